This is an optimization exercise on Yosys and OpenROAD, whose aim is small area, not a production implementation.
Only simulation tests tie the RTL to the original design; equivalence was not proved.
Runs are listed by start time; runs that overlapped did not see each other's results, and the first one shown may already differ from the original design.
The series may have gaps, and a smaller design here may also do less where the tests do not look.

$ cat design.v
module odd_even_sort_stage (
    input [7:0] a,
    input [7:0] b,
    output [7:0] hi,
    output [7:0] lo
);
    wire [7:0] g0 = a & ~b;
    wire [7:0] l0 = ~a & b;
    wire [3:0] g1, l1;
    wire [1:0] g2, l2;
    genvar i;
    generate
        for (i = 0; i < 4; i = i + 1) begin : t1
            assign g1[i] = g0[2 * i + 1] | (~l0[2 * i + 1] & g0[2 * i]);
            assign l1[i] = l0[2 * i + 1] | (~g0[2 * i + 1] & l0[2 * i]);
        end
        for (i = 0; i < 2; i = i + 1) begin : t2
            assign g2[i] = g1[2 * i + 1] | (~l1[2 * i + 1] & g1[2 * i]);
            assign l2[i] = l1[2 * i + 1] | (~g1[2 * i + 1] & l1[2 * i]);
        end
    endgenerate
    wire sel = ~(l2[1] | (~g2[1] & l2[0]));
    assign hi = sel ? a : b;
    assign lo = sel ? b : a;
endmodule
module odd_even_sort #(
    parameter n = 32,
    parameter k = 8
)
(
    input [n * k - 1:0] in,
    input clk, reset,
    output [n * k - 1:0] out
);
    reg [32:0] valid;
    always @(posedge clk, posedge reset)
    begin
        if (reset)
            valid <= 33'd0;
        else
            valid <= {valid[31:0], 1'b1};
    end
    reg [255:0] r0;
    always @(posedge clk) r0 <= in;
    wire [255:0] s0;
    odd_even_sort_stage ce0 (.a(r0[0 +: 8]), .b(r0[8 +: 8]), .hi(s0[0 +: 8]), .lo(s0[8 +: 8]));
    odd_even_sort_stage ce1 (.a(r0[16 +: 8]), .b(r0[24 +: 8]), .hi(s0[16 +: 8]), .lo(s0[24 +: 8]));
    odd_even_sort_stage ce2 (.a(r0[32 +: 8]), .b(r0[40 +: 8]), .hi(s0[32 +: 8]), .lo(s0[40 +: 8]));
    odd_even_sort_stage ce3 (.a(r0[48 +: 8]), .b(r0[56 +: 8]), .hi(s0[48 +: 8]), .lo(s0[56 +: 8]));
    odd_even_sort_stage ce4 (.a(r0[64 +: 8]), .b(r0[72 +: 8]), .hi(s0[64 +: 8]), .lo(s0[72 +: 8]));
    odd_even_sort_stage ce5 (.a(r0[80 +: 8]), .b(r0[88 +: 8]), .hi(s0[80 +: 8]), .lo(s0[88 +: 8]));
    odd_even_sort_stage ce6 (.a(r0[96 +: 8]), .b(r0[104 +: 8]), .hi(s0[96 +: 8]), .lo(s0[104 +: 8]));
    odd_even_sort_stage ce7 (.a(r0[112 +: 8]), .b(r0[120 +: 8]), .hi(s0[112 +: 8]), .lo(s0[120 +: 8]));
    odd_even_sort_stage ce8 (.a(r0[128 +: 8]), .b(r0[136 +: 8]), .hi(s0[128 +: 8]), .lo(s0[136 +: 8]));
    odd_even_sort_stage ce9 (.a(r0[144 +: 8]), .b(r0[152 +: 8]), .hi(s0[144 +: 8]), .lo(s0[152 +: 8]));
    odd_even_sort_stage ce10 (.a(r0[160 +: 8]), .b(r0[168 +: 8]), .hi(s0[160 +: 8]), .lo(s0[168 +: 8]));
    odd_even_sort_stage ce11 (.a(r0[176 +: 8]), .b(r0[184 +: 8]), .hi(s0[176 +: 8]), .lo(s0[184 +: 8]));
    odd_even_sort_stage ce12 (.a(r0[192 +: 8]), .b(r0[200 +: 8]), .hi(s0[192 +: 8]), .lo(s0[200 +: 8]));
    odd_even_sort_stage ce13 (.a(r0[208 +: 8]), .b(r0[216 +: 8]), .hi(s0[208 +: 8]), .lo(s0[216 +: 8]));
    odd_even_sort_stage ce14 (.a(r0[224 +: 8]), .b(r0[232 +: 8]), .hi(s0[224 +: 8]), .lo(s0[232 +: 8]));
    odd_even_sort_stage ce15 (.a(r0[240 +: 8]), .b(r0[248 +: 8]), .hi(s0[240 +: 8]), .lo(s0[248 +: 8]));
    wire [255:0] s1;
    odd_even_sort_stage ce16 (.a(s0[0 +: 8]), .b(s0[16 +: 8]), .hi(s1[0 +: 8]), .lo(s1[16 +: 8]));
    odd_even_sort_stage ce17 (.a(s0[8 +: 8]), .b(s0[24 +: 8]), .hi(s1[8 +: 8]), .lo(s1[24 +: 8]));
    odd_even_sort_stage ce18 (.a(s0[32 +: 8]), .b(s0[48 +: 8]), .hi(s1[32 +: 8]), .lo(s1[48 +: 8]));
    odd_even_sort_stage ce19 (.a(s0[40 +: 8]), .b(s0[56 +: 8]), .hi(s1[40 +: 8]), .lo(s1[56 +: 8]));
    odd_even_sort_stage ce20 (.a(s0[64 +: 8]), .b(s0[80 +: 8]), .hi(s1[64 +: 8]), .lo(s1[80 +: 8]));
    odd_even_sort_stage ce21 (.a(s0[72 +: 8]), .b(s0[88 +: 8]), .hi(s1[72 +: 8]), .lo(s1[88 +: 8]));
    odd_even_sort_stage ce22 (.a(s0[96 +: 8]), .b(s0[112 +: 8]), .hi(s1[96 +: 8]), .lo(s1[112 +: 8]));
    odd_even_sort_stage ce23 (.a(s0[104 +: 8]), .b(s0[120 +: 8]), .hi(s1[104 +: 8]), .lo(s1[120 +: 8]));
    odd_even_sort_stage ce24 (.a(s0[128 +: 8]), .b(s0[144 +: 8]), .hi(s1[128 +: 8]), .lo(s1[144 +: 8]));
    odd_even_sort_stage ce25 (.a(s0[136 +: 8]), .b(s0[152 +: 8]), .hi(s1[136 +: 8]), .lo(s1[152 +: 8]));
    odd_even_sort_stage ce26 (.a(s0[160 +: 8]), .b(s0[176 +: 8]), .hi(s1[160 +: 8]), .lo(s1[176 +: 8]));
    odd_even_sort_stage ce27 (.a(s0[168 +: 8]), .b(s0[184 +: 8]), .hi(s1[168 +: 8]), .lo(s1[184 +: 8]));
    odd_even_sort_stage ce28 (.a(s0[192 +: 8]), .b(s0[208 +: 8]), .hi(s1[192 +: 8]), .lo(s1[208 +: 8]));
    odd_even_sort_stage ce29 (.a(s0[200 +: 8]), .b(s0[216 +: 8]), .hi(s1[200 +: 8]), .lo(s1[216 +: 8]));
    odd_even_sort_stage ce30 (.a(s0[224 +: 8]), .b(s0[240 +: 8]), .hi(s1[224 +: 8]), .lo(s1[240 +: 8]));
    odd_even_sort_stage ce31 (.a(s0[232 +: 8]), .b(s0[248 +: 8]), .hi(s1[232 +: 8]), .lo(s1[248 +: 8]));
    reg [255:0] r1;
    always @(posedge clk) r1 <= s1;
    wire [255:0] s2;
    odd_even_sort_stage ce32 (.a(r1[8 +: 8]), .b(r1[16 +: 8]), .hi(s2[8 +: 8]), .lo(s2[16 +: 8]));
    odd_even_sort_stage ce33 (.a(r1[40 +: 8]), .b(r1[48 +: 8]), .hi(s2[40 +: 8]), .lo(s2[48 +: 8]));
    odd_even_sort_stage ce34 (.a(r1[72 +: 8]), .b(r1[80 +: 8]), .hi(s2[72 +: 8]), .lo(s2[80 +: 8]));
    odd_even_sort_stage ce35 (.a(r1[104 +: 8]), .b(r1[112 +: 8]), .hi(s2[104 +: 8]), .lo(s2[112 +: 8]));
    odd_even_sort_stage ce36 (.a(r1[136 +: 8]), .b(r1[144 +: 8]), .hi(s2[136 +: 8]), .lo(s2[144 +: 8]));
    odd_even_sort_stage ce37 (.a(r1[168 +: 8]), .b(r1[176 +: 8]), .hi(s2[168 +: 8]), .lo(s2[176 +: 8]));
    odd_even_sort_stage ce38 (.a(r1[200 +: 8]), .b(r1[208 +: 8]), .hi(s2[200 +: 8]), .lo(s2[208 +: 8]));
    odd_even_sort_stage ce39 (.a(r1[232 +: 8]), .b(r1[240 +: 8]), .hi(s2[232 +: 8]), .lo(s2[240 +: 8]));
    odd_even_sort_stage ce40 (.a(r1[0 +: 8]), .b(r1[32 +: 8]), .hi(s2[0 +: 8]), .lo(s2[32 +: 8]));
    odd_even_sort_stage ce41 (.a(r1[24 +: 8]), .b(r1[56 +: 8]), .hi(s2[24 +: 8]), .lo(s2[56 +: 8]));
    odd_even_sort_stage ce42 (.a(r1[64 +: 8]), .b(r1[96 +: 8]), .hi(s2[64 +: 8]), .lo(s2[96 +: 8]));
    odd_even_sort_stage ce43 (.a(r1[88 +: 8]), .b(r1[120 +: 8]), .hi(s2[88 +: 8]), .lo(s2[120 +: 8]));
    odd_even_sort_stage ce44 (.a(r1[128 +: 8]), .b(r1[160 +: 8]), .hi(s2[128 +: 8]), .lo(s2[160 +: 8]));
    odd_even_sort_stage ce45 (.a(r1[152 +: 8]), .b(r1[184 +: 8]), .hi(s2[152 +: 8]), .lo(s2[184 +: 8]));
    odd_even_sort_stage ce46 (.a(r1[192 +: 8]), .b(r1[224 +: 8]), .hi(s2[192 +: 8]), .lo(s2[224 +: 8]));
    odd_even_sort_stage ce47 (.a(r1[216 +: 8]), .b(r1[248 +: 8]), .hi(s2[216 +: 8]), .lo(s2[248 +: 8]));
    wire [255:0] s3;
    odd_even_sort_stage ce48 (.a(s2[8 +: 8]), .b(s2[40 +: 8]), .hi(s3[8 +: 8]), .lo(s3[40 +: 8]));
    odd_even_sort_stage ce49 (.a(s2[16 +: 8]), .b(s2[48 +: 8]), .hi(s3[16 +: 8]), .lo(s3[48 +: 8]));
    odd_even_sort_stage ce50 (.a(s2[72 +: 8]), .b(s2[104 +: 8]), .hi(s3[72 +: 8]), .lo(s3[104 +: 8]));
    odd_even_sort_stage ce51 (.a(s2[80 +: 8]), .b(s2[112 +: 8]), .hi(s3[80 +: 8]), .lo(s3[112 +: 8]));
    odd_even_sort_stage ce52 (.a(s2[136 +: 8]), .b(s2[168 +: 8]), .hi(s3[136 +: 8]), .lo(s3[168 +: 8]));
    odd_even_sort_stage ce53 (.a(s2[144 +: 8]), .b(s2[176 +: 8]), .hi(s3[144 +: 8]), .lo(s3[176 +: 8]));
    odd_even_sort_stage ce54 (.a(s2[200 +: 8]), .b(s2[232 +: 8]), .hi(s3[200 +: 8]), .lo(s3[232 +: 8]));
    odd_even_sort_stage ce55 (.a(s2[208 +: 8]), .b(s2[240 +: 8]), .hi(s3[208 +: 8]), .lo(s3[240 +: 8]));
    odd_even_sort_stage ce56 (.a(s2[0 +: 8]), .b(s2[64 +: 8]), .hi(s3[0 +: 8]), .lo(s3[64 +: 8]));
    odd_even_sort_stage ce57 (.a(s2[56 +: 8]), .b(s2[120 +: 8]), .hi(s3[56 +: 8]), .lo(s3[120 +: 8]));
    odd_even_sort_stage ce58 (.a(s2[128 +: 8]), .b(s2[192 +: 8]), .hi(s3[128 +: 8]), .lo(s3[192 +: 8]));
    odd_even_sort_stage ce59 (.a(s2[184 +: 8]), .b(s2[248 +: 8]), .hi(s3[184 +: 8]), .lo(s3[248 +: 8]));
    assign s3[24 +: 8] = s2[24 +: 8];
    assign s3[32 +: 8] = s2[32 +: 8];
    assign s3[88 +: 8] = s2[88 +: 8];
    assign s3[96 +: 8] = s2[96 +: 8];
    assign s3[152 +: 8] = s2[152 +: 8];
    assign s3[160 +: 8] = s2[160 +: 8];
    assign s3[216 +: 8] = s2[216 +: 8];
    assign s3[224 +: 8] = s2[224 +: 8];
    reg [255:0] r2;
    always @(posedge clk) r2 <= s3;
    wire [255:0] s4;
    odd_even_sort_stage ce60 (.a(r2[16 +: 8]), .b(r2[32 +: 8]), .hi(s4[16 +: 8]), .lo(s4[32 +: 8]));
    odd_even_sort_stage ce61 (.a(r2[24 +: 8]), .b(r2[40 +: 8]), .hi(s4[24 +: 8]), .lo(s4[40 +: 8]));
    odd_even_sort_stage ce62 (.a(r2[80 +: 8]), .b(r2[96 +: 8]), .hi(s4[80 +: 8]), .lo(s4[96 +: 8]));
    odd_even_sort_stage ce63 (.a(r2[88 +: 8]), .b(r2[104 +: 8]), .hi(s4[88 +: 8]), .lo(s4[104 +: 8]));
    odd_even_sort_stage ce64 (.a(r2[144 +: 8]), .b(r2[160 +: 8]), .hi(s4[144 +: 8]), .lo(s4[160 +: 8]));
    odd_even_sort_stage ce65 (.a(r2[152 +: 8]), .b(r2[168 +: 8]), .hi(s4[152 +: 8]), .lo(s4[168 +: 8]));
    odd_even_sort_stage ce66 (.a(r2[208 +: 8]), .b(r2[224 +: 8]), .hi(s4[208 +: 8]), .lo(s4[224 +: 8]));
    odd_even_sort_stage ce67 (.a(r2[216 +: 8]), .b(r2[232 +: 8]), .hi(s4[216 +: 8]), .lo(s4[232 +: 8]));
    odd_even_sort_stage ce68 (.a(r2[0 +: 8]), .b(r2[128 +: 8]), .hi(s4[0 +: 8]), .lo(s4[128 +: 8]));
    odd_even_sort_stage ce69 (.a(r2[120 +: 8]), .b(r2[248 +: 8]), .hi(s4[120 +: 8]), .lo(s4[248 +: 8]));
    assign s4[8 +: 8] = r2[8 +: 8];
    assign s4[48 +: 8] = r2[48 +: 8];
    assign s4[56 +: 8] = r2[56 +: 8];
    assign s4[64 +: 8] = r2[64 +: 8];
    assign s4[72 +: 8] = r2[72 +: 8];
    assign s4[112 +: 8] = r2[112 +: 8];
    assign s4[136 +: 8] = r2[136 +: 8];
    assign s4[176 +: 8] = r2[176 +: 8];
    assign s4[184 +: 8] = r2[184 +: 8];
    assign s4[192 +: 8] = r2[192 +: 8];
    assign s4[200 +: 8] = r2[200 +: 8];
    assign s4[240 +: 8] = r2[240 +: 8];
    wire [255:0] s5;
    odd_even_sort_stage ce70 (.a(s4[8 +: 8]), .b(s4[16 +: 8]), .hi(s5[8 +: 8]), .lo(s5[16 +: 8]));
    odd_even_sort_stage ce71 (.a(s4[24 +: 8]), .b(s4[32 +: 8]), .hi(s5[24 +: 8]), .lo(s5[32 +: 8]));
    odd_even_sort_stage ce72 (.a(s4[40 +: 8]), .b(s4[48 +: 8]), .hi(s5[40 +: 8]), .lo(s5[48 +: 8]));
    odd_even_sort_stage ce73 (.a(s4[72 +: 8]), .b(s4[80 +: 8]), .hi(s5[72 +: 8]), .lo(s5[80 +: 8]));
    odd_even_sort_stage ce74 (.a(s4[88 +: 8]), .b(s4[96 +: 8]), .hi(s5[88 +: 8]), .lo(s5[96 +: 8]));
    odd_even_sort_stage ce75 (.a(s4[104 +: 8]), .b(s4[112 +: 8]), .hi(s5[104 +: 8]), .lo(s5[112 +: 8]));
    odd_even_sort_stage ce76 (.a(s4[136 +: 8]), .b(s4[144 +: 8]), .hi(s5[136 +: 8]), .lo(s5[144 +: 8]));
    odd_even_sort_stage ce77 (.a(s4[152 +: 8]), .b(s4[160 +: 8]), .hi(s5[152 +: 8]), .lo(s5[160 +: 8]));
    odd_even_sort_stage ce78 (.a(s4[168 +: 8]), .b(s4[176 +: 8]), .hi(s5[168 +: 8]), .lo(s5[176 +: 8]));
    odd_even_sort_stage ce79 (.a(s4[200 +: 8]), .b(s4[208 +: 8]), .hi(s5[200 +: 8]), .lo(s5[208 +: 8]));
    odd_even_sort_stage ce80 (.a(s4[216 +: 8]), .b(s4[224 +: 8]), .hi(s5[216 +: 8]), .lo(s5[224 +: 8]));
    odd_even_sort_stage ce81 (.a(s4[232 +: 8]), .b(s4[240 +: 8]), .hi(s5[232 +: 8]), .lo(s5[240 +: 8]));
    assign s5[0 +: 8] = s4[0 +: 8];
    assign s5[56 +: 8] = s4[56 +: 8];
    assign s5[64 +: 8] = s4[64 +: 8];
    assign s5[120 +: 8] = s4[120 +: 8];
    assign s5[128 +: 8] = s4[128 +: 8];
    assign s5[184 +: 8] = s4[184 +: 8];
    assign s5[192 +: 8] = s4[192 +: 8];
    assign s5[248 +: 8] = s4[248 +: 8];
    reg [255:0] r3;
    always @(posedge clk) r3 <= s5;
    wire [255:0] s6;
    odd_even_sort_stage ce82 (.a(r3[8 +: 8]), .b(r3[72 +: 8]), .hi(s6[8 +: 8]), .lo(s6[72 +: 8]));
    odd_even_sort_stage ce83 (.a(r3[16 +: 8]), .b(r3[80 +: 8]), .hi(s6[16 +: 8]), .lo(s6[80 +: 8]));
    odd_even_sort_stage ce84 (.a(r3[24 +: 8]), .b(r3[88 +: 8]), .hi(s6[24 +: 8]), .lo(s6[88 +: 8]));
    odd_even_sort_stage ce85 (.a(r3[32 +: 8]), .b(r3[96 +: 8]), .hi(s6[32 +: 8]), .lo(s6[96 +: 8]));
    odd_even_sort_stage ce86 (.a(r3[40 +: 8]), .b(r3[104 +: 8]), .hi(s6[40 +: 8]), .lo(s6[104 +: 8]));
    odd_even_sort_stage ce87 (.a(r3[48 +: 8]), .b(r3[112 +: 8]), .hi(s6[48 +: 8]), .lo(s6[112 +: 8]));
    odd_even_sort_stage ce88 (.a(r3[136 +: 8]), .b(r3[200 +: 8]), .hi(s6[136 +: 8]), .lo(s6[200 +: 8]));
    odd_even_sort_stage ce89 (.a(r3[144 +: 8]), .b(r3[208 +: 8]), .hi(s6[144 +: 8]), .lo(s6[208 +: 8]));
    odd_even_sort_stage ce90 (.a(r3[152 +: 8]), .b(r3[216 +: 8]), .hi(s6[152 +: 8]), .lo(s6[216 +: 8]));
    odd_even_sort_stage ce91 (.a(r3[160 +: 8]), .b(r3[224 +: 8]), .hi(s6[160 +: 8]), .lo(s6[224 +: 8]));
    odd_even_sort_stage ce92 (.a(r3[168 +: 8]), .b(r3[232 +: 8]), .hi(s6[168 +: 8]), .lo(s6[232 +: 8]));
    odd_even_sort_stage ce93 (.a(r3[176 +: 8]), .b(r3[240 +: 8]), .hi(s6[176 +: 8]), .lo(s6[240 +: 8]));
    assign s6[0 +: 8] = r3[0 +: 8];
    assign s6[56 +: 8] = r3[56 +: 8];
    assign s6[64 +: 8] = r3[64 +: 8];
    assign s6[120 +: 8] = r3[120 +: 8];
    assign s6[128 +: 8] = r3[128 +: 8];
    assign s6[184 +: 8] = r3[184 +: 8];
    assign s6[192 +: 8] = r3[192 +: 8];
    assign s6[248 +: 8] = r3[248 +: 8];
    wire [255:0] s7;
    odd_even_sort_stage ce94 (.a(s6[32 +: 8]), .b(s6[64 +: 8]), .hi(s7[32 +: 8]), .lo(s7[64 +: 8]));
    odd_even_sort_stage ce95 (.a(s6[40 +: 8]), .b(s6[72 +: 8]), .hi(s7[40 +: 8]), .lo(s7[72 +: 8]));
    odd_even_sort_stage ce96 (.a(s6[48 +: 8]), .b(s6[80 +: 8]), .hi(s7[48 +: 8]), .lo(s7[80 +: 8]));
    odd_even_sort_stage ce97 (.a(s6[56 +: 8]), .b(s6[88 +: 8]), .hi(s7[56 +: 8]), .lo(s7[88 +: 8]));
    odd_even_sort_stage ce98 (.a(s6[160 +: 8]), .b(s6[192 +: 8]), .hi(s7[160 +: 8]), .lo(s7[192 +: 8]));
    odd_even_sort_stage ce99 (.a(s6[168 +: 8]), .b(s6[200 +: 8]), .hi(s7[168 +: 8]), .lo(s7[200 +: 8]));
    odd_even_sort_stage ce100 (.a(s6[176 +: 8]), .b(s6[208 +: 8]), .hi(s7[176 +: 8]), .lo(s7[208 +: 8]));
    odd_even_sort_stage ce101 (.a(s6[184 +: 8]), .b(s6[216 +: 8]), .hi(s7[184 +: 8]), .lo(s7[216 +: 8]));
    assign s7[0 +: 8] = s6[0 +: 8];
    assign s7[8 +: 8] = s6[8 +: 8];
    assign s7[16 +: 8] = s6[16 +: 8];
    assign s7[24 +: 8] = s6[24 +: 8];
    assign s7[96 +: 8] = s6[96 +: 8];
    assign s7[104 +: 8] = s6[104 +: 8];
    assign s7[112 +: 8] = s6[112 +: 8];
    assign s7[120 +: 8] = s6[120 +: 8];
    assign s7[128 +: 8] = s6[128 +: 8];
    assign s7[136 +: 8] = s6[136 +: 8];
    assign s7[144 +: 8] = s6[144 +: 8];
    assign s7[152 +: 8] = s6[152 +: 8];
    assign s7[224 +: 8] = s6[224 +: 8];
    assign s7[232 +: 8] = s6[232 +: 8];
    assign s7[240 +: 8] = s6[240 +: 8];
    assign s7[248 +: 8] = s6[248 +: 8];
    reg [255:0] r4;
    always @(posedge clk) r4 <= s7;
    wire [255:0] s8;
    odd_even_sort_stage ce102 (.a(r4[16 +: 8]), .b(r4[32 +: 8]), .hi(s8[16 +: 8]), .lo(s8[32 +: 8]));
    odd_even_sort_stage ce103 (.a(r4[24 +: 8]), .b(r4[40 +: 8]), .hi(s8[24 +: 8]), .lo(s8[40 +: 8]));
    odd_even_sort_stage ce104 (.a(r4[48 +: 8]), .b(r4[64 +: 8]), .hi(s8[48 +: 8]), .lo(s8[64 +: 8]));
    odd_even_sort_stage ce105 (.a(r4[56 +: 8]), .b(r4[72 +: 8]), .hi(s8[56 +: 8]), .lo(s8[72 +: 8]));
    odd_even_sort_stage ce106 (.a(r4[80 +: 8]), .b(r4[96 +: 8]), .hi(s8[80 +: 8]), .lo(s8[96 +: 8]));
    odd_even_sort_stage ce107 (.a(r4[88 +: 8]), .b(r4[104 +: 8]), .hi(s8[88 +: 8]), .lo(s8[104 +: 8]));
    odd_even_sort_stage ce108 (.a(r4[144 +: 8]), .b(r4[160 +: 8]), .hi(s8[144 +: 8]), .lo(s8[160 +: 8]));
    odd_even_sort_stage ce109 (.a(r4[152 +: 8]), .b(r4[168 +: 8]), .hi(s8[152 +: 8]), .lo(s8[168 +: 8]));
    odd_even_sort_stage ce110 (.a(r4[176 +: 8]), .b(r4[192 +: 8]), .hi(s8[176 +: 8]), .lo(s8[192 +: 8]));
    odd_even_sort_stage ce111 (.a(r4[184 +: 8]), .b(r4[200 +: 8]), .hi(s8[184 +: 8]), .lo(s8[200 +: 8]));
    odd_even_sort_stage ce112 (.a(r4[208 +: 8]), .b(r4[224 +: 8]), .hi(s8[208 +: 8]), .lo(s8[224 +: 8]));
    odd_even_sort_stage ce113 (.a(r4[216 +: 8]), .b(r4[232 +: 8]), .hi(s8[216 +: 8]), .lo(s8[232 +: 8]));
    assign s8[0 +: 8] = r4[0 +: 8];
    assign s8[8 +: 8] = r4[8 +: 8];
    assign s8[112 +: 8] = r4[112 +: 8];
    assign s8[120 +: 8] = r4[120 +: 8];
    assign s8[128 +: 8] = r4[128 +: 8];
    assign s8[136 +: 8] = r4[136 +: 8];
    assign s8[240 +: 8] = r4[240 +: 8];
    assign s8[248 +: 8] = r4[248 +: 8];
    wire [255:0] s9;
    odd_even_sort_stage ce114 (.a(s8[8 +: 8]), .b(s8[16 +: 8]), .hi(s9[8 +: 8]), .lo(s9[16 +: 8]));
    odd_even_sort_stage ce115 (.a(s8[24 +: 8]), .b(s8[32 +: 8]), .hi(s9[24 +: 8]), .lo(s9[32 +: 8]));
    odd_even_sort_stage ce116 (.a(s8[40 +: 8]), .b(s8[48 +: 8]), .hi(s9[40 +: 8]), .lo(s9[48 +: 8]));
    odd_even_sort_stage ce117 (.a(s8[56 +: 8]), .b(s8[64 +: 8]), .hi(s9[56 +: 8]), .lo(s9[64 +: 8]));
    odd_even_sort_stage ce118 (.a(s8[72 +: 8]), .b(s8[80 +: 8]), .hi(s9[72 +: 8]), .lo(s9[80 +: 8]));
    odd_even_sort_stage ce119 (.a(s8[88 +: 8]), .b(s8[96 +: 8]), .hi(s9[88 +: 8]), .lo(s9[96 +: 8]));
    odd_even_sort_stage ce120 (.a(s8[104 +: 8]), .b(s8[112 +: 8]), .hi(s9[104 +: 8]), .lo(s9[112 +: 8]));
    odd_even_sort_stage ce121 (.a(s8[136 +: 8]), .b(s8[144 +: 8]), .hi(s9[136 +: 8]), .lo(s9[144 +: 8]));
    odd_even_sort_stage ce122 (.a(s8[152 +: 8]), .b(s8[160 +: 8]), .hi(s9[152 +: 8]), .lo(s9[160 +: 8]));
    odd_even_sort_stage ce123 (.a(s8[168 +: 8]), .b(s8[176 +: 8]), .hi(s9[168 +: 8]), .lo(s9[176 +: 8]));
    odd_even_sort_stage ce124 (.a(s8[184 +: 8]), .b(s8[192 +: 8]), .hi(s9[184 +: 8]), .lo(s9[192 +: 8]));
    odd_even_sort_stage ce125 (.a(s8[200 +: 8]), .b(s8[208 +: 8]), .hi(s9[200 +: 8]), .lo(s9[208 +: 8]));
    odd_even_sort_stage ce126 (.a(s8[216 +: 8]), .b(s8[224 +: 8]), .hi(s9[216 +: 8]), .lo(s9[224 +: 8]));
    odd_even_sort_stage ce127 (.a(s8[232 +: 8]), .b(s8[240 +: 8]), .hi(s9[232 +: 8]), .lo(s9[240 +: 8]));
    assign s9[0 +: 8] = s8[0 +: 8];
    assign s9[120 +: 8] = s8[120 +: 8];
    assign s9[128 +: 8] = s8[128 +: 8];
    assign s9[248 +: 8] = s8[248 +: 8];
    reg [255:0] r5;
    always @(posedge clk) r5 <= s9;
    wire [255:0] s10;
    odd_even_sort_stage ce128 (.a(r5[8 +: 8]), .b(r5[136 +: 8]), .hi(s10[8 +: 8]), .lo(s10[136 +: 8]));
    odd_even_sort_stage ce129 (.a(r5[16 +: 8]), .b(r5[144 +: 8]), .hi(s10[16 +: 8]), .lo(s10[144 +: 8]));
    odd_even_sort_stage ce130 (.a(r5[24 +: 8]), .b(r5[152 +: 8]), .hi(s10[24 +: 8]), .lo(s10[152 +: 8]));
    odd_even_sort_stage ce131 (.a(r5[32 +: 8]), .b(r5[160 +: 8]), .hi(s10[32 +: 8]), .lo(s10[160 +: 8]));
    odd_even_sort_stage ce132 (.a(r5[40 +: 8]), .b(r5[168 +: 8]), .hi(s10[40 +: 8]), .lo(s10[168 +: 8]));
    odd_even_sort_stage ce133 (.a(r5[48 +: 8]), .b(r5[176 +: 8]), .hi(s10[48 +: 8]), .lo(s10[176 +: 8]));
    odd_even_sort_stage ce134 (.a(r5[56 +: 8]), .b(r5[184 +: 8]), .hi(s10[56 +: 8]), .lo(s10[184 +: 8]));
    odd_even_sort_stage ce135 (.a(r5[64 +: 8]), .b(r5[192 +: 8]), .hi(s10[64 +: 8]), .lo(s10[192 +: 8]));
    odd_even_sort_stage ce136 (.a(r5[72 +: 8]), .b(r5[200 +: 8]), .hi(s10[72 +: 8]), .lo(s10[200 +: 8]));
    odd_even_sort_stage ce137 (.a(r5[80 +: 8]), .b(r5[208 +: 8]), .hi(s10[80 +: 8]), .lo(s10[208 +: 8]));
    odd_even_sort_stage ce138 (.a(r5[88 +: 8]), .b(r5[216 +: 8]), .hi(s10[88 +: 8]), .lo(s10[216 +: 8]));
    odd_even_sort_stage ce139 (.a(r5[96 +: 8]), .b(r5[224 +: 8]), .hi(s10[96 +: 8]), .lo(s10[224 +: 8]));
    odd_even_sort_stage ce140 (.a(r5[104 +: 8]), .b(r5[232 +: 8]), .hi(s10[104 +: 8]), .lo(s10[232 +: 8]));
    odd_even_sort_stage ce141 (.a(r5[112 +: 8]), .b(r5[240 +: 8]), .hi(s10[112 +: 8]), .lo(s10[240 +: 8]));
    assign s10[0 +: 8] = r5[0 +: 8];
    assign s10[120 +: 8] = r5[120 +: 8];
    assign s10[128 +: 8] = r5[128 +: 8];
    assign s10[248 +: 8] = r5[248 +: 8];
    wire [255:0] s11;
    odd_even_sort_stage ce142 (.a(s10[64 +: 8]), .b(s10[128 +: 8]), .hi(s11[64 +: 8]), .lo(s11[128 +: 8]));
    odd_even_sort_stage ce143 (.a(s10[72 +: 8]), .b(s10[136 +: 8]), .hi(s11[72 +: 8]), .lo(s11[136 +: 8]));
    odd_even_sort_stage ce144 (.a(s10[80 +: 8]), .b(s10[144 +: 8]), .hi(s11[80 +: 8]), .lo(s11[144 +: 8]));
    odd_even_sort_stage ce145 (.a(s10[88 +: 8]), .b(s10[152 +: 8]), .hi(s11[88 +: 8]), .lo(s11[152 +: 8]));
    odd_even_sort_stage ce146 (.a(s10[96 +: 8]), .b(s10[160 +: 8]), .hi(s11[96 +: 8]), .lo(s11[160 +: 8]));
    odd_even_sort_stage ce147 (.a(s10[104 +: 8]), .b(s10[168 +: 8]), .hi(s11[104 +: 8]), .lo(s11[168 +: 8]));
    odd_even_sort_stage ce148 (.a(s10[112 +: 8]), .b(s10[176 +: 8]), .hi(s11[112 +: 8]), .lo(s11[176 +: 8]));
    odd_even_sort_stage ce149 (.a(s10[120 +: 8]), .b(s10[184 +: 8]), .hi(s11[120 +: 8]), .lo(s11[184 +: 8]));
    assign s11[0 +: 8] = s10[0 +: 8];
    assign s11[8 +: 8] = s10[8 +: 8];
    assign s11[16 +: 8] = s10[16 +: 8];
    assign s11[24 +: 8] = s10[24 +: 8];
    assign s11[32 +: 8] = s10[32 +: 8];
    assign s11[40 +: 8] = s10[40 +: 8];
    assign s11[48 +: 8] = s10[48 +: 8];
    assign s11[56 +: 8] = s10[56 +: 8];
    assign s11[192 +: 8] = s10[192 +: 8];
    assign s11[200 +: 8] = s10[200 +: 8];
    assign s11[208 +: 8] = s10[208 +: 8];
    assign s11[216 +: 8] = s10[216 +: 8];
    assign s11[224 +: 8] = s10[224 +: 8];
    assign s11[232 +: 8] = s10[232 +: 8];
    assign s11[240 +: 8] = s10[240 +: 8];
    assign s11[248 +: 8] = s10[248 +: 8];
    reg [255:0] r6;
    always @(posedge clk) r6 <= s11;
    wire [255:0] s12;
    odd_even_sort_stage ce150 (.a(r6[32 +: 8]), .b(r6[64 +: 8]), .hi(s12[32 +: 8]), .lo(s12[64 +: 8]));
    odd_even_sort_stage ce151 (.a(r6[40 +: 8]), .b(r6[72 +: 8]), .hi(s12[40 +: 8]), .lo(s12[72 +: 8]));
    odd_even_sort_stage ce152 (.a(r6[48 +: 8]), .b(r6[80 +: 8]), .hi(s12[48 +: 8]), .lo(s12[80 +: 8]));
    odd_even_sort_stage ce153 (.a(r6[56 +: 8]), .b(r6[88 +: 8]), .hi(s12[56 +: 8]), .lo(s12[88 +: 8]));
    odd_even_sort_stage ce154 (.a(r6[96 +: 8]), .b(r6[128 +: 8]), .hi(s12[96 +: 8]), .lo(s12[128 +: 8]));
    odd_even_sort_stage ce155 (.a(r6[104 +: 8]), .b(r6[136 +: 8]), .hi(s12[104 +: 8]), .lo(s12[136 +: 8]));
    odd_even_sort_stage ce156 (.a(r6[112 +: 8]), .b(r6[144 +: 8]), .hi(s12[112 +: 8]), .lo(s12[144 +: 8]));
    odd_even_sort_stage ce157 (.a(r6[120 +: 8]), .b(r6[152 +: 8]), .hi(s12[120 +: 8]), .lo(s12[152 +: 8]));
    odd_even_sort_stage ce158 (.a(r6[160 +: 8]), .b(r6[192 +: 8]), .hi(s12[160 +: 8]), .lo(s12[192 +: 8]));
    odd_even_sort_stage ce159 (.a(r6[168 +: 8]), .b(r6[200 +: 8]), .hi(s12[168 +: 8]), .lo(s12[200 +: 8]));
    odd_even_sort_stage ce160 (.a(r6[176 +: 8]), .b(r6[208 +: 8]), .hi(s12[176 +: 8]), .lo(s12[208 +: 8]));
    odd_even_sort_stage ce161 (.a(r6[184 +: 8]), .b(r6[216 +: 8]), .hi(s12[184 +: 8]), .lo(s12[216 +: 8]));
    assign s12[0 +: 8] = r6[0 +: 8];
    assign s12[8 +: 8] = r6[8 +: 8];
    assign s12[16 +: 8] = r6[16 +: 8];
    assign s12[24 +: 8] = r6[24 +: 8];
    assign s12[224 +: 8] = r6[224 +: 8];
    assign s12[232 +: 8] = r6[232 +: 8];
    assign s12[240 +: 8] = r6[240 +: 8];
    assign s12[248 +: 8] = r6[248 +: 8];
    wire [255:0] s13;
    odd_even_sort_stage ce162 (.a(s12[16 +: 8]), .b(s12[32 +: 8]), .hi(s13[16 +: 8]), .lo(s13[32 +: 8]));
    odd_even_sort_stage ce163 (.a(s12[24 +: 8]), .b(s12[40 +: 8]), .hi(s13[24 +: 8]), .lo(s13[40 +: 8]));
    odd_even_sort_stage ce164 (.a(s12[48 +: 8]), .b(s12[64 +: 8]), .hi(s13[48 +: 8]), .lo(s13[64 +: 8]));
    odd_even_sort_stage ce165 (.a(s12[56 +: 8]), .b(s12[72 +: 8]), .hi(s13[56 +: 8]), .lo(s13[72 +: 8]));
    odd_even_sort_stage ce166 (.a(s12[80 +: 8]), .b(s12[96 +: 8]), .hi(s13[80 +: 8]), .lo(s13[96 +: 8]));
    odd_even_sort_stage ce167 (.a(s12[88 +: 8]), .b(s12[104 +: 8]), .hi(s13[88 +: 8]), .lo(s13[104 +: 8]));
    odd_even_sort_stage ce168 (.a(s12[112 +: 8]), .b(s12[128 +: 8]), .hi(s13[112 +: 8]), .lo(s13[128 +: 8]));
    odd_even_sort_stage ce169 (.a(s12[120 +: 8]), .b(s12[136 +: 8]), .hi(s13[120 +: 8]), .lo(s13[136 +: 8]));
    odd_even_sort_stage ce170 (.a(s12[144 +: 8]), .b(s12[160 +: 8]), .hi(s13[144 +: 8]), .lo(s13[160 +: 8]));
    odd_even_sort_stage ce171 (.a(s12[152 +: 8]), .b(s12[168 +: 8]), .hi(s13[152 +: 8]), .lo(s13[168 +: 8]));
    odd_even_sort_stage ce172 (.a(s12[176 +: 8]), .b(s12[192 +: 8]), .hi(s13[176 +: 8]), .lo(s13[192 +: 8]));
    odd_even_sort_stage ce173 (.a(s12[184 +: 8]), .b(s12[200 +: 8]), .hi(s13[184 +: 8]), .lo(s13[200 +: 8]));
    odd_even_sort_stage ce174 (.a(s12[208 +: 8]), .b(s12[224 +: 8]), .hi(s13[208 +: 8]), .lo(s13[224 +: 8]));
    odd_even_sort_stage ce175 (.a(s12[216 +: 8]), .b(s12[232 +: 8]), .hi(s13[216 +: 8]), .lo(s13[232 +: 8]));
    assign s13[0 +: 8] = s12[0 +: 8];
    assign s13[8 +: 8] = s12[8 +: 8];
    assign s13[240 +: 8] = s12[240 +: 8];
    assign s13[248 +: 8] = s12[248 +: 8];
    reg [255:0] r7;
    always @(posedge clk) r7 <= s13;
    wire [255:0] s14;
    odd_even_sort_stage ce176 (.a(r7[8 +: 8]), .b(r7[16 +: 8]), .hi(s14[8 +: 8]), .lo(s14[16 +: 8]));
    odd_even_sort_stage ce177 (.a(r7[24 +: 8]), .b(r7[32 +: 8]), .hi(s14[24 +: 8]), .lo(s14[32 +: 8]));
    odd_even_sort_stage ce178 (.a(r7[40 +: 8]), .b(r7[48 +: 8]), .hi(s14[40 +: 8]), .lo(s14[48 +: 8]));
    odd_even_sort_stage ce179 (.a(r7[56 +: 8]), .b(r7[64 +: 8]), .hi(s14[56 +: 8]), .lo(s14[64 +: 8]));
    odd_even_sort_stage ce180 (.a(r7[72 +: 8]), .b(r7[80 +: 8]), .hi(s14[72 +: 8]), .lo(s14[80 +: 8]));
    odd_even_sort_stage ce181 (.a(r7[88 +: 8]), .b(r7[96 +: 8]), .hi(s14[88 +: 8]), .lo(s14[96 +: 8]));
    odd_even_sort_stage ce182 (.a(r7[104 +: 8]), .b(r7[112 +: 8]), .hi(s14[104 +: 8]), .lo(s14[112 +: 8]));
    odd_even_sort_stage ce183 (.a(r7[120 +: 8]), .b(r7[128 +: 8]), .hi(s14[120 +: 8]), .lo(s14[128 +: 8]));
    odd_even_sort_stage ce184 (.a(r7[136 +: 8]), .b(r7[144 +: 8]), .hi(s14[136 +: 8]), .lo(s14[144 +: 8]));
    odd_even_sort_stage ce185 (.a(r7[152 +: 8]), .b(r7[160 +: 8]), .hi(s14[152 +: 8]), .lo(s14[160 +: 8]));
    odd_even_sort_stage ce186 (.a(r7[168 +: 8]), .b(r7[176 +: 8]), .hi(s14[168 +: 8]), .lo(s14[176 +: 8]));
    odd_even_sort_stage ce187 (.a(r7[184 +: 8]), .b(r7[192 +: 8]), .hi(s14[184 +: 8]), .lo(s14[192 +: 8]));
    odd_even_sort_stage ce188 (.a(r7[200 +: 8]), .b(r7[208 +: 8]), .hi(s14[200 +: 8]), .lo(s14[208 +: 8]));
    odd_even_sort_stage ce189 (.a(r7[216 +: 8]), .b(r7[224 +: 8]), .hi(s14[216 +: 8]), .lo(s14[224 +: 8]));
    odd_even_sort_stage ce190 (.a(r7[232 +: 8]), .b(r7[240 +: 8]), .hi(s14[232 +: 8]), .lo(s14[240 +: 8]));
    assign s14[0 +: 8] = r7[0 +: 8];
    assign s14[248 +: 8] = r7[248 +: 8];
    wire [197:0] enc;
    assign enc[0 +: 5] = s14[0 +: 5];
    assign enc[5 +: 5] = s14[8 +: 5];
    assign enc[10 +: 5] = s14[16 +: 5];
    assign enc[15 +: 5] = s14[24 +: 5];
    assign enc[20 +: 5] = s14[32 +: 5];
    assign enc[25 +: 5] = s14[40 +: 5];
    assign enc[30 +: 5] = s14[48 +: 5];
    assign enc[35 +: 5] = s14[56 +: 5];
    assign enc[40 +: 5] = s14[64 +: 5];
    assign enc[45 +: 5] = s14[72 +: 5];
    assign enc[50 +: 5] = s14[80 +: 5];
    assign enc[55 +: 5] = s14[88 +: 5];
    assign enc[60 +: 5] = s14[96 +: 5];
    assign enc[65 +: 5] = s14[104 +: 5];
    assign enc[70 +: 5] = s14[112 +: 5];
    assign enc[75 +: 5] = s14[120 +: 5];
    assign enc[80 +: 5] = s14[128 +: 5];
    assign enc[85 +: 5] = s14[136 +: 5];
    assign enc[90 +: 5] = s14[144 +: 5];
    assign enc[95 +: 5] = s14[152 +: 5];
    assign enc[100 +: 5] = s14[160 +: 5];
    assign enc[105 +: 5] = s14[168 +: 5];
    assign enc[110 +: 5] = s14[176 +: 5];
    assign enc[115 +: 5] = s14[184 +: 5];
    assign enc[120 +: 5] = s14[192 +: 5];
    assign enc[125 +: 5] = s14[200 +: 5];
    assign enc[130 +: 5] = s14[208 +: 5];
    assign enc[135 +: 5] = s14[216 +: 5];
    assign enc[140 +: 5] = s14[224 +: 5];
    assign enc[145 +: 5] = s14[232 +: 5];
    assign enc[150 +: 5] = s14[240 +: 5];
    assign enc[155 +: 5] = s14[248 +: 5];
    wire [31:0] t1;
    assign t1[0] = s14[5 +: 3] >= 3'd1;
    assign t1[1] = s14[13 +: 3] >= 3'd1;
    assign t1[2] = s14[21 +: 3] >= 3'd1;
    assign t1[3] = s14[29 +: 3] >= 3'd1;
    assign t1[4] = s14[37 +: 3] >= 3'd1;
    assign t1[5] = s14[45 +: 3] >= 3'd1;
    assign t1[6] = s14[53 +: 3] >= 3'd1;
    assign t1[7] = s14[61 +: 3] >= 3'd1;
    assign t1[8] = s14[69 +: 3] >= 3'd1;
    assign t1[9] = s14[77 +: 3] >= 3'd1;
    assign t1[10] = s14[85 +: 3] >= 3'd1;
    assign t1[11] = s14[93 +: 3] >= 3'd1;
    assign t1[12] = s14[101 +: 3] >= 3'd1;
    assign t1[13] = s14[109 +: 3] >= 3'd1;
    assign t1[14] = s14[117 +: 3] >= 3'd1;
    assign t1[15] = s14[125 +: 3] >= 3'd1;
    assign t1[16] = s14[133 +: 3] >= 3'd1;
    assign t1[17] = s14[141 +: 3] >= 3'd1;
    assign t1[18] = s14[149 +: 3] >= 3'd1;
    assign t1[19] = s14[157 +: 3] >= 3'd1;
    assign t1[20] = s14[165 +: 3] >= 3'd1;
    assign t1[21] = s14[173 +: 3] >= 3'd1;
    assign t1[22] = s14[181 +: 3] >= 3'd1;
    assign t1[23] = s14[189 +: 3] >= 3'd1;
    assign t1[24] = s14[197 +: 3] >= 3'd1;
    assign t1[25] = s14[205 +: 3] >= 3'd1;
    assign t1[26] = s14[213 +: 3] >= 3'd1;
    assign t1[27] = s14[221 +: 3] >= 3'd1;
    assign t1[28] = s14[229 +: 3] >= 3'd1;
    assign t1[29] = s14[237 +: 3] >= 3'd1;
    assign t1[30] = s14[245 +: 3] >= 3'd1;
    assign t1[31] = 1'b0;
    wire [4:0] c1;
    assign c1[4] = t1[15];
    assign c1[3] = t1[{c1[4], 4'b0111}];
    assign c1[2] = t1[{c1[4:3], 3'b011}];
    assign c1[1] = t1[{c1[4:2], 2'b01}];
    assign c1[0] = t1[{c1[4:1], 1'b0}];
    assign enc[160 +: 5] = c1;
    wire [31:0] t2;
    assign t2[0] = s14[5 +: 3] >= 3'd2;
    assign t2[1] = s14[13 +: 3] >= 3'd2;
    assign t2[2] = s14[21 +: 3] >= 3'd2;
    assign t2[3] = s14[29 +: 3] >= 3'd2;
    assign t2[4] = s14[37 +: 3] >= 3'd2;
    assign t2[5] = s14[45 +: 3] >= 3'd2;
    assign t2[6] = s14[53 +: 3] >= 3'd2;
    assign t2[7] = s14[61 +: 3] >= 3'd2;
    assign t2[8] = s14[69 +: 3] >= 3'd2;
    assign t2[9] = s14[77 +: 3] >= 3'd2;
    assign t2[10] = s14[85 +: 3] >= 3'd2;
    assign t2[11] = s14[93 +: 3] >= 3'd2;
    assign t2[12] = s14[101 +: 3] >= 3'd2;
    assign t2[13] = s14[109 +: 3] >= 3'd2;
    assign t2[14] = s14[117 +: 3] >= 3'd2;
    assign t2[15] = s14[125 +: 3] >= 3'd2;
    assign t2[16] = s14[133 +: 3] >= 3'd2;
    assign t2[17] = s14[141 +: 3] >= 3'd2;
    assign t2[18] = s14[149 +: 3] >= 3'd2;
    assign t2[19] = s14[157 +: 3] >= 3'd2;
    assign t2[20] = s14[165 +: 3] >= 3'd2;
    assign t2[21] = s14[173 +: 3] >= 3'd2;
    assign t2[22] = s14[181 +: 3] >= 3'd2;
    assign t2[23] = s14[189 +: 3] >= 3'd2;
    assign t2[24] = s14[197 +: 3] >= 3'd2;
    assign t2[25] = s14[205 +: 3] >= 3'd2;
    assign t2[26] = s14[213 +: 3] >= 3'd2;
    assign t2[27] = s14[221 +: 3] >= 3'd2;
    assign t2[28] = s14[229 +: 3] >= 3'd2;
    assign t2[29] = s14[237 +: 3] >= 3'd2;
    assign t2[30] = s14[245 +: 3] >= 3'd2;
    assign t2[31] = 1'b0;
    wire [4:0] c2;
    assign c2[4] = t2[15];
    assign c2[3] = t2[{c2[4], 4'b0111}];
    assign c2[2] = t2[{c2[4:3], 3'b011}];
    assign c2[1] = t2[{c2[4:2], 2'b01}];
    assign c2[0] = t2[{c2[4:1], 1'b0}];
    assign enc[165 +: 5] = c2;
    wire [31:0] t3;
    assign t3[0] = s14[5 +: 3] >= 3'd3;
    assign t3[1] = s14[13 +: 3] >= 3'd3;
    assign t3[2] = s14[21 +: 3] >= 3'd3;
    assign t3[3] = s14[29 +: 3] >= 3'd3;
    assign t3[4] = s14[37 +: 3] >= 3'd3;
    assign t3[5] = s14[45 +: 3] >= 3'd3;
    assign t3[6] = s14[53 +: 3] >= 3'd3;
    assign t3[7] = s14[61 +: 3] >= 3'd3;
    assign t3[8] = s14[69 +: 3] >= 3'd3;
    assign t3[9] = s14[77 +: 3] >= 3'd3;
    assign t3[10] = s14[85 +: 3] >= 3'd3;
    assign t3[11] = s14[93 +: 3] >= 3'd3;
    assign t3[12] = s14[101 +: 3] >= 3'd3;
    assign t3[13] = s14[109 +: 3] >= 3'd3;
    assign t3[14] = s14[117 +: 3] >= 3'd3;
    assign t3[15] = s14[125 +: 3] >= 3'd3;
    assign t3[16] = s14[133 +: 3] >= 3'd3;
    assign t3[17] = s14[141 +: 3] >= 3'd3;
    assign t3[18] = s14[149 +: 3] >= 3'd3;
    assign t3[19] = s14[157 +: 3] >= 3'd3;
    assign t3[20] = s14[165 +: 3] >= 3'd3;
    assign t3[21] = s14[173 +: 3] >= 3'd3;
    assign t3[22] = s14[181 +: 3] >= 3'd3;
    assign t3[23] = s14[189 +: 3] >= 3'd3;
    assign t3[24] = s14[197 +: 3] >= 3'd3;
    assign t3[25] = s14[205 +: 3] >= 3'd3;
    assign t3[26] = s14[213 +: 3] >= 3'd3;
    assign t3[27] = s14[221 +: 3] >= 3'd3;
    assign t3[28] = s14[229 +: 3] >= 3'd3;
    assign t3[29] = s14[237 +: 3] >= 3'd3;
    assign t3[30] = s14[245 +: 3] >= 3'd3;
    assign t3[31] = 1'b0;
    wire [4:0] c3;
    assign c3[4] = t3[15];
    assign c3[3] = t3[{c3[4], 4'b0111}];
    assign c3[2] = t3[{c3[4:3], 3'b011}];
    assign c3[1] = t3[{c3[4:2], 2'b01}];
    assign c3[0] = t3[{c3[4:1], 1'b0}];
    assign enc[170 +: 5] = c3;
    wire [31:0] t4;
    assign t4[0] = s14[5 +: 3] >= 3'd4;
    assign t4[1] = s14[13 +: 3] >= 3'd4;
    assign t4[2] = s14[21 +: 3] >= 3'd4;
    assign t4[3] = s14[29 +: 3] >= 3'd4;
    assign t4[4] = s14[37 +: 3] >= 3'd4;
    assign t4[5] = s14[45 +: 3] >= 3'd4;
    assign t4[6] = s14[53 +: 3] >= 3'd4;
    assign t4[7] = s14[61 +: 3] >= 3'd4;
    assign t4[8] = s14[69 +: 3] >= 3'd4;
    assign t4[9] = s14[77 +: 3] >= 3'd4;
    assign t4[10] = s14[85 +: 3] >= 3'd4;
    assign t4[11] = s14[93 +: 3] >= 3'd4;
    assign t4[12] = s14[101 +: 3] >= 3'd4;
    assign t4[13] = s14[109 +: 3] >= 3'd4;
    assign t4[14] = s14[117 +: 3] >= 3'd4;
    assign t4[15] = s14[125 +: 3] >= 3'd4;
    assign t4[16] = s14[133 +: 3] >= 3'd4;
    assign t4[17] = s14[141 +: 3] >= 3'd4;
    assign t4[18] = s14[149 +: 3] >= 3'd4;
    assign t4[19] = s14[157 +: 3] >= 3'd4;
    assign t4[20] = s14[165 +: 3] >= 3'd4;
    assign t4[21] = s14[173 +: 3] >= 3'd4;
    assign t4[22] = s14[181 +: 3] >= 3'd4;
    assign t4[23] = s14[189 +: 3] >= 3'd4;
    assign t4[24] = s14[197 +: 3] >= 3'd4;
    assign t4[25] = s14[205 +: 3] >= 3'd4;
    assign t4[26] = s14[213 +: 3] >= 3'd4;
    assign t4[27] = s14[221 +: 3] >= 3'd4;
    assign t4[28] = s14[229 +: 3] >= 3'd4;
    assign t4[29] = s14[237 +: 3] >= 3'd4;
    assign t4[30] = s14[245 +: 3] >= 3'd4;
    assign t4[31] = 1'b0;
    wire [4:0] c4;
    assign c4[4] = t4[15];
    assign c4[3] = t4[{c4[4], 4'b0111}];
    assign c4[2] = t4[{c4[4:3], 3'b011}];
    assign c4[1] = t4[{c4[4:2], 2'b01}];
    assign c4[0] = t4[{c4[4:1], 1'b0}];
    assign enc[175 +: 5] = c4;
    wire [31:0] t5;
    assign t5[0] = s14[5 +: 3] >= 3'd5;
    assign t5[1] = s14[13 +: 3] >= 3'd5;
    assign t5[2] = s14[21 +: 3] >= 3'd5;
    assign t5[3] = s14[29 +: 3] >= 3'd5;
    assign t5[4] = s14[37 +: 3] >= 3'd5;
    assign t5[5] = s14[45 +: 3] >= 3'd5;
    assign t5[6] = s14[53 +: 3] >= 3'd5;
    assign t5[7] = s14[61 +: 3] >= 3'd5;
    assign t5[8] = s14[69 +: 3] >= 3'd5;
    assign t5[9] = s14[77 +: 3] >= 3'd5;
    assign t5[10] = s14[85 +: 3] >= 3'd5;
    assign t5[11] = s14[93 +: 3] >= 3'd5;
    assign t5[12] = s14[101 +: 3] >= 3'd5;
    assign t5[13] = s14[109 +: 3] >= 3'd5;
    assign t5[14] = s14[117 +: 3] >= 3'd5;
    assign t5[15] = s14[125 +: 3] >= 3'd5;
    assign t5[16] = s14[133 +: 3] >= 3'd5;
    assign t5[17] = s14[141 +: 3] >= 3'd5;
    assign t5[18] = s14[149 +: 3] >= 3'd5;
    assign t5[19] = s14[157 +: 3] >= 3'd5;
    assign t5[20] = s14[165 +: 3] >= 3'd5;
    assign t5[21] = s14[173 +: 3] >= 3'd5;
    assign t5[22] = s14[181 +: 3] >= 3'd5;
    assign t5[23] = s14[189 +: 3] >= 3'd5;
    assign t5[24] = s14[197 +: 3] >= 3'd5;
    assign t5[25] = s14[205 +: 3] >= 3'd5;
    assign t5[26] = s14[213 +: 3] >= 3'd5;
    assign t5[27] = s14[221 +: 3] >= 3'd5;
    assign t5[28] = s14[229 +: 3] >= 3'd5;
    assign t5[29] = s14[237 +: 3] >= 3'd5;
    assign t5[30] = s14[245 +: 3] >= 3'd5;
    assign t5[31] = 1'b0;
    wire [4:0] c5;
    assign c5[4] = t5[15];
    assign c5[3] = t5[{c5[4], 4'b0111}];
    assign c5[2] = t5[{c5[4:3], 3'b011}];
    assign c5[1] = t5[{c5[4:2], 2'b01}];
    assign c5[0] = t5[{c5[4:1], 1'b0}];
    assign enc[180 +: 5] = c5;
    wire [31:0] t6;
    assign t6[0] = s14[5 +: 3] >= 3'd6;
    assign t6[1] = s14[13 +: 3] >= 3'd6;
    assign t6[2] = s14[21 +: 3] >= 3'd6;
    assign t6[3] = s14[29 +: 3] >= 3'd6;
    assign t6[4] = s14[37 +: 3] >= 3'd6;
    assign t6[5] = s14[45 +: 3] >= 3'd6;
    assign t6[6] = s14[53 +: 3] >= 3'd6;
    assign t6[7] = s14[61 +: 3] >= 3'd6;
    assign t6[8] = s14[69 +: 3] >= 3'd6;
    assign t6[9] = s14[77 +: 3] >= 3'd6;
    assign t6[10] = s14[85 +: 3] >= 3'd6;
    assign t6[11] = s14[93 +: 3] >= 3'd6;
    assign t6[12] = s14[101 +: 3] >= 3'd6;
    assign t6[13] = s14[109 +: 3] >= 3'd6;
    assign t6[14] = s14[117 +: 3] >= 3'd6;
    assign t6[15] = s14[125 +: 3] >= 3'd6;
    assign t6[16] = s14[133 +: 3] >= 3'd6;
    assign t6[17] = s14[141 +: 3] >= 3'd6;
    assign t6[18] = s14[149 +: 3] >= 3'd6;
    assign t6[19] = s14[157 +: 3] >= 3'd6;
    assign t6[20] = s14[165 +: 3] >= 3'd6;
    assign t6[21] = s14[173 +: 3] >= 3'd6;
    assign t6[22] = s14[181 +: 3] >= 3'd6;
    assign t6[23] = s14[189 +: 3] >= 3'd6;
    assign t6[24] = s14[197 +: 3] >= 3'd6;
    assign t6[25] = s14[205 +: 3] >= 3'd6;
    assign t6[26] = s14[213 +: 3] >= 3'd6;
    assign t6[27] = s14[221 +: 3] >= 3'd6;
    assign t6[28] = s14[229 +: 3] >= 3'd6;
    assign t6[29] = s14[237 +: 3] >= 3'd6;
    assign t6[30] = s14[245 +: 3] >= 3'd6;
    assign t6[31] = 1'b0;
    wire [4:0] c6;
    assign c6[4] = t6[15];
    assign c6[3] = t6[{c6[4], 4'b0111}];
    assign c6[2] = t6[{c6[4:3], 3'b011}];
    assign c6[1] = t6[{c6[4:2], 2'b01}];
    assign c6[0] = t6[{c6[4:1], 1'b0}];
    assign enc[185 +: 5] = c6;
    wire [31:0] t7;
    assign t7[0] = s14[5 +: 3] >= 3'd7;
    assign t7[1] = s14[13 +: 3] >= 3'd7;
    assign t7[2] = s14[21 +: 3] >= 3'd7;
    assign t7[3] = s14[29 +: 3] >= 3'd7;
    assign t7[4] = s14[37 +: 3] >= 3'd7;
    assign t7[5] = s14[45 +: 3] >= 3'd7;
    assign t7[6] = s14[53 +: 3] >= 3'd7;
    assign t7[7] = s14[61 +: 3] >= 3'd7;
    assign t7[8] = s14[69 +: 3] >= 3'd7;
    assign t7[9] = s14[77 +: 3] >= 3'd7;
    assign t7[10] = s14[85 +: 3] >= 3'd7;
    assign t7[11] = s14[93 +: 3] >= 3'd7;
    assign t7[12] = s14[101 +: 3] >= 3'd7;
    assign t7[13] = s14[109 +: 3] >= 3'd7;
    assign t7[14] = s14[117 +: 3] >= 3'd7;
    assign t7[15] = s14[125 +: 3] >= 3'd7;
    assign t7[16] = s14[133 +: 3] >= 3'd7;
    assign t7[17] = s14[141 +: 3] >= 3'd7;
    assign t7[18] = s14[149 +: 3] >= 3'd7;
    assign t7[19] = s14[157 +: 3] >= 3'd7;
    assign t7[20] = s14[165 +: 3] >= 3'd7;
    assign t7[21] = s14[173 +: 3] >= 3'd7;
    assign t7[22] = s14[181 +: 3] >= 3'd7;
    assign t7[23] = s14[189 +: 3] >= 3'd7;
    assign t7[24] = s14[197 +: 3] >= 3'd7;
    assign t7[25] = s14[205 +: 3] >= 3'd7;
    assign t7[26] = s14[213 +: 3] >= 3'd7;
    assign t7[27] = s14[221 +: 3] >= 3'd7;
    assign t7[28] = s14[229 +: 3] >= 3'd7;
    assign t7[29] = s14[237 +: 3] >= 3'd7;
    assign t7[30] = s14[245 +: 3] >= 3'd7;
    assign t7[31] = 1'b0;
    wire [4:0] c7;
    assign c7[4] = t7[15];
    assign c7[3] = t7[{c7[4], 4'b0111}];
    assign c7[2] = t7[{c7[4:3], 3'b011}];
    assign c7[1] = t7[{c7[4:2], 2'b01}];
    assign c7[0] = t7[{c7[4:1], 1'b0}];
    assign enc[190 +: 5] = c7;
    assign enc[195 +: 3] = s14[253 +: 3];
    reg [197:0] r8;
    always @(posedge clk) r8 <= enc;
    reg [197:0] r9;
    always @(posedge clk) r9 <= r8;
    reg [197:0] r10;
    always @(posedge clk) r10 <= r9;
    reg [197:0] r11;
    always @(posedge clk) r11 <= r10;
    reg [197:0] r12;
    always @(posedge clk) r12 <= r11;
    reg [197:0] r13;
    always @(posedge clk) r13 <= r12;
    reg [197:0] r14;
    always @(posedge clk) r14 <= r13;
    reg [197:0] r15;
    always @(posedge clk) r15 <= r14;
    reg [197:0] r16;
    always @(posedge clk) r16 <= r15;
    reg [197:0] r17;
    always @(posedge clk) r17 <= r16;
    reg [197:0] r18;
    always @(posedge clk) r18 <= r17;
    reg [197:0] r19;
    always @(posedge clk) r19 <= r18;
    reg [197:0] r20;
    always @(posedge clk) r20 <= r19;
    reg [197:0] r21;
    always @(posedge clk) r21 <= r20;
    reg [197:0] r22;
    always @(posedge clk) r22 <= r21;
    reg [197:0] r23;
    always @(posedge clk) r23 <= r22;
    reg [197:0] r24;
    always @(posedge clk) r24 <= r23;
    reg [197:0] r25;
    always @(posedge clk) r25 <= r24;
    reg [197:0] r26;
    always @(posedge clk) r26 <= r25;
    reg [197:0] r27;
    always @(posedge clk) r27 <= r26;
    reg [197:0] r28;
    always @(posedge clk) r28 <= r27;
    reg [197:0] r29;
    always @(posedge clk) r29 <= r28;
    reg [197:0] r30;
    always @(posedge clk) r30 <= r29;
    reg [197:0] r31;
    always @(posedge clk) r31 <= r30;
    reg [197:0] r32;
    always @(posedge clk) r32 <= r31;
    wire [197:0] g = r32 & {198{valid[32]}};
    wire [4:0] d1 = g[160 +: 5];
    wire [4:0] d2 = g[165 +: 5];
    wire [4:0] d3 = g[170 +: 5];
    wire [4:0] d4 = g[175 +: 5];
    wire [4:0] d5 = g[180 +: 5];
    wire [4:0] d6 = g[185 +: 5];
    wire [4:0] d7 = g[190 +: 5];
    assign out[0 +: 5] = g[0 +: 5];
    wire [6:0] u0 = {(d7 > 5'd0), (d6 > 5'd0), (d5 > 5'd0), (d4 > 5'd0), (d3 > 5'd0), (d2 > 5'd0), (d1 > 5'd0)};
    assign out[7] = u0[3];
    assign out[6] = u0[3] ? u0[5] : u0[1];
    assign out[5] = u0[3] ? (u0[5] ? u0[6] : u0[4]) : (u0[1] ? u0[2] : u0[0]);
    assign out[8 +: 5] = g[5 +: 5];
    wire [6:0] u1 = {(d7 > 5'd1), (d6 > 5'd1), (d5 > 5'd1), (d4 > 5'd1), (d3 > 5'd1), (d2 > 5'd1), (d1 > 5'd1)};
    assign out[15] = u1[3];
    assign out[14] = u1[3] ? u1[5] : u1[1];
    assign out[13] = u1[3] ? (u1[5] ? u1[6] : u1[4]) : (u1[1] ? u1[2] : u1[0]);
    assign out[16 +: 5] = g[10 +: 5];
    wire [6:0] u2 = {(d7 > 5'd2), (d6 > 5'd2), (d5 > 5'd2), (d4 > 5'd2), (d3 > 5'd2), (d2 > 5'd2), (d1 > 5'd2)};
    assign out[23] = u2[3];
    assign out[22] = u2[3] ? u2[5] : u2[1];
    assign out[21] = u2[3] ? (u2[5] ? u2[6] : u2[4]) : (u2[1] ? u2[2] : u2[0]);
    assign out[24 +: 5] = g[15 +: 5];
    wire [6:0] u3 = {(d7 > 5'd3), (d6 > 5'd3), (d5 > 5'd3), (d4 > 5'd3), (d3 > 5'd3), (d2 > 5'd3), (d1 > 5'd3)};
    assign out[31] = u3[3];
    assign out[30] = u3[3] ? u3[5] : u3[1];
    assign out[29] = u3[3] ? (u3[5] ? u3[6] : u3[4]) : (u3[1] ? u3[2] : u3[0]);
    assign out[32 +: 5] = g[20 +: 5];
    wire [6:0] u4 = {(d7 > 5'd4), (d6 > 5'd4), (d5 > 5'd4), (d4 > 5'd4), (d3 > 5'd4), (d2 > 5'd4), (d1 > 5'd4)};
    assign out[39] = u4[3];
    assign out[38] = u4[3] ? u4[5] : u4[1];
    assign out[37] = u4[3] ? (u4[5] ? u4[6] : u4[4]) : (u4[1] ? u4[2] : u4[0]);
    assign out[40 +: 5] = g[25 +: 5];
    wire [6:0] u5 = {(d7 > 5'd5), (d6 > 5'd5), (d5 > 5'd5), (d4 > 5'd5), (d3 > 5'd5), (d2 > 5'd5), (d1 > 5'd5)};
    assign out[47] = u5[3];
    assign out[46] = u5[3] ? u5[5] : u5[1];
    assign out[45] = u5[3] ? (u5[5] ? u5[6] : u5[4]) : (u5[1] ? u5[2] : u5[0]);
    assign out[48 +: 5] = g[30 +: 5];
    wire [6:0] u6 = {(d7 > 5'd6), (d6 > 5'd6), (d5 > 5'd6), (d4 > 5'd6), (d3 > 5'd6), (d2 > 5'd6), (d1 > 5'd6)};
    assign out[55] = u6[3];
    assign out[54] = u6[3] ? u6[5] : u6[1];
    assign out[53] = u6[3] ? (u6[5] ? u6[6] : u6[4]) : (u6[1] ? u6[2] : u6[0]);
    assign out[56 +: 5] = g[35 +: 5];
    wire [6:0] u7 = {(d7 > 5'd7), (d6 > 5'd7), (d5 > 5'd7), (d4 > 5'd7), (d3 > 5'd7), (d2 > 5'd7), (d1 > 5'd7)};
    assign out[63] = u7[3];
    assign out[62] = u7[3] ? u7[5] : u7[1];
    assign out[61] = u7[3] ? (u7[5] ? u7[6] : u7[4]) : (u7[1] ? u7[2] : u7[0]);
    assign out[64 +: 5] = g[40 +: 5];
    wire [6:0] u8 = {(d7 > 5'd8), (d6 > 5'd8), (d5 > 5'd8), (d4 > 5'd8), (d3 > 5'd8), (d2 > 5'd8), (d1 > 5'd8)};
    assign out[71] = u8[3];
    assign out[70] = u8[3] ? u8[5] : u8[1];
    assign out[69] = u8[3] ? (u8[5] ? u8[6] : u8[4]) : (u8[1] ? u8[2] : u8[0]);
    assign out[72 +: 5] = g[45 +: 5];
    wire [6:0] u9 = {(d7 > 5'd9), (d6 > 5'd9), (d5 > 5'd9), (d4 > 5'd9), (d3 > 5'd9), (d2 > 5'd9), (d1 > 5'd9)};
    assign out[79] = u9[3];
    assign out[78] = u9[3] ? u9[5] : u9[1];
    assign out[77] = u9[3] ? (u9[5] ? u9[6] : u9[4]) : (u9[1] ? u9[2] : u9[0]);
    assign out[80 +: 5] = g[50 +: 5];
    wire [6:0] u10 = {(d7 > 5'd10), (d6 > 5'd10), (d5 > 5'd10), (d4 > 5'd10), (d3 > 5'd10), (d2 > 5'd10), (d1 > 5'd10)};
    assign out[87] = u10[3];
    assign out[86] = u10[3] ? u10[5] : u10[1];
    assign out[85] = u10[3] ? (u10[5] ? u10[6] : u10[4]) : (u10[1] ? u10[2] : u10[0]);
    assign out[88 +: 5] = g[55 +: 5];
    wire [6:0] u11 = {(d7 > 5'd11), (d6 > 5'd11), (d5 > 5'd11), (d4 > 5'd11), (d3 > 5'd11), (d2 > 5'd11), (d1 > 5'd11)};
    assign out[95] = u11[3];
    assign out[94] = u11[3] ? u11[5] : u11[1];
    assign out[93] = u11[3] ? (u11[5] ? u11[6] : u11[4]) : (u11[1] ? u11[2] : u11[0]);
    assign out[96 +: 5] = g[60 +: 5];
    wire [6:0] u12 = {(d7 > 5'd12), (d6 > 5'd12), (d5 > 5'd12), (d4 > 5'd12), (d3 > 5'd12), (d2 > 5'd12), (d1 > 5'd12)};
    assign out[103] = u12[3];
    assign out[102] = u12[3] ? u12[5] : u12[1];
    assign out[101] = u12[3] ? (u12[5] ? u12[6] : u12[4]) : (u12[1] ? u12[2] : u12[0]);
    assign out[104 +: 5] = g[65 +: 5];
    wire [6:0] u13 = {(d7 > 5'd13), (d6 > 5'd13), (d5 > 5'd13), (d4 > 5'd13), (d3 > 5'd13), (d2 > 5'd13), (d1 > 5'd13)};
    assign out[111] = u13[3];
    assign out[110] = u13[3] ? u13[5] : u13[1];
    assign out[109] = u13[3] ? (u13[5] ? u13[6] : u13[4]) : (u13[1] ? u13[2] : u13[0]);
    assign out[112 +: 5] = g[70 +: 5];
    wire [6:0] u14 = {(d7 > 5'd14), (d6 > 5'd14), (d5 > 5'd14), (d4 > 5'd14), (d3 > 5'd14), (d2 > 5'd14), (d1 > 5'd14)};
    assign out[119] = u14[3];
    assign out[118] = u14[3] ? u14[5] : u14[1];
    assign out[117] = u14[3] ? (u14[5] ? u14[6] : u14[4]) : (u14[1] ? u14[2] : u14[0]);
    assign out[120 +: 5] = g[75 +: 5];
    wire [6:0] u15 = {(d7 > 5'd15), (d6 > 5'd15), (d5 > 5'd15), (d4 > 5'd15), (d3 > 5'd15), (d2 > 5'd15), (d1 > 5'd15)};
    assign out[127] = u15[3];
    assign out[126] = u15[3] ? u15[5] : u15[1];
    assign out[125] = u15[3] ? (u15[5] ? u15[6] : u15[4]) : (u15[1] ? u15[2] : u15[0]);
    assign out[128 +: 5] = g[80 +: 5];
    wire [6:0] u16 = {(d7 > 5'd16), (d6 > 5'd16), (d5 > 5'd16), (d4 > 5'd16), (d3 > 5'd16), (d2 > 5'd16), (d1 > 5'd16)};
    assign out[135] = u16[3];
    assign out[134] = u16[3] ? u16[5] : u16[1];
    assign out[133] = u16[3] ? (u16[5] ? u16[6] : u16[4]) : (u16[1] ? u16[2] : u16[0]);
    assign out[136 +: 5] = g[85 +: 5];
    wire [6:0] u17 = {(d7 > 5'd17), (d6 > 5'd17), (d5 > 5'd17), (d4 > 5'd17), (d3 > 5'd17), (d2 > 5'd17), (d1 > 5'd17)};
    assign out[143] = u17[3];
    assign out[142] = u17[3] ? u17[5] : u17[1];
    assign out[141] = u17[3] ? (u17[5] ? u17[6] : u17[4]) : (u17[1] ? u17[2] : u17[0]);
    assign out[144 +: 5] = g[90 +: 5];
    wire [6:0] u18 = {(d7 > 5'd18), (d6 > 5'd18), (d5 > 5'd18), (d4 > 5'd18), (d3 > 5'd18), (d2 > 5'd18), (d1 > 5'd18)};
    assign out[151] = u18[3];
    assign out[150] = u18[3] ? u18[5] : u18[1];
    assign out[149] = u18[3] ? (u18[5] ? u18[6] : u18[4]) : (u18[1] ? u18[2] : u18[0]);
    assign out[152 +: 5] = g[95 +: 5];
    wire [6:0] u19 = {(d7 > 5'd19), (d6 > 5'd19), (d5 > 5'd19), (d4 > 5'd19), (d3 > 5'd19), (d2 > 5'd19), (d1 > 5'd19)};
    assign out[159] = u19[3];
    assign out[158] = u19[3] ? u19[5] : u19[1];
    assign out[157] = u19[3] ? (u19[5] ? u19[6] : u19[4]) : (u19[1] ? u19[2] : u19[0]);
    assign out[160 +: 5] = g[100 +: 5];
    wire [6:0] u20 = {(d7 > 5'd20), (d6 > 5'd20), (d5 > 5'd20), (d4 > 5'd20), (d3 > 5'd20), (d2 > 5'd20), (d1 > 5'd20)};
    assign out[167] = u20[3];
    assign out[166] = u20[3] ? u20[5] : u20[1];
    assign out[165] = u20[3] ? (u20[5] ? u20[6] : u20[4]) : (u20[1] ? u20[2] : u20[0]);
    assign out[168 +: 5] = g[105 +: 5];
    wire [6:0] u21 = {(d7 > 5'd21), (d6 > 5'd21), (d5 > 5'd21), (d4 > 5'd21), (d3 > 5'd21), (d2 > 5'd21), (d1 > 5'd21)};
    assign out[175] = u21[3];
    assign out[174] = u21[3] ? u21[5] : u21[1];
    assign out[173] = u21[3] ? (u21[5] ? u21[6] : u21[4]) : (u21[1] ? u21[2] : u21[0]);
    assign out[176 +: 5] = g[110 +: 5];
    wire [6:0] u22 = {(d7 > 5'd22), (d6 > 5'd22), (d5 > 5'd22), (d4 > 5'd22), (d3 > 5'd22), (d2 > 5'd22), (d1 > 5'd22)};
    assign out[183] = u22[3];
    assign out[182] = u22[3] ? u22[5] : u22[1];
    assign out[181] = u22[3] ? (u22[5] ? u22[6] : u22[4]) : (u22[1] ? u22[2] : u22[0]);
    assign out[184 +: 5] = g[115 +: 5];
    wire [6:0] u23 = {(d7 > 5'd23), (d6 > 5'd23), (d5 > 5'd23), (d4 > 5'd23), (d3 > 5'd23), (d2 > 5'd23), (d1 > 5'd23)};
    assign out[191] = u23[3];
    assign out[190] = u23[3] ? u23[5] : u23[1];
    assign out[189] = u23[3] ? (u23[5] ? u23[6] : u23[4]) : (u23[1] ? u23[2] : u23[0]);
    assign out[192 +: 5] = g[120 +: 5];
    wire [6:0] u24 = {(d7 > 5'd24), (d6 > 5'd24), (d5 > 5'd24), (d4 > 5'd24), (d3 > 5'd24), (d2 > 5'd24), (d1 > 5'd24)};
    assign out[199] = u24[3];
    assign out[198] = u24[3] ? u24[5] : u24[1];
    assign out[197] = u24[3] ? (u24[5] ? u24[6] : u24[4]) : (u24[1] ? u24[2] : u24[0]);
    assign out[200 +: 5] = g[125 +: 5];
    wire [6:0] u25 = {(d7 > 5'd25), (d6 > 5'd25), (d5 > 5'd25), (d4 > 5'd25), (d3 > 5'd25), (d2 > 5'd25), (d1 > 5'd25)};
    assign out[207] = u25[3];
    assign out[206] = u25[3] ? u25[5] : u25[1];
    assign out[205] = u25[3] ? (u25[5] ? u25[6] : u25[4]) : (u25[1] ? u25[2] : u25[0]);
    assign out[208 +: 5] = g[130 +: 5];
    wire [6:0] u26 = {(d7 > 5'd26), (d6 > 5'd26), (d5 > 5'd26), (d4 > 5'd26), (d3 > 5'd26), (d2 > 5'd26), (d1 > 5'd26)};
    assign out[215] = u26[3];
    assign out[214] = u26[3] ? u26[5] : u26[1];
    assign out[213] = u26[3] ? (u26[5] ? u26[6] : u26[4]) : (u26[1] ? u26[2] : u26[0]);
    assign out[216 +: 5] = g[135 +: 5];
    wire [6:0] u27 = {(d7 > 5'd27), (d6 > 5'd27), (d5 > 5'd27), (d4 > 5'd27), (d3 > 5'd27), (d2 > 5'd27), (d1 > 5'd27)};
    assign out[223] = u27[3];
    assign out[222] = u27[3] ? u27[5] : u27[1];
    assign out[221] = u27[3] ? (u27[5] ? u27[6] : u27[4]) : (u27[1] ? u27[2] : u27[0]);
    assign out[224 +: 5] = g[140 +: 5];
    wire [6:0] u28 = {(d7 > 5'd28), (d6 > 5'd28), (d5 > 5'd28), (d4 > 5'd28), (d3 > 5'd28), (d2 > 5'd28), (d1 > 5'd28)};
    assign out[231] = u28[3];
    assign out[230] = u28[3] ? u28[5] : u28[1];
    assign out[229] = u28[3] ? (u28[5] ? u28[6] : u28[4]) : (u28[1] ? u28[2] : u28[0]);
    assign out[232 +: 5] = g[145 +: 5];
    wire [6:0] u29 = {(d7 > 5'd29), (d6 > 5'd29), (d5 > 5'd29), (d4 > 5'd29), (d3 > 5'd29), (d2 > 5'd29), (d1 > 5'd29)};
    assign out[239] = u29[3];
    assign out[238] = u29[3] ? u29[5] : u29[1];
    assign out[237] = u29[3] ? (u29[5] ? u29[6] : u29[4]) : (u29[1] ? u29[2] : u29[0]);
    assign out[240 +: 5] = g[150 +: 5];
    wire [6:0] u30 = {(d7 > 5'd30), (d6 > 5'd30), (d5 > 5'd30), (d4 > 5'd30), (d3 > 5'd30), (d2 > 5'd30), (d1 > 5'd30)};
    assign out[247] = u30[3];
    assign out[246] = u30[3] ? u30[5] : u30[1];
    assign out[245] = u30[3] ? (u30[5] ? u30[6] : u30[4]) : (u30[1] ? u30[2] : u30[0]);
    assign out[248 +: 5] = g[155 +: 5];
    assign out[253 +: 3] = g[195 +: 3];
endmodule
$ cat run.sh
#!/bin/bash
# synth_recipe.tcl (not shown) runs the flow's synth.tcl, then flattens the netlist and writes it again
# the make line also repeats each setting of config.mk as NAME=value (left out here)
make -C /OpenROAD-flow-scripts/flow DESIGN_CONFIG=/design/flow/config.mk WORK_HOME=/design/flow/orfs CLKGATE_MAP_FILE= SYNTH_SCRIPT=/design/flow/synth_recipe.tcl finish
$ cat config.mk
export PLATFORM = sky130hd
export DESIGN_NAME = odd_even_sort
export DESIGN_NICKNAME = odd_even_sort
export VERILOG_FILES = /design/flow/design.v
export SDC_FILE = /design/flow/constraint.sdc
export NUM_CORES = 4
export LEC_CHECK = 0
export CAP_MARGIN = 20
export CORE_MARGIN = 2
export CORE_UTILIZATION = 45
export PLACE_DENSITY = 0.6
export SLEW_MARGIN = 20
$ cat constraint.sdc
create_clock -name core_clock -period 5.0 [get_ports {clk}]
set_input_delay 1.0000 -clock core_clock [delete_from_list [all_inputs] [get_ports {clk}]]
set_output_delay 1.0000 -clock core_clock [all_outputs]
set_load 0.01 [all_outputs]
==> results of run 1 <==
-- area by class of cell --
cell class              count  area [sq um]  share of cell area
flip-flops and latches   7031        141000               0.569
multi-input cells        9346         63900               0.258
clock buffers             946         19000              0.0768
repair buffers            933          8390              0.0339
well taps                6174          7720              0.0312
clock inverters           265          3840              0.0155
inverters                 965          3620              0.0146
diodes                     45           113            0.000455
-- metrics by stage --
stage,setup WS (ns),instances,util,instance area (sq um)
after global routing,0.00121,25700,0.533,248000
after detailed placement,-0.0516,24400,0.483,224000
after global placement,-0.0577,24400,0.483,224000
after floorplan,0.320,17800,-,210000
after CTS,0.000424,25700,0.533,247000
final,0.169,25700,0.533,248000
-- repair_timing --
action	CTS	global route
endpoints found under the setup margin	17	71
pin swaps	1	0
endpoints found under the hold margin	0	0
buffers inserted	4	0
gates resized for setup	6	27
-- critical path, delay by kind of cell (launching register included) --
family	cells	cell delay (ns)
AO/OA/AOI/OAI	3	0.74
buffers and inverters	1	0.58
flip-flops	1	0.88
AND/OR/NAND/NOR	3	0.57
-- flip-flops by register name (all words and copies together), names as in the netlist, 256 cells and up --
signal and flops:
r7 256, r4 256, r1 256, r0 256
r5 256, r6 256, r3 256, r2 256
-- synth_stat cells, types with 44 or more instances --
library cell | number | share of area
mux2_2 | 460 | 0.025
buf_2 | 52 | 0.0012
o21ai_1 | 111 | 0.0026
nor2_1 | 1030 | 0.018
a21oi_1 | 872 | 0.021
or2_2 | 51 | 0.0015
maj3_1 | 541 | 0.026
inv_1 | 952 | 0.017
nand3_1 | 138 | 0.0033
a22oi_1 | 70 | 0.0025
dfxtp_1 | 6998 | 0.67
and3_1 | 60 | 0.0018
mux2_1 | 123 | 0.0066
o221ai_1 | 83 | 0.0035
and2_1 | 260 | 0.0077
a21boi_0 | 44 | 0.0016
o22ai_1 | 153 | 0.0046
a221oi_1 | 101 | 0.0042
clkbuf_1 | 354 | 0.0063
nor2b_1 | 338 | 0.010
nand2_1 | 1029 | 0.018
nor4_1 | 45 | 0.0013
nand2b_1 | 338 | 0.010
a31oi_1 | 148 | 0.0044
nor3_1 | 220 | 0.0052
a211oi_1 | 134 | 0.0048
a21o_1 | 115 | 0.0041
o211ai_1 | 83 | 0.0030
o31ai_1 | 55 | 0.0020
o21a_1 | 90 | 0.0032
mux2i_1 | 1322 | 0.063
o21ai_0 | 668 | 0.016
buf_1 | 56 | 0.0010
-- logic make-up after synthesis --
kind of cell	after synthesis	synth area share
DFF	7031	0.671
and+or+nand+nor	3672	0.0834
AOI/OAI and AO/OA	3207	0.0981
muxes	1914	0.0952
buffers and inverters	1436	0.0262
adders and majority gates	550	0.0263
xor gates and xnor gates	2	0.0000834
other	1	0.0000179
-- worst paths after layout --
path / start / end / slack [ns] / cells after the start
worst min register to register: r24[191]$_DFF_P_ / r25[191]$_DFF_P_ / 0.26 / 0
worst min-delay path: r24[191]$_DFF_P_ / r25[191]$_DFF_P_ / 0.26 / 0
min in group asynchronous: reset / valid[32]$_DFF_PP0_ / 0.30 / 2
worst max register to register: r5[88]$_DFF_P_ / r6[88]$_DFF_P_ / 0.21 / 15
worst max-delay path: r32[188]$_DFF_P_ / out[13] / 0.17 / 7
max in group asynchronous: reset / valid[1]$_DFF_PP0_ / 4.18 / 3
-- layer usage --
layer,global-route usage,part of all wire
met5,0,0.00027
met4,0.128,0.069
met3,0.0307,0.045
met1,0.250,0.42
met2,0.345,0.47
==> notes.md, run 1 <==
status = complete, no violations
Via Count = 127k
Hold Crit Class = reg -> reg
Final nets = 19.2k
Hold Violations, Final = 0
ratio of cells with drive above 1 in the final layout = 0.109
FILL cells = 39.9k
Critical Path Max Stage Delay = 0.88 ns
critical-path cell list = nor2_1 -> nand2_1 -> o21ai_0 -> nand3b_1 -> o311ai_0 -> a21oi_1 -> clkdlybuf4s50_1
H-tree Lvls = 6
routed vias/inst = 4.95
Worst Path Required = 4.00 ns
initial core utilization = 0.453
post-synthesis cell count = 17.8k
sequential element share of the synthesized area = 0.671
core area = 464000 sq um
Net Count, Synth = 18.1k
Setup Skew = 0.0701 ns
critical path's slowest cell = dfxtp_1
Final GP Congestion = 0.981
WHS = 0.263 ns
first-pass GRT wire length = 746 mm
critical path launch point type = flip-flop
total track usage = 0.206
root buf cell = clkbuf_16
final period utilization = 0.966
area grow syn2layout = 17.8%
# DRC = 0
synth warn = 1
Die Wd = 687 um
Slew HR = 0.260
Synth Flop Type = dfxtp_1
Async S/R FF share, synth = 0.00469
syn avg cell area = 11.8 sq um
arrival time worst endpoint = 3.83 ns
final setup fails = 0
Clock Latency Late Sink = 1.09 ns
commonest non-fill, non-tap cell in the layout = dfxtp_1
Final ANT Viol Nets = 0
worst slew pin tran = 1.10 ns
Cell variety after synth = 102
# clock sinks = 7031
EDFF count, synth = 0
synthesized area = 210000 sq um
final-report max-slew violation count = 0
max cap viols = 0
Port Buffers = 513
clk slew on worst S/H paths = 0.06 ns
largest net degree at the start of global routing = 107
clk buf depth = 4
most frequent cells in the layout = dfxtp_1 (6996), mux2i_1 (1315), nand2_1 (1029)
die footprint = 472000 sq um
Pre-antenna DRT Iters = 6
vias in the first global route = 121k
TritonCTS buffer count = 661
RSZ-0062 raised after global routing = no
CP Max Fanout = 18
Tmin final = 4.83 ns
setup TNS = 0 ns
Synth Register Bits = 7031
Core Rows = 250
post-cts hold buffer count = 0
total congestion overflow = 0
routed len/inst = 19.6 um
initial drt markers = 8263
crit path kind = reg -> out
antenna violations before repair = 31
achievable frequency = 207 MHz
DIE HEIGHT = 687 um
drt total wl = 504 mm
crit end category = output port
Ports = 514
CTS tree = yes
post-DP HPWL = 388 mm
Power of run 1 is not shown: the default activity estimate is doubtful for this run.
==> inputs of run 2 (changes only) <==
--- a/config.mk
+++ b/config.mk
@@ -8,5 +8,5 @@
 export CAP_MARGIN = 20
 export CORE_MARGIN = 2
-export CORE_UTILIZATION = 45
-export PLACE_DENSITY = 0.6
+export CORE_UTILIZATION = 60
+export PLACE_DENSITY = 0.72
 export SLEW_MARGIN = 20
==> notes.md, run 2 <==
status = complete, no violations
drt total wl = 542 mm
Port Buffers = 513
ratio of cells with drive above 1 in the final layout = 0.105
initial drt markers = 10.3k
cell area after layout = 244000 sq um
end-of-flow core utilization = 0.700
# clock sinks = 7031
die footprint = 355000 sq um
most frequent cells in the layout = dfxtp_1 (6997), mux2i_1 (1318), nand2_1 (1029)
Async S/R FF share, synth = 0.00469
FILL cells = 23.9k
WHS = 0.269 ns
post-DP HPWL = 381 mm
Worst Path Required = 4.00 ns
final setup fails = 0
met2 WL = 267 mm
area grow syn2layout = 16.2%
achievable frequency = 203 MHz
setup TNS = 0 ns
Clock Latency Late Sink = 1.07 ns
root buf cell = clkbuf_16
Post-synth top cells = dfxtp_1 (6998), mux2i_1 (1322), nor2_1 (1030)
Synth Flop Type = dfxtp_1
DR top layer = met5
# DRC = 0
arrival time worst endpoint = 3.94 ns
Tmin final = 4.94 ns
CP Max Fanout = 6
total track usage = 0.296
count leader, synth = dfxtp_1
Net Count, Synth = 18.1k
critical path's slowest cell = clkdlybuf4s50_1
Synth top area share = 0.667
final period utilization = 0.987
Hold Violations, Final = 0
vias in the first global route = 130k
Core Rows = 217
largest net degree at the start of global routing = 102
Post-DP Area = 222000 sq um
Cell variety after synth = 102
crit path kind = reg -> out
syn avg cell area = 11.8 sq um
post-CTS setup buffer count = 0
detailed-routed wire length on met3 = 26.7 mm
first-pass GRT wire length = 799 mm
final-report max-slew violation count = 0
DIE HEIGHT = 596 um
routed vias/inst = 5.45
antenna violations before repair = 39
RSZ-0062 raised after global routing = no
Critical Path Max Stage Delay = 0.55 ns
met1 wire length = 210 mm
sequential element share of the synthesized area = 0.671
max cap viols = 0
Synth Register Bits = 7031
EDFF count, synth = 0
CTS tree = yes
initial core utilization = 0.602
TritonCTS buffer count = 631
Final nets = 19.2k
Via Count = 131k
top cells by area, synth = dfxtp_1 (67%), mux2i_1 (6.3%), maj3_1 (2.6%)
Pre-antenna DRT Iters = 7
Setup Skew = 0.0788 ns
Final ANT Viol Nets = 0
clk slew on worst S/H paths = 0.07 ns
critical path launch point type = flip-flop
worst slew pin tran = 1.24 ns
critical-path cell list = inv_1 -> nor2_1 -> o21ai_0 -> mux2_2 -> a21oi_1 -> clkdlybuf4s50_1
total congestion overflow = 0
Slew HR = 0.166
commonest non-fill, non-tap cell in the layout = dfxtp_1
Yosys top cell by area = dfxtp_1
Die Wd = 596 um
routed len/inst = 22.6 um
Final GP Congestion = 1.02
synth warn = 1
synthesized area = 210000 sq um
post-synthesis cell count = 17.8k
crit end category = output port
core area = 349000 sq um
Ports = 514
H-tree Lvls = 6
clk buf depth = 4
Hold Crit Class = reg -> reg
-- run 2: changes by cell type in the layout (fill, tap and decap cells not counted), sizes merged, moves of 4 or more --
cell / delta
clkbuf: -31
inv: +9
clkinvlp: -4
bufinv: -10
diode: -14
clkinv: -36
-- run 2: worst max-delay path: cells and delay by family, from the launching register on --
kind | cells | cell delay (ns)
AOI/OAI and AO/OA | 2 | 0.68
DFF | 1 | 0.46
muxes | 1 | 0.47
buffers and inverters | 2 | 0.74
and+or+nand+nor | 1 | 0.52
-- run 2: timing repair --
item | in CTS | in global routing
setup endpoints to repair | 5 | 48
gates resized for setup | 5 | 17
hold buffers | 0 | 0
-- run 2: layout make-up --
cell class                      instances  area, sq um  share of cell area
Antenna cell                           31         77.6            0.000318
Clock buffer                          916        18300              0.0749
Clock inverter                        224         3230              0.0132
Inverter                              965         3620              0.0148
Multi-Input combinational cell       9346        63900               0.262
Sequential cell                      7031       141000               0.577
Tap cell                             4599         5750              0.0236
Timing Repair Buffer                  930         8350              0.0342
-- run 2: final timing paths --
| path | endpoint | slack [ns] | startpoint | cells after the start |
|---|---|---|---|---|
| min in group asynchronous | valid[31]$_DFF_PP0_ | 0.28 | reset | 2 |
| max in group asynchronous | valid[10]$_DFF_PP0_ | 4.22 | reset | 3 |
| setup reg to reg | r6[88]$_DFF_P_ | 0.14 | r5[88]$_DFF_P_ | 15 |
| hold reg to reg | r17[144]$_DFF_P_ | 0.27 | r16[144]$_DFF_P_ | 0 |
| setup / recovery | out[165] | 0.06 | valid[32]$_DFF_PP0_ | 6 |
| hold / removal | r17[144]$_DFF_P_ | 0.27 | r16[144]$_DFF_P_ | 0 |
-- run 2: routing by layer --
metal  up-vias  global-route usage
met4        20               0.195
met5         -                   0
met1     62000               0.337
met2      4266               0.520
li1      63400                   -
met3      1344              0.0415
-- run 2: kinds of logic (layout without fill, tap and decap cells) --
logic type / after synthesis / in the layout / synth area share
XOR/XNOR: 2 / 2 / 0.0000834
flip-flops: 7031 / 7031 / 0.671
AO/OA/AOI/OAI: 3207 / 3207 / 0.0981
adder cells (fa/ha/maj): 550 / 550 / 0.0263
AND/OR/NAND/NOR: 3672 / 3672 / 0.0834
buffers and inverters: 1436 / 3035 / 0.0262
other: 1 / 32 / 0.0000179
multiplexers: 1914 / 1914 / 0.0952
-- run 2: stage by stage --
step,worst slack (ns),std cells
2_1_floorplan,0.320,17800
3_3_place_gp,0.0547,22900
3_5_place_dp,0.00702,22900
4_1_cts,0.0178,24000
5_1_grt,0.00177,24000
6_report,0.0648,24000
Power of run 2 is not shown: the default activity estimate is doubtful for this run.
==> inputs of run 3 (changes only) <==
==> design.v (replaced) <==
module odd_even_sort_stage (
    input [7:0] a,
    input [7:0] b,
    output [7:0] hi,
    output [7:0] lo
);
    wire [7:0] g0 = a & ~b;
    wire [7:0] l0 = ~a & b;
    wire [3:0] g1, l1;
    wire [1:0] g2, l2;
    genvar i;
    generate
        for (i = 0; i < 4; i = i + 1) begin : t1
            assign g1[i] = g0[2 * i + 1] | (~l0[2 * i + 1] & g0[2 * i]);
            assign l1[i] = l0[2 * i + 1] | (~g0[2 * i + 1] & l0[2 * i]);
        end
        for (i = 0; i < 2; i = i + 1) begin : t2
            assign g2[i] = g1[2 * i + 1] | (~l1[2 * i + 1] & g1[2 * i]);
            assign l2[i] = l1[2 * i + 1] | (~g1[2 * i + 1] & l1[2 * i]);
        end
    endgenerate
    wire sel = ~(l2[1] | (~g2[1] & l2[0]));
    assign hi = sel ? a : b;
    assign lo = sel ? b : a;
endmodule
module odd_even_sort #(
    parameter n = 32,
    parameter k = 8
)
(
    input [n * k - 1:0] in,
    input clk, reset,
    output [n * k - 1:0] out
);
    reg [32:0] valid;
    always @(posedge clk, posedge reset)
    begin
        if (reset)
            valid <= 33'd0;
        else
            valid <= {valid[31:0], 1'b1};
    end
    wire [255:0] s0;
    odd_even_sort_stage ce0 (.a(in[0 +: 8]), .b(in[104 +: 8]), .hi(s0[0 +: 8]), .lo(s0[104 +: 8]));
    odd_even_sort_stage ce1 (.a(in[8 +: 8]), .b(in[96 +: 8]), .hi(s0[8 +: 8]), .lo(s0[96 +: 8]));
    odd_even_sort_stage ce2 (.a(in[16 +: 8]), .b(in[120 +: 8]), .hi(s0[16 +: 8]), .lo(s0[120 +: 8]));
    odd_even_sort_stage ce3 (.a(in[24 +: 8]), .b(in[112 +: 8]), .hi(s0[24 +: 8]), .lo(s0[112 +: 8]));
    odd_even_sort_stage ce4 (.a(in[32 +: 8]), .b(in[64 +: 8]), .hi(s0[32 +: 8]), .lo(s0[64 +: 8]));
    odd_even_sort_stage ce5 (.a(in[40 +: 8]), .b(in[48 +: 8]), .hi(s0[40 +: 8]), .lo(s0[48 +: 8]));
    odd_even_sort_stage ce6 (.a(in[56 +: 8]), .b(in[88 +: 8]), .hi(s0[56 +: 8]), .lo(s0[88 +: 8]));
    odd_even_sort_stage ce7 (.a(in[72 +: 8]), .b(in[80 +: 8]), .hi(s0[72 +: 8]), .lo(s0[80 +: 8]));
    odd_even_sort_stage ce8 (.a(in[128 +: 8]), .b(in[232 +: 8]), .hi(s0[128 +: 8]), .lo(s0[232 +: 8]));
    odd_even_sort_stage ce9 (.a(in[136 +: 8]), .b(in[224 +: 8]), .hi(s0[136 +: 8]), .lo(s0[224 +: 8]));
    odd_even_sort_stage ce10 (.a(in[144 +: 8]), .b(in[248 +: 8]), .hi(s0[144 +: 8]), .lo(s0[248 +: 8]));
    odd_even_sort_stage ce11 (.a(in[152 +: 8]), .b(in[240 +: 8]), .hi(s0[152 +: 8]), .lo(s0[240 +: 8]));
    odd_even_sort_stage ce12 (.a(in[160 +: 8]), .b(in[192 +: 8]), .hi(s0[160 +: 8]), .lo(s0[192 +: 8]));
    odd_even_sort_stage ce13 (.a(in[168 +: 8]), .b(in[176 +: 8]), .hi(s0[168 +: 8]), .lo(s0[176 +: 8]));
    odd_even_sort_stage ce14 (.a(in[184 +: 8]), .b(in[216 +: 8]), .hi(s0[184 +: 8]), .lo(s0[216 +: 8]));
    odd_even_sort_stage ce15 (.a(in[200 +: 8]), .b(in[208 +: 8]), .hi(s0[200 +: 8]), .lo(s0[208 +: 8]));
    wire [255:0] s1;
    odd_even_sort_stage ce16 (.a(s0[0 +: 8]), .b(s0[40 +: 8]), .hi(s1[0 +: 8]), .lo(s1[40 +: 8]));
    odd_even_sort_stage ce17 (.a(s0[8 +: 8]), .b(s0[56 +: 8]), .hi(s1[8 +: 8]), .lo(s1[56 +: 8]));
    odd_even_sort_stage ce18 (.a(s0[16 +: 8]), .b(s0[72 +: 8]), .hi(s1[16 +: 8]), .lo(s1[72 +: 8]));
    odd_even_sort_stage ce19 (.a(s0[24 +: 8]), .b(s0[32 +: 8]), .hi(s1[24 +: 8]), .lo(s1[32 +: 8]));
    odd_even_sort_stage ce20 (.a(s0[48 +: 8]), .b(s0[104 +: 8]), .hi(s1[48 +: 8]), .lo(s1[104 +: 8]));
    odd_even_sort_stage ce21 (.a(s0[64 +: 8]), .b(s0[112 +: 8]), .hi(s1[64 +: 8]), .lo(s1[112 +: 8]));
    odd_even_sort_stage ce22 (.a(s0[80 +: 8]), .b(s0[120 +: 8]), .hi(s1[80 +: 8]), .lo(s1[120 +: 8]));
    odd_even_sort_stage ce23 (.a(s0[88 +: 8]), .b(s0[96 +: 8]), .hi(s1[88 +: 8]), .lo(s1[96 +: 8]));
    odd_even_sort_stage ce24 (.a(s0[128 +: 8]), .b(s0[168 +: 8]), .hi(s1[128 +: 8]), .lo(s1[168 +: 8]));
    odd_even_sort_stage ce25 (.a(s0[136 +: 8]), .b(s0[184 +: 8]), .hi(s1[136 +: 8]), .lo(s1[184 +: 8]));
    odd_even_sort_stage ce26 (.a(s0[144 +: 8]), .b(s0[200 +: 8]), .hi(s1[144 +: 8]), .lo(s1[200 +: 8]));
    odd_even_sort_stage ce27 (.a(s0[152 +: 8]), .b(s0[160 +: 8]), .hi(s1[152 +: 8]), .lo(s1[160 +: 8]));
    odd_even_sort_stage ce28 (.a(s0[176 +: 8]), .b(s0[232 +: 8]), .hi(s1[176 +: 8]), .lo(s1[232 +: 8]));
    odd_even_sort_stage ce29 (.a(s0[192 +: 8]), .b(s0[240 +: 8]), .hi(s1[192 +: 8]), .lo(s1[240 +: 8]));
    odd_even_sort_stage ce30 (.a(s0[208 +: 8]), .b(s0[248 +: 8]), .hi(s1[208 +: 8]), .lo(s1[248 +: 8]));
    odd_even_sort_stage ce31 (.a(s0[216 +: 8]), .b(s0[224 +: 8]), .hi(s1[216 +: 8]), .lo(s1[224 +: 8]));
    wire [255:0] s2;
    odd_even_sort_stage ce32 (.a(s1[0 +: 8]), .b(s1[8 +: 8]), .hi(s2[0 +: 8]), .lo(s2[8 +: 8]));
    odd_even_sort_stage ce33 (.a(s1[16 +: 8]), .b(s1[24 +: 8]), .hi(s2[16 +: 8]), .lo(s2[24 +: 8]));
    odd_even_sort_stage ce34 (.a(s1[32 +: 8]), .b(s1[40 +: 8]), .hi(s2[32 +: 8]), .lo(s2[40 +: 8]));
    odd_even_sort_stage ce35 (.a(s1[48 +: 8]), .b(s1[64 +: 8]), .hi(s2[48 +: 8]), .lo(s2[64 +: 8]));
    odd_even_sort_stage ce36 (.a(s1[56 +: 8]), .b(s1[72 +: 8]), .hi(s2[56 +: 8]), .lo(s2[72 +: 8]));
    odd_even_sort_stage ce37 (.a(s1[80 +: 8]), .b(s1[88 +: 8]), .hi(s2[80 +: 8]), .lo(s2[88 +: 8]));
    odd_even_sort_stage ce38 (.a(s1[96 +: 8]), .b(s1[104 +: 8]), .hi(s2[96 +: 8]), .lo(s2[104 +: 8]));
    odd_even_sort_stage ce39 (.a(s1[112 +: 8]), .b(s1[120 +: 8]), .hi(s2[112 +: 8]), .lo(s2[120 +: 8]));
    odd_even_sort_stage ce40 (.a(s1[128 +: 8]), .b(s1[136 +: 8]), .hi(s2[128 +: 8]), .lo(s2[136 +: 8]));
    odd_even_sort_stage ce41 (.a(s1[144 +: 8]), .b(s1[152 +: 8]), .hi(s2[144 +: 8]), .lo(s2[152 +: 8]));
    odd_even_sort_stage ce42 (.a(s1[160 +: 8]), .b(s1[168 +: 8]), .hi(s2[160 +: 8]), .lo(s2[168 +: 8]));
    odd_even_sort_stage ce43 (.a(s1[176 +: 8]), .b(s1[192 +: 8]), .hi(s2[176 +: 8]), .lo(s2[192 +: 8]));
    odd_even_sort_stage ce44 (.a(s1[184 +: 8]), .b(s1[200 +: 8]), .hi(s2[184 +: 8]), .lo(s2[200 +: 8]));
    odd_even_sort_stage ce45 (.a(s1[208 +: 8]), .b(s1[216 +: 8]), .hi(s2[208 +: 8]), .lo(s2[216 +: 8]));
    odd_even_sort_stage ce46 (.a(s1[224 +: 8]), .b(s1[232 +: 8]), .hi(s2[224 +: 8]), .lo(s2[232 +: 8]));
    odd_even_sort_stage ce47 (.a(s1[240 +: 8]), .b(s1[248 +: 8]), .hi(s2[240 +: 8]), .lo(s2[248 +: 8]));
    reg [255:0] r0;
    always @(posedge clk) r0 <= s2;
    wire [255:0] s3;
    odd_even_sort_stage ce48 (.a(r0[0 +: 8]), .b(r0[16 +: 8]), .hi(s3[0 +: 8]), .lo(s3[16 +: 8]));
    odd_even_sort_stage ce49 (.a(r0[8 +: 8]), .b(r0[24 +: 8]), .hi(s3[8 +: 8]), .lo(s3[24 +: 8]));
    odd_even_sort_stage ce50 (.a(r0[32 +: 8]), .b(r0[80 +: 8]), .hi(s3[32 +: 8]), .lo(s3[80 +: 8]));
    odd_even_sort_stage ce51 (.a(r0[40 +: 8]), .b(r0[88 +: 8]), .hi(s3[40 +: 8]), .lo(s3[88 +: 8]));
    odd_even_sort_stage ce52 (.a(r0[48 +: 8]), .b(r0[56 +: 8]), .hi(s3[48 +: 8]), .lo(s3[56 +: 8]));
    odd_even_sort_stage ce53 (.a(r0[64 +: 8]), .b(r0[72 +: 8]), .hi(s3[64 +: 8]), .lo(s3[72 +: 8]));
    odd_even_sort_stage ce54 (.a(r0[96 +: 8]), .b(r0[112 +: 8]), .hi(s3[96 +: 8]), .lo(s3[112 +: 8]));
    odd_even_sort_stage ce55 (.a(r0[104 +: 8]), .b(r0[120 +: 8]), .hi(s3[104 +: 8]), .lo(s3[120 +: 8]));
    odd_even_sort_stage ce56 (.a(r0[128 +: 8]), .b(r0[144 +: 8]), .hi(s3[128 +: 8]), .lo(s3[144 +: 8]));
    odd_even_sort_stage ce57 (.a(r0[136 +: 8]), .b(r0[152 +: 8]), .hi(s3[136 +: 8]), .lo(s3[152 +: 8]));
    odd_even_sort_stage ce58 (.a(r0[160 +: 8]), .b(r0[208 +: 8]), .hi(s3[160 +: 8]), .lo(s3[208 +: 8]));
    odd_even_sort_stage ce59 (.a(r0[168 +: 8]), .b(r0[216 +: 8]), .hi(s3[168 +: 8]), .lo(s3[216 +: 8]));
    odd_even_sort_stage ce60 (.a(r0[176 +: 8]), .b(r0[184 +: 8]), .hi(s3[176 +: 8]), .lo(s3[184 +: 8]));
    odd_even_sort_stage ce61 (.a(r0[192 +: 8]), .b(r0[200 +: 8]), .hi(s3[192 +: 8]), .lo(s3[200 +: 8]));
    odd_even_sort_stage ce62 (.a(r0[224 +: 8]), .b(r0[240 +: 8]), .hi(s3[224 +: 8]), .lo(s3[240 +: 8]));
    odd_even_sort_stage ce63 (.a(r0[232 +: 8]), .b(r0[248 +: 8]), .hi(s3[232 +: 8]), .lo(s3[248 +: 8]));
    wire [255:0] s4;
    odd_even_sort_stage ce64 (.a(s3[8 +: 8]), .b(s3[16 +: 8]), .hi(s4[8 +: 8]), .lo(s4[16 +: 8]));
    odd_even_sort_stage ce65 (.a(s3[24 +: 8]), .b(s3[96 +: 8]), .hi(s4[24 +: 8]), .lo(s4[96 +: 8]));
    odd_even_sort_stage ce66 (.a(s3[32 +: 8]), .b(s3[48 +: 8]), .hi(s4[32 +: 8]), .lo(s4[48 +: 8]));
    odd_even_sort_stage ce67 (.a(s3[40 +: 8]), .b(s3[56 +: 8]), .hi(s4[40 +: 8]), .lo(s4[56 +: 8]));
    odd_even_sort_stage ce68 (.a(s3[64 +: 8]), .b(s3[80 +: 8]), .hi(s4[64 +: 8]), .lo(s4[80 +: 8]));
    odd_even_sort_stage ce69 (.a(s3[72 +: 8]), .b(s3[88 +: 8]), .hi(s4[72 +: 8]), .lo(s4[88 +: 8]));
    odd_even_sort_stage ce70 (.a(s3[104 +: 8]), .b(s3[112 +: 8]), .hi(s4[104 +: 8]), .lo(s4[112 +: 8]));
    odd_even_sort_stage ce71 (.a(s3[136 +: 8]), .b(s3[144 +: 8]), .hi(s4[136 +: 8]), .lo(s4[144 +: 8]));
    odd_even_sort_stage ce72 (.a(s3[152 +: 8]), .b(s3[224 +: 8]), .hi(s4[152 +: 8]), .lo(s4[224 +: 8]));
    odd_even_sort_stage ce73 (.a(s3[160 +: 8]), .b(s3[176 +: 8]), .hi(s4[160 +: 8]), .lo(s4[176 +: 8]));
    odd_even_sort_stage ce74 (.a(s3[168 +: 8]), .b(s3[184 +: 8]), .hi(s4[168 +: 8]), .lo(s4[184 +: 8]));
    odd_even_sort_stage ce75 (.a(s3[192 +: 8]), .b(s3[208 +: 8]), .hi(s4[192 +: 8]), .lo(s4[208 +: 8]));
    odd_even_sort_stage ce76 (.a(s3[200 +: 8]), .b(s3[216 +: 8]), .hi(s4[200 +: 8]), .lo(s4[216 +: 8]));
    odd_even_sort_stage ce77 (.a(s3[232 +: 8]), .b(s3[240 +: 8]), .hi(s4[232 +: 8]), .lo(s4[240 +: 8]));
    odd_even_sort_stage ce78 (.a(s3[0 +: 8]), .b(s3[128 +: 8]), .hi(s4[0 +: 8]), .lo(s4[128 +: 8]));
    odd_even_sort_stage ce79 (.a(s3[120 +: 8]), .b(s3[248 +: 8]), .hi(s4[120 +: 8]), .lo(s4[248 +: 8]));
    reg [255:0] r1;
    always @(posedge clk) r1 <= s4;
    wire [255:0] s5;
    odd_even_sort_stage ce80 (.a(r1[8 +: 8]), .b(r1[32 +: 8]), .hi(s5[8 +: 8]), .lo(s5[32 +: 8]));
    odd_even_sort_stage ce81 (.a(r1[16 +: 8]), .b(r1[48 +: 8]), .hi(s5[16 +: 8]), .lo(s5[48 +: 8]));
    odd_even_sort_stage ce82 (.a(r1[40 +: 8]), .b(r1[64 +: 8]), .hi(s5[40 +: 8]), .lo(s5[64 +: 8]));
    odd_even_sort_stage ce83 (.a(r1[56 +: 8]), .b(r1[80 +: 8]), .hi(s5[56 +: 8]), .lo(s5[80 +: 8]));
    odd_even_sort_stage ce84 (.a(r1[72 +: 8]), .b(r1[104 +: 8]), .hi(s5[72 +: 8]), .lo(s5[104 +: 8]));
    odd_even_sort_stage ce85 (.a(r1[88 +: 8]), .b(r1[112 +: 8]), .hi(s5[88 +: 8]), .lo(s5[112 +: 8]));
    odd_even_sort_stage ce86 (.a(r1[136 +: 8]), .b(r1[160 +: 8]), .hi(s5[136 +: 8]), .lo(s5[160 +: 8]));
    odd_even_sort_stage ce87 (.a(r1[144 +: 8]), .b(r1[176 +: 8]), .hi(s5[144 +: 8]), .lo(s5[176 +: 8]));
    odd_even_sort_stage ce88 (.a(r1[168 +: 8]), .b(r1[192 +: 8]), .hi(s5[168 +: 8]), .lo(s5[192 +: 8]));
    odd_even_sort_stage ce89 (.a(r1[184 +: 8]), .b(r1[208 +: 8]), .hi(s5[184 +: 8]), .lo(s5[208 +: 8]));
    odd_even_sort_stage ce90 (.a(r1[200 +: 8]), .b(r1[232 +: 8]), .hi(s5[200 +: 8]), .lo(s5[232 +: 8]));
    odd_even_sort_stage ce91 (.a(r1[216 +: 8]), .b(r1[240 +: 8]), .hi(s5[216 +: 8]), .lo(s5[240 +: 8]));
    assign s5[0 +: 8] = r1[0 +: 8];
    assign s5[24 +: 8] = r1[24 +: 8];
    assign s5[96 +: 8] = r1[96 +: 8];
    assign s5[120 +: 8] = r1[120 +: 8];
    assign s5[128 +: 8] = r1[128 +: 8];
    assign s5[152 +: 8] = r1[152 +: 8];
    assign s5[224 +: 8] = r1[224 +: 8];
    assign s5[248 +: 8] = r1[248 +: 8];
    wire [255:0] s6;
    odd_even_sort_stage ce92 (.a(s5[16 +: 8]), .b(s5[32 +: 8]), .hi(s6[16 +: 8]), .lo(s6[32 +: 8]));
    odd_even_sort_stage ce93 (.a(s5[24 +: 8]), .b(s5[48 +: 8]), .hi(s6[24 +: 8]), .lo(s6[48 +: 8]));
    odd_even_sort_stage ce94 (.a(s5[72 +: 8]), .b(s5[96 +: 8]), .hi(s6[72 +: 8]), .lo(s6[96 +: 8]));
    odd_even_sort_stage ce95 (.a(s5[88 +: 8]), .b(s5[104 +: 8]), .hi(s6[88 +: 8]), .lo(s6[104 +: 8]));
    odd_even_sort_stage ce96 (.a(s5[144 +: 8]), .b(s5[160 +: 8]), .hi(s6[144 +: 8]), .lo(s6[160 +: 8]));
    odd_even_sort_stage ce97 (.a(s5[152 +: 8]), .b(s5[176 +: 8]), .hi(s6[152 +: 8]), .lo(s6[176 +: 8]));
    odd_even_sort_stage ce98 (.a(s5[200 +: 8]), .b(s5[224 +: 8]), .hi(s6[200 +: 8]), .lo(s6[224 +: 8]));
    odd_even_sort_stage ce99 (.a(s5[216 +: 8]), .b(s5[232 +: 8]), .hi(s6[216 +: 8]), .lo(s6[232 +: 8]));
    odd_even_sort_stage ce100 (.a(s5[8 +: 8]), .b(s5[136 +: 8]), .hi(s6[8 +: 8]), .lo(s6[136 +: 8]));
    odd_even_sort_stage ce101 (.a(s5[112 +: 8]), .b(s5[240 +: 8]), .hi(s6[112 +: 8]), .lo(s6[240 +: 8]));
    assign s6[0 +: 8] = s5[0 +: 8];
    assign s6[40 +: 8] = s5[40 +: 8];
    assign s6[56 +: 8] = s5[56 +: 8];
    assign s6[64 +: 8] = s5[64 +: 8];
    assign s6[80 +: 8] = s5[80 +: 8];
    assign s6[120 +: 8] = s5[120 +: 8];
    assign s6[128 +: 8] = s5[128 +: 8];
    assign s6[168 +: 8] = s5[168 +: 8];
    assign s6[184 +: 8] = s5[184 +: 8];
    assign s6[192 +: 8] = s5[192 +: 8];
    assign s6[208 +: 8] = s5[208 +: 8];
    assign s6[248 +: 8] = s5[248 +: 8];
    reg [255:0] r2;
    always @(posedge clk) r2 <= s6;
    wire [255:0] s7;
    odd_even_sort_stage ce102 (.a(r2[24 +: 8]), .b(r2[40 +: 8]), .hi(s7[24 +: 8]), .lo(s7[40 +: 8]));
    odd_even_sort_stage ce103 (.a(r2[48 +: 8]), .b(r2[64 +: 8]), .hi(s7[48 +: 8]), .lo(s7[64 +: 8]));
    odd_even_sort_stage ce104 (.a(r2[56 +: 8]), .b(r2[72 +: 8]), .hi(s7[56 +: 8]), .lo(s7[72 +: 8]));
    odd_even_sort_stage ce105 (.a(r2[80 +: 8]), .b(r2[96 +: 8]), .hi(s7[80 +: 8]), .lo(s7[96 +: 8]));
    odd_even_sort_stage ce106 (.a(r2[152 +: 8]), .b(r2[168 +: 8]), .hi(s7[152 +: 8]), .lo(s7[168 +: 8]));
    odd_even_sort_stage ce107 (.a(r2[176 +: 8]), .b(r2[192 +: 8]), .hi(s7[176 +: 8]), .lo(s7[192 +: 8]));
    odd_even_sort_stage ce108 (.a(r2[184 +: 8]), .b(r2[200 +: 8]), .hi(s7[184 +: 8]), .lo(s7[200 +: 8]));
    odd_even_sort_stage ce109 (.a(r2[208 +: 8]), .b(r2[224 +: 8]), .hi(s7[208 +: 8]), .lo(s7[224 +: 8]));
    odd_even_sort_stage ce110 (.a(r2[16 +: 8]), .b(r2[144 +: 8]), .hi(s7[16 +: 8]), .lo(s7[144 +: 8]));
    odd_even_sort_stage ce111 (.a(r2[104 +: 8]), .b(r2[232 +: 8]), .hi(s7[104 +: 8]), .lo(s7[232 +: 8]));
    assign s7[0 +: 8] = r2[0 +: 8];
    assign s7[8 +: 8] = r2[8 +: 8];
    assign s7[32 +: 8] = r2[32 +: 8];
    assign s7[88 +: 8] = r2[88 +: 8];
    assign s7[112 +: 8] = r2[112 +: 8];
    assign s7[120 +: 8] = r2[120 +: 8];
    assign s7[128 +: 8] = r2[128 +: 8];
    assign s7[136 +: 8] = r2[136 +: 8];
    assign s7[160 +: 8] = r2[160 +: 8];
    assign s7[216 +: 8] = r2[216 +: 8];
    assign s7[240 +: 8] = r2[240 +: 8];
    assign s7[248 +: 8] = r2[248 +: 8];
    wire [255:0] s8;
    odd_even_sort_stage ce112 (.a(s7[24 +: 8]), .b(s7[32 +: 8]), .hi(s8[24 +: 8]), .lo(s8[32 +: 8]));
    odd_even_sort_stage ce113 (.a(s7[40 +: 8]), .b(s7[48 +: 8]), .hi(s8[40 +: 8]), .lo(s8[48 +: 8]));
    odd_even_sort_stage ce114 (.a(s7[56 +: 8]), .b(s7[64 +: 8]), .hi(s8[56 +: 8]), .lo(s8[64 +: 8]));
    odd_even_sort_stage ce115 (.a(s7[72 +: 8]), .b(s7[80 +: 8]), .hi(s8[72 +: 8]), .lo(s8[80 +: 8]));
    odd_even_sort_stage ce116 (.a(s7[88 +: 8]), .b(s7[96 +: 8]), .hi(s8[88 +: 8]), .lo(s8[96 +: 8]));
    odd_even_sort_stage ce117 (.a(s7[152 +: 8]), .b(s7[160 +: 8]), .hi(s8[152 +: 8]), .lo(s8[160 +: 8]));
    odd_even_sort_stage ce118 (.a(s7[168 +: 8]), .b(s7[176 +: 8]), .hi(s8[168 +: 8]), .lo(s8[176 +: 8]));
    odd_even_sort_stage ce119 (.a(s7[184 +: 8]), .b(s7[192 +: 8]), .hi(s8[184 +: 8]), .lo(s8[192 +: 8]));
    odd_even_sort_stage ce120 (.a(s7[200 +: 8]), .b(s7[208 +: 8]), .hi(s8[200 +: 8]), .lo(s8[208 +: 8]));
    odd_even_sort_stage ce121 (.a(s7[216 +: 8]), .b(s7[224 +: 8]), .hi(s8[216 +: 8]), .lo(s8[224 +: 8]));
    assign s8[0 +: 8] = s7[0 +: 8];
    assign s8[8 +: 8] = s7[8 +: 8];
    assign s8[16 +: 8] = s7[16 +: 8];
    assign s8[104 +: 8] = s7[104 +: 8];
    assign s8[112 +: 8] = s7[112 +: 8];
    assign s8[120 +: 8] = s7[120 +: 8];
    assign s8[128 +: 8] = s7[128 +: 8];
    assign s8[136 +: 8] = s7[136 +: 8];
    assign s8[144 +: 8] = s7[144 +: 8];
    assign s8[232 +: 8] = s7[232 +: 8];
    assign s8[240 +: 8] = s7[240 +: 8];
    assign s8[248 +: 8] = s7[248 +: 8];
    reg [255:0] r3;
    always @(posedge clk) r3 <= s8;
    wire [255:0] s9;
    odd_even_sort_stage ce122 (.a(r3[48 +: 8]), .b(r3[56 +: 8]), .hi(s9[48 +: 8]), .lo(s9[56 +: 8]));
    odd_even_sort_stage ce123 (.a(r3[64 +: 8]), .b(r3[72 +: 8]), .hi(s9[64 +: 8]), .lo(s9[72 +: 8]));
    odd_even_sort_stage ce124 (.a(r3[176 +: 8]), .b(r3[184 +: 8]), .hi(s9[176 +: 8]), .lo(s9[184 +: 8]));
    odd_even_sort_stage ce125 (.a(r3[192 +: 8]), .b(r3[200 +: 8]), .hi(s9[192 +: 8]), .lo(s9[200 +: 8]));
    odd_even_sort_stage ce126 (.a(r3[24 +: 8]), .b(r3[152 +: 8]), .hi(s9[24 +: 8]), .lo(s9[152 +: 8]));
    odd_even_sort_stage ce127 (.a(r3[32 +: 8]), .b(r3[160 +: 8]), .hi(s9[32 +: 8]), .lo(s9[160 +: 8]));
    odd_even_sort_stage ce128 (.a(r3[40 +: 8]), .b(r3[168 +: 8]), .hi(s9[40 +: 8]), .lo(s9[168 +: 8]));
    odd_even_sort_stage ce129 (.a(r3[80 +: 8]), .b(r3[208 +: 8]), .hi(s9[80 +: 8]), .lo(s9[208 +: 8]));
    odd_even_sort_stage ce130 (.a(r3[88 +: 8]), .b(r3[216 +: 8]), .hi(s9[88 +: 8]), .lo(s9[216 +: 8]));
    odd_even_sort_stage ce131 (.a(r3[96 +: 8]), .b(r3[224 +: 8]), .hi(s9[96 +: 8]), .lo(s9[224 +: 8]));
    assign s9[0 +: 8] = r3[0 +: 8];
    assign s9[8 +: 8] = r3[8 +: 8];
    assign s9[16 +: 8] = r3[16 +: 8];
    assign s9[104 +: 8] = r3[104 +: 8];
    assign s9[112 +: 8] = r3[112 +: 8];
    assign s9[120 +: 8] = r3[120 +: 8];
    assign s9[128 +: 8] = r3[128 +: 8];
    assign s9[136 +: 8] = r3[136 +: 8];
    assign s9[144 +: 8] = r3[144 +: 8];
    assign s9[232 +: 8] = r3[232 +: 8];
    assign s9[240 +: 8] = r3[240 +: 8];
    assign s9[248 +: 8] = r3[248 +: 8];
    wire [255:0] s10;
    odd_even_sort_stage ce132 (.a(s9[48 +: 8]), .b(s9[176 +: 8]), .hi(s10[48 +: 8]), .lo(s10[176 +: 8]));
    odd_even_sort_stage ce133 (.a(s9[56 +: 8]), .b(s9[184 +: 8]), .hi(s10[56 +: 8]), .lo(s10[184 +: 8]));
    odd_even_sort_stage ce134 (.a(s9[64 +: 8]), .b(s9[192 +: 8]), .hi(s10[64 +: 8]), .lo(s10[192 +: 8]));
    odd_even_sort_stage ce135 (.a(s9[72 +: 8]), .b(s9[200 +: 8]), .hi(s10[72 +: 8]), .lo(s10[200 +: 8]));
    odd_even_sort_stage ce136 (.a(s9[80 +: 8]), .b(s9[144 +: 8]), .hi(s10[80 +: 8]), .lo(s10[144 +: 8]));
    odd_even_sort_stage ce137 (.a(s9[88 +: 8]), .b(s9[152 +: 8]), .hi(s10[88 +: 8]), .lo(s10[152 +: 8]));
    odd_even_sort_stage ce138 (.a(s9[96 +: 8]), .b(s9[160 +: 8]), .hi(s10[96 +: 8]), .lo(s10[160 +: 8]));
    odd_even_sort_stage ce139 (.a(s9[104 +: 8]), .b(s9[168 +: 8]), .hi(s10[104 +: 8]), .lo(s10[168 +: 8]));
    assign s10[0 +: 8] = s9[0 +: 8];
    assign s10[8 +: 8] = s9[8 +: 8];
    assign s10[16 +: 8] = s9[16 +: 8];
    assign s10[24 +: 8] = s9[24 +: 8];
    assign s10[32 +: 8] = s9[32 +: 8];
    assign s10[40 +: 8] = s9[40 +: 8];
    assign s10[112 +: 8] = s9[112 +: 8];
    assign s10[120 +: 8] = s9[120 +: 8];
    assign s10[128 +: 8] = s9[128 +: 8];
    assign s10[136 +: 8] = s9[136 +: 8];
    assign s10[208 +: 8] = s9[208 +: 8];
    assign s10[216 +: 8] = s9[216 +: 8];
    assign s10[224 +: 8] = s9[224 +: 8];
    assign s10[232 +: 8] = s9[232 +: 8];
    assign s10[240 +: 8] = s9[240 +: 8];
    assign s10[248 +: 8] = s9[248 +: 8];
    reg [255:0] r4;
    always @(posedge clk) r4 <= s10;
    wire [255:0] s11;
    odd_even_sort_stage ce140 (.a(r4[64 +: 8]), .b(r4[128 +: 8]), .hi(s11[64 +: 8]), .lo(s11[128 +: 8]));
    odd_even_sort_stage ce141 (.a(r4[72 +: 8]), .b(r4[136 +: 8]), .hi(s11[72 +: 8]), .lo(s11[136 +: 8]));
    odd_even_sort_stage ce142 (.a(r4[112 +: 8]), .b(r4[176 +: 8]), .hi(s11[112 +: 8]), .lo(s11[176 +: 8]));
    odd_even_sort_stage ce143 (.a(r4[120 +: 8]), .b(r4[184 +: 8]), .hi(s11[120 +: 8]), .lo(s11[184 +: 8]));
    odd_even_sort_stage ce144 (.a(r4[48 +: 8]), .b(r4[80 +: 8]), .hi(s11[48 +: 8]), .lo(s11[80 +: 8]));
    odd_even_sort_stage ce145 (.a(r4[56 +: 8]), .b(r4[88 +: 8]), .hi(s11[56 +: 8]), .lo(s11[88 +: 8]));
    odd_even_sort_stage ce146 (.a(r4[160 +: 8]), .b(r4[192 +: 8]), .hi(s11[160 +: 8]), .lo(s11[192 +: 8]));
    odd_even_sort_stage ce147 (.a(r4[168 +: 8]), .b(r4[200 +: 8]), .hi(s11[168 +: 8]), .lo(s11[200 +: 8]));
    assign s11[0 +: 8] = r4[0 +: 8];
    assign s11[8 +: 8] = r4[8 +: 8];
    assign s11[16 +: 8] = r4[16 +: 8];
    assign s11[24 +: 8] = r4[24 +: 8];
    assign s11[32 +: 8] = r4[32 +: 8];
    assign s11[40 +: 8] = r4[40 +: 8];
    assign s11[96 +: 8] = r4[96 +: 8];
    assign s11[104 +: 8] = r4[104 +: 8];
    assign s11[144 +: 8] = r4[144 +: 8];
    assign s11[152 +: 8] = r4[152 +: 8];
    assign s11[208 +: 8] = r4[208 +: 8];
    assign s11[216 +: 8] = r4[216 +: 8];
    assign s11[224 +: 8] = r4[224 +: 8];
    assign s11[232 +: 8] = r4[232 +: 8];
    assign s11[240 +: 8] = r4[240 +: 8];
    assign s11[248 +: 8] = r4[248 +: 8];
    wire [255:0] s12;
    odd_even_sort_stage ce148 (.a(s11[32 +: 8]), .b(s11[64 +: 8]), .hi(s12[32 +: 8]), .lo(s12[64 +: 8]));
    odd_even_sort_stage ce149 (.a(s11[40 +: 8]), .b(s11[72 +: 8]), .hi(s12[40 +: 8]), .lo(s12[72 +: 8]));
    odd_even_sort_stage ce150 (.a(s11[96 +: 8]), .b(s11[128 +: 8]), .hi(s12[96 +: 8]), .lo(s12[128 +: 8]));
    odd_even_sort_stage ce151 (.a(s11[104 +: 8]), .b(s11[136 +: 8]), .hi(s12[104 +: 8]), .lo(s12[136 +: 8]));
    odd_even_sort_stage ce152 (.a(s11[112 +: 8]), .b(s11[144 +: 8]), .hi(s12[112 +: 8]), .lo(s12[144 +: 8]));
    odd_even_sort_stage ce153 (.a(s11[120 +: 8]), .b(s11[152 +: 8]), .hi(s12[120 +: 8]), .lo(s12[152 +: 8]));
    odd_even_sort_stage ce154 (.a(s11[176 +: 8]), .b(s11[208 +: 8]), .hi(s12[176 +: 8]), .lo(s12[208 +: 8]));
    odd_even_sort_stage ce155 (.a(s11[184 +: 8]), .b(s11[216 +: 8]), .hi(s12[184 +: 8]), .lo(s12[216 +: 8]));
    assign s12[0 +: 8] = s11[0 +: 8];
    assign s12[8 +: 8] = s11[8 +: 8];
    assign s12[16 +: 8] = s11[16 +: 8];
    assign s12[24 +: 8] = s11[24 +: 8];
    assign s12[48 +: 8] = s11[48 +: 8];
    assign s12[56 +: 8] = s11[56 +: 8];
    assign s12[80 +: 8] = s11[80 +: 8];
    assign s12[88 +: 8] = s11[88 +: 8];
    assign s12[160 +: 8] = s11[160 +: 8];
    assign s12[168 +: 8] = s11[168 +: 8];
    assign s12[192 +: 8] = s11[192 +: 8];
    assign s12[200 +: 8] = s11[200 +: 8];
    assign s12[224 +: 8] = s11[224 +: 8];
    assign s12[232 +: 8] = s11[232 +: 8];
    assign s12[240 +: 8] = s11[240 +: 8];
    assign s12[248 +: 8] = s11[248 +: 8];
    reg [255:0] r5;
    always @(posedge clk) r5 <= s12;
    wire [255:0] s13;
    odd_even_sort_stage ce156 (.a(r5[16 +: 8]), .b(r5[32 +: 8]), .hi(s13[16 +: 8]), .lo(s13[32 +: 8]));
    odd_even_sort_stage ce157 (.a(r5[24 +: 8]), .b(r5[40 +: 8]), .hi(s13[24 +: 8]), .lo(s13[40 +: 8]));
    odd_even_sort_stage ce158 (.a(r5[48 +: 8]), .b(r5[64 +: 8]), .hi(s13[48 +: 8]), .lo(s13[64 +: 8]));
    odd_even_sort_stage ce159 (.a(r5[56 +: 8]), .b(r5[72 +: 8]), .hi(s13[56 +: 8]), .lo(s13[72 +: 8]));
    odd_even_sort_stage ce160 (.a(r5[80 +: 8]), .b(r5[96 +: 8]), .hi(s13[80 +: 8]), .lo(s13[96 +: 8]));
    odd_even_sort_stage ce161 (.a(r5[88 +: 8]), .b(r5[104 +: 8]), .hi(s13[88 +: 8]), .lo(s13[104 +: 8]));
    odd_even_sort_stage ce162 (.a(r5[112 +: 8]), .b(r5[128 +: 8]), .hi(s13[112 +: 8]), .lo(s13[128 +: 8]));
    odd_even_sort_stage ce163 (.a(r5[120 +: 8]), .b(r5[136 +: 8]), .hi(s13[120 +: 8]), .lo(s13[136 +: 8]));
    odd_even_sort_stage ce164 (.a(r5[144 +: 8]), .b(r5[160 +: 8]), .hi(s13[144 +: 8]), .lo(s13[160 +: 8]));
    odd_even_sort_stage ce165 (.a(r5[152 +: 8]), .b(r5[168 +: 8]), .hi(s13[152 +: 8]), .lo(s13[168 +: 8]));
    odd_even_sort_stage ce166 (.a(r5[176 +: 8]), .b(r5[192 +: 8]), .hi(s13[176 +: 8]), .lo(s13[192 +: 8]));
    odd_even_sort_stage ce167 (.a(r5[184 +: 8]), .b(r5[200 +: 8]), .hi(s13[184 +: 8]), .lo(s13[200 +: 8]));
    odd_even_sort_stage ce168 (.a(r5[208 +: 8]), .b(r5[224 +: 8]), .hi(s13[208 +: 8]), .lo(s13[224 +: 8]));
    odd_even_sort_stage ce169 (.a(r5[216 +: 8]), .b(r5[232 +: 8]), .hi(s13[216 +: 8]), .lo(s13[232 +: 8]));
    assign s13[0 +: 8] = r5[0 +: 8];
    assign s13[8 +: 8] = r5[8 +: 8];
    assign s13[240 +: 8] = r5[240 +: 8];
    assign s13[248 +: 8] = r5[248 +: 8];
    wire [255:0] s14;
    odd_even_sort_stage ce170 (.a(s13[8 +: 8]), .b(s13[16 +: 8]), .hi(s14[8 +: 8]), .lo(s14[16 +: 8]));
    odd_even_sort_stage ce171 (.a(s13[24 +: 8]), .b(s13[32 +: 8]), .hi(s14[24 +: 8]), .lo(s14[32 +: 8]));
    odd_even_sort_stage ce172 (.a(s13[40 +: 8]), .b(s13[48 +: 8]), .hi(s14[40 +: 8]), .lo(s14[48 +: 8]));
    odd_even_sort_stage ce173 (.a(s13[56 +: 8]), .b(s13[64 +: 8]), .hi(s14[56 +: 8]), .lo(s14[64 +: 8]));
    odd_even_sort_stage ce174 (.a(s13[72 +: 8]), .b(s13[80 +: 8]), .hi(s14[72 +: 8]), .lo(s14[80 +: 8]));
    odd_even_sort_stage ce175 (.a(s13[88 +: 8]), .b(s13[96 +: 8]), .hi(s14[88 +: 8]), .lo(s14[96 +: 8]));
    odd_even_sort_stage ce176 (.a(s13[104 +: 8]), .b(s13[112 +: 8]), .hi(s14[104 +: 8]), .lo(s14[112 +: 8]));
    odd_even_sort_stage ce177 (.a(s13[120 +: 8]), .b(s13[128 +: 8]), .hi(s14[120 +: 8]), .lo(s14[128 +: 8]));
    odd_even_sort_stage ce178 (.a(s13[136 +: 8]), .b(s13[144 +: 8]), .hi(s14[136 +: 8]), .lo(s14[144 +: 8]));
    odd_even_sort_stage ce179 (.a(s13[152 +: 8]), .b(s13[160 +: 8]), .hi(s14[152 +: 8]), .lo(s14[160 +: 8]));
    odd_even_sort_stage ce180 (.a(s13[168 +: 8]), .b(s13[176 +: 8]), .hi(s14[168 +: 8]), .lo(s14[176 +: 8]));
    odd_even_sort_stage ce181 (.a(s13[184 +: 8]), .b(s13[192 +: 8]), .hi(s14[184 +: 8]), .lo(s14[192 +: 8]));
    odd_even_sort_stage ce182 (.a(s13[200 +: 8]), .b(s13[208 +: 8]), .hi(s14[200 +: 8]), .lo(s14[208 +: 8]));
    odd_even_sort_stage ce183 (.a(s13[216 +: 8]), .b(s13[224 +: 8]), .hi(s14[216 +: 8]), .lo(s14[224 +: 8]));
    odd_even_sort_stage ce184 (.a(s13[232 +: 8]), .b(s13[240 +: 8]), .hi(s14[232 +: 8]), .lo(s14[240 +: 8]));
    assign s14[0 +: 8] = s13[0 +: 8];
    assign s14[248 +: 8] = s13[248 +: 8];
    wire [197:0] enc;
    assign enc[0 +: 5] = s14[0 +: 5];
    assign enc[5 +: 5] = s14[8 +: 5];
    assign enc[10 +: 5] = s14[16 +: 5];
    assign enc[15 +: 5] = s14[24 +: 5];
    assign enc[20 +: 5] = s14[32 +: 5];
    assign enc[25 +: 5] = s14[40 +: 5];
    assign enc[30 +: 5] = s14[48 +: 5];
    assign enc[35 +: 5] = s14[56 +: 5];
    assign enc[40 +: 5] = s14[64 +: 5];
    assign enc[45 +: 5] = s14[72 +: 5];
    assign enc[50 +: 5] = s14[80 +: 5];
    assign enc[55 +: 5] = s14[88 +: 5];
    assign enc[60 +: 5] = s14[96 +: 5];
    assign enc[65 +: 5] = s14[104 +: 5];
    assign enc[70 +: 5] = s14[112 +: 5];
    assign enc[75 +: 5] = s14[120 +: 5];
    assign enc[80 +: 5] = s14[128 +: 5];
    assign enc[85 +: 5] = s14[136 +: 5];
    assign enc[90 +: 5] = s14[144 +: 5];
    assign enc[95 +: 5] = s14[152 +: 5];
    assign enc[100 +: 5] = s14[160 +: 5];
    assign enc[105 +: 5] = s14[168 +: 5];
    assign enc[110 +: 5] = s14[176 +: 5];
    assign enc[115 +: 5] = s14[184 +: 5];
    assign enc[120 +: 5] = s14[192 +: 5];
    assign enc[125 +: 5] = s14[200 +: 5];
    assign enc[130 +: 5] = s14[208 +: 5];
    assign enc[135 +: 5] = s14[216 +: 5];
    assign enc[140 +: 5] = s14[224 +: 5];
    assign enc[145 +: 5] = s14[232 +: 5];
    assign enc[150 +: 5] = s14[240 +: 5];
    assign enc[155 +: 5] = s14[248 +: 5];
    wire [31:0] t1;
    assign t1[0] = s14[5 +: 3] >= 3'd1;
    assign t1[1] = s14[13 +: 3] >= 3'd1;
    assign t1[2] = s14[21 +: 3] >= 3'd1;
    assign t1[3] = s14[29 +: 3] >= 3'd1;
    assign t1[4] = s14[37 +: 3] >= 3'd1;
    assign t1[5] = s14[45 +: 3] >= 3'd1;
    assign t1[6] = s14[53 +: 3] >= 3'd1;
    assign t1[7] = s14[61 +: 3] >= 3'd1;
    assign t1[8] = s14[69 +: 3] >= 3'd1;
    assign t1[9] = s14[77 +: 3] >= 3'd1;
    assign t1[10] = s14[85 +: 3] >= 3'd1;
    assign t1[11] = s14[93 +: 3] >= 3'd1;
    assign t1[12] = s14[101 +: 3] >= 3'd1;
    assign t1[13] = s14[109 +: 3] >= 3'd1;
    assign t1[14] = s14[117 +: 3] >= 3'd1;
    assign t1[15] = s14[125 +: 3] >= 3'd1;
    assign t1[16] = s14[133 +: 3] >= 3'd1;
    assign t1[17] = s14[141 +: 3] >= 3'd1;
    assign t1[18] = s14[149 +: 3] >= 3'd1;
    assign t1[19] = s14[157 +: 3] >= 3'd1;
    assign t1[20] = s14[165 +: 3] >= 3'd1;
    assign t1[21] = s14[173 +: 3] >= 3'd1;
    assign t1[22] = s14[181 +: 3] >= 3'd1;
    assign t1[23] = s14[189 +: 3] >= 3'd1;
    assign t1[24] = s14[197 +: 3] >= 3'd1;
    assign t1[25] = s14[205 +: 3] >= 3'd1;
    assign t1[26] = s14[213 +: 3] >= 3'd1;
    assign t1[27] = s14[221 +: 3] >= 3'd1;
    assign t1[28] = s14[229 +: 3] >= 3'd1;
    assign t1[29] = s14[237 +: 3] >= 3'd1;
    assign t1[30] = s14[245 +: 3] >= 3'd1;
    assign t1[31] = 1'b0;
    wire [4:0] c1;
    assign c1[4] = t1[15];
    assign c1[3] = t1[{c1[4], 4'b0111}];
    assign c1[2] = t1[{c1[4:3], 3'b011}];
    assign c1[1] = t1[{c1[4:2], 2'b01}];
    assign c1[0] = t1[{c1[4:1], 1'b0}];
    assign enc[160 +: 5] = c1;
    wire [31:0] t2;
    assign t2[0] = s14[5 +: 3] >= 3'd2;
    assign t2[1] = s14[13 +: 3] >= 3'd2;
    assign t2[2] = s14[21 +: 3] >= 3'd2;
    assign t2[3] = s14[29 +: 3] >= 3'd2;
    assign t2[4] = s14[37 +: 3] >= 3'd2;
    assign t2[5] = s14[45 +: 3] >= 3'd2;
    assign t2[6] = s14[53 +: 3] >= 3'd2;
    assign t2[7] = s14[61 +: 3] >= 3'd2;
    assign t2[8] = s14[69 +: 3] >= 3'd2;
    assign t2[9] = s14[77 +: 3] >= 3'd2;
    assign t2[10] = s14[85 +: 3] >= 3'd2;
    assign t2[11] = s14[93 +: 3] >= 3'd2;
    assign t2[12] = s14[101 +: 3] >= 3'd2;
    assign t2[13] = s14[109 +: 3] >= 3'd2;
    assign t2[14] = s14[117 +: 3] >= 3'd2;
    assign t2[15] = s14[125 +: 3] >= 3'd2;
    assign t2[16] = s14[133 +: 3] >= 3'd2;
    assign t2[17] = s14[141 +: 3] >= 3'd2;
    assign t2[18] = s14[149 +: 3] >= 3'd2;
    assign t2[19] = s14[157 +: 3] >= 3'd2;
    assign t2[20] = s14[165 +: 3] >= 3'd2;
    assign t2[21] = s14[173 +: 3] >= 3'd2;
    assign t2[22] = s14[181 +: 3] >= 3'd2;
    assign t2[23] = s14[189 +: 3] >= 3'd2;
    assign t2[24] = s14[197 +: 3] >= 3'd2;
    assign t2[25] = s14[205 +: 3] >= 3'd2;
    assign t2[26] = s14[213 +: 3] >= 3'd2;
    assign t2[27] = s14[221 +: 3] >= 3'd2;
    assign t2[28] = s14[229 +: 3] >= 3'd2;
    assign t2[29] = s14[237 +: 3] >= 3'd2;
    assign t2[30] = s14[245 +: 3] >= 3'd2;
    assign t2[31] = 1'b0;
    wire [4:0] c2;
    assign c2[4] = t2[15];
    assign c2[3] = t2[{c2[4], 4'b0111}];
    assign c2[2] = t2[{c2[4:3], 3'b011}];
    assign c2[1] = t2[{c2[4:2], 2'b01}];
    assign c2[0] = t2[{c2[4:1], 1'b0}];
    assign enc[165 +: 5] = c2;
    wire [31:0] t3;
    assign t3[0] = s14[5 +: 3] >= 3'd3;
    assign t3[1] = s14[13 +: 3] >= 3'd3;
    assign t3[2] = s14[21 +: 3] >= 3'd3;
    assign t3[3] = s14[29 +: 3] >= 3'd3;
    assign t3[4] = s14[37 +: 3] >= 3'd3;
    assign t3[5] = s14[45 +: 3] >= 3'd3;
    assign t3[6] = s14[53 +: 3] >= 3'd3;
    assign t3[7] = s14[61 +: 3] >= 3'd3;
    assign t3[8] = s14[69 +: 3] >= 3'd3;
    assign t3[9] = s14[77 +: 3] >= 3'd3;
    assign t3[10] = s14[85 +: 3] >= 3'd3;
    assign t3[11] = s14[93 +: 3] >= 3'd3;
    assign t3[12] = s14[101 +: 3] >= 3'd3;
    assign t3[13] = s14[109 +: 3] >= 3'd3;
    assign t3[14] = s14[117 +: 3] >= 3'd3;
    assign t3[15] = s14[125 +: 3] >= 3'd3;
    assign t3[16] = s14[133 +: 3] >= 3'd3;
    assign t3[17] = s14[141 +: 3] >= 3'd3;
    assign t3[18] = s14[149 +: 3] >= 3'd3;
    assign t3[19] = s14[157 +: 3] >= 3'd3;
    assign t3[20] = s14[165 +: 3] >= 3'd3;
    assign t3[21] = s14[173 +: 3] >= 3'd3;
    assign t3[22] = s14[181 +: 3] >= 3'd3;
    assign t3[23] = s14[189 +: 3] >= 3'd3;
    assign t3[24] = s14[197 +: 3] >= 3'd3;
    assign t3[25] = s14[205 +: 3] >= 3'd3;
    assign t3[26] = s14[213 +: 3] >= 3'd3;
    assign t3[27] = s14[221 +: 3] >= 3'd3;
    assign t3[28] = s14[229 +: 3] >= 3'd3;
    assign t3[29] = s14[237 +: 3] >= 3'd3;
    assign t3[30] = s14[245 +: 3] >= 3'd3;
    assign t3[31] = 1'b0;
    wire [4:0] c3;
    assign c3[4] = t3[15];
    assign c3[3] = t3[{c3[4], 4'b0111}];
    assign c3[2] = t3[{c3[4:3], 3'b011}];
    assign c3[1] = t3[{c3[4:2], 2'b01}];
    assign c3[0] = t3[{c3[4:1], 1'b0}];
    assign enc[170 +: 5] = c3;
    wire [31:0] t4;
    assign t4[0] = s14[5 +: 3] >= 3'd4;
    assign t4[1] = s14[13 +: 3] >= 3'd4;
    assign t4[2] = s14[21 +: 3] >= 3'd4;
    assign t4[3] = s14[29 +: 3] >= 3'd4;
    assign t4[4] = s14[37 +: 3] >= 3'd4;
    assign t4[5] = s14[45 +: 3] >= 3'd4;
    assign t4[6] = s14[53 +: 3] >= 3'd4;
    assign t4[7] = s14[61 +: 3] >= 3'd4;
    assign t4[8] = s14[69 +: 3] >= 3'd4;
    assign t4[9] = s14[77 +: 3] >= 3'd4;
    assign t4[10] = s14[85 +: 3] >= 3'd4;
    assign t4[11] = s14[93 +: 3] >= 3'd4;
    assign t4[12] = s14[101 +: 3] >= 3'd4;
    assign t4[13] = s14[109 +: 3] >= 3'd4;
    assign t4[14] = s14[117 +: 3] >= 3'd4;
    assign t4[15] = s14[125 +: 3] >= 3'd4;
    assign t4[16] = s14[133 +: 3] >= 3'd4;
    assign t4[17] = s14[141 +: 3] >= 3'd4;
    assign t4[18] = s14[149 +: 3] >= 3'd4;
    assign t4[19] = s14[157 +: 3] >= 3'd4;
    assign t4[20] = s14[165 +: 3] >= 3'd4;
    assign t4[21] = s14[173 +: 3] >= 3'd4;
    assign t4[22] = s14[181 +: 3] >= 3'd4;
    assign t4[23] = s14[189 +: 3] >= 3'd4;
    assign t4[24] = s14[197 +: 3] >= 3'd4;
    assign t4[25] = s14[205 +: 3] >= 3'd4;
    assign t4[26] = s14[213 +: 3] >= 3'd4;
    assign t4[27] = s14[221 +: 3] >= 3'd4;
    assign t4[28] = s14[229 +: 3] >= 3'd4;
    assign t4[29] = s14[237 +: 3] >= 3'd4;
    assign t4[30] = s14[245 +: 3] >= 3'd4;
    assign t4[31] = 1'b0;
    wire [4:0] c4;
    assign c4[4] = t4[15];
    assign c4[3] = t4[{c4[4], 4'b0111}];
    assign c4[2] = t4[{c4[4:3], 3'b011}];
    assign c4[1] = t4[{c4[4:2], 2'b01}];
    assign c4[0] = t4[{c4[4:1], 1'b0}];
    assign enc[175 +: 5] = c4;
    wire [31:0] t5;
    assign t5[0] = s14[5 +: 3] >= 3'd5;
    assign t5[1] = s14[13 +: 3] >= 3'd5;
    assign t5[2] = s14[21 +: 3] >= 3'd5;
    assign t5[3] = s14[29 +: 3] >= 3'd5;
    assign t5[4] = s14[37 +: 3] >= 3'd5;
    assign t5[5] = s14[45 +: 3] >= 3'd5;
    assign t5[6] = s14[53 +: 3] >= 3'd5;
    assign t5[7] = s14[61 +: 3] >= 3'd5;
    assign t5[8] = s14[69 +: 3] >= 3'd5;
    assign t5[9] = s14[77 +: 3] >= 3'd5;
    assign t5[10] = s14[85 +: 3] >= 3'd5;
    assign t5[11] = s14[93 +: 3] >= 3'd5;
    assign t5[12] = s14[101 +: 3] >= 3'd5;
    assign t5[13] = s14[109 +: 3] >= 3'd5;
    assign t5[14] = s14[117 +: 3] >= 3'd5;
    assign t5[15] = s14[125 +: 3] >= 3'd5;
    assign t5[16] = s14[133 +: 3] >= 3'd5;
    assign t5[17] = s14[141 +: 3] >= 3'd5;
    assign t5[18] = s14[149 +: 3] >= 3'd5;
    assign t5[19] = s14[157 +: 3] >= 3'd5;
    assign t5[20] = s14[165 +: 3] >= 3'd5;
    assign t5[21] = s14[173 +: 3] >= 3'd5;
    assign t5[22] = s14[181 +: 3] >= 3'd5;
    assign t5[23] = s14[189 +: 3] >= 3'd5;
    assign t5[24] = s14[197 +: 3] >= 3'd5;
    assign t5[25] = s14[205 +: 3] >= 3'd5;
    assign t5[26] = s14[213 +: 3] >= 3'd5;
    assign t5[27] = s14[221 +: 3] >= 3'd5;
    assign t5[28] = s14[229 +: 3] >= 3'd5;
    assign t5[29] = s14[237 +: 3] >= 3'd5;
    assign t5[30] = s14[245 +: 3] >= 3'd5;
    assign t5[31] = 1'b0;
    wire [4:0] c5;
    assign c5[4] = t5[15];
    assign c5[3] = t5[{c5[4], 4'b0111}];
    assign c5[2] = t5[{c5[4:3], 3'b011}];
    assign c5[1] = t5[{c5[4:2], 2'b01}];
    assign c5[0] = t5[{c5[4:1], 1'b0}];
    assign enc[180 +: 5] = c5;
    wire [31:0] t6;
    assign t6[0] = s14[5 +: 3] >= 3'd6;
    assign t6[1] = s14[13 +: 3] >= 3'd6;
    assign t6[2] = s14[21 +: 3] >= 3'd6;
    assign t6[3] = s14[29 +: 3] >= 3'd6;
    assign t6[4] = s14[37 +: 3] >= 3'd6;
    assign t6[5] = s14[45 +: 3] >= 3'd6;
    assign t6[6] = s14[53 +: 3] >= 3'd6;
    assign t6[7] = s14[61 +: 3] >= 3'd6;
    assign t6[8] = s14[69 +: 3] >= 3'd6;
    assign t6[9] = s14[77 +: 3] >= 3'd6;
    assign t6[10] = s14[85 +: 3] >= 3'd6;
    assign t6[11] = s14[93 +: 3] >= 3'd6;
    assign t6[12] = s14[101 +: 3] >= 3'd6;
    assign t6[13] = s14[109 +: 3] >= 3'd6;
    assign t6[14] = s14[117 +: 3] >= 3'd6;
    assign t6[15] = s14[125 +: 3] >= 3'd6;
    assign t6[16] = s14[133 +: 3] >= 3'd6;
    assign t6[17] = s14[141 +: 3] >= 3'd6;
    assign t6[18] = s14[149 +: 3] >= 3'd6;
    assign t6[19] = s14[157 +: 3] >= 3'd6;
    assign t6[20] = s14[165 +: 3] >= 3'd6;
    assign t6[21] = s14[173 +: 3] >= 3'd6;
    assign t6[22] = s14[181 +: 3] >= 3'd6;
    assign t6[23] = s14[189 +: 3] >= 3'd6;
    assign t6[24] = s14[197 +: 3] >= 3'd6;
    assign t6[25] = s14[205 +: 3] >= 3'd6;
    assign t6[26] = s14[213 +: 3] >= 3'd6;
    assign t6[27] = s14[221 +: 3] >= 3'd6;
    assign t6[28] = s14[229 +: 3] >= 3'd6;
    assign t6[29] = s14[237 +: 3] >= 3'd6;
    assign t6[30] = s14[245 +: 3] >= 3'd6;
    assign t6[31] = 1'b0;
    wire [4:0] c6;
    assign c6[4] = t6[15];
    assign c6[3] = t6[{c6[4], 4'b0111}];
    assign c6[2] = t6[{c6[4:3], 3'b011}];
    assign c6[1] = t6[{c6[4:2], 2'b01}];
    assign c6[0] = t6[{c6[4:1], 1'b0}];
    assign enc[185 +: 5] = c6;
    wire [31:0] t7;
    assign t7[0] = s14[5 +: 3] >= 3'd7;
    assign t7[1] = s14[13 +: 3] >= 3'd7;
    assign t7[2] = s14[21 +: 3] >= 3'd7;
    assign t7[3] = s14[29 +: 3] >= 3'd7;
    assign t7[4] = s14[37 +: 3] >= 3'd7;
    assign t7[5] = s14[45 +: 3] >= 3'd7;
    assign t7[6] = s14[53 +: 3] >= 3'd7;
    assign t7[7] = s14[61 +: 3] >= 3'd7;
    assign t7[8] = s14[69 +: 3] >= 3'd7;
    assign t7[9] = s14[77 +: 3] >= 3'd7;
    assign t7[10] = s14[85 +: 3] >= 3'd7;
    assign t7[11] = s14[93 +: 3] >= 3'd7;
    assign t7[12] = s14[101 +: 3] >= 3'd7;
    assign t7[13] = s14[109 +: 3] >= 3'd7;
    assign t7[14] = s14[117 +: 3] >= 3'd7;
    assign t7[15] = s14[125 +: 3] >= 3'd7;
    assign t7[16] = s14[133 +: 3] >= 3'd7;
    assign t7[17] = s14[141 +: 3] >= 3'd7;
    assign t7[18] = s14[149 +: 3] >= 3'd7;
    assign t7[19] = s14[157 +: 3] >= 3'd7;
    assign t7[20] = s14[165 +: 3] >= 3'd7;
    assign t7[21] = s14[173 +: 3] >= 3'd7;
    assign t7[22] = s14[181 +: 3] >= 3'd7;
    assign t7[23] = s14[189 +: 3] >= 3'd7;
    assign t7[24] = s14[197 +: 3] >= 3'd7;
    assign t7[25] = s14[205 +: 3] >= 3'd7;
    assign t7[26] = s14[213 +: 3] >= 3'd7;
    assign t7[27] = s14[221 +: 3] >= 3'd7;
    assign t7[28] = s14[229 +: 3] >= 3'd7;
    assign t7[29] = s14[237 +: 3] >= 3'd7;
    assign t7[30] = s14[245 +: 3] >= 3'd7;
    assign t7[31] = 1'b0;
    wire [4:0] c7;
    assign c7[4] = t7[15];
    assign c7[3] = t7[{c7[4], 4'b0111}];
    assign c7[2] = t7[{c7[4:3], 3'b011}];
    assign c7[1] = t7[{c7[4:2], 2'b01}];
    assign c7[0] = t7[{c7[4:1], 1'b0}];
    assign enc[190 +: 5] = c7;
    assign enc[195 +: 3] = s14[253 +: 3];
    reg [197:0] r6;
    always @(posedge clk) r6 <= enc;
    reg [197:0] r7;
    always @(posedge clk) r7 <= r6;
    reg [197:0] r8;
    always @(posedge clk) r8 <= r7;
    reg [197:0] r9;
    always @(posedge clk) r9 <= r8;
    reg [197:0] r10;
    always @(posedge clk) r10 <= r9;
    reg [197:0] r11;
    always @(posedge clk) r11 <= r10;
    reg [197:0] r12;
    always @(posedge clk) r12 <= r11;
    reg [197:0] r13;
    always @(posedge clk) r13 <= r12;
    reg [197:0] r14;
    always @(posedge clk) r14 <= r13;
    reg [197:0] r15;
    always @(posedge clk) r15 <= r14;
    reg [197:0] r16;
    always @(posedge clk) r16 <= r15;
    reg [197:0] r17;
    always @(posedge clk) r17 <= r16;
    reg [197:0] r18;
    always @(posedge clk) r18 <= r17;
    reg [197:0] r19;
    always @(posedge clk) r19 <= r18;
    reg [197:0] r20;
    always @(posedge clk) r20 <= r19;
    reg [197:0] r21;
    always @(posedge clk) r21 <= r20;
    reg [197:0] r22;
    always @(posedge clk) r22 <= r21;
    reg [197:0] r23;
    always @(posedge clk) r23 <= r22;
    reg [197:0] r24;
    always @(posedge clk) r24 <= r23;
    reg [197:0] r25;
    always @(posedge clk) r25 <= r24;
    reg [197:0] r26;
    always @(posedge clk) r26 <= r25;
    reg [197:0] r27;
    always @(posedge clk) r27 <= r26;
    reg [197:0] r28;
    always @(posedge clk) r28 <= r27;
    reg [197:0] r29;
    always @(posedge clk) r29 <= r28;
    reg [197:0] r30;
    always @(posedge clk) r30 <= r29;
    reg [197:0] r31;
    always @(posedge clk) r31 <= r30;
    reg [197:0] r32;
    always @(posedge clk) r32 <= r31;
    wire [197:0] g = r32;
    wire [255:0] dec;
    wire [4:0] d1 = g[160 +: 5];
    wire [4:0] d2 = g[165 +: 5];
    wire [4:0] d3 = g[170 +: 5];
    wire [4:0] d4 = g[175 +: 5];
    wire [4:0] d5 = g[180 +: 5];
    wire [4:0] d6 = g[185 +: 5];
    wire [4:0] d7 = g[190 +: 5];
    assign dec[0 +: 5] = g[0 +: 5];
    wire [6:0] u0 = {(d7 > 5'd0), (d6 > 5'd0), (d5 > 5'd0), (d4 > 5'd0), (d3 > 5'd0), (d2 > 5'd0), (d1 > 5'd0)};
    assign dec[7] = u0[3];
    assign dec[6] = u0[3] ? u0[5] : u0[1];
    assign dec[5] = u0[3] ? (u0[5] ? u0[6] : u0[4]) : (u0[1] ? u0[2] : u0[0]);
    assign dec[8 +: 5] = g[5 +: 5];
    wire [6:0] u1 = {(d7 > 5'd1), (d6 > 5'd1), (d5 > 5'd1), (d4 > 5'd1), (d3 > 5'd1), (d2 > 5'd1), (d1 > 5'd1)};
    assign dec[15] = u1[3];
    assign dec[14] = u1[3] ? u1[5] : u1[1];
    assign dec[13] = u1[3] ? (u1[5] ? u1[6] : u1[4]) : (u1[1] ? u1[2] : u1[0]);
    assign dec[16 +: 5] = g[10 +: 5];
    wire [6:0] u2 = {(d7 > 5'd2), (d6 > 5'd2), (d5 > 5'd2), (d4 > 5'd2), (d3 > 5'd2), (d2 > 5'd2), (d1 > 5'd2)};
    assign dec[23] = u2[3];
    assign dec[22] = u2[3] ? u2[5] : u2[1];
    assign dec[21] = u2[3] ? (u2[5] ? u2[6] : u2[4]) : (u2[1] ? u2[2] : u2[0]);
    assign dec[24 +: 5] = g[15 +: 5];
    wire [6:0] u3 = {(d7 > 5'd3), (d6 > 5'd3), (d5 > 5'd3), (d4 > 5'd3), (d3 > 5'd3), (d2 > 5'd3), (d1 > 5'd3)};
    assign dec[31] = u3[3];
    assign dec[30] = u3[3] ? u3[5] : u3[1];
    assign dec[29] = u3[3] ? (u3[5] ? u3[6] : u3[4]) : (u3[1] ? u3[2] : u3[0]);
    assign dec[32 +: 5] = g[20 +: 5];
    wire [6:0] u4 = {(d7 > 5'd4), (d6 > 5'd4), (d5 > 5'd4), (d4 > 5'd4), (d3 > 5'd4), (d2 > 5'd4), (d1 > 5'd4)};
    assign dec[39] = u4[3];
    assign dec[38] = u4[3] ? u4[5] : u4[1];
    assign dec[37] = u4[3] ? (u4[5] ? u4[6] : u4[4]) : (u4[1] ? u4[2] : u4[0]);
    assign dec[40 +: 5] = g[25 +: 5];
    wire [6:0] u5 = {(d7 > 5'd5), (d6 > 5'd5), (d5 > 5'd5), (d4 > 5'd5), (d3 > 5'd5), (d2 > 5'd5), (d1 > 5'd5)};
    assign dec[47] = u5[3];
    assign dec[46] = u5[3] ? u5[5] : u5[1];
    assign dec[45] = u5[3] ? (u5[5] ? u5[6] : u5[4]) : (u5[1] ? u5[2] : u5[0]);
    assign dec[48 +: 5] = g[30 +: 5];
    wire [6:0] u6 = {(d7 > 5'd6), (d6 > 5'd6), (d5 > 5'd6), (d4 > 5'd6), (d3 > 5'd6), (d2 > 5'd6), (d1 > 5'd6)};
    assign dec[55] = u6[3];
    assign dec[54] = u6[3] ? u6[5] : u6[1];
    assign dec[53] = u6[3] ? (u6[5] ? u6[6] : u6[4]) : (u6[1] ? u6[2] : u6[0]);
    assign dec[56 +: 5] = g[35 +: 5];
    wire [6:0] u7 = {(d7 > 5'd7), (d6 > 5'd7), (d5 > 5'd7), (d4 > 5'd7), (d3 > 5'd7), (d2 > 5'd7), (d1 > 5'd7)};
    assign dec[63] = u7[3];
    assign dec[62] = u7[3] ? u7[5] : u7[1];
    assign dec[61] = u7[3] ? (u7[5] ? u7[6] : u7[4]) : (u7[1] ? u7[2] : u7[0]);
    assign dec[64 +: 5] = g[40 +: 5];
    wire [6:0] u8 = {(d7 > 5'd8), (d6 > 5'd8), (d5 > 5'd8), (d4 > 5'd8), (d3 > 5'd8), (d2 > 5'd8), (d1 > 5'd8)};
    assign dec[71] = u8[3];
    assign dec[70] = u8[3] ? u8[5] : u8[1];
    assign dec[69] = u8[3] ? (u8[5] ? u8[6] : u8[4]) : (u8[1] ? u8[2] : u8[0]);
    assign dec[72 +: 5] = g[45 +: 5];
    wire [6:0] u9 = {(d7 > 5'd9), (d6 > 5'd9), (d5 > 5'd9), (d4 > 5'd9), (d3 > 5'd9), (d2 > 5'd9), (d1 > 5'd9)};
    assign dec[79] = u9[3];
    assign dec[78] = u9[3] ? u9[5] : u9[1];
    assign dec[77] = u9[3] ? (u9[5] ? u9[6] : u9[4]) : (u9[1] ? u9[2] : u9[0]);
    assign dec[80 +: 5] = g[50 +: 5];
    wire [6:0] u10 = {(d7 > 5'd10), (d6 > 5'd10), (d5 > 5'd10), (d4 > 5'd10), (d3 > 5'd10), (d2 > 5'd10), (d1 > 5'd10)};
    assign dec[87] = u10[3];
    assign dec[86] = u10[3] ? u10[5] : u10[1];
    assign dec[85] = u10[3] ? (u10[5] ? u10[6] : u10[4]) : (u10[1] ? u10[2] : u10[0]);
    assign dec[88 +: 5] = g[55 +: 5];
    wire [6:0] u11 = {(d7 > 5'd11), (d6 > 5'd11), (d5 > 5'd11), (d4 > 5'd11), (d3 > 5'd11), (d2 > 5'd11), (d1 > 5'd11)};
    assign dec[95] = u11[3];
    assign dec[94] = u11[3] ? u11[5] : u11[1];
    assign dec[93] = u11[3] ? (u11[5] ? u11[6] : u11[4]) : (u11[1] ? u11[2] : u11[0]);
    assign dec[96 +: 5] = g[60 +: 5];
    wire [6:0] u12 = {(d7 > 5'd12), (d6 > 5'd12), (d5 > 5'd12), (d4 > 5'd12), (d3 > 5'd12), (d2 > 5'd12), (d1 > 5'd12)};
    assign dec[103] = u12[3];
    assign dec[102] = u12[3] ? u12[5] : u12[1];
    assign dec[101] = u12[3] ? (u12[5] ? u12[6] : u12[4]) : (u12[1] ? u12[2] : u12[0]);
    assign dec[104 +: 5] = g[65 +: 5];
    wire [6:0] u13 = {(d7 > 5'd13), (d6 > 5'd13), (d5 > 5'd13), (d4 > 5'd13), (d3 > 5'd13), (d2 > 5'd13), (d1 > 5'd13)};
    assign dec[111] = u13[3];
    assign dec[110] = u13[3] ? u13[5] : u13[1];
    assign dec[109] = u13[3] ? (u13[5] ? u13[6] : u13[4]) : (u13[1] ? u13[2] : u13[0]);
    assign dec[112 +: 5] = g[70 +: 5];
    wire [6:0] u14 = {(d7 > 5'd14), (d6 > 5'd14), (d5 > 5'd14), (d4 > 5'd14), (d3 > 5'd14), (d2 > 5'd14), (d1 > 5'd14)};
    assign dec[119] = u14[3];
    assign dec[118] = u14[3] ? u14[5] : u14[1];
    assign dec[117] = u14[3] ? (u14[5] ? u14[6] : u14[4]) : (u14[1] ? u14[2] : u14[0]);
    assign dec[120 +: 5] = g[75 +: 5];
    wire [6:0] u15 = {(d7 > 5'd15), (d6 > 5'd15), (d5 > 5'd15), (d4 > 5'd15), (d3 > 5'd15), (d2 > 5'd15), (d1 > 5'd15)};
    assign dec[127] = u15[3];
    assign dec[126] = u15[3] ? u15[5] : u15[1];
    assign dec[125] = u15[3] ? (u15[5] ? u15[6] : u15[4]) : (u15[1] ? u15[2] : u15[0]);
    assign dec[128 +: 5] = g[80 +: 5];
    wire [6:0] u16 = {(d7 > 5'd16), (d6 > 5'd16), (d5 > 5'd16), (d4 > 5'd16), (d3 > 5'd16), (d2 > 5'd16), (d1 > 5'd16)};
    assign dec[135] = u16[3];
    assign dec[134] = u16[3] ? u16[5] : u16[1];
    assign dec[133] = u16[3] ? (u16[5] ? u16[6] : u16[4]) : (u16[1] ? u16[2] : u16[0]);
    assign dec[136 +: 5] = g[85 +: 5];
    wire [6:0] u17 = {(d7 > 5'd17), (d6 > 5'd17), (d5 > 5'd17), (d4 > 5'd17), (d3 > 5'd17), (d2 > 5'd17), (d1 > 5'd17)};
    assign dec[143] = u17[3];
    assign dec[142] = u17[3] ? u17[5] : u17[1];
    assign dec[141] = u17[3] ? (u17[5] ? u17[6] : u17[4]) : (u17[1] ? u17[2] : u17[0]);
    assign dec[144 +: 5] = g[90 +: 5];
    wire [6:0] u18 = {(d7 > 5'd18), (d6 > 5'd18), (d5 > 5'd18), (d4 > 5'd18), (d3 > 5'd18), (d2 > 5'd18), (d1 > 5'd18)};
    assign dec[151] = u18[3];
    assign dec[150] = u18[3] ? u18[5] : u18[1];
    assign dec[149] = u18[3] ? (u18[5] ? u18[6] : u18[4]) : (u18[1] ? u18[2] : u18[0]);
    assign dec[152 +: 5] = g[95 +: 5];
    wire [6:0] u19 = {(d7 > 5'd19), (d6 > 5'd19), (d5 > 5'd19), (d4 > 5'd19), (d3 > 5'd19), (d2 > 5'd19), (d1 > 5'd19)};
    assign dec[159] = u19[3];
    assign dec[158] = u19[3] ? u19[5] : u19[1];
    assign dec[157] = u19[3] ? (u19[5] ? u19[6] : u19[4]) : (u19[1] ? u19[2] : u19[0]);
    assign dec[160 +: 5] = g[100 +: 5];
    wire [6:0] u20 = {(d7 > 5'd20), (d6 > 5'd20), (d5 > 5'd20), (d4 > 5'd20), (d3 > 5'd20), (d2 > 5'd20), (d1 > 5'd20)};
    assign dec[167] = u20[3];
    assign dec[166] = u20[3] ? u20[5] : u20[1];
    assign dec[165] = u20[3] ? (u20[5] ? u20[6] : u20[4]) : (u20[1] ? u20[2] : u20[0]);
    assign dec[168 +: 5] = g[105 +: 5];
    wire [6:0] u21 = {(d7 > 5'd21), (d6 > 5'd21), (d5 > 5'd21), (d4 > 5'd21), (d3 > 5'd21), (d2 > 5'd21), (d1 > 5'd21)};
    assign dec[175] = u21[3];
    assign dec[174] = u21[3] ? u21[5] : u21[1];
    assign dec[173] = u21[3] ? (u21[5] ? u21[6] : u21[4]) : (u21[1] ? u21[2] : u21[0]);
    assign dec[176 +: 5] = g[110 +: 5];
    wire [6:0] u22 = {(d7 > 5'd22), (d6 > 5'd22), (d5 > 5'd22), (d4 > 5'd22), (d3 > 5'd22), (d2 > 5'd22), (d1 > 5'd22)};
    assign dec[183] = u22[3];
    assign dec[182] = u22[3] ? u22[5] : u22[1];
    assign dec[181] = u22[3] ? (u22[5] ? u22[6] : u22[4]) : (u22[1] ? u22[2] : u22[0]);
    assign dec[184 +: 5] = g[115 +: 5];
    wire [6:0] u23 = {(d7 > 5'd23), (d6 > 5'd23), (d5 > 5'd23), (d4 > 5'd23), (d3 > 5'd23), (d2 > 5'd23), (d1 > 5'd23)};
    assign dec[191] = u23[3];
    assign dec[190] = u23[3] ? u23[5] : u23[1];
    assign dec[189] = u23[3] ? (u23[5] ? u23[6] : u23[4]) : (u23[1] ? u23[2] : u23[0]);
    assign dec[192 +: 5] = g[120 +: 5];
    wire [6:0] u24 = {(d7 > 5'd24), (d6 > 5'd24), (d5 > 5'd24), (d4 > 5'd24), (d3 > 5'd24), (d2 > 5'd24), (d1 > 5'd24)};
    assign dec[199] = u24[3];
    assign dec[198] = u24[3] ? u24[5] : u24[1];
    assign dec[197] = u24[3] ? (u24[5] ? u24[6] : u24[4]) : (u24[1] ? u24[2] : u24[0]);
    assign dec[200 +: 5] = g[125 +: 5];
    wire [6:0] u25 = {(d7 > 5'd25), (d6 > 5'd25), (d5 > 5'd25), (d4 > 5'd25), (d3 > 5'd25), (d2 > 5'd25), (d1 > 5'd25)};
    assign dec[207] = u25[3];
    assign dec[206] = u25[3] ? u25[5] : u25[1];
    assign dec[205] = u25[3] ? (u25[5] ? u25[6] : u25[4]) : (u25[1] ? u25[2] : u25[0]);
    assign dec[208 +: 5] = g[130 +: 5];
    wire [6:0] u26 = {(d7 > 5'd26), (d6 > 5'd26), (d5 > 5'd26), (d4 > 5'd26), (d3 > 5'd26), (d2 > 5'd26), (d1 > 5'd26)};
    assign dec[215] = u26[3];
    assign dec[214] = u26[3] ? u26[5] : u26[1];
    assign dec[213] = u26[3] ? (u26[5] ? u26[6] : u26[4]) : (u26[1] ? u26[2] : u26[0]);
    assign dec[216 +: 5] = g[135 +: 5];
    wire [6:0] u27 = {(d7 > 5'd27), (d6 > 5'd27), (d5 > 5'd27), (d4 > 5'd27), (d3 > 5'd27), (d2 > 5'd27), (d1 > 5'd27)};
    assign dec[223] = u27[3];
    assign dec[222] = u27[3] ? u27[5] : u27[1];
    assign dec[221] = u27[3] ? (u27[5] ? u27[6] : u27[4]) : (u27[1] ? u27[2] : u27[0]);
    assign dec[224 +: 5] = g[140 +: 5];
    wire [6:0] u28 = {(d7 > 5'd28), (d6 > 5'd28), (d5 > 5'd28), (d4 > 5'd28), (d3 > 5'd28), (d2 > 5'd28), (d1 > 5'd28)};
    assign dec[231] = u28[3];
    assign dec[230] = u28[3] ? u28[5] : u28[1];
    assign dec[229] = u28[3] ? (u28[5] ? u28[6] : u28[4]) : (u28[1] ? u28[2] : u28[0]);
    assign dec[232 +: 5] = g[145 +: 5];
    wire [6:0] u29 = {(d7 > 5'd29), (d6 > 5'd29), (d5 > 5'd29), (d4 > 5'd29), (d3 > 5'd29), (d2 > 5'd29), (d1 > 5'd29)};
    assign dec[239] = u29[3];
    assign dec[238] = u29[3] ? u29[5] : u29[1];
    assign dec[237] = u29[3] ? (u29[5] ? u29[6] : u29[4]) : (u29[1] ? u29[2] : u29[0]);
    assign dec[240 +: 5] = g[150 +: 5];
    wire [6:0] u30 = {(d7 > 5'd30), (d6 > 5'd30), (d5 > 5'd30), (d4 > 5'd30), (d3 > 5'd30), (d2 > 5'd30), (d1 > 5'd30)};
    assign dec[247] = u30[3];
    assign dec[246] = u30[3] ? u30[5] : u30[1];
    assign dec[245] = u30[3] ? (u30[5] ? u30[6] : u30[4]) : (u30[1] ? u30[2] : u30[0]);
    assign dec[248 +: 5] = g[155 +: 5];
    assign dec[253 +: 3] = g[195 +: 3];
    assign out = dec & {256{valid[32]}};
endmodule
--- a/config.mk
+++ b/config.mk
@@ -6,7 +6,11 @@
 export NUM_CORES = 4
 export LEC_CHECK = 0
+export ABC_AREA = 1
 export CAP_MARGIN = 20
 export CORE_MARGIN = 2
 export CORE_UTILIZATION = 60
+export CTS_BUF_LIST = sky130_fd_sc_hd__clkbuf_16
+export CTS_CLUSTER_DIAMETER = 80
+export CTS_CLUSTER_SIZE = 24
 export PLACE_DENSITY = 0.72
 export SLEW_MARGIN = 20
==> notes.md, run 3 <==
Pre-antenna DRT Iters = 7
Setup Skew = 0.0860 ns
top cells by area, synth = dfxtp_1 (68%), nand2_1 (9.2%), o21ai_0 (5.5%)
post-synthesis cell count = 21.6k
status = complete, no violations
Async S/R FF share, synth = 0.00477
Cell variety after synth = 79
Hold Crit Class = reg -> reg
r2r startpoint = r5[125]$_DFF_P_
post-cts hold buffer count = 0
Critical Path Max Stage Delay = 0.63 ns
Post-synth top cells = dfxtp_1 (6882), nand2_1 (4995), inv_1 (2618)
most frequent cells in the layout = dfxtp_1 (6879), nand2_1 (4995), inv_1 (2629)
routed vias/inst = 5.11
critical path's slowest cell = clkdlybuf4s50_1
Hold Crit Depth = 0
critical path launch point type = flip-flop
Synth Area in Adders = 0.000639
simple-gate area share of the yosys netlist = 0.153
Ports = 514
final period utilization = 0.985
vias in the first global route = 132k
CP startpoint = r32[168]$_DFF_P_
# DRC = 0
ratio of cells with drive above 1 in the final layout = 0.0628
Yosys top cell by area = dfxtp_1
Sequential cell area = 139000 sq um
first-pass GRT wire length = 776 mm
Slew HR = 0.196
EDFF count, synth = 0
CTS tree = yes
post-DP HPWL = 386 mm
root buf cell = clkbuf_16
critical-path cell list = nand2_1 -> nor2_1 -> nand2_1 -> nor4_1 -> a31oi_1 -> a221oi_1 -> clkdlybuf4s50_1
final-report max-slew violation count = 0
worst slew pin tran = 1.19 ns
antenna violations before repair = 36
TritonCTS buffer count = 342
die footprint = 344000 sq um
Final GP Congestion = 0.999
Port Buffers = 513
Worst Path Required = 4.00 ns
achievable frequency = 203 MHz
Final nets = 22.9k
max cap viols = 0
initial drt markers = 12.0k
initial core utilization = 0.604
FF-to-FF setup slack = 0.20 ns
total congestion overflow = 0
CP Max Fanout = 8
Synth Flop Type = dfxtp_1
Synth Register Bits = 6915
main combinational cell family by area after synthesis = simple AND/OR/NAND/NOR gates
syn avg cell area = 9.44 sq um
Compound-Gate Fraction of Synth Area = 0.105
Core Rows = 213
clk slew on worst S/H paths = 0.09 ns
clk buf depth = 4
count leader, synth = dfxtp_1
Worst Setup EP = out[229]
Worst Reg-to-Reg Cells = 30
crit path kind = reg -> out
# clock sinks = 6915
Net Count, Synth = 21.8k
xor/xnor share of the synthesized area = 0
routed len/inst = 19.1 um
area grow syn2layout = 11.8%
Hold Violations, Final = 0
Tmin final = 4.92 ns
crit end category = output port
Die Wd = 587 um
DIE HEIGHT = 587 um
commonest non-fill, non-tap cell in the layout = dfxtp_1
synth warn = 1
multiplexer area fraction after synthesis = 0
most numerous cell on the critical path = nand2_1
Clock Latency Late Sink = 0.98 ns
Via Count = 140k
largest net degree at the start of global routing = 93
WHS = 0.282 ns
final setup fails = 0
FILL cells = 25.4k
RSZ-0062 raised after global routing = yes
drt total wl = 523 mm
area occupied by multi-input gates = 52900 sq um
synthesized area = 204000 sq um
Reg2Reg Capture Point = r6[170]$_DFF_P_
sequential element share of the synthesized area = 0.681
core area = 337000 sq um
Synth top area share = 0.677
total track usage = 0.293
Final ANT Viol Nets = 0
H-tree Lvls = 5
arrival time worst endpoint = 3.92 ns
-- run 3: cell types whose count changed in the layout (fill, tap and decap cells not counted), sizes merged, moves of 311 or more --
cell and change:
buf +311, clkbuf -571, inv +1692, maj3 -537, mux2 -583, mux2i -1323
nand2 +4074, nand2b -338, nand3 +808, nor2 +426, nor2b -339, o21ai +1624
-- run 3: layout make-up --
| type | instances | share of cell area |
|---|---|---|
| clock inverters | 69 | 0.00413 |
| flip-flops and latches | 6915 | 0.609 |
| clock buffers | 345 | 0.0379 |
| multi-input cells | 11500 | 0.232 |
| inverters | 2666 | 0.0440 |
| well taps | 4515 | 0.0248 |
| repair buffers | 1241 | 0.0479 |
| diodes | 29 | 0.000319 |
-- run 3: per-layer routing --
layer / wire, um / track usage / vias to the layer above
li1: - / - / 70100
met1: 206000 / 0.344 / 63900
met2: 257000 / 0.523 / 4442
met3: 26400 / 0.0334 / 1111
met4: 32900 / 0.162 / 10
met5: 65 / 0 / -
-- run 3: cells by family (layout without fill, tap and decap cells) --
logic type,after synthesis,in the layout
buf+inv,3129,4321
fa+ha+maj,13,13
compound gates,3839,3839
other cells,1,30
simple gates,7664,7664
flops,6915,6915
-- run 3: timing repair --
item / 4_1_cts / 5_1_grt
setup buffers: 0 / 1
pin swaps: 0 / 1
gates resized for setup: 2 / 24
setup endpoints to repair: 3 / 10
gates cloned: 0 / 0
-- run 3: critical path: cells and delay by family (launching register included) --
family | cells | cell delay [ns]
AOI/OAI and AO/OA | 2 | 0.60
and+or+nand+nor | 4 | 1.16
DFF | 1 | 0.58
buffers and inverters | 1 | 0.63
-- run 3: worst min-delay path by stage --
stage                startpoint               end  slack, ns
4_1_cts        r28[154]$_DFF_P_  r29[154]$_DFF_P_       0.29
2_1_floorplan     r9[0]$_DFF_P_    r10[0]$_DFF_P_       0.31
5_1_grt        r21[160]$_DFF_P_  r22[160]$_DFF_P_       0.29
6_report         r25[5]$_DFF_P_    r26[5]$_DFF_P_       0.28
3_5_place_dp    r9[107]$_DFF_P_  r10[107]$_DFF_P_       0.31
3_3_place_gp   r29[175]$_DFF_P_  r30[175]$_DFF_P_       0.31
-- run 3: per-stage QoR --
step / util / cell area, sq um / worst slack [ns] / cells / setup TNS, ns
after floorplan: - / 204000 / 1.01 / 21600 / 0
after global placement: 0.647 / 218000 / -0.199 / 26900 / -5.33
after detailed placement: 0.647 / 218000 / -0.227 / 26900 / -7.99
after CTS: 0.675 / 228000 / 0.00656 / 27300 / 0
after global routing: 0.675 / 228000 / -0.0184 / 27300 / -0.0235
final: 0.676 / 228000 / 0.0774 / 27300 / 0
Power of run 3 is not shown: default switching activity piles up to over one toggle a cycle in this logic, so the estimate is an artifact.
==> inputs of run 4 (changes only) <==
--- a/design.v
+++ b/design.v
@@ -58,21 +58,23 @@
     odd_even_sort_stage ce14 (.a(in[184 +: 8]), .b(in[216 +: 8]), .hi(s0[184 +: 8]), .lo(s0[216 +: 8]));
     odd_even_sort_stage ce15 (.a(in[200 +: 8]), .b(in[208 +: 8]), .hi(s0[200 +: 8]), .lo(s0[208 +: 8]));
+    reg [255:0] r0;
+    always @(posedge clk) r0 <= s0;
     wire [255:0] s1;
-    odd_even_sort_stage ce16 (.a(s0[0 +: 8]), .b(s0[40 +: 8]), .hi(s1[0 +: 8]), .lo(s1[40 +: 8]));
-    odd_even_sort_stage ce17 (.a(s0[8 +: 8]), .b(s0[56 +: 8]), .hi(s1[8 +: 8]), .lo(s1[56 +: 8]));
-    odd_even_sort_stage ce18 (.a(s0[16 +: 8]), .b(s0[72 +: 8]), .hi(s1[16 +: 8]), .lo(s1[72 +: 8]));
-    odd_even_sort_stage ce19 (.a(s0[24 +: 8]), .b(s0[32 +: 8]), .hi(s1[24 +: 8]), .lo(s1[32 +: 8]));
-    odd_even_sort_stage ce20 (.a(s0[48 +: 8]), .b(s0[104 +: 8]), .hi(s1[48 +: 8]), .lo(s1[104 +: 8]));
-    odd_even_sort_stage ce21 (.a(s0[64 +: 8]), .b(s0[112 +: 8]), .hi(s1[64 +: 8]), .lo(s1[112 +: 8]));
-    odd_even_sort_stage ce22 (.a(s0[80 +: 8]), .b(s0[120 +: 8]), .hi(s1[80 +: 8]), .lo(s1[120 +: 8]));
-    odd_even_sort_stage ce23 (.a(s0[88 +: 8]), .b(s0[96 +: 8]), .hi(s1[88 +: 8]), .lo(s1[96 +: 8]));
-    odd_even_sort_stage ce24 (.a(s0[128 +: 8]), .b(s0[168 +: 8]), .hi(s1[128 +: 8]), .lo(s1[168 +: 8]));
-    odd_even_sort_stage ce25 (.a(s0[136 +: 8]), .b(s0[184 +: 8]), .hi(s1[136 +: 8]), .lo(s1[184 +: 8]));
-    odd_even_sort_stage ce26 (.a(s0[144 +: 8]), .b(s0[200 +: 8]), .hi(s1[144 +: 8]), .lo(s1[200 +: 8]));
-    odd_even_sort_stage ce27 (.a(s0[152 +: 8]), .b(s0[160 +: 8]), .hi(s1[152 +: 8]), .lo(s1[160 +: 8]));
-    odd_even_sort_stage ce28 (.a(s0[176 +: 8]), .b(s0[232 +: 8]), .hi(s1[176 +: 8]), .lo(s1[232 +: 8]));
-    odd_even_sort_stage ce29 (.a(s0[192 +: 8]), .b(s0[240 +: 8]), .hi(s1[192 +: 8]), .lo(s1[240 +: 8]));
-    odd_even_sort_stage ce30 (.a(s0[208 +: 8]), .b(s0[248 +: 8]), .hi(s1[208 +: 8]), .lo(s1[248 +: 8]));
-    odd_even_sort_stage ce31 (.a(s0[216 +: 8]), .b(s0[224 +: 8]), .hi(s1[216 +: 8]), .lo(s1[224 +: 8]));
+    odd_even_sort_stage ce16 (.a(r0[0 +: 8]), .b(r0[40 +: 8]), .hi(s1[0 +: 8]), .lo(s1[40 +: 8]));
+    odd_even_sort_stage ce17 (.a(r0[8 +: 8]), .b(r0[56 +: 8]), .hi(s1[8 +: 8]), .lo(s1[56 +: 8]));
+    odd_even_sort_stage ce18 (.a(r0[16 +: 8]), .b(r0[72 +: 8]), .hi(s1[16 +: 8]), .lo(s1[72 +: 8]));
+    odd_even_sort_stage ce19 (.a(r0[24 +: 8]), .b(r0[32 +: 8]), .hi(s1[24 +: 8]), .lo(s1[32 +: 8]));
+    odd_even_sort_stage ce20 (.a(r0[48 +: 8]), .b(r0[104 +: 8]), .hi(s1[48 +: 8]), .lo(s1[104 +: 8]));
+    odd_even_sort_stage ce21 (.a(r0[64 +: 8]), .b(r0[112 +: 8]), .hi(s1[64 +: 8]), .lo(s1[112 +: 8]));
+    odd_even_sort_stage ce22 (.a(r0[80 +: 8]), .b(r0[120 +: 8]), .hi(s1[80 +: 8]), .lo(s1[120 +: 8]));
+    odd_even_sort_stage ce23 (.a(r0[88 +: 8]), .b(r0[96 +: 8]), .hi(s1[88 +: 8]), .lo(s1[96 +: 8]));
+    odd_even_sort_stage ce24 (.a(r0[128 +: 8]), .b(r0[168 +: 8]), .hi(s1[128 +: 8]), .lo(s1[168 +: 8]));
+    odd_even_sort_stage ce25 (.a(r0[136 +: 8]), .b(r0[184 +: 8]), .hi(s1[136 +: 8]), .lo(s1[184 +: 8]));
+    odd_even_sort_stage ce26 (.a(r0[144 +: 8]), .b(r0[200 +: 8]), .hi(s1[144 +: 8]), .lo(s1[200 +: 8]));
+    odd_even_sort_stage ce27 (.a(r0[152 +: 8]), .b(r0[160 +: 8]), .hi(s1[152 +: 8]), .lo(s1[160 +: 8]));
+    odd_even_sort_stage ce28 (.a(r0[176 +: 8]), .b(r0[232 +: 8]), .hi(s1[176 +: 8]), .lo(s1[232 +: 8]));
+    odd_even_sort_stage ce29 (.a(r0[192 +: 8]), .b(r0[240 +: 8]), .hi(s1[192 +: 8]), .lo(s1[240 +: 8]));
+    odd_even_sort_stage ce30 (.a(r0[208 +: 8]), .b(r0[248 +: 8]), .hi(s1[208 +: 8]), .lo(s1[248 +: 8]));
+    odd_even_sort_stage ce31 (.a(r0[216 +: 8]), .b(r0[224 +: 8]), .hi(s1[216 +: 8]), .lo(s1[224 +: 8]));
     wire [255:0] s2;
     odd_even_sort_stage ce32 (.a(s1[0 +: 8]), .b(s1[8 +: 8]), .hi(s2[0 +: 8]), .lo(s2[8 +: 8]));
@@ -92,23 +94,23 @@
     odd_even_sort_stage ce46 (.a(s1[224 +: 8]), .b(s1[232 +: 8]), .hi(s2[224 +: 8]), .lo(s2[232 +: 8]));
     odd_even_sort_stage ce47 (.a(s1[240 +: 8]), .b(s1[248 +: 8]), .hi(s2[240 +: 8]), .lo(s2[248 +: 8]));
-    reg [255:0] r0;
-    always @(posedge clk) r0 <= s2;
+    reg [255:0] r1;
+    always @(posedge clk) r1 <= s2;
     wire [255:0] s3;
-    odd_even_sort_stage ce48 (.a(r0[0 +: 8]), .b(r0[16 +: 8]), .hi(s3[0 +: 8]), .lo(s3[16 +: 8]));
-    odd_even_sort_stage ce49 (.a(r0[8 +: 8]), .b(r0[24 +: 8]), .hi(s3[8 +: 8]), .lo(s3[24 +: 8]));
-    odd_even_sort_stage ce50 (.a(r0[32 +: 8]), .b(r0[80 +: 8]), .hi(s3[32 +: 8]), .lo(s3[80 +: 8]));
-    odd_even_sort_stage ce51 (.a(r0[40 +: 8]), .b(r0[88 +: 8]), .hi(s3[40 +: 8]), .lo(s3[88 +: 8]));
-    odd_even_sort_stage ce52 (.a(r0[48 +: 8]), .b(r0[56 +: 8]), .hi(s3[48 +: 8]), .lo(s3[56 +: 8]));
-    odd_even_sort_stage ce53 (.a(r0[64 +: 8]), .b(r0[72 +: 8]), .hi(s3[64 +: 8]), .lo(s3[72 +: 8]));
-    odd_even_sort_stage ce54 (.a(r0[96 +: 8]), .b(r0[112 +: 8]), .hi(s3[96 +: 8]), .lo(s3[112 +: 8]));
-    odd_even_sort_stage ce55 (.a(r0[104 +: 8]), .b(r0[120 +: 8]), .hi(s3[104 +: 8]), .lo(s3[120 +: 8]));
-    odd_even_sort_stage ce56 (.a(r0[128 +: 8]), .b(r0[144 +: 8]), .hi(s3[128 +: 8]), .lo(s3[144 +: 8]));
-    odd_even_sort_stage ce57 (.a(r0[136 +: 8]), .b(r0[152 +: 8]), .hi(s3[136 +: 8]), .lo(s3[152 +: 8]));
-    odd_even_sort_stage ce58 (.a(r0[160 +: 8]), .b(r0[208 +: 8]), .hi(s3[160 +: 8]), .lo(s3[208 +: 8]));
-    odd_even_sort_stage ce59 (.a(r0[168 +: 8]), .b(r0[216 +: 8]), .hi(s3[168 +: 8]), .lo(s3[216 +: 8]));
-    odd_even_sort_stage ce60 (.a(r0[176 +: 8]), .b(r0[184 +: 8]), .hi(s3[176 +: 8]), .lo(s3[184 +: 8]));
-    odd_even_sort_stage ce61 (.a(r0[192 +: 8]), .b(r0[200 +: 8]), .hi(s3[192 +: 8]), .lo(s3[200 +: 8]));
-    odd_even_sort_stage ce62 (.a(r0[224 +: 8]), .b(r0[240 +: 8]), .hi(s3[224 +: 8]), .lo(s3[240 +: 8]));
-    odd_even_sort_stage ce63 (.a(r0[232 +: 8]), .b(r0[248 +: 8]), .hi(s3[232 +: 8]), .lo(s3[248 +: 8]));
+    odd_even_sort_stage ce48 (.a(r1[0 +: 8]), .b(r1[16 +: 8]), .hi(s3[0 +: 8]), .lo(s3[16 +: 8]));
+    odd_even_sort_stage ce49 (.a(r1[8 +: 8]), .b(r1[24 +: 8]), .hi(s3[8 +: 8]), .lo(s3[24 +: 8]));
+    odd_even_sort_stage ce50 (.a(r1[32 +: 8]), .b(r1[80 +: 8]), .hi(s3[32 +: 8]), .lo(s3[80 +: 8]));
+    odd_even_sort_stage ce51 (.a(r1[40 +: 8]), .b(r1[88 +: 8]), .hi(s3[40 +: 8]), .lo(s3[88 +: 8]));
+    odd_even_sort_stage ce52 (.a(r1[48 +: 8]), .b(r1[56 +: 8]), .hi(s3[48 +: 8]), .lo(s3[56 +: 8]));
+    odd_even_sort_stage ce53 (.a(r1[64 +: 8]), .b(r1[72 +: 8]), .hi(s3[64 +: 8]), .lo(s3[72 +: 8]));
+    odd_even_sort_stage ce54 (.a(r1[96 +: 8]), .b(r1[112 +: 8]), .hi(s3[96 +: 8]), .lo(s3[112 +: 8]));
+    odd_even_sort_stage ce55 (.a(r1[104 +: 8]), .b(r1[120 +: 8]), .hi(s3[104 +: 8]), .lo(s3[120 +: 8]));
+    odd_even_sort_stage ce56 (.a(r1[128 +: 8]), .b(r1[144 +: 8]), .hi(s3[128 +: 8]), .lo(s3[144 +: 8]));
+    odd_even_sort_stage ce57 (.a(r1[136 +: 8]), .b(r1[152 +: 8]), .hi(s3[136 +: 8]), .lo(s3[152 +: 8]));
+    odd_even_sort_stage ce58 (.a(r1[160 +: 8]), .b(r1[208 +: 8]), .hi(s3[160 +: 8]), .lo(s3[208 +: 8]));
+    odd_even_sort_stage ce59 (.a(r1[168 +: 8]), .b(r1[216 +: 8]), .hi(s3[168 +: 8]), .lo(s3[216 +: 8]));
+    odd_even_sort_stage ce60 (.a(r1[176 +: 8]), .b(r1[184 +: 8]), .hi(s3[176 +: 8]), .lo(s3[184 +: 8]));
+    odd_even_sort_stage ce61 (.a(r1[192 +: 8]), .b(r1[200 +: 8]), .hi(s3[192 +: 8]), .lo(s3[200 +: 8]));
+    odd_even_sort_stage ce62 (.a(r1[224 +: 8]), .b(r1[240 +: 8]), .hi(s3[224 +: 8]), .lo(s3[240 +: 8]));
+    odd_even_sort_stage ce63 (.a(r1[232 +: 8]), .b(r1[248 +: 8]), .hi(s3[232 +: 8]), .lo(s3[248 +: 8]));
     wire [255:0] s4;
     odd_even_sort_stage ce64 (.a(s3[8 +: 8]), .b(s3[16 +: 8]), .hi(s4[8 +: 8]), .lo(s4[16 +: 8]));
@@ -128,27 +130,27 @@
     odd_even_sort_stage ce78 (.a(s3[0 +: 8]), .b(s3[128 +: 8]), .hi(s4[0 +: 8]), .lo(s4[128 +: 8]));
     odd_even_sort_stage ce79 (.a(s3[120 +: 8]), .b(s3[248 +: 8]), .hi(s4[120 +: 8]), .lo(s4[248 +: 8]));
-    reg [255:0] r1;
-    always @(posedge clk) r1 <= s4;
+    reg [255:0] r2;
+    always @(posedge clk) r2 <= s4;
     wire [255:0] s5;
-    odd_even_sort_stage ce80 (.a(r1[8 +: 8]), .b(r1[32 +: 8]), .hi(s5[8 +: 8]), .lo(s5[32 +: 8]));
-    odd_even_sort_stage ce81 (.a(r1[16 +: 8]), .b(r1[48 +: 8]), .hi(s5[16 +: 8]), .lo(s5[48 +: 8]));
-    odd_even_sort_stage ce82 (.a(r1[40 +: 8]), .b(r1[64 +: 8]), .hi(s5[40 +: 8]), .lo(s5[64 +: 8]));
-    odd_even_sort_stage ce83 (.a(r1[56 +: 8]), .b(r1[80 +: 8]), .hi(s5[56 +: 8]), .lo(s5[80 +: 8]));
-    odd_even_sort_stage ce84 (.a(r1[72 +: 8]), .b(r1[104 +: 8]), .hi(s5[72 +: 8]), .lo(s5[104 +: 8]));
-    odd_even_sort_stage ce85 (.a(r1[88 +: 8]), .b(r1[112 +: 8]), .hi(s5[88 +: 8]), .lo(s5[112 +: 8]));
-    odd_even_sort_stage ce86 (.a(r1[136 +: 8]), .b(r1[160 +: 8]), .hi(s5[136 +: 8]), .lo(s5[160 +: 8]));
-    odd_even_sort_stage ce87 (.a(r1[144 +: 8]), .b(r1[176 +: 8]), .hi(s5[144 +: 8]), .lo(s5[176 +: 8]));
-    odd_even_sort_stage ce88 (.a(r1[168 +: 8]), .b(r1[192 +: 8]), .hi(s5[168 +: 8]), .lo(s5[192 +: 8]));
-    odd_even_sort_stage ce89 (.a(r1[184 +: 8]), .b(r1[208 +: 8]), .hi(s5[184 +: 8]), .lo(s5[208 +: 8]));
-    odd_even_sort_stage ce90 (.a(r1[200 +: 8]), .b(r1[232 +: 8]), .hi(s5[200 +: 8]), .lo(s5[232 +: 8]));
-    odd_even_sort_stage ce91 (.a(r1[216 +: 8]), .b(r1[240 +: 8]), .hi(s5[216 +: 8]), .lo(s5[240 +: 8]));
-    assign s5[0 +: 8] = r1[0 +: 8];
-    assign s5[24 +: 8] = r1[24 +: 8];
-    assign s5[96 +: 8] = r1[96 +: 8];
-    assign s5[120 +: 8] = r1[120 +: 8];
-    assign s5[128 +: 8] = r1[128 +: 8];
-    assign s5[152 +: 8] = r1[152 +: 8];
-    assign s5[224 +: 8] = r1[224 +: 8];
-    assign s5[248 +: 8] = r1[248 +: 8];
+    odd_even_sort_stage ce80 (.a(r2[8 +: 8]), .b(r2[32 +: 8]), .hi(s5[8 +: 8]), .lo(s5[32 +: 8]));
+    odd_even_sort_stage ce81 (.a(r2[16 +: 8]), .b(r2[48 +: 8]), .hi(s5[16 +: 8]), .lo(s5[48 +: 8]));
+    odd_even_sort_stage ce82 (.a(r2[40 +: 8]), .b(r2[64 +: 8]), .hi(s5[40 +: 8]), .lo(s5[64 +: 8]));
+    odd_even_sort_stage ce83 (.a(r2[56 +: 8]), .b(r2[80 +: 8]), .hi(s5[56 +: 8]), .lo(s5[80 +: 8]));
+    odd_even_sort_stage ce84 (.a(r2[72 +: 8]), .b(r2[104 +: 8]), .hi(s5[72 +: 8]), .lo(s5[104 +: 8]));
+    odd_even_sort_stage ce85 (.a(r2[88 +: 8]), .b(r2[112 +: 8]), .hi(s5[88 +: 8]), .lo(s5[112 +: 8]));
+    odd_even_sort_stage ce86 (.a(r2[136 +: 8]), .b(r2[160 +: 8]), .hi(s5[136 +: 8]), .lo(s5[160 +: 8]));
+    odd_even_sort_stage ce87 (.a(r2[144 +: 8]), .b(r2[176 +: 8]), .hi(s5[144 +: 8]), .lo(s5[176 +: 8]));
+    odd_even_sort_stage ce88 (.a(r2[168 +: 8]), .b(r2[192 +: 8]), .hi(s5[168 +: 8]), .lo(s5[192 +: 8]));
+    odd_even_sort_stage ce89 (.a(r2[184 +: 8]), .b(r2[208 +: 8]), .hi(s5[184 +: 8]), .lo(s5[208 +: 8]));
+    odd_even_sort_stage ce90 (.a(r2[200 +: 8]), .b(r2[232 +: 8]), .hi(s5[200 +: 8]), .lo(s5[232 +: 8]));
+    odd_even_sort_stage ce91 (.a(r2[216 +: 8]), .b(r2[240 +: 8]), .hi(s5[216 +: 8]), .lo(s5[240 +: 8]));
+    assign s5[0 +: 8] = r2[0 +: 8];
+    assign s5[24 +: 8] = r2[24 +: 8];
+    assign s5[96 +: 8] = r2[96 +: 8];
+    assign s5[120 +: 8] = r2[120 +: 8];
+    assign s5[128 +: 8] = r2[128 +: 8];
+    assign s5[152 +: 8] = r2[152 +: 8];
+    assign s5[224 +: 8] = r2[224 +: 8];
+    assign s5[248 +: 8] = r2[248 +: 8];
     wire [255:0] s6;
     odd_even_sort_stage ce92 (.a(s5[16 +: 8]), .b(s5[32 +: 8]), .hi(s6[16 +: 8]), .lo(s6[32 +: 8]));
@@ -174,29 +176,29 @@
     assign s6[208 +: 8] = s5[208 +: 8];
     assign s6[248 +: 8] = s5[248 +: 8];
-    reg [255:0] r2;
-    always @(posedge clk) r2 <= s6;
+    reg [255:0] r3;
+    always @(posedge clk) r3 <= s6;
     wire [255:0] s7;
-    odd_even_sort_stage ce102 (.a(r2[24 +: 8]), .b(r2[40 +: 8]), .hi(s7[24 +: 8]), .lo(s7[40 +: 8]));
-    odd_even_sort_stage ce103 (.a(r2[48 +: 8]), .b(r2[64 +: 8]), .hi(s7[48 +: 8]), .lo(s7[64 +: 8]));
-    odd_even_sort_stage ce104 (.a(r2[56 +: 8]), .b(r2[72 +: 8]), .hi(s7[56 +: 8]), .lo(s7[72 +: 8]));
-    odd_even_sort_stage ce105 (.a(r2[80 +: 8]), .b(r2[96 +: 8]), .hi(s7[80 +: 8]), .lo(s7[96 +: 8]));
-    odd_even_sort_stage ce106 (.a(r2[152 +: 8]), .b(r2[168 +: 8]), .hi(s7[152 +: 8]), .lo(s7[168 +: 8]));
-    odd_even_sort_stage ce107 (.a(r2[176 +: 8]), .b(r2[192 +: 8]), .hi(s7[176 +: 8]), .lo(s7[192 +: 8]));
-    odd_even_sort_stage ce108 (.a(r2[184 +: 8]), .b(r2[200 +: 8]), .hi(s7[184 +: 8]), .lo(s7[200 +: 8]));
-    odd_even_sort_stage ce109 (.a(r2[208 +: 8]), .b(r2[224 +: 8]), .hi(s7[208 +: 8]), .lo(s7[224 +: 8]));
-    odd_even_sort_stage ce110 (.a(r2[16 +: 8]), .b(r2[144 +: 8]), .hi(s7[16 +: 8]), .lo(s7[144 +: 8]));
-    odd_even_sort_stage ce111 (.a(r2[104 +: 8]), .b(r2[232 +: 8]), .hi(s7[104 +: 8]), .lo(s7[232 +: 8]));
-    assign s7[0 +: 8] = r2[0 +: 8];
-    assign s7[8 +: 8] = r2[8 +: 8];
-    assign s7[32 +: 8] = r2[32 +: 8];
-    assign s7[88 +: 8] = r2[88 +: 8];
-    assign s7[112 +: 8] = r2[112 +: 8];
-    assign s7[120 +: 8] = r2[120 +: 8];
-    assign s7[128 +: 8] = r2[128 +: 8];
-    assign s7[136 +: 8] = r2[136 +: 8];
-    assign s7[160 +: 8] = r2[160 +: 8];
-    assign s7[216 +: 8] = r2[216 +: 8];
-    assign s7[240 +: 8] = r2[240 +: 8];
-    assign s7[248 +: 8] = r2[248 +: 8];
+    odd_even_sort_stage ce102 (.a(r3[24 +: 8]), .b(r3[40 +: 8]), .hi(s7[24 +: 8]), .lo(s7[40 +: 8]));
+    odd_even_sort_stage ce103 (.a(r3[48 +: 8]), .b(r3[64 +: 8]), .hi(s7[48 +: 8]), .lo(s7[64 +: 8]));
+    odd_even_sort_stage ce104 (.a(r3[56 +: 8]), .b(r3[72 +: 8]), .hi(s7[56 +: 8]), .lo(s7[72 +: 8]));
+    odd_even_sort_stage ce105 (.a(r3[80 +: 8]), .b(r3[96 +: 8]), .hi(s7[80 +: 8]), .lo(s7[96 +: 8]));
+    odd_even_sort_stage ce106 (.a(r3[152 +: 8]), .b(r3[168 +: 8]), .hi(s7[152 +: 8]), .lo(s7[168 +: 8]));
+    odd_even_sort_stage ce107 (.a(r3[176 +: 8]), .b(r3[192 +: 8]), .hi(s7[176 +: 8]), .lo(s7[192 +: 8]));
+    odd_even_sort_stage ce108 (.a(r3[184 +: 8]), .b(r3[200 +: 8]), .hi(s7[184 +: 8]), .lo(s7[200 +: 8]));
+    odd_even_sort_stage ce109 (.a(r3[208 +: 8]), .b(r3[224 +: 8]), .hi(s7[208 +: 8]), .lo(s7[224 +: 8]));
+    odd_even_sort_stage ce110 (.a(r3[16 +: 8]), .b(r3[144 +: 8]), .hi(s7[16 +: 8]), .lo(s7[144 +: 8]));
+    odd_even_sort_stage ce111 (.a(r3[104 +: 8]), .b(r3[232 +: 8]), .hi(s7[104 +: 8]), .lo(s7[232 +: 8]));
+    assign s7[0 +: 8] = r3[0 +: 8];
+    assign s7[8 +: 8] = r3[8 +: 8];
+    assign s7[32 +: 8] = r3[32 +: 8];
+    assign s7[88 +: 8] = r3[88 +: 8];
+    assign s7[112 +: 8] = r3[112 +: 8];
+    assign s7[120 +: 8] = r3[120 +: 8];
+    assign s7[128 +: 8] = r3[128 +: 8];
+    assign s7[136 +: 8] = r3[136 +: 8];
+    assign s7[160 +: 8] = r3[160 +: 8];
+    assign s7[216 +: 8] = r3[216 +: 8];
+    assign s7[240 +: 8] = r3[240 +: 8];
+    assign s7[248 +: 8] = r3[248 +: 8];
     wire [255:0] s8;
     odd_even_sort_stage ce112 (.a(s7[24 +: 8]), .b(s7[32 +: 8]), .hi(s8[24 +: 8]), .lo(s8[32 +: 8]));
@@ -222,29 +224,29 @@
     assign s8[240 +: 8] = s7[240 +: 8];
     assign s8[248 +: 8] = s7[248 +: 8];
-    reg [255:0] r3;
-    always @(posedge clk) r3 <= s8;
+    reg [255:0] r4;
+    always @(posedge clk) r4 <= s8;
     wire [255:0] s9;
-    odd_even_sort_stage ce122 (.a(r3[48 +: 8]), .b(r3[56 +: 8]), .hi(s9[48 +: 8]), .lo(s9[56 +: 8]));
-    odd_even_sort_stage ce123 (.a(r3[64 +: 8]), .b(r3[72 +: 8]), .hi(s9[64 +: 8]), .lo(s9[72 +: 8]));
-    odd_even_sort_stage ce124 (.a(r3[176 +: 8]), .b(r3[184 +: 8]), .hi(s9[176 +: 8]), .lo(s9[184 +: 8]));
-    odd_even_sort_stage ce125 (.a(r3[192 +: 8]), .b(r3[200 +: 8]), .hi(s9[192 +: 8]), .lo(s9[200 +: 8]));
-    odd_even_sort_stage ce126 (.a(r3[24 +: 8]), .b(r3[152 +: 8]), .hi(s9[24 +: 8]), .lo(s9[152 +: 8]));
-    odd_even_sort_stage ce127 (.a(r3[32 +: 8]), .b(r3[160 +: 8]), .hi(s9[32 +: 8]), .lo(s9[160 +: 8]));
-    odd_even_sort_stage ce128 (.a(r3[40 +: 8]), .b(r3[168 +: 8]), .hi(s9[40 +: 8]), .lo(s9[168 +: 8]));
-    odd_even_sort_stage ce129 (.a(r3[80 +: 8]), .b(r3[208 +: 8]), .hi(s9[80 +: 8]), .lo(s9[208 +: 8]));
-    odd_even_sort_stage ce130 (.a(r3[88 +: 8]), .b(r3[216 +: 8]), .hi(s9[88 +: 8]), .lo(s9[216 +: 8]));
-    odd_even_sort_stage ce131 (.a(r3[96 +: 8]), .b(r3[224 +: 8]), .hi(s9[96 +: 8]), .lo(s9[224 +: 8]));
-    assign s9[0 +: 8] = r3[0 +: 8];
-    assign s9[8 +: 8] = r3[8 +: 8];
-    assign s9[16 +: 8] = r3[16 +: 8];
-    assign s9[104 +: 8] = r3[104 +: 8];
-    assign s9[112 +: 8] = r3[112 +: 8];
-    assign s9[120 +: 8] = r3[120 +: 8];
-    assign s9[128 +: 8] = r3[128 +: 8];
-    assign s9[136 +: 8] = r3[136 +: 8];
-    assign s9[144 +: 8] = r3[144 +: 8];
-    assign s9[232 +: 8] = r3[232 +: 8];
-    assign s9[240 +: 8] = r3[240 +: 8];
-    assign s9[248 +: 8] = r3[248 +: 8];
+    odd_even_sort_stage ce122 (.a(r4[48 +: 8]), .b(r4[56 +: 8]), .hi(s9[48 +: 8]), .lo(s9[56 +: 8]));
+    odd_even_sort_stage ce123 (.a(r4[64 +: 8]), .b(r4[72 +: 8]), .hi(s9[64 +: 8]), .lo(s9[72 +: 8]));
+    odd_even_sort_stage ce124 (.a(r4[176 +: 8]), .b(r4[184 +: 8]), .hi(s9[176 +: 8]), .lo(s9[184 +: 8]));
+    odd_even_sort_stage ce125 (.a(r4[192 +: 8]), .b(r4[200 +: 8]), .hi(s9[192 +: 8]), .lo(s9[200 +: 8]));
+    odd_even_sort_stage ce126 (.a(r4[24 +: 8]), .b(r4[152 +: 8]), .hi(s9[24 +: 8]), .lo(s9[152 +: 8]));
+    odd_even_sort_stage ce127 (.a(r4[32 +: 8]), .b(r4[160 +: 8]), .hi(s9[32 +: 8]), .lo(s9[160 +: 8]));
+    odd_even_sort_stage ce128 (.a(r4[40 +: 8]), .b(r4[168 +: 8]), .hi(s9[40 +: 8]), .lo(s9[168 +: 8]));
+    odd_even_sort_stage ce129 (.a(r4[80 +: 8]), .b(r4[208 +: 8]), .hi(s9[80 +: 8]), .lo(s9[208 +: 8]));
+    odd_even_sort_stage ce130 (.a(r4[88 +: 8]), .b(r4[216 +: 8]), .hi(s9[88 +: 8]), .lo(s9[216 +: 8]));
+    odd_even_sort_stage ce131 (.a(r4[96 +: 8]), .b(r4[224 +: 8]), .hi(s9[96 +: 8]), .lo(s9[224 +: 8]));
+    assign s9[0 +: 8] = r4[0 +: 8];
+    assign s9[8 +: 8] = r4[8 +: 8];
+    assign s9[16 +: 8] = r4[16 +: 8];
+    assign s9[104 +: 8] = r4[104 +: 8];
+    assign s9[112 +: 8] = r4[112 +: 8];
+    assign s9[120 +: 8] = r4[120 +: 8];
+    assign s9[128 +: 8] = r4[128 +: 8];
+    assign s9[136 +: 8] = r4[136 +: 8];
+    assign s9[144 +: 8] = r4[144 +: 8];
+    assign s9[232 +: 8] = r4[232 +: 8];
+    assign s9[240 +: 8] = r4[240 +: 8];
+    assign s9[248 +: 8] = r4[248 +: 8];
     wire [255:0] s10;
     odd_even_sort_stage ce132 (.a(s9[48 +: 8]), .b(s9[176 +: 8]), .hi(s10[48 +: 8]), .lo(s10[176 +: 8]));
@@ -272,31 +274,31 @@
     assign s10[240 +: 8] = s9[240 +: 8];
     assign s10[248 +: 8] = s9[248 +: 8];
-    reg [255:0] r4;
-    always @(posedge clk) r4 <= s10;
+    reg [255:0] r5;
+    always @(posedge clk) r5 <= s10;
     wire [255:0] s11;
-    odd_even_sort_stage ce140 (.a(r4[64 +: 8]), .b(r4[128 +: 8]), .hi(s11[64 +: 8]), .lo(s11[128 +: 8]));
-    odd_even_sort_stage ce141 (.a(r4[72 +: 8]), .b(r4[136 +: 8]), .hi(s11[72 +: 8]), .lo(s11[136 +: 8]));
-    odd_even_sort_stage ce142 (.a(r4[112 +: 8]), .b(r4[176 +: 8]), .hi(s11[112 +: 8]), .lo(s11[176 +: 8]));
-    odd_even_sort_stage ce143 (.a(r4[120 +: 8]), .b(r4[184 +: 8]), .hi(s11[120 +: 8]), .lo(s11[184 +: 8]));
-    odd_even_sort_stage ce144 (.a(r4[48 +: 8]), .b(r4[80 +: 8]), .hi(s11[48 +: 8]), .lo(s11[80 +: 8]));
-    odd_even_sort_stage ce145 (.a(r4[56 +: 8]), .b(r4[88 +: 8]), .hi(s11[56 +: 8]), .lo(s11[88 +: 8]));
-    odd_even_sort_stage ce146 (.a(r4[160 +: 8]), .b(r4[192 +: 8]), .hi(s11[160 +: 8]), .lo(s11[192 +: 8]));
-    odd_even_sort_stage ce147 (.a(r4[168 +: 8]), .b(r4[200 +: 8]), .hi(s11[168 +: 8]), .lo(s11[200 +: 8]));
-    assign s11[0 +: 8] = r4[0 +: 8];
-    assign s11[8 +: 8] = r4[8 +: 8];
-    assign s11[16 +: 8] = r4[16 +: 8];
-    assign s11[24 +: 8] = r4[24 +: 8];
-    assign s11[32 +: 8] = r4[32 +: 8];
-    assign s11[40 +: 8] = r4[40 +: 8];
-    assign s11[96 +: 8] = r4[96 +: 8];
-    assign s11[104 +: 8] = r4[104 +: 8];
-    assign s11[144 +: 8] = r4[144 +: 8];
-    assign s11[152 +: 8] = r4[152 +: 8];
-    assign s11[208 +: 8] = r4[208 +: 8];
-    assign s11[216 +: 8] = r4[216 +: 8];
-    assign s11[224 +: 8] = r4[224 +: 8];
-    assign s11[232 +: 8] = r4[232 +: 8];
-    assign s11[240 +: 8] = r4[240 +: 8];
-    assign s11[248 +: 8] = r4[248 +: 8];
+    odd_even_sort_stage ce140 (.a(r5[64 +: 8]), .b(r5[128 +: 8]), .hi(s11[64 +: 8]), .lo(s11[128 +: 8]));
+    odd_even_sort_stage ce141 (.a(r5[72 +: 8]), .b(r5[136 +: 8]), .hi(s11[72 +: 8]), .lo(s11[136 +: 8]));
+    odd_even_sort_stage ce142 (.a(r5[112 +: 8]), .b(r5[176 +: 8]), .hi(s11[112 +: 8]), .lo(s11[176 +: 8]));
+    odd_even_sort_stage ce143 (.a(r5[120 +: 8]), .b(r5[184 +: 8]), .hi(s11[120 +: 8]), .lo(s11[184 +: 8]));
+    odd_even_sort_stage ce144 (.a(r5[48 +: 8]), .b(r5[80 +: 8]), .hi(s11[48 +: 8]), .lo(s11[80 +: 8]));
+    odd_even_sort_stage ce145 (.a(r5[56 +: 8]), .b(r5[88 +: 8]), .hi(s11[56 +: 8]), .lo(s11[88 +: 8]));
+    odd_even_sort_stage ce146 (.a(r5[160 +: 8]), .b(r5[192 +: 8]), .hi(s11[160 +: 8]), .lo(s11[192 +: 8]));
+    odd_even_sort_stage ce147 (.a(r5[168 +: 8]), .b(r5[200 +: 8]), .hi(s11[168 +: 8]), .lo(s11[200 +: 8]));
+    assign s11[0 +: 8] = r5[0 +: 8];
+    assign s11[8 +: 8] = r5[8 +: 8];
+    assign s11[16 +: 8] = r5[16 +: 8];
+    assign s11[24 +: 8] = r5[24 +: 8];
+    assign s11[32 +: 8] = r5[32 +: 8];
+    assign s11[40 +: 8] = r5[40 +: 8];
+    assign s11[96 +: 8] = r5[96 +: 8];
+    assign s11[104 +: 8] = r5[104 +: 8];
+    assign s11[144 +: 8] = r5[144 +: 8];
+    assign s11[152 +: 8] = r5[152 +: 8];
+    assign s11[208 +: 8] = r5[208 +: 8];
+    assign s11[216 +: 8] = r5[216 +: 8];
+    assign s11[224 +: 8] = r5[224 +: 8];
+    assign s11[232 +: 8] = r5[232 +: 8];
+    assign s11[240 +: 8] = r5[240 +: 8];
+    assign s11[248 +: 8] = r5[248 +: 8];
     wire [255:0] s12;
     odd_even_sort_stage ce148 (.a(s11[32 +: 8]), .b(s11[64 +: 8]), .hi(s12[32 +: 8]), .lo(s12[64 +: 8]));
@@ -324,25 +326,25 @@
     assign s12[240 +: 8] = s11[240 +: 8];
     assign s12[248 +: 8] = s11[248 +: 8];
-    reg [255:0] r5;
-    always @(posedge clk) r5 <= s12;
+    reg [255:0] r6;
+    always @(posedge clk) r6 <= s12;
     wire [255:0] s13;
-    odd_even_sort_stage ce156 (.a(r5[16 +: 8]), .b(r5[32 +: 8]), .hi(s13[16 +: 8]), .lo(s13[32 +: 8]));
-    odd_even_sort_stage ce157 (.a(r5[24 +: 8]), .b(r5[40 +: 8]), .hi(s13[24 +: 8]), .lo(s13[40 +: 8]));
-    odd_even_sort_stage ce158 (.a(r5[48 +: 8]), .b(r5[64 +: 8]), .hi(s13[48 +: 8]), .lo(s13[64 +: 8]));
-    odd_even_sort_stage ce159 (.a(r5[56 +: 8]), .b(r5[72 +: 8]), .hi(s13[56 +: 8]), .lo(s13[72 +: 8]));
-    odd_even_sort_stage ce160 (.a(r5[80 +: 8]), .b(r5[96 +: 8]), .hi(s13[80 +: 8]), .lo(s13[96 +: 8]));
-    odd_even_sort_stage ce161 (.a(r5[88 +: 8]), .b(r5[104 +: 8]), .hi(s13[88 +: 8]), .lo(s13[104 +: 8]));
-    odd_even_sort_stage ce162 (.a(r5[112 +: 8]), .b(r5[128 +: 8]), .hi(s13[112 +: 8]), .lo(s13[128 +: 8]));
-    odd_even_sort_stage ce163 (.a(r5[120 +: 8]), .b(r5[136 +: 8]), .hi(s13[120 +: 8]), .lo(s13[136 +: 8]));
-    odd_even_sort_stage ce164 (.a(r5[144 +: 8]), .b(r5[160 +: 8]), .hi(s13[144 +: 8]), .lo(s13[160 +: 8]));
-    odd_even_sort_stage ce165 (.a(r5[152 +: 8]), .b(r5[168 +: 8]), .hi(s13[152 +: 8]), .lo(s13[168 +: 8]));
-    odd_even_sort_stage ce166 (.a(r5[176 +: 8]), .b(r5[192 +: 8]), .hi(s13[176 +: 8]), .lo(s13[192 +: 8]));
-    odd_even_sort_stage ce167 (.a(r5[184 +: 8]), .b(r5[200 +: 8]), .hi(s13[184 +: 8]), .lo(s13[200 +: 8]));
-    odd_even_sort_stage ce168 (.a(r5[208 +: 8]), .b(r5[224 +: 8]), .hi(s13[208 +: 8]), .lo(s13[224 +: 8]));
-    odd_even_sort_stage ce169 (.a(r5[216 +: 8]), .b(r5[232 +: 8]), .hi(s13[216 +: 8]), .lo(s13[232 +: 8]));
-    assign s13[0 +: 8] = r5[0 +: 8];
-    assign s13[8 +: 8] = r5[8 +: 8];
-    assign s13[240 +: 8] = r5[240 +: 8];
-    assign s13[248 +: 8] = r5[248 +: 8];
+    odd_even_sort_stage ce156 (.a(r6[16 +: 8]), .b(r6[32 +: 8]), .hi(s13[16 +: 8]), .lo(s13[32 +: 8]));
+    odd_even_sort_stage ce157 (.a(r6[24 +: 8]), .b(r6[40 +: 8]), .hi(s13[24 +: 8]), .lo(s13[40 +: 8]));
+    odd_even_sort_stage ce158 (.a(r6[48 +: 8]), .b(r6[64 +: 8]), .hi(s13[48 +: 8]), .lo(s13[64 +: 8]));
+    odd_even_sort_stage ce159 (.a(r6[56 +: 8]), .b(r6[72 +: 8]), .hi(s13[56 +: 8]), .lo(s13[72 +: 8]));
+    odd_even_sort_stage ce160 (.a(r6[80 +: 8]), .b(r6[96 +: 8]), .hi(s13[80 +: 8]), .lo(s13[96 +: 8]));
+    odd_even_sort_stage ce161 (.a(r6[88 +: 8]), .b(r6[104 +: 8]), .hi(s13[88 +: 8]), .lo(s13[104 +: 8]));
+    odd_even_sort_stage ce162 (.a(r6[112 +: 8]), .b(r6[128 +: 8]), .hi(s13[112 +: 8]), .lo(s13[128 +: 8]));
+    odd_even_sort_stage ce163 (.a(r6[120 +: 8]), .b(r6[136 +: 8]), .hi(s13[120 +: 8]), .lo(s13[136 +: 8]));
+    odd_even_sort_stage ce164 (.a(r6[144 +: 8]), .b(r6[160 +: 8]), .hi(s13[144 +: 8]), .lo(s13[160 +: 8]));
+    odd_even_sort_stage ce165 (.a(r6[152 +: 8]), .b(r6[168 +: 8]), .hi(s13[152 +: 8]), .lo(s13[168 +: 8]));
+    odd_even_sort_stage ce166 (.a(r6[176 +: 8]), .b(r6[192 +: 8]), .hi(s13[176 +: 8]), .lo(s13[192 +: 8]));
+    odd_even_sort_stage ce167 (.a(r6[184 +: 8]), .b(r6[200 +: 8]), .hi(s13[184 +: 8]), .lo(s13[200 +: 8]));
+    odd_even_sort_stage ce168 (.a(r6[208 +: 8]), .b(r6[224 +: 8]), .hi(s13[208 +: 8]), .lo(s13[224 +: 8]));
+    odd_even_sort_stage ce169 (.a(r6[216 +: 8]), .b(r6[232 +: 8]), .hi(s13[216 +: 8]), .lo(s13[232 +: 8]));
+    assign s13[0 +: 8] = r6[0 +: 8];
+    assign s13[8 +: 8] = r6[8 +: 8];
+    assign s13[240 +: 8] = r6[240 +: 8];
+    assign s13[248 +: 8] = r6[248 +: 8];
     wire [255:0] s14;
     odd_even_sort_stage ce170 (.a(s13[8 +: 8]), .b(s13[16 +: 8]), .hi(s14[8 +: 8]), .lo(s14[16 +: 8]));
@@ -677,8 +679,6 @@
     assign enc[190 +: 5] = c7;
     assign enc[195 +: 3] = s14[253 +: 3];
-    reg [197:0] r6;
-    always @(posedge clk) r6 <= enc;
     reg [197:0] r7;
-    always @(posedge clk) r7 <= r6;
+    always @(posedge clk) r7 <= enc;
     reg [197:0] r8;
     always @(posedge clk) r8 <= r7;
==> notes.md, run 4 <==
routed len/inst = 20.3 um
r2r startpoint = r6[193]$_DFF_P_
synthesized area = 201000 sq um
Post-synth top cells = dfxtp_1 (6940), nand2_1 (4208), inv_1 (2615)
Worst Reg-to-Reg Cells = 33
Port Buffers = 513
die footprint = 340000 sq um
Ports = 514
crit path kind = reg -> out
Clock Latency Late Sink = 0.99 ns
CTS tree = yes
clk slew on worst S/H paths = 0.09 ns
synth warn = 1
final setup fails = 1
sequential element share of the synthesized area = 0.694
status = failed layout checks
end-of-flow core utilization = 0.669
Net Count, Synth = 21.1k
Final nets = 21.9k
drt total wl = 529 mm
RSZ-0062 raised after global routing = no
antenna violations before repair = 28
Hold Crit Depth = 0
final period utilization = 1.00
ratio of cells with drive above 1 in the final layout = 0.0467
Final GP Congestion = 0.994
Async S/R FF share, synth = 0.00473
detailed-routed wire length on met3 = 23.5 mm
Via Count = 134k
Worst Setup EP = out[14]
root buf cell = clkbuf_16
Final ANT Viol Nets = 0
post-synthesis cell count = 20.8k
Pre-antenna DRT Iters = 10
syn avg cell area = 9.66 sq um
Setup Skew = 0.0792 ns
PnR worst setup slack = -0.0158 ns
Tmin final = 5.02 ns
critical path launch point type = flip-flop
routed vias/inst = 5.14
DR top layer = met5
H-tree Lvls = 5
Synth top area share = 0.690
most frequent cells in the layout = dfxtp_1 (6940), nand2_1 (4206), inv_1 (2629)
TritonCTS buffer count = 343
EDFF count, synth = 0
Yosys top cell by area = dfxtp_1
Cell variety after synth = 74
total track usage = 0.303
Worst Path Required = 4.00 ns
crit end category = output port
Core Rows = 212
largest net degree at the start of global routing = 127
Sequential cell area = 140000 sq um
clk buf depth = 4
final-report max-slew violation count = 0
initial core utilization = 0.604
count leader, synth = dfxtp_1
CP startpoint = r32[178]$_DFF_P_
Synth Register Bits = 6973
# DRC = 0
FF-to-FF setup slack = 0.35 ns
initial drt markers = 10.7k
worst slew pin tran = 1.23 ns
Reg2Reg Capture Point = r7[165]$_DFF_P_
arrival time worst endpoint = 4.02 ns
max cap viols = 0
area occupied by multi-input gates = 49900 sq um
FILL cells = 24.9k
total congestion overflow = 0
Synth Flop Type = dfxtp_1
Die Wd = 583 um
achievable frequency = 199 MHz
CP Max Fanout = 8
# clock sinks = 6973
core area = 334000 sq um
post-DP HPWL = 390 mm
layout violations = setup timing
top cells by area, synth = dfxtp_1 (69%), nand2_1 (7.8%), o21ai_0 (6.4%)
Hold Violations, Final = 0
DIE HEIGHT = 583 um
area grow syn2layout = 10.8%
Slew HR = 0.169
met2 WL = 265 mm
met1 wire length = 205 mm
commonest non-fill, non-tap cell in the layout = dfxtp_1
Hold Crit Class = reg -> reg
first-pass GRT wire length = 780 mm
vias in the first global route = 129k
==> run 4: cell types whose count changed after synthesis, moves of 36 or more <==
cell,before,now
dfxtp_1,6882,6940
nand2_2,78,42
nand3_1,920,537
o21ai_0,2236,2579
clkbuf_1,279,403
nand2_1,4995,4208
buf_2,114,32
a21oi_1,561,670
a31oi_1,147,185
o21ai_1,148,63
==> run 4: layout make-up <==
class / count / area share
inverters: 2659 / 0.0447
well taps: 4387 / 0.0246
clock inverters: 80 / 0.00492
repair buffers: 909 / 0.0365
multi-input cells: 10800 / 0.223
diodes: 20 / 0.000224
clock buffers: 351 / 0.0394
flip-flops and latches: 6973 / 0.626
==> run 4: worst min path at each step <==
| stage | startpoint | end |
|---|---|---|
| after floorplan | r9[0]$_DFF_P_ | r10[0]$_DFF_P_ |
| after global placement | r24[145]$_DFF_P_ | r25[145]$_DFF_P_ |
| after detailed placement | r9[38]$_DFF_P_ | r10[38]$_DFF_P_ |
| after CTS | r7[197]$_DFF_P_ | r8[197]$_DFF_P_ |
| after global routing | r24[158]$_DFF_P_ | r25[158]$_DFF_P_ |
| final | r7[197]$_DFF_P_ | r8[197]$_DFF_P_ |
==> run 4: timing repair <==
action | CTS | global route
setup buffers | 0 | 0
endpoints found under the setup margin | 0 | 5
resized for setup | 0 | 8
hold buffers | 0 | 0
==> run 4: critical path: stages, from the launching register on <==
cell and delay (ns):
dfxtp_1 0.47, nor2_1 0.20, inv_1 0.20, nor2_1 0.74
o21ai_0 0.24, a21oi_1 0.52, clkdlybuf4s50_1 0.66
==> run 4: per-layer routing <==
layer | vias to the layer above | global-route usage
li1 | 67700 | -
met1 | 61400 | 0.345
met2 | 4018 | 0.549
met3 | 1179 | 0.0323
met4 | 2 | 0.181
met5 | - | 0
==> run 4: logic make-up after synthesis <==
kind of cell               Yosys count  synth area share
DFF                               6973             0.694
and+or+nand+nor                   6414             0.127
AOI/OAI and AO/OA                 4328             0.120
buffers and inverters             3117            0.0588
adders and majority gates           14          0.000696
muxes                                1         0.0000497
other                                1         0.0000186
==> run 4: through the flow <==
step           instance area [sq um]  setup TNS [ns]  hold WS, ns  cells  setup WS (ns)
2_1_floorplan                 201000               0        0.310  20800           1.69
3_3_place_gp                  213000               0        0.309  25700          0.438
3_5_place_dp                  213000               0        0.312  25700          0.429
4_1_cts                       223000               0        0.251  26100         0.0143
5_1_grt                       223000               0        0.251  26100        0.00813
6_report                      223000         -0.0158        0.258  26100        -0.0158
Power of run 4 is left out for the same reason.
==> inputs of run 5 (changes only) <==
==> flow/run.sh (new file) <==
#!/bin/bash
# The standard layout, with plain buf_1 cells (instead of the default delay
# buffers) as the port buffers that buffer_ports puts on every input and output.
set -euo pipefail
export BUFFER_PORTS_ARGS="-buffer_cell sky130_fd_sc_hd__buf_1"
bash standard.sh > standard.log 2>&1
==> standard.sh (new file) <==
#!/bin/bash
# synth_recipe.tcl (not shown) runs the flow's synth.tcl, then flattens the netlist and writes it again
# the make line also repeats each setting of config.mk as NAME=value (left out here)
make -C /OpenROAD-flow-scripts/flow DESIGN_CONFIG=/design/flow/config.mk WORK_HOME=/design/flow/orfs CLKGATE_MAP_FILE= SYNTH_SCRIPT=/design/flow/synth_recipe.tcl "${@:-finish}"
--- a/config.mk
+++ b/config.mk
@@ -9,8 +9,8 @@
 export CAP_MARGIN = 20
 export CORE_MARGIN = 2
-export CORE_UTILIZATION = 60
+export CORE_UTILIZATION = 50
 export CTS_BUF_LIST = sky130_fd_sc_hd__clkbuf_16
 export CTS_CLUSTER_DIAMETER = 80
 export CTS_CLUSTER_SIZE = 24
-export PLACE_DENSITY = 0.72
+export PLACE_DENSITY = 0.65
 export SLEW_MARGIN = 20
removed: run.sh
==> notes.md, run 5 <==
antenna violations before repair = 22
Bufs and invs on worst path = 2
arrival time worst endpoint = 3.76 ns
clk slew on worst S/H paths = 0.09 ns
Tmin final = 4.76 ns
total track usage = 0.222
initial core utilization = 0.501
area grow syn2layout = 10.1%
CTS tree = yes
vias in the first global route = 117k
Clock Latency Late Sink = 1.00 ns
Ports = 514
clk buf depth = 4
FF-to-FF setup slack = 0.52 ns
Compound-Gate Fraction of Synth Area = 0.120
ratio of cells with drive above 1 in the final layout = 0.0482
Pre-antenna DRT Iters = 6
post-DP HPWL = 369 mm
r2r startpoint = r6[213]$_DFF_P_
first-pass GRT wire length = 694 mm
Final ANT Viol Nets = 0
DIE HEIGHT = 639 um
Final GP Congestion = 0.975
final setup fails = 0
PnR worst setup slack = 0.242 ns
Critical Path Max Stage Delay = 0.66 ns
# clock sinks = 6973
Worst Reg-to-Reg Cells = 30
crit path kind = reg -> out
final period utilization = 0.952
Core Rows = 233
post-synthesis cell count = 20.8k
# DRC = 0
Final nets = 21.9k
Synth Register Bits = 6973
commonest non-fill, non-tap cell in the layout = dfxtp_1
Setup Skew = 0.0792 ns
EDFF count, synth = 0
CP Max Fanout = 10
Yosys top cell by area = dfxtp_1
Post-synth top cells = dfxtp_1 (6940), nand2_1 (4208), inv_1 (2615)
setup TNS = 0 ns
Worst Path Required = 4.00 ns
sequential element share of the synthesized area = 0.694
syn avg cell area = 9.66 sq um
Slew HR = 0.193
Port Buffers = 513
synth warn = 1
largest net degree at the start of global routing = 129
routed vias/inst = 4.77
status = complete, no violations
RSZ-0062 raised after global routing = no
simple-gate area share of the yosys netlist = 0.127
drt total wl = 466 mm
Hold Violations, Final = 0
TritonCTS buffer count = 351
Reg2Reg Capture Point = r7[160]$_DFF_P_
core area = 402000 sq um
Via Count = 129k
worst slew pin tran = 1.20 ns
synthesized area = 201000 sq um
routed len/inst = 17.2 um
die footprint = 408000 sq um
most frequent cells in the layout = dfxtp_1 (6940), nand2_1 (4207), inv_1 (2626)
crit end category = output port
Synth Flop Type = dfxtp_1
Cell variety after synth = 74
xor/xnor share of the synthesized area = 0
Net Count, Synth = 21.1k
Hold Crit Class = in -> async
H-tree Lvls = 5
pre-CTS setup slack = 0.430 ns
count leader, synth = dfxtp_1
Synth top area share = 0.690
Synth Area in Adders = 0.000696
multiplexer area fraction after synthesis = 0.0000497
main combinational cell family by area after synthesis = simple AND/OR/NAND/NOR gates
critical path launch point type = flip-flop
initial drt markers = 8778
top cells by area, synth = dfxtp_1 (69%), nand2_1 (7.8%), o21ai_0 (6.4%)
critical path's slowest cell = dfxtp_1
post-CTS setup buffer count = 0
root buf cell = clkbuf_16
Async S/R FF share, synth = 0.00473
achievable frequency = 210 MHz
final-report max-slew violation count = 0
critical-path cell list = clkinv_1 -> nor2_1 -> o21ai_0 -> a211o_1 -> a311oi_1 -> buf_1
Die Wd = 639 um
max cap viols = 0
total congestion overflow = 0
Crit path max-delay family = compound AO/OA/AOI/OAI gates
==> run 5: cell counts after synthesis <==
No cell type changed its count.
==> run 5: cells by family after synthesis <==
logic type / Yosys count
muxes: 1
AOI/OAI and AO/OA: 4328
adders and majority gates: 14
other: 1
DFF: 6973
buffers and inverters: 3117
and+or+nand+nor: 6414
==> run 5: worst max path at each step <==
stage          slack (ns)  cells past startpoint             start         endpoint
3_3_place_gp         0.45                     30   r6[213]$_DFF_P_  r7[190]$_DFF_P_
6_report             0.24                      6  r32[169]$_DFF_P_         out[165]
2_1_floorplan        1.69                     34   r6[127]$_DFF_P_  r7[190]$_DFF_P_
3_5_place_dp         0.43                     30   r6[213]$_DFF_P_  r7[190]$_DFF_P_
4_1_cts              0.25                      7  r32[179]$_DFF_P_         out[213]
5_1_grt              0.02                     29    r6[93]$_DFF_P_  r7[160]$_DFF_P_
==> run 5: worst min-delay path: stages <==
cell and delay, ns:
buf_1 0.07, inv_1 0.05, buf_4 0.37
==> run 5: final cells by class <==
class / count / area [sq um]
Antenna cell: 6 / 15.0
Clock buffer: 351 / 8780
Clock inverter: 100 / 1540
Fill cell: 35400 / 180000
Inverter: 2659 / 9980
Multi-Input combinational cell: 10800 / 49900
Sequential cell: 6973 / 140000
Tap cell: 5287 / 6620
Timing Repair Buffer: 928 / 5100
==> run 5: what timing repair did <==
item,4_1_cts,5_1_grt
hold buffers,0,0
endpoints found under the setup margin,0,6
resized for setup,0,7
endpoints found under the hold margin,0,0
==> run 5: per-layer routing <==
layer	track usage	wire length, um	vias to the layer above
met1	0.269	198000	57600
li1	-	-	67700
met4	0.110	26400	4
met3	0.0247	18500	864
met2	0.393	223000	2871
met5	0	34	-
==> run 5: stage by stage <==
stage / instance area, sq um / hold slack (ns) / instances / util
floorplan: 201000 / 0.310 / 20800 / -
global route: 222000 / 0.121 / 27100 / 0.551
finish: 222000 / 0.134 / 27100 / 0.551
CTS: 222000 / 0.0665 / 27100 / 0.551
global placement: 211000 / 0.310 / 26600 / 0.526
detailed placement: 211000 / 0.312 / 26600 / 0.526
Power of run 5 is left out for the same reason.
==> inputs of run 6 (changes only) <==
--- a/config.mk
+++ b/config.mk
@@ -9,8 +9,9 @@
 export CAP_MARGIN = 20
 export CORE_MARGIN = 2
-export CORE_UTILIZATION = 50
+export CORE_UTILIZATION = 55
 export CTS_BUF_LIST = sky130_fd_sc_hd__clkbuf_16
 export CTS_CLUSTER_DIAMETER = 80
 export CTS_CLUSTER_SIZE = 24
-export PLACE_DENSITY = 0.65
+export PLACE_DENSITY = 0.68
+export SETUP_SLACK_MARGIN = 0.1
 export SLEW_MARGIN = 20
==> notes.md, run 6 <==
FILL cells = 30.7k
crit end category = output port
DIE HEIGHT = 609 um
cell area after layout = 220000 sq um
Post-DP Area = 210000 sq um
vias in the first global route = 117k
final setup fails = 0
# clock sinks = 6973
critical-path cell list = clkinv_1 -> nor2_1 -> o21ai_0 -> a211o_1 -> a311oi_1 -> buf_1
pre-CTS setup slack = 0.510 ns
H-tree Lvls = 5
worst slew pin tran = 1.11 ns
fin cells = 26.5k
root buf cell = clkbuf_16
Yosys top cell by area = dfxtp_1
routed vias/inst = 4.88
Hold Violations, Final = 0
critical path's slowest cell = dfxtp_1
setup TNS = 0 ns
die footprint = 371000 sq um
Die Wd = 609 um
Placed Cells = 26.0k
arrival time worst endpoint = 3.66 ns
syn avg cell area = 9.66 sq um
RSZ-0062 raised after global routing = yes
total congestion overflow = 0
Cell variety after synth = 74
Worst Path Required = 4.00 ns
clk buf depth = 4
Via Count = 129k
Synth top area share = 0.690
Worst Reg-to-Reg Cells = 25
routed len/inst = 16.7 um
antenna violations before repair = 16
synthesized area = 201000 sq um
Final ANT Viol Nets = 0
synth warn = 1
post-DP HPWL = 345 mm
top cells by area, synth = dfxtp_1 (69%), nand2_1 (7.8%), o21ai_0 (6.4%)
CTS tree = yes
post-CTS setup buffer count = 0
initial core utilization = 0.552
drt total wl = 443 mm
first-pass GRT wire length = 664 mm
largest net degree at the start of global routing = 140
Synth Register Bits = 6973
Port Buffers = 513
Post-synth top cells = dfxtp_1 (6940), nand2_1 (4208), inv_1 (2615)
Slew HR = 0.251
Ports = 514
crit path kind = reg -> out
initial drt markers = 9559
Final GP Congestion = 0.986
CP Depth = 6
commonest non-fill, non-tap cell in the layout = dfxtp_1
PnR worst setup slack = 0.338 ns
final-report max-slew violation count = 0
Core Rows = 222
clk slew on worst S/H paths = 0.09 ns
area grow syn2layout = 9.11%
most frequent cells in the layout = dfxtp_1 (6940), nand2_1 (4205), inv_1 (2632)
EDFF count, synth = 0
core area = 365000 sq um
Crit path max-delay family = compound AO/OA/AOI/OAI gates
Synth Flop Type = dfxtp_1
max cap viols = 0
Hold Crit Class = in -> async
sequential element share of the synthesized area = 0.694
Critical Path Max Stage Delay = 0.61 ns
count leader, synth = dfxtp_1
Final nets = 21.8k
TritonCTS buffer count = 345
Async S/R FF share, synth = 0.00473
total track usage = 0.231
status = complete, no violations
Clock Latency Late Sink = 0.96 ns
Pre-antenna DRT Iters = 6
Tmin final = 4.66 ns
final period utilization = 0.932
critical path launch point type = flip-flop
ratio of cells with drive above 1 in the final layout = 0.0424
Bufs and invs on worst path = 2
Setup Skew = 0.0455 ns
post-cts hold buffer count = 0
# DRC = 0
CP Max Fanout = 10
achievable frequency = 215 MHz
post-synthesis cell count = 20.8k
Net Count, Synth = 21.1k
## run 6: cell counts after synthesis
No cell type changed its count.
## run 6: cell families (layout without fill, tap and decap cells)
group                    after synthesis  after routing  synth area share
other                                  1              7         0.0000186
buffers and inverters               3117           3907            0.0588
AO/OA/AOI/OAI                       4328           4328             0.120
multiplexers                           1              1         0.0000497
AND/OR/NAND/NOR                     6414           6414             0.127
flip-flops                          6973           6973             0.694
adder cells (fa/ha/maj)               14             14          0.000696
## run 6: worst paths after layout
| path | slack (ns) | start | endpoint |
|---|---|---|---|
| worst max register to register | 0.54 | r6[213]$_DFF_P_ | r7[175]$_DFF_P_ |
| min in group core_clock | 0.27 | in[39] | r0[71]$_DFF_P_ |
| worst min-delay path | 0.15 | reset | valid[10]$_DFF_PP0_ |
| max in group asynchronous | 4.48 | reset | valid[32]$_DFF_PP0_ |
| worst max-delay path | 0.34 | r32[169]$_DFF_P_ | out[165] |
| worst min register to register | 0.30 | r18[183]$_DFF_P_ | r19[183]$_DFF_P_ |
## run 6: routing by layer
layer / global-route usage / routed length, um / vias to the layer above
met5: 0 / 46 / -
met4: 0.137 / 30100 / 8
met3: 0.0309 / 20400 / 978
met2: 0.395 / 206000 / 3185
met1: 0.279 / 186000 / 57600
li1: - / - / 67500
## run 6: timing repair
item,CTS,global route
setup endpoints to repair,0,9
resized for setup,0,17
endpoints found under the hold margin,0,0
## run 6: area by class of cell
| cell class | count | area, sq um | area share |
|---|---|---|---|
| antenna | 6 | 15.0 | 0.0000683 |
| clock buffer | 350 | 8760 | 0.0399 |
| clock inverter | 87 | 1110 | 0.00503 |
| inverter | 2659 | 9980 | 0.0454 |
| multi-input combinational | 10800 | 49900 | 0.227 |
| sequential | 6973 | 140000 | 0.636 |
| tap | 4816 | 6030 | 0.0274 |
| timing repair buffer | 811 | 4180 | 0.0190 |
## run 6: per-stage QoR
step	util	hold WS (ns)
6_report	0.602	0.147
5_1_grt	0.602	0.162
4_1_cts	0.602	0.0807
3_5_place_dp	0.575	0.312
3_3_place_gp	0.575	0.310
2_1_floorplan	-	0.310
## run 6: tightest hold or removal path, cell delays in order
cell   delay, ns
buf_1       0.07
inv_1       0.04
buf_4       0.39
Power of run 6 is left out for the same reason.
==> inputs of run 7 (changes only) <==
--- a/design.v
+++ b/design.v
@@ -58,23 +58,24 @@
     odd_even_sort_stage ce14 (.a(in[184 +: 8]), .b(in[216 +: 8]), .hi(s0[184 +: 8]), .lo(s0[216 +: 8]));
     odd_even_sort_stage ce15 (.a(in[200 +: 8]), .b(in[208 +: 8]), .hi(s0[200 +: 8]), .lo(s0[208 +: 8]));
-    reg [255:0] r0;
-    always @(posedge clk) r0 <= s0;
+    reg [255:0] r0;   
+    always @(posedge clk) r0 <= ~s0;
+    wire [255:0] q0 = ~r0;
     wire [255:0] s1;
-    odd_even_sort_stage ce16 (.a(r0[0 +: 8]), .b(r0[40 +: 8]), .hi(s1[0 +: 8]), .lo(s1[40 +: 8]));
-    odd_even_sort_stage ce17 (.a(r0[8 +: 8]), .b(r0[56 +: 8]), .hi(s1[8 +: 8]), .lo(s1[56 +: 8]));
-    odd_even_sort_stage ce18 (.a(r0[16 +: 8]), .b(r0[72 +: 8]), .hi(s1[16 +: 8]), .lo(s1[72 +: 8]));
-    odd_even_sort_stage ce19 (.a(r0[24 +: 8]), .b(r0[32 +: 8]), .hi(s1[24 +: 8]), .lo(s1[32 +: 8]));
-    odd_even_sort_stage ce20 (.a(r0[48 +: 8]), .b(r0[104 +: 8]), .hi(s1[48 +: 8]), .lo(s1[104 +: 8]));
-    odd_even_sort_stage ce21 (.a(r0[64 +: 8]), .b(r0[112 +: 8]), .hi(s1[64 +: 8]), .lo(s1[112 +: 8]));
-    odd_even_sort_stage ce22 (.a(r0[80 +: 8]), .b(r0[120 +: 8]), .hi(s1[80 +: 8]), .lo(s1[120 +: 8]));
-    odd_even_sort_stage ce23 (.a(r0[88 +: 8]), .b(r0[96 +: 8]), .hi(s1[88 +: 8]), .lo(s1[96 +: 8]));
-    odd_even_sort_stage ce24 (.a(r0[128 +: 8]), .b(r0[168 +: 8]), .hi(s1[128 +: 8]), .lo(s1[168 +: 8]));
-    odd_even_sort_stage ce25 (.a(r0[136 +: 8]), .b(r0[184 +: 8]), .hi(s1[136 +: 8]), .lo(s1[184 +: 8]));
-    odd_even_sort_stage ce26 (.a(r0[144 +: 8]), .b(r0[200 +: 8]), .hi(s1[144 +: 8]), .lo(s1[200 +: 8]));
-    odd_even_sort_stage ce27 (.a(r0[152 +: 8]), .b(r0[160 +: 8]), .hi(s1[152 +: 8]), .lo(s1[160 +: 8]));
-    odd_even_sort_stage ce28 (.a(r0[176 +: 8]), .b(r0[232 +: 8]), .hi(s1[176 +: 8]), .lo(s1[232 +: 8]));
-    odd_even_sort_stage ce29 (.a(r0[192 +: 8]), .b(r0[240 +: 8]), .hi(s1[192 +: 8]), .lo(s1[240 +: 8]));
-    odd_even_sort_stage ce30 (.a(r0[208 +: 8]), .b(r0[248 +: 8]), .hi(s1[208 +: 8]), .lo(s1[248 +: 8]));
-    odd_even_sort_stage ce31 (.a(r0[216 +: 8]), .b(r0[224 +: 8]), .hi(s1[216 +: 8]), .lo(s1[224 +: 8]));
+    odd_even_sort_stage ce16 (.a(q0[0 +: 8]), .b(q0[40 +: 8]), .hi(s1[0 +: 8]), .lo(s1[40 +: 8]));
+    odd_even_sort_stage ce17 (.a(q0[8 +: 8]), .b(q0[56 +: 8]), .hi(s1[8 +: 8]), .lo(s1[56 +: 8]));
+    odd_even_sort_stage ce18 (.a(q0[16 +: 8]), .b(q0[72 +: 8]), .hi(s1[16 +: 8]), .lo(s1[72 +: 8]));
+    odd_even_sort_stage ce19 (.a(q0[24 +: 8]), .b(q0[32 +: 8]), .hi(s1[24 +: 8]), .lo(s1[32 +: 8]));
+    odd_even_sort_stage ce20 (.a(q0[48 +: 8]), .b(q0[104 +: 8]), .hi(s1[48 +: 8]), .lo(s1[104 +: 8]));
+    odd_even_sort_stage ce21 (.a(q0[64 +: 8]), .b(q0[112 +: 8]), .hi(s1[64 +: 8]), .lo(s1[112 +: 8]));
+    odd_even_sort_stage ce22 (.a(q0[80 +: 8]), .b(q0[120 +: 8]), .hi(s1[80 +: 8]), .lo(s1[120 +: 8]));
+    odd_even_sort_stage ce23 (.a(q0[88 +: 8]), .b(q0[96 +: 8]), .hi(s1[88 +: 8]), .lo(s1[96 +: 8]));
+    odd_even_sort_stage ce24 (.a(q0[128 +: 8]), .b(q0[168 +: 8]), .hi(s1[128 +: 8]), .lo(s1[168 +: 8]));
+    odd_even_sort_stage ce25 (.a(q0[136 +: 8]), .b(q0[184 +: 8]), .hi(s1[136 +: 8]), .lo(s1[184 +: 8]));
+    odd_even_sort_stage ce26 (.a(q0[144 +: 8]), .b(q0[200 +: 8]), .hi(s1[144 +: 8]), .lo(s1[200 +: 8]));
+    odd_even_sort_stage ce27 (.a(q0[152 +: 8]), .b(q0[160 +: 8]), .hi(s1[152 +: 8]), .lo(s1[160 +: 8]));
+    odd_even_sort_stage ce28 (.a(q0[176 +: 8]), .b(q0[232 +: 8]), .hi(s1[176 +: 8]), .lo(s1[232 +: 8]));
+    odd_even_sort_stage ce29 (.a(q0[192 +: 8]), .b(q0[240 +: 8]), .hi(s1[192 +: 8]), .lo(s1[240 +: 8]));
+    odd_even_sort_stage ce30 (.a(q0[208 +: 8]), .b(q0[248 +: 8]), .hi(s1[208 +: 8]), .lo(s1[248 +: 8]));
+    odd_even_sort_stage ce31 (.a(q0[216 +: 8]), .b(q0[224 +: 8]), .hi(s1[216 +: 8]), .lo(s1[224 +: 8]));
     wire [255:0] s2;
     odd_even_sort_stage ce32 (.a(s1[0 +: 8]), .b(s1[8 +: 8]), .hi(s2[0 +: 8]), .lo(s2[8 +: 8]));
@@ -94,23 +95,24 @@
     odd_even_sort_stage ce46 (.a(s1[224 +: 8]), .b(s1[232 +: 8]), .hi(s2[224 +: 8]), .lo(s2[232 +: 8]));
     odd_even_sort_stage ce47 (.a(s1[240 +: 8]), .b(s1[248 +: 8]), .hi(s2[240 +: 8]), .lo(s2[248 +: 8]));
-    reg [255:0] r1;
-    always @(posedge clk) r1 <= s2;
+    reg [255:0] r1;   
+    always @(posedge clk) r1 <= ~s2;
+    wire [255:0] q1 = ~r1;
     wire [255:0] s3;
-    odd_even_sort_stage ce48 (.a(r1[0 +: 8]), .b(r1[16 +: 8]), .hi(s3[0 +: 8]), .lo(s3[16 +: 8]));
-    odd_even_sort_stage ce49 (.a(r1[8 +: 8]), .b(r1[24 +: 8]), .hi(s3[8 +: 8]), .lo(s3[24 +: 8]));
-    odd_even_sort_stage ce50 (.a(r1[32 +: 8]), .b(r1[80 +: 8]), .hi(s3[32 +: 8]), .lo(s3[80 +: 8]));
-    odd_even_sort_stage ce51 (.a(r1[40 +: 8]), .b(r1[88 +: 8]), .hi(s3[40 +: 8]), .lo(s3[88 +: 8]));
-    odd_even_sort_stage ce52 (.a(r1[48 +: 8]), .b(r1[56 +: 8]), .hi(s3[48 +: 8]), .lo(s3[56 +: 8]));
-    odd_even_sort_stage ce53 (.a(r1[64 +: 8]), .b(r1[72 +: 8]), .hi(s3[64 +: 8]), .lo(s3[72 +: 8]));
-    odd_even_sort_stage ce54 (.a(r1[96 +: 8]), .b(r1[112 +: 8]), .hi(s3[96 +: 8]), .lo(s3[112 +: 8]));
-    odd_even_sort_stage ce55 (.a(r1[104 +: 8]), .b(r1[120 +: 8]), .hi(s3[104 +: 8]), .lo(s3[120 +: 8]));
-    odd_even_sort_stage ce56 (.a(r1[128 +: 8]), .b(r1[144 +: 8]), .hi(s3[128 +: 8]), .lo(s3[144 +: 8]));
-    odd_even_sort_stage ce57 (.a(r1[136 +: 8]), .b(r1[152 +: 8]), .hi(s3[136 +: 8]), .lo(s3[152 +: 8]));
-    odd_even_sort_stage ce58 (.a(r1[160 +: 8]), .b(r1[208 +: 8]), .hi(s3[160 +: 8]), .lo(s3[208 +: 8]));
-    odd_even_sort_stage ce59 (.a(r1[168 +: 8]), .b(r1[216 +: 8]), .hi(s3[168 +: 8]), .lo(s3[216 +: 8]));
-    odd_even_sort_stage ce60 (.a(r1[176 +: 8]), .b(r1[184 +: 8]), .hi(s3[176 +: 8]), .lo(s3[184 +: 8]));
-    odd_even_sort_stage ce61 (.a(r1[192 +: 8]), .b(r1[200 +: 8]), .hi(s3[192 +: 8]), .lo(s3[200 +: 8]));
-    odd_even_sort_stage ce62 (.a(r1[224 +: 8]), .b(r1[240 +: 8]), .hi(s3[224 +: 8]), .lo(s3[240 +: 8]));
-    odd_even_sort_stage ce63 (.a(r1[232 +: 8]), .b(r1[248 +: 8]), .hi(s3[232 +: 8]), .lo(s3[248 +: 8]));
+    odd_even_sort_stage ce48 (.a(q1[0 +: 8]), .b(q1[16 +: 8]), .hi(s3[0 +: 8]), .lo(s3[16 +: 8]));
+    odd_even_sort_stage ce49 (.a(q1[8 +: 8]), .b(q1[24 +: 8]), .hi(s3[8 +: 8]), .lo(s3[24 +: 8]));
+    odd_even_sort_stage ce50 (.a(q1[32 +: 8]), .b(q1[80 +: 8]), .hi(s3[32 +: 8]), .lo(s3[80 +: 8]));
+    odd_even_sort_stage ce51 (.a(q1[40 +: 8]), .b(q1[88 +: 8]), .hi(s3[40 +: 8]), .lo(s3[88 +: 8]));
+    odd_even_sort_stage ce52 (.a(q1[48 +: 8]), .b(q1[56 +: 8]), .hi(s3[48 +: 8]), .lo(s3[56 +: 8]));
+    odd_even_sort_stage ce53 (.a(q1[64 +: 8]), .b(q1[72 +: 8]), .hi(s3[64 +: 8]), .lo(s3[72 +: 8]));
+    odd_even_sort_stage ce54 (.a(q1[96 +: 8]), .b(q1[112 +: 8]), .hi(s3[96 +: 8]), .lo(s3[112 +: 8]));
+    odd_even_sort_stage ce55 (.a(q1[104 +: 8]), .b(q1[120 +: 8]), .hi(s3[104 +: 8]), .lo(s3[120 +: 8]));
+    odd_even_sort_stage ce56 (.a(q1[128 +: 8]), .b(q1[144 +: 8]), .hi(s3[128 +: 8]), .lo(s3[144 +: 8]));
+    odd_even_sort_stage ce57 (.a(q1[136 +: 8]), .b(q1[152 +: 8]), .hi(s3[136 +: 8]), .lo(s3[152 +: 8]));
+    odd_even_sort_stage ce58 (.a(q1[160 +: 8]), .b(q1[208 +: 8]), .hi(s3[160 +: 8]), .lo(s3[208 +: 8]));
+    odd_even_sort_stage ce59 (.a(q1[168 +: 8]), .b(q1[216 +: 8]), .hi(s3[168 +: 8]), .lo(s3[216 +: 8]));
+    odd_even_sort_stage ce60 (.a(q1[176 +: 8]), .b(q1[184 +: 8]), .hi(s3[176 +: 8]), .lo(s3[184 +: 8]));
+    odd_even_sort_stage ce61 (.a(q1[192 +: 8]), .b(q1[200 +: 8]), .hi(s3[192 +: 8]), .lo(s3[200 +: 8]));
+    odd_even_sort_stage ce62 (.a(q1[224 +: 8]), .b(q1[240 +: 8]), .hi(s3[224 +: 8]), .lo(s3[240 +: 8]));
+    odd_even_sort_stage ce63 (.a(q1[232 +: 8]), .b(q1[248 +: 8]), .hi(s3[232 +: 8]), .lo(s3[248 +: 8]));
     wire [255:0] s4;
     odd_even_sort_stage ce64 (.a(s3[8 +: 8]), .b(s3[16 +: 8]), .hi(s4[8 +: 8]), .lo(s4[16 +: 8]));
@@ -130,27 +132,28 @@
     odd_even_sort_stage ce78 (.a(s3[0 +: 8]), .b(s3[128 +: 8]), .hi(s4[0 +: 8]), .lo(s4[128 +: 8]));
     odd_even_sort_stage ce79 (.a(s3[120 +: 8]), .b(s3[248 +: 8]), .hi(s4[120 +: 8]), .lo(s4[248 +: 8]));
-    reg [255:0] r2;
-    always @(posedge clk) r2 <= s4;
+    reg [255:0] r2;   
+    always @(posedge clk) r2 <= ~s4;
+    wire [255:0] q2 = ~r2;
     wire [255:0] s5;
-    odd_even_sort_stage ce80 (.a(r2[8 +: 8]), .b(r2[32 +: 8]), .hi(s5[8 +: 8]), .lo(s5[32 +: 8]));
-    odd_even_sort_stage ce81 (.a(r2[16 +: 8]), .b(r2[48 +: 8]), .hi(s5[16 +: 8]), .lo(s5[48 +: 8]));
-    odd_even_sort_stage ce82 (.a(r2[40 +: 8]), .b(r2[64 +: 8]), .hi(s5[40 +: 8]), .lo(s5[64 +: 8]));
-    odd_even_sort_stage ce83 (.a(r2[56 +: 8]), .b(r2[80 +: 8]), .hi(s5[56 +: 8]), .lo(s5[80 +: 8]));
-    odd_even_sort_stage ce84 (.a(r2[72 +: 8]), .b(r2[104 +: 8]), .hi(s5[72 +: 8]), .lo(s5[104 +: 8]));
-    odd_even_sort_stage ce85 (.a(r2[88 +: 8]), .b(r2[112 +: 8]), .hi(s5[88 +: 8]), .lo(s5[112 +: 8]));
-    odd_even_sort_stage ce86 (.a(r2[136 +: 8]), .b(r2[160 +: 8]), .hi(s5[136 +: 8]), .lo(s5[160 +: 8]));
-    odd_even_sort_stage ce87 (.a(r2[144 +: 8]), .b(r2[176 +: 8]), .hi(s5[144 +: 8]), .lo(s5[176 +: 8]));
-    odd_even_sort_stage ce88 (.a(r2[168 +: 8]), .b(r2[192 +: 8]), .hi(s5[168 +: 8]), .lo(s5[192 +: 8]));
-    odd_even_sort_stage ce89 (.a(r2[184 +: 8]), .b(r2[208 +: 8]), .hi(s5[184 +: 8]), .lo(s5[208 +: 8]));
-    odd_even_sort_stage ce90 (.a(r2[200 +: 8]), .b(r2[232 +: 8]), .hi(s5[200 +: 8]), .lo(s5[232 +: 8]));
-    odd_even_sort_stage ce91 (.a(r2[216 +: 8]), .b(r2[240 +: 8]), .hi(s5[216 +: 8]), .lo(s5[240 +: 8]));
-    assign s5[0 +: 8] = r2[0 +: 8];
-    assign s5[24 +: 8] = r2[24 +: 8];
-    assign s5[96 +: 8] = r2[96 +: 8];
-    assign s5[120 +: 8] = r2[120 +: 8];
-    assign s5[128 +: 8] = r2[128 +: 8];
-    assign s5[152 +: 8] = r2[152 +: 8];
-    assign s5[224 +: 8] = r2[224 +: 8];
-    assign s5[248 +: 8] = r2[248 +: 8];
+    odd_even_sort_stage ce80 (.a(q2[8 +: 8]), .b(q2[32 +: 8]), .hi(s5[8 +: 8]), .lo(s5[32 +: 8]));
+    odd_even_sort_stage ce81 (.a(q2[16 +: 8]), .b(q2[48 +: 8]), .hi(s5[16 +: 8]), .lo(s5[48 +: 8]));
+    odd_even_sort_stage ce82 (.a(q2[40 +: 8]), .b(q2[64 +: 8]), .hi(s5[40 +: 8]), .lo(s5[64 +: 8]));
+    odd_even_sort_stage ce83 (.a(q2[56 +: 8]), .b(q2[80 +: 8]), .hi(s5[56 +: 8]), .lo(s5[80 +: 8]));
+    odd_even_sort_stage ce84 (.a(q2[72 +: 8]), .b(q2[104 +: 8]), .hi(s5[72 +: 8]), .lo(s5[104 +: 8]));
+    odd_even_sort_stage ce85 (.a(q2[88 +: 8]), .b(q2[112 +: 8]), .hi(s5[88 +: 8]), .lo(s5[112 +: 8]));
+    odd_even_sort_stage ce86 (.a(q2[136 +: 8]), .b(q2[160 +: 8]), .hi(s5[136 +: 8]), .lo(s5[160 +: 8]));
+    odd_even_sort_stage ce87 (.a(q2[144 +: 8]), .b(q2[176 +: 8]), .hi(s5[144 +: 8]), .lo(s5[176 +: 8]));
+    odd_even_sort_stage ce88 (.a(q2[168 +: 8]), .b(q2[192 +: 8]), .hi(s5[168 +: 8]), .lo(s5[192 +: 8]));
+    odd_even_sort_stage ce89 (.a(q2[184 +: 8]), .b(q2[208 +: 8]), .hi(s5[184 +: 8]), .lo(s5[208 +: 8]));
+    odd_even_sort_stage ce90 (.a(q2[200 +: 8]), .b(q2[232 +: 8]), .hi(s5[200 +: 8]), .lo(s5[232 +: 8]));
+    odd_even_sort_stage ce91 (.a(q2[216 +: 8]), .b(q2[240 +: 8]), .hi(s5[216 +: 8]), .lo(s5[240 +: 8]));
+    assign s5[0 +: 8] = q2[0 +: 8];
+    assign s5[24 +: 8] = q2[24 +: 8];
+    assign s5[96 +: 8] = q2[96 +: 8];
+    assign s5[120 +: 8] = q2[120 +: 8];
+    assign s5[128 +: 8] = q2[128 +: 8];
+    assign s5[152 +: 8] = q2[152 +: 8];
+    assign s5[224 +: 8] = q2[224 +: 8];
+    assign s5[248 +: 8] = q2[248 +: 8];
     wire [255:0] s6;
     odd_even_sort_stage ce92 (.a(s5[16 +: 8]), .b(s5[32 +: 8]), .hi(s6[16 +: 8]), .lo(s6[32 +: 8]));
@@ -176,29 +179,30 @@
     assign s6[208 +: 8] = s5[208 +: 8];
     assign s6[248 +: 8] = s5[248 +: 8];
-    reg [255:0] r3;
-    always @(posedge clk) r3 <= s6;
+    reg [255:0] r3;   
+    always @(posedge clk) r3 <= ~s6;
+    wire [255:0] q3 = ~r3;
     wire [255:0] s7;
-    odd_even_sort_stage ce102 (.a(r3[24 +: 8]), .b(r3[40 +: 8]), .hi(s7[24 +: 8]), .lo(s7[40 +: 8]));
-    odd_even_sort_stage ce103 (.a(r3[48 +: 8]), .b(r3[64 +: 8]), .hi(s7[48 +: 8]), .lo(s7[64 +: 8]));
-    odd_even_sort_stage ce104 (.a(r3[56 +: 8]), .b(r3[72 +: 8]), .hi(s7[56 +: 8]), .lo(s7[72 +: 8]));
-    odd_even_sort_stage ce105 (.a(r3[80 +: 8]), .b(r3[96 +: 8]), .hi(s7[80 +: 8]), .lo(s7[96 +: 8]));
-    odd_even_sort_stage ce106 (.a(r3[152 +: 8]), .b(r3[168 +: 8]), .hi(s7[152 +: 8]), .lo(s7[168 +: 8]));
-    odd_even_sort_stage ce107 (.a(r3[176 +: 8]), .b(r3[192 +: 8]), .hi(s7[176 +: 8]), .lo(s7[192 +: 8]));
-    odd_even_sort_stage ce108 (.a(r3[184 +: 8]), .b(r3[200 +: 8]), .hi(s7[184 +: 8]), .lo(s7[200 +: 8]));
-    odd_even_sort_stage ce109 (.a(r3[208 +: 8]), .b(r3[224 +: 8]), .hi(s7[208 +: 8]), .lo(s7[224 +: 8]));
-    odd_even_sort_stage ce110 (.a(r3[16 +: 8]), .b(r3[144 +: 8]), .hi(s7[16 +: 8]), .lo(s7[144 +: 8]));
-    odd_even_sort_stage ce111 (.a(r3[104 +: 8]), .b(r3[232 +: 8]), .hi(s7[104 +: 8]), .lo(s7[232 +: 8]));
-    assign s7[0 +: 8] = r3[0 +: 8];
-    assign s7[8 +: 8] = r3[8 +: 8];
-    assign s7[32 +: 8] = r3[32 +: 8];
-    assign s7[88 +: 8] = r3[88 +: 8];
-    assign s7[112 +: 8] = r3[112 +: 8];
-    assign s7[120 +: 8] = r3[120 +: 8];
-    assign s7[128 +: 8] = r3[128 +: 8];
-    assign s7[136 +: 8] = r3[136 +: 8];
-    assign s7[160 +: 8] = r3[160 +: 8];
-    assign s7[216 +: 8] = r3[216 +: 8];
-    assign s7[240 +: 8] = r3[240 +: 8];
-    assign s7[248 +: 8] = r3[248 +: 8];
+    odd_even_sort_stage ce102 (.a(q3[24 +: 8]), .b(q3[40 +: 8]), .hi(s7[24 +: 8]), .lo(s7[40 +: 8]));
+    odd_even_sort_stage ce103 (.a(q3[48 +: 8]), .b(q3[64 +: 8]), .hi(s7[48 +: 8]), .lo(s7[64 +: 8]));
+    odd_even_sort_stage ce104 (.a(q3[56 +: 8]), .b(q3[72 +: 8]), .hi(s7[56 +: 8]), .lo(s7[72 +: 8]));
+    odd_even_sort_stage ce105 (.a(q3[80 +: 8]), .b(q3[96 +: 8]), .hi(s7[80 +: 8]), .lo(s7[96 +: 8]));
+    odd_even_sort_stage ce106 (.a(q3[152 +: 8]), .b(q3[168 +: 8]), .hi(s7[152 +: 8]), .lo(s7[168 +: 8]));
+    odd_even_sort_stage ce107 (.a(q3[176 +: 8]), .b(q3[192 +: 8]), .hi(s7[176 +: 8]), .lo(s7[192 +: 8]));
+    odd_even_sort_stage ce108 (.a(q3[184 +: 8]), .b(q3[200 +: 8]), .hi(s7[184 +: 8]), .lo(s7[200 +: 8]));
+    odd_even_sort_stage ce109 (.a(q3[208 +: 8]), .b(q3[224 +: 8]), .hi(s7[208 +: 8]), .lo(s7[224 +: 8]));
+    odd_even_sort_stage ce110 (.a(q3[16 +: 8]), .b(q3[144 +: 8]), .hi(s7[16 +: 8]), .lo(s7[144 +: 8]));
+    odd_even_sort_stage ce111 (.a(q3[104 +: 8]), .b(q3[232 +: 8]), .hi(s7[104 +: 8]), .lo(s7[232 +: 8]));
+    assign s7[0 +: 8] = q3[0 +: 8];
+    assign s7[8 +: 8] = q3[8 +: 8];
+    assign s7[32 +: 8] = q3[32 +: 8];
+    assign s7[88 +: 8] = q3[88 +: 8];
+    assign s7[112 +: 8] = q3[112 +: 8];
+    assign s7[120 +: 8] = q3[120 +: 8];
+    assign s7[128 +: 8] = q3[128 +: 8];
+    assign s7[136 +: 8] = q3[136 +: 8];
+    assign s7[160 +: 8] = q3[160 +: 8];
+    assign s7[216 +: 8] = q3[216 +: 8];
+    assign s7[240 +: 8] = q3[240 +: 8];
+    assign s7[248 +: 8] = q3[248 +: 8];
     wire [255:0] s8;
     odd_even_sort_stage ce112 (.a(s7[24 +: 8]), .b(s7[32 +: 8]), .hi(s8[24 +: 8]), .lo(s8[32 +: 8]));
@@ -224,29 +228,30 @@
     assign s8[240 +: 8] = s7[240 +: 8];
     assign s8[248 +: 8] = s7[248 +: 8];
-    reg [255:0] r4;
-    always @(posedge clk) r4 <= s8;
+    reg [255:0] r4;   
+    always @(posedge clk) r4 <= ~s8;
+    wire [255:0] q4 = ~r4;
     wire [255:0] s9;
-    odd_even_sort_stage ce122 (.a(r4[48 +: 8]), .b(r4[56 +: 8]), .hi(s9[48 +: 8]), .lo(s9[56 +: 8]));
-    odd_even_sort_stage ce123 (.a(r4[64 +: 8]), .b(r4[72 +: 8]), .hi(s9[64 +: 8]), .lo(s9[72 +: 8]));
-    odd_even_sort_stage ce124 (.a(r4[176 +: 8]), .b(r4[184 +: 8]), .hi(s9[176 +: 8]), .lo(s9[184 +: 8]));
-    odd_even_sort_stage ce125 (.a(r4[192 +: 8]), .b(r4[200 +: 8]), .hi(s9[192 +: 8]), .lo(s9[200 +: 8]));
-    odd_even_sort_stage ce126 (.a(r4[24 +: 8]), .b(r4[152 +: 8]), .hi(s9[24 +: 8]), .lo(s9[152 +: 8]));
-    odd_even_sort_stage ce127 (.a(r4[32 +: 8]), .b(r4[160 +: 8]), .hi(s9[32 +: 8]), .lo(s9[160 +: 8]));
-    odd_even_sort_stage ce128 (.a(r4[40 +: 8]), .b(r4[168 +: 8]), .hi(s9[40 +: 8]), .lo(s9[168 +: 8]));
-    odd_even_sort_stage ce129 (.a(r4[80 +: 8]), .b(r4[208 +: 8]), .hi(s9[80 +: 8]), .lo(s9[208 +: 8]));
-    odd_even_sort_stage ce130 (.a(r4[88 +: 8]), .b(r4[216 +: 8]), .hi(s9[88 +: 8]), .lo(s9[216 +: 8]));
-    odd_even_sort_stage ce131 (.a(r4[96 +: 8]), .b(r4[224 +: 8]), .hi(s9[96 +: 8]), .lo(s9[224 +: 8]));
-    assign s9[0 +: 8] = r4[0 +: 8];
-    assign s9[8 +: 8] = r4[8 +: 8];
-    assign s9[16 +: 8] = r4[16 +: 8];
-    assign s9[104 +: 8] = r4[104 +: 8];
-    assign s9[112 +: 8] = r4[112 +: 8];
-    assign s9[120 +: 8] = r4[120 +: 8];
-    assign s9[128 +: 8] = r4[128 +: 8];
-    assign s9[136 +: 8] = r4[136 +: 8];
-    assign s9[144 +: 8] = r4[144 +: 8];
-    assign s9[232 +: 8] = r4[232 +: 8];
-    assign s9[240 +: 8] = r4[240 +: 8];
-    assign s9[248 +: 8] = r4[248 +: 8];
+    odd_even_sort_stage ce122 (.a(q4[48 +: 8]), .b(q4[56 +: 8]), .hi(s9[48 +: 8]), .lo(s9[56 +: 8]));
+    odd_even_sort_stage ce123 (.a(q4[64 +: 8]), .b(q4[72 +: 8]), .hi(s9[64 +: 8]), .lo(s9[72 +: 8]));
+    odd_even_sort_stage ce124 (.a(q4[176 +: 8]), .b(q4[184 +: 8]), .hi(s9[176 +: 8]), .lo(s9[184 +: 8]));
+    odd_even_sort_stage ce125 (.a(q4[192 +: 8]), .b(q4[200 +: 8]), .hi(s9[192 +: 8]), .lo(s9[200 +: 8]));
+    odd_even_sort_stage ce126 (.a(q4[24 +: 8]), .b(q4[152 +: 8]), .hi(s9[24 +: 8]), .lo(s9[152 +: 8]));
+    odd_even_sort_stage ce127 (.a(q4[32 +: 8]), .b(q4[160 +: 8]), .hi(s9[32 +: 8]), .lo(s9[160 +: 8]));
+    odd_even_sort_stage ce128 (.a(q4[40 +: 8]), .b(q4[168 +: 8]), .hi(s9[40 +: 8]), .lo(s9[168 +: 8]));
+    odd_even_sort_stage ce129 (.a(q4[80 +: 8]), .b(q4[208 +: 8]), .hi(s9[80 +: 8]), .lo(s9[208 +: 8]));
+    odd_even_sort_stage ce130 (.a(q4[88 +: 8]), .b(q4[216 +: 8]), .hi(s9[88 +: 8]), .lo(s9[216 +: 8]));
+    odd_even_sort_stage ce131 (.a(q4[96 +: 8]), .b(q4[224 +: 8]), .hi(s9[96 +: 8]), .lo(s9[224 +: 8]));
+    assign s9[0 +: 8] = q4[0 +: 8];
+    assign s9[8 +: 8] = q4[8 +: 8];
+    assign s9[16 +: 8] = q4[16 +: 8];
+    assign s9[104 +: 8] = q4[104 +: 8];
+    assign s9[112 +: 8] = q4[112 +: 8];
+    assign s9[120 +: 8] = q4[120 +: 8];
+    assign s9[128 +: 8] = q4[128 +: 8];
+    assign s9[136 +: 8] = q4[136 +: 8];
+    assign s9[144 +: 8] = q4[144 +: 8];
+    assign s9[232 +: 8] = q4[232 +: 8];
+    assign s9[240 +: 8] = q4[240 +: 8];
+    assign s9[248 +: 8] = q4[248 +: 8];
     wire [255:0] s10;
     odd_even_sort_stage ce132 (.a(s9[48 +: 8]), .b(s9[176 +: 8]), .hi(s10[48 +: 8]), .lo(s10[176 +: 8]));
@@ -274,31 +279,32 @@
     assign s10[240 +: 8] = s9[240 +: 8];
     assign s10[248 +: 8] = s9[248 +: 8];
-    reg [255:0] r5;
-    always @(posedge clk) r5 <= s10;
+    reg [255:0] r5;   
+    always @(posedge clk) r5 <= ~s10;
+    wire [255:0] q5 = ~r5;
     wire [255:0] s11;
-    odd_even_sort_stage ce140 (.a(r5[64 +: 8]), .b(r5[128 +: 8]), .hi(s11[64 +: 8]), .lo(s11[128 +: 8]));
-    odd_even_sort_stage ce141 (.a(r5[72 +: 8]), .b(r5[136 +: 8]), .hi(s11[72 +: 8]), .lo(s11[136 +: 8]));
-    odd_even_sort_stage ce142 (.a(r5[112 +: 8]), .b(r5[176 +: 8]), .hi(s11[112 +: 8]), .lo(s11[176 +: 8]));
-    odd_even_sort_stage ce143 (.a(r5[120 +: 8]), .b(r5[184 +: 8]), .hi(s11[120 +: 8]), .lo(s11[184 +: 8]));
-    odd_even_sort_stage ce144 (.a(r5[48 +: 8]), .b(r5[80 +: 8]), .hi(s11[48 +: 8]), .lo(s11[80 +: 8]));
-    odd_even_sort_stage ce145 (.a(r5[56 +: 8]), .b(r5[88 +: 8]), .hi(s11[56 +: 8]), .lo(s11[88 +: 8]));
-    odd_even_sort_stage ce146 (.a(r5[160 +: 8]), .b(r5[192 +: 8]), .hi(s11[160 +: 8]), .lo(s11[192 +: 8]));
-    odd_even_sort_stage ce147 (.a(r5[168 +: 8]), .b(r5[200 +: 8]), .hi(s11[168 +: 8]), .lo(s11[200 +: 8]));
-    assign s11[0 +: 8] = r5[0 +: 8];
-    assign s11[8 +: 8] = r5[8 +: 8];
-    assign s11[16 +: 8] = r5[16 +: 8];
-    assign s11[24 +: 8] = r5[24 +: 8];
-    assign s11[32 +: 8] = r5[32 +: 8];
-    assign s11[40 +: 8] = r5[40 +: 8];
-    assign s11[96 +: 8] = r5[96 +: 8];
-    assign s11[104 +: 8] = r5[104 +: 8];
-    assign s11[144 +: 8] = r5[144 +: 8];
-    assign s11[152 +: 8] = r5[152 +: 8];
-    assign s11[208 +: 8] = r5[208 +: 8];
-    assign s11[216 +: 8] = r5[216 +: 8];
-    assign s11[224 +: 8] = r5[224 +: 8];
-    assign s11[232 +: 8] = r5[232 +: 8];
-    assign s11[240 +: 8] = r5[240 +: 8];
-    assign s11[248 +: 8] = r5[248 +: 8];
+    odd_even_sort_stage ce140 (.a(q5[64 +: 8]), .b(q5[128 +: 8]), .hi(s11[64 +: 8]), .lo(s11[128 +: 8]));
+    odd_even_sort_stage ce141 (.a(q5[72 +: 8]), .b(q5[136 +: 8]), .hi(s11[72 +: 8]), .lo(s11[136 +: 8]));
+    odd_even_sort_stage ce142 (.a(q5[112 +: 8]), .b(q5[176 +: 8]), .hi(s11[112 +: 8]), .lo(s11[176 +: 8]));
+    odd_even_sort_stage ce143 (.a(q5[120 +: 8]), .b(q5[184 +: 8]), .hi(s11[120 +: 8]), .lo(s11[184 +: 8]));
+    odd_even_sort_stage ce144 (.a(q5[48 +: 8]), .b(q5[80 +: 8]), .hi(s11[48 +: 8]), .lo(s11[80 +: 8]));
+    odd_even_sort_stage ce145 (.a(q5[56 +: 8]), .b(q5[88 +: 8]), .hi(s11[56 +: 8]), .lo(s11[88 +: 8]));
+    odd_even_sort_stage ce146 (.a(q5[160 +: 8]), .b(q5[192 +: 8]), .hi(s11[160 +: 8]), .lo(s11[192 +: 8]));
+    odd_even_sort_stage ce147 (.a(q5[168 +: 8]), .b(q5[200 +: 8]), .hi(s11[168 +: 8]), .lo(s11[200 +: 8]));
+    assign s11[0 +: 8] = q5[0 +: 8];
+    assign s11[8 +: 8] = q5[8 +: 8];
+    assign s11[16 +: 8] = q5[16 +: 8];
+    assign s11[24 +: 8] = q5[24 +: 8];
+    assign s11[32 +: 8] = q5[32 +: 8];
+    assign s11[40 +: 8] = q5[40 +: 8];
+    assign s11[96 +: 8] = q5[96 +: 8];
+    assign s11[104 +: 8] = q5[104 +: 8];
+    assign s11[144 +: 8] = q5[144 +: 8];
+    assign s11[152 +: 8] = q5[152 +: 8];
+    assign s11[208 +: 8] = q5[208 +: 8];
+    assign s11[216 +: 8] = q5[216 +: 8];
+    assign s11[224 +: 8] = q5[224 +: 8];
+    assign s11[232 +: 8] = q5[232 +: 8];
+    assign s11[240 +: 8] = q5[240 +: 8];
+    assign s11[248 +: 8] = q5[248 +: 8];
     wire [255:0] s12;
     odd_even_sort_stage ce148 (.a(s11[32 +: 8]), .b(s11[64 +: 8]), .hi(s12[32 +: 8]), .lo(s12[64 +: 8]));
@@ -326,25 +332,26 @@
     assign s12[240 +: 8] = s11[240 +: 8];
     assign s12[248 +: 8] = s11[248 +: 8];
-    reg [255:0] r6;
-    always @(posedge clk) r6 <= s12;
+    reg [255:0] r6;   
+    always @(posedge clk) r6 <= ~s12;
+    wire [255:0] q6 = ~r6;
     wire [255:0] s13;
-    odd_even_sort_stage ce156 (.a(r6[16 +: 8]), .b(r6[32 +: 8]), .hi(s13[16 +: 8]), .lo(s13[32 +: 8]));
-    odd_even_sort_stage ce157 (.a(r6[24 +: 8]), .b(r6[40 +: 8]), .hi(s13[24 +: 8]), .lo(s13[40 +: 8]));
-    odd_even_sort_stage ce158 (.a(r6[48 +: 8]), .b(r6[64 +: 8]), .hi(s13[48 +: 8]), .lo(s13[64 +: 8]));
-    odd_even_sort_stage ce159 (.a(r6[56 +: 8]), .b(r6[72 +: 8]), .hi(s13[56 +: 8]), .lo(s13[72 +: 8]));
-    odd_even_sort_stage ce160 (.a(r6[80 +: 8]), .b(r6[96 +: 8]), .hi(s13[80 +: 8]), .lo(s13[96 +: 8]));
-    odd_even_sort_stage ce161 (.a(r6[88 +: 8]), .b(r6[104 +: 8]), .hi(s13[88 +: 8]), .lo(s13[104 +: 8]));
-    odd_even_sort_stage ce162 (.a(r6[112 +: 8]), .b(r6[128 +: 8]), .hi(s13[112 +: 8]), .lo(s13[128 +: 8]));
-    odd_even_sort_stage ce163 (.a(r6[120 +: 8]), .b(r6[136 +: 8]), .hi(s13[120 +: 8]), .lo(s13[136 +: 8]));
-    odd_even_sort_stage ce164 (.a(r6[144 +: 8]), .b(r6[160 +: 8]), .hi(s13[144 +: 8]), .lo(s13[160 +: 8]));
-    odd_even_sort_stage ce165 (.a(r6[152 +: 8]), .b(r6[168 +: 8]), .hi(s13[152 +: 8]), .lo(s13[168 +: 8]));
-    odd_even_sort_stage ce166 (.a(r6[176 +: 8]), .b(r6[192 +: 8]), .hi(s13[176 +: 8]), .lo(s13[192 +: 8]));
-    odd_even_sort_stage ce167 (.a(r6[184 +: 8]), .b(r6[200 +: 8]), .hi(s13[184 +: 8]), .lo(s13[200 +: 8]));
-    odd_even_sort_stage ce168 (.a(r6[208 +: 8]), .b(r6[224 +: 8]), .hi(s13[208 +: 8]), .lo(s13[224 +: 8]));
-    odd_even_sort_stage ce169 (.a(r6[216 +: 8]), .b(r6[232 +: 8]), .hi(s13[216 +: 8]), .lo(s13[232 +: 8]));
-    assign s13[0 +: 8] = r6[0 +: 8];
-    assign s13[8 +: 8] = r6[8 +: 8];
-    assign s13[240 +: 8] = r6[240 +: 8];
-    assign s13[248 +: 8] = r6[248 +: 8];
+    odd_even_sort_stage ce156 (.a(q6[16 +: 8]), .b(q6[32 +: 8]), .hi(s13[16 +: 8]), .lo(s13[32 +: 8]));
+    odd_even_sort_stage ce157 (.a(q6[24 +: 8]), .b(q6[40 +: 8]), .hi(s13[24 +: 8]), .lo(s13[40 +: 8]));
+    odd_even_sort_stage ce158 (.a(q6[48 +: 8]), .b(q6[64 +: 8]), .hi(s13[48 +: 8]), .lo(s13[64 +: 8]));
+    odd_even_sort_stage ce159 (.a(q6[56 +: 8]), .b(q6[72 +: 8]), .hi(s13[56 +: 8]), .lo(s13[72 +: 8]));
+    odd_even_sort_stage ce160 (.a(q6[80 +: 8]), .b(q6[96 +: 8]), .hi(s13[80 +: 8]), .lo(s13[96 +: 8]));
+    odd_even_sort_stage ce161 (.a(q6[88 +: 8]), .b(q6[104 +: 8]), .hi(s13[88 +: 8]), .lo(s13[104 +: 8]));
+    odd_even_sort_stage ce162 (.a(q6[112 +: 8]), .b(q6[128 +: 8]), .hi(s13[112 +: 8]), .lo(s13[128 +: 8]));
+    odd_even_sort_stage ce163 (.a(q6[120 +: 8]), .b(q6[136 +: 8]), .hi(s13[120 +: 8]), .lo(s13[136 +: 8]));
+    odd_even_sort_stage ce164 (.a(q6[144 +: 8]), .b(q6[160 +: 8]), .hi(s13[144 +: 8]), .lo(s13[160 +: 8]));
+    odd_even_sort_stage ce165 (.a(q6[152 +: 8]), .b(q6[168 +: 8]), .hi(s13[152 +: 8]), .lo(s13[168 +: 8]));
+    odd_even_sort_stage ce166 (.a(q6[176 +: 8]), .b(q6[192 +: 8]), .hi(s13[176 +: 8]), .lo(s13[192 +: 8]));
+    odd_even_sort_stage ce167 (.a(q6[184 +: 8]), .b(q6[200 +: 8]), .hi(s13[184 +: 8]), .lo(s13[200 +: 8]));
+    odd_even_sort_stage ce168 (.a(q6[208 +: 8]), .b(q6[224 +: 8]), .hi(s13[208 +: 8]), .lo(s13[224 +: 8]));
+    odd_even_sort_stage ce169 (.a(q6[216 +: 8]), .b(q6[232 +: 8]), .hi(s13[216 +: 8]), .lo(s13[232 +: 8]));
+    assign s13[0 +: 8] = q6[0 +: 8];
+    assign s13[8 +: 8] = q6[8 +: 8];
+    assign s13[240 +: 8] = q6[240 +: 8];
+    assign s13[248 +: 8] = q6[248 +: 8];
     wire [255:0] s14;
     odd_even_sort_stage ce170 (.a(s13[8 +: 8]), .b(s13[16 +: 8]), .hi(s14[8 +: 8]), .lo(s14[16 +: 8]));
@@ -679,57 +686,57 @@
     assign enc[190 +: 5] = c7;
     assign enc[195 +: 3] = s14[253 +: 3];
-    reg [197:0] r7;
-    always @(posedge clk) r7 <= enc;
-    reg [197:0] r8;
+    reg [197:0] r7;   
+    always @(posedge clk) r7 <= ~enc;
+    reg [197:0] r8;   
     always @(posedge clk) r8 <= r7;
-    reg [197:0] r9;
+    reg [197:0] r9;   
     always @(posedge clk) r9 <= r8;
-    reg [197:0] r10;
+    reg [197:0] r10;   
     always @(posedge clk) r10 <= r9;
-    reg [197:0] r11;
+    reg [197:0] r11;   
     always @(posedge clk) r11 <= r10;
-    reg [197:0] r12;
+    reg [197:0] r12;   
     always @(posedge clk) r12 <= r11;
-    reg [197:0] r13;
+    reg [197:0] r13;   
     always @(posedge clk) r13 <= r12;
-    reg [197:0] r14;
+    reg [197:0] r14;   
     always @(posedge clk) r14 <= r13;
-    reg [197:0] r15;
+    reg [197:0] r15;   
     always @(posedge clk) r15 <= r14;
-    reg [197:0] r16;
+    reg [197:0] r16;   
     always @(posedge clk) r16 <= r15;
-    reg [197:0] r17;
+    reg [197:0] r17;   
     always @(posedge clk) r17 <= r16;
-    reg [197:0] r18;
+    reg [197:0] r18;   
     always @(posedge clk) r18 <= r17;
-    reg [197:0] r19;
+    reg [197:0] r19;   
     always @(posedge clk) r19 <= r18;
-    reg [197:0] r20;
+    reg [197:0] r20;   
     always @(posedge clk) r20 <= r19;
-    reg [197:0] r21;
+    reg [197:0] r21;   
     always @(posedge clk) r21 <= r20;
-    reg [197:0] r22;
+    reg [197:0] r22;   
     always @(posedge clk) r22 <= r21;
-    reg [197:0] r23;
+    reg [197:0] r23;   
     always @(posedge clk) r23 <= r22;
-    reg [197:0] r24;
+    reg [197:0] r24;   
     always @(posedge clk) r24 <= r23;
-    reg [197:0] r25;
+    reg [197:0] r25;   
     always @(posedge clk) r25 <= r24;
-    reg [197:0] r26;
+    reg [197:0] r26;   
     always @(posedge clk) r26 <= r25;
-    reg [197:0] r27;
+    reg [197:0] r27;   
     always @(posedge clk) r27 <= r26;
-    reg [197:0] r28;
+    reg [197:0] r28;   
     always @(posedge clk) r28 <= r27;
-    reg [197:0] r29;
+    reg [197:0] r29;   
     always @(posedge clk) r29 <= r28;
-    reg [197:0] r30;
+    reg [197:0] r30;   
     always @(posedge clk) r30 <= r29;
-    reg [197:0] r31;
+    reg [197:0] r31;   
     always @(posedge clk) r31 <= r30;
-    reg [197:0] r32;
+    reg [197:0] r32;   
     always @(posedge clk) r32 <= r31;
-    wire [197:0] g = r32;
+    wire [197:0] g = ~r32;
     wire [255:0] dec;
     wire [4:0] d1 = g[160 +: 5];
==> notes.md, run 7 <==
post-synthesis cell count = 20.6k
initial core utilization = 0.553
syn avg cell area = 9.74 sq um
Hold Crit Class = in -> async
count leader, synth = dfxtp_1
clk buf depth = 4
met1 wire length = 198 mm
Async S/R FF share, synth = 0.00473
final-report max-slew violation count = 0
routed len/inst = 18.4 um
crit end category = output port
Worst Path Required = 4.00 ns
max cap viols = 0
Die Wd = 608 um
total congestion overflow = 0
synthesized area = 201000 sq um
Final ANT Viol Nets = 0
EDFF count, synth = 0
Pre-antenna DRT Iters = 8
DIE HEIGHT = 608 um
Tmin final = 4.53 ns
setup TNS = 0 ns
Final nets = 21.7k
Critical Path Max Stage Delay = 0.82 ns
H-tree Lvls = 5
Synth Register Bits = 6973
Via Count = 130k
synth warn = 1
status = complete, no violations
most numerous cell on the critical path = o21ai_0
routed vias/inst = 4.92
commonest non-fill, non-tap cell in the layout = dfxtp_1
critical-path cell list = nor2_1 -> o21ai_0 -> a21oi_1 -> inv_1 -> o21ai_0 -> o21ai_0 -> a31oi_1 -> buf_1
Yosys top cell by area = dfxtp_1
FF-to-FF setup slack = 0.55 ns
crit path kind = reg -> out
largest net degree at the start of global routing = 65
Synth top area share = 0.692
final period utilization = 0.907
Clock Latency Late Sink = 0.98 ns
detailed-routed wire length on met3 = 18.3 mm
Net Count, Synth = 20.9k
clk slew on worst S/H paths = 0.09 ns
top cells by area, synth = dfxtp_1 (69%), nand2_1 (7.4%), o21ai_0 (6.5%)
final setup fails = 0
Setup Skew = 0.0649 ns
Core Rows = 221
arrival time worst endpoint = 3.53 ns
Cell variety after synth = 72
DR top layer = met5
achievable frequency = 221 MHz
met2 WL = 236 mm
most frequent cells in the layout = dfxtp_1 (6940), nand2_1 (3976), o21ai_0 (2580)
critical path launch point type = flip-flop
CTS tree = yes
Final GP Congestion = 1.02
fin cells = 26.4k
RSZ-0062 raised after global routing = yes
Post-synth top cells = dfxtp_1 (6940), nand2_1 (3977), o21ai_0 (2606)
post-DP HPWL = 375 mm
antenna violations before repair = 31
first-pass GRT wire length = 710 mm
TritonCTS buffer count = 349
root buf cell = clkbuf_16
CP Max Fanout = 7
total track usage = 0.254
sequential element share of the synthesized area = 0.696
core area = 363000 sq um
# clock sinks = 6973
Slew HR = 0.234
vias in the first global route = 119k
Bufs and invs on worst path = 2
ratio of cells with drive above 1 in the final layout = 0.0497
Placed Cells = 25.9k
Port Buffers = 513
die footprint = 370000 sq um
drt total wl = 485 mm
Crit path max-delay family = compound AO/OA/AOI/OAI gates
Synth Flop Type = dfxtp_1
Hold Violations, Final = 0
initial drt markers = 9074
Ports = 514
area grow syn2layout = 9.89%
critical path's slowest cell = o21ai_0
worst slew pin tran = 1.14 ns
# DRC = 0
[run 7: cell types whose count changed in the layout (fill, tap and decap cells not counted), sizes merged, moves of 19 or more]
cell   delta
o21ai    +19
nand2   -221
nor2    +126
o22ai    +39
nand3    -32
buf     +148
o21a     -20
a21oi    -37
nor3     -21
inv     -164
diode    +41
[run 7: worst paths after layout]
path	depth (start not counted)	end	from
worst max-delay path	8	out[181]	r32[176]$_DFF_P_
worst min-delay path	3	valid[29]$_DFF_PP0_	reset
worst max register to register	19	r4[187]$_DFF_P_	r3[177]$_DFF_P_
worst min register to register	0	r19[90]$_DFF_P_	r18[90]$_DFF_P_
max in group asynchronous	3	valid[8]$_DFF_PP0_	reset
min in group core_clock	2	r0[127]$_DFF_P_	in[127]
[run 7: kinds of logic (layout without fill, tap and decap cells)]
logic type,count (synthesis),in the layout,share of synthesized area
flops,6973,6973,0.696
simple gates,6284,6284,0.125
compound gates,4359,4359,0.121
buf+inv,2964,3905,0.0561
fa+ha+maj,16,16,0.000798
other cells,1,48,0.0000187
mux,1,1,0.0000499
[run 7: tightest hold or removal path, stage by stage]
cell and delay [ns]:
buf_1 0.07, inv_1 0.04, buf_4 0.35
[run 7: cell type report]
cell class                      instances  area (sq um)
Fill cell                           30000        142000
Clock inverter                         86          1410
Timing Repair Buffer                  959          5330
Multi-Input combinational cell      10700         49700
Antenna cell                           47           118
Clock buffer                          350          8760
Tap cell                             4794          6000
Inverter                             2510          9430
Sequential cell                      6973        140000
[run 7: timing repair]
| item | 4_1_cts | 5_1_grt |
|---|---|---|
| hold buffers | 0 | 0 |
| gates resized for setup | 0 | 5 |
| setup buffers | 0 | 0 |
| endpoints found under the setup margin | 0 | 7 |
| endpoints found under the hold margin | 0 | 0 |
[run 7: per-stage QoR]
stage          cell area (sq um)  hold WS (ns)  setup slack (ns)   util
2_1_floorplan             201000         0.310              1.66      -
3_3_place_gp              210000         0.309             0.544  0.579
3_5_place_dp              210000         0.312             0.560  0.579
4_1_cts                   220000       0.00525             0.461  0.607
5_1_grt                   221000        0.0805            0.0565  0.608
6_report                  221000        0.0896             0.467  0.608
[run 7: metal layers]
metal	vias up	global-route usage
met5	-	0
met4	2	0.151
met3	920	0.0257
met2	3056	0.449
met1	58600	0.298
li1	67300	-
Power of run 7 is left out for the same reason.
==> inputs of run 8 (changes only) <==
--- a/design.v
+++ b/design.v
@@ -33,11 +33,17 @@
     output [n * k - 1:0] out
 );
-    reg [32:0] valid;
+    reg [5:0] since;
+    reg valid;
     always @(posedge clk, posedge reset)
     begin
-        if (reset)
-            valid <= 33'd0;
-        else
-            valid <= {valid[31:0], 1'b1};
+        if (reset) begin
+            since <= 6'd0;
+            valid <= 1'b0;
+        end else begin
+            if (since != 6'd32)
+                since <= since + 6'd1;
+            if (since == 6'd32)
+                valid <= 1'b1;
+        end
     end
     wire [255:0] s0;
@@ -904,4 +910,4 @@
     assign dec[248 +: 5] = g[155 +: 5];
     assign dec[253 +: 3] = g[195 +: 3];
-    assign out = dec & {256{valid[32]}};
+    assign out = dec & {256{valid}};
 endmodule
==> notes.md, run 8 <==
status = complete, no violations
Core Rows = 221
Final ANT Viol Nets = 0
Via Count = 129k
die footprint = 369000 sq um
synth warn = 1
total congestion overflow = 0
Net Count, Synth = 21.0k
# clock sinks = 6947
Synth top area share = 0.693
clk slew on worst S/H paths = 0.08 ns
count leader, synth = dfxtp_1
FILL cells = 30.1k
Synth Register Bits = 6947
largest net degree at the start of global routing = 67
area grow syn2layout = 9.93%
Cell variety after synth = 74
achievable frequency = 219 MHz
ratio of cells with drive above 1 in the final layout = 0.0490
Clock Latency Late Sink = 0.97 ns
routed len/inst = 17.6 um
Setup Skew = 0.0574 ns
TritonCTS buffer count = 348
Hold Violations, Final = 0
Tmin final = 4.57 ns
vias in the first global route = 118k
initial drt markers = 8663
max cap viols = 0
DIE HEIGHT = 608 um
crit end category = output port
critical path launch point type = flip-flop
synthesized area = 201000 sq um
Final nets = 21.8k
EDFF count, synth = 0
initial core utilization = 0.553
Pre-antenna DRT Iters = 6
arrival time worst endpoint = 3.57 ns
most frequent cells in the layout = dfxtp_1 (6940), nand2_1 (4046), o21ai_0 (2642)
worst slew pin tran = 1.17 ns
top cells by area, synth = dfxtp_1 (69%), nand2_1 (7.6%), o21ai_0 (6.7%)
Synth Flop Type = dfxtp_1
final-report max-slew violation count = 0
routed vias/inst = 4.89
Slew HR = 0.215
Die Wd = 608 um
final setup fails = 0
root buf cell = clkbuf_16
post-DP HPWL = 362 mm
Post-synth top cells = dfxtp_1 (6940), nand2_1 (4048), o21ai_0 (2665)
commonest non-fill, non-tap cell in the layout = dfxtp_1
final period utilization = 0.914
Worst Path Required = 4.00 ns
Final GP Congestion = 0.986
H-tree Lvls = 5
antenna violations before repair = 21
Hold Crit Class = in -> reg
post-CTS setup buffer count = 0
CTS tree = yes
first-pass GRT wire length = 692 mm
setup TNS = 0 ns
syn avg cell area = 9.68 sq um
post-synthesis cell count = 20.7k
drt total wl = 466 mm
Async S/R FF share, synth = 0.00101
Sequential cell area = 139000 sq um
Yosys top cell by area = dfxtp_1
total track usage = 0.245
clk buf depth = 4
Port Buffers = 513
CP Max Fanout = 12
core area = 363000 sq um
Ports = 514
RSZ-0062 raised after global routing = yes
area occupied by multi-input gates = 50100 sq um
sequential element share of the synthesized area = 0.694
# DRC = 0
crit path kind = reg -> out
## run 8: cell count changes after synthesis, moves of 10 or more
cell	change
o31ai_1	+16
inv_1	+26
o21ai_0	+59
nand2_1	+71
o22ai_1	-11
dfrtp_1	-26
clkbuf_1	+23
nand3_1	+24
o21a_1	-10
nand3b_1	-12
a31oi_1	+16
o211ai_1	-25
o21ai_1	-27
## run 8: per-stage QoR
stage | util | worst slack, ns | area, sq um | hold slack, ns | instances
4_1_cts | 0.608 | 0.393 | 220000 | 0.141 | 26400
3_3_place_gp | 0.580 | 0.435 | 210000 | 0.309 | 26000
3_5_place_dp | 0.580 | 0.454 | 210000 | 0.312 | 26000
2_1_floorplan | - | 1.59 | 201000 | 0.310 | 20700
6_report | 0.608 | 0.432 | 220000 | 0.211 | 26400
5_1_grt | 0.608 | 0.0851 | 220000 | 0.201 | 26400
## run 8: cell families (layout without fill, tap and decap cells)
logic type | count (synthesis) | after routing | synth area share
flip-flops | 6947 | 6947 | 0.694
AND/OR/NAND/NOR | 6362 | 6362 | 0.127
AO/OA/AOI/OAI | 4375 | 4375 | 0.121
buffers and inverters | 3001 | 3911 | 0.0567
adder cells (fa/ha/maj) | 13 | 13 | 0.000674
XOR/XNOR | 4 | 4 | 0.000175
multiplexers | 1 | 1 | 0.0000562
other | 0 | 42 | 0
## run 8: area by class of cell
cell class / count / area share
Clock buffer: 350 / 0.0397
Clock inverter: 85 / 0.00618
Antenna cell: 42 / 0.000477
Inverter: 2532 / 0.0432
Tap cell: 4794 / 0.0272
Timing Repair Buffer: 944 / 0.0247
Multi-Input combinational cell: 10800 / 0.227
Sequential cell: 6947 / 0.631
## run 8: what timing repair did
item / in CTS / in global routing
endpoints found under the setup margin: 0 / 9
resized for setup: 0 / 10
hold buffers: 1 / 0
endpoints found under the hold margin: 7 / 0
## run 8: worst paths after layout
kind | startpoint | endpoint | cells past startpoint | slack (ns)
setup / recovery | r32[179]$_DFF_P_ | out[5] | 9 | 0.43
hold / removal | in[215] | r0[215]$_DFF_P_ | 2 | 0.21
setup reg to reg | r6[103]$_DFF_P_ | r7[165]$_DFF_P_ | 30 | 0.54
hold reg to reg | r22[115]$_DFF_P_ | r23[115]$_DFF_P_ | 0 | 0.30
max in group asynchronous | reset | valid$_DFFE_PP0N_ | 3 | 4.21
min in group asynchronous | reset | since[0]$_DFFE_PP0P_ | 3 | 0.56
## run 8: worst max-delay path, stage by stage (launching register included)
cell and delay [ns]:
dfxtp_1 0.66, nand2_1 0.47, nor2_1 0.48, inv_1 0.17, nor2_1 0.18, inv_1 0.12
a31oi_1 0.13, o21ai_0 0.10, nor2_1 0.14, buf_1 0.17
## run 8: routing by layer
layer,vias to the layer above,GRT usage,part of all wire
met2,3054,0.426,0.48
met4,6,0.128,0.060
met3,821,0.0287,0.044
met5,-,0,0.000077
met1,58000,0.297,0.42
li1,67500,-,-
Power of run 8 is left out for the same reason.
==> inputs of run 9 (changes only) <==
--- a/design.v
+++ b/design.v
@@ -64,318 +64,318 @@
     odd_even_sort_stage ce14 (.a(in[184 +: 8]), .b(in[216 +: 8]), .hi(s0[184 +: 8]), .lo(s0[216 +: 8]));
     odd_even_sort_stage ce15 (.a(in[200 +: 8]), .b(in[208 +: 8]), .hi(s0[200 +: 8]), .lo(s0[208 +: 8]));
+    wire [255:0] s1;
+    odd_even_sort_stage ce16 (.a(s0[0 +: 8]), .b(s0[40 +: 8]), .hi(s1[0 +: 8]), .lo(s1[40 +: 8]));
+    odd_even_sort_stage ce17 (.a(s0[8 +: 8]), .b(s0[56 +: 8]), .hi(s1[8 +: 8]), .lo(s1[56 +: 8]));
+    odd_even_sort_stage ce18 (.a(s0[16 +: 8]), .b(s0[72 +: 8]), .hi(s1[16 +: 8]), .lo(s1[72 +: 8]));
+    odd_even_sort_stage ce19 (.a(s0[24 +: 8]), .b(s0[32 +: 8]), .hi(s1[24 +: 8]), .lo(s1[32 +: 8]));
+    odd_even_sort_stage ce20 (.a(s0[48 +: 8]), .b(s0[104 +: 8]), .hi(s1[48 +: 8]), .lo(s1[104 +: 8]));
+    odd_even_sort_stage ce21 (.a(s0[64 +: 8]), .b(s0[112 +: 8]), .hi(s1[64 +: 8]), .lo(s1[112 +: 8]));
+    odd_even_sort_stage ce22 (.a(s0[80 +: 8]), .b(s0[120 +: 8]), .hi(s1[80 +: 8]), .lo(s1[120 +: 8]));
+    odd_even_sort_stage ce23 (.a(s0[88 +: 8]), .b(s0[96 +: 8]), .hi(s1[88 +: 8]), .lo(s1[96 +: 8]));
+    odd_even_sort_stage ce24 (.a(s0[128 +: 8]), .b(s0[168 +: 8]), .hi(s1[128 +: 8]), .lo(s1[168 +: 8]));
+    odd_even_sort_stage ce25 (.a(s0[136 +: 8]), .b(s0[184 +: 8]), .hi(s1[136 +: 8]), .lo(s1[184 +: 8]));
+    odd_even_sort_stage ce26 (.a(s0[144 +: 8]), .b(s0[200 +: 8]), .hi(s1[144 +: 8]), .lo(s1[200 +: 8]));
+    odd_even_sort_stage ce27 (.a(s0[152 +: 8]), .b(s0[160 +: 8]), .hi(s1[152 +: 8]), .lo(s1[160 +: 8]));
+    odd_even_sort_stage ce28 (.a(s0[176 +: 8]), .b(s0[232 +: 8]), .hi(s1[176 +: 8]), .lo(s1[232 +: 8]));
+    odd_even_sort_stage ce29 (.a(s0[192 +: 8]), .b(s0[240 +: 8]), .hi(s1[192 +: 8]), .lo(s1[240 +: 8]));
+    odd_even_sort_stage ce30 (.a(s0[208 +: 8]), .b(s0[248 +: 8]), .hi(s1[208 +: 8]), .lo(s1[248 +: 8]));
+    odd_even_sort_stage ce31 (.a(s0[216 +: 8]), .b(s0[224 +: 8]), .hi(s1[216 +: 8]), .lo(s1[224 +: 8]));
     reg [255:0] r0;   
-    always @(posedge clk) r0 <= ~s0;
+    always @(posedge clk) r0 <= ~s1;
     wire [255:0] q0 = ~r0;
-    wire [255:0] s1;
-    odd_even_sort_stage ce16 (.a(q0[0 +: 8]), .b(q0[40 +: 8]), .hi(s1[0 +: 8]), .lo(s1[40 +: 8]));
-    odd_even_sort_stage ce17 (.a(q0[8 +: 8]), .b(q0[56 +: 8]), .hi(s1[8 +: 8]), .lo(s1[56 +: 8]));
-    odd_even_sort_stage ce18 (.a(q0[16 +: 8]), .b(q0[72 +: 8]), .hi(s1[16 +: 8]), .lo(s1[72 +: 8]));
-    odd_even_sort_stage ce19 (.a(q0[24 +: 8]), .b(q0[32 +: 8]), .hi(s1[24 +: 8]), .lo(s1[32 +: 8]));
-    odd_even_sort_stage ce20 (.a(q0[48 +: 8]), .b(q0[104 +: 8]), .hi(s1[48 +: 8]), .lo(s1[104 +: 8]));
-    odd_even_sort_stage ce21 (.a(q0[64 +: 8]), .b(q0[112 +: 8]), .hi(s1[64 +: 8]), .lo(s1[112 +: 8]));
-    odd_even_sort_stage ce22 (.a(q0[80 +: 8]), .b(q0[120 +: 8]), .hi(s1[80 +: 8]), .lo(s1[120 +: 8]));
-    odd_even_sort_stage ce23 (.a(q0[88 +: 8]), .b(q0[96 +: 8]), .hi(s1[88 +: 8]), .lo(s1[96 +: 8]));
-    odd_even_sort_stage ce24 (.a(q0[128 +: 8]), .b(q0[168 +: 8]), .hi(s1[128 +: 8]), .lo(s1[168 +: 8]));
-    odd_even_sort_stage ce25 (.a(q0[136 +: 8]), .b(q0[184 +: 8]), .hi(s1[136 +: 8]), .lo(s1[184 +: 8]));
-    odd_even_sort_stage ce26 (.a(q0[144 +: 8]), .b(q0[200 +: 8]), .hi(s1[144 +: 8]), .lo(s1[200 +: 8]));
-    odd_even_sort_stage ce27 (.a(q0[152 +: 8]), .b(q0[160 +: 8]), .hi(s1[152 +: 8]), .lo(s1[160 +: 8]));
-    odd_even_sort_stage ce28 (.a(q0[176 +: 8]), .b(q0[232 +: 8]), .hi(s1[176 +: 8]), .lo(s1[232 +: 8]));
-    odd_even_sort_stage ce29 (.a(q0[192 +: 8]), .b(q0[240 +: 8]), .hi(s1[192 +: 8]), .lo(s1[240 +: 8]));
-    odd_even_sort_stage ce30 (.a(q0[208 +: 8]), .b(q0[248 +: 8]), .hi(s1[208 +: 8]), .lo(s1[248 +: 8]));
-    odd_even_sort_stage ce31 (.a(q0[216 +: 8]), .b(q0[224 +: 8]), .hi(s1[216 +: 8]), .lo(s1[224 +: 8]));
     wire [255:0] s2;
-    odd_even_sort_stage ce32 (.a(s1[0 +: 8]), .b(s1[8 +: 8]), .hi(s2[0 +: 8]), .lo(s2[8 +: 8]));
-    odd_even_sort_stage ce33 (.a(s1[16 +: 8]), .b(s1[24 +: 8]), .hi(s2[16 +: 8]), .lo(s2[24 +: 8]));
-    odd_even_sort_stage ce34 (.a(s1[32 +: 8]), .b(s1[40 +: 8]), .hi(s2[32 +: 8]), .lo(s2[40 +: 8]));
-    odd_even_sort_stage ce35 (.a(s1[48 +: 8]), .b(s1[64 +: 8]), .hi(s2[48 +: 8]), .lo(s2[64 +: 8]));
-    odd_even_sort_stage ce36 (.a(s1[56 +: 8]), .b(s1[72 +: 8]), .hi(s2[56 +: 8]), .lo(s2[72 +: 8]));
-    odd_even_sort_stage ce37 (.a(s1[80 +: 8]), .b(s1[88 +: 8]), .hi(s2[80 +: 8]), .lo(s2[88 +: 8]));
-    odd_even_sort_stage ce38 (.a(s1[96 +: 8]), .b(s1[104 +: 8]), .hi(s2[96 +: 8]), .lo(s2[104 +: 8]));
-    odd_even_sort_stage ce39 (.a(s1[112 +: 8]), .b(s1[120 +: 8]), .hi(s2[112 +: 8]), .lo(s2[120 +: 8]));
-    odd_even_sort_stage ce40 (.a(s1[128 +: 8]), .b(s1[136 +: 8]), .hi(s2[128 +: 8]), .lo(s2[136 +: 8]));
-    odd_even_sort_stage ce41 (.a(s1[144 +: 8]), .b(s1[152 +: 8]), .hi(s2[144 +: 8]), .lo(s2[152 +: 8]));
-    odd_even_sort_stage ce42 (.a(s1[160 +: 8]), .b(s1[168 +: 8]), .hi(s2[160 +: 8]), .lo(s2[168 +: 8]));
-    odd_even_sort_stage ce43 (.a(s1[176 +: 8]), .b(s1[192 +: 8]), .hi(s2[176 +: 8]), .lo(s2[192 +: 8]));
-    odd_even_sort_stage ce44 (.a(s1[184 +: 8]), .b(s1[200 +: 8]), .hi(s2[184 +: 8]), .lo(s2[200 +: 8]));
-    odd_even_sort_stage ce45 (.a(s1[208 +: 8]), .b(s1[216 +: 8]), .hi(s2[208 +: 8]), .lo(s2[216 +: 8]));
-    odd_even_sort_stage ce46 (.a(s1[224 +: 8]), .b(s1[232 +: 8]), .hi(s2[224 +: 8]), .lo(s2[232 +: 8]));
-    odd_even_sort_stage ce47 (.a(s1[240 +: 8]), .b(s1[248 +: 8]), .hi(s2[240 +: 8]), .lo(s2[248 +: 8]));
+    odd_even_sort_stage ce32 (.a(q0[0 +: 8]), .b(q0[8 +: 8]), .hi(s2[0 +: 8]), .lo(s2[8 +: 8]));
+    odd_even_sort_stage ce33 (.a(q0[16 +: 8]), .b(q0[24 +: 8]), .hi(s2[16 +: 8]), .lo(s2[24 +: 8]));
+    odd_even_sort_stage ce34 (.a(q0[32 +: 8]), .b(q0[40 +: 8]), .hi(s2[32 +: 8]), .lo(s2[40 +: 8]));
+    odd_even_sort_stage ce35 (.a(q0[48 +: 8]), .b(q0[64 +: 8]), .hi(s2[48 +: 8]), .lo(s2[64 +: 8]));
+    odd_even_sort_stage ce36 (.a(q0[56 +: 8]), .b(q0[72 +: 8]), .hi(s2[56 +: 8]), .lo(s2[72 +: 8]));
+    odd_even_sort_stage ce37 (.a(q0[80 +: 8]), .b(q0[88 +: 8]), .hi(s2[80 +: 8]), .lo(s2[88 +: 8]));
+    odd_even_sort_stage ce38 (.a(q0[96 +: 8]), .b(q0[104 +: 8]), .hi(s2[96 +: 8]), .lo(s2[104 +: 8]));
+    odd_even_sort_stage ce39 (.a(q0[112 +: 8]), .b(q0[120 +: 8]), .hi(s2[112 +: 8]), .lo(s2[120 +: 8]));
+    odd_even_sort_stage ce40 (.a(q0[128 +: 8]), .b(q0[136 +: 8]), .hi(s2[128 +: 8]), .lo(s2[136 +: 8]));
+    odd_even_sort_stage ce41 (.a(q0[144 +: 8]), .b(q0[152 +: 8]), .hi(s2[144 +: 8]), .lo(s2[152 +: 8]));
+    odd_even_sort_stage ce42 (.a(q0[160 +: 8]), .b(q0[168 +: 8]), .hi(s2[160 +: 8]), .lo(s2[168 +: 8]));
+    odd_even_sort_stage ce43 (.a(q0[176 +: 8]), .b(q0[192 +: 8]), .hi(s2[176 +: 8]), .lo(s2[192 +: 8]));
+    odd_even_sort_stage ce44 (.a(q0[184 +: 8]), .b(q0[200 +: 8]), .hi(s2[184 +: 8]), .lo(s2[200 +: 8]));
+    odd_even_sort_stage ce45 (.a(q0[208 +: 8]), .b(q0[216 +: 8]), .hi(s2[208 +: 8]), .lo(s2[216 +: 8]));
+    odd_even_sort_stage ce46 (.a(q0[224 +: 8]), .b(q0[232 +: 8]), .hi(s2[224 +: 8]), .lo(s2[232 +: 8]));
+    odd_even_sort_stage ce47 (.a(q0[240 +: 8]), .b(q0[248 +: 8]), .hi(s2[240 +: 8]), .lo(s2[248 +: 8]));
+    wire [255:0] s3;
+    odd_even_sort_stage ce48 (.a(s2[0 +: 8]), .b(s2[16 +: 8]), .hi(s3[0 +: 8]), .lo(s3[16 +: 8]));
+    odd_even_sort_stage ce49 (.a(s2[8 +: 8]), .b(s2[24 +: 8]), .hi(s3[8 +: 8]), .lo(s3[24 +: 8]));
+    odd_even_sort_stage ce50 (.a(s2[32 +: 8]), .b(s2[80 +: 8]), .hi(s3[32 +: 8]), .lo(s3[80 +: 8]));
+    odd_even_sort_stage ce51 (.a(s2[40 +: 8]), .b(s2[88 +: 8]), .hi(s3[40 +: 8]), .lo(s3[88 +: 8]));
+    odd_even_sort_stage ce52 (.a(s2[48 +: 8]), .b(s2[56 +: 8]), .hi(s3[48 +: 8]), .lo(s3[56 +: 8]));
+    odd_even_sort_stage ce53 (.a(s2[64 +: 8]), .b(s2[72 +: 8]), .hi(s3[64 +: 8]), .lo(s3[72 +: 8]));
+    odd_even_sort_stage ce54 (.a(s2[96 +: 8]), .b(s2[112 +: 8]), .hi(s3[96 +: 8]), .lo(s3[112 +: 8]));
+    odd_even_sort_stage ce55 (.a(s2[104 +: 8]), .b(s2[120 +: 8]), .hi(s3[104 +: 8]), .lo(s3[120 +: 8]));
+    odd_even_sort_stage ce56 (.a(s2[128 +: 8]), .b(s2[144 +: 8]), .hi(s3[128 +: 8]), .lo(s3[144 +: 8]));
+    odd_even_sort_stage ce57 (.a(s2[136 +: 8]), .b(s2[152 +: 8]), .hi(s3[136 +: 8]), .lo(s3[152 +: 8]));
+    odd_even_sort_stage ce58 (.a(s2[160 +: 8]), .b(s2[208 +: 8]), .hi(s3[160 +: 8]), .lo(s3[208 +: 8]));
+    odd_even_sort_stage ce59 (.a(s2[168 +: 8]), .b(s2[216 +: 8]), .hi(s3[168 +: 8]), .lo(s3[216 +: 8]));
+    odd_even_sort_stage ce60 (.a(s2[176 +: 8]), .b(s2[184 +: 8]), .hi(s3[176 +: 8]), .lo(s3[184 +: 8]));
+    odd_even_sort_stage ce61 (.a(s2[192 +: 8]), .b(s2[200 +: 8]), .hi(s3[192 +: 8]), .lo(s3[200 +: 8]));
+    odd_even_sort_stage ce62 (.a(s2[224 +: 8]), .b(s2[240 +: 8]), .hi(s3[224 +: 8]), .lo(s3[240 +: 8]));
+    odd_even_sort_stage ce63 (.a(s2[232 +: 8]), .b(s2[248 +: 8]), .hi(s3[232 +: 8]), .lo(s3[248 +: 8]));
     reg [255:0] r1;   
-    always @(posedge clk) r1 <= ~s2;
+    always @(posedge clk) r1 <= ~s3;
     wire [255:0] q1 = ~r1;
-    wire [255:0] s3;
-    odd_even_sort_stage ce48 (.a(q1[0 +: 8]), .b(q1[16 +: 8]), .hi(s3[0 +: 8]), .lo(s3[16 +: 8]));
-    odd_even_sort_stage ce49 (.a(q1[8 +: 8]), .b(q1[24 +: 8]), .hi(s3[8 +: 8]), .lo(s3[24 +: 8]));
-    odd_even_sort_stage ce50 (.a(q1[32 +: 8]), .b(q1[80 +: 8]), .hi(s3[32 +: 8]), .lo(s3[80 +: 8]));
-    odd_even_sort_stage ce51 (.a(q1[40 +: 8]), .b(q1[88 +: 8]), .hi(s3[40 +: 8]), .lo(s3[88 +: 8]));
-    odd_even_sort_stage ce52 (.a(q1[48 +: 8]), .b(q1[56 +: 8]), .hi(s3[48 +: 8]), .lo(s3[56 +: 8]));
-    odd_even_sort_stage ce53 (.a(q1[64 +: 8]), .b(q1[72 +: 8]), .hi(s3[64 +: 8]), .lo(s3[72 +: 8]));
-    odd_even_sort_stage ce54 (.a(q1[96 +: 8]), .b(q1[112 +: 8]), .hi(s3[96 +: 8]), .lo(s3[112 +: 8]));
-    odd_even_sort_stage ce55 (.a(q1[104 +: 8]), .b(q1[120 +: 8]), .hi(s3[104 +: 8]), .lo(s3[120 +: 8]));
-    odd_even_sort_stage ce56 (.a(q1[128 +: 8]), .b(q1[144 +: 8]), .hi(s3[128 +: 8]), .lo(s3[144 +: 8]));
-    odd_even_sort_stage ce57 (.a(q1[136 +: 8]), .b(q1[152 +: 8]), .hi(s3[136 +: 8]), .lo(s3[152 +: 8]));
-    odd_even_sort_stage ce58 (.a(q1[160 +: 8]), .b(q1[208 +: 8]), .hi(s3[160 +: 8]), .lo(s3[208 +: 8]));
-    odd_even_sort_stage ce59 (.a(q1[168 +: 8]), .b(q1[216 +: 8]), .hi(s3[168 +: 8]), .lo(s3[216 +: 8]));
-    odd_even_sort_stage ce60 (.a(q1[176 +: 8]), .b(q1[184 +: 8]), .hi(s3[176 +: 8]), .lo(s3[184 +: 8]));
-    odd_even_sort_stage ce61 (.a(q1[192 +: 8]), .b(q1[200 +: 8]), .hi(s3[192 +: 8]), .lo(s3[200 +: 8]));
-    odd_even_sort_stage ce62 (.a(q1[224 +: 8]), .b(q1[240 +: 8]), .hi(s3[224 +: 8]), .lo(s3[240 +: 8]));
-    odd_even_sort_stage ce63 (.a(q1[232 +: 8]), .b(q1[248 +: 8]), .hi(s3[232 +: 8]), .lo(s3[248 +: 8]));
     wire [255:0] s4;
-    odd_even_sort_stage ce64 (.a(s3[8 +: 8]), .b(s3[16 +: 8]), .hi(s4[8 +: 8]), .lo(s4[16 +: 8]));
-    odd_even_sort_stage ce65 (.a(s3[24 +: 8]), .b(s3[96 +: 8]), .hi(s4[24 +: 8]), .lo(s4[96 +: 8]));
-    odd_even_sort_stage ce66 (.a(s3[32 +: 8]), .b(s3[48 +: 8]), .hi(s4[32 +: 8]), .lo(s4[48 +: 8]));
-    odd_even_sort_stage ce67 (.a(s3[40 +: 8]), .b(s3[56 +: 8]), .hi(s4[40 +: 8]), .lo(s4[56 +: 8]));
-    odd_even_sort_stage ce68 (.a(s3[64 +: 8]), .b(s3[80 +: 8]), .hi(s4[64 +: 8]), .lo(s4[80 +: 8]));
-    odd_even_sort_stage ce69 (.a(s3[72 +: 8]), .b(s3[88 +: 8]), .hi(s4[72 +: 8]), .lo(s4[88 +: 8]));
-    odd_even_sort_stage ce70 (.a(s3[104 +: 8]), .b(s3[112 +: 8]), .hi(s4[104 +: 8]), .lo(s4[112 +: 8]));
-    odd_even_sort_stage ce71 (.a(s3[136 +: 8]), .b(s3[144 +: 8]), .hi(s4[136 +: 8]), .lo(s4[144 +: 8]));
-    odd_even_sort_stage ce72 (.a(s3[152 +: 8]), .b(s3[224 +: 8]), .hi(s4[152 +: 8]), .lo(s4[224 +: 8]));
-    odd_even_sort_stage ce73 (.a(s3[160 +: 8]), .b(s3[176 +: 8]), .hi(s4[160 +: 8]), .lo(s4[176 +: 8]));
-    odd_even_sort_stage ce74 (.a(s3[168 +: 8]), .b(s3[184 +: 8]), .hi(s4[168 +: 8]), .lo(s4[184 +: 8]));
-    odd_even_sort_stage ce75 (.a(s3[192 +: 8]), .b(s3[208 +: 8]), .hi(s4[192 +: 8]), .lo(s4[208 +: 8]));
-    odd_even_sort_stage ce76 (.a(s3[200 +: 8]), .b(s3[216 +: 8]), .hi(s4[200 +: 8]), .lo(s4[216 +: 8]));
-    odd_even_sort_stage ce77 (.a(s3[232 +: 8]), .b(s3[240 +: 8]), .hi(s4[232 +: 8]), .lo(s4[240 +: 8]));
-    odd_even_sort_stage ce78 (.a(s3[0 +: 8]), .b(s3[128 +: 8]), .hi(s4[0 +: 8]), .lo(s4[128 +: 8]));
-    odd_even_sort_stage ce79 (.a(s3[120 +: 8]), .b(s3[248 +: 8]), .hi(s4[120 +: 8]), .lo(s4[248 +: 8]));
+    odd_even_sort_stage ce64 (.a(q1[8 +: 8]), .b(q1[16 +: 8]), .hi(s4[8 +: 8]), .lo(s4[16 +: 8]));
+    odd_even_sort_stage ce65 (.a(q1[24 +: 8]), .b(q1[96 +: 8]), .hi(s4[24 +: 8]), .lo(s4[96 +: 8]));
+    odd_even_sort_stage ce66 (.a(q1[32 +: 8]), .b(q1[48 +: 8]), .hi(s4[32 +: 8]), .lo(s4[48 +: 8]));
+    odd_even_sort_stage ce67 (.a(q1[40 +: 8]), .b(q1[56 +: 8]), .hi(s4[40 +: 8]), .lo(s4[56 +: 8]));
+    odd_even_sort_stage ce68 (.a(q1[64 +: 8]), .b(q1[80 +: 8]), .hi(s4[64 +: 8]), .lo(s4[80 +: 8]));
+    odd_even_sort_stage ce69 (.a(q1[72 +: 8]), .b(q1[88 +: 8]), .hi(s4[72 +: 8]), .lo(s4[88 +: 8]));
+    odd_even_sort_stage ce70 (.a(q1[104 +: 8]), .b(q1[112 +: 8]), .hi(s4[104 +: 8]), .lo(s4[112 +: 8]));
+    odd_even_sort_stage ce71 (.a(q1[136 +: 8]), .b(q1[144 +: 8]), .hi(s4[136 +: 8]), .lo(s4[144 +: 8]));
+    odd_even_sort_stage ce72 (.a(q1[152 +: 8]), .b(q1[224 +: 8]), .hi(s4[152 +: 8]), .lo(s4[224 +: 8]));
+    odd_even_sort_stage ce73 (.a(q1[160 +: 8]), .b(q1[176 +: 8]), .hi(s4[160 +: 8]), .lo(s4[176 +: 8]));
+    odd_even_sort_stage ce74 (.a(q1[168 +: 8]), .b(q1[184 +: 8]), .hi(s4[168 +: 8]), .lo(s4[184 +: 8]));
+    odd_even_sort_stage ce75 (.a(q1[192 +: 8]), .b(q1[208 +: 8]), .hi(s4[192 +: 8]), .lo(s4[208 +: 8]));
+    odd_even_sort_stage ce76 (.a(q1[200 +: 8]), .b(q1[216 +: 8]), .hi(s4[200 +: 8]), .lo(s4[216 +: 8]));
+    odd_even_sort_stage ce77 (.a(q1[232 +: 8]), .b(q1[240 +: 8]), .hi(s4[232 +: 8]), .lo(s4[240 +: 8]));
+    odd_even_sort_stage ce78 (.a(q1[0 +: 8]), .b(q1[128 +: 8]), .hi(s4[0 +: 8]), .lo(s4[128 +: 8]));
+    odd_even_sort_stage ce79 (.a(q1[120 +: 8]), .b(q1[248 +: 8]), .hi(s4[120 +: 8]), .lo(s4[248 +: 8]));
+    wire [255:0] s5;
+    odd_even_sort_stage ce80 (.a(s4[8 +: 8]), .b(s4[32 +: 8]), .hi(s5[8 +: 8]), .lo(s5[32 +: 8]));
+    odd_even_sort_stage ce81 (.a(s4[16 +: 8]), .b(s4[48 +: 8]), .hi(s5[16 +: 8]), .lo(s5[48 +: 8]));
+    odd_even_sort_stage ce82 (.a(s4[40 +: 8]), .b(s4[64 +: 8]), .hi(s5[40 +: 8]), .lo(s5[64 +: 8]));
+    odd_even_sort_stage ce83 (.a(s4[56 +: 8]), .b(s4[80 +: 8]), .hi(s5[56 +: 8]), .lo(s5[80 +: 8]));
+    odd_even_sort_stage ce84 (.a(s4[72 +: 8]), .b(s4[104 +: 8]), .hi(s5[72 +: 8]), .lo(s5[104 +: 8]));
+    odd_even_sort_stage ce85 (.a(s4[88 +: 8]), .b(s4[112 +: 8]), .hi(s5[88 +: 8]), .lo(s5[112 +: 8]));
+    odd_even_sort_stage ce86 (.a(s4[136 +: 8]), .b(s4[160 +: 8]), .hi(s5[136 +: 8]), .lo(s5[160 +: 8]));
+    odd_even_sort_stage ce87 (.a(s4[144 +: 8]), .b(s4[176 +: 8]), .hi(s5[144 +: 8]), .lo(s5[176 +: 8]));
+    odd_even_sort_stage ce88 (.a(s4[168 +: 8]), .b(s4[192 +: 8]), .hi(s5[168 +: 8]), .lo(s5[192 +: 8]));
+    odd_even_sort_stage ce89 (.a(s4[184 +: 8]), .b(s4[208 +: 8]), .hi(s5[184 +: 8]), .lo(s5[208 +: 8]));
+    odd_even_sort_stage ce90 (.a(s4[200 +: 8]), .b(s4[232 +: 8]), .hi(s5[200 +: 8]), .lo(s5[232 +: 8]));
+    odd_even_sort_stage ce91 (.a(s4[216 +: 8]), .b(s4[240 +: 8]), .hi(s5[216 +: 8]), .lo(s5[240 +: 8]));
+    assign s5[0 +: 8] = s4[0 +: 8];
+    assign s5[24 +: 8] = s4[24 +: 8];
+    assign s5[96 +: 8] = s4[96 +: 8];
+    assign s5[120 +: 8] = s4[120 +: 8];
+    assign s5[128 +: 8] = s4[128 +: 8];
+    assign s5[152 +: 8] = s4[152 +: 8];
+    assign s5[224 +: 8] = s4[224 +: 8];
+    assign s5[248 +: 8] = s4[248 +: 8];
     reg [255:0] r2;   
-    always @(posedge clk) r2 <= ~s4;
+    always @(posedge clk) r2 <= ~s5;
     wire [255:0] q2 = ~r2;
-    wire [255:0] s5;
-    odd_even_sort_stage ce80 (.a(q2[8 +: 8]), .b(q2[32 +: 8]), .hi(s5[8 +: 8]), .lo(s5[32 +: 8]));
-    odd_even_sort_stage ce81 (.a(q2[16 +: 8]), .b(q2[48 +: 8]), .hi(s5[16 +: 8]), .lo(s5[48 +: 8]));
-    odd_even_sort_stage ce82 (.a(q2[40 +: 8]), .b(q2[64 +: 8]), .hi(s5[40 +: 8]), .lo(s5[64 +: 8]));
-    odd_even_sort_stage ce83 (.a(q2[56 +: 8]), .b(q2[80 +: 8]), .hi(s5[56 +: 8]), .lo(s5[80 +: 8]));
-    odd_even_sort_stage ce84 (.a(q2[72 +: 8]), .b(q2[104 +: 8]), .hi(s5[72 +: 8]), .lo(s5[104 +: 8]));
-    odd_even_sort_stage ce85 (.a(q2[88 +: 8]), .b(q2[112 +: 8]), .hi(s5[88 +: 8]), .lo(s5[112 +: 8]));
-    odd_even_sort_stage ce86 (.a(q2[136 +: 8]), .b(q2[160 +: 8]), .hi(s5[136 +: 8]), .lo(s5[160 +: 8]));
-    odd_even_sort_stage ce87 (.a(q2[144 +: 8]), .b(q2[176 +: 8]), .hi(s5[144 +: 8]), .lo(s5[176 +: 8]));
-    odd_even_sort_stage ce88 (.a(q2[168 +: 8]), .b(q2[192 +: 8]), .hi(s5[168 +: 8]), .lo(s5[192 +: 8]));
-    odd_even_sort_stage ce89 (.a(q2[184 +: 8]), .b(q2[208 +: 8]), .hi(s5[184 +: 8]), .lo(s5[208 +: 8]));
-    odd_even_sort_stage ce90 (.a(q2[200 +: 8]), .b(q2[232 +: 8]), .hi(s5[200 +: 8]), .lo(s5[232 +: 8]));
-    odd_even_sort_stage ce91 (.a(q2[216 +: 8]), .b(q2[240 +: 8]), .hi(s5[216 +: 8]), .lo(s5[240 +: 8]));
-    assign s5[0 +: 8] = q2[0 +: 8];
-    assign s5[24 +: 8] = q2[24 +: 8];
-    assign s5[96 +: 8] = q2[96 +: 8];
-    assign s5[120 +: 8] = q2[120 +: 8];
-    assign s5[128 +: 8] = q2[128 +: 8];
-    assign s5[152 +: 8] = q2[152 +: 8];
-    assign s5[224 +: 8] = q2[224 +: 8];
-    assign s5[248 +: 8] = q2[248 +: 8];
     wire [255:0] s6;
-    odd_even_sort_stage ce92 (.a(s5[16 +: 8]), .b(s5[32 +: 8]), .hi(s6[16 +: 8]), .lo(s6[32 +: 8]));
-    odd_even_sort_stage ce93 (.a(s5[24 +: 8]), .b(s5[48 +: 8]), .hi(s6[24 +: 8]), .lo(s6[48 +: 8]));
-    odd_even_sort_stage ce94 (.a(s5[72 +: 8]), .b(s5[96 +: 8]), .hi(s6[72 +: 8]), .lo(s6[96 +: 8]));
-    odd_even_sort_stage ce95 (.a(s5[88 +: 8]), .b(s5[104 +: 8]), .hi(s6[88 +: 8]), .lo(s6[104 +: 8]));
-    odd_even_sort_stage ce96 (.a(s5[144 +: 8]), .b(s5[160 +: 8]), .hi(s6[144 +: 8]), .lo(s6[160 +: 8]));
-    odd_even_sort_stage ce97 (.a(s5[152 +: 8]), .b(s5[176 +: 8]), .hi(s6[152 +: 8]), .lo(s6[176 +: 8]));
-    odd_even_sort_stage ce98 (.a(s5[200 +: 8]), .b(s5[224 +: 8]), .hi(s6[200 +: 8]), .lo(s6[224 +: 8]));
-    odd_even_sort_stage ce99 (.a(s5[216 +: 8]), .b(s5[232 +: 8]), .hi(s6[216 +: 8]), .lo(s6[232 +: 8]));
-    odd_even_sort_stage ce100 (.a(s5[8 +: 8]), .b(s5[136 +: 8]), .hi(s6[8 +: 8]), .lo(s6[136 +: 8]));
-    odd_even_sort_stage ce101 (.a(s5[112 +: 8]), .b(s5[240 +: 8]), .hi(s6[112 +: 8]), .lo(s6[240 +: 8]));
-    assign s6[0 +: 8] = s5[0 +: 8];
-    assign s6[40 +: 8] = s5[40 +: 8];
-    assign s6[56 +: 8] = s5[56 +: 8];
-    assign s6[64 +: 8] = s5[64 +: 8];
-    assign s6[80 +: 8] = s5[80 +: 8];
-    assign s6[120 +: 8] = s5[120 +: 8];
-    assign s6[128 +: 8] = s5[128 +: 8];
-    assign s6[168 +: 8] = s5[168 +: 8];
-    assign s6[184 +: 8] = s5[184 +: 8];
-    assign s6[192 +: 8] = s5[192 +: 8];
-    assign s6[208 +: 8] = s5[208 +: 8];
-    assign s6[248 +: 8] = s5[248 +: 8];
+    odd_even_sort_stage ce92 (.a(q2[16 +: 8]), .b(q2[32 +: 8]), .hi(s6[16 +: 8]), .lo(s6[32 +: 8]));
+    odd_even_sort_stage ce93 (.a(q2[24 +: 8]), .b(q2[48 +: 8]), .hi(s6[24 +: 8]), .lo(s6[48 +: 8]));
+    odd_even_sort_stage ce94 (.a(q2[72 +: 8]), .b(q2[96 +: 8]), .hi(s6[72 +: 8]), .lo(s6[96 +: 8]));
+    odd_even_sort_stage ce95 (.a(q2[88 +: 8]), .b(q2[104 +: 8]), .hi(s6[88 +: 8]), .lo(s6[104 +: 8]));
+    odd_even_sort_stage ce96 (.a(q2[144 +: 8]), .b(q2[160 +: 8]), .hi(s6[144 +: 8]), .lo(s6[160 +: 8]));
+    odd_even_sort_stage ce97 (.a(q2[152 +: 8]), .b(q2[176 +: 8]), .hi(s6[152 +: 8]), .lo(s6[176 +: 8]));
+    odd_even_sort_stage ce98 (.a(q2[200 +: 8]), .b(q2[224 +: 8]), .hi(s6[200 +: 8]), .lo(s6[224 +: 8]));
+    odd_even_sort_stage ce99 (.a(q2[216 +: 8]), .b(q2[232 +: 8]), .hi(s6[216 +: 8]), .lo(s6[232 +: 8]));
+    odd_even_sort_stage ce100 (.a(q2[8 +: 8]), .b(q2[136 +: 8]), .hi(s6[8 +: 8]), .lo(s6[136 +: 8]));
+    odd_even_sort_stage ce101 (.a(q2[112 +: 8]), .b(q2[240 +: 8]), .hi(s6[112 +: 8]), .lo(s6[240 +: 8]));
+    assign s6[0 +: 8] = q2[0 +: 8];
+    assign s6[40 +: 8] = q2[40 +: 8];
+    assign s6[56 +: 8] = q2[56 +: 8];
+    assign s6[64 +: 8] = q2[64 +: 8];
+    assign s6[80 +: 8] = q2[80 +: 8];
+    assign s6[120 +: 8] = q2[120 +: 8];
+    assign s6[128 +: 8] = q2[128 +: 8];
+    assign s6[168 +: 8] = q2[168 +: 8];
+    assign s6[184 +: 8] = q2[184 +: 8];
+    assign s6[192 +: 8] = q2[192 +: 8];
+    assign s6[208 +: 8] = q2[208 +: 8];
+    assign s6[248 +: 8] = q2[248 +: 8];
+    wire [255:0] s7;
+    odd_even_sort_stage ce102 (.a(s6[24 +: 8]), .b(s6[40 +: 8]), .hi(s7[24 +: 8]), .lo(s7[40 +: 8]));
+    odd_even_sort_stage ce103 (.a(s6[48 +: 8]), .b(s6[64 +: 8]), .hi(s7[48 +: 8]), .lo(s7[64 +: 8]));
+    odd_even_sort_stage ce104 (.a(s6[56 +: 8]), .b(s6[72 +: 8]), .hi(s7[56 +: 8]), .lo(s7[72 +: 8]));
+    odd_even_sort_stage ce105 (.a(s6[80 +: 8]), .b(s6[96 +: 8]), .hi(s7[80 +: 8]), .lo(s7[96 +: 8]));
+    odd_even_sort_stage ce106 (.a(s6[152 +: 8]), .b(s6[168 +: 8]), .hi(s7[152 +: 8]), .lo(s7[168 +: 8]));
+    odd_even_sort_stage ce107 (.a(s6[176 +: 8]), .b(s6[192 +: 8]), .hi(s7[176 +: 8]), .lo(s7[192 +: 8]));
+    odd_even_sort_stage ce108 (.a(s6[184 +: 8]), .b(s6[200 +: 8]), .hi(s7[184 +: 8]), .lo(s7[200 +: 8]));
+    odd_even_sort_stage ce109 (.a(s6[208 +: 8]), .b(s6[224 +: 8]), .hi(s7[208 +: 8]), .lo(s7[224 +: 8]));
+    odd_even_sort_stage ce110 (.a(s6[16 +: 8]), .b(s6[144 +: 8]), .hi(s7[16 +: 8]), .lo(s7[144 +: 8]));
+    odd_even_sort_stage ce111 (.a(s6[104 +: 8]), .b(s6[232 +: 8]), .hi(s7[104 +: 8]), .lo(s7[232 +: 8]));
+    assign s7[0 +: 8] = s6[0 +: 8];
+    assign s7[8 +: 8] = s6[8 +: 8];
+    assign s7[32 +: 8] = s6[32 +: 8];
+    assign s7[88 +: 8] = s6[88 +: 8];
+    assign s7[112 +: 8] = s6[112 +: 8];
+    assign s7[120 +: 8] = s6[120 +: 8];
+    assign s7[128 +: 8] = s6[128 +: 8];
+    assign s7[136 +: 8] = s6[136 +: 8];
+    assign s7[160 +: 8] = s6[160 +: 8];
+    assign s7[216 +: 8] = s6[216 +: 8];
+    assign s7[240 +: 8] = s6[240 +: 8];
+    assign s7[248 +: 8] = s6[248 +: 8];
     reg [255:0] r3;   
-    always @(posedge clk) r3 <= ~s6;
+    always @(posedge clk) r3 <= ~s7;
     wire [255:0] q3 = ~r3;
-    wire [255:0] s7;
-    odd_even_sort_stage ce102 (.a(q3[24 +: 8]), .b(q3[40 +: 8]), .hi(s7[24 +: 8]), .lo(s7[40 +: 8]));
-    odd_even_sort_stage ce103 (.a(q3[48 +: 8]), .b(q3[64 +: 8]), .hi(s7[48 +: 8]), .lo(s7[64 +: 8]));
-    odd_even_sort_stage ce104 (.a(q3[56 +: 8]), .b(q3[72 +: 8]), .hi(s7[56 +: 8]), .lo(s7[72 +: 8]));
-    odd_even_sort_stage ce105 (.a(q3[80 +: 8]), .b(q3[96 +: 8]), .hi(s7[80 +: 8]), .lo(s7[96 +: 8]));
-    odd_even_sort_stage ce106 (.a(q3[152 +: 8]), .b(q3[168 +: 8]), .hi(s7[152 +: 8]), .lo(s7[168 +: 8]));
-    odd_even_sort_stage ce107 (.a(q3[176 +: 8]), .b(q3[192 +: 8]), .hi(s7[176 +: 8]), .lo(s7[192 +: 8]));
-    odd_even_sort_stage ce108 (.a(q3[184 +: 8]), .b(q3[200 +: 8]), .hi(s7[184 +: 8]), .lo(s7[200 +: 8]));
-    odd_even_sort_stage ce109 (.a(q3[208 +: 8]), .b(q3[224 +: 8]), .hi(s7[208 +: 8]), .lo(s7[224 +: 8]));
-    odd_even_sort_stage ce110 (.a(q3[16 +: 8]), .b(q3[144 +: 8]), .hi(s7[16 +: 8]), .lo(s7[144 +: 8]));
-    odd_even_sort_stage ce111 (.a(q3[104 +: 8]), .b(q3[232 +: 8]), .hi(s7[104 +: 8]), .lo(s7[232 +: 8]));
-    assign s7[0 +: 8] = q3[0 +: 8];
-    assign s7[8 +: 8] = q3[8 +: 8];
-    assign s7[32 +: 8] = q3[32 +: 8];
-    assign s7[88 +: 8] = q3[88 +: 8];
-    assign s7[112 +: 8] = q3[112 +: 8];
-    assign s7[120 +: 8] = q3[120 +: 8];
-    assign s7[128 +: 8] = q3[128 +: 8];
-    assign s7[136 +: 8] = q3[136 +: 8];
-    assign s7[160 +: 8] = q3[160 +: 8];
-    assign s7[216 +: 8] = q3[216 +: 8];
-    assign s7[240 +: 8] = q3[240 +: 8];
-    assign s7[248 +: 8] = q3[248 +: 8];
     wire [255:0] s8;
-    odd_even_sort_stage ce112 (.a(s7[24 +: 8]), .b(s7[32 +: 8]), .hi(s8[24 +: 8]), .lo(s8[32 +: 8]));
-    odd_even_sort_stage ce113 (.a(s7[40 +: 8]), .b(s7[48 +: 8]), .hi(s8[40 +: 8]), .lo(s8[48 +: 8]));
-    odd_even_sort_stage ce114 (.a(s7[56 +: 8]), .b(s7[64 +: 8]), .hi(s8[56 +: 8]), .lo(s8[64 +: 8]));
-    odd_even_sort_stage ce115 (.a(s7[72 +: 8]), .b(s7[80 +: 8]), .hi(s8[72 +: 8]), .lo(s8[80 +: 8]));
-    odd_even_sort_stage ce116 (.a(s7[88 +: 8]), .b(s7[96 +: 8]), .hi(s8[88 +: 8]), .lo(s8[96 +: 8]));
-    odd_even_sort_stage ce117 (.a(s7[152 +: 8]), .b(s7[160 +: 8]), .hi(s8[152 +: 8]), .lo(s8[160 +: 8]));
-    odd_even_sort_stage ce118 (.a(s7[168 +: 8]), .b(s7[176 +: 8]), .hi(s8[168 +: 8]), .lo(s8[176 +: 8]));
-    odd_even_sort_stage ce119 (.a(s7[184 +: 8]), .b(s7[192 +: 8]), .hi(s8[184 +: 8]), .lo(s8[192 +: 8]));
-    odd_even_sort_stage ce120 (.a(s7[200 +: 8]), .b(s7[208 +: 8]), .hi(s8[200 +: 8]), .lo(s8[208 +: 8]));
-    odd_even_sort_stage ce121 (.a(s7[216 +: 8]), .b(s7[224 +: 8]), .hi(s8[216 +: 8]), .lo(s8[224 +: 8]));
-    assign s8[0 +: 8] = s7[0 +: 8];
-    assign s8[8 +: 8] = s7[8 +: 8];
-    assign s8[16 +: 8] = s7[16 +: 8];
-    assign s8[104 +: 8] = s7[104 +: 8];
-    assign s8[112 +: 8] = s7[112 +: 8];
-    assign s8[120 +: 8] = s7[120 +: 8];
-    assign s8[128 +: 8] = s7[128 +: 8];
-    assign s8[136 +: 8] = s7[136 +: 8];
-    assign s8[144 +: 8] = s7[144 +: 8];
-    assign s8[232 +: 8] = s7[232 +: 8];
-    assign s8[240 +: 8] = s7[240 +: 8];
-    assign s8[248 +: 8] = s7[248 +: 8];
+    odd_even_sort_stage ce112 (.a(q3[24 +: 8]), .b(q3[32 +: 8]), .hi(s8[24 +: 8]), .lo(s8[32 +: 8]));
+    odd_even_sort_stage ce113 (.a(q3[40 +: 8]), .b(q3[48 +: 8]), .hi(s8[40 +: 8]), .lo(s8[48 +: 8]));
+    odd_even_sort_stage ce114 (.a(q3[56 +: 8]), .b(q3[64 +: 8]), .hi(s8[56 +: 8]), .lo(s8[64 +: 8]));
+    odd_even_sort_stage ce115 (.a(q3[72 +: 8]), .b(q3[80 +: 8]), .hi(s8[72 +: 8]), .lo(s8[80 +: 8]));
+    odd_even_sort_stage ce116 (.a(q3[88 +: 8]), .b(q3[96 +: 8]), .hi(s8[88 +: 8]), .lo(s8[96 +: 8]));
+    odd_even_sort_stage ce117 (.a(q3[152 +: 8]), .b(q3[160 +: 8]), .hi(s8[152 +: 8]), .lo(s8[160 +: 8]));
+    odd_even_sort_stage ce118 (.a(q3[168 +: 8]), .b(q3[176 +: 8]), .hi(s8[168 +: 8]), .lo(s8[176 +: 8]));
+    odd_even_sort_stage ce119 (.a(q3[184 +: 8]), .b(q3[192 +: 8]), .hi(s8[184 +: 8]), .lo(s8[192 +: 8]));
+    odd_even_sort_stage ce120 (.a(q3[200 +: 8]), .b(q3[208 +: 8]), .hi(s8[200 +: 8]), .lo(s8[208 +: 8]));
+    odd_even_sort_stage ce121 (.a(q3[216 +: 8]), .b(q3[224 +: 8]), .hi(s8[216 +: 8]), .lo(s8[224 +: 8]));
+    assign s8[0 +: 8] = q3[0 +: 8];
+    assign s8[8 +: 8] = q3[8 +: 8];
+    assign s8[16 +: 8] = q3[16 +: 8];
+    assign s8[104 +: 8] = q3[104 +: 8];
+    assign s8[112 +: 8] = q3[112 +: 8];
+    assign s8[120 +: 8] = q3[120 +: 8];
+    assign s8[128 +: 8] = q3[128 +: 8];
+    assign s8[136 +: 8] = q3[136 +: 8];
+    assign s8[144 +: 8] = q3[144 +: 8];
+    assign s8[232 +: 8] = q3[232 +: 8];
+    assign s8[240 +: 8] = q3[240 +: 8];
+    assign s8[248 +: 8] = q3[248 +: 8];
+    wire [255:0] s9;
+    odd_even_sort_stage ce122 (.a(s8[48 +: 8]), .b(s8[56 +: 8]), .hi(s9[48 +: 8]), .lo(s9[56 +: 8]));
+    odd_even_sort_stage ce123 (.a(s8[64 +: 8]), .b(s8[72 +: 8]), .hi(s9[64 +: 8]), .lo(s9[72 +: 8]));
+    odd_even_sort_stage ce124 (.a(s8[176 +: 8]), .b(s8[184 +: 8]), .hi(s9[176 +: 8]), .lo(s9[184 +: 8]));
+    odd_even_sort_stage ce125 (.a(s8[192 +: 8]), .b(s8[200 +: 8]), .hi(s9[192 +: 8]), .lo(s9[200 +: 8]));
+    odd_even_sort_stage ce126 (.a(s8[24 +: 8]), .b(s8[152 +: 8]), .hi(s9[24 +: 8]), .lo(s9[152 +: 8]));
+    odd_even_sort_stage ce127 (.a(s8[32 +: 8]), .b(s8[160 +: 8]), .hi(s9[32 +: 8]), .lo(s9[160 +: 8]));
+    odd_even_sort_stage ce128 (.a(s8[40 +: 8]), .b(s8[168 +: 8]), .hi(s9[40 +: 8]), .lo(s9[168 +: 8]));
+    odd_even_sort_stage ce129 (.a(s8[80 +: 8]), .b(s8[208 +: 8]), .hi(s9[80 +: 8]), .lo(s9[208 +: 8]));
+    odd_even_sort_stage ce130 (.a(s8[88 +: 8]), .b(s8[216 +: 8]), .hi(s9[88 +: 8]), .lo(s9[216 +: 8]));
+    odd_even_sort_stage ce131 (.a(s8[96 +: 8]), .b(s8[224 +: 8]), .hi(s9[96 +: 8]), .lo(s9[224 +: 8]));
+    assign s9[0 +: 8] = s8[0 +: 8];
+    assign s9[8 +: 8] = s8[8 +: 8];
+    assign s9[16 +: 8] = s8[16 +: 8];
+    assign s9[104 +: 8] = s8[104 +: 8];
+    assign s9[112 +: 8] = s8[112 +: 8];
+    assign s9[120 +: 8] = s8[120 +: 8];
+    assign s9[128 +: 8] = s8[128 +: 8];
+    assign s9[136 +: 8] = s8[136 +: 8];
+    assign s9[144 +: 8] = s8[144 +: 8];
+    assign s9[232 +: 8] = s8[232 +: 8];
+    assign s9[240 +: 8] = s8[240 +: 8];
+    assign s9[248 +: 8] = s8[248 +: 8];
     reg [255:0] r4;   
-    always @(posedge clk) r4 <= ~s8;
+    always @(posedge clk) r4 <= ~s9;
     wire [255:0] q4 = ~r4;
-    wire [255:0] s9;
-    odd_even_sort_stage ce122 (.a(q4[48 +: 8]), .b(q4[56 +: 8]), .hi(s9[48 +: 8]), .lo(s9[56 +: 8]));
-    odd_even_sort_stage ce123 (.a(q4[64 +: 8]), .b(q4[72 +: 8]), .hi(s9[64 +: 8]), .lo(s9[72 +: 8]));
-    odd_even_sort_stage ce124 (.a(q4[176 +: 8]), .b(q4[184 +: 8]), .hi(s9[176 +: 8]), .lo(s9[184 +: 8]));
-    odd_even_sort_stage ce125 (.a(q4[192 +: 8]), .b(q4[200 +: 8]), .hi(s9[192 +: 8]), .lo(s9[200 +: 8]));
-    odd_even_sort_stage ce126 (.a(q4[24 +: 8]), .b(q4[152 +: 8]), .hi(s9[24 +: 8]), .lo(s9[152 +: 8]));
-    odd_even_sort_stage ce127 (.a(q4[32 +: 8]), .b(q4[160 +: 8]), .hi(s9[32 +: 8]), .lo(s9[160 +: 8]));
-    odd_even_sort_stage ce128 (.a(q4[40 +: 8]), .b(q4[168 +: 8]), .hi(s9[40 +: 8]), .lo(s9[168 +: 8]));
-    odd_even_sort_stage ce129 (.a(q4[80 +: 8]), .b(q4[208 +: 8]), .hi(s9[80 +: 8]), .lo(s9[208 +: 8]));
-    odd_even_sort_stage ce130 (.a(q4[88 +: 8]), .b(q4[216 +: 8]), .hi(s9[88 +: 8]), .lo(s9[216 +: 8]));
-    odd_even_sort_stage ce131 (.a(q4[96 +: 8]), .b(q4[224 +: 8]), .hi(s9[96 +: 8]), .lo(s9[224 +: 8]));
-    assign s9[0 +: 8] = q4[0 +: 8];
-    assign s9[8 +: 8] = q4[8 +: 8];
-    assign s9[16 +: 8] = q4[16 +: 8];
-    assign s9[104 +: 8] = q4[104 +: 8];
-    assign s9[112 +: 8] = q4[112 +: 8];
-    assign s9[120 +: 8] = q4[120 +: 8];
-    assign s9[128 +: 8] = q4[128 +: 8];
-    assign s9[136 +: 8] = q4[136 +: 8];
-    assign s9[144 +: 8] = q4[144 +: 8];
-    assign s9[232 +: 8] = q4[232 +: 8];
-    assign s9[240 +: 8] = q4[240 +: 8];
-    assign s9[248 +: 8] = q4[248 +: 8];
     wire [255:0] s10;
-    odd_even_sort_stage ce132 (.a(s9[48 +: 8]), .b(s9[176 +: 8]), .hi(s10[48 +: 8]), .lo(s10[176 +: 8]));
-    odd_even_sort_stage ce133 (.a(s9[56 +: 8]), .b(s9[184 +: 8]), .hi(s10[56 +: 8]), .lo(s10[184 +: 8]));
-    odd_even_sort_stage ce134 (.a(s9[64 +: 8]), .b(s9[192 +: 8]), .hi(s10[64 +: 8]), .lo(s10[192 +: 8]));
-    odd_even_sort_stage ce135 (.a(s9[72 +: 8]), .b(s9[200 +: 8]), .hi(s10[72 +: 8]), .lo(s10[200 +: 8]));
-    odd_even_sort_stage ce136 (.a(s9[80 +: 8]), .b(s9[144 +: 8]), .hi(s10[80 +: 8]), .lo(s10[144 +: 8]));
-    odd_even_sort_stage ce137 (.a(s9[88 +: 8]), .b(s9[152 +: 8]), .hi(s10[88 +: 8]), .lo(s10[152 +: 8]));
-    odd_even_sort_stage ce138 (.a(s9[96 +: 8]), .b(s9[160 +: 8]), .hi(s10[96 +: 8]), .lo(s10[160 +: 8]));
-    odd_even_sort_stage ce139 (.a(s9[104 +: 8]), .b(s9[168 +: 8]), .hi(s10[104 +: 8]), .lo(s10[168 +: 8]));
-    assign s10[0 +: 8] = s9[0 +: 8];
-    assign s10[8 +: 8] = s9[8 +: 8];
-    assign s10[16 +: 8] = s9[16 +: 8];
-    assign s10[24 +: 8] = s9[24 +: 8];
-    assign s10[32 +: 8] = s9[32 +: 8];
-    assign s10[40 +: 8] = s9[40 +: 8];
-    assign s10[112 +: 8] = s9[112 +: 8];
-    assign s10[120 +: 8] = s9[120 +: 8];
-    assign s10[128 +: 8] = s9[128 +: 8];
-    assign s10[136 +: 8] = s9[136 +: 8];
-    assign s10[208 +: 8] = s9[208 +: 8];
-    assign s10[216 +: 8] = s9[216 +: 8];
-    assign s10[224 +: 8] = s9[224 +: 8];
-    assign s10[232 +: 8] = s9[232 +: 8];
-    assign s10[240 +: 8] = s9[240 +: 8];
-    assign s10[248 +: 8] = s9[248 +: 8];
+    odd_even_sort_stage ce132 (.a(q4[48 +: 8]), .b(q4[176 +: 8]), .hi(s10[48 +: 8]), .lo(s10[176 +: 8]));
+    odd_even_sort_stage ce133 (.a(q4[56 +: 8]), .b(q4[184 +: 8]), .hi(s10[56 +: 8]), .lo(s10[184 +: 8]));
+    odd_even_sort_stage ce134 (.a(q4[64 +: 8]), .b(q4[192 +: 8]), .hi(s10[64 +: 8]), .lo(s10[192 +: 8]));
+    odd_even_sort_stage ce135 (.a(q4[72 +: 8]), .b(q4[200 +: 8]), .hi(s10[72 +: 8]), .lo(s10[200 +: 8]));
+    odd_even_sort_stage ce136 (.a(q4[80 +: 8]), .b(q4[144 +: 8]), .hi(s10[80 +: 8]), .lo(s10[144 +: 8]));
+    odd_even_sort_stage ce137 (.a(q4[88 +: 8]), .b(q4[152 +: 8]), .hi(s10[88 +: 8]), .lo(s10[152 +: 8]));
+    odd_even_sort_stage ce138 (.a(q4[96 +: 8]), .b(q4[160 +: 8]), .hi(s10[96 +: 8]), .lo(s10[160 +: 8]));
+    odd_even_sort_stage ce139 (.a(q4[104 +: 8]), .b(q4[168 +: 8]), .hi(s10[104 +: 8]), .lo(s10[168 +: 8]));
+    assign s10[0 +: 8] = q4[0 +: 8];
+    assign s10[8 +: 8] = q4[8 +: 8];
+    assign s10[16 +: 8] = q4[16 +: 8];
+    assign s10[24 +: 8] = q4[24 +: 8];
+    assign s10[32 +: 8] = q4[32 +: 8];
+    assign s10[40 +: 8] = q4[40 +: 8];
+    assign s10[112 +: 8] = q4[112 +: 8];
+    assign s10[120 +: 8] = q4[120 +: 8];
+    assign s10[128 +: 8] = q4[128 +: 8];
+    assign s10[136 +: 8] = q4[136 +: 8];
+    assign s10[208 +: 8] = q4[208 +: 8];
+    assign s10[216 +: 8] = q4[216 +: 8];
+    assign s10[224 +: 8] = q4[224 +: 8];
+    assign s10[232 +: 8] = q4[232 +: 8];
+    assign s10[240 +: 8] = q4[240 +: 8];
+    assign s10[248 +: 8] = q4[248 +: 8];
+    wire [255:0] s11;
+    odd_even_sort_stage ce140 (.a(s10[64 +: 8]), .b(s10[128 +: 8]), .hi(s11[64 +: 8]), .lo(s11[128 +: 8]));
+    odd_even_sort_stage ce141 (.a(s10[72 +: 8]), .b(s10[136 +: 8]), .hi(s11[72 +: 8]), .lo(s11[136 +: 8]));
+    odd_even_sort_stage ce142 (.a(s10[112 +: 8]), .b(s10[176 +: 8]), .hi(s11[112 +: 8]), .lo(s11[176 +: 8]));
+    odd_even_sort_stage ce143 (.a(s10[120 +: 8]), .b(s10[184 +: 8]), .hi(s11[120 +: 8]), .lo(s11[184 +: 8]));
+    odd_even_sort_stage ce144 (.a(s10[48 +: 8]), .b(s10[80 +: 8]), .hi(s11[48 +: 8]), .lo(s11[80 +: 8]));
+    odd_even_sort_stage ce145 (.a(s10[56 +: 8]), .b(s10[88 +: 8]), .hi(s11[56 +: 8]), .lo(s11[88 +: 8]));
+    odd_even_sort_stage ce146 (.a(s10[160 +: 8]), .b(s10[192 +: 8]), .hi(s11[160 +: 8]), .lo(s11[192 +: 8]));
+    odd_even_sort_stage ce147 (.a(s10[168 +: 8]), .b(s10[200 +: 8]), .hi(s11[168 +: 8]), .lo(s11[200 +: 8]));
+    assign s11[0 +: 8] = s10[0 +: 8];
+    assign s11[8 +: 8] = s10[8 +: 8];
+    assign s11[16 +: 8] = s10[16 +: 8];
+    assign s11[24 +: 8] = s10[24 +: 8];
+    assign s11[32 +: 8] = s10[32 +: 8];
+    assign s11[40 +: 8] = s10[40 +: 8];
+    assign s11[96 +: 8] = s10[96 +: 8];
+    assign s11[104 +: 8] = s10[104 +: 8];
+    assign s11[144 +: 8] = s10[144 +: 8];
+    assign s11[152 +: 8] = s10[152 +: 8];
+    assign s11[208 +: 8] = s10[208 +: 8];
+    assign s11[216 +: 8] = s10[216 +: 8];
+    assign s11[224 +: 8] = s10[224 +: 8];
+    assign s11[232 +: 8] = s10[232 +: 8];
+    assign s11[240 +: 8] = s10[240 +: 8];
+    assign s11[248 +: 8] = s10[248 +: 8];
     reg [255:0] r5;   
-    always @(posedge clk) r5 <= ~s10;
+    always @(posedge clk) r5 <= ~s11;
     wire [255:0] q5 = ~r5;
-    wire [255:0] s11;
-    odd_even_sort_stage ce140 (.a(q5[64 +: 8]), .b(q5[128 +: 8]), .hi(s11[64 +: 8]), .lo(s11[128 +: 8]));
-    odd_even_sort_stage ce141 (.a(q5[72 +: 8]), .b(q5[136 +: 8]), .hi(s11[72 +: 8]), .lo(s11[136 +: 8]));
-    odd_even_sort_stage ce142 (.a(q5[112 +: 8]), .b(q5[176 +: 8]), .hi(s11[112 +: 8]), .lo(s11[176 +: 8]));
-    odd_even_sort_stage ce143 (.a(q5[120 +: 8]), .b(q5[184 +: 8]), .hi(s11[120 +: 8]), .lo(s11[184 +: 8]));
-    odd_even_sort_stage ce144 (.a(q5[48 +: 8]), .b(q5[80 +: 8]), .hi(s11[48 +: 8]), .lo(s11[80 +: 8]));
-    odd_even_sort_stage ce145 (.a(q5[56 +: 8]), .b(q5[88 +: 8]), .hi(s11[56 +: 8]), .lo(s11[88 +: 8]));
-    odd_even_sort_stage ce146 (.a(q5[160 +: 8]), .b(q5[192 +: 8]), .hi(s11[160 +: 8]), .lo(s11[192 +: 8]));
-    odd_even_sort_stage ce147 (.a(q5[168 +: 8]), .b(q5[200 +: 8]), .hi(s11[168 +: 8]), .lo(s11[200 +: 8]));
-    assign s11[0 +: 8] = q5[0 +: 8];
-    assign s11[8 +: 8] = q5[8 +: 8];
-    assign s11[16 +: 8] = q5[16 +: 8];
-    assign s11[24 +: 8] = q5[24 +: 8];
-    assign s11[32 +: 8] = q5[32 +: 8];
-    assign s11[40 +: 8] = q5[40 +: 8];
-    assign s11[96 +: 8] = q5[96 +: 8];
-    assign s11[104 +: 8] = q5[104 +: 8];
-    assign s11[144 +: 8] = q5[144 +: 8];
-    assign s11[152 +: 8] = q5[152 +: 8];
-    assign s11[208 +: 8] = q5[208 +: 8];
-    assign s11[216 +: 8] = q5[216 +: 8];
-    assign s11[224 +: 8] = q5[224 +: 8];
-    assign s11[232 +: 8] = q5[232 +: 8];
-    assign s11[240 +: 8] = q5[240 +: 8];
-    assign s11[248 +: 8] = q5[248 +: 8];
     wire [255:0] s12;
-    odd_even_sort_stage ce148 (.a(s11[32 +: 8]), .b(s11[64 +: 8]), .hi(s12[32 +: 8]), .lo(s12[64 +: 8]));
-    odd_even_sort_stage ce149 (.a(s11[40 +: 8]), .b(s11[72 +: 8]), .hi(s12[40 +: 8]), .lo(s12[72 +: 8]));
-    odd_even_sort_stage ce150 (.a(s11[96 +: 8]), .b(s11[128 +: 8]), .hi(s12[96 +: 8]), .lo(s12[128 +: 8]));
-    odd_even_sort_stage ce151 (.a(s11[104 +: 8]), .b(s11[136 +: 8]), .hi(s12[104 +: 8]), .lo(s12[136 +: 8]));
-    odd_even_sort_stage ce152 (.a(s11[112 +: 8]), .b(s11[144 +: 8]), .hi(s12[112 +: 8]), .lo(s12[144 +: 8]));
-    odd_even_sort_stage ce153 (.a(s11[120 +: 8]), .b(s11[152 +: 8]), .hi(s12[120 +: 8]), .lo(s12[152 +: 8]));
-    odd_even_sort_stage ce154 (.a(s11[176 +: 8]), .b(s11[208 +: 8]), .hi(s12[176 +: 8]), .lo(s12[208 +: 8]));
-    odd_even_sort_stage ce155 (.a(s11[184 +: 8]), .b(s11[216 +: 8]), .hi(s12[184 +: 8]), .lo(s12[216 +: 8]));
-    assign s12[0 +: 8] = s11[0 +: 8];
-    assign s12[8 +: 8] = s11[8 +: 8];
-    assign s12[16 +: 8] = s11[16 +: 8];
-    assign s12[24 +: 8] = s11[24 +: 8];
-    assign s12[48 +: 8] = s11[48 +: 8];
-    assign s12[56 +: 8] = s11[56 +: 8];
-    assign s12[80 +: 8] = s11[80 +: 8];
-    assign s12[88 +: 8] = s11[88 +: 8];
-    assign s12[160 +: 8] = s11[160 +: 8];
-    assign s12[168 +: 8] = s11[168 +: 8];
-    assign s12[192 +: 8] = s11[192 +: 8];
-    assign s12[200 +: 8] = s11[200 +: 8];
-    assign s12[224 +: 8] = s11[224 +: 8];
-    assign s12[232 +: 8] = s11[232 +: 8];
-    assign s12[240 +: 8] = s11[240 +: 8];
-    assign s12[248 +: 8] = s11[248 +: 8];
+    odd_even_sort_stage ce148 (.a(q5[32 +: 8]), .b(q5[64 +: 8]), .hi(s12[32 +: 8]), .lo(s12[64 +: 8]));
+    odd_even_sort_stage ce149 (.a(q5[40 +: 8]), .b(q5[72 +: 8]), .hi(s12[40 +: 8]), .lo(s12[72 +: 8]));
+    odd_even_sort_stage ce150 (.a(q5[96 +: 8]), .b(q5[128 +: 8]), .hi(s12[96 +: 8]), .lo(s12[128 +: 8]));
+    odd_even_sort_stage ce151 (.a(q5[104 +: 8]), .b(q5[136 +: 8]), .hi(s12[104 +: 8]), .lo(s12[136 +: 8]));
+    odd_even_sort_stage ce152 (.a(q5[112 +: 8]), .b(q5[144 +: 8]), .hi(s12[112 +: 8]), .lo(s12[144 +: 8]));
+    odd_even_sort_stage ce153 (.a(q5[120 +: 8]), .b(q5[152 +: 8]), .hi(s12[120 +: 8]), .lo(s12[152 +: 8]));
+    odd_even_sort_stage ce154 (.a(q5[176 +: 8]), .b(q5[208 +: 8]), .hi(s12[176 +: 8]), .lo(s12[208 +: 8]));
+    odd_even_sort_stage ce155 (.a(q5[184 +: 8]), .b(q5[216 +: 8]), .hi(s12[184 +: 8]), .lo(s12[216 +: 8]));
+    assign s12[0 +: 8] = q5[0 +: 8];
+    assign s12[8 +: 8] = q5[8 +: 8];
+    assign s12[16 +: 8] = q5[16 +: 8];
+    assign s12[24 +: 8] = q5[24 +: 8];
+    assign s12[48 +: 8] = q5[48 +: 8];
+    assign s12[56 +: 8] = q5[56 +: 8];
+    assign s12[80 +: 8] = q5[80 +: 8];
+    assign s12[88 +: 8] = q5[88 +: 8];
+    assign s12[160 +: 8] = q5[160 +: 8];
+    assign s12[168 +: 8] = q5[168 +: 8];
+    assign s12[192 +: 8] = q5[192 +: 8];
+    assign s12[200 +: 8] = q5[200 +: 8];
+    assign s12[224 +: 8] = q5[224 +: 8];
+    assign s12[232 +: 8] = q5[232 +: 8];
+    assign s12[240 +: 8] = q5[240 +: 8];
+    assign s12[248 +: 8] = q5[248 +: 8];
+    wire [255:0] s13;
+    odd_even_sort_stage ce156 (.a(s12[16 +: 8]), .b(s12[32 +: 8]), .hi(s13[16 +: 8]), .lo(s13[32 +: 8]));
+    odd_even_sort_stage ce157 (.a(s12[24 +: 8]), .b(s12[40 +: 8]), .hi(s13[24 +: 8]), .lo(s13[40 +: 8]));
+    odd_even_sort_stage ce158 (.a(s12[48 +: 8]), .b(s12[64 +: 8]), .hi(s13[48 +: 8]), .lo(s13[64 +: 8]));
+    odd_even_sort_stage ce159 (.a(s12[56 +: 8]), .b(s12[72 +: 8]), .hi(s13[56 +: 8]), .lo(s13[72 +: 8]));
+    odd_even_sort_stage ce160 (.a(s12[80 +: 8]), .b(s12[96 +: 8]), .hi(s13[80 +: 8]), .lo(s13[96 +: 8]));
+    odd_even_sort_stage ce161 (.a(s12[88 +: 8]), .b(s12[104 +: 8]), .hi(s13[88 +: 8]), .lo(s13[104 +: 8]));
+    odd_even_sort_stage ce162 (.a(s12[112 +: 8]), .b(s12[128 +: 8]), .hi(s13[112 +: 8]), .lo(s13[128 +: 8]));
+    odd_even_sort_stage ce163 (.a(s12[120 +: 8]), .b(s12[136 +: 8]), .hi(s13[120 +: 8]), .lo(s13[136 +: 8]));
+    odd_even_sort_stage ce164 (.a(s12[144 +: 8]), .b(s12[160 +: 8]), .hi(s13[144 +: 8]), .lo(s13[160 +: 8]));
+    odd_even_sort_stage ce165 (.a(s12[152 +: 8]), .b(s12[168 +: 8]), .hi(s13[152 +: 8]), .lo(s13[168 +: 8]));
+    odd_even_sort_stage ce166 (.a(s12[176 +: 8]), .b(s12[192 +: 8]), .hi(s13[176 +: 8]), .lo(s13[192 +: 8]));
+    odd_even_sort_stage ce167 (.a(s12[184 +: 8]), .b(s12[200 +: 8]), .hi(s13[184 +: 8]), .lo(s13[200 +: 8]));
+    odd_even_sort_stage ce168 (.a(s12[208 +: 8]), .b(s12[224 +: 8]), .hi(s13[208 +: 8]), .lo(s13[224 +: 8]));
+    odd_even_sort_stage ce169 (.a(s12[216 +: 8]), .b(s12[232 +: 8]), .hi(s13[216 +: 8]), .lo(s13[232 +: 8]));
+    assign s13[0 +: 8] = s12[0 +: 8];
+    assign s13[8 +: 8] = s12[8 +: 8];
+    assign s13[240 +: 8] = s12[240 +: 8];
+    assign s13[248 +: 8] = s12[248 +: 8];
     reg [255:0] r6;   
-    always @(posedge clk) r6 <= ~s12;
+    always @(posedge clk) r6 <= ~s13;
     wire [255:0] q6 = ~r6;
-    wire [255:0] s13;
-    odd_even_sort_stage ce156 (.a(q6[16 +: 8]), .b(q6[32 +: 8]), .hi(s13[16 +: 8]), .lo(s13[32 +: 8]));
-    odd_even_sort_stage ce157 (.a(q6[24 +: 8]), .b(q6[40 +: 8]), .hi(s13[24 +: 8]), .lo(s13[40 +: 8]));
-    odd_even_sort_stage ce158 (.a(q6[48 +: 8]), .b(q6[64 +: 8]), .hi(s13[48 +: 8]), .lo(s13[64 +: 8]));
-    odd_even_sort_stage ce159 (.a(q6[56 +: 8]), .b(q6[72 +: 8]), .hi(s13[56 +: 8]), .lo(s13[72 +: 8]));
-    odd_even_sort_stage ce160 (.a(q6[80 +: 8]), .b(q6[96 +: 8]), .hi(s13[80 +: 8]), .lo(s13[96 +: 8]));
-    odd_even_sort_stage ce161 (.a(q6[88 +: 8]), .b(q6[104 +: 8]), .hi(s13[88 +: 8]), .lo(s13[104 +: 8]));
-    odd_even_sort_stage ce162 (.a(q6[112 +: 8]), .b(q6[128 +: 8]), .hi(s13[112 +: 8]), .lo(s13[128 +: 8]));
-    odd_even_sort_stage ce163 (.a(q6[120 +: 8]), .b(q6[136 +: 8]), .hi(s13[120 +: 8]), .lo(s13[136 +: 8]));
-    odd_even_sort_stage ce164 (.a(q6[144 +: 8]), .b(q6[160 +: 8]), .hi(s13[144 +: 8]), .lo(s13[160 +: 8]));
-    odd_even_sort_stage ce165 (.a(q6[152 +: 8]), .b(q6[168 +: 8]), .hi(s13[152 +: 8]), .lo(s13[168 +: 8]));
-    odd_even_sort_stage ce166 (.a(q6[176 +: 8]), .b(q6[192 +: 8]), .hi(s13[176 +: 8]), .lo(s13[192 +: 8]));
-    odd_even_sort_stage ce167 (.a(q6[184 +: 8]), .b(q6[200 +: 8]), .hi(s13[184 +: 8]), .lo(s13[200 +: 8]));
-    odd_even_sort_stage ce168 (.a(q6[208 +: 8]), .b(q6[224 +: 8]), .hi(s13[208 +: 8]), .lo(s13[224 +: 8]));
-    odd_even_sort_stage ce169 (.a(q6[216 +: 8]), .b(q6[232 +: 8]), .hi(s13[216 +: 8]), .lo(s13[232 +: 8]));
-    assign s13[0 +: 8] = q6[0 +: 8];
-    assign s13[8 +: 8] = q6[8 +: 8];
-    assign s13[240 +: 8] = q6[240 +: 8];
-    assign s13[248 +: 8] = q6[248 +: 8];
     wire [255:0] s14;
-    odd_even_sort_stage ce170 (.a(s13[8 +: 8]), .b(s13[16 +: 8]), .hi(s14[8 +: 8]), .lo(s14[16 +: 8]));
-    odd_even_sort_stage ce171 (.a(s13[24 +: 8]), .b(s13[32 +: 8]), .hi(s14[24 +: 8]), .lo(s14[32 +: 8]));
-    odd_even_sort_stage ce172 (.a(s13[40 +: 8]), .b(s13[48 +: 8]), .hi(s14[40 +: 8]), .lo(s14[48 +: 8]));
-    odd_even_sort_stage ce173 (.a(s13[56 +: 8]), .b(s13[64 +: 8]), .hi(s14[56 +: 8]), .lo(s14[64 +: 8]));
-    odd_even_sort_stage ce174 (.a(s13[72 +: 8]), .b(s13[80 +: 8]), .hi(s14[72 +: 8]), .lo(s14[80 +: 8]));
-    odd_even_sort_stage ce175 (.a(s13[88 +: 8]), .b(s13[96 +: 8]), .hi(s14[88 +: 8]), .lo(s14[96 +: 8]));
-    odd_even_sort_stage ce176 (.a(s13[104 +: 8]), .b(s13[112 +: 8]), .hi(s14[104 +: 8]), .lo(s14[112 +: 8]));
-    odd_even_sort_stage ce177 (.a(s13[120 +: 8]), .b(s13[128 +: 8]), .hi(s14[120 +: 8]), .lo(s14[128 +: 8]));
-    odd_even_sort_stage ce178 (.a(s13[136 +: 8]), .b(s13[144 +: 8]), .hi(s14[136 +: 8]), .lo(s14[144 +: 8]));
-    odd_even_sort_stage ce179 (.a(s13[152 +: 8]), .b(s13[160 +: 8]), .hi(s14[152 +: 8]), .lo(s14[160 +: 8]));
-    odd_even_sort_stage ce180 (.a(s13[168 +: 8]), .b(s13[176 +: 8]), .hi(s14[168 +: 8]), .lo(s14[176 +: 8]));
-    odd_even_sort_stage ce181 (.a(s13[184 +: 8]), .b(s13[192 +: 8]), .hi(s14[184 +: 8]), .lo(s14[192 +: 8]));
-    odd_even_sort_stage ce182 (.a(s13[200 +: 8]), .b(s13[208 +: 8]), .hi(s14[200 +: 8]), .lo(s14[208 +: 8]));
-    odd_even_sort_stage ce183 (.a(s13[216 +: 8]), .b(s13[224 +: 8]), .hi(s14[216 +: 8]), .lo(s14[224 +: 8]));
-    odd_even_sort_stage ce184 (.a(s13[232 +: 8]), .b(s13[240 +: 8]), .hi(s14[232 +: 8]), .lo(s14[240 +: 8]));
-    assign s14[0 +: 8] = s13[0 +: 8];
-    assign s14[248 +: 8] = s13[248 +: 8];
+    odd_even_sort_stage ce170 (.a(q6[8 +: 8]), .b(q6[16 +: 8]), .hi(s14[8 +: 8]), .lo(s14[16 +: 8]));
+    odd_even_sort_stage ce171 (.a(q6[24 +: 8]), .b(q6[32 +: 8]), .hi(s14[24 +: 8]), .lo(s14[32 +: 8]));
+    odd_even_sort_stage ce172 (.a(q6[40 +: 8]), .b(q6[48 +: 8]), .hi(s14[40 +: 8]), .lo(s14[48 +: 8]));
+    odd_even_sort_stage ce173 (.a(q6[56 +: 8]), .b(q6[64 +: 8]), .hi(s14[56 +: 8]), .lo(s14[64 +: 8]));
+    odd_even_sort_stage ce174 (.a(q6[72 +: 8]), .b(q6[80 +: 8]), .hi(s14[72 +: 8]), .lo(s14[80 +: 8]));
+    odd_even_sort_stage ce175 (.a(q6[88 +: 8]), .b(q6[96 +: 8]), .hi(s14[88 +: 8]), .lo(s14[96 +: 8]));
+    odd_even_sort_stage ce176 (.a(q6[104 +: 8]), .b(q6[112 +: 8]), .hi(s14[104 +: 8]), .lo(s14[112 +: 8]));
+    odd_even_sort_stage ce177 (.a(q6[120 +: 8]), .b(q6[128 +: 8]), .hi(s14[120 +: 8]), .lo(s14[128 +: 8]));
+    odd_even_sort_stage ce178 (.a(q6[136 +: 8]), .b(q6[144 +: 8]), .hi(s14[136 +: 8]), .lo(s14[144 +: 8]));
+    odd_even_sort_stage ce179 (.a(q6[152 +: 8]), .b(q6[160 +: 8]), .hi(s14[152 +: 8]), .lo(s14[160 +: 8]));
+    odd_even_sort_stage ce180 (.a(q6[168 +: 8]), .b(q6[176 +: 8]), .hi(s14[168 +: 8]), .lo(s14[176 +: 8]));
+    odd_even_sort_stage ce181 (.a(q6[184 +: 8]), .b(q6[192 +: 8]), .hi(s14[184 +: 8]), .lo(s14[192 +: 8]));
+    odd_even_sort_stage ce182 (.a(q6[200 +: 8]), .b(q6[208 +: 8]), .hi(s14[200 +: 8]), .lo(s14[208 +: 8]));
+    odd_even_sort_stage ce183 (.a(q6[216 +: 8]), .b(q6[224 +: 8]), .hi(s14[216 +: 8]), .lo(s14[224 +: 8]));
+    odd_even_sort_stage ce184 (.a(q6[232 +: 8]), .b(q6[240 +: 8]), .hi(s14[232 +: 8]), .lo(s14[240 +: 8]));
+    assign s14[0 +: 8] = q6[0 +: 8];
+    assign s14[248 +: 8] = q6[248 +: 8];
     wire [197:0] enc;
     assign enc[0 +: 5] = s14[0 +: 5];
@@ -445,9 +445,9 @@
     assign t1[31] = 1'b0;
     wire [4:0] c1;
-    assign c1[4] = t1[15];
-    assign c1[3] = t1[{c1[4], 4'b0111}];
-    assign c1[2] = t1[{c1[4:3], 3'b011}];
-    assign c1[1] = t1[{c1[4:2], 2'b01}];
-    assign c1[0] = t1[{c1[4:1], 1'b0}];
+    assign c1[0] = (t1[0] & ~t1[1]) | (t1[2] & ~t1[3]) | (t1[4] & ~t1[5]) | (t1[6] & ~t1[7]) | (t1[8] & ~t1[9]) | (t1[10] & ~t1[11]) | (t1[12] & ~t1[13]) | (t1[14] & ~t1[15]) | (t1[16] & ~t1[17]) | (t1[18] & ~t1[19]) | (t1[20] & ~t1[21]) | (t1[22] & ~t1[23]) | (t1[24] & ~t1[25]) | (t1[26] & ~t1[27]) | (t1[28] & ~t1[29]) | (t1[30] & ~t1[31]);
+    assign c1[1] = (t1[1] & ~t1[3]) | (t1[5] & ~t1[7]) | (t1[9] & ~t1[11]) | (t1[13] & ~t1[15]) | (t1[17] & ~t1[19]) | (t1[21] & ~t1[23]) | (t1[25] & ~t1[27]) | (t1[29] & ~t1[31]);
+    assign c1[2] = (t1[3] & ~t1[7]) | (t1[11] & ~t1[15]) | (t1[19] & ~t1[23]) | (t1[27] & ~t1[31]);
+    assign c1[3] = (t1[7] & ~t1[15]) | (t1[23] & ~t1[31]);
+    assign c1[4] = (t1[15] & ~t1[31]);
     assign enc[160 +: 5] = c1;
     wire [31:0] t2;
@@ -485,9 +485,9 @@
     assign t2[31] = 1'b0;
     wire [4:0] c2;
-    assign c2[4] = t2[15];
-    assign c2[3] = t2[{c2[4], 4'b0111}];
-    assign c2[2] = t2[{c2[4:3], 3'b011}];
-    assign c2[1] = t2[{c2[4:2], 2'b01}];
-    assign c2[0] = t2[{c2[4:1], 1'b0}];
+    assign c2[0] = (t2[0] & ~t2[1]) | (t2[2] & ~t2[3]) | (t2[4] & ~t2[5]) | (t2[6] & ~t2[7]) | (t2[8] & ~t2[9]) | (t2[10] & ~t2[11]) | (t2[12] & ~t2[13]) | (t2[14] & ~t2[15]) | (t2[16] & ~t2[17]) | (t2[18] & ~t2[19]) | (t2[20] & ~t2[21]) | (t2[22] & ~t2[23]) | (t2[24] & ~t2[25]) | (t2[26] & ~t2[27]) | (t2[28] & ~t2[29]) | (t2[30] & ~t2[31]);
+    assign c2[1] = (t2[1] & ~t2[3]) | (t2[5] & ~t2[7]) | (t2[9] & ~t2[11]) | (t2[13] & ~t2[15]) | (t2[17] & ~t2[19]) | (t2[21] & ~t2[23]) | (t2[25] & ~t2[27]) | (t2[29] & ~t2[31]);
+    assign c2[2] = (t2[3] & ~t2[7]) | (t2[11] & ~t2[15]) | (t2[19] & ~t2[23]) | (t2[27] & ~t2[31]);
+    assign c2[3] = (t2[7] & ~t2[15]) | (t2[23] & ~t2[31]);
+    assign c2[4] = (t2[15] & ~t2[31]);
     assign enc[165 +: 5] = c2;
     wire [31:0] t3;
@@ -525,9 +525,9 @@
     assign t3[31] = 1'b0;
     wire [4:0] c3;
-    assign c3[4] = t3[15];
-    assign c3[3] = t3[{c3[4], 4'b0111}];
-    assign c3[2] = t3[{c3[4:3], 3'b011}];
-    assign c3[1] = t3[{c3[4:2], 2'b01}];
-    assign c3[0] = t3[{c3[4:1], 1'b0}];
+    assign c3[0] = (t3[0] & ~t3[1]) | (t3[2] & ~t3[3]) | (t3[4] & ~t3[5]) | (t3[6] & ~t3[7]) | (t3[8] & ~t3[9]) | (t3[10] & ~t3[11]) | (t3[12] & ~t3[13]) | (t3[14] & ~t3[15]) | (t3[16] & ~t3[17]) | (t3[18] & ~t3[19]) | (t3[20] & ~t3[21]) | (t3[22] & ~t3[23]) | (t3[24] & ~t3[25]) | (t3[26] & ~t3[27]) | (t3[28] & ~t3[29]) | (t3[30] & ~t3[31]);
+    assign c3[1] = (t3[1] & ~t3[3]) | (t3[5] & ~t3[7]) | (t3[9] & ~t3[11]) | (t3[13] & ~t3[15]) | (t3[17] & ~t3[19]) | (t3[21] & ~t3[23]) | (t3[25] & ~t3[27]) | (t3[29] & ~t3[31]);
+    assign c3[2] = (t3[3] & ~t3[7]) | (t3[11] & ~t3[15]) | (t3[19] & ~t3[23]) | (t3[27] & ~t3[31]);
+    assign c3[3] = (t3[7] & ~t3[15]) | (t3[23] & ~t3[31]);
+    assign c3[4] = (t3[15] & ~t3[31]);
     assign enc[170 +: 5] = c3;
     wire [31:0] t4;
@@ -565,9 +565,9 @@
     assign t4[31] = 1'b0;
     wire [4:0] c4;
-    assign c4[4] = t4[15];
-    assign c4[3] = t4[{c4[4], 4'b0111}];
-    assign c4[2] = t4[{c4[4:3], 3'b011}];
-    assign c4[1] = t4[{c4[4:2], 2'b01}];
-    assign c4[0] = t4[{c4[4:1], 1'b0}];
+    assign c4[0] = (t4[0] & ~t4[1]) | (t4[2] & ~t4[3]) | (t4[4] & ~t4[5]) | (t4[6] & ~t4[7]) | (t4[8] & ~t4[9]) | (t4[10] & ~t4[11]) | (t4[12] & ~t4[13]) | (t4[14] & ~t4[15]) | (t4[16] & ~t4[17]) | (t4[18] & ~t4[19]) | (t4[20] & ~t4[21]) | (t4[22] & ~t4[23]) | (t4[24] & ~t4[25]) | (t4[26] & ~t4[27]) | (t4[28] & ~t4[29]) | (t4[30] & ~t4[31]);
+    assign c4[1] = (t4[1] & ~t4[3]) | (t4[5] & ~t4[7]) | (t4[9] & ~t4[11]) | (t4[13] & ~t4[15]) | (t4[17] & ~t4[19]) | (t4[21] & ~t4[23]) | (t4[25] & ~t4[27]) | (t4[29] & ~t4[31]);
+    assign c4[2] = (t4[3] & ~t4[7]) | (t4[11] & ~t4[15]) | (t4[19] & ~t4[23]) | (t4[27] & ~t4[31]);
+    assign c4[3] = (t4[7] & ~t4[15]) | (t4[23] & ~t4[31]);
+    assign c4[4] = (t4[15] & ~t4[31]);
     assign enc[175 +: 5] = c4;
     wire [31:0] t5;
@@ -605,9 +605,9 @@
     assign t5[31] = 1'b0;
     wire [4:0] c5;
-    assign c5[4] = t5[15];
-    assign c5[3] = t5[{c5[4], 4'b0111}];
-    assign c5[2] = t5[{c5[4:3], 3'b011}];
-    assign c5[1] = t5[{c5[4:2], 2'b01}];
-    assign c5[0] = t5[{c5[4:1], 1'b0}];
+    assign c5[0] = (t5[0] & ~t5[1]) | (t5[2] & ~t5[3]) | (t5[4] & ~t5[5]) | (t5[6] & ~t5[7]) | (t5[8] & ~t5[9]) | (t5[10] & ~t5[11]) | (t5[12] & ~t5[13]) | (t5[14] & ~t5[15]) | (t5[16] & ~t5[17]) | (t5[18] & ~t5[19]) | (t5[20] & ~t5[21]) | (t5[22] & ~t5[23]) | (t5[24] & ~t5[25]) | (t5[26] & ~t5[27]) | (t5[28] & ~t5[29]) | (t5[30] & ~t5[31]);
+    assign c5[1] = (t5[1] & ~t5[3]) | (t5[5] & ~t5[7]) | (t5[9] & ~t5[11]) | (t5[13] & ~t5[15]) | (t5[17] & ~t5[19]) | (t5[21] & ~t5[23]) | (t5[25] & ~t5[27]) | (t5[29] & ~t5[31]);
+    assign c5[2] = (t5[3] & ~t5[7]) | (t5[11] & ~t5[15]) | (t5[19] & ~t5[23]) | (t5[27] & ~t5[31]);
+    assign c5[3] = (t5[7] & ~t5[15]) | (t5[23] & ~t5[31]);
+    assign c5[4] = (t5[15] & ~t5[31]);
     assign enc[180 +: 5] = c5;
     wire [31:0] t6;
@@ -645,9 +645,9 @@
     assign t6[31] = 1'b0;
     wire [4:0] c6;
-    assign c6[4] = t6[15];
-    assign c6[3] = t6[{c6[4], 4'b0111}];
-    assign c6[2] = t6[{c6[4:3], 3'b011}];
-    assign c6[1] = t6[{c6[4:2], 2'b01}];
-    assign c6[0] = t6[{c6[4:1], 1'b0}];
+    assign c6[0] = (t6[0] & ~t6[1]) | (t6[2] & ~t6[3]) | (t6[4] & ~t6[5]) | (t6[6] & ~t6[7]) | (t6[8] & ~t6[9]) | (t6[10] & ~t6[11]) | (t6[12] & ~t6[13]) | (t6[14] & ~t6[15]) | (t6[16] & ~t6[17]) | (t6[18] & ~t6[19]) | (t6[20] & ~t6[21]) | (t6[22] & ~t6[23]) | (t6[24] & ~t6[25]) | (t6[26] & ~t6[27]) | (t6[28] & ~t6[29]) | (t6[30] & ~t6[31]);
+    assign c6[1] = (t6[1] & ~t6[3]) | (t6[5] & ~t6[7]) | (t6[9] & ~t6[11]) | (t6[13] & ~t6[15]) | (t6[17] & ~t6[19]) | (t6[21] & ~t6[23]) | (t6[25] & ~t6[27]) | (t6[29] & ~t6[31]);
+    assign c6[2] = (t6[3] & ~t6[7]) | (t6[11] & ~t6[15]) | (t6[19] & ~t6[23]) | (t6[27] & ~t6[31]);
+    assign c6[3] = (t6[7] & ~t6[15]) | (t6[23] & ~t6[31]);
+    assign c6[4] = (t6[15] & ~t6[31]);
     assign enc[185 +: 5] = c6;
     wire [31:0] t7;
@@ -685,9 +685,9 @@
     assign t7[31] = 1'b0;
     wire [4:0] c7;
-    assign c7[4] = t7[15];
-    assign c7[3] = t7[{c7[4], 4'b0111}];
-    assign c7[2] = t7[{c7[4:3], 3'b011}];
-    assign c7[1] = t7[{c7[4:2], 2'b01}];
-    assign c7[0] = t7[{c7[4:1], 1'b0}];
+    assign c7[0] = (t7[0] & ~t7[1]) | (t7[2] & ~t7[3]) | (t7[4] & ~t7[5]) | (t7[6] & ~t7[7]) | (t7[8] & ~t7[9]) | (t7[10] & ~t7[11]) | (t7[12] & ~t7[13]) | (t7[14] & ~t7[15]) | (t7[16] & ~t7[17]) | (t7[18] & ~t7[19]) | (t7[20] & ~t7[21]) | (t7[22] & ~t7[23]) | (t7[24] & ~t7[25]) | (t7[26] & ~t7[27]) | (t7[28] & ~t7[29]) | (t7[30] & ~t7[31]);
+    assign c7[1] = (t7[1] & ~t7[3]) | (t7[5] & ~t7[7]) | (t7[9] & ~t7[11]) | (t7[13] & ~t7[15]) | (t7[17] & ~t7[19]) | (t7[21] & ~t7[23]) | (t7[25] & ~t7[27]) | (t7[29] & ~t7[31]);
+    assign c7[2] = (t7[3] & ~t7[7]) | (t7[11] & ~t7[15]) | (t7[19] & ~t7[23]) | (t7[27] & ~t7[31]);
+    assign c7[3] = (t7[7] & ~t7[15]) | (t7[23] & ~t7[31]);
+    assign c7[4] = (t7[15] & ~t7[31]);
     assign enc[190 +: 5] = c7;
     assign enc[195 +: 3] = s14[253 +: 3];
==> flow/run.sh (replaced) <==
#!/bin/bash
# The standard layout with two changes:
# - synthesis maps the logic with ABC's area-oriented mapper (amap) instead of
#   the delay-oriented one: flow/abc_area.script replaces ORFS's abc_area.script
#   in a copy of ORFS's scripts folder; the rest of synthesis is unchanged, so
#   the registers are the standard synthesis's;
# - buffer_ports puts plain buf_1 cells on every input and output port.
set -euo pipefail
here=$(pwd)
rm -rf "$here/scripts_amap"
cp -r "$FLOW_HOME/scripts" "$here/scripts_amap"
cp "$here/flow/abc_area.script" "$here/scripts_amap/abc_area.script"
export SCRIPTS_DIR="$here/scripts_amap"
export BUFFER_PORTS_ARGS="-buffer_cell sky130_fd_sc_hd__buf_1"
bash standard.sh > standard.log 2>&1
==> flow/abc_area.script (new file) <==
strash
dch
amap
topo
stime -c
buffer -c
upsize -c
dnsize -c
==> notes.md, run 9 <==
status = complete, no violations
Cell variety after synth = 79
critical-path cell list = inv_1 -> o21ai_0 -> a31oi_1 -> a311oi_1 -> nor3_1 -> buf_1
clk buf depth = 4
post-synthesis cell count = 16.7k
commonest non-fill, non-tap cell in the layout = dfxtp_1
Setup Skew = 0.0522 ns
Synth Register Bits = 6947
ratio of cells with drive above 1 in the final layout = 0.0613
final period utilization = 0.962
Post-DP Area = 200000 sq um
Final ANT Viol Nets = 0
final-report max-slew violation count = 0
Slew HR = 0.167
RSZ-0062 raised after global routing = no
Worst Reg-to-Reg Cells = 17
Port Buffers = 513
critical path launch point type = flip-flop
Clock Latency Late Sink = 0.95 ns
vias in the first global route = 108k
hold_sp = r26[177]$_DFF_P_
total track usage = 0.249
initial core utilization = 0.551
FILL cells = 27.5k
count leader, synth = dfxtp_1
detailed-routed wire length on met3 = 21.1 mm
# clock sinks = 6947
syn avg cell area = 11.4 sq um
final setup fails = 0
total congestion overflow = 0
Worst Setup EP = out[165]
# DRC = 0
CP Max Fanout = 7
initial drt markers = 9106
CTS tree = yes
post-CTS setup buffer count = 0
die footprint = 351000 sq um
Hold Violations, Final = 0
r2r startpoint = r6[153]$_DFF_P_
Final nets = 17.8k
pre-CTS setup slack = 0.317 ns
max cap viols = 0
synthesized area = 190000 sq um
largest net degree at the start of global routing = 112
crit end category = output port
Final GP Congestion = 1.04
Ports = 514
Synth top area share = 0.730
setup TNS = 0 ns
end-of-flow core utilization = 0.607
Critical Path Max Stage Delay = 0.81 ns
arrival time worst endpoint = 3.81 ns
routed vias/inst = 5.33
TritonCTS buffer count = 343
DIE HEIGHT = 592 um
met1 wire length = 180 mm
PnR worst setup slack = 0.191 ns
Yosys top cell by area = dfxtp_1
clk slew on worst S/H paths = 0.09 ns
Async S/R FF share, synth = 0.00101
Reg2Reg Capture Point = r7[192]$_DFF_P_
post-DP HPWL = 352 mm
routed len/inst = 20.5 um
root buf cell = clkbuf_16
synth warn = 1
met2 WL = 216 mm
achievable frequency = 208 MHz
CP startpoint = r32[168]$_DFF_P_
top cells by area, synth = dfxtp_1 (73%), o22ai_1 (9.9%), inv_1 (5.0%)
FF-to-FF setup slack = 0.27 ns
Pre-antenna DRT Iters = 10
Core Rows = 216
Die Wd = 592 um
H-tree Lvls = 5
first-pass GRT wire length = 657 mm
EDFF count, synth = 0
Worst Path Required = 4.00 ns
critical path's slowest cell = o21ai_0
Via Count = 119k
sequential element share of the synthesized area = 0.731
area grow syn2layout = 10.1%
Net Count, Synth = 17.0k
Hold Crit Class = reg -> reg
Post-synth top cells = dfxtp_1 (6940), o22ai_1 (3025), inv_1 (2515)
cell area after layout = 210000 sq um
antenna violations before repair = 40
Tmin final = 4.81 ns
most frequent cells in the layout = dfxtp_1 (6939), o22ai_1 (3017), inv_1 (2518)
crit path kind = reg -> out
drt total wl = 456 mm
core area = 345000 sq um
Synth Flop Type = dfxtp_1
worst slew pin tran = 1.25 ns
DR top layer = met5
[run 9: cell count changes in the layout (fill, tap and decap cells not counted), sizes merged, moves of 140 or more]
cell | previous run | this run
nor3 | 40 | 339
o22ai | 232 | 3046
nand3 | 554 | 33
a21oi | 641 | 501
nor2 | 1573 | 1082
nand2 | 4118 | 294
o21ai | 2699 | 246
[run 9: final cells by class]
cell class | count | area, sq um | area share
diodes | 63 | 158 | 0.000752
clock buffers | 345 | 8630 | 0.0412
clock inverters | 77 | 1180 | 0.00564
inverters | 2619 | 9840 | 0.0469
multi-input cells | 6733 | 40000 | 0.191
flip-flops and latches | 6947 | 139000 | 0.664
well taps | 4578 | 5730 | 0.0273
repair buffers | 921 | 5020 | 0.0239
[run 9: timing repair]
action / 4_1_cts / 5_1_grt
gates resized for setup: 0 / 9
endpoints found under the hold margin: 7 / 0
hold buffers: 1 / 0
setup endpoints to repair: 0 / 51
[run 9: cell families after synthesis]
family                   share of synthesized area
buffers and inverters                       0.0601
flip-flops                                   0.731
AO/OA/AOI/OAI                                0.165
adder cells (fa/ha/maj)                   0.000131
AND/OR/NAND/NOR                             0.0445
[run 9: worst max-delay path, delay by kind of cell (launching register included)]
kind,cells,cell delay (ns)
compound gates,3,1.77
flops,1,0.59
buf+inv,2,0.36
simple gates,1,0.17
[run 9: metrics by stage]
stage | std cells | hold slack (ns)
2_1_floorplan | 16700 | 0.310
3_3_place_gp | 21800 | 0.309
3_5_place_dp | 21800 | 0.312
4_1_cts | 22200 | 0.280
5_1_grt | 22300 | 0.290
6_report | 22300 | 0.282
[run 9: how the worst min path moves through the flow]
stage / to / slack, ns / cells after the start
after floorplan: r10[0]$_DFF_P_ / 0.31 / 0
after global placement: r24[178]$_DFF_P_ / 0.31 / 0
after detailed placement: r10[113]$_DFF_P_ / 0.31 / 0
after CTS: r27[177]$_DFF_P_ / 0.28 / 0
after global routing: r27[177]$_DFF_P_ / 0.29 / 0
final: r27[177]$_DFF_P_ / 0.28 / 0
[run 9: layer usage]
layer / global-route usage / vias up
met5: 0 / -
met4: 0.185 / 6
met3: 0.0295 / 1071
met2: 0.426 / 3753
met1: 0.287 / 54400
li1: - / 59500
Power of run 9 is left out for the same reason.
==> inputs of run 10 (changes only) <==
--- a/design.v
+++ b/design.v
@@ -5,20 +5,20 @@
     output [7:0] lo
 );
-    wire [7:0] g0 = a & ~b;
-    wire [7:0] l0 = ~a & b;
-    wire [3:0] g1, l1;
-    wire [1:0] g2, l2;
+    wire [7:0] gt = a & ~b;
+    wire [7:0] lt = ~a & b;
+    wire [4:0] ge;
+    assign ge[0] = 1'b1;
+    wire [4:0] hg, hl;
+    assign hg[0] = 1'b0;
+    assign hl[0] = 1'b0;
     genvar i;
     generate
-        for (i = 0; i < 4; i = i + 1) begin : t1
-            assign g1[i] = g0[2 * i + 1] | (~l0[2 * i + 1] & g0[2 * i]);
-            assign l1[i] = l0[2 * i + 1] | (~g0[2 * i + 1] & l0[2 * i]);
-        end
-        for (i = 0; i < 2; i = i + 1) begin : t2
-            assign g2[i] = g1[2 * i + 1] | (~l1[2 * i + 1] & g1[2 * i]);
-            assign l2[i] = l1[2 * i + 1] | (~g1[2 * i + 1] & l1[2 * i]);
+        for (i = 0; i < 4; i = i + 1) begin : c
+            assign ge[i + 1] = gt[i] | (~lt[i] & ge[i]);
+            assign hg[i + 1] = gt[i + 4] | (~lt[i + 4] & hg[i]);
+            assign hl[i + 1] = lt[i + 4] | (~gt[i + 4] & hl[i]);
         end
     endgenerate
-    wire sel = ~(l2[1] | (~g2[1] & l2[0]));
+    wire sel = hg[4] | (~hl[4] & ge[4]);
     assign hi = sel ? a : b;
     assign lo = sel ? b : a;
==> notes.md, run 10 <==
Tmin final = 4.64 ns
sequential element share of the synthesized area = 0.734
# clock sinks = 6947
Compound-Gate Fraction of Synth Area = 0.158
area grow syn2layout = 9.71%
final setup fails = 0
main combinational cell family by area after synthesis = compound AO/OA/AOI/OAI gates
Die Wd = 591 um
commonest non-fill, non-tap cell in the layout = dfxtp_1
post-synthesis cell count = 16.7k
Ports = 514
clk buf depth = 4
multiplexer area fraction after synthesis = 0
largest net degree at the start of global routing = 124
Synth Register Bits = 6947
RSZ-0062 raised after global routing = yes
Clock Latency Late Sink = 0.95 ns
clk slew on worst S/H paths = 0.08 ns
Async S/R FF share, synth = 0.00101
crit end category = output port
crit path kind = reg -> out
Worst Reg-to-Reg Cells = 23
met1 usage = 0.289
final period utilization = 0.929
root buf cell = clkbuf_16
TritonCTS buffer count = 344
DIE HEIGHT = 591 um
Final ANT Viol Nets = 0
Hold Violations, Final = 0
Worst Path Required = 4.00 ns
# DRC = 0
simple-gate area share of the yosys netlist = 0.0437
vias in the first global route = 108k
Hold Crit Class = reg -> reg
Core Rows = 215
Final nets = 17.7k
syn avg cell area = 11.4 sq um
global routing's busiest layer = met2
EDFF count, synth = 0
total track usage = 0.252
Synth Area in Adders = 0.000132
synthesized area = 190000 sq um
core area = 343000 sq um
Final GP Congestion = 1.03
routed len/inst = 20.6 um
Pre-antenna DRT Iters = 7
arrival time worst endpoint = 3.64 ns
CP Max Fanout = 11
WHS = 0.302 ns
Post-synth top cells = dfxtp_1 (6940), o22ai_1 (2763), inv_1 (2682)
Placed Cells = 21.7k
achievable frequency = 215 MHz
ratio of cells with drive above 1 in the final layout = 0.0598
most frequent cells in the layout = dfxtp_1 (6940), o22ai_1 (2759), inv_1 (2687)
antenna violations before repair = 18
CTS tree = yes
M2 GR Usage = 0.447
Synth top area share = 0.733
count leader, synth = dfxtp_1
xor/xnor share of the synthesized area = 0
r2r startpoint = r4[193]$_DFF_P_
Hold Crit Depth = 0
Cell variety after synth = 72
critical path launch point type = flip-flop
FF-to-FF setup slack = 0.45 ns
Yosys top cell by area = dfxtp_1
routed vias/inst = 5.25
total congestion overflow = 0
H-tree Lvls = 5
max cap viols = 0
initial drt markers = 8696
hold_sp = r31[90]$_DFF_P_
Slew HR = 0.263
Setup Skew = 0.0564 ns
drt total wl = 456 mm
met3 Usage GRT = 0.0294
post-DP HPWL = 351 mm
initial core utilization = 0.553
Via Count = 116k
setup TNS = 0 ns
synth warn = 1
end-of-flow core utilization = 0.607
Synth Flop Type = dfxtp_1
worst slew pin tran = 1.10 ns
fin cells = 22.1k
Port Buffers = 513
first-pass GRT wire length = 662 mm
die footprint = 349000 sq um
hold endpoint = r32[90]$_DFF_P_
Reg2Reg Capture Point = r5[192]$_DFF_P_
Net Count, Synth = 16.9k
status = complete, no violations
final-report max-slew violation count = 0
top cells by area, synth = dfxtp_1 (73%), o22ai_1 (9.1%), inv_1 (5.3%)
-- run 10: changes by cell type after synthesis, moves of 40 or more --
cell	delta
a221o_1	+42
o22ai_1	-262
o21ai_1	+74
nand2_1	+93
a21oi_1	-172
a22oi_1	-65
nor2_1	+188
inv_1	+167
o21ai_2	+43
buf_2	+84
a32oi_1	-40
a2111o_1	+55
clkbuf_1	-107
-- run 10: through the flow --
step	setup WS, ns	area [sq um]
floorplan	0.951	190000
global placement	0.0640	198000
detailed placement	0.142	198000
CTS	0.101	208000
global route	0.0904	208000
finish	0.355	208000
-- run 10: worst max path at each step --
stage                                 from               to  slack, ns  depth (start not counted)
after global routing       r0[233]$_DFF_P_  r1[249]$_DFF_P_       0.09                         23
after global placement      r6[40]$_DFF_P_  r7[170]$_DFF_P_       0.06                         20
final                     r32[179]$_DFF_P_         out[229]       0.36                         10
after detailed placement    r6[40]$_DFF_P_  r7[170]$_DFF_P_       0.14                         20
after floorplan                     in[73]   r0[74]$_DFF_P_       0.95                         20
after CTS                   r6[40]$_DFF_P_  r7[170]$_DFF_P_       0.10                         20
-- run 10: kinds of logic (layout without fill, tap and decap cells) --
group | after synthesis | after routing
adder cells (fa/ha/maj) | 2 | 2
AND/OR/NAND/NOR | 2051 | 2051
AO/OA/AOI/OAI | 4454 | 4454
buffers and inverters | 3207 | 4068
other | 0 | 14
flip-flops | 6947 | 6947
-- run 10: layer usage --
metal | part of all wire | wire length (um)
met5 | 0.000090 | 41
met4 | 0.076 | 34600
met3 | 0.043 | 19700
met2 | 0.49 | 222000
met1 | 0.39 | 180000
-- run 10: critical path: stages (launching register included) --
cell	delay, ns
dfxtp_1	0.32
buf_4	0.18
nor2_1	0.32
inv_1	0.31
nor2_1	0.24
inv_1	0.13
nor2_1	0.35
inv_1	0.15
a311oi_1	0.40
nor3_1	0.14
buf_1	0.17
-- run 10: timing repair --
action,CTS,global route
buffers inserted,0,0
endpoints found under the hold margin,7,0
hold buffers,1,0
resized for setup,0,16
setup endpoints to repair,0,50
-- run 10: area by class of cell --
| type | instances | area, sq um |
|---|---|---|
| Clock buffer | 350 | 8760 |
| Multi-Input combinational cell | 6507 | 38400 |
| Clock inverter | 78 | 1070 |
| Timing Repair Buffer | 844 | 4440 |
| Antenna cell | 14 | 35.0 |
| Sequential cell | 6947 | 139000 |
| Inverter | 2796 | 10500 |
| Tap cell | 4557 | 5700 |
| Fill cell | 27300 | 135000 |
Power of run 10 is not shown: the default activity estimate is doubtful for this run.
==> inputs of run 11 (changes only) <==
--- a/design.v
+++ b/design.v
@@ -7,18 +7,20 @@
     wire [7:0] gt = a & ~b;
     wire [7:0] lt = ~a & b;
+    wire [3:0] g, l;
+    genvar i;
+    generate
+        for (i = 0; i < 4; i = i + 1) begin : grp
+            assign g[i] = gt[2 * i + 1] | (~lt[2 * i + 1] & gt[2 * i]);
+            assign l[i] = lt[2 * i + 1] | (~gt[2 * i + 1] & lt[2 * i]);
+        end
+    endgenerate
     wire [4:0] ge;
     assign ge[0] = 1'b1;
-    wire [4:0] hg, hl;
-    assign hg[0] = 1'b0;
-    assign hl[0] = 1'b0;
-    genvar i;
     generate
         for (i = 0; i < 4; i = i + 1) begin : c
-            assign ge[i + 1] = gt[i] | (~lt[i] & ge[i]);
-            assign hg[i + 1] = gt[i + 4] | (~lt[i + 4] & hg[i]);
-            assign hl[i + 1] = lt[i + 4] | (~gt[i + 4] & hl[i]);
+            assign ge[i + 1] = g[i] | (~l[i] & ge[i]);
         end
     endgenerate
-    wire sel = hg[4] | (~hl[4] & ge[4]);
+    wire sel = ge[4];
     assign hi = sel ? a : b;
     assign lo = sel ? b : a;
@@ -742,7 +744,5 @@
     reg [197:0] r31;   
     always @(posedge clk) r31 <= r30;
-    reg [197:0] r32;   
-    always @(posedge clk) r32 <= r31;
-    wire [197:0] g = ~r32;
+    wire [197:0] g = ~r31;
     wire [255:0] dec;
     wire [4:0] d1 = g[160 +: 5];
@@ -910,4 +910,6 @@
     assign dec[248 +: 5] = g[155 +: 5];
     assign dec[253 +: 3] = g[195 +: 3];
-    assign out = dec & {256{valid}};
+    reg [255:0] r32;   
+    always @(posedge clk) r32 <= dec;
+    assign out = r32 & {256{valid}};
 endmodule
==> notes.md, run 11 <==
total congestion overflow = 0
count leader, synth = dfxtp_1
core area = 346000 sq um
root buf cell = clkbuf_16
Port Buffers = 513
Tmin final = 4.65 ns
post-CTS setup buffer count = 0
detailed-routed wire length on met3 = 19.0 mm
met1 wire length = 178 mm
CTS tree = yes
EDFF count, synth = 0
Hold Crit Class = in -> reg
vias in the first global route = 106k
top cells by area, synth = dfxtp_1 (73%), o22ai_1 (8.7%), inv_1 (5.1%)
RSZ-0062 raised after global routing = yes
# clock sinks = 7005
Critical Path Max Stage Delay = 0.47 ns
Pre-antenna DRT Iters = 6
most frequent cells in the layout = dfxtp_1 (6998), o22ai_1 (2646), inv_1 (2614)
Cell variety after synth = 88
max cap viols = 0
area grow syn2layout = 9.88%
Reg2Reg Capture Point = r6[216]$_DFF_P_
antenna violations before repair = 36
Die Wd = 594 um
Final nets = 17.7k
Core Rows = 216
Slew HR = 0.0898
TritonCTS buffer count = 348
sequential element share of the synthesized area = 0.734
Via Count = 115k
H-tree Lvls = 5
final period utilization = 0.931
Crit path max-delay family = compound AO/OA/AOI/OAI gates
routed vias/inst = 5.20
initial core utilization = 0.552
worst slew pin tran = 1.37 ns
post-synthesis cell count = 16.6k
DIE HEIGHT = 594 um
Final ANT Viol Nets = 0
hold_sp = in[215]
total track usage = 0.243
synth warn = 1
ratio of cells with drive above 1 in the final layout = 0.0616
Bufs and invs on worst path = 4
crit end category = flip-flop
Synth top area share = 0.733
drt total wl = 446 mm
status = complete, no violations
FF-to-FF setup slack = 0.35 ns
critical path's slowest cell = o22ai_1
clk slew on worst S/H paths = 0.10 ns
syn avg cell area = 11.5 sq um
Ports = 514
synthesized area = 191000 sq um
met2 WL = 214 mm
Final GP Congestion = 1.01
crit path kind = reg -> reg
Worst Path Required = 5.80 ns
setup TNS = 0 ns
achievable frequency = 215 MHz
CP Max Fanout = 15
Worst Reg-to-Reg Cells = 24
Setup Skew = 0.0552 ns
Clock Latency Late Sink = 0.96 ns
final-report max-slew violation count = 0
clk buf depth = 4
CP Depth = 24
post-DP HPWL = 346 mm
Synth Flop Type = dfxtp_1
Hold Violations, Final = 0
first-pass GRT wire length = 647 mm
critical-path cell list = inv_1 -> nor2_1 -> o32ai_1 -> o21a_1 -> a21oi_1 -> a21oi_1 -> a221oi_1 -> a221oi_1 -> o31ai_1 -> o21ai_2 -> inv_2 -> o22ai_1 -> o32ai_1 -> o21a_1 -> a21oi_1 -> a21oi_1 -> a221oi_1 -> a221oi_1 -> a2111oi_0 -> nor2_1 -> o31ai_1 -> buf_4 -> inv_2 -> o22ai_1
final setup fails = 0
Hold Crit Depth = 2
arrival time worst endpoint = 5.45 ns
hold endpoint = r0[255]$_DFF_P_
DR top layer = met5
Async S/R FF share, synth = 0.000999
Net Count, Synth = 16.9k
initial drt markers = 8320
critical path launch point type = flip-flop
die footprint = 352000 sq um
routed len/inst = 20.1 um
Post-synth top cells = dfxtp_1 (6998), o22ai_1 (2655), inv_1 (2609)
Yosys top cell by area = dfxtp_1
Synth Register Bits = 7005
r2r startpoint = r5[217]$_DFF_P_
commonest non-fill, non-tap cell in the layout = dfxtp_1
largest net degree at the start of global routing = 135
# DRC = 0
[run 11: metal layers]
layer	track usage	vias up
met1	0.279	52900
li1	-	58100
met4	0.167	10
met2	0.423	3228
met5	0	-
met3	0.0304	947
[run 11: cells by family (layout without fill, tap and decap cells)]
kind of cell | Yosys count | in the layout | synth area share
buf+inv | 3135 | 4042 | 0.0633
compound gates | 4439 | 4439 | 0.157
other cells | 0 | 32 | 0
flops | 7005 | 7005 | 0.734
fa+ha+maj | 2 | 2 | 0.000131
simple gates | 2035 | 2035 | 0.0460
[run 11: worst max path at each step]
stage | start | end | slack [ns]
floorplan | in[80] | r0[120]$_DFF_P_ | 0.90
global placement | in[177] | r0[170]$_DFF_P_ | 0.32
detailed placement | in[177] | r0[170]$_DFF_P_ | 0.26
CTS | r3[185]$_DFF_P_ | r4[184]$_DFF_P_ | 0.28
global route | r3[193]$_DFF_P_ | r4[185]$_DFF_P_ | 0.02
finish | r5[217]$_DFF_P_ | r6[216]$_DFF_P_ | 0.35
[run 11: timing repair]
action | CTS | global route
hold endpoints to repair | 7 | 0
gates resized for setup | 0 | 18
hold buffers | 1 | 0
setup endpoints to repair | 0 | 52
[run 11: cell type report]
| type | count | area (sq um) |
|---|---|---|
| fillers | 27700 | 136000 |
| clock inverters | 84 | 1300 |
| diodes | 32 | 80.1 |
| clock buffers | 350 | 8760 |
| well taps | 4578 | 5730 |
| inverters | 2725 | 10300 |
| flip-flops and latches | 7005 | 140000 |
| repair buffers | 883 | 4740 |
| multi-input cells | 6476 | 39000 |
[run 11: stage by stage]
| stage | utilization | cells | area [sq um] | hold WS, ns | setup slack (ns) |
|---|---|---|---|---|---|
| floorplan | - | 16600 | 191000 | 0.310 | 0.903 |
| global placement | 0.577 | 21700 | 200000 | 0.310 | 0.324 |
| detailed placement | 0.577 | 21700 | 200000 | 0.312 | 0.262 |
| CTS | 0.606 | 22100 | 210000 | 0.255 | 0.281 |
| global route | 0.607 | 22100 | 210000 | 0.298 | 0.0195 |
| finish | 0.607 | 22100 | 210000 | 0.304 | 0.346 |
Power of run 11 is not shown: the default activity estimate is doubtful for this run.
==> inputs of run 12 (changes only) <==
--- a/design.v
+++ b/design.v
@@ -744,5 +744,7 @@
     reg [197:0] r31;   
     always @(posedge clk) r31 <= r30;
-    wire [197:0] g = ~r31;
+    reg [197:0] r32;   
+    always @(posedge clk) r32 <= r31;
+    wire [197:0] g = ~r32;
     wire [255:0] dec;
     wire [4:0] d1 = g[160 +: 5];
@@ -910,6 +912,4 @@
     assign dec[248 +: 5] = g[155 +: 5];
     assign dec[253 +: 3] = g[195 +: 3];
-    reg [255:0] r32;   
-    always @(posedge clk) r32 <= dec;
-    assign out = r32 & {256{valid}};
+    assign out = dec & {256{valid}};
 endmodule
==> notes.md, run 12 <==
TritonCTS buffer count = 342
Placed Cells = 21.3k
Net Count, Synth = 16.5k
antenna violations before repair = 19
Worst Setup EP = r7[190]$_DFF_P_
final-report max-slew violation count = 0
RSZ-0062 raised after global routing = yes
Final nets = 17.4k
Tmin final = 4.73 ns
r2r startpoint = r6[17]$_DFF_P_
final period utilization = 0.947
Post-synth top cells = dfxtp_1 (6940), o22ai_1 (2641), inv_1 (2458)
routed vias/inst = 5.22
count leader, synth = dfxtp_1
Synth Flop Type = dfxtp_1
CP Max Fanout = 6
Clock Latency Late Sink = 0.99 ns
Reg2Reg Capture Point = r7[190]$_DFF_P_
die footprint = 347000 sq um
max cap viols = 0
total track usage = 0.238
crit end category = flip-flop
first-pass GRT wire length = 624 mm
Yosys top cell by area = dfxtp_1
ratio of cells with drive above 1 in the final layout = 0.0565
CP startpoint = r6[17]$_DFF_P_
initial core utilization = 0.553
total congestion overflow = 0
vias in the first global route = 103k
Port Buffers = 513
synthesized area = 188000 sq um
status = complete, no violations
CTS tree = yes
achievable frequency = 211 MHz
# clock sinks = 6947
largest net degree at the start of global routing = 126
final setup fails = 0
Hold Crit Class = reg -> reg
FF-to-FF setup slack = 0.27 ns
synth warn = 1
clk slew on worst S/H paths = 0.09 ns
H-tree Lvls = 5
clk buf depth = 4
sequential element share of the synthesized area = 0.740
Worst Path Required = 5.84 ns
arrival time worst endpoint = 5.58 ns
root buf cell = clkbuf_16
Die Wd = 589 um
Synth top area share = 0.739
EDFF count, synth = 0
Final ANT Viol Nets = 0
Core Rows = 214
Worst Reg-to-Reg Cells = 23
Ports = 514
fin cells = 21.7k
DIE HEIGHT = 589 um
Pre-antenna DRT Iters = 12
Async S/R FF share, synth = 0.00101
commonest non-fill, non-tap cell in the layout = dfxtp_1
crit path kind = reg -> reg
top cells by area, synth = dfxtp_1 (74%), o22ai_1 (8.8%), inv_1 (4.9%)
Hold Violations, Final = 0
end-of-flow core utilization = 0.608
Synth Register Bits = 6947
most frequent cells in the layout = dfxtp_1 (6940), o22ai_1 (2633), inv_1 (2460)
core area = 340000 sq um
worst slew pin tran = 1.11 ns
area grow syn2layout = 9.90%
initial drt markers = 8644
syn avg cell area = 11.5 sq um
critical path launch point type = flip-flop
routed len/inst = 19.8 um
Hold Crit Depth = 0
Cell variety after synth = 94
Via Count = 113k
post-synthesis cell count = 16.3k
drt total wl = 430 mm
post-DP HPWL = 333 mm
Final GP Congestion = 1.01
Setup Skew = 0.0931 ns
# DRC = 0
Slew HR = 0.251
run 12: area by class of cell:
type                            instances  area (sq um)
Clock inverter                         68           981
Antenna cell                           13          32.5
Inverter                             2519          9470
Multi-Input combinational cell       6407         37900
Sequential cell                      6947        139000
Timing Repair Buffer                  887          4760
Fill cell                           27300        133000
Clock buffer                          348          8710
Tap cell                             4536          5680
run 12: worst max-delay path, stage by stage, from the launching register on:
cell and delay (ns):
dfxtp_1 0.36, inv_2 0.06, o211ai_2 0.13, o221ai_1 0.13, o221ai_1 0.14, a31oi_2 0.16, a2111o_1 0.35, o311ai_4 0.13
o22ai_2 0.18, nor2_2 0.15, nand2_1 0.09, and3_1 0.19, a311oi_1 0.40, o31ai_1 0.18, a311oi_1 0.28, buf_4 0.16
o31ai_1 0.06, a311oi_1 0.26, o31ai_1 0.13, a311o_1 0.35, a31oi_1 0.19, o31a_1 0.23, o31a_1 0.16, a21boi_2 0.14
run 12: timing repair:
item | CTS | global route
gates resized for setup | 1 | 17
endpoints found under the hold margin | 7 | 0
buffers inserted | 0 | 10
hold buffers | 1 | 0
setup endpoints to repair | 14 | 227
pin swaps | 0 | 2
run 12: logic make-up (layout without fill, tap and decap cells):
logic type,Yosys count,count (layout),share of synthesized area
simple gates,1965,1965,0.0422
buf+inv,2930,3822,0.0592
compound gates,4440,4440,0.159
fa+ha+maj,2,2,0.000133
flops,6947,6947,0.740
other cells,0,13,0
run 12: stage by stage:
step	area, sq um	setup slack (ns)	hold slack [ns]	setup TNS, ns
final	207000	0.265	0.256	0
after global routing	207000	0.0710	0.246	0
after CTS	206000	0.144	0.236	0
after detailed placement	197000	-0.216	0.312	-2.62
after global placement	197000	-0.247	0.309	-3.29
after floorplan	188000	0.739	0.310	0
run 12: per-layer routing:
metal | global-route usage | vias up | part of all wire
met5 | 0 | - | 0.00013
met4 | 0.165 | 8 | 0.079
met3 | 0.0243 | 981 | 0.041
met2 | 0.413 | 3196 | 0.48
met1 | 0.277 | 51900 | 0.40
li1 | - | 57400 | -
run 12: worst min path at each step:
| stage | startpoint | end | slack [ns] |
|---|---|---|---|
| final | r16[170]$_DFF_P_ | r17[170]$_DFF_P_ | 0.26 |
| after global placement | r28[16]$_DFF_P_ | r29[16]$_DFF_P_ | 0.31 |
| after detailed placement | r8[2]$_DFF_P_ | r9[2]$_DFF_P_ | 0.31 |
| after CTS | r16[170]$_DFF_P_ | r17[170]$_DFF_P_ | 0.24 |
| after floorplan | r9[0]$_DFF_P_ | r10[0]$_DFF_P_ | 0.31 |
| after global routing | r16[170]$_DFF_P_ | r17[170]$_DFF_P_ | 0.25 |
Power of run 12 is not shown: the default activity estimate is doubtful for this run.
==> inputs of run 13 (changes only) <==
--- a/design.v
+++ b/design.v
@@ -7,20 +7,18 @@
     wire [7:0] gt = a & ~b;
     wire [7:0] lt = ~a & b;
-    wire [3:0] g, l;
-    genvar i;
-    generate
-        for (i = 0; i < 4; i = i + 1) begin : grp
-            assign g[i] = gt[2 * i + 1] | (~lt[2 * i + 1] & gt[2 * i]);
-            assign l[i] = lt[2 * i + 1] | (~gt[2 * i + 1] & lt[2 * i]);
-        end
-    endgenerate
     wire [4:0] ge;
     assign ge[0] = 1'b1;
+    wire [4:0] hg, hl;
+    assign hg[0] = 1'b0;
+    assign hl[0] = 1'b0;
+    genvar i;
     generate
         for (i = 0; i < 4; i = i + 1) begin : c
-            assign ge[i + 1] = g[i] | (~l[i] & ge[i]);
+            assign ge[i + 1] = gt[i] | (~lt[i] & ge[i]);
+            assign hg[i + 1] = gt[i + 4] | (~lt[i + 4] & hg[i]);
+            assign hl[i + 1] = lt[i + 4] | (~gt[i + 4] & hl[i]);
         end
     endgenerate
-    wire sel = ge[4];
+    wire sel = hg[4] | (~hl[4] & ge[4]);
     assign hi = sel ? a : b;
     assign lo = sel ? b : a;
--- a/config.mk
+++ b/config.mk
@@ -12,5 +12,5 @@
 export CTS_BUF_LIST = sky130_fd_sc_hd__clkbuf_16
 export CTS_CLUSTER_DIAMETER = 80
-export CTS_CLUSTER_SIZE = 24
+export CTS_CLUSTER_SIZE = 28
 export PLACE_DENSITY = 0.68
 export SETUP_SLACK_MARGIN = 0.1
==> notes.md, run 13 <==
status = complete, no violations
synthesized area = 190000 sq um
H-tree Lvls = 5
die footprint = 349000 sq um
Net Count, Synth = 16.9k
Final ANT Viol Nets = 0
post-DP HPWL = 351 mm
Hold Violations, Final = 0
FILL cells = 27.4k
Synth Area in Adders = 0.000132
worst slew pin tran = 1.16 ns
Core Rows = 215
arrival time worst endpoint = 3.60 ns
setup TNS = 0 ns
Ports = 514
max cap viols = 0
Tmin final = 4.60 ns
area grow syn2layout = 9.30%
Clock Latency Late Sink = 0.95 ns
simple-gate area share of the yosys netlist = 0.0437
CP Max Fanout = 11
initial drt markers = 8627
Synth Register Bits = 6947
main combinational cell family by area after synthesis = compound AO/OA/AOI/OAI gates
critical path launch point type = flip-flop
drt total wl = 451 mm
post-synthesis cell count = 16.7k
critical-path cell list = buf_4 -> nor2_1 -> inv_1 -> nor2_1 -> inv_1 -> nor2_1 -> inv_1 -> a311oi_1 -> nor3_1 -> buf_1
core area = 343000 sq um
EDFF count, synth = 0
post-CTS setup buffer count = 0
largest net degree at the start of global routing = 124
TritonCTS buffer count = 307
synth warn = 1
Crit path max-delay family = simple AND/OR/NAND/NOR gates
sequential element share of the synthesized area = 0.734
crit end category = output port
final period utilization = 0.919
Synth top area share = 0.733
Post-synth top cells = dfxtp_1 (6940), o22ai_1 (2763), inv_1 (2682)
Via Count = 116k
area occupied by multi-input gates = 38400 sq um
Critical Path Max Stage Delay = 0.40 ns
commonest non-fill, non-tap cell in the layout = dfxtp_1
Port Buffers = 513
# clock sinks = 6947
Hold Crit Class = reg -> reg
first-pass GRT wire length = 654 mm
initial core utilization = 0.553
Die Wd = 591 um
final-report max-slew violation count = 0
crit path kind = reg -> out
multiplexer area fraction after synthesis = 0
# DRC = 0
critical path's slowest cell = a311oi_1
top cells by area, synth = dfxtp_1 (73%), o22ai_1 (9.1%), inv_1 (5.3%)
syn avg cell area = 11.4 sq um
final setup fails = 0
Slew HR = 0.224
CTS tree = yes
Cell variety after synth = 72
Yosys top cell by area = dfxtp_1
Sequential cell area = 139000 sq um
most frequent cells in the layout = dfxtp_1 (6940), o22ai_1 (2761), inv_1 (2687)
RSZ-0062 raised after global routing = no
xor/xnor share of the synthesized area = 0
Setup Skew = 0.0529 ns
root buf cell = clkbuf_16
antenna violations before repair = 16
Async S/R FF share, synth = 0.00101
clk slew on worst S/H paths = 0.09 ns
Compound-Gate Fraction of Synth Area = 0.158
routed vias/inst = 5.24
Synth Flop Type = dfxtp_1
Final nets = 17.7k
Pre-antenna DRT Iters = 7
count leader, synth = dfxtp_1
achievable frequency = 218 MHz
routed len/inst = 20.5 um
ratio of cells with drive above 1 in the final layout = 0.0580
Worst Path Required = 4.00 ns
Bufs and invs on worst path = 5
Final GP Congestion = 1.03
total track usage = 0.250
clk buf depth = 4
DIE HEIGHT = 591 um
vias in the first global route = 107k
total congestion overflow = 0
run 13: cell types whose count changed in the layout (fill, tap and decap cells not counted), moves of 52 or more:
cell and change:
o21ai_0 +70, nor3_1 +121, o21ai_1 +68, a221oi_1 -139, inv_1 +227, o21a_1 -91, a21oi_1 -131, o211ai_1 -60
inv_2 +58, a2111o_1 +53, o22ai_1 +128, a211oi_1 +52
run 13: per-layer routing:
layer,track usage,up-vias,share of wire,routed length (um)
li1,-,58200,-,-
met1,0.286,53100,0.40,179000
met2,0.437,3363,0.48,217000
met3,0.0297,956,0.045,20400
met4,0.169,6,0.079,35800
met5,0,-,0.00010,46
run 13: path summary, 6_finish.rpt:
path | startpoint | to | slack [ns] | depth (start not counted)
worst max-delay path | r32[179]$_DFF_P_ | out[229] | 0.40 | 10
worst min-delay path | r15[138]$_DFF_P_ | r16[138]$_DFF_P_ | 0.31 | 0
worst max register to register | r4[193]$_DFF_P_ | r5[192]$_DFF_P_ | 0.44 | 23
worst min register to register | r15[138]$_DFF_P_ | r16[138]$_DFF_P_ | 0.31 | 0
max in group asynchronous | reset | since[5]$_DFFE_PP0P_ | 4.20 | 3
min in group asynchronous | reset | since[3]$_DFFE_PP0P_ | 0.58 | 3
run 13: through the flow:
stage / worst slack (ns) / hold slack, ns / std cells / area [sq um] / utilization
global route: 0.103 / 0.303 / 22100 / 207000 / 0.604
finish: 0.405 / 0.310 / 22100 / 207000 / 0.604
CTS: 0.174 / 0.302 / 22000 / 207000 / 0.604
global placement: 0.0640 / 0.309 / 21700 / 198000 / 0.577
detailed placement: 0.142 / 0.312 / 21700 / 198000 / 0.577
floorplan: 0.951 / 0.310 / 16700 / 190000 / -
run 13: kinds of logic after synthesis:
family,after synthesis
compound gates,4454
fa+ha+maj,2
buf+inv,3207
flops,6947
simple gates,2051
run 13: layout make-up:
class	instances	share of cell area
inverters	2796	0.0507
flip-flops and latches	6947	0.671
diodes	12	0.000145
well taps	4557	0.0275
clock buffers	313	0.0378
clock inverters	80	0.00605
repair buffers	844	0.0214
multi-input cells	6507	0.185
run 13: timing repair:
| item | CTS | global route |
|---|---|---|
| hold buffers | 1 | 0 |
| hold endpoints to repair | 7 | 0 |
| gates resized for setup | 1 | 13 |
| gates cloned | 0 | 0 |
| setup endpoints to repair | 1 | 52 |
Power of run 13 is not shown: the default activity estimate is doubtful for this run.
==> inputs of run 14 (changes only) <==
--- a/design.v
+++ b/design.v
@@ -7,18 +7,20 @@
     wire [7:0] gt = a & ~b;
     wire [7:0] lt = ~a & b;
+    wire [3:0] g, l;
+    genvar i;
+    generate
+        for (i = 0; i < 4; i = i + 1) begin : grp
+            assign g[i] = gt[2 * i + 1] | (~lt[2 * i + 1] & gt[2 * i]);
+            assign l[i] = lt[2 * i + 1] | (~gt[2 * i + 1] & lt[2 * i]);
+        end
+    endgenerate
     wire [4:0] ge;
     assign ge[0] = 1'b1;
-    wire [4:0] hg, hl;
-    assign hg[0] = 1'b0;
-    assign hl[0] = 1'b0;
-    genvar i;
     generate
         for (i = 0; i < 4; i = i + 1) begin : c
-            assign ge[i + 1] = gt[i] | (~lt[i] & ge[i]);
-            assign hg[i + 1] = gt[i + 4] | (~lt[i + 4] & hg[i]);
-            assign hl[i + 1] = lt[i + 4] | (~gt[i + 4] & hl[i]);
+            assign ge[i + 1] = g[i] | (~l[i] & ge[i]);
         end
     endgenerate
-    wire sel = hg[4] | (~hl[4] & ge[4]);
+    wire sel = ge[4];
     assign hi = sel ? a : b;
     assign lo = sel ? b : a;
==> notes.md, run 14 <==
status = complete, no violations
vias in the first global route = 102k
Crit path max-delay family = compound AO/OA/AOI/OAI gates
Synth Flop Type = dfxtp_1
initial drt markers = 8402
final setup fails = 0
achievable frequency = 212 MHz
post-synthesis cell count = 16.3k
area grow syn2layout = 9.49%
Post-synth top cells = dfxtp_1 (6940), o22ai_1 (2641), inv_1 (2458)
top cells by area, synth = dfxtp_1 (74%), o22ai_1 (8.8%), inv_1 (4.9%)
Port Buffers = 513
RSZ-0062 raised after global routing = yes
critical-path cell list = inv_1 -> o221ai_1 -> a222oi_1 -> a221o_1 -> a311oi_1 -> buf_4 -> inv_1 -> o22ai_1 -> nor2_1 -> or4_1 -> a2111oi_0 -> buf_4 -> o21ai_0 -> a2111oi_0 -> buf_4
Tmin final = 4.72 ns
CTS tree = yes
largest net degree at the start of global routing = 126
Bufs and invs on worst path = 5
max cap viols = 0
final-report max-slew violation count = 0
Ports = 514
critical path launch point type = flip-flop
EDFF count, synth = 0
routed vias/inst = 5.21
# clock sinks = 6947
Final ANT Viol Nets = 0
most numerous cell on the critical path = buf_4
total congestion overflow = 0
Critical Path Max Stage Delay = 0.53 ns
ratio of cells with drive above 1 in the final layout = 0.0548
commonest non-fill, non-tap cell in the layout = dfxtp_1
Synth top area share = 0.739
first-pass GRT wire length = 619 mm
Post-DP Area = 197000 sq um
antenna violations before repair = 17
initial core utilization = 0.553
CP Max Fanout = 15
Hold Crit Class = reg -> reg
clk slew on worst S/H paths = 0.10 ns
Async S/R FF share, synth = 0.00101
H-tree Lvls = 5
count leader, synth = dfxtp_1
total track usage = 0.236
Synth Register Bits = 6947
Cell variety after synth = 94
synthesized area = 188000 sq um
cell area after layout = 206000 sq um
die footprint = 347000 sq um
Worst Path Required = 5.86 ns
critical path's slowest cell = or4_1
end-of-flow core utilization = 0.605
post-DP HPWL = 333 mm
Via Count = 113k
Final nets = 17.3k
area occupied by multi-input gates = 37900 sq um
Pre-antenna DRT Iters = 9
Die Wd = 589 um
worst slew pin tran = 1.11 ns
# DRC = 0
Core Rows = 214
synth warn = 1
arrival time worst endpoint = 5.58 ns
Clock Latency Late Sink = 0.94 ns
crit path kind = reg -> reg
Final GP Congestion = 1.01
Yosys top cell by area = dfxtp_1
TritonCTS buffer count = 304
crit end category = flip-flop
hold_sp = r31[31]$_DFF_P_
Setup Skew = 0.0525 ns
routed len/inst = 19.7 um
setup TNS = 0 ns
drt total wl = 427 mm
most frequent cells in the layout = dfxtp_1 (6940), o22ai_1 (2634), inv_1 (2463)
Net Count, Synth = 16.5k
sequential element share of the synthesized area = 0.740
clk buf depth = 4
Slew HR = 0.253
CP startpoint = r6[233]$_DFF_P_
FILL cells = 27.5k
r2r startpoint = r6[233]$_DFF_P_
syn avg cell area = 11.5 sq um
final period utilization = 0.943
Sequential cell area = 139000 sq um
core area = 340000 sq um
root buf cell = clkbuf_16
Hold Violations, Final = 0
DIE HEIGHT = 589 um
==> run 14: per-stage QoR <==
stage | instances | setup slack, ns | hold WS (ns)
4_1_cts | 21700 | 0.135 | 0.295
2_1_floorplan | 16300 | 0.739 | 0.310
3_5_place_dp | 21300 | -0.216 | 0.312
6_report | 21700 | 0.284 | 0.310
3_3_place_gp | 21300 | -0.247 | 0.309
5_1_grt | 21700 | 0.0797 | 0.301
==> run 14: per-layer routing <==
layer | share of wire | up-vias | track usage
met5 | 0.00015 | - | 0
met4 | 0.076 | 6 | 0.158
met3 | 0.042 | 932 | 0.0275
met2 | 0.48 | 3218 | 0.409
met1 | 0.40 | 51600 | 0.276
li1 | - | 57300 | -
==> run 14: cells by family after synthesis <==
kind of cell,Yosys count,synth area share
flip-flops,6947,0.740
buffers and inverters,2930,0.0592
adder cells (fa/ha/maj),2,0.000133
AO/OA/AOI/OAI,4440,0.159
AND/OR/NAND/NOR,1965,0.0422
==> run 14: worst paths after layout <==
| check | end | slack [ns] | cells past startpoint |
|---|---|---|---|
| worst max register to register | r7[170]$_DFF_P_ | 0.28 | 15 |
| min in group asynchronous | valid$_DFFE_PP0N_ | 0.57 | 3 |
| worst min register to register | r32[31]$_DFF_P_ | 0.31 | 0 |
| worst max-delay path | r7[170]$_DFF_P_ | 0.28 | 15 |
| max in group asynchronous | since[5]$_DFFE_PP0P_ | 4.22 | 3 |
| worst min-delay path | r32[31]$_DFF_P_ | 0.31 | 0 |
==> run 14: area by class of cell <==
cell class	instances	area share
diodes	17	0.000207
clock buffers	309	0.0376
clock inverters	81	0.00574
inverters	2519	0.0460
multi-input cells	6407	0.184
flip-flops and latches	6947	0.676
well taps	4536	0.0276
repair buffers	887	0.0231
==> run 14: timing repair <==
action / 4_1_cts / 5_1_grt
gates resized for setup: 1 / 17
endpoints found under the hold margin: 7 / 0
pin swaps: 0 / 2
buffers inserted: 0 / 10
endpoints found under the setup margin: 14 / 229
hold buffers: 1 / 0
Power of run 14 is not shown: the default activity estimate is doubtful for this run.

-- what the ideal ports hide --
Ports are ideal in the flow. The routed layouts listed here were re-timed in OpenROAD.
Step 1: set_driving_cell puts a clkbuf_16 on clk and a buf_2 on each other input, an assumption about the parent block.
Step 2, shift: input delay + t, output delay - t, t = (earliest + latest rising clock arrival at the registers) / 2. This alone moves slack from input paths to output paths.
Three values: ideal ports, drivers, drivers and shift; two values: the first two.
run	t, ns	setup WS [ns]	worst setup path at the end
run 1	1.169	0.169 / 0.037 / 0.208	register to register
run 2	1.163	0.065 / -0.059 / 0.139	register to register
run 3	1.053	0.077 / -0.037 / -0.203	input to register
run 4	1.073	-0.016 / -0.141 / 0.354	register to register
run 5	1.076	0.242 / 0.121 / 0.520	register to register
run 6	1.042	0.338 / 0.222 / 0.542	register to register
run 7	1.050	0.467 / 0.349 / 0.552	register to register
run 8	1.054	0.432 / 0.311 / 0.536	register to register
run 9	1.057	0.191 / 0.066 / 0.244	input to register
run 10	1.032	0.355 / 0.245 / 0.092	input to register
run 11	1.054	0.346 / 0.346 / 0.236	input to register
run 12	1.050	0.265 / 0.216 / -0.111	input to register
run 13	1.039	0.405 / 0.294 / 0.121	input to register
run 14	1.033	0.284 / 0.185 / -0.081	input to register
Met with ideal ports but missed after step 2: setup timing in run 3, run 12 and run 14. For run 12, which loses most, drivers alone change the setup slack by -0.049 ns; drivers and shift together by -0.376 ns.
